This design comes from an exercise in tuning for small area, a short achievable clock period and few clock cycles on the open sky130 flow, not from production work. RTL that was checked went through simulation tests only; none was proved equivalent to the original. Runs are listed by start time; runs that overlapped did not see each other's results, and the first one shown may already differ from the original design. Not every run is shown, and edits may drop behaviour that the tests do not exercise. For runs 2 to 7, 12, 24 to 28, 35 to 37, 46, 48, 49, 56 to 58, 61, 64 and 65, only the layout was checked, not whether the RTL still works. No activity file was given, so power comes from the tool's default toggle rates.

## design/flow/run.sh

```bash
#!/bin/bash
# synth_recipe.tcl (not shown) runs the flow's synth.tcl, then flattens the netlist and writes it again
# the make line also repeats each setting of config.mk as NAME=value (left out here)
make -C /OpenROAD-flow-scripts/flow DESIGN_CONFIG=/design/flow/config.mk WORK_HOME=/design/flow/orfs CLKGATE_MAP_FILE= SYNTH_SCRIPT=/design/flow/synth_recipe.tcl finish
```

## design/flow/config.mk

```make
export PLATFORM = sky130hd
export DESIGN_NAME = FAdd
export DESIGN_NICKNAME = FAdd
export VERILOG_FILES = /design/flow/design.v
export SDC_FILE = /design/flow/constraint.sdc
export NUM_CORES = 4
export LEC_CHECK = 0
export CAP_MARGIN = 20
export CORE_MARGIN = 2
export CORE_UTILIZATION = 40
export SLEW_MARGIN = 20
```

## design/flow/constraint.sdc

```tcl
create_clock -name core_clock -period 10.0 [get_ports {clk}]
set_input_delay 2.0000 -clock core_clock [delete_from_list [all_inputs] [get_ports {clk}]]
set_output_delay 2.0000 -clock core_clock [all_outputs]
set_load 0.01 [all_outputs]
```

## design/flow/design.v

```verilog
module FAdd(
    input rst,
    input clk,
    input  [31:0]               a,
    input  [31:0]               b,
    output reg [31:0]           c,
    output reg [2:0]           state
);
    parameter NAN = 32'b01111111100000000000000000000001;  
    parameter ZERO = 32'b0;  
    wire a_s = a[31];
    wire b_s = b[31];
    wire [7:0] a_e = a[30:23];
    wire [7:0] b_e = b[30:23];
    wire [22:0] a_m = a[22:0];
    wire [22:0] b_m = b[22:0];
    wire a_e_max = a_e == 8'b11111111;
    wire b_e_max = b_e == 8'b11111111;
    wire a_e_min = a_e == 8'b0;
    wire b_e_min = b_e == 8'b0;
    wire a_m_min = a_m == 23'b0;
    wire b_m_min = b_m == 23'b0;
    wire a_inf = a_e_max & a_m_min;
    wire b_inf = b_e_max & b_m_min;
    wire a_nan = a_e_max & ~a_m_min;
    wire b_nan = b_e_max & ~b_m_min;
    wire a_zero = a_e_min & a_m_min;
    wire b_zero = b_e_min & b_m_min;
    wire a_denorm = a_e_min & ~a_m_min;
    wire b_denorm = b_e_min & ~b_m_min;
    wire inverse = (a_s ^ b_s) & (a_e == b_e) & (a_m == b_m);
    wire special_case = a_nan | b_nan | a_inf | b_inf | a_zero | b_zero | inverse;
    wire [31:0] special_output = (a_nan | b_nan) ? NAN :
    a_inf ? ((b_inf & (a_s ^ b_s)) ? NAN : a) :
    b_inf ? b :
    a_zero ? ((b_zero & (a_s ^ b_s) ? ZERO : b)) :
    b_zero ? a :
    inverse ? ZERO : 32'hffffffff;
    reg a_sign;
    reg b_sign;
    reg [26:0] a_add;
    reg [26:0] b_add;
    reg [7:0] a_exp;
    reg [7:0] b_exp;
    parameter READ = 3'd0,
    ALIGN = 3'd1,
    ADD = 3'd2,
    NORM = 3'd3,
    DENORM = 3'd4,
    ROUND = 3'd5,
    PACK = 3'd6,
    OUTPUT = 3'd7;
    reg c_sign;
    reg[27:0] c_add;
    reg[7:0] c_exp;
always @(posedge clk) begin
if (!rst) begin
    state <= READ;
end
else begin
case (state)
READ: begin
    a_sign <= a_s;
    b_sign <= b_s;
    a_add <= {~a_denorm, a_m, 3'b0};
    b_add <= {~b_denorm, b_m, 3'b0};
    a_exp <= a_denorm ? 8'b1 : a_e;
    b_exp <= b_denorm ? 8'b1 : b_e;
    c <= special_output;
    state <= special_case ? OUTPUT : ALIGN;
end
ALIGN: begin
    if (a_exp > b_exp) begin
        b_exp <= b_exp + 1;
        b_add <= b_add >> 1;
        b_add[0] <= b_add[0] | b_add[1];  
    end else if (a_exp < b_exp) begin
        a_exp <= a_exp + 1;
        a_add <= a_add >> 1;
        a_add[0] <= a_add[0] | a_add[1];
    end else begin
        state <= ADD;
    end
end
ADD: begin
    c_exp <= a_exp;
    if (a_sign == b_sign) begin
        c_add <= a_add + b_add;
        c_sign <= a_sign;
    end else if (a_add > b_add) begin
        c_add <= a_add - b_add;
        c_sign <= a_sign;
    end else begin
        c_add <= b_add - a_add;
        c_sign <= b_sign;
    end
    state <= NORM;
end
NORM: begin
    if (c_add[27]) begin  
        c_exp <= c_exp + 1;
        c_add <= c_add >> 1;
        c_add[0] <= c_add[0] | c_add[1];
    end else if (~c_add[26] & c_exp != 8'b0) begin  
        c_exp <= c_exp - 1;
        c_add <= c_add << 1;
    end else begin
        state <= DENORM;
    end
end
DENORM: begin
    if (c_exp == 8'b0) begin  
        c_exp <= c_exp + 1;
        c_add <= c_add >> 1;
        c_add[0] <= c_add[0] | c_add[1];
    end
    state <= ROUND;
end
ROUND: begin
    if (c_add[2] & (c_add[1] | c_add[0] | c_add[3])) begin
        c_add <= c_add + 4'b1000;
    end
    state <= PACK;
end
PACK: begin
    c[31] <= c_sign;
    c[22:0] <= c_add[25:3];
    if (c_exp == 8'b11111111) begin  
        c[30:0] <= {8'b11111111, 23'b0};
    end else if (c_add[27]) begin  
        c[30:23] <= c_exp + 1;
    end else if (~c_add[26]) begin  
        c[30:23] <= c_exp - 1;
    end else begin
        c[30:23] <= c_exp;
    end
    state <= OUTPUT;
end
OUTPUT: begin
end
endcase
end
end
endmodule
```

==> flow_summary.ini, run 1 <==
[power]
power_frac_comb_pct = 46.5
p_switching_uw = 1297
swShare_pct = 44.34
power_frac_clock_pct = 22.3
powerDensity_mw_per_mm2 = 195.7
leakagePower_uw = 0.005778
internal_power_uw = 1627
vdd_ir_drop_max_mv = 0.1302
p_total_uw = 2924
power_frac_seq_pct = 31.1

[grt]
antenna_found_initial = 2
use_met1_pct = 39.28
grt_max_degree = 74
grt_pass1_wl_mm = 73.17
grt-ovfl-total = 0
first_global_vias = 11860
use_met2_pct = 45.25
grt_busiest_layer = met2
use_met3_pct = 3.912
grt.total_usage_pct = 28.78

[die]
ioPinCount = 101
die_w_microns = 184.5
core_area_sq_mm = 0.03229
die-area_sq_mm = 0.03405
die_y_microns = 184.5
rows = 66
start_util_pct = 40.38

[finish]
area_growth_pct = 14.58
final_area_sq_mm = 0.01494
layout.nets = 1747
layout-drive-gt1-share_pct = 5.016
instances_no_fill = 2038

[timing]
rsz0062_at_grt = false
final-setup-viol-count = 0
period_needed_ns = 5.267
tightest_slew_ns = 1.249
setup_tns_ns = 0
finalCritPeriodShare_pct = 52.67
clock.fmax_ghz = 0.1899
relSlewSlack_pct = 16.55
skew_ns = 0.01462
finalHoldViolations = 0
final_max_slew_viol_count = 0

[setup_path]
regToRegEndpoint = c_add[8]
cpMaxStageDelayCell = or3_2
critPathMaxStageDelay_ns = 0.82
r2r_slack_ns = 5.56
reg2reg_from = a_add[10]
start_kind = input pin
critPathRequiredTime_ns = 10.33
worstPathCellList = clkdlybuf4s50_1 > nor4_1 > nand4_1 > or3_2 > a221oi_2 > nor2_2 > o21ai_0 > a22o_1
endpoint_kind = register
path_max_fanout = 35
crit_end = c[5]
rr_worst_depth = 12
cp-startpoint = b[17]
worstSetupPathType = in2reg
arrival_ns = 5.60

[routing]
ant_nets = 0
first_pass_iters = 9
vias_per_cell = 6.200
vias = 12640
drc = 0
drt_wl_total_mm = 48.70
wl_per_cell_microns = 23.89
drtIter0Drc = 1532

[logic_synthesis]
yosysSeqAreaShare_pct = 32.94
syn_inst = 1542
syn_nets = 1707
syn_area_per_cell_sq_um = 8.455
synth_edf_count = 141
ys_ff_latch = 144
synth_cell_types = 80
synth_flop_cell = edfxtp_1
syn-cell-area_sq_mm = 0.01304
async_reset_ff_share_pct = 0
yosysWarnings = 1

[placement]
placed_cell_area_sq_mm = 0.01437
post-place-cells = 2004
portBuffers = 100
routabilityCongestion = 1.030
post-dp-hpwl_mm = 37.36

[status]
status = timing/DRC/antenna clean

[clocking]
cts_max_level = 4
cts_buffer_depth = 2
cts_resized = 0
holdBufCountCts = 0
cts_buffers = 17
cts_sinks = 144
path_clk_slew_ns = 0.08
cts_root_buffer = clkbuf_16
cts_setup_buffers = 0
cts_tree = done
clk_latency_ns = 0.47

[worst_hold_path]
min_path_type = reg2reg

[job]
maxCapViolCount = 0
==> synthesized netlist by cell type (5+ instances only) <==
cell type,number,area (sq um)
inv_1,97,364.1
a221o_1,7,70.07
and3_1,17,106.4
o31a_1,6,52.55
mux2i_1,18,180.2
a32oi_1,8,70.07
nand2b_1,14,87.58
o21a_1,9,67.56
edfxtp_1,141,4234
o221ai_1,8,70.07
clkbuf_1,75,281.5
o31ai_1,15,112.6
buf_2,6,30.03
nor3_1,37,185.2
ha_1,96,1201
nor2b_1,11,68.82
a22oi_1,6,45.04
a41oi_1,5,43.79
a211oi_1,7,52.55
nand2_1,170,638.1
nand4_1,22,137.6
xnor2_1,35,306.5
nand3_1,46,230.2
a21oi_1,92,460.4
xor2_1,57,499.2
or3_1,13,81.33
a222oi_1,19,190.2
a22o_1,29,254.0
o211ai_1,13,97.59
o21ai_0,131,655.6
o21bai_1,17,127.6
nor2_1,124,465.5
buf_4,5,37.54
a221oi_1,8,70.07
a31oi_1,13,81.33
a2111oi_0,6,52.55
a21o_1,26,195.2
o21ai_1,16,80.08
nor4_1,28,175.2
o311ai_0,5,43.79
and2_1,7,43.79
==> power groups by stage <==
stage / registers, uW / logic (uW) / clock network [uW]
finish: 910 / 1360 / 653
global route: 923 / 1490 / 682
CTS: 908 / 1340 / 664
detailed placement: 921 / 1330 / 0
global placement: 918 / 1330 / 0
floorplan: 877 / 971 / 0
==> metrics by stage <==
step,utilization (%),hold WS [ns],setup slack (ns)
after floorplan,-,0.5451,5.256
after global placement,44.47,0.5849,4.177
after detailed placement,44.49,0.5785,4.176
after CTS,46.23,0.5974,4.667
after global routing,46.26,0.6259,4.610
final,46.26,0.5965,4.733
==> sequential cells by signal (all words and copies together) (netlist names) <==
name and count:
c 32, c_add 28, a_add 27, b_add 27, a_exp 8, b_exp 8, c_exp 8, state 3
a_sign 1, b_sign 1, c_sign 1
==> area by class of cell <==
class | instances | area (sq um)
clock inverters | 15 | 137.6
flip-flops and latches | 144 | 4294
well taps | 442 | 553.0
fillers | 3138 | 17350
diodes | 1 | 2.502
multi-input cells | 1207 | 8056
repair buffers | 113 | 1096
inverters | 99 | 372.9
clock buffers | 17 | 425.4
==> metal layers <==
metal	wire length (microns)	vias to the layer above
met4	2130	0
met2	22010	591
met1	21230	6140
met3	3324	105
met5	0	-
li1	-	5800
==> how the worst min path moves through the flow <==
| stage | start | to | slack, ns | depth (start not counted) |
|---|---|---|---|---|
| finish | c_sign | c[31] | 0.60 | 2 |
| global placement | c_sign | c[31] | 0.58 | 2 |
| floorplan | c_sign | c[31] | 0.55 | 2 |
| detailed placement | c_sign | c[31] | 0.58 | 2 |
| global route | c_sign | c[31] | 0.63 | 2 |
| CTS | c_sign | c[31] | 0.60 | 2 |
==> cells by family after synthesis <==
logic type      count (synthesis)  share of synthesized area (%)
compound gates                481                          24.95
simple gates                  512                          18.43
buf+inv                       191                          6.017
fa+ha+maj                      99                          9.674
xor+xnor                       92                          6.180
mux                            23                          1.814
flops                         144                          32.94
==> critical path: cells and delay by family <==
kind | cells | cell delay [ns]
AND/OR/NAND/NOR | 4 | 1.93
AO/OA/AOI/OAI | 3 | 1.17
buffers and inverters | 1 | 0.48
==> layout by cell type, fill, tap and decap left out, drive strengths merged, types with 6 or more instances in the layout <==
cell type | Yosys | final
a31oi | 13 | 13
clkbuf | 75 | 18
nor2b | 11 | 11
a211oi | 7 | 7
o21a | 9 | 9
o211ai | 13 | 13
nor4 | 28 | 28
o31a | 6 | 6
and2 | 7 | 7
o21ai | 147 | 147
o21bai | 17 | 17
o31ai | 17 | 17
nand4 | 22 | 22
a222oi | 19 | 19
o221ai | 8 | 8
xnor2 | 35 | 35
a32oi | 8 | 8
and3 | 17 | 17
mux2i | 18 | 18
nand3 | 47 | 47
buf | 17 | 12
nand2b | 14 | 14
xor2 | 57 | 57
o311ai | 8 | 8
a22oi | 6 | 6
a21o | 26 | 26
nand2 | 170 | 170
ha | 96 | 96
a22o | 29 | 29
a221o | 7 | 7
clkdlybuf4s50 | 0 | 100
edfxtp | 141 | 141
a21oi | 92 | 92
inv | 98 | 111
a2111oi | 8 | 8
nor2 | 125 | 125
or3 | 13 | 13
a221oi | 9 | 9
nor3 | 38 | 38
Testbench counts, summed over its fixed seeds: cycles 116,666.
==> run 2, diff against run 1 <==
==> design/flow/design.v (replaced) <==
module FAdd(
    input rst,
    input clk,
    input  [31:0]               a,
    input  [31:0]               b,
    output reg [31:0]           c,
    output reg [2:0]            state
);
    wire a_s = a[31];
    wire b_s = b[31];
    wire [7:0] a_e = a[30:23];
    wire [7:0] b_e = b[30:23];
    wire a_h = |a_e;
    wire b_h = |b_e;
    wire a_max = &a_e;
    wire b_max = &b_e;
    wire a_mz = ~|a[22:0];
    wire b_mz = ~|b[22:0];
    wire a_inf = a_max & a_mz;
    wire b_inf = b_max & b_mz;
    wire any_nan = (a_max & ~a_mz) | (b_max & ~b_mz) | (a_inf & b_inf & (a_s ^ b_s));
    wire any_inf = a_inf | b_inf;
    wire swap = b[30:0] > a[30:0];
    wire [7:0] ea1 = {a_e[7:1], a_e[0] | ~a_h};    
    wire [7:0] eb1 = {b_e[7:1], b_e[0] | ~b_h};
    wire [7:0] dab = ea1 - eb1;
    wire [7:0] dba = eb1 - ea1;
    wire [7:0] d = swap ? dba : dab;
    wire [7:0] e_big = swap ? eb1 : ea1;
    wire s_big = swap ? b_s : a_s;
    wire [23:0] m_big = swap ? {b_h, b[22:0]} : {a_h, a[22:0]};
    wire [23:0] m_sml = swap ? {a_h, a[22:0]} : {b_h, b[22:0]};
    wire sub = a_s ^ b_s;
    wire big_shift = |d[7:5];
    wire [4:0] sh = d[4:0];
    wire [25:0] al = big_shift ? 26'd0 : ({m_sml, 2'b00} >> sh);
    wire [23:0] lost_mask = big_shift ? {24{1'b1}} : ~({24{1'b1}} << (sh > 5'd2 ? sh - 5'd2 : 5'd0));
    wire sticky = |(m_sml & lost_mask);
    wire [26:0] op_b = {m_big, 3'b000};
    wire [26:0] op_s = {al, sticky};
    wire [27:0] sum = sub ? {1'b0, op_b} - {1'b0, op_s} : {1'b0, op_b} + {1'b0, op_s};
    reg first_n;               
    reg [27:0] r_sum;
    reg [7:0]  r_e;
    reg        r_s;
    reg        r_sub;
    reg        r_nan;
    reg        r_inf;
    always @(posedge clk) begin
        first_n <= rst;
        if (!first_n) begin
            r_sum <= sum;
            r_e   <= e_big;
            r_s   <= s_big;
            r_sub <= sub;
            r_nan <= any_nan;
            r_inf <= any_inf;
        end
    end
    wire [7:0] em1 = r_e - 8'd1;
    reg [26:0] lim;
    integer i;
    always @* begin
        for (i = 0; i < 27; i = i + 1)
            lim[i] = (em1 == 26 - i);
    end
    wire [26:0] lz_in = r_sum[26:0] | lim;
    reg [4:0] lz;
    always @* begin
        lz = 5'd27;
        for (i = 0; i < 27; i = i + 1)
            if (lz_in[i]) lz = 26 - i;
    end
    wire [26:0] nl = r_sum[26:0] << lz;
    wire [7:0] el = r_e - {3'b0, lz};
    wire [26:0] nr = {r_sum[27:1], r_sum[0]} | 27'd0;
    wire [26:0] nrs = {r_sum[27:2], r_sum[1] | r_sum[0]};
    wire [26:0] n = r_sum[27] ? nrs : nl;
    wire [7:0] en = r_sum[27] ? r_e + 8'd1 : el;
    wire rnd = n[2] & (n[1] | n[0] | n[3]);
    wire [24:0] mr = {1'b0, n[26:3]} + {24'd0, rnd};
    wire [7:0] ef = mr[24] ? en + 8'd1 : (mr[23] ? en : 8'd0);
    wire ovf = (en == 8'hff) | (ef == 8'hff);
    wire zero = ~|r_sum;
    wire sgn = (zero & r_sub) ? 1'b0 : r_s;
    always @* begin
        state = {3{first_n}};
        if (r_nan)
            c = 32'h7f800001;
        else if (r_inf | ovf)
            c = {r_s, 8'hff, 23'd0};
        else
            c = {sgn, ef, mr[22:0]};
    end
endmodule
==> flow_summary.ini, run 2 <==
[die]
die-area_sq_mm = 0.03396
start_util_pct = 40.26
die_y_microns = 184.3
taps = 442
rows = 66
ioPinCount = 101
core_area_sq_mm = 0.03229
die_w_microns = 184.3

[logic_synthesis]
yosys-top-cells-count = 228 x nand2_1, 131 x nor2_1, 124 x a21oi_1
netlist_top_cells_area = ha_1 9.5%, edfxtp_1 9.2%, mux2i_1 7.7%
synth-xor-area-share_pct = 3.908
synth_flop_cell = edfxtp_1
syn_area_per_cell_sq_um = 7.038
yosysWarnings = 1
synth.largest_area_cell = ha_1
syn_nets = 2016
synth_most_common_cell = nand2_1
synth_cell_types = 105
yosysSeqAreaShare_pct = 9.394
synthAdderAreaFrac_pct = 10.14
synth_simple_gate_area_share_pct = 27.59
synth_edf_count = 40
synth_top_family_by_area = compound AO/OA/AOI/OAI gates
synth_top_area_share_pct = 9.528
ys_ff_latch = 41
syn_inst = 1847
synth_compound_area_share_pct = 31.45

[finish]
clkCellAreaFrac_pct = 1.100
non_clock_inverter_count = 125
largest-register = r_sum
sh_seq_area_pct = 8.261
clock_buffers = 6
reg_top3 = r_sum x28, r_e x8
largest_reg_flops = 28
layout-drive-gt1-share_pct = 8.800
ff_latch_area_sq_mm = 0.001221
nFlopsAndLatches = 41
layout_commonest_cell = nand2_1
multi_input_area_share_pct = 73.05
fin_util_pct = 45.78
buf_share_pct = 10.63
multi_input_comb_cells = 1564
multi_input_area_sq_mm = 0.01080
final_cell_mix = 228 x nand2_1, 131 x nor2_1, 124 x a21oi_1, 120 x inv_1, 105 x o21ai_0
n_antenna_cell = 0
area_growth_pct = 13.71

[setup_path]
path_delay_family = simple AND/OR/NAND/NOR gates
crit_buf_inv = 3
arrival_ns = 7.57
reg2reg_from = first_n
path_max_fanout = 21
critPathRequiredTime_ns = 8.00
cp-startpoint = r_e[5]
critPathMaxStageDelay_ns = 0.73
worstSetupPathType = reg2out
endpoint_kind = primary output

[clocking]
clk_latency_ns = 0.28
cts_buffers = 5
cts_tree = done
holdBufCountCts = 0
cts_buffer_depth = 2
path_clk_slew_ns = 0.06
cts_max_level = 2
cts_root_buffer = clkbuf_16

[timing]
finalCritPeriodShare_pct = 95.66
clock.fmax_ghz = 0.1045
whs_ns = 0.9276
rsz0062_at_grt = false
final-setup-viol-count = 0
fin_ws_ns = 0.4341
relSlewSlack_pct = 31.30
finalHoldViolations = 0
final_max_slew_viol_count = 0
skew_ns = 0.004336
tightest_slew_ns = 1.029
period_needed_ns = 9.566

[worst_hold_path]
min_path_type = reg2reg
holdCritStartpoint = first_n

[routing]
ant_nets = 0
wl_per_cell_microns = 23.00
vias = 14980
drc = 0
vias_per_cell = 6.370
first_pass_iters = 6

[grt]
grt_pass1_wl_mm = 83.41
use_met2_pct = 54.51
grt-ovfl-total = 0
grt.total_usage_pct = 31.49
use_met1_pct = 37.70
grt_max_degree = 89
antenna_found_initial = 0
first_global_vias = 14410

[placement]
place_ws_ns = 0.2642
post-dp-hpwl_mm = 43.48

[job]
maxCapViolCount = 0

[power]
p_switching_uw = 1336
powerDensity_mw_per_mm2 = 165.6
leakagePower_uw = 0.006229
internal_power_uw = 1112
vdd_ir_drop_max_mv = 0.07398
power_frac_seq_pct = 14.0

[status]
status = timing/DRC/antenna clean
[run 2: cell types whose count changed after synthesis, moves of 31 or more]
cell,previous run,this run
nand2_1,170,228
mux2i_1,18,100
a21oi_1,92,124
xor2_1,57,24
a211oi_1,7,38
edfxtp_1,141,40
[run 2: logic make-up after synthesis]
family,after synthesis
adder cells (fa/ha/maj),103
flip-flops,41
multiplexers,119
XOR/XNOR,58
AND/OR/NAND/NOR,699
AO/OA/AOI/OAI,584
buffers and inverters,243
[run 2: worst register-to-register path: stages, from the launching register on]
cell and delay (ns):
dfxtp_1 0.33, inv_1 0.06, buf_4 0.42
[run 2: what timing repair did]
action                     4_1_cts  5_1_grt
buffers inserted                 0        2
setup endpoints to repair        0        5
resized for setup                0        1
[run 2: per-layer routing]
metal	share of wire, %	wire, microns
met3	6.7	3613
met4	7.0	3777
met1	39	21320
met5	0	0
met2	47	25360
[run 2: worst paths after layout]
check | endpoint | slack [ns] | cells past startpoint
min reg2reg | r_nan | 0.93 | 2
min | r_nan | 0.93 | 2
max reg2reg | r_sum[9] | 8.79 | 2
max | c[16] | 0.43 | 20
[run 2: metrics by stage]
stage / instances / power (uW) / instance area, sq um
6_report: 2351 / 2448 / 14780
5_1_grt: 2351 / 2617 / 14780
4_1_cts: 2348 / 2401 / 14740
3_5_place_dp: 2340 / 2215 / 14580
3_3_place_gp: 2340 / 2220 / 14580
2_1_floorplan: 1847 / 1548 / 13000
[run 2: power groups by stage]
stage / clock network (uW) / logic (uW) / registers [uW]
6_report: 178 / 1930 / 343
3_3_place_gp: 0 / 1880 / 337
4_1_cts: 181 / 1890 / 334
3_5_place_dp: 0 / 1880 / 337
2_1_floorplan: 0 / 1290 / 261
5_1_grt: 190 / 2080 / 342
==> run 3, diff against run 2 <==
--- a/design/flow/config.mk
+++ b/design/flow/config.mk
@@ -5,7 +5,9 @@
 export SDC_FILE = /design/flow/constraint.sdc
 export NUM_CORES = 4
 export LEC_CHECK = 0
+export ABC_AREA = 1
 export CAP_MARGIN = 20
 export CORE_MARGIN = 2
-export CORE_UTILIZATION = 40
+export CORE_UTILIZATION = 65
+export PLACE_DENSITY = 0.75
 export SLEW_MARGIN = 20
==> flow_summary.ini, run 3 <==
[status]
status = timing/DRC/antenna clean

[logic_synthesis]
synth_top_family_by_area = simple AND/OR/NAND/NOR gates
synthAdderAreaFrac_pct = 11.47
syn_nets = 2185
synth_compound_area_share_pct = 18.65
synth-xor-area-share_pct = 4.265
synth_simple_gate_area_share_pct = 40.47
synth_edf_count = 40
synth_most_common_cell = nand2_1
synth_top_area_share_pct = 16.94
synth_cell_types = 65
yosysWarnings = 1
netlist_top_cells_area = nand2_1 17%, ha_1 11%, edfxtp_1 10%
synth_flop_cell = edfxtp_1
syn_area_per_cell_sq_um = 5.705
ys_ff_latch = 41
synth.largest_area_cell = nand2_1
syn_inst = 2016
yosysSeqAreaShare_pct = 10.62
yosys-top-cells-count = 519 x nand2_1, 303 x inv_1, 217 x nand3_1

[clocking]
cts_max_level = 2
cts_root_buffer = clkbuf_16
clk_latency_ns = 0.29
path_clk_slew_ns = 0.06
cts_setup_buffers = 0
cts_tree = done
cts_buffer_depth = 2
holdBufCountCts = 0
cts_buffers = 5

[grt]
grt_pass1_wl_mm = 62.43
antenna_found_initial = 2
first_global_vias = 12770
grt_max_degree = 59
use_met1_pct = 48.41
grt-ovfl-total = 0
use_met2_pct = 69.71
grt.total_usage_pct = 41.77

[setup_path]
path_max_fanout = 19
critPathMaxStageDelay_ns = 0.62
worstSetupPathType = in2reg
rr_worst_depth = 2
critPathRequiredTime_ns = 10.04
endpoint_kind = register
regToRegEndpoint = r_sum[10]
arrival_ns = 9.34
r2r_slack_ns = 8.81

[die]
ioPinCount = 101
die-area_sq_mm = 0.01877
start_util_pct = 66.49
die_y_microns = 137.0
core_area_sq_mm = 0.01730
die_w_microns = 137.0

[power]
powerDensity_mw_per_mm2 = 179.0
pg_comb_uw = 1790
power-top-group = combinational cells
powerSeq_uw = 292
p_switching_uw = 1258
p_clk_uw = 182
internal_power_uw = 1010
power_frac_seq_pct = 12.9
leakagePower_uw = 0.006339
vdd_ir_drop_max_mv = 0.1586

[timing]
relSlewSlack_pct = 32.18
skew_ns = 0.006239
period_needed_ns = 9.306
final-setup-viol-count = 0
final_max_slew_viol_count = 0
rsz0062_at_grt = false
finalCritPeriodShare_pct = 93.06
finalHoldViolations = 0
whs_ns = 0.9201
fin_ws_ns = 0.6945
clock.fmax_ghz = 0.1075
tightest_slew_ns = 1.016
setup_tns_ns = 0

[finish]
area_growth_pct = 10.18
layout-drive-gt1-share_pct = 5.217
n_antenna_cell = 0
largest_reg_flops = 28
fillerInstances = 1570
final_cell_mix = 518 x nand2_1, 303 x inv_1, 217 x nand3_1, 208 x o21ai_0, 148 x nor2_1
reg_top3 = r_sum x28, r_e x8
multi_input_area_sq_mm = 0.008676
layout_commonest_cell = nand2_1
largest-register = r_sum
final_area_sq_mm = 0.01267
ff_latch_area_sq_mm = 0.001221

[placement]
post-dp-hpwl_mm = 31.90
portBuffers = 100
place_ws_ns = 0.6073
placed_cell_area_sq_mm = 0.01250

[routing]
ant_nets = 0
first_pass_iters = 8
vias_per_cell = 6.105
drc = 0
wl_per_cell_microns = 17.03
vias = 14010

[job]
maxCapViolCount = 0

[worst_hold_path]
holdCritStartpoint = first_n
holdPathEnd = r_s
worstHoldPathCells = 2
min_path_type = reg2reg
-- run 3: cell types whose count changed after synthesis, sizes merged, moves of 24 or more --
cell    change
a211oi     -35
a21oi      -32
clkbuf     -26
inv       +185
mux2i      -94
nand2     +305
nand2b     -31
nand3     +166
nor2       +48
nor3       -60
o211ai     -25
o21ai     +110
xnor2      -24
-- run 3: final cells by class --
type	instances	area share (%)
multi-input combinational	1592	68.46
sequential	41	9.637
timing repair buffer	121	9.242
inverter	308	9.123
tap	225	2.222
clock buffer	5	0.9874
clock inverter	3	0.3258
-- run 3: worst max-delay path, delay by kind of cell --
family / cells / cell delay [ns]
fa+ha+maj: 2 / 0.57
buf+inv: 7 / 1.57
compound gates: 5 / 1.20
simple gates: 23 / 3.68
xor+xnor: 2 / 0.31
-- run 3: repair_timing --
item | CTS | global route
endpoints found under the setup margin | 0 | 1
gates resized for setup | 0 | 1
hold endpoints to repair | 0 | 0
-- run 3: how the worst max path moves through the flow --
stage / start / endpoint / slack (ns)
floorplan: a[24] / r_sum[26] / 1.90
global placement: a[24] / r_sum[24] / 0.72
detailed placement: a[24] / r_sum[26] / 0.61
CTS: a[24] / r_sum[26] / 0.89
global route: a[24] / r_sum[24] / 0.05
finish: a[24] / r_sum[24] / 0.69
-- run 3: layer usage --
metal / vias to the layer above / wire length, microns / part of all wire [%]
li1: 6784 / - / -
met1: 6149 / 14310 / 37
met2: 862 / 17830 / 46
met3: 212 / 3612 / 9.2
met4: 4 / 3324 / 8.5
met5: - / 20 / 0.051
-- run 3: stage by stage --
step                      instances  util, %  power [uW]
after floorplan                2016        -        1519
after global placement         2287    72.27        1994
after detailed placement       2287    72.27        2029
after CTS                      2295    73.24        2216
after global routing           2295    73.26        2477
final                          2295    73.26        2268
==> run 4, diff against run 3 <==
--- a/design/flow/config.mk
+++ b/design/flow/config.mk
@@ -8,6 +8,5 @@
 export ABC_AREA = 1
 export CAP_MARGIN = 20
 export CORE_MARGIN = 2
-export CORE_UTILIZATION = 65
-export PLACE_DENSITY = 0.75
+export CORE_UTILIZATION = 40
 export SLEW_MARGIN = 20
==> flow_summary.ini, run 4 <==
[logic_synthesis]
synth-xor-area-share_pct = 4.265
syn-cell-area_sq_mm = 0.01150
syn_inst = 2016
yosysSeqAreaShare_pct = 10.62
syn_nets = 2185
synth_edf_count = 40
synth_cell_types = 65
synth_simple_gate_area_share_pct = 40.47
synth_compound_area_share_pct = 18.65
muxShareOfSynthArea_pct = 0.5222
netlist_top_cells_area = nand2_1 17%, ha_1 11%, edfxtp_1 10%
synth_top_family_by_area = simple AND/OR/NAND/NOR gates
yosysWarnings = 1
syn_area_per_cell_sq_um = 5.705
synth.largest_area_cell = nand2_1
ys_ff_latch = 41
async_reset_ff_share_pct = 0
synthAdderAreaFrac_pct = 11.47
synth_top_area_share_pct = 16.94
yosys-top-cells-count = 519 x nand2_1, 303 x inv_1, 217 x nand3_1
synth_flop_cell = edfxtp_1
synth_most_common_cell = nand2_1

[finish]
layout_commonest_cell = nand2_1
largest_reg_flops = 28
reg_top3 = r_sum x28, r_e x8
largest-register = r_sum
ff_latch_area_sq_mm = 0.001221
n_antenna_cell = 0
area_growth_pct = 13.56
layout.nets = 2251
fillerInstances = 3099
layout-drive-gt1-share_pct = 5.905
multi_input_area_sq_mm = 0.008695
final_cell_mix = 518 x nand2_1, 303 x inv_1, 217 x nand3_1, 208 x o21ai_0, 148 x nor2_1

[setup_path]
critPathRequiredTime_ns = 10.05
cp-startpoint = a[24]
rr_worst_depth = 2
arrival_ns = 9.25
regToRegEndpoint = r_sum[16]
r2r_slack_ns = 8.81
path_max_fanout = 39
reg2reg_from = first_n
endpoint_kind = register
critPathMaxStageDelay_ns = 0.67
cpMaxStageDelayCell = clkdlybuf4s50_1
worstSetupPathType = in2reg
start_kind = input pin
crit_top_cell = nand2_1

[status]
status = timing/DRC/antenna clean

[routing]
first_pass_iters = 6
wl_per_cell_microns = 17.33
vias = 13600
met3_length_mm = 2.327
drc = 0
wl_met1_mm = 17.66
drt_wl_total_mm = 42.76
ant_nets = 0
highest_layer = met4
drtIter0Drc = 1239
vias_per_cell = 5.513
met2_length_mm = 20.23

[grt]
grt.total_usage_pct = 27.83
grt-ovfl-total = 0
first_global_vias = 12650
grt_pass1_wl_mm = 67.48
grt_max_degree = 42
antenna_found_initial = 0

[worst_hold_path]
holdPathEnd = r_s
min_path_type = reg2reg
worstHoldPathCells = 2
holdCritStartpoint = first_n

[die]
die_y_microns = 173.6
die_w_microns = 173.6
rows = 62
ioPinCount = 101
core_area_sq_mm = 0.02847
die-area_sq_mm = 0.03012
start_util_pct = 40.40

[timing]
skew_ns = 0.003856
final-setup-viol-count = 0
finalCritPeriodShare_pct = 92.03
clock.fmax_ghz = 0.1087
setup_tns_ns = 0
rsz0062_at_grt = false
final_max_slew_viol_count = 0
relSlewSlack_pct = 35.43
tightest_slew_ns = 0.9584
period_needed_ns = 9.203
finalHoldViolations = 0

[clocking]
cts_sinks = 41
cts_buffer_depth = 2
cts_max_level = 2
path_clk_slew_ns = 0.06
clk_latency_ns = 0.29
cts_root_buffer = clkbuf_16
cts_buffers = 5
cts_tree = done

[job]
maxCapViolCount = 0

[power]
leakagePower_uw = 0.006438
p_total_uw = 2339
powerDensity_mw_per_mm2 = 179.1
vdd_ir_drop_max_mv = 0.06813

[placement]
routabilityCongestion = 0.9752
post-dp-hpwl_mm = 35.64
portBuffers = 100
[run 4: cell counts after synthesis]
No cell type changed its count.
[run 4: how the worst max path moves through the flow]
stage	endpoint	slack [ns]	cells after the start
5_1_grt	r_sum[25]	0.02	46
4_1_cts	c[1]	0.69	54
3_3_place_gp	r_sum[26]	0.54	39
2_1_floorplan	r_sum[26]	1.90	40
6_report	r_sum[23]	0.80	45
3_5_place_dp	r_sum[25]	0.48	46
[run 4: where the power goes]
part	internal (uW)	total (uW)	switching (uW)
registers	238	295	57.4
logic	669	1830	1160
clock network	144	210	66.5
total	1050	2340	1290
[run 4: layout make-up]
class,instances,share of cell area (%)
tap,384,3.679
multi-input combinational,1592,66.57
clock inverter,3,0.5269
timing repair buffer,134,10.06
inverter,308,8.852
sequential,41,9.350
clock buffer,5,0.9580
[run 4: critical path: cells and delay by family]
kind	cells	cell delay, ns
fa+ha+maj	3	0.95
buf+inv	10	1.76
xor+xnor	1	0.23
simple gates	19	2.34
compound gates	12	1.95
[run 4: metrics by stage]
step	std cells	setup slack (ns)	instance area, sq um	hold slack, ns	utilization, %
2_1_floorplan	2016	1.899	11500	1.147	-
3_5_place_dp	2455	0.4843	12790	0.9378	44.93
4_1_cts	2463	0.6902	12990	0.9596	45.61
6_report	2467	0.7974	13060	0.9252	45.87
3_3_place_gp	2455	0.5432	12790	0.9015	44.93
5_1_grt	2467	0.01861	13060	1.020	45.87
[run 4: what timing repair did]
item / CTS / global route
hold buffers: 0 / 0
setup buffers: 0 / 3
gates resized for setup: 0 / 4
hold endpoints to repair: 0 / 0
setup endpoints to repair: 0 / 14
[run 4: metal layers]
metal  vias up  GRT usage (%)
met5         -              0
met4         0          15.15
met3       109          1.623
met2       536          48.43
met1      6143          34.44
li1       6812              -
==> run 5, diff against run 4 <==
==> design/flow/design.v (replaced) <==
module FAdd(
    input rst,
    input clk,
    input  [31:0]               a,
    input  [31:0]               b,
    output reg [31:0]           c,
    output reg [2:0]            state
);
    wire a_s = a[31];
    wire b_s = b[31];
    wire [7:0] a_e = a[30:23];
    wire [7:0] b_e = b[30:23];
    wire a_h = |a_e;
    wire b_h = |b_e;
    wire a_max = &a_e;
    wire b_max = &b_e;
    wire a_mz = ~|a[22:0];
    wire b_mz = ~|b[22:0];
    wire a_inf = a_max & a_mz;
    wire b_inf = b_max & b_mz;
    wire any_nan = (a_max & ~a_mz) | (b_max & ~b_mz) | (a_inf & b_inf & (a_s ^ b_s));
    wire any_inf = a_inf | b_inf;
    wire swap = b[30:0] > a[30:0];
    wire [7:0] ea1 = {a_e[7:1], a_e[0] | ~a_h};    
    wire [7:0] eb1 = {b_e[7:1], b_e[0] | ~b_h};
    wire [7:0] d = swap ? eb1 - ea1 : ea1 - eb1;
    wire [7:0] e_big = swap ? eb1 : ea1;
    wire s_big = swap ? b_s : a_s;
    wire [23:0] m_big = swap ? {b_h, b[22:0]} : {a_h, a[22:0]};
    wire [23:0] m_sml = swap ? {a_h, a[22:0]} : {b_h, b[22:0]};
    wire sub = a_s ^ b_s;
    wire big_shift = |d[7:5];
    wire [4:0] sh = d[4:0];
    wire [25:0] al = big_shift ? 26'd0 : ({m_sml, 2'b00} >> sh);
    wire [23:0] lost_mask = big_shift ? {24{1'b1}} : ~({24{1'b1}} << (sh > 5'd2 ? sh - 5'd2 : 5'd0));
    wire sticky = |(m_sml & lost_mask);
    wire [27:0] op_s = {1'b0, al, sticky};
    wire [27:0] sum = {1'b0, m_big, 3'b000} + (op_s ^ {28{sub}}) + {27'd0, sub};
    reg first_n;               
    reg [27:0] r_sum;
    reg [7:0]  r_e;
    reg        r_s;
    reg        r_sub;
    reg        r_nan;
    reg        r_inf;
    always @(posedge clk) begin
        first_n <= rst;
        if (!first_n) begin
            r_sum <= sum;
            r_e   <= e_big;
            r_s   <= s_big;
            r_sub <= sub;
            r_nan <= any_nan;
            r_inf <= any_inf;
        end
    end
    reg [27:0] lim;
    integer i;
    always @* begin
        for (i = 0; i < 28; i = i + 1)
            lim[i] = (r_e == 27 - i);
    end
    wire [27:0] lz_in = r_sum | lim;
    reg [4:0] lz;
    always @* begin
        lz = 5'd28;
        for (i = 0; i < 28; i = i + 1)
            if (lz_in[i]) lz = 27 - i;
    end
    wire zero = ~|lz_in;               
    wire [27:0] n = r_sum << lz;
    wire [7:0] ex = zero ? 8'd0 : r_e - {3'b0, lz} + {7'd0, n[27]};
    wire rnd = n[3] & (n[2] | n[1] | n[0] | n[4]);
    wire [30:0] pk = {ex, n[26:4]} + {30'd0, rnd};
    wire ovf = (r_e == 8'd254) & r_sum[27];
    wire sgn = (~|r_sum & r_sub) ? 1'b0 : r_s;
    always @* begin
        state = {3{first_n}};
        if (r_nan)
            c = 32'h7f800001;
        else if (r_inf | ovf)
            c = {r_s, 8'hff, 23'd0};
        else
            c = {sgn, pk};
    end
endmodule
==> flow_summary.ini, run 5 <==
[clocking]
holdBufCountCts = 0
cts_root_buffer = clkbuf_16
cts_sinks = 41
path_clk_slew_ns = 0.06
cts_tree = done
cts_buffers = 5
cts_max_level = 2
clk_latency_ns = 0.29
cts_buffer_depth = 2

[finish]
reg_top3 = r_sum x28, r_e x8
instances_no_fill = 2219
layout-drive-gt1-share_pct = 4.129
ff_latch_area_sq_mm = 0.001221
layout.nets = 2038
layout_commonest_cell = nand2_1
fillerInstances = 2766
area_growth_pct = 14.25
multi_input_area_sq_mm = 0.007881
n_antenna_cell = 0
largest_reg_flops = 28
final_cell_mix = 493 x nand2_1, 232 x inv_1, 206 x nand3_1, 173 x o21ai_0, 156 x nor2_1
fin_util_pct = 46.56
largest-register = r_sum

[grt]
grt-ovfl-total = 0
grt_pass1_wl_mm = 62.20
grt_max_degree = 71
antenna_found_initial = 0
first_global_vias = 11660
grt.total_usage_pct = 29.19

[logic_synthesis]
netlist_top_cells_area = nand2_1 18%, edfxtp_1 12%, nand3_1 10%
synth_edf_count = 40
yosysSeqAreaShare_pct = 11.87
syn_nets = 1976
syn_inst = 1826
syn_area_per_cell_sq_um = 5.636
yosys-top-cells-count = 493 x nand2_1, 232 x inv_1, 206 x nand3_1
ys_ff_latch = 41
yosysWarnings = 1
synth_cell_types = 62
synth_flop_cell = edfxtp_1
synth_most_common_cell = nand2_1
synth_top_area_share_pct = 17.98
synth.largest_area_cell = nand2_1
async_reset_ff_share_pct = 0
syn-cell-area_sq_mm = 0.01029

[timing]
finalHoldViolations = 0
skew_ns = 0.005429
final-setup-viol-count = 0
setup_tns_ns = 0
period_needed_ns = 9.108
rsz0062_at_grt = false
final_max_slew_viol_count = 0
finalCritPeriodShare_pct = 91.08
relSlewSlack_pct = 39.22
clock.fmax_ghz = 0.1098
tightest_slew_ns = 0.9022

[worst_hold_path]
min_path_type = reg2reg

[placement]
post-dp-hpwl_mm = 32.82
routabilityCongestion = 0.9731
portBuffers = 100
post-place-cells = 2211

[status]
status = timing/DRC/antenna clean

[die]
die_y_microns = 164.4
rows = 58
core_area_sq_mm = 0.02525
ioPinCount = 101
die_w_microns = 164.4
start_util_pct = 40.75
die-area_sq_mm = 0.02703

[setup_path]
cpMaxStageDelayCell = clkdlybuf4s50_1
critPathMaxStageDelay_ns = 0.57
worstSetupPathType = reg2out
arrival_ns = 7.11
crit_buf_inv = 8
endpoint_kind = primary output
crit_top_cell = nand2_1
start_kind = register
path_max_fanout = 30
path_delay_family = simple AND/OR/NAND/NOR gates
critPathRequiredTime_ns = 8.00

[power]
p_total_uw = 2433
powerDensity_mw_per_mm2 = 207.0
vdd_ir_drop_max_mv = 0.1128
leakagePower_uw = 0.005671

[routing]
vias_per_cell = 5.566
vias = 12350
first_pass_iters = 6
wl_per_cell_microns = 17.61
drc = 0
drtIter0Drc = 1259
ant_nets = 0
drt_wl_total_mm = 39.07

[job]
maxCapViolCount = 0
run 5: area by class of cell:
type	instances	share of cell area, %
multi-input cells	1479	67.03
clock inverters	3	0.5853
clock buffers	5	1.064
well taps	330	3.512
flip-flops and latches	41	10.39
inverters	244	7.822
repair buffers	117	9.599
run 5: final timing paths:
check        cells after the start  slack (ns)  startpoint         to
min                              2        0.93     first_n     r_e[7]
min reg2reg                      2        0.93     first_n     r_e[7]
max reg2reg                      2        8.78     first_n  r_sum[15]
max                             33        0.89      r_e[6]      c[29]
run 5: power by group:
part	leakage, uW	internal [uW]	switching [uW]
Combinational	0.00517	663	1240
Sequential	0.000407	255	60.2
Clock	0.0000944	144	69.1
Total	0.00567	1060	1370
run 5: repair_timing:
item                                   4_1_cts  5_1_grt
setup buffers                                0        0
setup endpoints to repair                    0        3
gates resized for setup                      0        2
endpoints found under the hold margin        0        0
run 5: per-layer routing:
layer	vias to the layer above	GRT usage, %	wire (microns)
met5	-	0	0
met4	0	10.59	1466
met1	5569	38.91	17610
met2	472	49.54	17960
li1	6231	-	-
met3	78	2.160	2036
run 5: cells by family after synthesis:
group,share of synthesized area (%)
xor+xnor,4.742
buf+inv,11.71
compound gates,19.34
simple gates,41.31
mux,0.5958
fa+ha+maj,10.43
flops,11.87
run 5: stage by stage:
step / instance area, sq um / worst slack (ns) / hold WS [ns]
2_1_floorplan: 10290 / 2.748 / 1.147
3_3_place_gp: 11550 / 0.9721 / 0.9493
3_5_place_dp: 11550 / 0.9763 / 0.9429
4_1_cts: 11750 / 0.6390 / 0.9637
5_1_grt: 11760 / 0.001394 / 1.017
6_report: 11760 / 0.8924 / 0.9340
==> run 6, diff against run 5 <==
--- a/design/flow/config.mk
+++ b/design/flow/config.mk
@@ -9,4 +9,5 @@
 export CAP_MARGIN = 20
 export CORE_MARGIN = 2
 export CORE_UTILIZATION = 40
+export SETUP_SLACK_MARGIN = 1.5
 export SLEW_MARGIN = 20
==> flow_summary.ini, run 6 <==
[status]
status = timing/DRC/antenna clean

[setup_path]
rr_worst_depth = 2
start_kind = register
critPathMaxStageDelay_ns = 0.52
path_max_fanout = 26
worstSetupPathType = reg2out
arrival_ns = 6.10
path_delay_family = simple AND/OR/NAND/NOR gates
endpoint_kind = primary output
cpMaxStageDelayCell = inv_1
crit_buf_inv = 9
cp_num_cells = 33
critPathRequiredTime_ns = 8.00
reg2reg_from = first_n
cp-startpoint = r_e[5]

[routing]
drc = 0
vias = 12680
vias_per_cell = 5.632
ant_nets = 0
drt_wl_total_mm = 39.88
first_pass_iters = 5
drtIter0Drc = 1375
wl_per_cell_microns = 17.71

[finish]
area_growth_pct = 19.96
reg_top3 = r_sum x28, r_e x8
n_antenna_cell = 0
final_cell_mix = 471 x nand2_1, 227 x inv_1, 193 x nand3_1, 165 x o21ai_0, 151 x nor2_1
largest-register = r_sum
final_area_sq_mm = 0.01235
instances_no_fill = 2252
layout_commonest_cell = nand2_1
layout-drive-gt1-share_pct = 8.897
layout.nets = 2071
largest_reg_flops = 28

[die]
die_w_microns = 164.4
start_util_pct = 40.75
die_y_microns = 164.4
core_area_sq_mm = 0.02525
die-area_sq_mm = 0.02703
ioPinCount = 101
rows = 58

[logic_synthesis]
synth_cell_types = 62
syn_area_per_cell_sq_um = 5.636
yosysWarnings = 1
synth_top_area_share_pct = 17.98
synth.largest_area_cell = nand2_1
synth_most_common_cell = nand2_1
synth_flop_cell = edfxtp_1
async_reset_ff_share_pct = 0
syn_nets = 1976
syn-cell-area_sq_mm = 0.01029
yosys-top-cells-count = 493 x nand2_1, 232 x inv_1, 206 x nand3_1
netlist_top_cells_area = nand2_1 18%, edfxtp_1 12%, nand3_1 10%
ys_ff_latch = 41
synth_edf_count = 40
syn_inst = 1826
yosysSeqAreaShare_pct = 11.87

[power]
powerDensity_mw_per_mm2 = 208.8
vdd_ir_drop_max_mv = 0.1123
leakagePower_uw = 0.005912

[clocking]
clk_latency_ns = 0.29
cts_buffers = 5
path_clk_slew_ns = 0.06
cts_resized = 14
cts_max_level = 2
cts_root_buffer = clkbuf_16
cts_sinks = 41
cts_setup_buffers = 1
cts_tree = done
holdBufCountCts = 0
cts_buffer_depth = 2

[placement]
post-place-cells = 2211
routabilityCongestion = 0.9731
placed_cell_area_sq_mm = 0.01155
portBuffers = 100
post-dp-hpwl_mm = 32.82

[timing]
final-setup-viol-count = 0
tightest_slew_ns = 0.7951
rsz0062_at_grt = true
finalCritPeriodShare_pct = 81.00
skew_ns = 0.004890
clock.fmax_ghz = 0.1235
relSlewSlack_pct = 46.94
period_needed_ns = 8.100
finalHoldViolations = 0
setup_tns_ns = 0
final_max_slew_viol_count = 0

[worst_hold_path]
worstHoldPathCells = 2
holdCritStartpoint = first_n
min_path_type = reg2reg

[grt]
grt_busiest_layer = met2
use_met3_pct = 1.783
grt_pass1_wl_mm = 62.72
grt.total_usage_pct = 29.38
use_met1_pct = 39.37
grt-ovfl-total = 0
use_met2_pct = 50.48
antenna_found_initial = 0
first_global_vias = 11730
grt_max_degree = 71

[job]
maxCapViolCount = 0
[run 6: logic make-up after synthesis]
family	Yosys count	share of synthesized area, %
AO/OA/AOI/OAI	359	19.34
buffers and inverters	306	11.71
XOR/XNOR	54	4.742
flip-flops	41	11.87
AND/OR/NAND/NOR	976	41.31
adder cells (fa/ha/maj)	84	10.43
multiplexers	6	0.5958
[run 6: cell type report]
cell class,count,area [sq um]
clock inverter,3,68.82
inverter,244,930.9
multi-input combinational,1484,8219
clock buffer,5,125.1
sequential,41,1221
fill,2732,12910
tap,330,412.9
timing repair buffer,145,1368
[run 6: per-stage QoR]
stage / util [%] / setup slack, ns / total power, uW / hold WS, ns
global placement: 45.75 / 0.9721 / 2198 / 0.9493
detailed placement: 45.75 / 0.9763 / 2183 / 0.9429
CTS: 46.83 / 1.528 / 2427 / 0.9637
floorplan: - / 2.748 / 1555 / 1.147
finish: 48.89 / 1.900 / 2578 / 0.9323
global route: 48.89 / 1.378 / 2813 / 1.017
[run 6: path summary, 6_finish.rpt]
path                                   to  slack [ns]
worst max register to register  r_sum[15]        8.78
worst min register to register     r_e[7]        0.93
worst max-delay path                c[29]        1.90
worst min-delay path               r_e[7]        0.93
[run 6: where the power goes]
part | switching [uW] | leakage, uW | total, uW | internal, uW
Clock | 69.4 | 0.0000944 | 213 | 144
Combinational | 1310 | 0.00541 | 2050 | 736
Sequential | 63.8 | 0.000407 | 319 | 256
[run 6: per-layer routing]
layer / wire length (microns) / vias up
met5: 0 / -
met4: 1413 / 0
met3: 2262 / 86
met2: 18540 / 541
met1: 17670 / 5741
li1: - / 6316
[run 6: tightest hold or removal path, cell delays in order, from the launching register on]
cell and delay (ns):
dfxtp_1 0.38, inv_1 0.06, buf_4 0.27
==> run 7, diff against run 6 <==
--- a/design/flow/config.mk
+++ b/design/flow/config.mk
@@ -9,5 +9,5 @@
 export CAP_MARGIN = 20
 export CORE_MARGIN = 2
 export CORE_UTILIZATION = 40
-export SETUP_SLACK_MARGIN = 1.5
+export SETUP_SLACK_MARGIN = 3
 export SLEW_MARGIN = 20
==> flow_summary.ini, run 7 <==
[status]
status = timing/DRC/antenna clean

[setup_path]
start_kind = register
reg2reg_from = first_n
cp-startpoint = r_e[7]
crit_end = c[30]
r2r_slack_ns = 8.78
path_max_fanout = 6
regToRegEndpoint = r_sum[16]
cp_num_cells = 62
path_delay_family = simple AND/OR/NAND/NOR gates
crit_top_cell = nand2_1
rr_worst_depth = 2
endpoint_kind = primary output
cpMaxStageDelayCell = edfxtp_1
worstSetupPathType = reg2out
critPathRequiredTime_ns = 8.00
critPathMaxStageDelay_ns = 0.43
crit_buf_inv = 7
arrival_ns = 6.09

[clocking]
path_clk_slew_ns = 0.06
cts_root_buffer = clkbuf_16
clk_latency_ns = 0.30
cts_buffers = 5
holdBufCountCts = 0
cts_sinks = 41
cts_max_level = 2
cts_setup_buffers = 129
cts_tree = done
cts_buffer_depth = 2
cts_resized = 446

[placement]
post-dp-hpwl_mm = 33.23
place_ws_ns = 1.202
post-place-cells = 2211
placed_cell_area_sq_mm = 0.01160
routabilityCongestion = 0.9523
portBuffers = 100

[die]
die-area_sq_mm = 0.02703
die_w_microns = 164.4
core_area_sq_mm = 0.02525
start_util_pct = 40.75
rows = 58
ioPinCount = 101
die_y_microns = 164.4

[logic_synthesis]
yosysSeqAreaShare_pct = 11.87
synth_most_common_cell = nand2_1
ys_ff_latch = 41
synth_flop_cell = edfxtp_1
syn_area_per_cell_sq_um = 5.636
yosysWarnings = 1
syn_nets = 1976
netlist_top_cells_area = nand2_1 18%, edfxtp_1 12%, nand3_1 10%
synth.largest_area_cell = nand2_1
synth_cell_types = 62
syn_inst = 1826
yosys-top-cells-count = 493 x nand2_1, 232 x inv_1, 206 x nand3_1
syn-cell-area_sq_mm = 0.01029
synth_edf_count = 40
synth_top_area_share_pct = 17.98
async_reset_ff_share_pct = 0

[finish]
layout_commonest_cell = nand2_1
final_cell_mix = 437 x nand2_1, 185 x inv_1, 164 x nand3_1, 163 x buf_4, 112 x nor2_1
reg_top3 = r_sum x28, r_e x8
largest-register = r_sum
ff_latch_area_sq_mm = 0.001221
n_antenna_cell = 0
layout-drive-gt1-share_pct = 31.81
final_area_sq_mm = 0.01532
fin_util_pct = 60.65
layout.nets = 2246
area_growth_pct = 48.84
fillerInstances = 2422
instances_no_fill = 2427
multi_input_area_sq_mm = 0.009806
largest_reg_flops = 28

[grt]
first_global_vias = 12780
grt.total_usage_pct = 32.79
grt_max_degree = 41
grt_pass1_wl_mm = 69.37
grt-ovfl-total = 0
antenna_found_initial = 1

[routing]
drtIter0Drc = 1302
first_pass_iters = 5
wl_per_cell_microns = 19.50
ant_nets = 0
drc = 0
drt_wl_total_mm = 47.32
vias = 14110
vias_per_cell = 5.813

[power]
powerDensity_mw_per_mm2 = 217.8
vdd_ir_drop_max_mv = 0.1235
p_total_uw = 3336
leakagePower_uw = 0.007279

[timing]
rsz0062_at_grt = true
fin_ws_ns = 1.906
relSlewSlack_pct = 39.55
final_max_slew_viol_count = 0
finalCritPeriodShare_pct = 80.94
final-setup-viol-count = 0
tightest_slew_ns = 0.8973
setup_tns_ns = 0
whs_ns = 0.9309
finalHoldViolations = 0
clock.fmax_ghz = 0.1235
skew_ns = 0.002787
period_needed_ns = 8.094

[worst_hold_path]
min_path_type = reg2reg

[job]
maxCapViolCount = 0
## run 7: kinds of logic after synthesis
family | synth area share (%)
AO/OA/AOI/OAI | 19.34
XOR/XNOR | 4.742
adder cells (fa/ha/maj) | 10.43
buffers and inverters | 11.71
flip-flops | 11.87
multiplexers | 0.5958
AND/OR/NAND/NOR | 41.31
## run 7: layer usage
| layer | wire length (microns) | share of wire (%) | track usage [%] | up-vias |
|---|---|---|---|---|
| met3 | 3246 | 6.9 | 2.737 | 192 |
| met2 | 21820 | 46 | 55.36 | 696 |
| met5 | 13 | 0.027 | 0 | - |
| met4 | 2647 | 5.6 | 13.91 | 2 |
| met1 | 19600 | 41 | 42.97 | 6530 |
| li1 | - | - | - | 6687 |
## run 7: layout make-up
| class | instances | area share, % |
|---|---|---|
| sequential | 41 | 7.973 |
| tap | 330 | 2.696 |
| timing repair buffer | 319 | 17.85 |
| inverter | 244 | 6.151 |
| timing repair inverter | 1 | 0.04901 |
| clock buffer | 5 | 0.8169 |
| multi-input combinational | 1484 | 64.02 |
| clock inverter | 3 | 0.4493 |
## run 7: report_power, final
group	internal [uW]	switching, uW	total (uW)
Clock	144	76.6	221
Sequential	256	68.9	324
Combinational	1110	1680	2790
Total	1510	1830	3340
## run 7: how the worst min path moves through the flow
stage          startpoint      to  slack (ns)  depth (start not counted)
3_3_place_gp      first_n  r_e[5]        0.92                          2
4_1_cts           first_n  r_e[5]        0.95                          2
2_1_floorplan     first_n  r_e[0]        1.15                          1
3_5_place_dp      first_n  r_e[5]        0.93                          2
5_1_grt           first_n  r_e[5]        1.01                          2
6_report          first_n  r_e[5]        0.93                          2
## run 7: worst reg2reg max path, delay by kind of cell, from the launching register on
kind	cells	cell delay [ns]
buf+inv	2	0.50
flops	1	0.33
==> run 8, diff against run 7 <==
--- a/design/flow/design.v
+++ b/design/flow/design.v
@@ -20,7 +20,8 @@
     wire b_inf = b_max & b_mz;
     wire any_nan = (a_max & ~a_mz) | (b_max & ~b_mz) | (a_inf & b_inf & (a_s ^ b_s));
     wire any_inf = a_inf | b_inf;
-    wire swap = b[30:0] > a[30:0];
+    wire swap;
+    fa_gt #(31) u_cmp(.a(b[30:0]), .b(a[30:0]), .gt(swap));
     wire [7:0] ea1 = {a_e[7:1], a_e[0] | ~a_h};    
     wire [7:0] eb1 = {b_e[7:1], b_e[0] | ~b_h};
     wire [7:0] d = swap ? eb1 - ea1 : ea1 - eb1;
@@ -35,7 +36,8 @@
     wire [23:0] lost_mask = big_shift ? {24{1'b1}} : ~({24{1'b1}} << (sh > 5'd2 ? sh - 5'd2 : 5'd0));
     wire sticky = |(m_sml & lost_mask);
     wire [27:0] op_s = {1'b0, al, sticky};
-    wire [27:0] sum = {1'b0, m_big, 3'b000} + (op_s ^ {28{sub}}) + {27'd0, sub};
+    wire [27:0] sum;
+    fa_add #(28) u_add(.x({1'b0, m_big, 3'b000}), .y(op_s ^ {28{sub}}), .ci(sub), .s(sum));
     reg first_n;               
     reg [27:0] r_sum;
     reg [7:0]  r_e;
@@ -71,7 +73,8 @@
     wire [27:0] n = r_sum << lz;
     wire [7:0] ex = zero ? 8'd0 : r_e - {3'b0, lz} + {7'd0, n[27]};
     wire rnd = n[3] & (n[2] | n[1] | n[0] | n[4]);
-    wire [30:0] pk = {ex, n[26:4]} + {30'd0, rnd};
+    wire [30:0] pk;
+    fa_inc #(31) u_inc(.x({ex, n[26:4]}), .ci(rnd), .s(pk));
     wire ovf = (r_e == 8'd254) & r_sum[27];
     wire sgn = (~|r_sum & r_sub) ? 1'b0 : r_s;
     always @* begin
@@ -84,3 +87,67 @@
             c = {sgn, pk};
     end
 endmodule
+module fa_add #(parameter N = 28) (
+    input  [N-1:0] x,
+    input  [N-1:0] y,
+    input          ci,
+    output [N-1:0] s
+);
+    localparam M = N + 1;
+    reg [M-1:0] g, p, gn, pn;
+    integer l, i;
+    always @* begin
+        g = {x & y, ci};
+        p = {x ^ y, 1'b0};
+        for (l = 1; l < M; l = l * 2) begin
+            gn = g; pn = p;
+            for (i = 0; i < M; i = i + 1)
+                if ((i / l) % 2 == 1) begin
+                    gn[i] = g[i] | (p[i] & g[(i/l)*l - 1]);
+                    pn[i] = p[i] & p[(i/l)*l - 1];
+                end
+            g = gn; p = pn;
+        end
+    end
+    assign s = x ^ y ^ g[M-2:0];
+endmodule
+module fa_inc #(parameter N = 31) (
+    input  [N-1:0] x,
+    input          ci,
+    output [N-1:0] s
+);
+    reg [N-1:0] p, pn;
+    integer l, i;
+    always @* begin
+        p = x;
+        for (l = 1; l < N; l = l * 2) begin
+            pn = p;
+            for (i = 0; i < N; i = i + 1)
+                if ((i / l) % 2 == 1) pn[i] = p[i] & p[(i/l)*l - 1];
+            p = pn;
+        end
+    end
+    assign s = x ^ ({p[N-2:0], 1'b1} & {N{ci}});
+endmodule
+module fa_gt #(parameter N = 31) (
+    input  [N-1:0] a,
+    input  [N-1:0] b,
+    output         gt
+);
+    reg [N-1:0] g, e, gn, en;
+    integer l, i;
+    always @* begin
+        g = a & ~b;
+        e = ~(a ^ b);
+        for (l = 1; l < N; l = l * 2) begin
+            gn = g; en = e;
+            for (i = 0; i < N; i = i + 1)
+                if ((i / l) % 2 == 1) begin
+                    gn[i] = g[i] | (e[i] & g[(i/l)*l - 1]);
+                    en[i] = e[i] & e[(i/l)*l - 1];
+                end
+            g = gn; e = en;
+        end
+    end
+    assign gt = g[N-1];
+endmodule
--- a/design/flow/config.mk
+++ b/design/flow/config.mk
@@ -9,5 +9,5 @@
 export CAP_MARGIN = 20
 export CORE_MARGIN = 2
 export CORE_UTILIZATION = 40
-export SETUP_SLACK_MARGIN = 3
+export SETUP_SLACK_MARGIN = 1.5
 export SLEW_MARGIN = 20
==> flow_summary.ini, run 8 <==
[die]
core_area_sq_mm = 0.02347
start_util_pct = 40.83
die-area_sq_mm = 0.02521
die_w_microns = 158.8
ioPinCount = 101
rows = 56
die_y_microns = 158.8

[placement]
portBuffers = 100
post-place-cells = 2030
routabilityCongestion = 0.9522
post-dp-hpwl_mm = 28.50
place_ws_ns = 1.026

[clocking]
holdBufCountCts = 0
cts_buffer_depth = 2
cts_buffers = 5
clk_latency_ns = 0.29
cts_tree = done
cts_root_buffer = clkbuf_16
path_clk_slew_ns = 0.07
cts_max_level = 2
cts_sinks = 41

[job]
maxCapViolCount = 0

[logic_synthesis]
yosys-top-cells-count = 472 x nand2_1, 207 x nand3_1, 192 x inv_1
syn_area_per_cell_sq_um = 5.774
synth_flop_cell = edfxtp_1
syn_inst = 1660
async_reset_ff_share_pct = 0
synth.largest_area_cell = nand2_1
syn-cell-area_sq_mm = 0.009584
yosysWarnings = 4
synth_top_area_share_pct = 18.49
synth_cell_types = 60
netlist_top_cells_area = nand2_1 18%, edfxtp_1 13%, nand3_1 11%
syn_nets = 1811
ys_ff_latch = 41
synth_edf_count = 40
yosysSeqAreaShare_pct = 12.74
synth_most_common_cell = nand2_1

[power]
power_frac_clock_pct = 8.2
p_clk_uw = 187
powerSeq_uw = 343
power-top-group = combinational cells
powerDensity_mw_per_mm2 = 197.0
power_frac_comb_pct = 76.8
pg_comb_uw = 1750
vdd_ir_drop_max_mv = 0.09885
leakagePower_uw = 0.005504
p_switching_uw = 1237
swShare_pct = 54.31
internal_power_uw = 1041
power_frac_seq_pct = 15.0

[setup_path]
cpMaxStageDelayCell = clkdlybuf4s50_1
endpoint_kind = register
worstSetupPathType = in2reg
critPathMaxStageDelay_ns = 0.50
critPathRequiredTime_ns = 10.04
r2r_slack_ns = 8.81
path_max_fanout = 19
start_kind = input pin
arrival_ns = 8.05
crit_top_cell = inv_1

[finish]
n_antenna_cell = 0
fin_util_pct = 49.26
largest_reg_flops = 28
instances_no_fill = 2076
reg_top3 = r_sum x28, r_e x8
layout-drive-gt1-share_pct = 9.789
largest-register = r_sum
layout_commonest_cell = nand2_1
layout.nets = 1907
final_cell_mix = 456 x nand2_1, 197 x nand3_1, 185 x inv_1, 146 x o21ai_0, 127 x nor2_1
area_growth_pct = 20.64

[grt]
grt.total_usage_pct = 27.03
first_global_vias = 10530
antenna_found_initial = 0
grt-ovfl-total = 0
grt_pass1_wl_mm = 55.49
grt_max_degree = 95

[routing]
vias_per_cell = 5.437
ant_nets = 0
drc = 0
first_pass_iters = 5
drt_wl_total_mm = 35.10
vias = 11290
wl_per_cell_microns = 16.91
drtIter0Drc = 947

[timing]
whs_ns = 0.9102
setup_tns_ns = 0
clock.fmax_ghz = 0.1248
finalHoldViolations = 0
final_max_slew_viol_count = 0
fin_ws_ns = 1.989
tightest_slew_ns = 1.071
period_needed_ns = 8.011
rsz0062_at_grt = false
skew_ns = 0.004489
finalCritPeriodShare_pct = 80.11
relSlewSlack_pct = 28.61
final-setup-viol-count = 0

[status]
status = timing/DRC/antenna clean

[worst_hold_path]
min_path_type = reg2reg
-- run 8: area by class of cell --
class / instances / area [sq um]
Tap cell: 319 / 399.1
Multi-Input combinational cell: 1353 / 7599
Fill cell: 2501 / 11910
Clock buffer: 5 / 125.1
Timing Repair Buffer: 149 / 1384
Clock inverter: 3 / 46.29
Inverter: 206 / 788.3
Sequential cell: 41 / 1221
-- run 8: through the flow --
stage	power (uW)	instance area, sq um
floorplan	1398	9584
global route	2492	11560
detailed placement	1937	10780
CTS	2162	11100
global placement	1939	10780
finish	2278	11560
-- run 8: routing by layer --
layer  vias up  part of all wire [%]  global-route usage (%)
li1       5728                     -                       -
met4         0                   3.5                   10.22
met3        50                   4.8                   1.176
met5         -                     0                       0
met1      5138                    43                   34.16
met2       371                    49                   48.55
-- run 8: repair_timing --
action | CTS | global route
cloned | 4 | 1
resized for setup | 13 | 82
setup buffers | 7 | 26
setup endpoints to repair | 7 | 26
pin swaps | 5 | 40
-- run 8: critical path, delay by kind of cell --
kind                     cells  cell delay [ns]
AO/OA/AOI/OAI               10             1.96
AND/OR/NAND/NOR             10             1.32
XOR/XNOR                     2             0.30
buffers and inverters        9             1.48
adder cells (fa/ha/maj)      3             0.99
-- run 8: worst paths after layout --
kind                 from         to  cells after the start
setup reg to reg  first_n   r_sum[9]                      2
hold reg to reg   first_n     r_e[7]                      2
setup / recovery    a[27]  r_sum[16]                     34
hold / removal    first_n     r_e[7]                      2
-- run 8: cell families after synthesis --
group           count (synthesis)  share of synthesized area (%)
compound gates                298                          17.58
xor+xnor                       50                          4.569
fa+ha+maj                      85                          11.57
buf+inv                       271                          11.59
flops                          41                          12.74
mux                             3                         0.3133
simple gates                  912                          41.63
Testbench counts for the RTL of run 8, summed over its fixed seeds: cycles 24,000.
==> run 9, diff against run 8 <==
==> design/flow/flow/run.sh (new file) <==
#!/bin/bash
# Standard layout, but with a faster cell for the port buffers that
# buffer_ports inserts (every input and output still gets its own buffer).
set -euo pipefail
export BUFFER_PORTS_ARGS="-buffer_cell sky130_fd_sc_hd__buf_2"
bash standard.sh > standard.log 2>&1
==> design/flow/standard.sh (new file) <==
#!/bin/bash
# synth_recipe.tcl (not shown) runs the flow's synth.tcl, then flattens the netlist and writes it again
# the make line also repeats each setting of config.mk as NAME=value (left out here)
make -C /OpenROAD-flow-scripts/flow DESIGN_CONFIG=/design/flow/config.mk WORK_HOME=/design/flow/orfs CLKGATE_MAP_FILE= SYNTH_SCRIPT=/design/flow/synth_recipe.tcl "${@:-finish}"
--- a/design/flow/config.mk
+++ b/design/flow/config.mk
@@ -9,5 +9,5 @@
 export CAP_MARGIN = 20
 export CORE_MARGIN = 2
 export CORE_UTILIZATION = 40
-export SETUP_SLACK_MARGIN = 1.5
+export SETUP_SLACK_MARGIN = 1.0
 export SLEW_MARGIN = 20
removed: design/flow/run.sh
==> flow_summary.ini, run 9 <==
[power]
vdd_ir_drop_max_mv = 0.08232
leakagePower_uw = 0.005276
powerDensity_mw_per_mm2 = 195.1
p_total_uw = 2055

[timing]
rsz0062_at_grt = false
setup_tns_ns = 0
clock.fmax_ghz = 0.1192
final_max_slew_viol_count = 0
whs_ns = 0.8963
finalCritPeriodShare_pct = 83.88
period_needed_ns = 8.388
finalHoldViolations = 0
skew_ns = 0.003101
tightest_slew_ns = 1.020
relSlewSlack_pct = 31.72
final-setup-viol-count = 0

[grt]
grt_busiest_layer = met2
antenna_found_initial = 0
use_met1_pct = 33.44
use_met2_pct = 44.60
first_global_vias = 10010
grt-ovfl-total = 0
grt_max_degree = 111
use_met3_pct = 1.045
grt.total_usage_pct = 25.36
grt_pass1_wl_mm = 52.31

[logic_synthesis]
syn_inst = 1660
synth_edf_count = 40
synth_top_family_by_area = simple AND/OR/NAND/NOR gates
synth_top_area_share_pct = 18.49
syn_nets = 1811
synth_simple_gate_area_share_pct = 41.63
ys_ff_latch = 41
synth_cell_types = 60
synth_most_common_cell = nand2_1
synth_flop_cell = edfxtp_1
synth-xor-area-share_pct = 4.569
async_reset_ff_share_pct = 0
netlist_top_cells_area = nand2_1 18%, edfxtp_1 13%, nand3_1 11%
syn-cell-area_sq_mm = 0.009584
yosys-top-cells-count = 472 x nand2_1, 207 x nand3_1, 192 x inv_1
yosysSeqAreaShare_pct = 12.74
synth.largest_area_cell = nand2_1
yosysWarnings = 4
synth_compound_area_share_pct = 17.58
muxShareOfSynthArea_pct = 0.3133
syn_area_per_cell_sq_um = 5.774
synthAdderAreaFrac_pct = 11.57

[setup_path]
arrival_ns = 8.42
path_max_fanout = 20
worstSetupPathType = in2reg
critPathRequiredTime_ns = 10.03
critPathMaxStageDelay_ns = 0.41
crit_top_cell = inv_1
start_kind = input pin
endpoint_kind = register
cpMaxStageDelayCell = o31ai_4
cp_num_cells = 36
path_delay_family = simple AND/OR/NAND/NOR gates
rr_worst_depth = 2
crit_buf_inv = 8

[finish]
largest-register = r_sum
fillerInstances = 2548
largest_reg_flops = 28
final_area_sq_mm = 0.01054
layout-drive-gt1-share_pct = 10.68
layout.nets = 1873
area_growth_pct = 9.922
layout_commonest_cell = nand2_1
instances_no_fill = 2042
ff_latch_area_sq_mm = 0.001221
multi_input_area_sq_mm = 0.007323
final_cell_mix = 471 x nand2_1, 206 x nand3_1, 192 x inv_1, 152 x o21ai_0, 134 x nor2_1
reg_top3 = r_sum x28, r_e x8
n_antenna_cell = 0

[die]
rows = 56
die_w_microns = 158.8
die_y_microns = 158.8
start_util_pct = 40.83
die-area_sq_mm = 0.02521
core_area_sq_mm = 0.02347
ioPinCount = 101

[job]
maxCapViolCount = 0

[routing]
vias = 10940
drtIter0Drc = 959
ant_nets = 0
wl_per_cell_microns = 16.12
first_pass_iters = 9
drt_wl_total_mm = 32.91
drc = 0
vias_per_cell = 5.356

[clocking]
cts_max_level = 2
cts_buffer_depth = 2
cts_tree = done
clk_latency_ns = 0.29
cts_buffers = 5
cts_sinks = 41
path_clk_slew_ns = 0.06
cts_root_buffer = clkbuf_16

[placement]
post-dp-hpwl_mm = 27.28
routabilityCongestion = 0.9415
post-place-cells = 2029
portBuffers = 100
placed_cell_area_sq_mm = 0.01027

[worst_hold_path]
min_path_type = reg2reg
worstHoldPathCells = 2

[status]
status = timing/DRC/antenna clean
==> run 9: cell counts after synthesis <==
Identical to the previous run, type by type.
==> run 9: cell type report <==
cell class                 instances  area share, %
clock inverter                     3         0.4394
inverter                         206          7.340
clock buffer                       5          1.188
timing repair buffer             119          6.140
sequential                        41          11.59
multi-input combinational       1349          69.51
tap                              319          3.789
==> run 9: per-layer routing <==
metal	share of wire, %	vias to the layer above
li1	-	5655
met1	45	4851
met2	47	382
met3	4.8	49
met4	3.1	0
met5	0	-
==> run 9: per-stage QoR <==
step	util [%]	worst slack [ns]
after floorplan	-	2.687
after global placement	43.77	0.9825
after detailed placement	43.77	1.050
after CTS	44.50	1.329
after global routing	44.88	1.021
final	44.88	1.612
==> run 9: path summary, 6_finish.rpt <==
kind                 from        end  slack [ns]
setup / recovery    a[19]  r_sum[16]        1.61
hold / removal    first_n     r_e[5]        0.90
setup reg to reg  first_n   r_sum[9]        8.83
hold reg to reg   first_n     r_e[5]        0.90
==> run 9: cell families (layout without fill, tap and decap cells) <==
kind of cell	after synthesis	after routing
muxes	3	3
and+or+nand+nor	912	913
adders and majority gates	85	85
DFF	41	41
buffers and inverters	271	333
AOI/OAI and AO/OA	298	298
xor gates and xnor gates	50	50
==> run 9: worst reg2reg max path, stage by stage (launching register included) <==
cell and delay [ns]:
dfxtp_1 0.33, inv_1 0.06, buf_4 0.40
==> run 9: report_power, final <==
group	total (uW)	internal, uW	switching [uW]
Sequential	332	255	76.8
Clock	187	118	68.4
Combinational	1540	512	1030
==> run 9: timing repair <==
action / 4_1_cts / 5_1_grt
hold buffers: 0 / 0
gates resized for setup: 0 / 9
buffers inserted: 0 / 4
endpoints found under the setup margin: 0 / 16
==> run 10, diff against run 9 <==
--- a/design/flow/config.mk
+++ b/design/flow/config.mk
@@ -9,5 +9,5 @@
 export CAP_MARGIN = 20
 export CORE_MARGIN = 2
 export CORE_UTILIZATION = 40
-export SETUP_SLACK_MARGIN = 1.0
+export SETUP_SLACK_MARGIN = 2.2
 export SLEW_MARGIN = 20
==> flow_summary.ini, run 10 <==
[status]
status = timing/DRC/antenna clean

[setup_path]
path_max_fanout = 8
critPathMaxStageDelay_ns = 0.40
rr_worst_depth = 2
reg2reg_from = first_n
start_kind = register
critPathRequiredTime_ns = 8.00
cpMaxStageDelayCell = edfxtp_1
crit_top_cell = nand2_1
path_delay_family = simple AND/OR/NAND/NOR gates
arrival_ns = 5.81
r2r_slack_ns = 8.82
worstSetupPathType = reg2out
regToRegEndpoint = r_sum[9]

[clocking]
cts_sinks = 41
cts_buffer_depth = 2
holdBufCountCts = 0
cts_buffers = 5
cts_max_level = 2
cts_root_buffer = clkbuf_16
cts_tree = done
clk_latency_ns = 0.29

[routing]
vias_per_cell = 5.396
vias = 11350
first_pass_iters = 8
drc = 0
highest_layer = met4
drtIter0Drc = 888
wl_per_cell_microns = 16.46
met2_length_mm = 16.34
met3_length_mm = 1.787

[finish]
final_cell_mix = 456 x nand2_1, 193 x nand3_1, 183 x inv_1, 147 x o21ai_0, 120 x nor2_1
largest_class = multi-input combinational cells
n_all_buffers = 174
buf_share_pct = 9.829
sh_seq_area_pct = 10.71
layout.nets = 1934
ff_latch_area_sq_mm = 0.001221
multi_input_comb_cells = 1354
largest_reg_flops = 28
multi_input_area_sq_mm = 0.007686
n_antenna_cell = 0
fin_util_pct = 48.59
largest-register = r_sum
area_growth_pct = 19.01
layout-drive-gt1-share_pct = 17.94
clkCellAreaFrac_pct = 1.503
non_clock_inverter_count = 207
multi_input_area_share_pct = 67.39

[grt]
antenna_found_initial = 0
grt_max_degree = 111
use_met2_pct = 45.16
first_global_vias = 10330
grt-ovfl-total = 0
use_met1_pct = 34.40
grt.total_usage_pct = 26.06

[worst_hold_path]
holdCritStartpoint = first_n
holdPathEnd = r_e[5]
worstHoldPathCells = 2
min_path_type = reg2reg

[power]
internal_power_uw = 993.1
powerDensity_mw_per_mm2 = 197.1
power_frac_seq_pct = 14.8
swShare_pct = 55.83
p_clk_uw = 186
power-top-group = combinational cells
power_frac_clock_pct = 8.3
powerSeq_uw = 333
leakagePower_uw = 0.005639
pg_comb_uw = 1730

[die]
ioPinCount = 101
die-area_sq_mm = 0.02521
start_util_pct = 40.83
die_w_microns = 158.8
die_y_microns = 158.8
rows = 56
taps = 319

[logic_synthesis]
yosys-top-cells-count = 472 x nand2_1, 207 x nand3_1, 192 x inv_1
synth_top_area_share_pct = 18.49
synth_cell_types = 60
syn-cell-area_sq_mm = 0.009584
yosysSeqAreaShare_pct = 12.74
ys_ff_latch = 41
synth_edf_count = 40
syn_nets = 1811
yosysWarnings = 4
syn_area_per_cell_sq_um = 5.774
syn_inst = 1660
synth_flop_cell = edfxtp_1

[timing]
clock.fmax_ghz = 0.1280
finalHoldViolations = 0
finalCritPeriodShare_pct = 78.11
whs_ns = 0.9068
final-setup-viol-count = 0
final_max_slew_viol_count = 0
tightest_slew_ns = 0.7052
relSlewSlack_pct = 52.49
period_needed_ns = 7.811
rsz0062_at_grt = true

[job]
maxCapViolCount = 0

[placement]
post-dp-hpwl_mm = 27.28
portBuffers = 100
[run 10: cell count changes in the layout (fill, tap and decap cells not counted), sizes merged]
cell,before,now
nand2,486,489
buf,119,174
nor2,147,149
clkinv,5,6
clkinvlp,1,4
inv,202,199
[run 10: how the worst max path moves through the flow]
stage               startpoint        end  slack, ns  depth (start not counted)
finish                  r_e[6]      c[30]       2.19                         60
floorplan                a[27]  r_sum[15]       2.69                         36
global route            r_e[6]      c[30]       1.52                         59
CTS                     r_e[7]      c[30]       2.20                         58
detailed placement       a[28]  r_sum[16]       1.05                         30
global placement         a[28]  r_sum[16]       0.98                         30
[run 10: metrics by stage]
stage | std cells | cell area, sq um | worst slack, ns | power, uW
5_1_grt | 2103 | 11410 | 1.520 | 2454
2_1_floorplan | 1660 | 9584 | 2.687 | 1398
6_report | 2103 | 11410 | 2.189 | 2248
3_5_place_dp | 2029 | 10270 | 1.050 | 1828
3_3_place_gp | 2029 | 10270 | 0.9825 | 1833
4_1_cts | 2069 | 10840 | 2.200 | 2106
[run 10: kinds of logic (layout without fill, tap and decap cells)]
| group | after synthesis | count (layout) | share of synthesized area, % |
|---|---|---|---|
| AND/OR/NAND/NOR | 912 | 918 | 41.63 |
| AO/OA/AOI/OAI | 298 | 298 | 17.58 |
| buffers and inverters | 271 | 389 | 11.59 |
| adder cells (fa/ha/maj) | 85 | 85 | 11.57 |
| XOR/XNOR | 50 | 50 | 4.569 |
| flip-flops | 41 | 41 | 12.74 |
| multiplexers | 3 | 3 | 0.3133 |
[run 10: what timing repair did]
item / 4_1_cts / 5_1_grt
buffers inserted: 26 / 31
setup endpoints to repair: 28 / 28
resized for setup: 38 / 78
cloned: 6 / 3
pin swaps: 20 / 41
==> run 11, diff against run 10 <==
--- a/design/flow/config.mk
+++ b/design/flow/config.mk
@@ -9,5 +9,5 @@
 export CAP_MARGIN = 20
 export CORE_MARGIN = 2
 export CORE_UTILIZATION = 40
-export SETUP_SLACK_MARGIN = 2.2
+export SETUP_SLACK_MARGIN = 1.5
 export SLEW_MARGIN = 20
==> flow_summary.ini, run 11 <==
[die]
die-area_sq_mm = 0.02521
die_y_microns = 158.8
rows = 56
ioPinCount = 101
die_w_microns = 158.8
start_util_pct = 40.83

[grt]
antenna_found_initial = 0
use_met1_pct = 33.47
first_global_vias = 10010
grt.total_usage_pct = 25.37
grt_max_degree = 111
grt-ovfl-total = 0
use_met2_pct = 44.60

[logic_synthesis]
synth_cell_types = 60
ys_ff_latch = 41
synth_top_area_share_pct = 18.49
synthAdderAreaFrac_pct = 11.57
syn_area_per_cell_sq_um = 5.774
yosys-top-cells-count = 472 x nand2_1, 207 x nand3_1, 192 x inv_1
synth_top_family_by_area = simple AND/OR/NAND/NOR gates
synth_compound_area_share_pct = 17.58
syn_nets = 1811
synth_edf_count = 40
synth-xor-area-share_pct = 4.569
muxShareOfSynthArea_pct = 0.3133
yosysSeqAreaShare_pct = 12.74
synth.largest_area_cell = nand2_1
syn-cell-area_sq_mm = 0.009584
synth_most_common_cell = nand2_1
syn_inst = 1660
synth_simple_gate_area_share_pct = 41.63
yosysWarnings = 4
synth_flop_cell = edfxtp_1

[setup_path]
critPathMaxStageDelay_ns = 0.41
crit_end = r_sum[16]
cpMaxStageDelayCell = o31ai_4
worstSetupPathType = in2reg
regToRegEndpoint = r_sum[9]
rr_worst_depth = 2
cp-startpoint = a[19]
start_kind = input pin
arrival_ns = 8.07
reg2reg_from = first_n
r2r_slack_ns = 8.82
critPathRequiredTime_ns = 10.04
crit_top_cell = inv_1
path_max_fanout = 21

[worst_hold_path]
holdPathEnd = r_e[5]
min_path_type = reg2reg
holdCritStartpoint = first_n
worstHoldPathCells = 2

[clocking]
path_clk_slew_ns = 0.06
cts_max_level = 2
cts_sinks = 41
holdBufCountCts = 0
cts_buffer_depth = 2
clk_latency_ns = 0.29
cts_tree = done
cts_buffers = 5
cts_root_buffer = clkbuf_16

[timing]
finalHoldViolations = 0
relSlewSlack_pct = 51.18
final-setup-viol-count = 0
finalCritPeriodShare_pct = 80.31
rsz0062_at_grt = true
final_max_slew_viol_count = 0
clock.fmax_ghz = 0.1245
fin_ws_ns = 1.969
period_needed_ns = 8.031
tightest_slew_ns = 0.7246
whs_ns = 0.8998

[finish]
largest_reg_flops = 28
area_growth_pct = 12.72
final_area_sq_mm = 0.01080
ff_latch_area_sq_mm = 0.001221
n_antenna_cell = 0
layout-drive-gt1-share_pct = 13.06
largest-register = r_sum
multi_input_area_sq_mm = 0.007476
final_cell_mix = 468 x nand2_1, 203 x nand3_1, 186 x inv_1, 152 x o21ai_0, 127 x nor2_1
reg_top3 = r_sum x28, r_e x8
layout.nets = 1888

[routing]
drtIter0Drc = 964
first_pass_iters = 5
vias = 11030
drc = 0
vias_per_cell = 5.361
ant_nets = 0
wl_per_cell_microns = 16.29

[power]
power_frac_comb_pct = 75.4
swShare_pct = 56.84
internal_power_uw = 909.7
leakagePower_uw = 0.005360
power_frac_seq_pct = 15.8
powerDensity_mw_per_mm2 = 195.1
power_frac_clock_pct = 8.9

[placement]
post-dp-hpwl_mm = 27.28
placed_cell_area_sq_mm = 0.01027
portBuffers = 100
place_ws_ns = 1.050

[job]
maxCapViolCount = 0

[status]
status = timing/DRC/antenna clean
run 11: final cells by class:
class	count	share of cell area [%]
Inverter	206	7.308
Clock buffer	5	1.158
Multi-Input combinational cell	1352	69.20
Sequential cell	41	11.30
Clock inverter	3	0.4285
Timing Repair inverter	1	0.04633
Timing Repair Buffer	130	6.857
Tap cell	319	3.695
run 11: through the flow:
| step | std cells | total power (uW) | utilization [%] |
|---|---|---|---|
| 2_1_floorplan | 1660 | 1398 | - |
| 3_3_place_gp | 2029 | 1833 | 43.77 |
| 3_5_place_dp | 2029 | 1828 | 43.77 |
| 4_1_cts | 2037 | 2023 | 44.59 |
| 5_1_grt | 2057 | 2315 | 46.02 |
| 6_report | 2057 | 2108 | 46.02 |
run 11: metal layers:
layer | vias up | wire length, microns
met4 | 0 | 1096
met5 | - | 0
met3 | 58 | 1497
met2 | 364 | 15780
li1 | 5688 | -
met1 | 4918 | 15130
run 11: power by group through the flow:
stage | logic [uW] | registers, uW | clock network (uW)
2_1_floorplan | 1110 | 288 | 0
3_3_place_gp | 1500 | 333 | 0
3_5_place_dp | 1500 | 332 | 0
4_1_cts | 1500 | 328 | 191
5_1_grt | 1790 | 332 | 197
6_report | 1590 | 332 | 187
run 11: timing repair:
item	CTS	global route
pin swaps	0	13
setup buffers	0	15
setup endpoints to repair	2	25
resized for setup	4	47
gates cloned	0	5
run 11: critical path, delay by kind of cell:
kind,cells,cell delay [ns]
buffers and inverters,7,0.96
adder cells (fa/ha/maj),3,0.87
AO/OA/AOI/OAI,10,2.20
XOR/XNOR,2,0.44
AND/OR/NAND/NOR,10,1.58
==> run 12, diff against run 11 <==
--- a/design/flow/design.v
+++ b/design/flow/design.v
@@ -20,16 +20,20 @@
     wire b_inf = b_max & b_mz;
     wire any_nan = (a_max & ~a_mz) | (b_max & ~b_mz) | (a_inf & b_inf & (a_s ^ b_s));
     wire any_inf = a_inf | b_inf;
-    wire swap;
-    fa_gt #(31) u_cmp(.a(b[30:0]), .b(a[30:0]), .gt(swap));
     wire [7:0] ea1 = {a_e[7:1], a_e[0] | ~a_h};    
     wire [7:0] eb1 = {b_e[7:1], b_e[0] | ~b_h};
-    wire [7:0] d = swap ? eb1 - ea1 : ea1 - eb1;
+    wire [8:0] dab = {1'b0, ea1} - {1'b0, eb1};
+    wire [7:0] dba = eb1 - ea1;
+    wire swap = dab[8];
+    wire [7:0] d = swap ? dba : dab[7:0];
     wire [7:0] e_big = swap ? eb1 : ea1;
     wire s_big = swap ? b_s : a_s;
     wire [23:0] m_big = swap ? {b_h, b[22:0]} : {a_h, a[22:0]};
     wire [23:0] m_sml = swap ? {a_h, a[22:0]} : {b_h, b[22:0]};
     wire sub = a_s ^ b_s;
+    wire b_gt;
+    fa_gt #(24) u_cmp(.a({b_h, b[22:0]}), .b({a_h, a[22:0]}), .gt(b_gt));
+    wire rev = sub & (ea1 == eb1) & b_gt;
     wire big_shift = |d[7:5];
     wire [4:0] sh = d[4:0];
     wire [25:0] al = big_shift ? 26'd0 : ({m_sml, 2'b00} >> sh);
@@ -37,7 +41,7 @@
     wire sticky = |(m_sml & lost_mask);
     wire [27:0] op_s = {1'b0, al, sticky};
     wire [27:0] sum;
-    fa_add #(28) u_add(.x({1'b0, m_big, 3'b000}), .y(op_s ^ {28{sub}}), .ci(sub), .s(sum));
+    fa_add #(28) u_add(.x({1'b0, m_big, 3'b000} ^ {28{rev}}), .y(op_s ^ {28{sub & ~rev}}), .ci(sub), .s(sum));
     reg first_n;               
     reg [27:0] r_sum;
     reg [7:0]  r_e;
@@ -50,7 +54,7 @@
         if (!first_n) begin
             r_sum <= sum;
             r_e   <= e_big;
-            r_s   <= s_big;
+            r_s   <= s_big ^ rev;
             r_sub <= sub;
             r_nan <= any_nan;
             r_inf <= any_inf;
==> flow_summary.ini, run 12 <==
[status]
status = timing/DRC/antenna clean

[setup_path]
endpoint_kind = register
crit_top_cell = nand2_1
start_kind = input pin
cp_num_cells = 29
worstSetupPathType = in2reg
rr_worst_depth = 2
path_max_fanout = 41
path_delay_family = simple AND/OR/NAND/NOR gates
crit_buf_inv = 5
cpMaxStageDelayCell = o21ai_0
arrival_ns = 8.06
critPathRequiredTime_ns = 10.04
critPathMaxStageDelay_ns = 0.62

[logic_synthesis]
synth_cell_types = 64
synth_top_area_share_pct = 19.16
syn_inst = 1737
synth_compound_area_share_pct = 16.65
synth.largest_area_cell = nand2_1
syn_nets = 1889
netlist_top_cells_area = nand2_1 19%, edfxtp_1 12%, ha_1 9.9%
synth_top_family_by_area = simple AND/OR/NAND/NOR gates
synth_edf_count = 40
synth_simple_gate_area_share_pct = 41.79
muxShareOfSynthArea_pct = 0.2004
synthAdderAreaFrac_pct = 11.29
syn-cell-area_sq_mm = 0.009992
synth_flop_cell = edfxtp_1
syn_area_per_cell_sq_um = 5.752
synth_most_common_cell = nand2_1
ys_ff_latch = 41
async_reset_ff_share_pct = 0
yosysSeqAreaShare_pct = 12.22
yosysWarnings = 4
yosys-top-cells-count = 510 x nand2_1, 201 x inv_1, 195 x nand3_1
synth-xor-area-share_pct = 6.286

[routing]
drt_wl_total_mm = 34.71
wl_per_cell_microns = 16.19
first_pass_iters = 6
highest_layer = met4
ant_nets = 0
vias = 11580
vias_per_cell = 5.399
drc = 0
met2_length_mm = 16.51
met3_length_mm = 1.687
wl_met1_mm = 14.45
drtIter0Drc = 832

[grt]
grt-ovfl-total = 0
use_met1_pct = 30.98
grt_max_degree = 82
antenna_found_initial = 0
grt_pass1_wl_mm = 53.52
grt_busiest_layer = met2
grt.total_usage_pct = 25.22
first_global_vias = 10320
use_met3_pct = 1.507
use_met2_pct = 44.37

[finish]
largest-register = r_sum
final_area_sq_mm = 0.01130
layout.nets = 1971
largest_reg_flops = 28
reg_top3 = r_sum x28, r_e x8
layout_commonest_cell = nand2_1
n_antenna_cell = 0
layout-drive-gt1-share_pct = 14.12
area_growth_pct = 13.06
final_cell_mix = 495 x nand2_1, 199 x inv_1, 187 x nand3_1, 147 x o21ai_0, 140 x nor2_1

[clocking]
cts_buffers = 5
cts_root_buffer = clkbuf_16
cts_tree = done
path_clk_slew_ns = 0.06
cts_sinks = 41
holdBufCountCts = 0
clk_latency_ns = 0.28
cts_resized = 3
cts_buffer_depth = 2
cts_max_level = 2
cts_setup_buffers = 0

[power]
vdd_ir_drop_max_mv = 0.08055
powerDensity_mw_per_mm2 = 188.3
leakagePower_uw = 0.005568

[timing]
setup_tns_ns = 0
skew_ns = 0.004451
rsz0062_at_grt = true
final_max_slew_viol_count = 0
tightest_slew_ns = 1.094
period_needed_ns = 8.027
relSlewSlack_pct = 27.09
finalCritPeriodShare_pct = 80.27
finalHoldViolations = 0
clock.fmax_ghz = 0.1246
final-setup-viol-count = 0

[placement]
portBuffers = 100
routabilityCongestion = 0.9939
placed_cell_area_sq_mm = 0.01072
post-dp-hpwl_mm = 28.13

[die]
rows = 57
die_w_microns = 162.1
core_area_sq_mm = 0.02439
ioPinCount = 101
die_y_microns = 162.1
die-area_sq_mm = 0.02626
start_util_pct = 40.97

[worst_hold_path]
worstHoldPathCells = 2
min_path_type = reg2reg

[job]
maxCapViolCount = 0
-- run 12: changes by cell type in the layout (fill, tap and decap cells not counted), sizes merged, moves of 5 or more --
cell / before / now
xor2: 46 / 55
buf: 130 / 139
nor3: 27 / 22
o2111ai: 6 / 1
nand2: 489 / 528
nand3: 212 / 202
nor2: 147 / 156
xnor2: 4 / 15
a21oi: 69 / 76
o221ai: 3 / 9
inv: 200 / 213
-- run 12: final timing paths --
path	end	slack [ns]	from
worst max-delay path	r_sum[16]	1.97	b[29]
worst min-delay path	r_e[6]	0.88	first_n
worst max register to register	r_sum[20]	8.83	first_n
worst min register to register	r_e[6]	0.88	first_n
-- run 12: report_power, final --
group	switching, uW	internal, uW
sequential	67.9	253
clock	63.3	117
combinational	1070	551
-- run 12: metrics by stage --
step / total power (uW) / hold WS (ns) / setup slack (ns) / std cells / utilization [%]
6_report: 2127 / 0.8834 / 1.973 / 2144 / 46.32
5_1_grt: 2333 / 0.9768 / 1.386 / 2144 / 46.32
4_1_cts: 2027 / 0.9040 / 1.522 / 2118 / 44.70
3_5_place_dp: 1834 / 0.8897 / 1.269 / 2110 / 43.94
3_3_place_gp: 1830 / 0.8814 / 1.416 / 2110 / 43.94
2_1_floorplan: 1410 / 1.147 / 2.548 / 1737 / -
-- run 12: layout make-up --
cell class / count / area, sq um
Sequential cell: 41 / 1221
Multi-Input combinational cell: 1411 / 7854
Timing Repair Buffer: 139 / 804.5
Timing Repair inverter: 1 / 5.005
Inverter: 220 / 840.8
Clock inverter: 3 / 41.29
Fill cell: 2665 / 13090
Clock buffer: 5 / 125.1
Tap cell: 324 / 405.4
-- run 12: worst reg2reg max path, cell delays in order (launching register included) --
cell and delay (ns):
dfxtp_1 0.32, inv_1 0.05, buf_4 0.40
==> run 13, diff against run 12 <==
--- a/design/flow/design.v
+++ b/design/flow/design.v
@@ -20,20 +20,16 @@
     wire b_inf = b_max & b_mz;
     wire any_nan = (a_max & ~a_mz) | (b_max & ~b_mz) | (a_inf & b_inf & (a_s ^ b_s));
     wire any_inf = a_inf | b_inf;
+    wire swap;
+    fa_gt #(31) u_cmp(.a(b[30:0]), .b(a[30:0]), .gt(swap));
     wire [7:0] ea1 = {a_e[7:1], a_e[0] | ~a_h};    
     wire [7:0] eb1 = {b_e[7:1], b_e[0] | ~b_h};
-    wire [8:0] dab = {1'b0, ea1} - {1'b0, eb1};
-    wire [7:0] dba = eb1 - ea1;
-    wire swap = dab[8];
-    wire [7:0] d = swap ? dba : dab[7:0];
+    wire [7:0] d = swap ? eb1 - ea1 : ea1 - eb1;
     wire [7:0] e_big = swap ? eb1 : ea1;
     wire s_big = swap ? b_s : a_s;
     wire [23:0] m_big = swap ? {b_h, b[22:0]} : {a_h, a[22:0]};
     wire [23:0] m_sml = swap ? {a_h, a[22:0]} : {b_h, b[22:0]};
     wire sub = a_s ^ b_s;
-    wire b_gt;
-    fa_gt #(24) u_cmp(.a({b_h, b[22:0]}), .b({a_h, a[22:0]}), .gt(b_gt));
-    wire rev = sub & (ea1 == eb1) & b_gt;
     wire big_shift = |d[7:5];
     wire [4:0] sh = d[4:0];
     wire [25:0] al = big_shift ? 26'd0 : ({m_sml, 2'b00} >> sh);
@@ -41,7 +37,7 @@
     wire sticky = |(m_sml & lost_mask);
     wire [27:0] op_s = {1'b0, al, sticky};
     wire [27:0] sum;
-    fa_add #(28) u_add(.x({1'b0, m_big, 3'b000} ^ {28{rev}}), .y(op_s ^ {28{sub & ~rev}}), .ci(sub), .s(sum));
+    fa_add #(28) u_add(.x({1'b0, m_big, 3'b000}), .y(op_s ^ {28{sub}}), .ci(sub), .s(sum));
     reg first_n;               
     reg [27:0] r_sum;
     reg [7:0]  r_e;
@@ -54,7 +50,7 @@
         if (!first_n) begin
             r_sum <= sum;
             r_e   <= e_big;
-            r_s   <= s_big ^ rev;
+            r_s   <= s_big;
             r_sub <= sub;
             r_nan <= any_nan;
             r_inf <= any_inf;
==> design/flow/flow/run.sh (replaced) <==
#!/bin/bash
# Layout flow: the standard flow (standard.sh) with two changes.
#  1. Synthesis is the standard synthesis script, except that ABC maps
#     the logic with flow/map.abc instead of ORFS's abc_area.script.  All
#     other synthesis steps, and so every register, are unchanged.
#  2. buffer_ports uses sky130_fd_sc_hd__buf_2 for the port buffers (every
#     input and output still gets its own buffer).
set -euo pipefail
W=$(pwd)
cat > "$W/my_synth.tcl" <<EOT
proc abc {args} {
  set i [lsearch -exact \$args -script]
  if {\$i >= 0} { lset args [expr {\$i+1}] $W/flow/map.abc }
  yosys abc {*}\$args
}
source $W/synth_recipe.tcl
EOT
sed "s#SYNTH_SCRIPT=[^ ]*#SYNTH_SCRIPT=$W/my_synth.tcl#" standard.sh > my_standard.sh
grep -q "SYNTH_SCRIPT=$W/my_synth.tcl" my_standard.sh
export BUFFER_PORTS_ARGS="-buffer_cell sky130_fd_sc_hd__buf_2"
bash my_standard.sh > standard.log 2>&1
==> design/flow/flow/map.abc (new file) <==
strash
dch
map -D 4000
topo
stime -c
buffer -c
upsize -c
dnsize -c
==> flow_summary.ini, run 13 <==
[routing]
ant_nets = 0
first_pass_iters = 6
vias_per_cell = 5.525
drtIter0Drc = 726
wl_per_cell_microns = 16.19
drc = 0
drt_wl_total_mm = 30.51
vias = 10410

[power]
p_clk_uw = 168
pg_comb_uw = 1490
power_frac_clock_pct = 8.6
powerSeq_uw = 300
power_frac_seq_pct = 15.4
leakagePower_uw = 0.004939
powerDensity_mw_per_mm2 = 184.0
vdd_ir_drop_max_mv = 0.07358
swShare_pct = 54.76
p_switching_uw = 1070
power_frac_comb_pct = 76.1
internal_power_uw = 883.7
p_total_uw = 1953
power-top-group = combinational cells

[logic_synthesis]
async_reset_ff_share_pct = 0
synth_edf_count = 40
synth_most_common_cell = nand2_1
syn_area_per_cell_sq_um = 6.021
syn-cell-area_sq_mm = 0.008965
yosysWarnings = 4
syn_inst = 1489
yosys-top-cells-count = 310 x nand2_1, 200 x inv_1, 187 x o21ai_0
synth_flop_cell = edfxtp_1
netlist_top_cells_area = edfxtp_1 13%, nand2_1 13%, ha_1 11%
yosysSeqAreaShare_pct = 13.62
synth_cell_types = 66
synth_top_area_share_pct = 13.40
synth.largest_area_cell = edfxtp_1
ys_ff_latch = 41
syn_nets = 1640

[worst_hold_path]
worstHoldPathCells = 2
min_path_type = reg2reg

[finish]
reg_top3 = r_sum x28, r_e x8
instances_no_fill = 1884
layout-drive-gt1-share_pct = 17.58
layout.nets = 1754
largest_reg_flops = 28
fin_util_pct = 48.50
area_growth_pct = 18.42
final_area_sq_mm = 0.01062
n_antenna_cell = 0
final_cell_mix = 307 x nand2_1, 196 x inv_1, 170 x o21ai_0, 148 x nor2_1, 100 x buf_2
largest-register = r_sum
layout_commonest_cell = nand2_1

[placement]
post-place-cells = 1825
post-dp-hpwl_mm = 24.94
placed_cell_area_sq_mm = 0.009641
routabilityCongestion = 1.005
place_ws_ns = 0.9806
portBuffers = 100

[grt]
first_global_vias = 9239
grt-ovfl-total = 0
antenna_found_initial = 0
grt_max_degree = 65
grt_pass1_wl_mm = 47.36
grt.total_usage_pct = 24.38

[clocking]
cts_root_buffer = clkbuf_16
path_clk_slew_ns = 0.07
cts_tree = done
cts_buffer_depth = 2
cts_sinks = 41
cts_buffers = 5
cts_max_level = 2
clk_latency_ns = 0.29

[die]
die_y_microns = 153.7
die_w_microns = 153.7
core_area_sq_mm = 0.02189
start_util_pct = 40.95
rows = 54
die-area_sq_mm = 0.02363
ioPinCount = 101

[timing]
fin_ws_ns = 1.543
tightest_slew_ns = 0.9156
whs_ns = 0.8918
clock.fmax_ghz = 0.1182
skew_ns = 0.005696
period_needed_ns = 8.457
setup_tns_ns = 0
finalCritPeriodShare_pct = 84.57
finalHoldViolations = 0
final_max_slew_viol_count = 0
relSlewSlack_pct = 38.55
rsz0062_at_grt = true
final-setup-viol-count = 0

[setup_path]
crit_top_cell = a21oi_1
critPathRequiredTime_ns = 8.00
cp_num_cells = 44
worstSetupPathType = reg2out
cpMaxStageDelayCell = edfxtp_1
critPathMaxStageDelay_ns = 0.51
endpoint_kind = primary output
path_delay_family = compound AO/OA/AOI/OAI gates
rr_worst_depth = 2
arrival_ns = 6.46
r2r_slack_ns = 8.82
start_kind = register
crit_buf_inv = 5
path_max_fanout = 8

[job]
maxCapViolCount = 0

[status]
status = timing/DRC/antenna clean
-- run 13: cell types whose count changed in the layout (fill, tap and decap cells not counted), moves of 9 or more --
cell,delta
nor3_1,+14
nand2_1,-188
nand3_2,-12
nand2_2,-20
o21ai_0,+23
o21ai_1,+41
nor2_4,+9
a21oi_1,+18
a31oi_1,+10
buf_4,+19
nand3_1,-162
-- run 13: final cells by class --
cell class	instances	area (sq um)
well taps	280	350.3
repair buffers	162	1015
clock buffers	5	125.1
flip-flops and latches	41	1221
clock inverters	3	28.78
fillers	2294	11270
inverters	217	827.0
multi-input cells	1176	7049
-- run 13: logic make-up (layout without fill, tap and decap cells) --
family	count (synthesis)	count (layout)	synth area share, %
simple gates	600	603	28.19
xor+xnor	58	58	5.834
compound gates	427	427	27.34
buf+inv	275	387	12.30
flops	41	41	13.62
fa+ha+maj	85	85	12.37
mux	3	3	0.3489
-- run 13: worst paths after layout --
| kind | to | from |
|---|---|---|
| worst max-delay path | c[30] | r_e[1] |
| worst min-delay path | r_e[5] | first_n |
| worst max register to register | r_sub | first_n |
| worst min register to register | r_e[5] | first_n |
-- run 13: what timing repair did --
item,4_1_cts,5_1_grt
setup buffers,10,37
endpoints found under the hold margin,0,0
gates cloned,2,2
hold buffers,0,0
resized for setup,24,89
pin swaps,13,41
setup endpoints to repair,19,43
-- run 13: per-layer routing --
metal | part of all wire [%] | global-route usage (%) | wire [microns] | vias up
li1 | - | - | - | 5254
met3 | 4.5 | 1.015 | 1371 | 66
met1 | 44 | 32.36 | 13450 | 4732
met4 | 3.2 | 8.475 | 975 | 0
met5 | 0 | 0 | 0 | -
met2 | 48 | 42.39 | 14710 | 357
Testbench counts for the RTL of run 13, summed over its fixed seeds: cycles 24,000.
==> run 14, diff against run 13 <==
--- a/design/flow/design.v
+++ b/design/flow/design.v
@@ -63,13 +63,9 @@
             lim[i] = (r_e == 27 - i);
     end
     wire [27:0] lz_in = r_sum | lim;
-    reg [4:0] lz;
-    always @* begin
-        lz = 5'd28;
-        for (i = 0; i < 28; i = i + 1)
-            if (lz_in[i]) lz = 27 - i;
-    end
-    wire zero = ~|lz_in;               
+    wire [4:0] lz;
+    wire zero;                         
+    fa_lzc u_lzc(.x({lz_in, 4'b0000}), .n(lz), .zero(zero));
     wire [27:0] n = r_sum << lz;
     wire [7:0] ex = zero ? 8'd0 : r_e - {3'b0, lz} + {7'd0, n[27]};
     wire rnd = n[3] & (n[2] | n[1] | n[0] | n[4]);
@@ -151,3 +147,34 @@
     end
     assign gt = g[N-1];
 endmodule
+module fa_lzc (
+    input  [31:0] x,
+    output [4:0]  n,
+    output        zero
+);
+    reg [15:0] z0;  reg [15:0] c0;       
+    reg [7:0]  z1;  reg [15:0] c1;       
+    reg [3:0]  z2;  reg [11:0] c2;       
+    reg [1:0]  z3;  reg [7:0]  c3;       
+    integer i;
+    always @* begin
+        for (i = 0; i < 16; i = i + 1) begin
+            z0[i] = ~x[2*i+1] & ~x[2*i];
+            c0[i] = ~x[2*i+1];
+        end
+        for (i = 0; i < 8; i = i + 1) begin
+            z1[i] = z0[2*i+1] & z0[2*i];
+            c1[2*i +: 2] = z0[2*i+1] ? {1'b1, c0[2*i]} : {1'b0, c0[2*i+1]};
+        end
+        for (i = 0; i < 4; i = i + 1) begin
+            z2[i] = z1[2*i+1] & z1[2*i];
+            c2[3*i +: 3] = z1[2*i+1] ? {1'b1, c1[2*(2*i) +: 2]} : {1'b0, c1[2*(2*i+1) +: 2]};
+        end
+        for (i = 0; i < 2; i = i + 1) begin
+            z3[i] = z2[2*i+1] & z2[2*i];
+            c3[4*i +: 4] = z2[2*i+1] ? {1'b1, c2[3*(2*i) +: 3]} : {1'b0, c2[3*(2*i+1) +: 3]};
+        end
+    end
+    assign n = z3[1] ? {1'b1, c3[3:0]} : {1'b0, c3[7:4]};
+    assign zero = z3[1] & z3[0];
+endmodule
==> design/flow/flow/run.sh (replaced) <==
#!/bin/bash
# Standard layout, but with a faster cell for the port buffers that
# buffer_ports inserts (every input and output still gets its own buffer).
set -euo pipefail
export BUFFER_PORTS_ARGS="-buffer_cell sky130_fd_sc_hd__buf_2"
bash standard.sh > standard.log 2>&1
removed: design/flow/flow/map.abc
==> flow_summary.ini, run 14 <==
[setup_path]
endpoint_kind = register
crit_end = r_sum[27]
cp-startpoint = a[27]
crit_buf_inv = 7
arrival_ns = 7.86
path_delay_family = simple AND/OR/NAND/NOR gates
regToRegEndpoint = r_sum[4]
rr_worst_depth = 2
path_max_fanout = 29
critPathRequiredTime_ns = 10.04
r2r_slack_ns = 8.83
cp_num_cells = 44
critPathMaxStageDelay_ns = 0.46
crit_top_cell = nand2_1

[die]
ioPinCount = 101
start_util_pct = 40.43
rows = 58
core_area_sq_mm = 0.02496
die_y_microns = 162.8
die_w_microns = 162.8

[timing]
finalCritPeriodShare_pct = 78.26
skew_ns = 0.003277
period_needed_ns = 7.826
final_max_slew_viol_count = 0
rsz0062_at_grt = false
relSlewSlack_pct = 33.49
fin_ws_ns = 2.174
whs_ns = 0.8962
tightest_slew_ns = 0.9900
clock.fmax_ghz = 0.1278
finalHoldViolations = 0
setup_tns_ns = 0

[power]
powerDensity_mw_per_mm2 = 177.1
swShare_pct = 56.41
power_frac_seq_pct = 14.9
vdd_ir_drop_max_mv = 0.07629
p_switching_uw = 1100
power_frac_comb_pct = 75.8
internal_power_uw = 850.4
p_clk_uw = 181
power_frac_clock_pct = 9.3
leakagePower_uw = 0.005643

[finish]
reg_top3 = r_sum x28, r_e x8
layout_commonest_cell = nand2_1
layout.nets = 1950
largest_reg_flops = 28
n_antenna_cell = 0
largest-register = r_sum
final_cell_mix = 464 x nand2_1, 299 x nand3_1, 192 x inv_1, 133 x nor2_1, 100 x buf_2
layout-drive-gt1-share_pct = 12.11
final_area_sq_mm = 0.01102

[logic_synthesis]
yosysSeqAreaShare_pct = 12.10
syn_inst = 1741
synth.largest_area_cell = nand2_1
syn-cell-area_sq_mm = 0.01009
synth_most_common_cell = nand2_1
async_reset_ff_share_pct = 0
synth_flop_cell = edfxtp_1
synth_edf_count = 40
yosys-top-cells-count = 465 x nand2_1, 299 x nand3_1, 193 x inv_1
yosysWarnings = 5
synth_cell_types = 61
ys_ff_latch = 41
synth_top_area_share_pct = 17.29
syn_nets = 1892
netlist_top_cells_area = nand2_1 17%, nand3_1 15%, edfxtp_1 12%
syn_area_per_cell_sq_um = 5.797

[clocking]
holdBufCountCts = 0
cts_buffer_depth = 2
clk_latency_ns = 0.28
cts_sinks = 41
path_clk_slew_ns = 0.06
cts_buffers = 5

[routing]
drtIter0Drc = 871
wl_met1_mm = 14.85
vias_per_cell = 5.456
met3_length_mm = 1.526
ant_nets = 0
wl_per_cell_microns = 16.34
vias = 11620
met2_length_mm = 16.95
first_pass_iters = 5
drt_wl_total_mm = 34.80
drc = 0
highest_layer = met4

[grt]
use_met3_pct = 1.324
antenna_found_initial = 0
use_met2_pct = 45.94
grt.total_usage_pct = 25.75
use_met1_pct = 32.20
grt_pass1_wl_mm = 54.88
first_global_vias = 10630
grt_max_degree = 59
grt_busiest_layer = met2

[job]
maxCapViolCount = 0

[worst_hold_path]
min_path_type = reg2reg

[status]
status = timing/DRC/antenna clean

[placement]
routabilityCongestion = 0.9612
place_ws_ns = 1.384
portBuffers = 100
post-dp-hpwl_mm = 28.81
placed_cell_area_sq_mm = 0.01071
-- run 14: cell count changes after synthesis, sizes merged, moves of 6 or more --
cell,delta
o221ai,-8
buf,+24
nor4,-7
nor2,-24
nor3,-13
clkbuf,-15
o21ai,-125
o22ai,-6
a21oi,-11
nand4,+13
a31oi,-9
nand2,+176
nand3,+278
-- run 14: worst min path at each step --
stage | slack [ns] | start | endpoint | cells past startpoint
after global placement | 0.89 | first_n | r_e[3] | 2
after floorplan | 1.15 | first_n | r_e[0] | 1
after detailed placement | 0.90 | first_n | r_s | 2
after global routing | 0.96 | first_n | r_e[4] | 2
final | 0.90 | first_n | r_e[4] | 2
after CTS | 0.92 | first_n | r_s | 2
-- run 14: area by class of cell --
class                   instances  area, sq um
inverters                     221        848.3
multi-input cells            1416         7756
flip-flops and latches         41         1221
well taps                     330        412.9
clock inverters                 3        41.29
repair buffers                114        613.1
fillers                      2795        13950
clock buffers                   5        125.1
-- run 14: cell families after synthesis --
kind of cell,after synthesis,synth area share [%]
AND/OR/NAND/NOR,1026,46.52
buffers and inverters,288,12.03
XOR/XNOR,50,4.339
flip-flops,41,12.10
AO/OA/AOI/OAI,251,14.03
adder cells (fa/ha/maj),85,10.98
-- run 14: timing repair --
action,4_1_cts,5_1_grt
buffers inserted,0,5
resized for setup,0,16
endpoints found under the setup margin,0,10
-- run 14: through the flow --
stage | power, uW | cells | utilization (%)
final | 1951 | 2130 | 44.14
after floorplan | 1365 | 1741 | -
after detailed placement | 1741 | 2113 | 42.89
after CTS | 1930 | 2121 | 43.55
after global placement | 1740 | 2113 | 42.89
after global routing | 2160 | 2130 | 44.14
-- run 14: worst reg2reg max path: stages (launching register included) --
cell     delay [ns]
dfxtp_1        0.32
inv_1          0.05
buf_4          0.41
Testbench counts for the RTL of run 14, summed over its fixed seeds: cycles 24,000.
==> run 15, diff against run 14 <==
--- a/design/flow/config.mk
+++ b/design/flow/config.mk
@@ -9,5 +9,5 @@
 export CAP_MARGIN = 20
 export CORE_MARGIN = 2
 export CORE_UTILIZATION = 40
-export SETUP_SLACK_MARGIN = 1.5
+export SETUP_SLACK_MARGIN = 2.5
 export SLEW_MARGIN = 20
==> flow_summary.ini, run 15 <==
[status]
status = timing/DRC/antenna clean

[finish]
layout.nets = 2044
instances_no_fill = 2224
n_antenna_cell = 0
area_growth_pct = 23.39
largest-register = r_sum
layout_commonest_cell = nand2_1
largest_reg_flops = 28
reg_top3 = r_sum x28, r_e x8
final_cell_mix = 435 x nand2_1, 287 x nand3_1, 183 x inv_1, 123 x nor2_1, 98 x buf_2
layout-drive-gt1-share_pct = 21.81

[clocking]
cts_buffers = 5
cts_buffer_depth = 2
cts_root_buffer = clkbuf_16
holdBufCountCts = 0
cts_sinks = 41
path_clk_slew_ns = 0.06
clk_latency_ns = 0.28
cts_max_level = 2
cts_tree = done

[die]
ioPinCount = 101
die_y_microns = 162.8
start_util_pct = 40.43
die-area_sq_mm = 0.02652
rows = 58
die_w_microns = 162.8
core_area_sq_mm = 0.02496

[setup_path]
start_kind = input pin
cpMaxStageDelayCell = ha_2
arrival_ns = 7.34
path_max_fanout = 26
rr_worst_depth = 2
critPathRequiredTime_ns = 10.04
worstSetupPathType = in2reg
critPathMaxStageDelay_ns = 0.33
crit_top_cell = nand2_1
endpoint_kind = register

[grt]
grt-ovfl-total = 0
grt_max_degree = 50
grt_pass1_wl_mm = 56.85
first_global_vias = 10930
grt.total_usage_pct = 26.82
antenna_found_initial = 0

[timing]
skew_ns = 0.003830
final-setup-viol-count = 0
relSlewSlack_pct = 26.02
tightest_slew_ns = 1.101
setup_tns_ns = 0
period_needed_ns = 7.295
clock.fmax_ghz = 0.1371
rsz0062_at_grt = true
whs_ns = 0.8996
finalHoldViolations = 0
finalCritPeriodShare_pct = 72.95
final_max_slew_viol_count = 0

[logic_synthesis]
yosysWarnings = 5
netlist_top_cells_area = nand2_1 17%, nand3_1 15%, edfxtp_1 12%
synthAdderAreaFrac_pct = 10.98
synth.largest_area_cell = nand2_1
syn-cell-area_sq_mm = 0.01009
syn_nets = 1892
synth_compound_area_share_pct = 14.03
async_reset_ff_share_pct = 0
yosys-top-cells-count = 465 x nand2_1, 299 x nand3_1, 193 x inv_1
ys_ff_latch = 41
synth_top_area_share_pct = 17.29
synth_flop_cell = edfxtp_1
synth_top_family_by_area = simple AND/OR/NAND/NOR gates
muxShareOfSynthArea_pct = 0
syn_area_per_cell_sq_um = 5.797
synth_simple_gate_area_share_pct = 46.52
yosysSeqAreaShare_pct = 12.10
synth_edf_count = 40
synth_cell_types = 61
synth_most_common_cell = nand2_1
synth-xor-area-share_pct = 4.339
syn_inst = 1741

[power]
pg_comb_uw = 1720
p_switching_uw = 1211
swShare_pct = 55.20
power_frac_comb_pct = 78.2
p_total_uw = 2194
power_frac_clock_pct = 8.3
power_frac_seq_pct = 13.4
power-top-group = combinational cells
vdd_ir_drop_max_mv = 0.07824
leakagePower_uw = 0.006213
powerSeq_uw = 294
internal_power_uw = 983.0
powerDensity_mw_per_mm2 = 176.2
p_clk_uw = 183

[routing]
vias_per_cell = 5.612
met3_length_mm = 2.270
met2_length_mm = 18.41
first_pass_iters = 6
drt_wl_total_mm = 38.15
highest_layer = met4
vias = 12480
drtIter0Drc = 1081
drc = 0
ant_nets = 0
wl_per_cell_microns = 17.16
wl_met1_mm = 15.19

[job]
maxCapViolCount = 0

[worst_hold_path]
min_path_type = reg2reg
worstHoldPathCells = 2

[placement]
post-dp-hpwl_mm = 28.81
post-place-cells = 2113
routabilityCongestion = 0.9612
portBuffers = 100
==> run 15: cell counts after synthesis <==
No cell type changed its count.
==> run 15: critical path, delay by kind of cell <==
kind	cells	cell delay, ns
AOI/OAI and AO/OA	8	1.33
and+or+nand+nor	20	1.95
adders and majority gates	2	0.52
xor gates and xnor gates	1	0.19
buffers and inverters	11	1.33
==> run 15: final timing paths <==
kind	startpoint	end	slack [ns]
worst min register to register	first_n	r_s	0.90
worst min-delay path	first_n	r_s	0.90
worst max register to register	first_n	r_sum[4]	8.82
worst max-delay path	a[29]	r_sum[27]	2.71
==> run 15: through the flow <==
stage | area (sq um) | setup slack [ns] | utilization, %
floorplan | 10090 | 2.633 | -
global placement | 10710 | 1.464 | 42.89
detailed placement | 10710 | 1.384 | 42.89
CTS | 11240 | 2.487 | 45.01
global route | 12450 | 2.285 | 49.88
finish | 12450 | 2.705 | 49.88
==> run 15: cell type report <==
| cell class | count | area, sq um |
|---|---|---|
| clock buffer | 5 | 125.1 |
| clock inverter | 3 | 41.29 |
| fill | 2648 | 12510 |
| inverter | 221 | 890.9 |
| multi-input combinational | 1425 | 8396 |
| sequential | 41 | 1221 |
| tap | 330 | 412.9 |
| timing repair buffer | 198 | 1358 |
| timing repair inverter | 1 | 8.758 |
==> run 15: per-layer routing <==
layer | track usage (%) | vias to the layer above
met5 | 0 | -
met4 | 12.83 | 0
met3 | 1.961 | 150
met2 | 47.86 | 582
met1 | 32.62 | 5618
li1 | - | 6131
==> run 15: timing repair <==
item                       CTS  global route
resized for setup           34           146
buffers inserted            17            70
pin swaps                   13            73
cloned                       9             7
setup endpoints to repair   29            26
==> run 16, diff against run 15 <==
--- a/design/flow/config.mk
+++ b/design/flow/config.mk
@@ -8,6 +8,7 @@
 export ABC_AREA = 1
 export CAP_MARGIN = 20
 export CORE_MARGIN = 2
-export CORE_UTILIZATION = 40
-export SETUP_SLACK_MARGIN = 2.5
+export CORE_UTILIZATION = 60
+export PLACE_DENSITY = 0.8
+export SETUP_SLACK_MARGIN = 1.5
 export SLEW_MARGIN = 20
==> flow_summary.ini, run 16 <==
[die]
rows = 47
ioPinCount = 101
die_y_microns = 133.7
core_area_sq_mm = 0.01652
die_w_microns = 133.7
die-area_sq_mm = 0.01787
start_util_pct = 61.07

[setup_path]
worstSetupPathType = reg2out
arrival_ns = 5.99
critPathMaxStageDelay_ns = 0.44
cpMaxStageDelayCell = fa_1
endpoint_kind = primary output
regToRegEndpoint = r_sum[2]
start_kind = register
path_max_fanout = 27
path_delay_family = simple AND/OR/NAND/NOR gates
reg2reg_from = first_n
rr_worst_depth = 2
crit_top_cell = inv_1
r2r_slack_ns = 8.81
crit_buf_inv = 11
critPathRequiredTime_ns = 8.00
cp-startpoint = r_e[6]

[grt]
grt-ovfl-total = 0
grt_max_degree = 58
use_met3_pct = 3.615
use_met2_pct = 59.94
use_met1_pct = 42.05
grt.total_usage_pct = 34.50
grt_busiest_layer = met2
antenna_found_initial = 0
first_global_vias = 10670
grt_pass1_wl_mm = 50.42

[finish]
final_cell_mix = 465 x nand2_1, 299 x nand3_1, 193 x inv_1, 133 x nor2_1, 100 x buf_2
final_area_sq_mm = 0.01084
n_antenna_cell = 0
multi_input_area_sq_mm = 0.007734
reg_top3 = r_sum x28, r_e x8
layout_commonest_cell = nand2_1
instances_no_fill = 2018
area_growth_pct = 7.426
ff_latch_area_sq_mm = 0.001221
layout-drive-gt1-share_pct = 11.96
largest-register = r_sum
layout.nets = 1948
fillerInstances = 1624
largest_reg_flops = 28

[clocking]
cts_root_buffer = clkbuf_16
cts_tree = done
cts_buffers = 5
cts_max_level = 2
cts_sinks = 41
clk_latency_ns = 0.29
cts_buffer_depth = 2
path_clk_slew_ns = 0.06

[timing]
clock.fmax_ghz = 0.1252
finalCritPeriodShare_pct = 79.88
relSlewSlack_pct = 37.29
rsz0062_at_grt = false
period_needed_ns = 7.988
finalHoldViolations = 0
skew_ns = 0.006563
fin_ws_ns = 2.012
final_max_slew_viol_count = 0
tightest_slew_ns = 0.9406
setup_tns_ns = 0
final-setup-viol-count = 0

[routing]
wl_met1_mm = 12.99
vias_per_cell = 5.944
drc = 0
ant_nets = 0
met2_length_mm = 14.96
met3_length_mm = 2.100
wl_per_cell_microns = 15.96
drtIter0Drc = 1007
first_pass_iters = 7
drt_wl_total_mm = 32.21
highest_layer = met4
vias = 12000

[logic_synthesis]
synth_edf_count = 40
synth_most_common_cell = nand2_1
synth_cell_types = 61
synth.largest_area_cell = nand2_1
yosys-top-cells-count = 465 x nand2_1, 299 x nand3_1, 193 x inv_1
netlist_top_cells_area = nand2_1 17%, nand3_1 15%, edfxtp_1 12%
synth_top_area_share_pct = 17.29
syn-cell-area_sq_mm = 0.01009
syn_inst = 1741
yosysWarnings = 5
async_reset_ff_share_pct = 0
synth_flop_cell = edfxtp_1
ys_ff_latch = 41
yosysSeqAreaShare_pct = 12.10
syn_nets = 1892
syn_area_per_cell_sq_um = 5.797

[power]
leakagePower_uw = 0.005624
vdd_ir_drop_max_mv = 0.1229
powerDensity_mw_per_mm2 = 180.4

[job]
maxCapViolCount = 0

[placement]
place_ws_ns = 1.507
placed_cell_area_sq_mm = 0.01055
portBuffers = 100
post-place-cells = 2001
routabilityCongestion = 1.039
post-dp-hpwl_mm = 26.09

[worst_hold_path]
holdPathEnd = r_e[4]
min_path_type = reg2reg
holdCritStartpoint = first_n
worstHoldPathCells = 2

[status]
status = timing/DRC/antenna clean
==> run 16: where the power goes <==
part | internal (uW) | switching [uW] | total, uW | leakage [uW]
Combinational | 482 | 1000 | 1480 | 0.00514
Sequential | 250 | 40.9 | 290 | 0.000406
Clock | 118 | 63.6 | 182 | 0.0000800
Total | 849 | 1110 | 1960 | 0.00562
==> run 16: layout make-up <==
| class | instances | share of cell area, % |
|---|---|---|
| clock buffers | 5 | 1.154 |
| clock inverters | 3 | 0.4270 |
| inverters | 221 | 7.802 |
| multi-input cells | 1416 | 71.33 |
| flip-flops and latches | 41 | 11.26 |
| well taps | 220 | 2.539 |
| repair buffers | 112 | 5.482 |
==> run 16: logic make-up after synthesis <==
kind of cell,synth area share [%]
buffers and inverters,12.03
adder cells (fa/ha/maj),10.98
XOR/XNOR,4.339
AND/OR/NAND/NOR,46.52
flip-flops,12.10
AO/OA/AOI/OAI,14.03
==> run 16: repair_timing <==
action | CTS | global route
setup buffers | 0 | 5
endpoints found under the setup margin | 0 | 8
hold buffers | 0 | 0
resized for setup | 0 | 10
==> run 16: tightest hold or removal path, delay by kind of cell (launching register included) <==
family                 cells  cell delay, ns
DFF                        1            0.36
buffers and inverters      2            0.32
==> run 16: worst max path at each step <==
stage	endpoint	slack [ns]	cells past startpoint
global placement	r_sum[27]	1.72	42
CTS	r_sum[27]	1.73	42
finish	c[29]	2.01	38
floorplan	r_sum[27]	2.63	47
detailed placement	r_sum[27]	1.51	42
global route	r_sum[27]	1.43	44
==> run 16: stage by stage <==
stage               utilization, %  power, uW  hold slack, ns
detailed placement           63.87       1722          0.9048
CTS                          64.91       1910          0.9251
global route                 65.61       2134          0.9585
floorplan                        -       1365           1.147
global placement             63.87       1708          0.8730
finish                       65.61       1956          0.9153
==> run 17, diff against run 16 <==
--- a/design/flow/config.mk
+++ b/design/flow/config.mk
@@ -8,7 +8,6 @@
 export ABC_AREA = 1
 export CAP_MARGIN = 20
 export CORE_MARGIN = 2
-export CORE_UTILIZATION = 60
-export PLACE_DENSITY = 0.8
-export SETUP_SLACK_MARGIN = 1.5
+export CORE_UTILIZATION = 40
+export SETUP_SLACK_MARGIN = 2.0
 export SLEW_MARGIN = 20
==> flow_summary.ini, run 17 <==
[die]
die_y_microns = 162.8
die-area_sq_mm = 0.02652
ioPinCount = 101
rows = 58
core_area_sq_mm = 0.02496
die_w_microns = 162.8
start_util_pct = 40.43

[routing]
highest_layer = met4
wl_per_cell_microns = 16.71
vias_per_cell = 5.543
met3_length_mm = 1.888
wl_met1_mm = 14.84
first_pass_iters = 6
ant_nets = 0
drc = 0
vias = 11980
drtIter0Drc = 995
drt_wl_total_mm = 36.13
met2_length_mm = 17.38

[setup_path]
regToRegEndpoint = r_sum[4]
rr_worst_depth = 2
r2r_slack_ns = 8.83
cpMaxStageDelayCell = a21oi_1
crit_buf_inv = 6
worstSetupPathType = in2reg
arrival_ns = 7.61
critPathRequiredTime_ns = 10.03
reg2reg_from = first_n
critPathMaxStageDelay_ns = 0.45
path_max_fanout = 20
crit_top_cell = nand2_1
start_kind = input pin
endpoint_kind = register
path_delay_family = simple AND/OR/NAND/NOR gates

[timing]
whs_ns = 0.8991
skew_ns = 0.003226
relSlewSlack_pct = 25.10
rsz0062_at_grt = true
fin_ws_ns = 2.419
tightest_slew_ns = 1.115
final-setup-viol-count = 0
final_max_slew_viol_count = 0
finalHoldViolations = 0
finalCritPeriodShare_pct = 75.81
setup_tns_ns = 0
clock.fmax_ghz = 0.1319
period_needed_ns = 7.581

[worst_hold_path]
holdPathEnd = r_e[4]
worstHoldPathCells = 2
holdCritStartpoint = first_n
min_path_type = reg2reg

[grt]
antenna_found_initial = 0
use_met3_pct = 1.426
grt_busiest_layer = met2
grt_max_degree = 59
use_met2_pct = 45.40
grt-ovfl-total = 0
grt_pass1_wl_mm = 54.98
grt.total_usage_pct = 25.79
first_global_vias = 10650
use_met1_pct = 32.17

[logic_synthesis]
synth.largest_area_cell = nand2_1
synth_most_common_cell = nand2_1
ys_ff_latch = 41
synth_top_area_share_pct = 17.29
yosys-top-cells-count = 465 x nand2_1, 299 x nand3_1, 193 x inv_1
syn_inst = 1741
yosysSeqAreaShare_pct = 12.10
yosysWarnings = 5
synth_cell_types = 61
synth_edf_count = 40
synth_flop_cell = edfxtp_1
syn_area_per_cell_sq_um = 5.797
syn-cell-area_sq_mm = 0.01009
async_reset_ff_share_pct = 0
netlist_top_cells_area = nand2_1 17%, nand3_1 15%, edfxtp_1 12%
syn_nets = 1892

[finish]
final_area_sq_mm = 0.01144
layout-drive-gt1-share_pct = 14.63
fin_util_pct = 45.82
largest_reg_flops = 28
layout_commonest_cell = nand2_1
reg_top3 = r_sum x28, r_e x8
largest-register = r_sum
layout.nets = 1982
n_antenna_cell = 0
area_growth_pct = 13.34
final_cell_mix = 463 x nand2_1, 298 x nand3_1, 192 x inv_1, 128 x nor2_1, 100 x buf_2
instances_no_fill = 2162

[clocking]
cts_buffer_depth = 2
cts_max_level = 2
cts_root_buffer = clkbuf_16
path_clk_slew_ns = 0.06
cts_buffers = 5
cts_sinks = 41
cts_tree = done
clk_latency_ns = 0.28

[power]
power_frac_clock_pct = 9.0
p_total_uw = 2019
leakagePower_uw = 0.005823
power_frac_comb_pct = 76.5
internal_power_uw = 884.6
p_switching_uw = 1134
powerDensity_mw_per_mm2 = 176.5
swShare_pct = 56.18
power_frac_seq_pct = 14.5
vdd_ir_drop_max_mv = 0.07952

[placement]
post-place-cells = 2113
routabilityCongestion = 0.9612
place_ws_ns = 1.384
placed_cell_area_sq_mm = 0.01071
post-dp-hpwl_mm = 28.81
portBuffers = 100

[status]
status = timing/DRC/antenna clean

[job]
maxCapViolCount = 0
[run 17: cell types whose count changed in the layout (fill, tap and decap cells not counted), sizes merged]
cell,previous run,this run
nor2,151,152
clkinvlp,1,2
nand2,488,492
buf,112,140
clkbuf,5,6
clkinv,5,4
[run 17: worst max-delay path by stage]
stage	slack, ns	start	depth (start not counted)	end
finish	2.42	a[26]	34	r_sum[16]
global route	1.91	a[26]	44	r_sum[27]
CTS	1.84	a[27]	43	r_sum[27]
detailed placement	1.38	a[27]	43	r_sum[27]
global placement	1.46	a[27]	43	r_sum[27]
floorplan	2.63	a[23]	47	r_sum[27]
[run 17: repair_timing]
item,4_1_cts,5_1_grt
cloned,0,10
endpoints found under the setup margin,10,27
buffers inserted,2,29
hold buffers,0,0
pin swaps,1,17
gates resized for setup,2,54
[run 17: cell families after synthesis]
family	after synthesis	share of synthesized area, %
xor gates and xnor gates	50	4.339
and+or+nand+nor	1026	46.52
adders and majority gates	85	10.98
AOI/OAI and AO/OA	251	14.03
DFF	41	12.10
buffers and inverters	288	12.03
[run 17: power groups by stage]
| stage | sequential [uW] | combinational [uW] | clock (uW) |
|---|---|---|---|
| after floorplan | 275 | 1090 | 0 |
| after global placement | 294 | 1450 | 0 |
| after detailed placement | 295 | 1450 | 0 |
| after CTS | 291 | 1450 | 186 |
| after global routing | 298 | 1740 | 193 |
| final | 293 | 1550 | 181 |
[run 17: final cells by class]
type | count | area, sq um
clock buffers | 5 | 125.1
well taps | 330 | 412.9
inverters | 221 | 865.8
clock inverters | 3 | 41.29
repair buffers | 141 | 863.3
fillers | 2760 | 13530
flip-flops and latches | 41 | 1221
multi-input cells | 1421 | 7909
==> run 18, diff against run 17 <==
==> design/flow/config.mk (replaced) <==
export PLATFORM = sky130hd
export DESIGN_NAME = FAdd
export DESIGN_NICKNAME = FAdd
export VERILOG_FILES = /design/flow/design.v
export SDC_FILE = /design/flow/constraint.sdc
export NUM_CORES = 4
export LEC_CHECK = 0
export ABC_AREA = 0
export CAP_MARGIN = 20
export CORE_MARGIN = 2
export CORE_UTILIZATION = 40
export SETUP_SLACK_MARGIN = 1.5
export SLEW_MARGIN = 20
==> flow_summary.ini, run 18 <==
[timing]
period_needed_ns = 8.256
setup_tns_ns = 0
rsz0062_at_grt = true
clock.fmax_ghz = 0.1211
finalCritPeriodShare_pct = 82.56
relSlewSlack_pct = 34.15
tightest_slew_ns = 0.9787
final-setup-viol-count = 0
finalHoldViolations = 0
skew_ns = 0.003299

[clocking]
cts_sinks = 41
cts_max_level = 2
cts_buffer_depth = 2
holdBufCountCts = 0
cts_buffers = 5
cts_tree = done
clk_latency_ns = 0.28
cts_root_buffer = clkbuf_16

[finish]
multi_input_comb_cells = 1284
fillerInstances = 2757
area_growth_pct = 13.79
n_all_buffers = 162
ff_latch_area_sq_mm = 0.001221
clock_buffers = 7
largest-register = r_sum
largest_reg_flops = 28
buf_share_pct = 7.964
layout-drive-gt1-share_pct = 17.55
n_antenna_cell = 0
final_cell_mix = 190 x nand2_1, 129 x nor2_1, 100 x buf_2, 96 x mux2i_1, 93 x a21oi_1
nFlopsAndLatches = 41
non_clock_inverter_count = 83
sh_seq_area_pct = 9.953
layout.nets = 1728
layout_commonest_cell = nand2_1
multi_input_area_share_pct = 74.38
multi_input_area_sq_mm = 0.009126
reg_top3 = r_sum x28, r_e x8
clkCellAreaFrac_pct = 1.407

[logic_synthesis]
yosysSeqAreaShare_pct = 11.33
async_reset_ff_share_pct = 0
synth_edf_count = 40
synth_compound_area_share_pct = 26.62
synth_top_area_share_pct = 11.14
yosys-top-cells-count = 192 x nand2_1, 132 x nor2_1, 101 x mux2i_1
syn_inst = 1501
synth_cell_types = 94
syn_area_per_cell_sq_um = 7.184
netlist_top_cells_area = edfxtp_1 11%, mux2i_1 9.4%, ha_1 9.2%
synth_top_family_by_area = compound AO/OA/AOI/OAI gates
synth-xor-area-share_pct = 6.301
synth_simple_gate_area_share_pct = 25.77
syn_nets = 1652
synth.largest_area_cell = edfxtp_1
syn-cell-area_sq_mm = 0.01078

[setup_path]
crit_top_cell = inv_1
r2r_slack_ns = 8.86
rr_worst_depth = 2
critPathMaxStageDelay_ns = 0.56
path_delay_family = simple AND/OR/NAND/NOR gates
path_max_fanout = 7
start_kind = input pin
reg2reg_from = first_n
endpoint_kind = register
arrival_ns = 8.30
cp-startpoint = a[24]
crit_end = r_sum[15]
cpMaxStageDelayCell = or4_1
crit_buf_inv = 5

[power]
p_switching_uw = 1203
pg_comb_uw = 1800
internal_power_uw = 1122
p_clk_uw = 184
power_frac_comb_pct = 77.4
swShare_pct = 51.75
leakagePower_uw = 0.005167
powerSeq_uw = 341
powerDensity_mw_per_mm2 = 189.5
p_total_uw = 2325
power_frac_clock_pct = 7.9

[die]
die_w_microns = 168.2
ioPinCount = 101
rows = 60
taps = 341
die-area_sq_mm = 0.02829
die_y_microns = 168.2

[worst_hold_path]
min_path_type = reg2reg

[routing]
drtIter0Drc = 1010
drt_wl_total_mm = 37.36
first_pass_iters = 6
wl_per_cell_microns = 19.47
ant_nets = 0
drc = 0
vias_per_cell = 6.121

[placement]
routabilityCongestion = 0.9417
portBuffers = 100
post-dp-hpwl_mm = 29.75

[grt]
grt_max_degree = 56
first_global_vias = 10770
grt-ovfl-total = 0
grt_pass1_wl_mm = 58.69

[status]
status = timing/DRC/antenna clean
-- run 18: what timing repair did --
item                                    4_1_cts  5_1_grt
pin swaps                                     2       11
setup buffers                                 4       34
resized for setup                            18       52
endpoints found under the setup margin       19       23
gates cloned                                  0        2
-- run 18: per-stage QoR --
step	instance area, sq um	worst slack (ns)	std cells	utilization (%)	hold slack (ns)
5_1_grt	12270	1.426	1919	45.91	0.9454
3_5_place_dp	11520	0.7735	1871	43.10	0.8894
6_report	12270	1.744	1919	45.91	0.8774
2_1_floorplan	10800	1.555	1501	-	1.147
4_1_cts	11790	1.378	1883	44.13	0.9045
3_3_place_gp	11520	0.8856	1871	43.10	0.8790
-- run 18: routing by layer --
| metal | share of wire (%) | wire length [microns] | vias to the layer above | GRT usage [%] |
|---|---|---|---|---|
| li1 | - | - | 5713 | - |
| met1 | 42 | 15810 | 5470 | 32.80 |
| met2 | 49 | 18150 | 486 | 45.49 |
| met3 | 5.5 | 2068 | 78 | 1.434 |
| met4 | 3.6 | 1332 | 0 | 9.445 |
| met5 | 0 | 0 | - | 0 |
-- run 18: worst min-delay path by stage --
| stage | from | endpoint | slack [ns] | cells after the start |
|---|---|---|---|---|
| finish | first_n | r_e[6] | 0.88 | 2 |
| global route | first_n | r_e[5] | 0.95 | 2 |
| CTS | first_n | r_e[6] | 0.90 | 2 |
| detailed placement | first_n | r_e[6] | 0.89 | 2 |
| global placement | first_n | r_e[6] | 0.88 | 2 |
| floorplan | first_n | r_e[0] | 1.15 | 1 |
-- run 18: worst reg2reg max path: stages (launching register included) --
cell and delay (ns):
dfxtp_1 0.32, inv_1 0.05, buf_4 0.39
==> run 19, diff against run 18 <==
==> design/flow/flow/run.sh (replaced) <==
#!/bin/bash
# Layout flow: the standard flow (standard.sh) with two changes.
#  1. Synthesis is the standard synthesis script, except that ABC maps
#     the logic with flow/map.abc instead of ORFS's abc_area.script.  All
#     other synthesis steps, and so every register, are unchanged.
#  2. buffer_ports uses sky130_fd_sc_hd__buf_2 for the port buffers (every
#     input and output still gets its own buffer).
set -euo pipefail
W=$(pwd)
cat > "$W/my_synth.tcl" <<EOT
proc abc {args} {
  set i [lsearch -exact \$args -script]
  if {\$i >= 0} { lset args [expr {\$i+1}] $W/flow/map.abc }
  yosys abc {*}\$args
}
source $W/synth_recipe.tcl
EOT
sed "s#SYNTH_SCRIPT=[^ ]*#SYNTH_SCRIPT=$W/my_synth.tcl#" standard.sh > my_standard.sh
grep -q "SYNTH_SCRIPT=$W/my_synth.tcl" my_standard.sh
export BUFFER_PORTS_ARGS="-buffer_cell sky130_fd_sc_hd__buf_2"
bash my_standard.sh > standard.log 2>&1
==> design/flow/flow/map.abc (new file) <==
strash
dch
amap
topo
stime -c
buffer -c
upsize -c
dnsize -c
--- a/design/flow/config.mk
+++ b/design/flow/config.mk
@@ -5,7 +5,7 @@
 export SDC_FILE = /design/flow/constraint.sdc
 export NUM_CORES = 4
 export LEC_CHECK = 0
-export ABC_AREA = 0
+export ABC_AREA = 1
 export CAP_MARGIN = 20
 export CORE_MARGIN = 2
 export CORE_UTILIZATION = 40
==> flow_summary.ini, run 19 <==
[status]
status = timing/DRC/antenna clean

[logic_synthesis]
synth_top_area_share_pct = 14.40
async_reset_ff_share_pct = 0
syn-cell-area_sq_mm = 0.008342
ys_ff_latch = 41
synth_flop_cell = edfxtp_1
syn_area_per_cell_sq_um = 6.711
yosys-top-cells-count = 242 x nor2_1, 127 x a21oi_1, 108 x inv_1
syn_inst = 1243
synth_edf_count = 40
syn_nets = 1394
yosysSeqAreaShare_pct = 14.64
yosysWarnings = 5
synth.largest_area_cell = edfxtp_1
synth_cell_types = 79
netlist_top_cells_area = edfxtp_1 14%, ha_1 12%, nor2_1 11%
synth_most_common_cell = nor2_1

[grt]
grt_max_degree = 64
grt.total_usage_pct = 24.79
grt_pass1_wl_mm = 44.33
antenna_found_initial = 0
grt-ovfl-total = 0
first_global_vias = 8567

[placement]
post-place-cells = 1576
post-dp-hpwl_mm = 22.81
portBuffers = 100
routabilityCongestion = 0.9539

[die]
ioPinCount = 101
rows = 52
die_y_microns = 148.4
start_util_pct = 40.96
die_w_microns = 148.4
die-area_sq_mm = 0.02203
core_area_sq_mm = 0.02036

[setup_path]
path_delay_family = compound AO/OA/AOI/OAI gates
r2r_slack_ns = 8.82
start_kind = input pin
cpMaxStageDelayCell = ha_1
critPathMaxStageDelay_ns = 0.38
path_max_fanout = 17
endpoint_kind = register
arrival_ns = 8.22
crit_top_cell = nor2_1
cp_num_cells = 46
reg2reg_from = first_n
crit_end = r_sum[27]
regToRegEndpoint = r_e[5]
worstSetupPathType = in2reg
critPathRequiredTime_ns = 10.00
rr_worst_depth = 2
crit_buf_inv = 10
cp-startpoint = a[1]

[clocking]
cts_tree = done
cts_max_level = 2
clk_latency_ns = 0.29
holdBufCountCts = 0
cts_root_buffer = clkbuf_16
path_clk_slew_ns = 0.06
cts_buffer_depth = 2
cts_buffers = 5
cts_sinks = 41

[power]
internal_power_uw = 863.0
p_total_uw = 1753
power-top-group = combinational cells
swShare_pct = 50.78
pg_comb_uw = 1310
p_switching_uw = 890.3
power_frac_clock_pct = 9.1
power_frac_comb_pct = 75.0
powerSeq_uw = 280
powerDensity_mw_per_mm2 = 173.2
p_clk_uw = 159
vdd_ir_drop_max_mv = 0.06985
power_frac_seq_pct = 16.0
leakagePower_uw = 0.004156

[timing]
finalCritPeriodShare_pct = 82.16
relSlewSlack_pct = 29.80
finalHoldViolations = 0
skew_ns = 0.004824
final_max_slew_viol_count = 0
period_needed_ns = 8.216
clock.fmax_ghz = 0.1217
rsz0062_at_grt = true
tightest_slew_ns = 1.045
setup_tns_ns = 0
final-setup-viol-count = 0

[routing]
first_pass_iters = 5
vias = 9668
drtIter0Drc = 803
wl_per_cell_microns = 17.71
vias_per_cell = 5.979
drc = 0
ant_nets = 0
drt_wl_total_mm = 28.63

[worst_hold_path]
worstHoldPathCells = 2
min_path_type = reg2reg
holdCritStartpoint = first_n
holdPathEnd = r_sum[12]

[finish]
n_antenna_cell = 0
layout-drive-gt1-share_pct = 22.35
layout.nets = 1497
final_cell_mix = 229 x nor2_1, 115 x a21oi_1, 102 x inv_1, 95 x buf_2, 78 x nand2_1
largest-register = r_sum
reg_top3 = r_sum x28, r_e x8
instances_no_fill = 1617
fin_util_pct = 49.71
fillerInstances = 2060
layout_commonest_cell = nor2_1
largest_reg_flops = 28
area_growth_pct = 21.34

[job]
maxCapViolCount = 0
## run 19: changes by cell type in the layout (fill, tap and decap cells not counted), moves of 18 or more
| cell | change |
|---|---|
| o21ai_0 | -35 |
| o211ai_1 | -18 |
| o22ai_1 | +55 |
| nor2_1 | +100 |
| mux2i_1 | -96 |
| o22a_1 | +61 |
| nand2_1 | -112 |
| inv_1 | +26 |
| xnor2_1 | -55 |
| nand3_1 | -21 |
| a21oi_1 | +22 |
## run 19: cell type report
cell class              instances  area, sq um  area share (%)
well taps                     270        337.8           3.337
clock inverters                 3        17.52          0.1731
flip-flops and latches         41         1221           12.06
clock buffers                   5        125.1           1.236
multi-input cells            1019         6855           67.73
repair inverters                1        5.005         0.04944
repair buffers                157         1075           10.62
inverters                     121        485.5           4.796
## run 19: routing by layer
layer / up-vias / global-route usage, % / wire length, microns
li1: 4836 / - / -
met2: 365 / 40.39 / 12840
met3: 41 / 2.669 / 1825
met1: 4426 / 35.94 / 13440
met5: - / 0 / 0
met4: 0 / 4.238 / 535
## run 19: per-stage QoR
stage	hold WS [ns]	setup slack, ns	instance area, sq um
floorplan	1.147	1.913	8342
global placement	0.8915	1.072	9116
detailed placement	0.9022	1.008	9116
CTS	0.9178	1.430	9286
global route	0.9668	1.207	10120
finish	0.8894	1.784	10120
## run 19: kinds of logic (layout without fill, tap and decap cells)
group           after synthesis  in the layout  share of synthesized area [%]
flops                        41             41                          14.64
xor+xnor                      1              1                         0.1050
simple gates                475            475                          26.47
fa+ha+maj                    85             85                          13.29
buf+inv                     183            287                          8.610
compound gates              458            458                          36.88
## run 19: repair_timing
action                                  CTS  global route
pin swaps                                 0            49
setup buffers                             0            30
endpoints found under the setup margin    5            29
gates cloned                              0             3
gates resized for setup                   6           130
==> run 20, diff against run 19 <==
--- a/design/flow/config.mk
+++ b/design/flow/config.mk
@@ -9,5 +9,5 @@
 export CAP_MARGIN = 20
 export CORE_MARGIN = 2
 export CORE_UTILIZATION = 40
-export SETUP_SLACK_MARGIN = 1.5
+export SETUP_SLACK_MARGIN = 0
 export SLEW_MARGIN = 20
==> flow_summary.ini, run 20 <==
[logic_synthesis]
syn-cell-area_sq_mm = 0.008342
synth_cell_types = 79
synth_flop_cell = edfxtp_1
async_reset_ff_share_pct = 0
synth_top_area_share_pct = 14.40
yosysWarnings = 5
syn_area_per_cell_sq_um = 6.711
yosys-top-cells-count = 242 x nor2_1, 127 x a21oi_1, 108 x inv_1
synth_most_common_cell = nor2_1
syn_inst = 1243
synth_edf_count = 40
ys_ff_latch = 41
yosysSeqAreaShare_pct = 14.64
syn_nets = 1394
netlist_top_cells_area = edfxtp_1 14%, ha_1 12%, nor2_1 11%
synth.largest_area_cell = edfxtp_1

[clocking]
cts_buffer_depth = 2
cts_buffers = 5
cts_tree = done
cts_max_level = 2
path_clk_slew_ns = 0.06
clk_latency_ns = 0.29
holdBufCountCts = 0
cts_sinks = 41
cts_resized = 0
cts_setup_buffers = 0
cts_root_buffer = clkbuf_16

[timing]
final-setup-viol-count = 0
finalCritPeriodShare_pct = 88.50
period_needed_ns = 8.850
relSlewSlack_pct = 45.78
clock.fmax_ghz = 0.1130
rsz0062_at_grt = false
final_max_slew_viol_count = 0
setup_tns_ns = 0
tightest_slew_ns = 0.8070
finalHoldViolations = 0
skew_ns = 0.004796

[finish]
largest_reg_flops = 28
fin_util_pct = 45.47
final_cell_mix = 242 x nor2_1, 127 x a21oi_1, 108 x inv_1, 100 x buf_2, 81 x o22ai_1
layout-drive-gt1-share_pct = 14.31
area_growth_pct = 10.99
largest-register = r_sum
reg_top3 = r_sum x28, r_e x8
final_area_sq_mm = 0.009259
fillerInstances = 2142
n_antenna_cell = 0
layout_commonest_cell = nor2_1
layout.nets = 1464

[setup_path]
arrival_ns = 6.85
crit_end = c[30]
start_kind = register
regToRegEndpoint = r_e[5]
worstSetupPathType = reg2out
cpMaxStageDelayCell = o21ai_2
cp-startpoint = r_e[6]
rr_worst_depth = 2
critPathRequiredTime_ns = 8.00
critPathMaxStageDelay_ns = 0.47
r2r_slack_ns = 8.83
endpoint_kind = primary output
reg2reg_from = first_n
path_max_fanout = 27

[routing]
vias = 9440
first_pass_iters = 5
drc = 0
ant_nets = 0
drtIter0Drc = 813
drt_wl_total_mm = 27.47
wl_per_cell_microns = 17.34
vias_per_cell = 5.960

[grt]
grt-ovfl-total = 0
antenna_found_initial = 0
grt_pass1_wl_mm = 44.28
grt.total_usage_pct = 24.76
grt_max_degree = 64
first_global_vias = 8560

[worst_hold_path]
worstHoldPathCells = 2
holdCritStartpoint = first_n
holdPathEnd = r_sum[12]
min_path_type = reg2reg

[status]
status = timing/DRC/antenna clean

[power]
vdd_ir_drop_max_mv = 0.06907
leakagePower_uw = 0.003858
powerDensity_mw_per_mm2 = 176.6
p_total_uw = 1635

[placement]
routabilityCongestion = 0.9539
portBuffers = 100
placed_cell_area_sq_mm = 0.009116
post-dp-hpwl_mm = 22.81

[die]
die_y_microns = 148.4
start_util_pct = 40.96
die_w_microns = 148.4
core_area_sq_mm = 0.02036
rows = 52
ioPinCount = 101
die-area_sq_mm = 0.02203

[job]
maxCapViolCount = 0
run 20: cell counts after synthesis:
No cell type changed its count.
run 20: report_power, final:
group / internal, uW / leakage [uW] / switching, uW
registers: 240 / 0.000405 / 38.8
logic: 464 / 0.00338 / 734
clock network: 91.5 / 0.0000696 / 66.8
total: 796 / 0.00386 / 839
run 20: cells by family (layout without fill, tap and decap cells):
logic type | Yosys count | in the layout | synth area share (%)
AO/OA/AOI/OAI | 458 | 458 | 36.88
XOR/XNOR | 1 | 1 | 0.1050
adder cells (fa/ha/maj) | 85 | 85 | 13.29
buffers and inverters | 183 | 254 | 8.610
flip-flops | 41 | 41 | 14.64
AND/OR/NAND/NOR | 475 | 475 | 26.47
run 20: layout make-up:
cell class,instances,area [sq um],share of cell area (%)
multi-input cells,1019,6415,69.28
clock buffers,5,125.1,1.351
well taps,270,337.8,3.649
flip-flops and latches,41,1221,13.19
inverters,121,454.2,4.905
clock inverters,3,17.52,0.1892
repair buffers,125,688.2,7.432
run 20: critical path: cells and delay by family, from the launching register on:
family,cells,cell delay (ns)
flip-flops,1,0.36
adder cells (fa/ha/maj),4,1.03
AND/OR/NAND/NOR,12,1.76
buffers and inverters,7,1.08
AO/OA/AOI/OAI,11,2.32
run 20: layer usage:
layer	global-route usage [%]	vias up	part of all wire [%]
met5	0	-	0
met4	4.238	0	1.6
met3	2.669	39	6.1
met2	40.37	351	44
met1	35.86	4278	48
li1	-	4772	-
run 20: per-stage QoR:
step | instances | hold WS, ns | worst slack (ns)
floorplan | 1243 | 1.147 | 1.913
global placement | 1576 | 0.8915 | 1.072
detailed placement | 1576 | 0.9022 | 1.008
CTS | 1584 | 0.9178 | 1.188
global route | 1584 | 0.9668 | 0.3298
finish | 1584 | 0.8886 | 1.150
==> run 21, diff against run 20 <==
--- a/design/flow/config.mk
+++ b/design/flow/config.mk
@@ -9,5 +9,5 @@
 export CAP_MARGIN = 20
 export CORE_MARGIN = 2
 export CORE_UTILIZATION = 40
-export SETUP_SLACK_MARGIN = 0
+export SETUP_SLACK_MARGIN = 0.5
 export SLEW_MARGIN = 20
==> flow_summary.ini, run 21 <==
[power]
pg_comb_uw = 1200
p_clk_uw = 158
vdd_ir_drop_max_mv = 0.07022
power_frac_clock_pct = 9.7
swShare_pct = 51.29
power-top-group = combinational cells
leakagePower_uw = 0.003860
internal_power_uw = 796.4
p_switching_uw = 838.5
power_frac_comb_pct = 73.3
power_frac_seq_pct = 17.0
powerSeq_uw = 278
powerDensity_mw_per_mm2 = 176.4

[timing]
clock.fmax_ghz = 0.1144
rsz0062_at_grt = true
final_max_slew_viol_count = 0
setup_tns_ns = 0
final-setup-viol-count = 0
skew_ns = 0.005198
finalHoldViolations = 0
tightest_slew_ns = 0.7919
relSlewSlack_pct = 46.80
period_needed_ns = 8.744
finalCritPeriodShare_pct = 87.44

[logic_synthesis]
synth_edf_count = 40
synth_compound_area_share_pct = 36.88
synth_top_family_by_area = compound AO/OA/AOI/OAI gates
yosysSeqAreaShare_pct = 14.64
syn_nets = 1394
ys_ff_latch = 41
synth_simple_gate_area_share_pct = 26.47
muxShareOfSynthArea_pct = 0
synth.largest_area_cell = edfxtp_1
synth_most_common_cell = nor2_1
synthAdderAreaFrac_pct = 13.29
yosysWarnings = 5
synth_cell_types = 79
synth-xor-area-share_pct = 0.1050
syn_inst = 1243
synth_top_area_share_pct = 14.40
yosys-top-cells-count = 242 x nor2_1, 127 x a21oi_1, 108 x inv_1
syn-cell-area_sq_mm = 0.008342
syn_area_per_cell_sq_um = 6.711
netlist_top_cells_area = edfxtp_1 14%, ha_1 12%, nor2_1 11%
synth_flop_cell = edfxtp_1
async_reset_ff_share_pct = 0

[setup_path]
endpoint_kind = primary output
cp-startpoint = r_e[1]
critPathMaxStageDelay_ns = 0.54
path_delay_family = compound AO/OA/AOI/OAI gates
crit_buf_inv = 4
reg2reg_from = first_n
critPathRequiredTime_ns = 8.00
cpMaxStageDelayCell = edfxtp_1
arrival_ns = 6.74
path_max_fanout = 27
start_kind = register
crit_top_cell = nor2_1
worstSetupPathType = reg2out
r2r_slack_ns = 8.83

[placement]
post-place-cells = 1576
portBuffers = 100
routabilityCongestion = 0.9539
post-dp-hpwl_mm = 22.81

[die]
die_y_microns = 148.4
start_util_pct = 40.96
core_area_sq_mm = 0.02036
ioPinCount = 101
rows = 52
die_w_microns = 148.4
die-area_sq_mm = 0.02203

[grt]
grt-ovfl-total = 0
first_global_vias = 8560
grt_max_degree = 64
grt_pass1_wl_mm = 44.28
grt.total_usage_pct = 24.76
antenna_found_initial = 0

[clocking]
cts_root_buffer = clkbuf_16
cts_tree = done
clk_latency_ns = 0.29
cts_buffers = 5
cts_sinks = 41
cts_max_level = 2
path_clk_slew_ns = 0.06
cts_buffer_depth = 2

[routing]
drtIter0Drc = 795
ant_nets = 0
first_pass_iters = 5
wl_per_cell_microns = 17.33
drc = 0
drt_wl_total_mm = 27.46
vias_per_cell = 5.940
vias = 9409

[finish]
largest-register = r_sum
layout.nets = 1464
largest_reg_flops = 28
n_antenna_cell = 0
reg_top3 = r_sum x28, r_e x8
instances_no_fill = 1584
fillerInstances = 2143
layout_commonest_cell = nor2_1
final_cell_mix = 242 x nor2_1, 127 x a21oi_1, 108 x inv_1, 100 x buf_2, 81 x o22ai_1
fin_util_pct = 45.52
layout-drive-gt1-share_pct = 14.31
area_growth_pct = 11.13

[worst_hold_path]
min_path_type = reg2reg
holdCritStartpoint = first_n

[job]
maxCapViolCount = 0

[status]
status = timing/DRC/antenna clean
run 21: metal layers:
layer / vias to the layer above / wire, microns / global-route usage [%]
li1: 4777 / - / -
met2: 314 / 12120 / 40.37
met4: 0 / 431 / 4.238
met5: - / 0 / 0
met3: 35 / 1545 / 2.669
met1: 4283 / 13360 / 35.86
run 21: repair_timing:
item | CTS | global route
endpoints found under the setup margin | 0 | 2
setup buffers | 0 | 0
resized for setup | 0 | 2
hold buffers | 0 | 0
run 21: through the flow:
stage | power [uW] | instance area, sq um | hold slack, ns | worst slack (ns)
2_1_floorplan | 1142 | 8342 | 1.147 | 1.913
3_3_place_gp | 1461 | 9116 | 0.8915 | 1.072
3_5_place_dp | 1459 | 9116 | 0.9022 | 1.008
4_1_cts | 1626 | 9259 | 0.9178 | 1.188
5_1_grt | 1793 | 9270 | 0.9668 | 0.4988
6_report | 1635 | 9270 | 0.8883 | 1.256
run 21: final cells by class:
cell class              instances  area, sq um  area share [%]
flip-flops and latches         41         1221           13.17
inverters                     121        454.2           4.899
clock inverters                 3        17.52          0.1890
repair buffers                125        691.9           7.464
multi-input cells            1019         6422           69.28
clock buffers                   5        125.1           1.350
well taps                     270        337.8           3.644
run 21: worst reg2reg max path: cells and delay by family, from the launching register on:
kind / cells / cell delay [ns]
buffers and inverters: 2 / 0.45
DFF: 1 / 0.32
run 21: final timing paths:
| kind | to | cells past startpoint |
|---|---|---|
| setup / recovery | c[30] | 29 |
| hold / removal | r_sum[12] | 2 |
| setup reg to reg | r_e[5] | 2 |
| hold reg to reg | r_sum[12] | 2 |
==> run 22, diff against run 21 <==
--- a/design/flow/flow/run.sh
+++ b/design/flow/flow/run.sh
@@ -17,5 +17,5 @@
 EOT
 sed "s#SYNTH_SCRIPT=[^ ]*#SYNTH_SCRIPT=$W/my_synth.tcl#" standard.sh > my_standard.sh
 grep -q "SYNTH_SCRIPT=$W/my_synth.tcl" my_standard.sh
-export BUFFER_PORTS_ARGS="-buffer_cell sky130_fd_sc_hd__buf_2"
+export BUFFER_PORTS_ARGS="-buffer_cell sky130_fd_sc_hd__buf_1"
 bash my_standard.sh > standard.log 2>&1
--- a/design/flow/config.mk
+++ b/design/flow/config.mk
@@ -9,5 +9,5 @@
 export CAP_MARGIN = 20
 export CORE_MARGIN = 2
 export CORE_UTILIZATION = 40
-export SETUP_SLACK_MARGIN = 0.5
+export SETUP_SLACK_MARGIN = 1.0
 export SLEW_MARGIN = 20
==> flow_summary.ini, run 22 <==
[status]
status = timing/DRC/antenna clean

[grt]
antenna_found_initial = 0
grt_max_degree = 43
grt-ovfl-total = 0
use_met1_pct = 34.22
use_met3_pct = 3.589
grt_pass1_wl_mm = 43.66
first_global_vias = 8464
grt_busiest_layer = met2
use_met2_pct = 38.82
grt.total_usage_pct = 24.37

[routing]
drtIter0Drc = 855
met3_length_mm = 1.903
vias = 9523
highest_layer = met4
met2_length_mm = 12.09
drt_wl_total_mm = 27.54
wl_met1_mm = 12.67
vias_per_cell = 6.001
ant_nets = 0
drc = 0
wl_per_cell_microns = 17.35
first_pass_iters = 6

[logic_synthesis]
synth_most_common_cell = nor2_1
synth_top_area_share_pct = 14.40
synth_flop_cell = edfxtp_1
syn-cell-area_sq_mm = 0.008342
synth.largest_area_cell = edfxtp_1
yosysWarnings = 5
async_reset_ff_share_pct = 0
syn_nets = 1394
yosysSeqAreaShare_pct = 14.64
netlist_top_cells_area = edfxtp_1 14%, ha_1 12%, nor2_1 11%
syn_inst = 1243
synth_edf_count = 40
ys_ff_latch = 41
synth_cell_types = 79
syn_area_per_cell_sq_um = 6.711
yosys-top-cells-count = 242 x nor2_1, 127 x a21oi_1, 108 x inv_1

[finish]
largest_reg_flops = 28
fillerInstances = 2162
layout-drive-gt1-share_pct = 8.732
final_area_sq_mm = 0.009371
instances_no_fill = 1587
reg_top3 = r_sum x28, r_e x8
multi_input_area_sq_mm = 0.006563
largest-register = r_sum
layout.nets = 1467
fin_util_pct = 46.02
ff_latch_area_sq_mm = 0.001221
final_cell_mix = 242 x nor2_1, 119 x a21oi_1, 107 x inv_1, 100 x buf_1, 79 x ha_1
layout_commonest_cell = nor2_1
n_antenna_cell = 0
area_growth_pct = 12.34

[timing]
final_max_slew_viol_count = 0
relSlewSlack_pct = 49.11
tightest_slew_ns = 0.7575
skew_ns = 0.007946
setup_tns_ns = 0
final-setup-viol-count = 0
rsz0062_at_grt = true
finalCritPeriodShare_pct = 85.31
finalHoldViolations = 0
clock.fmax_ghz = 0.1172
period_needed_ns = 8.531

[job]
maxCapViolCount = 0

[setup_path]
crit_buf_inv = 6
start_kind = register
endpoint_kind = primary output
path_delay_family = compound AO/OA/AOI/OAI gates
regToRegEndpoint = r_e[5]
path_max_fanout = 17
reg2reg_from = first_n
r2r_slack_ns = 8.81
rr_worst_depth = 2
arrival_ns = 6.53
cp-startpoint = r_e[6]
critPathRequiredTime_ns = 8.00
crit_end = c[30]
cpMaxStageDelayCell = fa_1
worstSetupPathType = reg2out
cp_num_cells = 32
critPathMaxStageDelay_ns = 0.43

[die]
die_w_microns = 148.4
die_y_microns = 148.4
ioPinCount = 101
rows = 52
die-area_sq_mm = 0.02203
core_area_sq_mm = 0.02036
start_util_pct = 40.96

[clocking]
path_clk_slew_ns = 0.06
cts_buffers = 5
cts_tree = done
holdBufCountCts = 0
cts_max_level = 2
clk_latency_ns = 0.28
cts_buffer_depth = 2
cts_root_buffer = clkbuf_16
cts_sinks = 41

[worst_hold_path]
min_path_type = reg2reg
holdCritStartpoint = first_n
holdPathEnd = r_sum[11]
worstHoldPathCells = 2

[placement]
portBuffers = 100
placed_cell_area_sq_mm = 0.008984
post-place-cells = 1575
routabilityCongestion = 0.9152
post-dp-hpwl_mm = 22.70

[power]
vdd_ir_drop_max_mv = 0.06842
powerDensity_mw_per_mm2 = 178.6
leakagePower_uw = 0.003661
p_total_uw = 1674
==> run 22: cell types whose count changed in the layout (fill, tap and decap cells not counted), sizes merged <==
cell | previous run | this run
buf | 125 | 128
bufinv | 0 | 1
clkbuf | 5 | 6
clkinv | 5 | 4
inv | 118 | 117
==> run 22: cell type report <==
| type | instances | share of cell area, % |
|---|---|---|
| Clock buffer | 6 | 1.375 |
| Clock inverter | 2 | 0.3738 |
| Inverter | 121 | 4.967 |
| Multi-Input combinational cell | 1019 | 70.03 |
| Sequential cell | 41 | 13.03 |
| Tap cell | 270 | 3.605 |
| Timing Repair Buffer | 128 | 6.622 |
==> run 22: timing repair <==
action / CTS / global route
gates cloned: 0 / 0
gates resized for setup: 0 / 45
pin swaps: 1 / 3
setup endpoints to repair: 2 / 19
buffers inserted: 1 / 3
==> run 22: power breakdown <==
| group | switching, uW | internal [uW] | total, uW |
|---|---|---|---|
| Clock | 63.5 | 117 | 181 |
| Combinational | 753 | 457 | 1210 |
| Sequential | 43.4 | 240 | 283 |
| Total | 860 | 814 | 1670 |
==> run 22: kinds of logic (layout without fill, tap and decap cells) <==
kind of cell / Yosys count / in the layout / synth area share [%]
AND/OR/NAND/NOR: 475 / 475 / 26.47
AO/OA/AOI/OAI: 458 / 458 / 36.88
buffers and inverters: 183 / 257 / 8.610
adder cells (fa/ha/maj): 85 / 85 / 13.29
flip-flops: 41 / 41 / 14.64
XOR/XNOR: 1 / 1 / 0.1050
==> run 22: metrics by stage <==
step	setup slack, ns	hold slack (ns)
after floorplan	1.913	1.147
after global placement	1.077	0.9107
after detailed placement	1.045	0.9170
after CTS	1.303	0.9315
after global routing	0.9284	0.9869
final	1.469	0.9226
==> run 23, diff against run 22 <==
--- a/design/flow/flow/run.sh
+++ b/design/flow/flow/run.sh
@@ -17,5 +17,5 @@
 EOT
 sed "s#SYNTH_SCRIPT=[^ ]*#SYNTH_SCRIPT=$W/my_synth.tcl#" standard.sh > my_standard.sh
 grep -q "SYNTH_SCRIPT=$W/my_synth.tcl" my_standard.sh
-export BUFFER_PORTS_ARGS="-buffer_cell sky130_fd_sc_hd__buf_1"
+export BUFFER_PORTS_ARGS="-buffer_cell sky130_fd_sc_hd__buf_2"
 bash my_standard.sh > standard.log 2>&1
==> flow_summary.ini, run 23 <==
[status]
status = timing/DRC/antenna clean

[grt]
antenna_found_initial = 0
use_met3_pct = 2.669
grt_max_degree = 64
grt_pass1_wl_mm = 44.28
grt.total_usage_pct = 24.76
use_met2_pct = 40.37
grt_busiest_layer = met2
first_global_vias = 8560
grt-ovfl-total = 0
use_met1_pct = 35.86

[finish]
largest-register = r_sum
instances_no_fill = 1588
area_growth_pct = 12.72
fin_util_pct = 46.17
final_area_sq_mm = 0.009403
largest_reg_flops = 28
n_antenna_cell = 0
layout.nets = 1468
layout-drive-gt1-share_pct = 15.48
final_cell_mix = 241 x nor2_1, 126 x a21oi_1, 108 x inv_1, 100 x buf_2, 80 x nand2_1
reg_top3 = r_sum x28, r_e x8
layout_commonest_cell = nor2_1

[setup_path]
regToRegEndpoint = r_e[5]
path_max_fanout = 27
rr_worst_depth = 2
cp-startpoint = r_e[1]
start_kind = register
critPathMaxStageDelay_ns = 0.56
worstSetupPathType = reg2out
reg2reg_from = first_n
critPathRequiredTime_ns = 8.00
cpMaxStageDelayCell = edfxtp_1
endpoint_kind = primary output
arrival_ns = 6.50
crit_top_cell = nor2_1
r2r_slack_ns = 8.82

[logic_synthesis]
synth_edf_count = 40
synth.largest_area_cell = edfxtp_1
synth_cell_types = 79
syn_area_per_cell_sq_um = 6.711
synth_top_area_share_pct = 14.40
yosys-top-cells-count = 242 x nor2_1, 127 x a21oi_1, 108 x inv_1
synth_most_common_cell = nor2_1
netlist_top_cells_area = edfxtp_1 14%, ha_1 12%, nor2_1 11%
synth_flop_cell = edfxtp_1
yosysWarnings = 5
syn_nets = 1394
ys_ff_latch = 41
yosysSeqAreaShare_pct = 14.64
syn-cell-area_sq_mm = 0.008342
async_reset_ff_share_pct = 0
syn_inst = 1243

[worst_hold_path]
holdPathEnd = r_sum[12]
worstHoldPathCells = 2
holdCritStartpoint = first_n
min_path_type = reg2reg

[clocking]
cts_buffer_depth = 2
path_clk_slew_ns = 0.06
clk_latency_ns = 0.29
cts_max_level = 2
cts_tree = done
cts_resized = 0
cts_sinks = 41
cts_buffers = 5
cts_root_buffer = clkbuf_16
cts_setup_buffers = 0
holdBufCountCts = 0

[routing]
met2_length_mm = 12.30
met3_length_mm = 1.778
drtIter0Drc = 852
vias = 9507
wl_per_cell_microns = 17.40
drc = 0
ant_nets = 0
drt_wl_total_mm = 27.63
vias_per_cell = 5.987
first_pass_iters = 5
highest_layer = met4
wl_met1_mm = 13.14

[job]
maxCapViolCount = 0

[placement]
portBuffers = 100
routabilityCongestion = 0.9539
placed_cell_area_sq_mm = 0.009116
post-place-cells = 1576
post-dp-hpwl_mm = 22.81
place_ws_ns = 1.008

[die]
rows = 52
die-area_sq_mm = 0.02203
start_util_pct = 40.96
die_w_microns = 148.4
ioPinCount = 101
die_y_microns = 148.4
core_area_sq_mm = 0.02036

[timing]
finalHoldViolations = 0
final-setup-viol-count = 0
period_needed_ns = 8.498
finalCritPeriodShare_pct = 84.98
skew_ns = 0.005220
clock.fmax_ghz = 0.1177
final_max_slew_viol_count = 0
setup_tns_ns = 0
rsz0062_at_grt = true
fin_ws_ns = 1.502
relSlewSlack_pct = 46.48
tightest_slew_ns = 0.7967

[power]
leakagePower_uw = 0.003904
vdd_ir_drop_max_mv = 0.07147
powerDensity_mw_per_mm2 = 176.4
## run 23: cell types whose count changed in the layout (fill, tap and decap cells not counted), sizes merged
cell / change
clkbuf: -1
bufinv: -1
buf: +1
inv: +1
clkinv: +1
## run 23: worst max-delay path: cells and delay by family, from the launching register on
family | cells | cell delay [ns]
AND/OR/NAND/NOR | 11 | 1.38
flip-flops | 1 | 0.56
AO/OA/AOI/OAI | 11 | 2.41
adder cells (fa/ha/maj) | 3 | 0.91
buffers and inverters | 5 | 0.93
## run 23: power breakdown
part,total (uW),switching (uW),internal (uW)
logic,1220,743,478
registers,279,39.0,240
clock network,158,66.9,91.5
total,1660,849,809
## run 23: kinds of logic (layout without fill, tap and decap cells)
group,Yosys count,in the layout,synth area share [%]
buf+inv,183,258,8.610
simple gates,475,475,26.47
xor+xnor,1,1,0.1050
flops,41,41,14.64
compound gates,458,458,36.88
fa+ha+maj,85,85,13.29
## run 23: final cells by class
class / instances / area, sq um
sequential: 41 / 1221
inverter: 121 / 456.7
clock buffer: 5 / 125.1
clock inverter: 3 / 17.52
fill: 2135 / 10960
tap: 270 / 337.8
timing repair buffer: 129 / 747.0
multi-input combinational: 1019 / 6497
## run 23: how the worst max path moves through the flow
stage,slack [ns],depth (start not counted),end
final,1.50,30,c[30]
after global routing,0.90,48,r_sum[27]
after CTS,1.19,34,c[30]
after detailed placement,1.01,44,r_sum[27]
after global placement,1.07,45,r_sum[27]
after floorplan,1.91,32,r_sum[15]
## run 23: stage by stage
stage / hold WS [ns] / total power (uW)
after detailed placement: 0.9022 / 1459
after global placement: 0.8915 / 1461
after floorplan: 1.147 / 1142
final: 0.8925 / 1658
after global routing: 0.9668 / 1814
after CTS: 0.9178 / 1626
==> run 24, diff against run 23 <==
--- a/design/flow/design.v
+++ b/design/flow/design.v
@@ -20,8 +20,8 @@
     wire b_inf = b_max & b_mz;
     wire any_nan = (a_max & ~a_mz) | (b_max & ~b_mz) | (a_inf & b_inf & (a_s ^ b_s));
     wire any_inf = a_inf | b_inf;
-    wire swap;
-    fa_gt #(31) u_cmp(.a(b[30:0]), .b(a[30:0]), .gt(swap));
+    wire swap, same;
+    fa_gt #(31) u_cmp(.a(b[30:0]), .b(a[30:0]), .gt(swap), .eq(same));
     wire [7:0] ea1 = {a_e[7:1], a_e[0] | ~a_h};    
     wire [7:0] eb1 = {b_e[7:1], b_e[0] | ~b_h};
     wire [7:0] d = swap ? eb1 - ea1 : ea1 - eb1;
@@ -42,7 +42,6 @@
     reg [27:0] r_sum;
     reg [7:0]  r_e;
     reg        r_s;
-    reg        r_sub;
     reg        r_nan;
     reg        r_inf;
     always @(posedge clk) begin
@@ -50,8 +49,7 @@
         if (!first_n) begin
             r_sum <= sum;
             r_e   <= e_big;
-            r_s   <= s_big;
-            r_sub <= sub;
+            r_s   <= s_big & ~(sub & same);    
             r_nan <= any_nan;
             r_inf <= any_inf;
         end
@@ -72,7 +70,6 @@
     wire [30:0] pk;
     fa_inc #(31) u_inc(.x({ex, n[26:4]}), .ci(rnd), .s(pk));
     wire ovf = (r_e == 8'd254) & r_sum[27];
-    wire sgn = (~|r_sum & r_sub) ? 1'b0 : r_s;
     always @* begin
         state = {3{first_n}};
         if (r_nan)
@@ -80,7 +77,7 @@
         else if (r_inf | ovf)
             c = {r_s, 8'hff, 23'd0};
         else
-            c = {sgn, pk};
+            c = {r_s, pk};
     end
 endmodule
 module fa_add #(parameter N = 28) (
@@ -128,7 +125,8 @@
 module fa_gt #(parameter N = 31) (
     input  [N-1:0] a,
     input  [N-1:0] b,
-    output         gt
+    output         gt,
+    output         eq
 );
     reg [N-1:0] g, e, gn, en;
     integer l, i;
@@ -146,6 +144,7 @@
         end
     end
     assign gt = g[N-1];
+    assign eq = e[N-1];
 endmodule
 module fa_lzc (
     input  [31:0] x,
==> flow_summary.ini, run 24 <==
[setup_path]
r2r_slack_ns = 8.83
crit_top_cell = or3_4
critPathRequiredTime_ns = 8.00
reg2reg_from = first_n
start_kind = register
cpMaxStageDelayCell = or3_4
cp-startpoint = r_e[6]
critPathMaxStageDelay_ns = 0.40
endpoint_kind = primary output
worstSetupPathType = reg2out
path_max_fanout = 8
arrival_ns = 6.78

[routing]
drt_wl_total_mm = 29.31
highest_layer = met4
met3_length_mm = 1.954
drtIter0Drc = 944
met2_length_mm = 13.25
drc = 0
wl_per_cell_microns = 17.78
first_pass_iters = 6
vias_per_cell = 5.941
vias = 9791
ant_nets = 0
wl_met1_mm = 13.25

[power]
leakagePower_uw = 0.004095
power-top-group = combinational cells
swShare_pct = 49.45
p_switching_uw = 891.1
powerDensity_mw_per_mm2 = 180.2
power_frac_clock_pct = 11.4
pg_comb_uw = 1320
powerSeq_uw = 271
power_frac_comb_pct = 73.5
p_total_uw = 1802
vdd_ir_drop_max_mv = 0.08127
p_clk_uw = 206
power_frac_seq_pct = 15.1
internal_power_uw = 910.8

[clocking]
path_clk_slew_ns = 0.06
clk_latency_ns = 0.28
cts_resized = 18
cts_max_level = 2
cts_tree = done
cts_setup_buffers = 13
holdBufCountCts = 0
cts_buffer_depth = 2
cts_sinks = 40
cts_root_buffer = clkbuf_16
cts_buffers = 5

[finish]
largest_reg_flops = 28
largest-register = r_sum
fin_util_pct = 48.01
area_growth_pct = 18.70
layout-drive-gt1-share_pct = 19.37
layout_commonest_cell = nor2_1
fillerInstances = 2152
n_antenna_cell = 0
reg_top3 = r_sum x28, r_e x8
final_cell_mix = 252 x nor2_1, 119 x a21oi_1, 105 x inv_1, 101 x buf_2, 82 x o22ai_1
layout.nets = 1524

[worst_hold_path]
min_path_type = reg2reg
holdCritStartpoint = first_n

[die]
start_util_pct = 40.45
die_w_microns = 149.1
die_y_microns = 149.1
rows = 53
die-area_sq_mm = 0.02223
core_area_sq_mm = 0.02082
ioPinCount = 101

[logic_synthesis]
yosysSeqAreaShare_pct = 14.14
synth_top_area_share_pct = 13.91
synth_cell_types = 75
async_reset_ff_share_pct = 0
synth.largest_area_cell = edfxtp_1
synth_most_common_cell = nor2_1
syn_inst = 1269
syn_nets = 1421
yosysWarnings = 5
syn_area_per_cell_sq_um = 6.637
ys_ff_latch = 40
synth_flop_cell = edfxtp_1
synth_edf_count = 39
yosys-top-cells-count = 255 x nor2_1, 123 x a21oi_1, 106 x inv_1
syn-cell-area_sq_mm = 0.008422
netlist_top_cells_area = edfxtp_1 14%, ha_1 12%, nor2_1 11%

[grt]
grt_pass1_wl_mm = 44.53
grt_max_degree = 68
first_global_vias = 8450
grt.total_usage_pct = 24.94
antenna_found_initial = 0
grt-ovfl-total = 0

[timing]
final_max_slew_viol_count = 0
clock.fmax_ghz = 0.1139
relSlewSlack_pct = 52.95
skew_ns = 0.006293
period_needed_ns = 8.779
finalHoldViolations = 0
finalCritPeriodShare_pct = 87.79
tightest_slew_ns = 0.7049
final-setup-viol-count = 0
setup_tns_ns = 0
rsz0062_at_grt = false

[placement]
post-dp-hpwl_mm = 23.12
portBuffers = 100
routabilityCongestion = 1.064

[job]
maxCapViolCount = 0

[status]
status = timing/DRC/antenna clean
run 24: worst max-delay path: cells and delay by family (launching register included):
kind | cells | cell delay [ns]
flip-flops | 1 | 0.37
AND/OR/NAND/NOR | 13 | 2.84
AO/OA/AOI/OAI | 9 | 1.69
buffers and inverters | 7 | 0.73
adder cells (fa/ha/maj) | 4 | 0.88
run 24: through the flow:
stage                     setup WS, ns  instances  hold WS (ns)  cell area (sq um)
after floorplan                  1.418       1269         1.134               8422
after global placement          0.4293       1597        0.9308               9138
after detailed placement        0.5228       1597        0.9277               9138
after CTS                        1.014       1618        0.9414               9522
after global routing            0.9077       1648        0.9779               9997
final                            1.222       1648        0.9043               9997
run 24: routing by layer:
metal,vias to the layer above,GRT usage (%)
met5,-,0
met4,0,7.000
met3,63,2.416
met2,406,40.32
met1,4413,35.38
li1,4909,-
run 24: worst paths after layout:
kind / to / depth (start not counted)
max: c[30] / 33
min: r_sum[4] / 2
max reg2reg: r_e[1] / 2
min reg2reg: r_sum[4] / 2
run 24: kinds of logic (layout without fill, tap and decap cells):
family	Yosys count	in the layout	share of synthesized area [%]
and+or+nand+nor	490	490	27.28
AOI/OAI and AO/OA	457	458	35.83
buffers and inverters	196	299	9.434
adders and majority gates	86	86	13.31
DFF	40	40	14.14
run 24: area by class of cell:
class / count / area, sq um / share of cell area (%)
Clock buffer: 6 / 128.9 / 1.289
Clock inverter: 2 / 60.06 / 0.6008
Inverter: 126 / 491.7 / 4.919
Multi-Input combinational cell: 1034 / 6699 / 67.01
Sequential cell: 40 / 1191 / 11.91
Tap cell: 275 / 344.1 / 3.442
Timing Repair Buffer: 164 / 1077 / 10.78
Timing Repair inverter: 1 / 5.005 / 0.05006
==> run 25, diff against run 24 <==
--- a/design/flow/design.v
+++ b/design/flow/design.v
@@ -20,8 +20,8 @@
     wire b_inf = b_max & b_mz;
     wire any_nan = (a_max & ~a_mz) | (b_max & ~b_mz) | (a_inf & b_inf & (a_s ^ b_s));
     wire any_inf = a_inf | b_inf;
-    wire swap, same;
-    fa_gt #(31) u_cmp(.a(b[30:0]), .b(a[30:0]), .gt(swap), .eq(same));
+    wire swap;
+    fa_gt #(31) u_cmp(.a(b[30:0]), .b(a[30:0]), .gt(swap));
     wire [7:0] ea1 = {a_e[7:1], a_e[0] | ~a_h};    
     wire [7:0] eb1 = {b_e[7:1], b_e[0] | ~b_h};
     wire [7:0] d = swap ? eb1 - ea1 : ea1 - eb1;
@@ -30,11 +30,19 @@
     wire [23:0] m_big = swap ? {b_h, b[22:0]} : {a_h, a[22:0]};
     wire [23:0] m_sml = swap ? {a_h, a[22:0]} : {b_h, b[22:0]};
     wire sub = a_s ^ b_s;
-    wire big_shift = |d[7:5];
-    wire [4:0] sh = d[4:0];
-    wire [25:0] al = big_shift ? 26'd0 : ({m_sml, 2'b00} >> sh);
-    wire [23:0] lost_mask = big_shift ? {24{1'b1}} : ~({24{1'b1}} << (sh > 5'd2 ? sh - 5'd2 : 5'd0));
-    wire sticky = |(m_sml & lost_mask);
+    wire [4:0] sh = d[4:0] | {5{|d[7:5]}};
+    reg [25:0] al;
+    reg        sticky;
+    integer k;
+    always @* begin
+        al = {m_sml, 2'b00};
+        sticky = 1'b0;
+        for (k = 4; k >= 0; k = k - 1)
+            if (sh[k]) begin
+                sticky = sticky | |(al & ((26'd1 << (1 << k)) - 1));
+                al = al >> (1 << k);
+            end
+    end
     wire [27:0] op_s = {1'b0, al, sticky};
     wire [27:0] sum;
     fa_add #(28) u_add(.x({1'b0, m_big, 3'b000}), .y(op_s ^ {28{sub}}), .ci(sub), .s(sum));
@@ -42,6 +50,7 @@
     reg [27:0] r_sum;
     reg [7:0]  r_e;
     reg        r_s;
+    reg        r_sub;
     reg        r_nan;
     reg        r_inf;
     always @(posedge clk) begin
@@ -49,7 +58,8 @@
         if (!first_n) begin
             r_sum <= sum;
             r_e   <= e_big;
-            r_s   <= s_big & ~(sub & same);    
+            r_s   <= s_big;
+            r_sub <= sub;
             r_nan <= any_nan;
             r_inf <= any_inf;
         end
@@ -70,6 +80,7 @@
     wire [30:0] pk;
     fa_inc #(31) u_inc(.x({ex, n[26:4]}), .ci(rnd), .s(pk));
     wire ovf = (r_e == 8'd254) & r_sum[27];
+    wire sgn = (~|r_sum & r_sub) ? 1'b0 : r_s;
     always @* begin
         state = {3{first_n}};
         if (r_nan)
@@ -77,7 +88,7 @@
         else if (r_inf | ovf)
             c = {r_s, 8'hff, 23'd0};
         else
-            c = {r_s, pk};
+            c = {sgn, pk};
     end
 endmodule
 module fa_add #(parameter N = 28) (
@@ -125,8 +136,7 @@
 module fa_gt #(parameter N = 31) (
     input  [N-1:0] a,
     input  [N-1:0] b,
-    output         gt,
-    output         eq
+    output         gt
 );
     reg [N-1:0] g, e, gn, en;
     integer l, i;
@@ -144,7 +154,6 @@
         end
     end
     assign gt = g[N-1];
-    assign eq = e[N-1];
 endmodule
 module fa_lzc (
     input  [31:0] x,
==> flow_summary.ini, run 25 <==
[routing]
ant_nets = 0
drt_wl_total_mm = 25.74
first_pass_iters = 5
drtIter0Drc = 963
wl_per_cell_microns = 16.56
vias_per_cell = 5.964
drc = 0
vias = 9268

[setup_path]
critPathRequiredTime_ns = 10.03
path_max_fanout = 12
r2r_slack_ns = 8.80
regToRegEndpoint = r_inf
critPathMaxStageDelay_ns = 0.43
endpoint_kind = register
arrival_ns = 8.73
rr_worst_depth = 2
reg2reg_from = first_n
cp-startpoint = b[23]
start_kind = input pin
worstSetupPathType = in2reg
cpMaxStageDelayCell = fa_1

[timing]
relSlewSlack_pct = 35.34
setup_tns_ns = 0
rsz0062_at_grt = true
finalHoldViolations = 0
final_max_slew_viol_count = 0
fin_ws_ns = 1.297
tightest_slew_ns = 0.9625
clock.fmax_ghz = 0.1149
finalCritPeriodShare_pct = 87.03
skew_ns = 0.004260
period_needed_ns = 8.703

[logic_synthesis]
ys_ff_latch = 41
syn_nets = 1344
syn_area_per_cell_sq_um = 6.843
netlist_top_cells_area = edfxtp_1 15%, ha_1 12%, o22a_1 8.7%
synth_edf_count = 40
synth_most_common_cell = nor2_1
syn-cell-area_sq_mm = 0.008170
async_reset_ff_share_pct = 0
synth_top_area_share_pct = 14.70
yosys-top-cells-count = 179 x nor2_1, 106 x inv_1, 105 x a21oi_1
syn_inst = 1194
yosysSeqAreaShare_pct = 14.95
synth.largest_area_cell = edfxtp_1
synth_cell_types = 83
synth_flop_cell = edfxtp_1

[power]
p_switching_uw = 973.2
power_frac_seq_pct = 16.7
internal_power_uw = 954.2
leakagePower_uw = 0.003945
vdd_ir_drop_max_mv = 0.09950
swShare_pct = 50.49
powerDensity_mw_per_mm2 = 203.4
power_frac_clock_pct = 9.5

[clocking]
clk_latency_ns = 0.28
cts_buffers = 5
cts_max_level = 2
path_clk_slew_ns = 0.06
holdBufCountCts = 0
cts_resized = 4
cts_root_buffer = clkbuf_16
cts_tree = done
cts_setup_buffers = 1

[die]
taps = 270
rows = 52
die-area_sq_mm = 0.02159
die_y_microns = 146.9
die_w_microns = 146.9
core_area_sq_mm = 0.02017
start_util_pct = 40.51
ioPinCount = 101

[finish]
clkCellAreaFrac_pct = 1.756
ff_latch_area_sq_mm = 0.001221
reg_top3 = r_sum x28, r_e x8
final_cell_mix = 174 x nor2_1, 104 x inv_1, 103 x nand2_1, 100 x buf_2, 95 x a21oi_1
layout.nets = 1433
multi_input_comb_cells = 977
instances_no_fill = 1554
nFlopsAndLatches = 41
clock_buffers = 5
fillerInstances = 2080
layout-drive-gt1-share_pct = 19.31
non_clock_inverter_count = 123
largest_reg_flops = 28
n_all_buffers = 135
largest-register = r_sum
sh_seq_area_pct = 12.88
multi_input_area_sq_mm = 0.006490

[grt]
first_global_vias = 8042
antenna_found_initial = 0
grt-ovfl-total = 0

[worst_hold_path]
min_path_type = reg2reg
worstHoldPathCells = 2
holdPathEnd = r_sum[8]

[placement]
portBuffers = 100
place_ws_ns = 0.4642
post-dp-hpwl_mm = 20.21
post-place-cells = 1517
routabilityCongestion = 0.9555

[job]
maxCapViolCount = 0

[status]
status = timing/DRC/antenna clean
run 25: metal layers:
layer	up-vias	track usage, %	share of wire [%]	wire length [microns]
li1	4656	-	-	-
met1	4205	32.52	46	11930
met2	365	35.82	44	11400
met3	42	2.671	7.3	1888
met4	0	4.760	2.0	520
met5	-	0	0	0
run 25: cell families after synthesis:
| group | after synthesis | synth area share [%] |
|---|---|---|
| compound gates | 462 | 38.19 |
| simple gates | 427 | 24.67 |
| buf+inv | 180 | 8.775 |
| fa+ha+maj | 84 | 13.42 |
| flops | 41 | 14.95 |
run 25: how the worst max path moves through the flow:
stage / end / slack [ns] / depth (start not counted)
global placement: r_sum[27] / 0.47 / 48
detailed placement: r_sum[27] / 0.46 / 48
floorplan: r_sum[27] / 1.32 / 50
finish: r_sum[27] / 1.30 / 50
CTS: r_sum[27] / 0.97 / 49
global route: r_sum[27] / 0.71 / 51
run 25: power by group through the flow:
stage / logic, uW / registers [uW] / clock network [uW]
floorplan: 1020 / 297 / 0
global placement: 1310 / 323 / 0
detailed placement: 1320 / 324 / 0
CTS: 1330 / 320 / 187
global route: 1590 / 328 / 192
finish: 1420 / 322 / 182
run 25: worst max-delay path, delay by kind of cell:
kind	cells	cell delay (ns)
and+or+nand+nor	21	2.34
adders and majority gates	3	1.01
buffers and inverters	9	0.78
AOI/OAI and AO/OA	17	2.56
run 25: through the flow:
step	utilization [%]	instance area [sq um]	power [uW]	hold slack (ns)
3_3_place_gp	43.90	8853	1636	0.9491
6_report	46.99	9478	1927	0.9336
4_1_cts	44.88	9052	1839	0.9756
3_5_place_dp	43.93	8861	1645	0.9613
2_1_floorplan	-	8170	1315	1.147
5_1_grt	46.99	9478	2107	1.024
==> run 26, diff against run 25 <==
==> design/flow/flow/map.abc (replaced) <==
&get -n
&st
&dch
&nf -R 1000
&put
topo
stime -c
buffer -c
upsize -c
dnsize -c
==> flow_summary.ini, run 26 <==
[status]
status = timing/DRC/antenna clean

[timing]
final-setup-viol-count = 0
clock.fmax_ghz = 0.1180
tightest_slew_ns = 0.8439
relSlewSlack_pct = 43.74
finalHoldViolations = 0
setup_tns_ns = 0
final_max_slew_viol_count = 0
whs_ns = 0.8787
skew_ns = 0.003762
finalCritPeriodShare_pct = 84.74
rsz0062_at_grt = true
period_needed_ns = 8.474
fin_ws_ns = 1.526

[logic_synthesis]
synth_flop_cell = edfxtp_1
synth_cell_types = 76
yosysSeqAreaShare_pct = 14.43
syn_area_per_cell_sq_um = 7.385
ys_ff_latch = 41
synth.largest_area_cell = edfxtp_1
synth_top_area_share_pct = 14.19
syn-cell-area_sq_mm = 0.008463
yosysWarnings = 5
async_reset_ff_share_pct = 0
netlist_top_cells_area = edfxtp_1 14%, mux2i_1 14%, ha_1 12%
syn_inst = 1146
syn_nets = 1296
yosys-top-cells-count = 155 x nor2_1, 124 x a21oi_1, 119 x mux2i_1
synth_edf_count = 40
synth_most_common_cell = nor2_1

[finish]
largest_reg_flops = 28
fillerInstances = 2175
clkCellAreaFrac_pct = 1.739
largest_class = multi-input combinational cells
layout_commonest_cell = nor2_1
largest-register = r_sum
n_all_buffers = 118
clock_buffers = 6
nFlopsAndLatches = 41
non_clock_inverter_count = 61
instances_no_fill = 1484
reg_top3 = r_sum x28, r_e x8
multi_input_comb_cells = 981
area_growth_pct = 10.54
layout.nets = 1358
multi_input_area_sq_mm = 0.006746
sh_seq_area_pct = 13.05
ff_latch_area_sq_mm = 0.001221
layout-drive-gt1-share_pct = 13.73
n_antenna_cell = 0
final_cell_mix = 154 x nor2_1, 123 x a21oi_1, 119 x mux2i_1, 100 x buf_2, 98 x nand2_1
multi_input_area_share_pct = 72.11
buf_share_pct = 6.968

[placement]
post-dp-hpwl_mm = 19.62
place_ws_ns = 1.071
post-place-cells = 1474
portBuffers = 100
routabilityCongestion = 0.9051

[routing]
first_pass_iters = 5
drt_wl_total_mm = 23.21
drc = 0
vias = 8149
ant_nets = 0
wl_per_cell_microns = 15.64
vias_per_cell = 5.491
drtIter0Drc = 498

[grt]
grt-ovfl-total = 0
grt_pass1_wl_mm = 37.29
grt.total_usage_pct = 20.55
antenna_found_initial = 0
grt_max_degree = 93
first_global_vias = 7462

[power]
powerDensity_mw_per_mm2 = 205.9
p_total_uw = 1926
vdd_ir_drop_max_mv = 0.07952
leakagePower_uw = 0.004203

[die]
die-area_sq_mm = 0.02234
core_area_sq_mm = 0.02089
start_util_pct = 40.52
die_y_microns = 149.5
ioPinCount = 101
die_w_microns = 149.5
taps = 275
rows = 53

[job]
maxCapViolCount = 0

[clocking]
clk_latency_ns = 0.28
cts_tree = done
cts_root_buffer = clkbuf_16
cts_buffer_depth = 2
path_clk_slew_ns = 0.06
cts_max_level = 2
cts_buffers = 5
cts_sinks = 41

[setup_path]
endpoint_kind = register
path_delay_family = compound AO/OA/AOI/OAI gates
start_kind = input pin
crit_buf_inv = 3
rr_worst_depth = 2
cpMaxStageDelayCell = a21oi_4
critPathMaxStageDelay_ns = 0.58
arrival_ns = 8.50
crit_top_cell = a21o_1
cp_num_cells = 32
critPathRequiredTime_ns = 10.02
path_max_fanout = 45
worstSetupPathType = in2reg

[worst_hold_path]
worstHoldPathCells = 2
min_path_type = reg2reg
==> run 26: cell count changes in the layout (fill, tap and decap cells not counted), sizes merged, moves of 27 or more <==
cell / delta
inv: -50
nor2: -27
mux2i: +119
xnor2: +50
o22a: -82
o22ai: -93
==> run 26: path summary, 6_finish.rpt <==
path	startpoint	to	slack [ns]
max	a[17]	r_sum[27]	1.53
max reg2reg	first_n	r_e[5]	8.86
min	first_n	r_sum[9]	0.88
min reg2reg	first_n	r_sum[9]	0.88
==> run 26: through the flow <==
step,instance area [sq um],utilization (%)
detailed placement,9143,43.77
global placement,9143,43.77
global route,9355,44.79
finish,9355,44.79
CTS,9305,44.55
floorplan,8463,-
==> run 26: logic make-up after synthesis <==
group,count (synthesis),share of synthesized area (%)
and+or+nand+nor,400,22.12
AOI/OAI and AO/OA,308,22.61
buffers and inverters,124,6.431
muxes,124,14.74
adders and majority gates,84,12.95
xor gates and xnor gates,65,6.727
DFF,41,14.43
==> run 26: what timing repair did <==
action | in CTS | in global routing
setup endpoints to repair | 0 | 7
hold endpoints to repair | 0 | 0
hold buffers | 0 | 0
setup buffers | 0 | 2
gates resized for setup | 0 | 7
==> run 26: where the power goes <==
| group | total (uW) | internal [uW] | switching [uW] |
|---|---|---|---|
| Combinational | 1420 | 585 | 833 |
| Sequential | 334 | 272 | 62.0 |
| Clock | 174 | 117 | 56.8 |
| Total | 1930 | 974 | 952 |
==> run 26: per-layer routing <==
metal / vias to the layer above / wire length [microns] / track usage, %
met5: - / 0 / 0
met2: 208 / 10830 / 35.73
li1: 4275 / - / -
met1: 3622 / 10920 / 27.25
met3: 44 / 766 / 0.7622
met4: 0 / 690 / 7.238
==> run 27, diff against run 26 <==
--- a/design/flow/config.mk
+++ b/design/flow/config.mk
@@ -9,5 +9,5 @@
 export CAP_MARGIN = 20
 export CORE_MARGIN = 2
 export CORE_UTILIZATION = 40
-export SETUP_SLACK_MARGIN = 1.0
+export SETUP_SLACK_MARGIN = 1.5
 export SLEW_MARGIN = 20
==> flow_summary.ini, run 27 <==
[status]
status = timing/DRC/antenna clean

[clocking]
clk_latency_ns = 0.28
path_clk_slew_ns = 0.06
cts_max_level = 2
cts_root_buffer = clkbuf_16
holdBufCountCts = 0
cts_buffers = 5
cts_sinks = 41
cts_buffer_depth = 2
cts_tree = done

[power]
leakagePower_uw = 0.004344
vdd_ir_drop_max_mv = 0.07915
p_total_uw = 1971
powerDensity_mw_per_mm2 = 204.1

[finish]
fillerInstances = 2148
largest-register = r_sum
instances_no_fill = 1501
layout-drive-gt1-share_pct = 16.07
largest_reg_flops = 28
multi_input_area_sq_mm = 0.006902
reg_top3 = r_sum x28, r_e x8
layout.nets = 1375
ff_latch_area_sq_mm = 0.001221
layout_commonest_cell = nor2_1
final_cell_mix = 152 x nor2_1, 120 x a21oi_1, 118 x mux2i_1, 100 x buf_2, 98 x nand2_1
fin_util_pct = 46.23
area_growth_pct = 14.10
final_area_sq_mm = 0.009657
n_antenna_cell = 0

[placement]
place_ws_ns = 1.071
placed_cell_area_sq_mm = 0.009143
routabilityCongestion = 0.9051
portBuffers = 100
post-place-cells = 1474
post-dp-hpwl_mm = 19.62

[logic_synthesis]
syn_area_per_cell_sq_um = 7.385
async_reset_ff_share_pct = 0
synth_cell_types = 76
yosysSeqAreaShare_pct = 14.43
synth_top_area_share_pct = 14.19
ys_ff_latch = 41
netlist_top_cells_area = edfxtp_1 14%, mux2i_1 14%, ha_1 12%
synth_edf_count = 40
synth.largest_area_cell = edfxtp_1
synth_most_common_cell = nor2_1
syn_nets = 1296
syn-cell-area_sq_mm = 0.008463
syn_inst = 1146
synth_flop_cell = edfxtp_1
yosys-top-cells-count = 155 x nor2_1, 124 x a21oi_1, 119 x mux2i_1
yosysWarnings = 5

[die]
rows = 53
start_util_pct = 40.52
die_y_microns = 149.5
core_area_sq_mm = 0.02089
die-area_sq_mm = 0.02234
die_w_microns = 149.5
ioPinCount = 101

[routing]
met2_length_mm = 11.37
wl_met1_mm = 11.09
ant_nets = 0
drc = 0
met3_length_microns = 925
drtIter0Drc = 542
highest_layer = met4
first_pass_iters = 6
vias = 8352
wl_per_cell_microns = 16.03
vias_per_cell = 5.564
drt_wl_total_mm = 24.07

[timing]
final-setup-viol-count = 0
skew_ns = 0.003784
whs_ns = 0.8770
rsz0062_at_grt = true
period_needed_ns = 8.155
tightest_slew_ns = 0.8444
final_max_slew_viol_count = 0
finalCritPeriodShare_pct = 81.55
finalHoldViolations = 0
clock.fmax_ghz = 0.1226
setup_tns_ns = 0
fin_ws_ns = 1.845
relSlewSlack_pct = 43.71

[grt]
grt_max_degree = 93
grt_pass1_wl_mm = 37.33
first_global_vias = 7459
grt-ovfl-total = 0
antenna_found_initial = 0
grt.total_usage_pct = 20.57

[setup_path]
cpMaxStageDelayCell = a2111oi_4
endpoint_kind = register
critPathRequiredTime_ns = 10.02
critPathMaxStageDelay_ns = 0.39
start_kind = input pin
crit_top_cell = a21o_1
crit_buf_inv = 3
arrival_ns = 8.18
path_max_fanout = 22
worstSetupPathType = in2reg
path_delay_family = compound AO/OA/AOI/OAI gates

[job]
maxCapViolCount = 0

[worst_hold_path]
min_path_type = reg2reg
-- run 27: cell counts after synthesis --
Identical to the previous run, type by type.
-- run 27: path summary, 6_finish.rpt --
| path | startpoint | to | slack, ns | cells past startpoint |
|---|---|---|---|---|
| worst max-delay path | a[28] | r_sum[27] | 1.84 | 37 |
| worst min-delay path | first_n | r_sum[9] | 0.88 | 2 |
| worst max register to register | first_n | r_e[5] | 8.86 | 2 |
| worst min register to register | first_n | r_sum[9] | 0.88 | 2 |
-- run 27: timing repair --
| item | 4_1_cts | 5_1_grt |
|---|---|---|
| setup endpoints to repair | 2 | 22 |
| cloned | 0 | 3 |
| resized for setup | 3 | 42 |
| pin swaps | 0 | 18 |
| setup buffers | 0 | 16 |
-- run 27: worst reg2reg max path, stage by stage, from the launching register on --
cell,delay (ns)
dfxtp_1,0.32
inv_1,0.05
buf_4,0.39
-- run 27: cell families (layout without fill, tap and decap cells) --
group           count (synthesis)  count (layout)  share of synthesized area [%]
buf+inv                       124             202                          6.431
xor+xnor                       65              65                          6.727
mux                           124             124                          14.74
flops                          41              41                          14.43
compound gates                308             310                          22.61
simple gates                  400             400                          22.12
fa+ha+maj                      84              84                          12.95
-- run 27: cell type report --
cell class / count / area share, %
clock buffer: 6 / 1.335
inverter: 61 / 2.371
sequential: 41 / 12.65
clock inverter: 2 / 0.3498
tap: 275 / 3.563
multi-input combinational: 983 / 71.47
timing repair buffer: 133 / 8.266
-- run 27: metal layers --
layer  track usage (%)  up-vias
met2             35.89      227
li1                  -     4309
met4             6.952        0
met5                 0        -
met1             27.31     3766
met3            0.7622       50
-- run 27: where the power goes --
part	switching, uW	internal, uW
clock network	56.5	117
logic	857	607
registers	61.8	272
==> run 28, diff against run 27 <==
--- a/design/flow/config.mk
+++ b/design/flow/config.mk
@@ -9,5 +9,5 @@
 export CAP_MARGIN = 20
 export CORE_MARGIN = 2
 export CORE_UTILIZATION = 40
-export SETUP_SLACK_MARGIN = 1.5
+export SETUP_SLACK_MARGIN = 0.5
 export SLEW_MARGIN = 20
==> flow_summary.ini, run 28 <==
[routing]
first_pass_iters = 5
drc = 0
wl_per_cell_microns = 15.68
ant_nets = 0
drt_wl_total_mm = 23.23
vias = 8166
drtIter0Drc = 490
vias_per_cell = 5.510

[clocking]
cts_root_buffer = clkbuf_16
cts_setup_buffers = 0
cts_max_level = 2
cts_tree = done
holdBufCountCts = 0
cts_resized = 0
path_clk_slew_ns = 0.06
cts_sinks = 41
cts_buffer_depth = 2
clk_latency_ns = 0.28
cts_buffers = 5

[die]
die_y_microns = 149.5
ioPinCount = 101
die-area_sq_mm = 0.02234
rows = 53
die_w_microns = 149.5
start_util_pct = 40.52
core_area_sq_mm = 0.02089

[finish]
layout.nets = 1356
reg_top3 = r_sum x28, r_e x8
final_area_sq_mm = 0.009305
largest-register = r_sum
n_antenna_cell = 0
final_cell_mix = 154 x nor2_1, 124 x a21oi_1, 119 x mux2i_1, 100 x buf_2, 98 x nand2_1
layout_commonest_cell = nor2_1
layout-drive-gt1-share_pct = 13.17
fillerInstances = 2181
area_growth_pct = 9.950
instances_no_fill = 1482
largest_reg_flops = 28

[logic_synthesis]
ys_ff_latch = 41
syn_nets = 1296
netlist_top_cells_area = edfxtp_1 14%, mux2i_1 14%, ha_1 12%
synth_flop_cell = edfxtp_1
syn_area_per_cell_sq_um = 7.385
synth_most_common_cell = nor2_1
synth.largest_area_cell = edfxtp_1
syn-cell-area_sq_mm = 0.008463
yosysWarnings = 5
syn_inst = 1146
async_reset_ff_share_pct = 0
synth_top_area_share_pct = 14.19
yosys-top-cells-count = 155 x nor2_1, 124 x a21oi_1, 119 x mux2i_1
yosysSeqAreaShare_pct = 14.43
synth_cell_types = 76
synth_edf_count = 40

[power]
swShare_pct = 49.46
power_frac_comb_pct = 73.6
powerDensity_mw_per_mm2 = 206.5
power_frac_clock_pct = 9.0
p_switching_uw = 950.5
power_frac_seq_pct = 17.4
p_total_uw = 1922
leakagePower_uw = 0.004185
vdd_ir_drop_max_mv = 0.07955
internal_power_uw = 971.3

[setup_path]
crit_top_cell = a21o_1
path_delay_family = compound AO/OA/AOI/OAI gates
r2r_slack_ns = 8.86
endpoint_kind = register
rr_worst_depth = 2
critPathMaxStageDelay_ns = 0.35
cp-startpoint = a[24]
crit_end = r_sum[27]
crit_buf_inv = 3
worstSetupPathType = in2reg
cpMaxStageDelayCell = or2_2
cp_num_cells = 37
arrival_ns = 8.70
reg2reg_from = first_n
regToRegEndpoint = r_e[5]
critPathRequiredTime_ns = 10.02
start_kind = input pin
path_max_fanout = 44

[timing]
finalCritPeriodShare_pct = 86.77
finalHoldViolations = 0
clock.fmax_ghz = 0.1153
relSlewSlack_pct = 43.53
setup_tns_ns = 0
skew_ns = 0.004204
final-setup-viol-count = 0
period_needed_ns = 8.677
final_max_slew_viol_count = 0
fin_ws_ns = 1.324
tightest_slew_ns = 0.8471
rsz0062_at_grt = false

[placement]
placed_cell_area_sq_mm = 0.009143
portBuffers = 100
post-place-cells = 1474
post-dp-hpwl_mm = 19.62
place_ws_ns = 1.071
routabilityCongestion = 0.9051

[worst_hold_path]
worstHoldPathCells = 2
holdCritStartpoint = first_n
holdPathEnd = r_sum[9]
min_path_type = reg2reg

[grt]
antenna_found_initial = 0
grt.total_usage_pct = 20.55
first_global_vias = 7462
grt_pass1_wl_mm = 37.29
grt_max_degree = 93
grt-ovfl-total = 0

[status]
status = timing/DRC/antenna clean

[job]
maxCapViolCount = 0
run 28: cell counts after synthesis:
Identical to the previous run, type by type.
run 28: per-stage QoR:
step                utilization [%]  hold slack (ns)
floorplan                         -            1.147
global placement              43.77           0.8766
detailed placement            43.77           0.8773
CTS                           44.55           0.8931
global route                  44.55           0.9382
finish                        44.55           0.8789
run 28: layout make-up:
cell class | instances | area, sq um | share of cell area (%)
clock inverter | 2 | 33.78 | 0.3630
inverter | 61 | 229.0 | 2.461
timing repair buffer | 116 | 633.1 | 6.804
sequential | 41 | 1221 | 13.12
clock buffer | 6 | 128.9 | 1.385
multi-input combinational | 981 | 6715 | 72.17
tap | 275 | 344.1 | 3.698
run 28: worst min-delay path: cells and delay by family (launching register included):
| kind | cells | cell delay, ns |
|---|---|---|
| buf+inv | 2 | 0.31 |
| flops | 1 | 0.34 |
run 28: power groups by stage:
stage          clock [uW]  sequential, uW  combinational (uW)
2_1_floorplan           0             311                1080
3_3_place_gp            0             335                1400
3_5_place_dp            0             336                1410
4_1_cts               178             332                1420
5_1_grt               185             342                1590
6_report              173             334                1410
run 28: logic make-up after synthesis:
| family | Yosys count | synth area share (%) |
|---|---|---|
| AND/OR/NAND/NOR | 400 | 22.12 |
| AO/OA/AOI/OAI | 308 | 22.61 |
| buffers and inverters | 124 | 6.431 |
| multiplexers | 124 | 14.74 |
| adder cells (fa/ha/maj) | 84 | 12.95 |
| XOR/XNOR | 65 | 6.727 |
| flip-flops | 41 | 14.43 |
run 28: metal layers:
layer	share of wire [%]	vias to the layer above	track usage (%)
li1	-	4272	-
met1	47	3639	27.25
met2	47	207	35.73
met3	3.0	48	0.7622
met4	3.0	0	7.238
met5	0	-	0
==> run 29, diff against run 28 <==
--- a/design/flow/design.v
+++ b/design/flow/design.v
@@ -20,8 +20,8 @@
     wire b_inf = b_max & b_mz;
     wire any_nan = (a_max & ~a_mz) | (b_max & ~b_mz) | (a_inf & b_inf & (a_s ^ b_s));
     wire any_inf = a_inf | b_inf;
-    wire swap;
-    fa_gt #(31) u_cmp(.a(b[30:0]), .b(a[30:0]), .gt(swap));
+    wire swap, same;
+    fa_gt #(31) u_cmp(.a(b[30:0]), .b(a[30:0]), .gt(swap), .eq(same));
     wire [7:0] ea1 = {a_e[7:1], a_e[0] | ~a_h};    
     wire [7:0] eb1 = {b_e[7:1], b_e[0] | ~b_h};
     wire [7:0] d = swap ? eb1 - ea1 : ea1 - eb1;
@@ -30,19 +30,21 @@
     wire [23:0] m_big = swap ? {b_h, b[22:0]} : {a_h, a[22:0]};
     wire [23:0] m_sml = swap ? {a_h, a[22:0]} : {b_h, b[22:0]};
     wire sub = a_s ^ b_s;
-    wire [4:0] sh = d[4:0] | {5{|d[7:5]}};
-    reg [25:0] al;
-    reg        sticky;
+    wire big = |d[7:5];
+    reg [25:0] t;
+    reg        st;
     integer k;
     always @* begin
-        al = {m_sml, 2'b00};
-        sticky = 1'b0;
-        for (k = 4; k >= 0; k = k - 1)
-            if (sh[k]) begin
-                sticky = sticky | |(al & ((26'd1 << (1 << k)) - 1));
-                al = al >> (1 << k);
+        t = {m_sml, 2'b00};
+        st = 1'b0;
+        for (k = 0; k < 5; k = k + 1)
+            if (d[k]) begin
+                st = st | |(t & ((26'd1 << (1 << k)) - 1));
+                t = t >> (1 << k);
             end
     end
+    wire [25:0] al = big ? 26'd0 : t;
+    wire sticky = big ? |m_sml : st;
     wire [27:0] op_s = {1'b0, al, sticky};
     wire [27:0] sum;
     fa_add #(28) u_add(.x({1'b0, m_big, 3'b000}), .y(op_s ^ {28{sub}}), .ci(sub), .s(sum));
@@ -50,7 +52,6 @@
     reg [27:0] r_sum;
     reg [7:0]  r_e;
     reg        r_s;
-    reg        r_sub;
     reg        r_nan;
     reg        r_inf;
     always @(posedge clk) begin
@@ -58,8 +59,7 @@
         if (!first_n) begin
             r_sum <= sum;
             r_e   <= e_big;
-            r_s   <= s_big;
-            r_sub <= sub;
+            r_s   <= s_big & ~(sub & same);    
             r_nan <= any_nan;
             r_inf <= any_inf;
         end
@@ -72,15 +72,13 @@
     end
     wire [27:0] lz_in = r_sum | lim;
     wire [4:0] lz;
-    wire zero;                         
-    fa_lzc u_lzc(.x({lz_in, 4'b0000}), .n(lz), .zero(zero));
+    fa_lzc u_lzc(.x({lz_in, 4'b0000}), .n(lz), .zero());
     wire [27:0] n = r_sum << lz;
-    wire [7:0] ex = zero ? 8'd0 : r_e - {3'b0, lz} + {7'd0, n[27]};
+    wire [7:0] ex = {8{n[27]}} & (r_e + 8'd1 - {3'b0, lz});
     wire rnd = n[3] & (n[2] | n[1] | n[0] | n[4]);
     wire [30:0] pk;
     fa_inc #(31) u_inc(.x({ex, n[26:4]}), .ci(rnd), .s(pk));
     wire ovf = (r_e == 8'd254) & r_sum[27];
-    wire sgn = (~|r_sum & r_sub) ? 1'b0 : r_s;
     always @* begin
         state = {3{first_n}};
         if (r_nan)
@@ -88,7 +86,7 @@
         else if (r_inf | ovf)
             c = {r_s, 8'hff, 23'd0};
         else
-            c = {sgn, pk};
+            c = {r_s, pk};
     end
 endmodule
 module fa_add #(parameter N = 28) (
@@ -136,7 +134,8 @@
 module fa_gt #(parameter N = 31) (
     input  [N-1:0] a,
     input  [N-1:0] b,
-    output         gt
+    output         gt,
+    output         eq
 );
     reg [N-1:0] g, e, gn, en;
     integer l, i;
@@ -154,6 +153,7 @@
         end
     end
     assign gt = g[N-1];
+    assign eq = e[N-1];
 endmodule
 module fa_lzc (
     input  [31:0] x,
--- a/design/flow/config.mk
+++ b/design/flow/config.mk
@@ -9,5 +9,5 @@
 export CAP_MARGIN = 20
 export CORE_MARGIN = 2
 export CORE_UTILIZATION = 40
-export SETUP_SLACK_MARGIN = 0.5
+export SETUP_SLACK_MARGIN = 1.0
 export SLEW_MARGIN = 20
==> flow_summary.ini, run 29 <==
[status]
status = timing/DRC/antenna clean

[finish]
n_antenna_cell = 0
reg_top3 = r_sum x28, r_e x8
final_area_sq_mm = 0.009295
layout-drive-gt1-share_pct = 13.37
largest-register = r_sum
final_cell_mix = 130 x nor2_1, 126 x mux2i_1, 125 x nand2_1, 111 x a21oi_1, 100 x buf_2
fillerInstances = 2208
layout.nets = 1368
fin_util_pct = 44.50
largest_reg_flops = 28
instances_no_fill = 1494
area_growth_pct = 10.06

[grt]
first_global_vias = 7649
use_met3_pct = 0.5810
grt.total_usage_pct = 21.44
grt-ovfl-total = 0
antenna_found_initial = 0
grt_pass1_wl_mm = 38.67
use_met1_pct = 27.67
grt_max_degree = 106

[power]
p_total_uw = 1841
power-top-group = combinational cells
powerDensity_mw_per_mm2 = 198.0
internal_power_uw = 892.3
p_clk_uw = 152
p_switching_uw = 948.4
leakagePower_uw = 0.004120
powerSeq_uw = 301
pg_comb_uw = 1390
swShare_pct = 51.52
vdd_ir_drop_max_mv = 0.06937
power_frac_clock_pct = 8.2

[routing]
first_pass_iters = 9
drtIter0Drc = 490
vias = 8334
drc = 0
vias_per_cell = 5.578
drt_wl_total_mm = 24.25
ant_nets = 0
wl_per_cell_microns = 16.23

[timing]
final-setup-viol-count = 0
skew_ns = 0.003109
tightest_slew_ns = 0.9047
final_max_slew_viol_count = 0
whs_ns = 0.8766
relSlewSlack_pct = 39.39
period_needed_ns = 8.364
fin_ws_ns = 1.636
finalCritPeriodShare_pct = 83.64
clock.fmax_ghz = 0.1196
setup_tns_ns = 0

[logic_synthesis]
syn-cell-area_sq_mm = 0.008446
yosysWarnings = 5
synth_cell_types = 74
synth-xor-area-share_pct = 6.622
synth_flop_cell = edfxtp_1
muxShareOfSynthArea_pct = 15.36
yosys-top-cells-count = 131 x nor2_1, 126 x mux2i_1, 125 x nand2_1
netlist_top_cells_area = mux2i_1 15%, edfxtp_1 14%, ha_1 12%
synth_compound_area_share_pct = 20.95
synth_top_area_share_pct = 14.93
synth_edf_count = 39
syn_area_per_cell_sq_um = 7.300
syn_nets = 1307
yosysSeqAreaShare_pct = 14.10
synth.largest_area_cell = mux2i_1
synth_top_family_by_area = simple AND/OR/NAND/NOR gates
async_reset_ff_share_pct = 0
synth_most_common_cell = nor2_1
synthAdderAreaFrac_pct = 12.98
ys_ff_latch = 40

[setup_path]
worstSetupPathType = reg2out
critPathMaxStageDelay_ns = 0.57
cpMaxStageDelayCell = a311oi_1
path_max_fanout = 19
crit_buf_inv = 7
critPathRequiredTime_ns = 8.00
start_kind = register
endpoint_kind = primary output
arrival_ns = 6.36

[clocking]
path_clk_slew_ns = 0.06
cts_max_level = 2
holdBufCountCts = 0
cts_buffer_depth = 2
cts_root_buffer = clkbuf_16
cts_buffers = 5
cts_sinks = 40
cts_tree = done

[placement]
post-place-cells = 1486
routabilityCongestion = 0.9472
post-dp-hpwl_mm = 20.48
place_ws_ns = 0.9672
placed_cell_area_sq_mm = 0.009133
portBuffers = 100

[die]
core_area_sq_mm = 0.02089
die_w_microns = 149.3
die-area_sq_mm = 0.02229
start_util_pct = 40.43
rows = 53

[worst_hold_path]
min_path_type = reg2reg

[job]
maxCapViolCount = 0
## run 29: changes by cell type after synthesis, moves of 11 or more
cell	change
nand2_1	+27
nor2_1	-24
nor3_1	-17
a311oi_1	+16
o21ai_0	-16
inv_1	+14
a21oi_1	-13
o21ai_1	+13
buf_2	-11
## run 29: cells by family after synthesis
group                      count (synthesis)
AOI/OAI and AO/OA                        296
xor gates and xnor gates                  63
adders and majority gates                 84
buffers and inverters                    143
DFF                                       40
muxes                                    129
and+or+nand+nor                          402
## run 29: what timing repair did
item / 4_1_cts / 5_1_grt
resized for setup: 0 / 4
setup endpoints to repair: 0 / 7
buffers inserted: 0 / 0
## run 29: final cells by class
cell class,instances,area [sq um],share of cell area [%]
multi-input combinational,974,6688,71.95
sequential,40,1191,12.81
timing repair buffer,113,610.6,6.569
tap,275,344.1,3.702
inverter,84,317.8,3.419
clock buffer,5,125.1,1.346
clock inverter,3,18.77,0.2019
## run 29: final timing paths
check / startpoint / to / slack (ns) / cells past startpoint
setup reg to reg: first_n / r_sum[25] / 8.86 / 2
hold / removal: first_n / r_sum[13] / 0.88 / 2
hold reg to reg: first_n / r_sum[13] / 0.88 / 2
setup / recovery: r_e[6] / c[29] / 1.64 / 27
## run 29: per-layer routing
| layer | part of all wire, % | routed length (microns) | vias to the layer above |
|---|---|---|---|
| li1 | - | - | 4296 |
| met1 | 45 | 10900 | 3776 |
| met2 | 49 | 11810 | 232 |
| met3 | 3.9 | 957 | 30 |
| met4 | 2.4 | 579 | 0 |
| met5 | 0 | 0 | - |
## run 29: worst register-to-register path, cell delays in order (launching register included)
cell	delay [ns]
dfxtp_1	0.32
inv_1	0.05
buf_4	0.39
Testbench counts for the RTL of run 29, summed over its fixed seeds: cycles 24,000.
==> run 30, diff against run 29 <==
--- a/design/flow/config.mk
+++ b/design/flow/config.mk
@@ -9,5 +9,5 @@
 export CAP_MARGIN = 20
 export CORE_MARGIN = 2
 export CORE_UTILIZATION = 40
-export SETUP_SLACK_MARGIN = 1.0
+export SETUP_SLACK_MARGIN = 2.5
 export SLEW_MARGIN = 20
==> flow_summary.ini, run 30 <==
[job]
maxCapViolCount = 0

[finish]
largest_reg_flops = 28
largest-register = r_sum
area_growth_pct = 31.59
instances_no_fill = 1582
layout_commonest_cell = nor2_1
layout.nets = 1456
final_area_sq_mm = 0.01111
n_antenna_cell = 0
final_cell_mix = 124 x nor2_1, 121 x nand2_1, 99 x buf_2, 97 x mux2i_1, 90 x a21oi_1
fin_util_pct = 53.20
fillerInstances = 1983
reg_top3 = r_sum x28, r_e x8
layout-drive-gt1-share_pct = 28.54

[timing]
setup_tns_ns = 0
whs_ns = 0.8769
final-setup-viol-count = 0
finalHoldViolations = 0
fin_ws_ns = 2.600
rsz0062_at_grt = true
skew_ns = 0.005082
final_max_slew_viol_count = 0
tightest_slew_ns = 0.6595
finalCritPeriodShare_pct = 74.00
period_needed_ns = 7.400
relSlewSlack_pct = 55.84
clock.fmax_ghz = 0.1351

[logic_synthesis]
synth_edf_count = 39
netlist_top_cells_area = mux2i_1 15%, edfxtp_1 14%, ha_1 12%
synth.largest_area_cell = mux2i_1
yosysSeqAreaShare_pct = 14.10
ys_ff_latch = 40
yosysWarnings = 5
synth_top_area_share_pct = 14.93
syn_area_per_cell_sq_um = 7.300
syn_inst = 1157
synth_flop_cell = edfxtp_1
syn_nets = 1307
syn-cell-area_sq_mm = 0.008446
synth_cell_types = 74
synth_most_common_cell = nor2_1
async_reset_ff_share_pct = 0
yosys-top-cells-count = 131 x nor2_1, 126 x mux2i_1, 125 x nand2_1

[clocking]
path_clk_slew_ns = 0.06
clk_latency_ns = 0.28
cts_buffer_depth = 2
cts_tree = done
cts_buffers = 5
cts_root_buffer = clkbuf_16
cts_max_level = 2
cts_sinks = 40
holdBufCountCts = 0

[routing]
met3_length_microns = 859
first_pass_iters = 6
wl_per_cell_microns = 17.00
drc = 0
vias = 8969
met2_length_mm = 13.52
highest_layer = met4
wl_met1_mm = 11.52
vias_per_cell = 5.669
drtIter0Drc = 532
drt_wl_total_mm = 26.90
ant_nets = 0

[power]
leakagePower_uw = 0.004722
vdd_ir_drop_max_mv = 0.07171
powerDensity_mw_per_mm2 = 198.1
p_total_uw = 2201

[setup_path]
path_delay_family = simple AND/OR/NAND/NOR gates
endpoint_kind = primary output
start_kind = register
crit_buf_inv = 8
critPathMaxStageDelay_ns = 0.41
worstSetupPathType = reg2out
critPathRequiredTime_ns = 8.00
arrival_ns = 5.40
path_max_fanout = 10
cpMaxStageDelayCell = or4_4

[placement]
place_ws_ns = 1.112
portBuffers = 100
post-dp-hpwl_mm = 20.22
post-place-cells = 1487
placed_cell_area_sq_mm = 0.009131
routabilityCongestion = 0.9614

[grt]
first_global_vias = 7912
antenna_found_initial = 0
grt_pass1_wl_mm = 39.21
grt_max_degree = 42
grt.total_usage_pct = 21.74
grt-ovfl-total = 0
use_met1_pct = 27.26
grt_busiest_layer = met2
use_met3_pct = 0.6422
use_met2_pct = 39.70

[die]
die_w_microns = 149.3
rows = 53
die-area_sq_mm = 0.02229
die_y_microns = 149.3
ioPinCount = 101
start_util_pct = 40.43
core_area_sq_mm = 0.02089

[status]
status = timing/DRC/antenna clean

[worst_hold_path]
min_path_type = reg2reg
-- run 30: cell counts after synthesis --
No cell type changed its count.
-- run 30: worst paths after layout --
check,startpoint,endpoint,slack [ns],depth (start not counted)
max,r_e[6],c[29],2.60,30
max reg2reg,first_n,r_nan,8.87,2
min,first_n,r_sum[12],0.88,2
min reg2reg,first_n,r_sum[12],0.88,2
-- run 30: what timing repair did --
| item | 4_1_cts | 5_1_grt |
|---|---|---|
| setup endpoints to repair | 53 | 38 |
| pin swaps | 13 | 49 |
| cloned | 2 | 7 |
| gates resized for setup | 63 | 150 |
| buffers inserted | 21 | 57 |
-- run 30: area by class of cell --
class                           count  area [sq um]  share of cell area (%)
Timing Repair Buffer              199          1575                   14.17
Clock inverter                      3         18.77                  0.1689
Clock buffer                        5         125.1                   1.126
Tap cell                          275         344.1                   3.096
Inverter                           84         344.1                   3.096
Sequential cell                    40          1191                   10.72
Timing Repair inverter              1         5.005                 0.04503
Multi-Input combinational cell    975          7510                   67.57
-- run 30: cells by family after synthesis --
logic type / share of synthesized area [%]
buffers and inverters: 7.511
adder cells (fa/ha/maj): 12.98
multiplexers: 15.36
AO/OA/AOI/OAI: 20.95
flip-flops: 14.10
AND/OR/NAND/NOR: 22.47
XOR/XNOR: 6.622
-- run 30: power by group --
| group | total [uW] | leakage (uW) | switching [uW] | internal, uW |
|---|---|---|---|---|
| clock | 153 | 0.0000736 | 61.1 | 91.7 |
| sequential | 307 | 0.000395 | 53.3 | 254 |
| combinational | 1740 | 0.00425 | 976 | 766 |
| total | 2200 | 0.00472 | 1090 | 1110 |
==> run 31, diff against run 30 <==
--- a/design/flow/config.mk
+++ b/design/flow/config.mk
@@ -9,5 +9,5 @@
 export CAP_MARGIN = 20
 export CORE_MARGIN = 2
 export CORE_UTILIZATION = 40
-export SETUP_SLACK_MARGIN = 2.5
+export SETUP_SLACK_MARGIN = 2.0
 export SLEW_MARGIN = 20
==> flow_summary.ini, run 31 <==
[status]
status = timing/DRC/antenna clean

[finish]
area_growth_pct = 16.55
layout.nets = 1393
multi_input_area_share_pct = 70.56
n_antenna_cell = 0
reg_top3 = r_sum x28, r_e x8
multi_input_area_sq_mm = 0.006945
clock_buffers = 5
n_all_buffers = 138
largest_reg_flops = 28
fin_util_pct = 47.12
layout-drive-gt1-share_pct = 18.01
nFlopsAndLatches = 40
ff_latch_area_sq_mm = 0.001191
sh_seq_area_pct = 12.10
largest_class = multi-input combinational cells
layout_commonest_cell = nor2_1
fillerInstances = 2151
multi_input_comb_cells = 974
final_cell_mix = 128 x nor2_1, 123 x nand2_1, 121 x mux2i_1, 106 x a21oi_1, 100 x buf_2
buf_share_pct = 9.076
clkCellAreaFrac_pct = 1.462
non_clock_inverter_count = 84
largest-register = r_sum

[placement]
routabilityCongestion = 0.9472
post-dp-hpwl_mm = 20.48
portBuffers = 100

[setup_path]
critPathRequiredTime_ns = 10.02
path_max_fanout = 26
crit_buf_inv = 5
arrival_ns = 7.77
worstSetupPathType = in2reg
path_delay_family = compound AO/OA/AOI/OAI gates
endpoint_kind = register
cpMaxStageDelayCell = a2111oi_1
critPathMaxStageDelay_ns = 0.35
start_kind = input pin

[timing]
period_needed_ns = 7.744
setup_tns_ns = 0
tightest_slew_ns = 0.8505
clock.fmax_ghz = 0.1291
whs_ns = 0.8794
skew_ns = 0.002908
relSlewSlack_pct = 43.05
final-setup-viol-count = 0
finalCritPeriodShare_pct = 77.44
finalHoldViolations = 0
rsz0062_at_grt = true
final_max_slew_viol_count = 0

[logic_synthesis]
netlist_top_cells_area = mux2i_1 15%, edfxtp_1 14%, ha_1 12%
synth_flop_cell = edfxtp_1
async_reset_ff_share_pct = 0
synth_top_area_share_pct = 14.93
ys_ff_latch = 40
yosys-top-cells-count = 131 x nor2_1, 126 x mux2i_1, 125 x nand2_1
syn_inst = 1157
syn_nets = 1307
synth_most_common_cell = nor2_1
syn-cell-area_sq_mm = 0.008446
yosysSeqAreaShare_pct = 14.10
syn_area_per_cell_sq_um = 7.300
synth_cell_types = 74
synth.largest_area_cell = mux2i_1
synth_edf_count = 39
yosysWarnings = 5

[power]
leakagePower_uw = 0.004320
powerDensity_mw_per_mm2 = 195.3
vdd_ir_drop_max_mv = 0.06978

[die]
taps = 275
start_util_pct = 40.43
rows = 53
ioPinCount = 101
core_area_sq_mm = 0.02089
die_w_microns = 149.3
die_y_microns = 149.3
die-area_sq_mm = 0.02229

[routing]
vias_per_cell = 5.604
drt_wl_total_mm = 25.33
wl_per_cell_microns = 16.68
highest_layer = met4
drc = 0
ant_nets = 0
first_pass_iters = 7
drtIter0Drc = 448
wl_met1_mm = 11.40
vias = 8513
met3_length_microns = 863
met2_length_mm = 12.48

[clocking]
cts_tree = done
cts_root_buffer = clkbuf_16
cts_buffers = 5
cts_sinks = 40
cts_buffer_depth = 2
path_clk_slew_ns = 0.06
cts_max_level = 2
clk_latency_ns = 0.28
holdBufCountCts = 0

[grt]
grt_pass1_wl_mm = 39.63
use_met3_pct = 0.5810
antenna_found_initial = 0
grt-ovfl-total = 0
grt_busiest_layer = met2
use_met2_pct = 40.12
first_global_vias = 7721
grt_max_degree = 53
grt.total_usage_pct = 21.97
use_met1_pct = 28.40

[job]
maxCapViolCount = 0

[worst_hold_path]
min_path_type = reg2reg
==> run 31: worst register-to-register path, cell delays in order (launching register included) <==
cell     delay (ns)
dfxtp_1        0.32
inv_1          0.05
buf_4          0.40
==> run 31: cells by family after synthesis <==
| family | count (synthesis) | synth area share (%) |
|---|---|---|
| simple gates | 402 | 22.47 |
| compound gates | 296 | 20.95 |
| buf+inv | 143 | 7.511 |
| mux | 129 | 15.36 |
| fa+ha+maj | 84 | 12.98 |
| xor+xnor | 63 | 6.622 |
| flops | 40 | 14.10 |
==> run 31: repair_timing <==
| action | 4_1_cts | 5_1_grt |
|---|---|---|
| pin swaps | 4 | 11 |
| setup endpoints to repair | 40 | 36 |
| resized for setup | 17 | 49 |
| gates cloned | 2 | 0 |
| setup buffers | 7 | 16 |
==> run 31: worst paths after layout <==
check | slack, ns | startpoint | cells after the start | to
setup / recovery | 2.26 | a[11] | 29 | r_sum[20]
hold / removal | 0.88 | first_n | 2 | r_sum[13]
setup reg to reg | 8.86 | first_n | 2 | r_sum[25]
hold reg to reg | 0.88 | first_n | 2 | r_sum[13]
==> run 31: per-stage QoR <==
| stage | cells | instance area [sq um] | setup WS (ns) | power (uW) |
|---|---|---|---|---|
| 6_report | 1519 | 9843 | 2.256 | 1923 |
| 3_3_place_gp | 1486 | 9133 | 1.062 | 1669 |
| 2_1_floorplan | 1157 | 8446 | 2.239 | 1323 |
| 5_1_grt | 1519 | 9843 | 1.906 | 2091 |
| 3_5_place_dp | 1486 | 9133 | 0.9672 | 1679 |
| 4_1_cts | 1503 | 9492 | 2.001 | 1868 |
==> run 31: power by group <==
part           total (uW)  switching, uW  internal [uW]
registers             306           52.0            254
clock network         152           60.5           91.3
logic                1470            872            593
total                1920            985            938
==> run 32, diff against run 31 <==
--- a/design/flow/config.mk
+++ b/design/flow/config.mk
@@ -9,5 +9,5 @@
 export CAP_MARGIN = 20
 export CORE_MARGIN = 2
 export CORE_UTILIZATION = 40
-export SETUP_SLACK_MARGIN = 2.0
+export SETUP_SLACK_MARGIN = 1.5
 export SLEW_MARGIN = 20
==> flow_summary.ini, run 32 <==
[finish]
largest_reg_flops = 28
largest-register = r_sum
layout.nets = 1375
layout_commonest_cell = nor2_1
reg_top3 = r_sum x28, r_e x8
fillerInstances = 2198
final_cell_mix = 130 x nor2_1, 125 x mux2i_1, 124 x nand2_1, 110 x a21oi_1, 100 x buf_2
area_growth_pct = 11.59
n_antenna_cell = 0
fin_util_pct = 45.12
instances_no_fill = 1501
ff_latch_area_sq_mm = 0.001191
layout-drive-gt1-share_pct = 14.44
multi_input_area_sq_mm = 0.006751

[logic_synthesis]
netlist_top_cells_area = mux2i_1 15%, edfxtp_1 14%, ha_1 12%
synth_flop_cell = edfxtp_1
synth_most_common_cell = nor2_1
synth_top_area_share_pct = 14.93
syn_nets = 1307
synth.largest_area_cell = mux2i_1
synth_cell_types = 74
yosysWarnings = 5
synth_edf_count = 39
syn-cell-area_sq_mm = 0.008446
syn_inst = 1157
yosys-top-cells-count = 131 x nor2_1, 126 x mux2i_1, 125 x nand2_1
async_reset_ff_share_pct = 0
ys_ff_latch = 40
yosysSeqAreaShare_pct = 14.10
syn_area_per_cell_sq_um = 7.300

[routing]
first_pass_iters = 5
ant_nets = 0
vias = 8443
drt_wl_total_mm = 24.68
vias_per_cell = 5.625
drc = 0
wl_per_cell_microns = 16.45
drtIter0Drc = 540

[setup_path]
critPathRequiredTime_ns = 8.00
worstSetupPathType = reg2out
arrival_ns = 6.11
start_kind = register
crit_top_cell = nand2_1
path_max_fanout = 29
endpoint_kind = primary output
critPathMaxStageDelay_ns = 0.48
cpMaxStageDelayCell = a311oi_1

[clocking]
cts_sinks = 40
holdBufCountCts = 0
cts_setup_buffers = 0
cts_buffer_depth = 2
cts_resized = 3
cts_buffers = 5
cts_root_buffer = clkbuf_16
cts_tree = done
clk_latency_ns = 0.28
cts_max_level = 2
path_clk_slew_ns = 0.06

[timing]
clock.fmax_ghz = 0.1232
skew_ns = 0.002954
setup_tns_ns = 0
final_max_slew_viol_count = 0
final-setup-viol-count = 0
tightest_slew_ns = 0.9181
finalHoldViolations = 0
rsz0062_at_grt = true
period_needed_ns = 8.114
fin_ws_ns = 1.886
finalCritPeriodShare_pct = 81.14
relSlewSlack_pct = 38.49
whs_ns = 0.8795

[placement]
post-place-cells = 1486
place_ws_ns = 0.9672
post-dp-hpwl_mm = 20.48
routabilityCongestion = 0.9472
portBuffers = 100

[power]
vdd_ir_drop_max_mv = 0.06926
powerDensity_mw_per_mm2 = 197.7
leakagePower_uw = 0.004181

[die]
die_y_microns = 149.3
die-area_sq_mm = 0.02229
die_w_microns = 149.3
core_area_sq_mm = 0.02089
rows = 53
start_util_pct = 40.43
ioPinCount = 101

[worst_hold_path]
min_path_type = reg2reg

[grt]
grt_pass1_wl_mm = 38.65
first_global_vias = 7647
grt.total_usage_pct = 21.43
grt_max_degree = 106
grt-ovfl-total = 0
antenna_found_initial = 0

[job]
maxCapViolCount = 0

[status]
status = timing/DRC/antenna clean
==> run 32: final timing paths <==
check	from	to	slack, ns	depth (start not counted)
max	r_e[6]	c[29]	1.89	28
min reg2reg	first_n	r_sum[13]	0.88	2
max reg2reg	first_n	r_sum[25]	8.86	2
min	first_n	r_sum[13]	0.88	2
==> run 32: kinds of logic after synthesis <==
family	count (synthesis)	synth area share, %
AND/OR/NAND/NOR	402	22.47
AO/OA/AOI/OAI	296	20.95
buffers and inverters	143	7.511
multiplexers	129	15.36
adder cells (fa/ha/maj)	84	12.98
XOR/XNOR	63	6.622
flip-flops	40	14.10
==> run 32: worst max-delay path: cells and delay by family, from the launching register on <==
kind / cells / cell delay (ns)
AOI/OAI and AO/OA: 3 / 0.89
adders and majority gates: 1 / 0.22
buffers and inverters: 7 / 1.02
DFF: 1 / 0.37
muxes: 1 / 0.22
and+or+nand+nor: 16 / 3.09
==> run 32: final cells by class <==
class                   instances  share of cell area, %
multi-input cells             974                  71.64
flip-flops and latches         40                  12.64
repair buffers                120                  7.130
well taps                     275                  3.651
inverters                      84                  3.412
clock buffers                   5                  1.328
clock inverters                 3                 0.1992
==> run 32: stage by stage <==
step / total power, uW / cell area, sq um
after global placement: 1669 / 9133
after CTS: 1841 / 9290
final: 1863 / 9424
after floorplan: 1323 / 8446
after detailed placement: 1679 / 9133
after global routing: 2037 / 9424
==> run 32: routing by layer <==
metal	up-vias	track usage, %	part of all wire (%)
li1	4318	-	-
met1	3853	27.65	45
met2	238	38.62	49
met3	34	0.5810	4.1
met4	0	7.095	2.5
met5	-	0	0
==> run 32: report_power, final <==
group / internal (uW) / switching, uW
Clock: 91.3 / 60.3
Sequential: 254 / 48.7
Combinational: 561 / 848
Total: 906 / 957
==> run 33, diff against run 32 <==
--- a/design/flow/config.mk
+++ b/design/flow/config.mk
@@ -9,5 +9,6 @@
 export CAP_MARGIN = 20
 export CORE_MARGIN = 2
 export CORE_UTILIZATION = 40
+export CTS_BUF_LIST = sky130_fd_sc_hd__clkbuf_8
 export SETUP_SLACK_MARGIN = 1.5
 export SLEW_MARGIN = 20
==> flow_summary.ini, run 33 <==
[status]
status = timing/DRC/antenna clean

[setup_path]
critPathMaxStageDelay_ns = 0.58
reg2reg_from = first_n
endpoint_kind = primary output
start_kind = register
crit_top_cell = nand2_1
path_max_fanout = 29
regToRegEndpoint = r_sum[25]
rr_worst_depth = 2
cpMaxStageDelayCell = nor3b_4

[logic_synthesis]
synth_top_area_share_pct = 14.93
synth_cell_types = 74
yosysSeqAreaShare_pct = 14.10
synth_compound_area_share_pct = 20.95
synth-xor-area-share_pct = 6.622
synth.largest_area_cell = mux2i_1
yosysWarnings = 5
syn_inst = 1157
synthAdderAreaFrac_pct = 12.98
syn_area_per_cell_sq_um = 7.300
synth_most_common_cell = nor2_1
synth_top_family_by_area = simple AND/OR/NAND/NOR gates
synth_simple_gate_area_share_pct = 22.47
ys_ff_latch = 40
async_reset_ff_share_pct = 0
yosys-top-cells-count = 131 x nor2_1, 126 x mux2i_1, 125 x nand2_1
syn_nets = 1307
synth_edf_count = 39
netlist_top_cells_area = mux2i_1 15%, edfxtp_1 14%, ha_1 12%
muxShareOfSynthArea_pct = 15.36

[worst_hold_path]
min_path_type = reg2reg
holdPathEnd = r_sum[13]
holdCritStartpoint = first_n
worstHoldPathCells = 2

[placement]
post-place-cells = 1486
portBuffers = 100
post-dp-hpwl_mm = 20.48
placed_cell_area_sq_mm = 0.009133
routabilityCongestion = 0.9472
place_ws_ns = 0.9672

[grt]
antenna_found_initial = 0
grt_pass1_wl_mm = 38.70
first_global_vias = 7633
grt.total_usage_pct = 21.44
grt-ovfl-total = 0
grt_max_degree = 106

[timing]
rsz0062_at_grt = true
fin_ws_ns = 1.876
finalCritPeriodShare_pct = 81.24
final-setup-viol-count = 0
relSlewSlack_pct = 38.43
setup_tns_ns = 0
final_max_slew_viol_count = 0
whs_ns = 0.8807
clock.fmax_ghz = 0.1231
tightest_slew_ns = 0.9190
finalHoldViolations = 0
skew_ns = 0.003214
period_needed_ns = 8.124

[die]
ioPinCount = 101
core_area_sq_mm = 0.02089
die-area_sq_mm = 0.02229
die_w_microns = 149.3
rows = 53
start_util_pct = 40.43

[power]
internal_power_uw = 863.3
powerDensity_mw_per_mm2 = 193.9
leakagePower_uw = 0.004157
p_switching_uw = 954.4
swShare_pct = 52.51
vdd_ir_drop_max_mv = 0.05310
p_total_uw = 1818
power_frac_clock_pct = 5.7
power_frac_comb_pct = 77.7
power_frac_seq_pct = 16.7

[routing]
ant_nets = 0
first_pass_iters = 5
met2_length_mm = 12.20
drt_wl_total_mm = 24.76
vias = 8426
wl_met1_mm = 11.09
vias_per_cell = 5.614
highest_layer = met4
drc = 0
drtIter0Drc = 574
met3_length_microns = 916

[finish]
instances_no_fill = 1501
largest-register = r_sum
final_area_sq_mm = 0.009374
layout-drive-gt1-share_pct = 14.52
final_cell_mix = 130 x nor2_1, 125 x mux2i_1, 124 x nand2_1, 110 x a21oi_1, 100 x buf_2
layout_commonest_cell = nor2_1
layout.nets = 1375
largest_reg_flops = 28
reg_top3 = r_sum x28, r_e x8
area_growth_pct = 10.99

[clocking]
clk_latency_ns = 0.29
cts_max_level = 2
cts_buffer_depth = 2
cts_sinks = 40
cts_root_buffer = clkbuf_8
cts_tree = done
[run 33: cell counts after synthesis]
Identical to the previous run, type by type.
[run 33: routing by layer]
metal / track usage, % / vias to the layer above
met5: 0 / -
met4: 6.857 / 0
met2: 38.71 / 223
met1: 27.69 / 3861
li1: - / 4310
met3: 0.5810 / 32
[run 33: worst max path at each step]
stage / from / to
3_5_place_dp: a[1] / r_sum[20]
6_report: r_e[6] / c[29]
5_1_grt: r_e[6] / c[30]
2_1_floorplan: a[11] / r_sum[20]
4_1_cts: a[1] / r_sum[20]
3_3_place_gp: a[1] / r_sum[20]
[run 33: area by class of cell]
| type | instances | area, sq um |
|---|---|---|
| timing repair buffer | 120 | 671.9 |
| tap | 275 | 344.1 |
| inverter | 84 | 321.6 |
| multi-input combinational | 974 | 6758 |
| clock buffer | 5 | 68.82 |
| sequential | 40 | 1191 |
| fill | 2202 | 11510 |
| clock inverter | 3 | 18.77 |
[run 33: what timing repair did]
action,4_1_cts,5_1_grt
cloned,0,1
resized for setup,2,17
pin swaps,0,2
buffers inserted,0,6
endpoints found under the setup margin,7,35
[run 33: worst max-delay path, delay by kind of cell, from the launching register on]
family,cells,cell delay (ns)
AND/OR/NAND/NOR,16,3.21
buffers and inverters,7,1.17
AO/OA/AOI/OAI,3,0.56
flip-flops,1,0.42
multiplexers,1,0.27
adder cells (fa/ha/maj),1,0.18
[run 33: cell families (layout without fill, tap and decap cells)]
family / Yosys count / count (layout)
xor+xnor: 63 / 63
buf+inv: 143 / 212
mux: 129 / 129
simple gates: 402 / 402
flops: 40 / 40
compound gates: 296 / 296
fa+ha+maj: 84 / 84
==> run 34, diff against run 33 <==
==> design/flow/flow/map.abc (replaced) <==
&get -n
&st
&dch
&nf -R 1000
&put
strash
dch
amap
topo
stime -c
buffer -c
upsize -c
dnsize -c
==> flow_summary.ini, run 34 <==
[status]
status = timing/DRC/antenna clean

[logic_synthesis]
syn_area_per_cell_sq_um = 6.689
async_reset_ff_share_pct = 0
netlist_top_cells_area = edfxtp_1 15%, o22ai_1 13%, ha_1 12%
yosysWarnings = 5
ys_ff_latch = 40
synth_most_common_cell = nor2_1
syn-cell-area_sq_mm = 0.008054
yosys-top-cells-count = 226 x nor2_1, 171 x o22ai_1, 116 x a21oi_1
syn_nets = 1354
synth.largest_area_cell = edfxtp_1
synth_flop_cell = edfxtp_1
yosysSeqAreaShare_pct = 14.79
synth_top_area_share_pct = 14.54
synth_cell_types = 82
synth_edf_count = 39
syn_inst = 1204

[finish]
layout_commonest_cell = nor2_1
fillerInstances = 2028
multi_input_area_sq_mm = 0.006256
ff_latch_area_sq_mm = 0.001191
largest-register = r_sum
final_cell_mix = 222 x nor2_1, 168 x o22ai_1, 114 x a21oi_1, 108 x inv_1, 101 x buf_2
area_growth_pct = 16.13
layout-drive-gt1-share_pct = 19.09
largest_reg_flops = 28
fin_util_pct = 47.74
layout.nets = 1443
reg_top3 = r_sum x28, r_e x8
final_area_sq_mm = 0.009353
n_antenna_cell = 0
instances_no_fill = 1559

[setup_path]
crit_top_cell = a21oi_1
endpoint_kind = register
crit_end = r_sum[27]
rr_worst_depth = 2
crit_buf_inv = 4
critPathRequiredTime_ns = 10.03
cpMaxStageDelayCell = nor4_4
path_max_fanout = 13
r2r_slack_ns = 8.84
reg2reg_from = first_n
arrival_ns = 8.11
regToRegEndpoint = r_e[6]
worstSetupPathType = in2reg
path_delay_family = compound AO/OA/AOI/OAI gates
cp_num_cells = 29
critPathMaxStageDelay_ns = 0.56
start_kind = input pin
cp-startpoint = a[15]

[routing]
drc = 0
ant_nets = 0
wl_per_cell_microns = 17.56
vias_per_cell = 6.015
drt_wl_total_mm = 27.38
drtIter0Drc = 981
vias = 9377
first_pass_iters = 8

[placement]
placed_cell_area_sq_mm = 0.008710
routabilityCongestion = 0.9643
portBuffers = 100
post-place-cells = 1516
post-dp-hpwl_mm = 21.36

[timing]
finalCritPeriodShare_pct = 80.85
clock.fmax_ghz = 0.1237
final-setup-viol-count = 0
period_needed_ns = 8.085
tightest_slew_ns = 0.8439
final_max_slew_viol_count = 0
skew_ns = 0.006213
setup_tns_ns = 0
relSlewSlack_pct = 43.15
rsz0062_at_grt = true
finalHoldViolations = 0

[worst_hold_path]
min_path_type = reg2reg
holdCritStartpoint = first_n
worstHoldPathCells = 2
holdPathEnd = r_sum[4]

[die]
core_area_sq_mm = 0.01959
die-area_sq_mm = 0.02129
start_util_pct = 41.11
die_y_microns = 145.9
die_w_microns = 145.9
rows = 51
ioPinCount = 101

[grt]
antenna_found_initial = 0
grt_pass1_wl_mm = 41.00
grt_max_degree = 77
grt.total_usage_pct = 23.13
grt-ovfl-total = 0
first_global_vias = 7970

[job]
maxCapViolCount = 0

[clocking]
cts_tree = done
cts_max_level = 2
cts_sinks = 40
path_clk_slew_ns = 0.08
cts_buffer_depth = 2
cts_buffers = 5
cts_root_buffer = clkbuf_8
clk_latency_ns = 0.30
holdBufCountCts = 0

[power]
powerDensity_mw_per_mm2 = 169.5
p_total_uw = 1585
leakagePower_uw = 0.003808
vdd_ir_drop_max_mv = 0.07864
run 34: cell types whose count changed in the layout (fill, tap and decap cells not counted), moves of 12 or more:
cell,before,now
a311oi_1,14,1
a31oi_1,18,3
and3_1,17,2
buf_4,18,33
inv_1,72,108
mux2i_1,125,0
nand2_1,124,62
nor2_1,130,222
nor3_1,15,44
o21ai_0,62,41
o21ai_1,24,12
o22ai_1,11,168
or3_1,2,14
xnor2_1,49,0
run 34: kinds of logic after synthesis:
family                   synth area share, %
AO/OA/AOI/OAI                          34.43
adder cells (fa/ha/maj)                13.61
buffers and inverters                  9.678
flip-flops                             14.79
AND/OR/NAND/NOR                        27.50
run 34: stage by stage:
step	worst slack, ns	hold slack (ns)
after floorplan	2.283	1.134
after global placement	1.319	0.8965
after detailed placement	1.262	0.9015
after CTS	1.576	0.9189
after global routing	1.423	0.9664
final	1.915	0.8920
run 34: timing repair:
| item | 4_1_cts | 5_1_grt |
|---|---|---|
| resized for setup | 0 | 56 |
| endpoints found under the setup margin | 7 | 28 |
| setup buffers | 2 | 25 |
| gates cloned | 0 | 8 |
| pin swaps | 2 | 13 |
run 34: layer usage:
layer,track usage (%),share of wire [%]
met2,37.22,44
met3,2.665,7.4
met5,0,0
met4,4.902,2.3
met1,33.29,46
run 34: area by class of cell:
class | instances | area share (%)
Clock inverter | 3 | 0.6823
Timing Repair inverter | 4 | 0.2408
Tap cell | 265 | 3.545
Timing Repair Buffer | 143 | 9.565
Clock buffer | 5 | 0.7358
Multi-Input combinational cell | 970 | 66.89
Inverter | 129 | 5.605
Sequential cell | 40 | 12.74
run 34: report_power, final:
group,switching [uW],internal (uW)
logic,724,440
registers,36.2,229
clock network,57.0,98.7
==> run 35, diff against run 34 <==
--- a/design/flow/design.v
+++ b/design/flow/design.v
@@ -24,7 +24,9 @@
     fa_gt #(31) u_cmp(.a(b[30:0]), .b(a[30:0]), .gt(swap), .eq(same));
     wire [7:0] ea1 = {a_e[7:1], a_e[0] | ~a_h};    
     wire [7:0] eb1 = {b_e[7:1], b_e[0] | ~b_h};
-    wire [7:0] d = swap ? eb1 - ea1 : ea1 - eb1;
+    wire eb_gt;
+    fa_gt #(8) u_ecmp(.a(b_e), .b(a_e), .gt(eb_gt), .eq());    
+    wire [7:0] d = eb_gt ? eb1 - ea1 : ea1 - eb1;
     wire [7:0] e_big = swap ? eb1 : ea1;
     wire s_big = swap ? b_s : a_s;
     wire [23:0] m_big = swap ? {b_h, b[22:0]} : {a_h, a[22:0]};
==> design/flow/flow/map.abc (replaced) <==
&get -n
&st
&dch
&nf -R 1000
&put
topo
stime -c
buffer -c
upsize -c
dnsize -c
==> flow_summary.ini, run 35 <==
[status]
status = timing/DRC/antenna clean

[timing]
fin_ws_ns = 1.914
whs_ns = 0.8828
setup_tns_ns = 0
finalHoldViolations = 0
finalCritPeriodShare_pct = 80.86
final-setup-viol-count = 0
clock.fmax_ghz = 0.1237
tightest_slew_ns = 1.067
rsz0062_at_grt = true
relSlewSlack_pct = 28.58
period_needed_ns = 8.086
final_max_slew_viol_count = 0
skew_ns = 0.006911

[die]
rows = 53
start_util_pct = 40.84
die_w_microns = 150.5
die-area_sq_mm = 0.02265
die_y_microns = 150.5

[logic_synthesis]
synth_most_common_cell = nor2_1
yosysWarnings = 6
synth.largest_area_cell = edfxtp_1
syn_area_per_cell_sq_um = 7.389
async_reset_ff_share_pct = 0
ys_ff_latch = 40
yosys-top-cells-count = 154 x nor2_1, 130 x a21oi_1, 115 x mux2i_1
synth_edf_count = 39
synth_flop_cell = edfxtp_1
synth_cell_types = 82
syn_nets = 1312
synth_top_area_share_pct = 13.64
syn_inst = 1162
syn-cell-area_sq_mm = 0.008586
yosysSeqAreaShare_pct = 13.87

[finish]
ff_latch_area_sq_mm = 0.001191
final_area_sq_mm = 0.009473
area_growth_pct = 10.33
largest_reg_flops = 28
layout_commonest_cell = nor2_1
layout-drive-gt1-share_pct = 15.72
n_antenna_cell = 0
multi_input_area_sq_mm = 0.006872
reg_top3 = r_sum x28, r_e x8
fillerInstances = 2158
instances_no_fill = 1509
layout.nets = 1383
fin_util_pct = 45.06
final_cell_mix = 154 x nor2_1, 129 x a21oi_1, 113 x mux2i_1, 100 x buf_2, 99 x nand2_1
largest-register = r_sum

[power]
power_frac_clock_pct = 5.3
vdd_ir_drop_max_mv = 0.06495
power_frac_comb_pct = 78.9
p_total_uw = 1930
internal_power_uw = 913.2
power_frac_seq_pct = 15.9
powerDensity_mw_per_mm2 = 203.7
leakagePower_uw = 0.004163
swShare_pct = 52.68

[routing]
first_pass_iters = 7
drtIter0Drc = 497
drc = 0
vias = 8473
vias_per_cell = 5.615
wl_per_cell_microns = 16.49
ant_nets = 0

[clocking]
path_clk_slew_ns = 0.08
holdBufCountCts = 0
cts_sinks = 40
cts_buffer_depth = 2
cts_buffers = 5
cts_setup_buffers = 0
cts_root_buffer = clkbuf_8
clk_latency_ns = 0.29
cts_resized = 4

[setup_path]
cp-startpoint = r_e[6]
arrival_ns = 6.09
reg2reg_from = first_n
path_max_fanout = 24
path_delay_family = simple AND/OR/NAND/NOR gates
endpoint_kind = primary output
critPathMaxStageDelay_ns = 0.49
rr_worst_depth = 2
cpMaxStageDelayCell = or3_1
crit_buf_inv = 4
critPathRequiredTime_ns = 8.00
cp_num_cells = 24
start_kind = register
worstPathCellList = inv_1 > ha_1 > nor3b_4 > buf_4 > a311oi_4 > nand2_2 > nor4_4 > and2_4 > inv_4 > a211oi_2 > nor2_4 > mux2i_1 > o21ai_0 > nor2_1 > and3_4 > and3_1 > nand4_4 > nor4_4 > nand3_2 > or3_1 > or3_1 > nand2_1 > o211ai_1 > buf_2

[grt]
grt_max_degree = 114
grt-ovfl-total = 0
grt_pass1_wl_mm = 39.86
first_global_vias = 7863
grt.total_usage_pct = 21.76

[placement]
routabilityCongestion = 0.9038
place_ws_ns = 1.449
placed_cell_area_sq_mm = 0.009246
post-place-cells = 1488
post-dp-hpwl_mm = 20.67
portBuffers = 100

[worst_hold_path]
holdCritStartpoint = first_n
min_path_type = reg2reg

[job]
maxCapViolCount = 0
## run 35: cell types whose count changed in the layout (fill, tap and decap cells not counted), sizes merged, moves of 12 or more
cell | before | now
a21oi | 117 | 132
a311oi | 1 | 15
buf | 142 | 126
inv | 122 | 65
mux2i | 0 | 115
nand2 | 66 | 104
nor2 | 234 | 160
nor3 | 46 | 21
o21ai | 58 | 79
o22ai | 173 | 15
o32ai | 13 | 1
xnor2 | 0 | 26
xor2 | 0 | 37
## run 35: final cells by class
cell class	count	share of cell area, %
Clock buffer	5	0.7265
Clock inverter	3	0.1981
Inverter	69	2.853
Multi-Input combinational cell	991	72.54
Sequential cell	40	12.57
Tap cell	275	3.632
Timing Repair Buffer	126	7.476
## run 35: power groups by stage
stage | combinational (uW) | clock (uW) | sequential [uW]
finish | 1520 | 102 | 306
floorplan | 1120 | 0 | 288
detailed placement | 1470 | 0 | 308
CTS | 1480 | 107 | 305
global route | 1680 | 112 | 312
global placement | 1470 | 0 | 307
## run 35: metal layers
metal	global-route usage, %	vias to the layer above	wire [microns]
met1	28.51	3841	11540
met3	1.152	42	742
met4	6.132	0	623
li1	-	4363	-
met2	38.70	227	11980
met5	0	-	0
## run 35: worst paths after layout
check / to / slack [ns]
setup / recovery: c[28] / 1.91
hold reg to reg: r_sum[9] / 0.88
setup reg to reg: r_sum[24] / 8.85
hold / removal: r_sum[9] / 0.88
## run 35: kinds of logic after synthesis
logic type,share of synthesized area (%)
adder cells (fa/ha/maj),12.77
buffers and inverters,7.462
flip-flops,13.87
AO/OA/AOI/OAI,22.11
multiplexers,14.33
AND/OR/NAND/NOR,23.04
XOR/XNOR,6.427
==> run 36, diff against run 35 <==
==> design/flow/flow/map.abc (replaced) <==
&get -n
&st
&dch
&nf -R 1000
&put
strash
dch
amap
topo
stime -c
buffer -c
upsize -c
dnsize -c
==> flow_summary.ini, run 36 <==
[placement]
portBuffers = 100
post-dp-hpwl_mm = 22.19
place_ws_ns = 0.9621
routabilityCongestion = 0.9580
placed_cell_area_sq_mm = 0.008656
post-place-cells = 1531

[finish]
layout_commonest_cell = nor2_1
layout.nets = 1476
area_growth_pct = 21.69
reg_top3 = r_sum x28, r_e x8
ff_latch_area_sq_mm = 0.001191
final_cell_mix = 224 x nor2_1, 158 x o22ai_1, 118 x a21oi_1, 100 x buf_2, 98 x inv_1
multi_input_area_sq_mm = 0.006414
layout-drive-gt1-share_pct = 22.16
largest-register = r_sum
n_antenna_cell = 0
fillerInstances = 1998
largest_reg_flops = 28
final_area_sq_mm = 0.009625
instances_no_fill = 1592
fin_util_pct = 49.46

[grt]
grt-ovfl-total = 0
first_global_vias = 8107
grt_max_degree = 48
grt_pass1_wl_mm = 42.50
antenna_found_initial = 0
grt.total_usage_pct = 25.35

[logic_synthesis]
yosysSeqAreaShare_pct = 15.06
syn_nets = 1359
netlist_top_cells_area = edfxtp_1 15%, o22ai_1 14%, ha_1 12%
ys_ff_latch = 40
yosys-top-cells-count = 228 x nor2_1, 177 x o22ai_1, 120 x a21oi_1
synth_edf_count = 39
synth_most_common_cell = nor2_1
synth_cell_types = 70
syn-cell-area_sq_mm = 0.007910
syn_inst = 1209
synth_flop_cell = edfxtp_1
yosysWarnings = 6
syn_area_per_cell_sq_um = 6.543
async_reset_ff_share_pct = 0
synth_top_area_share_pct = 14.81
synth.largest_area_cell = edfxtp_1

[timing]
fin_ws_ns = 1.676
finalCritPeriodShare_pct = 83.24
rsz0062_at_grt = true
tightest_slew_ns = 0.9360
relSlewSlack_pct = 37.47
whs_ns = 0.9016
final_max_slew_viol_count = 0
setup_tns_ns = 0
finalHoldViolations = 0
clock.fmax_ghz = 0.1201
final-setup-viol-count = 0
skew_ns = 0.01035
period_needed_ns = 8.324

[power]
p_total_uw = 1634
swShare_pct = 51.56
power_frac_clock_pct = 9.5
internal_power_uw = 791.5
power_frac_comb_pct = 74.1
leakagePower_uw = 0.003934
power_frac_seq_pct = 16.4
p_switching_uw = 842.5
vdd_ir_drop_max_mv = 0.08085
pg_comb_uw = 1210
powerDensity_mw_per_mm2 = 169.8
p_clk_uw = 156
powerSeq_uw = 268
power-top-group = combinational cells

[setup_path]
cp-startpoint = r_e[1]
endpoint_kind = primary output
critPathMaxStageDelay_ns = 0.43
crit_buf_inv = 10
reg2reg_from = first_n
cpMaxStageDelayCell = or3_4
start_kind = register
arrival_ns = 6.32
rr_worst_depth = 2
path_max_fanout = 28
path_delay_family = simple AND/OR/NAND/NOR gates
critPathRequiredTime_ns = 8.00
regToRegEndpoint = r_sum[18]
r2r_slack_ns = 8.83
worstSetupPathType = reg2out
crit_top_cell = nor2_4

[die]
rows = 51
die_w_microns = 144.6
die-area_sq_mm = 0.02092
ioPinCount = 101
start_util_pct = 40.64
core_area_sq_mm = 0.01946
die_y_microns = 144.6

[routing]
drt_wl_total_mm = 28.23
first_pass_iters = 8
wl_per_cell_microns = 17.73
vias_per_cell = 5.945
drc = 0
vias = 9465
drtIter0Drc = 838
ant_nets = 0

[clocking]
cts_max_level = 2
holdBufCountCts = 0
cts_buffer_depth = 2
cts_buffers = 5
cts_sinks = 40
clk_latency_ns = 0.30
path_clk_slew_ns = 0.08
cts_root_buffer = clkbuf_8
cts_tree = done

[status]
status = timing/DRC/antenna clean

[worst_hold_path]
holdCritStartpoint = first_n
worstHoldPathCells = 2
min_path_type = reg2reg
holdPathEnd = r_sum[7]

[job]
maxCapViolCount = 0
[run 36: cell count changes after synthesis, moves of 11 or more]
cell,delta
nand2_1,-28
o21ai_0,-25
mux2i_1,-115
a311oi_1,-12
nor2_1,+74
inv_2,+16
or3_1,+12
xor2_1,-37
o22a_1,+11
o22ai_1,+162
inv_1,+39
clkbuf_1,+17
xnor2_1,-26
nor3_1,+25
[run 36: worst max path at each step]
stage | end | depth (start not counted)
after detailed placement | r_sum[27] | 35
after floorplan | r_sum[27] | 33
final | c[30] | 36
after global routing | c[30] | 34
after CTS | r_sum[27] | 34
after global placement | r_sum[27] | 35
[run 36: kinds of logic after synthesis]
logic type                 count (synthesis)  synth area share [%]
and+or+nand+nor                          467                 28.12
AOI/OAI and AO/OA                        433                 33.93
buffers and inverters                    185                 9.032
adders and majority gates                 84                 13.86
DFF                                       40                 15.06
[run 36: layout make-up]
type | count | area share, %
Tap cell | 265 | 3.445
Clock buffer | 5 | 0.7149
Inverter | 125 | 5.161
Multi-Input combinational cell | 985 | 66.63
Sequential cell | 40 | 12.37
Timing Repair Buffer | 165 | 10.78
Timing Repair inverter | 4 | 0.2340
Clock inverter | 3 | 0.6629
[run 36: layer usage]
metal	part of all wire [%]	up-vias	global-route usage [%]
met5	0	-	0
met2	46	371	41.76
met4	2.1	0	5.519
met3	5.6	32	1.556
li1	-	4744	-
met1	47	4318	36.51
[run 36: timing repair]
item / in CTS / in global routing
pin swaps: 4 / 25
gates resized for setup: 14 / 80
setup endpoints to repair: 21 / 31
cloned: 2 / 4
setup buffers: 4 / 43
==> run 37, diff against run 36 <==
--- a/design/flow/design.v
+++ b/design/flow/design.v
@@ -24,29 +24,25 @@
     fa_gt #(31) u_cmp(.a(b[30:0]), .b(a[30:0]), .gt(swap), .eq(same));
     wire [7:0] ea1 = {a_e[7:1], a_e[0] | ~a_h};    
     wire [7:0] eb1 = {b_e[7:1], b_e[0] | ~b_h};
-    wire eb_gt;
-    fa_gt #(8) u_ecmp(.a(b_e), .b(a_e), .gt(eb_gt), .eq());    
-    wire [7:0] d = eb_gt ? eb1 - ea1 : ea1 - eb1;
+    wire [7:0] d = swap ? eb1 - ea1 : ea1 - eb1;
     wire [7:0] e_big = swap ? eb1 : ea1;
     wire s_big = swap ? b_s : a_s;
     wire [23:0] m_big = swap ? {b_h, b[22:0]} : {a_h, a[22:0]};
     wire [23:0] m_sml = swap ? {a_h, a[22:0]} : {b_h, b[22:0]};
     wire sub = a_s ^ b_s;
-    wire big = |d[7:5];
-    reg [25:0] t;
-    reg        st;
+    wire [4:0] sh = d[4:0] | {5{|d[7:5]}};
+    reg [25:0] al;
+    reg        sticky;
     integer k;
     always @* begin
-        t = {m_sml, 2'b00};
-        st = 1'b0;
-        for (k = 0; k < 5; k = k + 1)
-            if (d[k]) begin
-                st = st | |(t & ((26'd1 << (1 << k)) - 1));
-                t = t >> (1 << k);
+        al = {m_sml, 2'b00};
+        sticky = 1'b0;
+        for (k = 4; k >= 0; k = k - 1)
+            if (sh[k]) begin
+                sticky = sticky | |(al & ((26'd1 << (1 << k)) - 1));
+                al = al >> (1 << k);
             end
     end
-    wire [25:0] al = big ? 26'd0 : t;
-    wire sticky = big ? |m_sml : st;
     wire [27:0] op_s = {1'b0, al, sticky};
     wire [27:0] sum;
     fa_add #(28) u_add(.x({1'b0, m_big, 3'b000}), .y(op_s ^ {28{sub}}), .ci(sub), .s(sum));
==> design/flow/flow/map.abc (replaced) <==
&get -n
&st
&dch
&nf -R 1000
&put
topo
stime -c
buffer -c
upsize -c
dnsize -c
==> flow_summary.ini, run 37 <==
[setup_path]
rr_worst_depth = 2
r2r_slack_ns = 8.86
critPathMaxStageDelay_ns = 0.56
start_kind = input pin
endpoint_kind = register
worstSetupPathType = in2reg
crit_top_cell = buf_4
arrival_ns = 8.15
crit_buf_inv = 5
cp-startpoint = a[17]
reg2reg_from = first_n
regToRegEndpoint = r_e[1]
critPathRequiredTime_ns = 10.04
path_delay_family = compound AO/OA/AOI/OAI gates
path_max_fanout = 16
cpMaxStageDelayCell = o31ai_1

[worst_hold_path]
holdPathEnd = r_sum[5]
holdCritStartpoint = first_n
min_path_type = reg2reg
worstHoldPathCells = 2

[logic_synthesis]
syn_inst = 1112
synth_top_area_share_pct = 16.07
synth.largest_area_cell = mux2i_1
synth_flop_cell = edfxtp_1
netlist_top_cells_area = mux2i_1 16%, edfxtp_1 14%, ha_1 12%
yosys-top-cells-count = 134 x mux2i_1, 124 x nor2_1, 103 x a21oi_1
yosysWarnings = 5
syn_nets = 1262
synth_edf_count = 39
yosysSeqAreaShare_pct = 14.28
async_reset_ff_share_pct = 0
syn-cell-area_sq_mm = 0.008344
ys_ff_latch = 40
synth_cell_types = 78
syn_area_per_cell_sq_um = 7.504
synth_most_common_cell = mux2i_1

[placement]
portBuffers = 100
post-dp-hpwl_mm = 18.79
post-place-cells = 1432
place_ws_ns = 1.083
placed_cell_area_sq_mm = 0.009031
routabilityCongestion = 0.9158

[grt]
grt-ovfl-total = 0
first_global_vias = 7211
grt_pass1_wl_mm = 35.32
antenna_found_initial = 0
grt.total_usage_pct = 19.53
grt_max_degree = 76

[routing]
vias = 8207
first_pass_iters = 6
ant_nets = 0
drtIter0Drc = 463
drc = 0
vias_per_cell = 5.617
wl_per_cell_microns = 15.51
drt_wl_total_mm = 22.66

[clocking]
cts_root_buffer = clkbuf_8
cts_buffer_depth = 2
clk_latency_ns = 0.29
cts_sinks = 40
cts_tree = done
cts_buffers = 5
path_clk_slew_ns = 0.07
cts_max_level = 2

[die]
ioPinCount = 101
start_util_pct = 40.97
core_area_sq_mm = 0.02036
die_y_microns = 148.4
rows = 52
die_w_microns = 148.4
die-area_sq_mm = 0.02203

[finish]
instances_no_fill = 1461
layout.nets = 1340
n_antenna_cell = 0
final_cell_mix = 132 x mux2i_1, 119 x nor2_1, 101 x a21oi_1, 100 x buf_2, 98 x nand2_1
final_area_sq_mm = 0.009575
reg_top3 = r_sum x28, r_e x8
area_growth_pct = 14.75
layout-drive-gt1-share_pct = 17.72
largest_reg_flops = 28
layout_commonest_cell = mux2i_1
fin_util_pct = 47.02
largest-register = r_sum

[timing]
period_needed_ns = 8.115
clock.fmax_ghz = 0.1232
skew_ns = 0.002523
setup_tns_ns = 0
rsz0062_at_grt = true
whs_ns = 0.8820
relSlewSlack_pct = 47.49
tightest_slew_ns = 0.7867
finalHoldViolations = 0
fin_ws_ns = 1.885
finalCritPeriodShare_pct = 81.15
final_max_slew_viol_count = 0
final-setup-viol-count = 0

[power]
leakagePower_uw = 0.004242
swShare_pct = 49.93
p_switching_uw = 893.3
power_frac_comb_pct = 75.3
p_total_uw = 1789
power_frac_seq_pct = 17.5
vdd_ir_drop_max_mv = 0.06392
powerDensity_mw_per_mm2 = 186.9
power_frac_clock_pct = 7.3
internal_power_uw = 895.9

[status]
status = timing/DRC/antenna clean

[job]
maxCapViolCount = 0
[run 37: worst max path at each step]
stage	endpoint	slack, ns	depth (start not counted)
detailed placement	r_sum[27]	1.08	31
CTS	r_sum[27]	1.55	31
global route	r_sum[27]	1.40	34
floorplan	r_sum[27]	1.76	35
finish	r_sum[15]	1.88	26
global placement	r_sum[15]	1.16	23
[run 37: power by group through the flow]
stage | combinational [uW] | sequential [uW] | clock (uW)
CTS | 1290 | 309 | 134
finish | 1350 | 313 | 130
floorplan | 978 | 293 | 0
global route | 1500 | 321 | 141
detailed placement | 1280 | 312 | 0
global placement | 1280 | 311 | 0
[run 37: layout make-up]
cell class	count	area [sq um]
inverters	61	231.5
clock buffers	5	68.82
clock inverters	3	46.29
well taps	270	337.8
fillers	2023	10790
multi-input cells	949	6889
flip-flops and latches	40	1191
repair buffers	133	810.8
[run 37: kinds of logic (layout without fill, tap and decap cells)]
kind of cell | count (synthesis) | in the layout | share of synthesized area (%)
DFF | 40 | 40 | 14.27
AOI/OAI and AO/OA | 295 | 295 | 21.49
and+or+nand+nor | 365 | 366 | 21.19
muxes | 140 | 140 | 16.88
adders and majority gates | 84 | 84 | 13.14
buffers and inverters | 124 | 202 | 6.313
xor gates and xnor gates | 64 | 64 | 6.718
[run 37: timing repair]
item,in CTS,in global routing
buffers inserted,1,17
gates resized for setup,4,51
hold buffers,0,0
cloned,0,3
setup endpoints to repair,18,36
pin swaps,1,9
[run 37: per-layer routing]
layer	up-vias	part of all wire, %	GRT usage [%]
met5	-	0	0
met4	0	3.5	8.190
met3	49	3.3	0.5828
met2	240	46	32.94
met1	3701	47	26.39
li1	4217	-	-
==> run 38, diff against run 37 <==
--- a/design/flow/design.v
+++ b/design/flow/design.v
@@ -30,19 +30,21 @@
     wire [23:0] m_big = swap ? {b_h, b[22:0]} : {a_h, a[22:0]};
     wire [23:0] m_sml = swap ? {a_h, a[22:0]} : {b_h, b[22:0]};
     wire sub = a_s ^ b_s;
-    wire [4:0] sh = d[4:0] | {5{|d[7:5]}};
-    reg [25:0] al;
-    reg        sticky;
+    wire big = |d[7:5];
+    reg [25:0] t;
+    reg        st;
     integer k;
     always @* begin
-        al = {m_sml, 2'b00};
-        sticky = 1'b0;
-        for (k = 4; k >= 0; k = k - 1)
-            if (sh[k]) begin
-                sticky = sticky | |(al & ((26'd1 << (1 << k)) - 1));
-                al = al >> (1 << k);
+        t = {m_sml, 2'b00};
+        st = 1'b0;
+        for (k = 0; k < 5; k = k + 1)
+            if (d[k]) begin
+                st = st | |(t & ((26'd1 << (1 << k)) - 1));
+                t = t >> (1 << k);
             end
     end
+    wire [25:0] al = big ? 26'd0 : t;
+    wire sticky = big ? |m_sml : st;
     wire [27:0] op_s = {1'b0, al, sticky};
     wire [27:0] sum;
     fa_add #(28) u_add(.x({1'b0, m_big, 3'b000}), .y(op_s ^ {28{sub}}), .ci(sub), .s(sum));
--- a/design/flow/config.mk
+++ b/design/flow/config.mk
@@ -8,7 +8,7 @@
 export ABC_AREA = 1
 export CAP_MARGIN = 20
 export CORE_MARGIN = 2
-export CORE_UTILIZATION = 40
+export CORE_UTILIZATION = 55
 export CTS_BUF_LIST = sky130_fd_sc_hd__clkbuf_8
 export SETUP_SLACK_MARGIN = 1.5
 export SLEW_MARGIN = 20
==> flow_summary.ini, run 38 <==
[clocking]
cts_sinks = 40
cts_buffers = 5
cts_max_level = 2
cts_tree = done
path_clk_slew_ns = 0.08
cts_buffer_depth = 2
clk_latency_ns = 0.29
holdBufCountCts = 0
cts_root_buffer = clkbuf_8

[power]
leakagePower_uw = 0.004144
powerDensity_mw_per_mm2 = 201.9
p_total_uw = 1864
vdd_ir_drop_max_mv = 0.1115

[worst_hold_path]
holdPathEnd = r_sum[4]
worstHoldPathCells = 2
holdCritStartpoint = first_n

[logic_synthesis]
syn-cell-area_sq_mm = 0.008446
muxShareOfSynthArea_pct = 15.36
synth_most_common_cell = nor2_1
synth_compound_area_share_pct = 20.95
yosysWarnings = 5
synth_cell_types = 74
netlist_top_cells_area = mux2i_1 15%, edfxtp_1 14%, ha_1 12%
yosysSeqAreaShare_pct = 14.10
synth_top_area_share_pct = 14.93
yosys-top-cells-count = 131 x nor2_1, 126 x mux2i_1, 125 x nand2_1
synth_edf_count = 39
synthAdderAreaFrac_pct = 12.98
synth_simple_gate_area_share_pct = 22.47
synth_top_family_by_area = simple AND/OR/NAND/NOR gates
syn_area_per_cell_sq_um = 7.300
ys_ff_latch = 40
synth_flop_cell = edfxtp_1
syn_inst = 1157
synth.largest_area_cell = mux2i_1

[finish]
n_antenna_cell = 0
reg_top3 = r_sum x28, r_e x8
instances_no_fill = 1410
area_growth_pct = 9.333
layout-drive-gt1-share_pct = 14.08
layout_commonest_cell = nor2_1
final_cell_mix = 130 x nor2_1, 125 x mux2i_1, 124 x nand2_1, 111 x a21oi_1, 100 x buf_2
fillerInstances = 1455
final_area_sq_mm = 0.009234
largest-register = r_sum
layout.nets = 1371

[job]
maxCapViolCount = 0

[placement]
placed_cell_area_sq_mm = 0.009004
place_ws_ns = 1.349
post-dp-hpwl_mm = 20.22
portBuffers = 100

[setup_path]
critPathRequiredTime_ns = 8.00
reg2reg_from = first_n
crit_end = c[29]
crit_buf_inv = 6
worstSetupPathType = reg2out
cpMaxStageDelayCell = edfxtp_1
cp-startpoint = r_e[1]
rr_worst_depth = 2
r2r_slack_ns = 8.84
regToRegEndpoint = r_sum[26]
path_max_fanout = 23
arrival_ns = 6.07
cp_num_cells = 22
critPathMaxStageDelay_ns = 0.66
path_delay_family = simple AND/OR/NAND/NOR gates
start_kind = register
endpoint_kind = primary output

[grt]
grt-ovfl-total = 0
antenna_found_initial = 0
use_met3_pct = 2.003
grt_pass1_wl_mm = 37.63
use_met2_pct = 50.46
use_met1_pct = 38.58
grt_max_degree = 65
grt.total_usage_pct = 28.73

[timing]
final_max_slew_viol_count = 0
final-setup-viol-count = 0
fin_ws_ns = 1.934
rsz0062_at_grt = false
clock.fmax_ghz = 0.1240
skew_ns = 0.01117
finalCritPeriodShare_pct = 80.66
finalHoldViolations = 0
tightest_slew_ns = 0.7976
period_needed_ns = 8.066
relSlewSlack_pct = 46.59

[die]
core_area_sq_mm = 0.01509
start_util_pct = 55.97
ioPinCount = 101
die_y_microns = 127.9
die_w_microns = 127.9
rows = 45

[routing]
drt_wl_total_mm = 23.93
drc = 0
ant_nets = 0
first_pass_iters = 6
vias_per_cell = 5.965
drtIter0Drc = 578
vias = 8410
wl_per_cell_microns = 16.97

[status]
status = timing/DRC/antenna clean
[run 38: cell type report]
cell class / instances / area, sq um / area share (%)
Inverter: 84 / 321.6 / 3.482
Clock inverter: 3 / 63.81 / 0.6911
Timing Repair Buffer: 116 / 644.4 / 6.978
Multi-Input combinational cell: 974 / 6709 / 72.66
Clock buffer: 5 / 68.82 / 0.7453
Sequential cell: 40 / 1191 / 12.90
Tap cell: 188 / 235.2 / 2.547
[run 38: metal layers]
layer	wire, microns	up-vias	part of all wire [%]
met4	499	0	2.1
li1	-	4307	-
met3	1307	38	5.5
met2	11420	300	48
met1	10700	3765	45
met5	0	-	0
[run 38: kinds of logic (layout without fill, tap and decap cells)]
group | after synthesis | in the layout
AO/OA/AOI/OAI | 296 | 296
XOR/XNOR | 63 | 63
multiplexers | 129 | 129
buffers and inverters | 143 | 208
flip-flops | 40 | 40
adder cells (fa/ha/maj) | 84 | 84
AND/OR/NAND/NOR | 402 | 402
[run 38: timing repair]
action                     CTS  global route
setup endpoints to repair   14            24
pin swaps                    1             1
setup buffers                1             3
resized for setup            1            16
[run 38: where the power goes]
part	switching, uW	internal [uW]	total [uW]
sequential	51.2	253	304
combinational	854	554	1410
clock	52.8	98.7	151
total	958	906	1860
[run 38: stage by stage]
stage	utilization, %	hold WS (ns)
after floorplan	-	1.134
after global placement	59.67	0.8699
after detailed placement	59.67	0.8832
after CTS	60.65	0.9025
after global routing	61.19	0.9490
final	61.19	0.8843
[run 38: worst min-delay path, cell delays in order (launching register included)]
cell and delay, ns:
dfxtp_1 0.35, inv_1 0.05, buf_4 0.26
Testbench counts for the RTL of run 38, summed over its fixed seeds: cycles 24,000.
==> run 39, diff against run 38 <==
--- a/design/flow/config.mk
+++ b/design/flow/config.mk
@@ -6,9 +6,9 @@
 export NUM_CORES = 4
 export LEC_CHECK = 0
 export ABC_AREA = 1
-export CAP_MARGIN = 20
+export CAP_MARGIN = 0
 export CORE_MARGIN = 2
-export CORE_UTILIZATION = 55
+export CORE_UTILIZATION = 40
 export CTS_BUF_LIST = sky130_fd_sc_hd__clkbuf_8
 export SETUP_SLACK_MARGIN = 1.5
-export SLEW_MARGIN = 20
+export SLEW_MARGIN = 0
==> flow_summary.ini, run 39 <==
[finish]
largest_reg_flops = 28
largest-register = r_sum
reg_top3 = r_sum x28, r_e x8
final_cell_mix = 130 x nor2_1, 125 x mux2i_1, 124 x nand2_1, 110 x a21oi_1, 100 x buf_2
layout-drive-gt1-share_pct = 14.51
layout_commonest_cell = nor2_1
area_growth_pct = 11.17
layout.nets = 1376
final_area_sq_mm = 0.009389
n_antenna_cell = 0

[routing]
met3_length_microns = 893
ant_nets = 0
met2_length_mm = 12.20
drtIter0Drc = 579
drt_wl_total_mm = 24.87
drc = 0
wl_per_cell_microns = 16.56
vias = 8443
highest_layer = met4
wl_met1_mm = 11.17
first_pass_iters = 6
vias_per_cell = 5.621

[die]
die_w_microns = 149.3
die_y_microns = 149.3
start_util_pct = 40.43
rows = 53
core_area_sq_mm = 0.02089
ioPinCount = 101
die-area_sq_mm = 0.02229

[worst_hold_path]
holdCritStartpoint = first_n
min_path_type = reg2reg
holdPathEnd = r_sum[13]
worstHoldPathCells = 2

[clocking]
cts_max_level = 2
cts_sinks = 40
path_clk_slew_ns = 0.08
cts_buffers = 5
clk_latency_ns = 0.29
holdBufCountCts = 0
cts_tree = done
cts_buffer_depth = 2
cts_root_buffer = clkbuf_8

[logic_synthesis]
syn-cell-area_sq_mm = 0.008446
synth_edf_count = 39
synth_cell_types = 74
async_reset_ff_share_pct = 0
syn_inst = 1157
synth_flop_cell = edfxtp_1
syn_nets = 1307
yosysSeqAreaShare_pct = 14.10
synth_most_common_cell = nor2_1
netlist_top_cells_area = mux2i_1 15%, edfxtp_1 14%, ha_1 12%
syn_area_per_cell_sq_um = 7.300
yosys-top-cells-count = 131 x nor2_1, 126 x mux2i_1, 125 x nand2_1
yosysWarnings = 5
synth.largest_area_cell = mux2i_1
ys_ff_latch = 40
synth_top_area_share_pct = 14.93

[placement]
routabilityCongestion = 0.9472
place_ws_ns = 0.9672
post-dp-hpwl_mm = 20.48
placed_cell_area_sq_mm = 0.009133
portBuffers = 100

[status]
status = timing/DRC/antenna clean

[grt]
use_met1_pct = 27.69
grt-ovfl-total = 0
use_met3_pct = 0.5810
grt_max_degree = 106
use_met2_pct = 38.71
first_global_vias = 7633
grt.total_usage_pct = 21.44
grt_busiest_layer = met2
antenna_found_initial = 0
grt_pass1_wl_mm = 38.70

[power]
powerDensity_mw_per_mm2 = 193.9
vdd_ir_drop_max_mv = 0.05316
leakagePower_uw = 0.004167

[setup_path]
start_kind = input pin
r2r_slack_ns = 8.86
arrival_ns = 8.13
rr_worst_depth = 2
cpMaxStageDelayCell = a2111oi_0
crit_top_cell = a21oi_1
reg2reg_from = first_n
cp-startpoint = a[11]
path_max_fanout = 53
regToRegEndpoint = r_sum[25]
endpoint_kind = register
critPathRequiredTime_ns = 10.03
critPathMaxStageDelay_ns = 0.37
worstSetupPathType = in2reg
crit_end = r_sum[27]

[job]
maxCapViolCount = 0

[timing]
finalCritPeriodShare_pct = 80.95
finalHoldViolations = 0
relSlewSlack_pct = 24.37
clock.fmax_ghz = 0.1235
fin_ws_ns = 1.905
period_needed_ns = 8.095
final_max_slew_viol_count = 0
rsz0062_at_grt = true
setup_tns_ns = 0
tightest_slew_ns = 1.132
final-setup-viol-count = 0
skew_ns = 0.003159
[run 39: cell counts after synthesis]
Identical to the previous run, type by type.
[run 39: repair_timing]
action / 4_1_cts / 5_1_grt
gates resized for setup: 2 / 18
buffers inserted: 0 / 6
gates cloned: 0 / 2
pin swaps: 0 / 2
setup endpoints to repair: 7 / 35
[run 39: final cells by class]
cell class,instances,area [sq um]
Multi-Input combinational cell,975,6773
Inverter,84,321.6
Fill cell,2201,11500
Clock buffer,5,68.82
Clock inverter,3,18.77
Tap cell,275,344.1
Timing Repair Buffer,120,671.9
Sequential cell,40,1191
[run 39: report_power, final]
group	switching, uW	internal, uW	total (uW)
clock network	54.9	48.1	103
registers	50.2	253	303
logic	851	562	1410
[run 39: worst max-delay path: cells and delay by family]
kind / cells / cell delay [ns]
and+or+nand+nor: 4 / 0.84
xor gates and xnor gates: 3 / 0.43
adders and majority gates: 2 / 0.63
buffers and inverters: 5 / 0.77
AOI/OAI and AO/OA: 18 / 3.44
[run 39: cell families after synthesis]
family	synth area share, %
AOI/OAI and AO/OA	20.95
xor gates and xnor gates	6.622
adders and majority gates	12.98
buffers and inverters	7.511
DFF	14.10
muxes	15.36
and+or+nand+nor	22.47
[run 39: per-stage QoR]
step | power [uW] | hold WS, ns | cells | utilization [%]
after detailed placement | 1679 | 0.8886 | 1486 | 43.72
after CTS | 1792 | 0.9062 | 1494 | 44.18
after global routing | 1991 | 0.9665 | 1502 | 44.95
after floorplan | 1323 | 1.134 | 1157 | -
final | 1820 | 0.8803 | 1502 | 44.95
after global placement | 1669 | 0.8805 | 1486 | 43.72
==> run 40, diff against run 39 <==
--- a/design/flow/config.mk
+++ b/design/flow/config.mk
@@ -6,9 +6,9 @@
 export NUM_CORES = 4
 export LEC_CHECK = 0
 export ABC_AREA = 1
-export CAP_MARGIN = 0
+export CAP_MARGIN = 20
 export CORE_MARGIN = 2
-export CORE_UTILIZATION = 40
+export CORE_UTILIZATION = 30
 export CTS_BUF_LIST = sky130_fd_sc_hd__clkbuf_8
 export SETUP_SLACK_MARGIN = 1.5
-export SLEW_MARGIN = 0
+export SLEW_MARGIN = 20
==> flow_summary.ini, run 40 <==
[timing]
finalHoldViolations = 0
finalCritPeriodShare_pct = 80.13
setup_tns_ns = 0
clock.fmax_ghz = 0.1248
period_needed_ns = 8.013
fin_ws_ns = 1.987
skew_ns = 0.007152
tightest_slew_ns = 0.7673
final-setup-viol-count = 0
final_max_slew_viol_count = 0
rsz0062_at_grt = false

[die]
die_y_microns = 171.8
rows = 61
start_util_pct = 30.40
ioPinCount = 101
die-area_sq_mm = 0.02951
core_area_sq_mm = 0.02778

[finish]
n_antenna_cell = 0
multi_input_area_sq_mm = 0.006708
area_growth_pct = 12.16
final_area_sq_mm = 0.009473
final_cell_mix = 130 x nor2_1, 125 x mux2i_1, 124 x nand2_1, 111 x a21oi_1, 100 x buf_2
ff_latch_area_sq_mm = 0.001191
layout-drive-gt1-share_pct = 14.15
fin_util_pct = 34.10
fillerInstances = 3068
instances_no_fill = 1601
largest-register = r_sum
largest_reg_flops = 28
layout.nets = 1372

[power]
leakagePower_uw = 0.004142
pg_comb_uw = 1410
p_total_uw = 1838
p_clk_uw = 131
vdd_ir_drop_max_mv = 0.06507
internal_power_uw = 884.1
power_frac_comb_pct = 76.5
powerSeq_uw = 301
swShare_pct = 51.89
power-top-group = combinational cells
p_switching_uw = 953.6

[placement]
place_ws_ns = 0.9671
placed_cell_area_sq_mm = 0.009249
post-dp-hpwl_mm = 20.69
post-place-cells = 1589
routabilityCongestion = 0.9455

[routing]
first_pass_iters = 5
drtIter0Drc = 458
drc = 0
vias = 8321
vias_per_cell = 5.197
ant_nets = 0
wl_per_cell_microns = 15.15

[logic_synthesis]
synth_top_area_share_pct = 14.93
syn_nets = 1307
yosysWarnings = 5
async_reset_ff_share_pct = 0
syn-cell-area_sq_mm = 0.008446
syn_inst = 1157
ys_ff_latch = 40
synth.largest_area_cell = mux2i_1
syn_area_per_cell_sq_um = 7.300
synth_cell_types = 74
yosys-top-cells-count = 131 x nor2_1, 126 x mux2i_1, 125 x nand2_1
synth_flop_cell = edfxtp_1
yosysSeqAreaShare_pct = 14.10
netlist_top_cells_area = mux2i_1 15%, edfxtp_1 14%, ha_1 12%
synth_most_common_cell = nor2_1

[job]
maxCapViolCount = 0

[worst_hold_path]
holdCritStartpoint = first_n
worstHoldPathCells = 2
holdPathEnd = r_sum[14]

[setup_path]
path_max_fanout = 29
cp-startpoint = r_e[6]
critPathMaxStageDelay_ns = 0.52
arrival_ns = 6.01
start_kind = register
path_delay_family = simple AND/OR/NAND/NOR gates
endpoint_kind = primary output
cp_num_cells = 27
regToRegEndpoint = r_sum[23]
critPathRequiredTime_ns = 8.00
rr_worst_depth = 2
crit_buf_inv = 6
worstSetupPathType = reg2out
r2r_slack_ns = 8.84
reg2reg_from = first_n

[clocking]
holdBufCountCts = 0
path_clk_slew_ns = 0.08
cts_tree = done
cts_sinks = 40
clk_latency_ns = 0.29
cts_buffer_depth = 2
cts_buffers = 5
cts_root_buffer = clkbuf_8
cts_max_level = 2

[grt]
grt-ovfl-total = 0
grt_max_degree = 45
grt.total_usage_pct = 16.26
grt_pass1_wl_mm = 38.94
antenna_found_initial = 0

[status]
status = timing/DRC/antenna clean
-- run 40: cell counts after synthesis --
Identical to the previous run, type by type.
-- run 40: what timing repair did --
item / in CTS / in global routing
setup endpoints to repair: 28 / 38
setup buffers: 1 / 2
resized for setup: 2 / 13
pin swaps: 1 / 1
hold endpoints to repair: 0 / 0
-- run 40: final cells by class --
type / count / share of cell area (%)
Timing Repair Buffer: 117 / 7.014
Multi-Input combinational cell: 974 / 70.81
Inverter: 84 / 3.395
Clock inverter: 3 / 0.4887
Clock buffer: 5 / 0.7265
Tap cell: 378 / 4.993
Sequential cell: 40 / 12.57
-- run 40: cell families (layout without fill, tap and decap cells) --
| logic type | count (synthesis) | in the layout | share of synthesized area [%] |
|---|---|---|---|
| buffers and inverters | 143 | 209 | 7.511 |
| multiplexers | 129 | 129 | 15.36 |
| AND/OR/NAND/NOR | 402 | 402 | 22.47 |
| flip-flops | 40 | 40 | 14.10 |
| adder cells (fa/ha/maj) | 84 | 84 | 12.98 |
| XOR/XNOR | 63 | 63 | 6.622 |
| AO/OA/AOI/OAI | 296 | 296 | 20.95 |
-- run 40: layer usage --
layer | up-vias | track usage (%) | share of wire, % | routed length, microns
li1 | 4299 | - | - | -
met1 | 3774 | 22.64 | 49 | 11920
met2 | 203 | 27.13 | 45 | 10930
met3 | 45 | 0.3912 | 3.0 | 734
met4 | 0 | 5.517 | 2.8 | 671
met5 | - | 0 | 0 | 0
-- run 40: worst max path at each step --
stage                           end  slack [ns]
after global placement    r_sum[20]        1.07
after CTS                 r_sum[20]        1.52
after detailed placement  r_sum[20]        0.97
final                         c[29]        1.99
after global routing          c[30]        1.51
after floorplan           r_sum[20]        2.24
==> run 41, diff against run 40 <==
--- a/design/flow/config.mk
+++ b/design/flow/config.mk
@@ -8,7 +8,8 @@
 export ABC_AREA = 1
 export CAP_MARGIN = 20
 export CORE_MARGIN = 2
-export CORE_UTILIZATION = 30
+export CORE_UTILIZATION = 40
 export CTS_BUF_LIST = sky130_fd_sc_hd__clkbuf_8
+export PLACE_DENSITY = 0.7
 export SETUP_SLACK_MARGIN = 1.5
 export SLEW_MARGIN = 20
==> flow_summary.ini, run 41 <==
[power]
powerSeq_uw = 301
vdd_ir_drop_max_mv = 0.06403
p_total_uw = 1847
internal_power_uw = 884.1
power-top-group = combinational cells
p_switching_uw = 962.7
pg_comb_uw = 1410
leakagePower_uw = 0.004143
power_frac_comb_pct = 76.4
swShare_pct = 52.13
p_clk_uw = 134
power_frac_clock_pct = 7.3

[routing]
vias_per_cell = 5.725
drtIter0Drc = 622
wl_per_cell_microns = 16.18
vias = 8587
ant_nets = 0
drc = 0
first_pass_iters = 6

[clocking]
path_clk_slew_ns = 0.08
cts_tree = done
clk_latency_ns = 0.30
cts_root_buffer = clkbuf_8
holdBufCountCts = 0
cts_sinks = 40
cts_buffers = 5
cts_buffer_depth = 2
cts_max_level = 2

[logic_synthesis]
muxShareOfSynthArea_pct = 15.36
syn_nets = 1307
synthAdderAreaFrac_pct = 12.98
syn-cell-area_sq_mm = 0.008446
syn_area_per_cell_sq_um = 7.300
synth-xor-area-share_pct = 6.622
synth_edf_count = 39
synth_most_common_cell = nor2_1
netlist_top_cells_area = mux2i_1 15%, edfxtp_1 14%, ha_1 12%
yosysWarnings = 5
async_reset_ff_share_pct = 0
yosys-top-cells-count = 131 x nor2_1, 126 x mux2i_1, 125 x nand2_1
syn_inst = 1157
synth_top_family_by_area = simple AND/OR/NAND/NOR gates
synth_cell_types = 74
synth_simple_gate_area_share_pct = 22.47
synth_compound_area_share_pct = 20.95
ys_ff_latch = 40
yosysSeqAreaShare_pct = 14.10
synth.largest_area_cell = mux2i_1
synth_flop_cell = edfxtp_1

[timing]
finalHoldViolations = 0
clock.fmax_ghz = 0.1224
setup_tns_ns = 0
period_needed_ns = 8.168
skew_ns = 0.003267
final_max_slew_viol_count = 0
final-setup-viol-count = 0
fin_ws_ns = 1.832
tightest_slew_ns = 1.048
finalCritPeriodShare_pct = 81.68

[placement]
post-place-cells = 1483
post-dp-hpwl_mm = 19.75
place_ws_ns = 0.8898
placed_cell_area_sq_mm = 0.009110
routabilityCongestion = 0.9633

[die]
core_area_sq_mm = 0.02089
die-area_sq_mm = 0.02229
rows = 53
die_y_microns = 149.3
start_util_pct = 40.43

[finish]
final_area_sq_mm = 0.009373
layout.nets = 1374
layout-drive-gt1-share_pct = 14.37
largest_reg_flops = 28
final_cell_mix = 130 x nor2_1, 125 x mux2i_1, 124 x nand2_1, 111 x a21oi_1, 100 x buf_2
n_antenna_cell = 0
fin_util_pct = 44.87
instances_no_fill = 1500
area_growth_pct = 10.98

[setup_path]
critPathMaxStageDelay_ns = 0.48
start_kind = register
reg2reg_from = first_n
regToRegEndpoint = r_sum[24]
rr_worst_depth = 2
r2r_slack_ns = 8.86
worstSetupPathType = reg2out
crit_end = c[29]
critPathRequiredTime_ns = 8.00
path_max_fanout = 29
arrival_ns = 6.17
cp-startpoint = r_e[6]
endpoint_kind = primary output

[job]
maxCapViolCount = 0

[status]
status = timing/DRC/antenna clean

[grt]
use_met2_pct = 37.37
grt_max_degree = 89
grt_pass1_wl_mm = 38.25
use_met3_pct = 0.6728
grt-ovfl-total = 0
grt.total_usage_pct = 21.07
antenna_found_initial = 0
use_met1_pct = 27.66
grt_busiest_layer = met2
-- run 41: cell counts after synthesis --
No cell type changed its count.
-- run 41: metal layers --
layer / vias to the layer above / wire length, microns
met3: 48 / 1094
li1: 4313 / -
met5: - / 0
met1: 3932 / 10900
met2: 294 / 11580
met4: 0 / 695
-- run 41: layout make-up --
cell class                 instances  area, sq um
inverter                          84        321.6
multi-input combinational        977         6759
fill                            2161        11520
timing repair buffer             116        641.9
tap                              275        344.1
clock buffer                       5        68.82
clock inverter                     3        46.29
sequential                        40         1191
-- run 41: worst max-delay path, delay by kind of cell, from the launching register on --
| kind | cells | cell delay (ns) |
|---|---|---|
| and+or+nand+nor | 16 | 3.20 |
| AOI/OAI and AO/OA | 3 | 0.93 |
| buffers and inverters | 6 | 0.82 |
| DFF | 1 | 0.37 |
| muxes | 1 | 0.31 |
| adders and majority gates | 1 | 0.20 |
-- run 41: cell families after synthesis --
family | after synthesis
multiplexers | 129
flip-flops | 40
AO/OA/AOI/OAI | 296
adder cells (fa/ha/maj) | 84
AND/OR/NAND/NOR | 402
buffers and inverters | 143
XOR/XNOR | 63
-- run 41: worst min-delay path by stage --
stage / startpoint / slack, ns / depth (start not counted) / endpoint
after floorplan: first_n / 1.13 / 1 / r_e[0]
after global placement: first_n / 0.87 / 2 / r_sum[12]
after detailed placement: first_n / 0.88 / 2 / r_sum[8]
after CTS: first_n / 0.90 / 2 / r_sum[8]
after global routing: first_n / 0.95 / 2 / r_sum[10]
final: first_n / 0.88 / 2 / r_sum[8]
-- run 41: what timing repair did --
action,CTS,global route
gates resized for setup,2,12
gates cloned,2,2
setup endpoints to repair,14,29
pin swaps,2,2
endpoints found under the hold margin,0,0
buffers inserted,3,2
==> run 42, diff against run 41 <==
--- a/design/flow/config.mk
+++ b/design/flow/config.mk
@@ -8,8 +8,7 @@
 export ABC_AREA = 1
 export CAP_MARGIN = 20
 export CORE_MARGIN = 2
-export CORE_UTILIZATION = 40
+export CORE_UTILIZATION = 55
 export CTS_BUF_LIST = sky130_fd_sc_hd__clkbuf_8
-export PLACE_DENSITY = 0.7
-export SETUP_SLACK_MARGIN = 1.5
+export SETUP_SLACK_MARGIN = 2.0
 export SLEW_MARGIN = 20
==> flow_summary.ini, run 42 <==
[setup_path]
critPathMaxStageDelay_ns = 0.41
path_max_fanout = 29
worstSetupPathType = reg2out
reg2reg_from = first_n
regToRegEndpoint = r_sum[26]
crit_end = c[29]
critPathRequiredTime_ns = 8.00
r2r_slack_ns = 8.84
start_kind = register
endpoint_kind = primary output
cp-startpoint = r_e[6]
arrival_ns = 5.71
rr_worst_depth = 2

[timing]
final-setup-viol-count = 0
tightest_slew_ns = 0.8086
period_needed_ns = 7.709
skew_ns = 0.01252
fin_ws_ns = 2.291
rsz0062_at_grt = true
finalCritPeriodShare_pct = 77.09
finalHoldViolations = 0
final_max_slew_viol_count = 0
clock.fmax_ghz = 0.1297
setup_tns_ns = 0

[clocking]
cts_tree = done
cts_root_buffer = clkbuf_8
cts_buffers = 5
cts_sinks = 40
clk_latency_ns = 0.29
cts_buffer_depth = 2
path_clk_slew_ns = 0.08
cts_max_level = 2

[grt]
grt.total_usage_pct = 28.82
grt-ovfl-total = 0
grt_pass1_wl_mm = 37.74
antenna_found_initial = 0
grt_max_degree = 65

[finish]
fillerInstances = 1399
final_area_sq_mm = 0.009794
largest_reg_flops = 28
final_cell_mix = 128 x nor2_1, 122 x nand2_1, 115 x mux2i_1, 107 x a21oi_1, 100 x buf_2
layout.nets = 1394
ff_latch_area_sq_mm = 0.001191
multi_input_area_sq_mm = 0.006964
n_antenna_cell = 0
area_growth_pct = 15.97
fin_util_pct = 64.91
layout-drive-gt1-share_pct = 18.15
instances_no_fill = 1433
reg_top3 = r_sum x28, r_e x8

[logic_synthesis]
synth_top_family_by_area = simple AND/OR/NAND/NOR gates
synth_cell_types = 74
yosysSeqAreaShare_pct = 14.10
synth.largest_area_cell = mux2i_1
ys_ff_latch = 40
syn_inst = 1157
syn_nets = 1307
synth-xor-area-share_pct = 6.622
synthAdderAreaFrac_pct = 12.98
synth_most_common_cell = nor2_1
syn-cell-area_sq_mm = 0.008446
syn_area_per_cell_sq_um = 7.300
synth_flop_cell = edfxtp_1
yosysWarnings = 5
synth_simple_gate_area_share_pct = 22.47
yosys-top-cells-count = 131 x nor2_1, 126 x mux2i_1, 125 x nand2_1
synth_edf_count = 39
netlist_top_cells_area = mux2i_1 15%, edfxtp_1 14%, ha_1 12%
muxShareOfSynthArea_pct = 15.36
synth_compound_area_share_pct = 20.95
async_reset_ff_share_pct = 0

[power]
p_total_uw = 1964
leakagePower_uw = 0.004339
power_frac_clock_pct = 7.7
power-top-group = combinational cells
powerSeq_uw = 311
vdd_ir_drop_max_mv = 0.1115
p_switching_uw = 1001
p_clk_uw = 151
power_frac_comb_pct = 76.4
pg_comb_uw = 1500
swShare_pct = 50.98
internal_power_uw = 962.7

[routing]
vias_per_cell = 5.985
drtIter0Drc = 670
first_pass_iters = 6
vias = 8576
wl_per_cell_microns = 17.39
ant_nets = 0
drc = 0

[die]
die-area_sq_mm = 0.01636
die_y_microns = 127.9
core_area_sq_mm = 0.01509
rows = 45

[worst_hold_path]
min_path_type = reg2reg

[placement]
post-dp-hpwl_mm = 20.22
routabilityCongestion = 0.9475
post-place-cells = 1398
place_ws_ns = 1.349
placed_cell_area_sq_mm = 0.009004

[status]
status = timing/DRC/antenna clean

[job]
maxCapViolCount = 0
-- run 42: repair_timing --
| item | CTS | global route |
|---|---|---|
| gates resized for setup | 11 | 63 |
| gates cloned | 0 | 4 |
| setup buffers | 2 | 21 |
| endpoints found under the setup margin | 34 | 41 |
| pin swaps | 2 | 8 |
| hold buffers | 0 | 0 |
-- run 42: per-layer routing --
layer  vias up  wire (microns)  track usage [%]
li1       4359               -                -
met1      3863           10870            38.81
met2       316           12110            50.49
met3        38            1415            1.836
met4         0             517            7.175
met5         -               0                0
-- run 42: layout make-up --
cell class	count	area share [%]
clock inverter	3	0.6515
clock buffer	5	0.7026
inverter	84	3.283
tap	188	2.402
sequential	40	12.16
multi-input combinational	974	71.10
timing repair buffer	139	9.696
-- run 42: cells by family (layout without fill, tap and decap cells) --
group,count (synthesis),after routing
compound gates,296,296
flops,40,40
simple gates,402,402
buf+inv,143,231
mux,129,129
fa+ha+maj,84,84
xor+xnor,63,63
-- run 42: how the worst min path moves through the flow --
stage / from / endpoint / slack, ns / depth (start not counted)
after floorplan: first_n / r_e[0] / 1.13 / 1
after global placement: first_n / r_sum[4] / 0.87 / 2
after detailed placement: first_n / r_sum[4] / 0.88 / 2
after CTS: first_n / r_sum[4] / 0.90 / 2
after global routing: first_n / r_sum[8] / 0.95 / 2
final: first_n / r_sum[4] / 0.89 / 2
-- run 42: critical path, delay by kind of cell (launching register included) --
| family | cells | cell delay (ns) |
|---|---|---|
| AOI/OAI and AO/OA | 3 | 0.72 |
| adders and majority gates | 1 | 0.22 |
| buffers and inverters | 8 | 0.97 |
| DFF | 1 | 0.35 |
| muxes | 1 | 0.22 |
| and+or+nand+nor | 16 | 2.92 |
==> run 43, diff against run 42 <==
==> design/flow/flow/map.abc (replaced) <==
&get -n
&st
&dch
&nf -R 1000
&put
topo
dnsize -c
--- a/design/flow/config.mk
+++ b/design/flow/config.mk
@@ -8,7 +8,7 @@
 export ABC_AREA = 1
 export CAP_MARGIN = 20
 export CORE_MARGIN = 2
-export CORE_UTILIZATION = 55
+export CORE_UTILIZATION = 40
 export CTS_BUF_LIST = sky130_fd_sc_hd__clkbuf_8
-export SETUP_SLACK_MARGIN = 2.0
+export SETUP_SLACK_MARGIN = 1.5
 export SLEW_MARGIN = 20
==> flow_summary.ini, run 43 <==
[setup_path]
rr_worst_depth = 2
path_delay_family = simple AND/OR/NAND/NOR gates
worstSetupPathType = reg2out
cp_num_cells = 22
arrival_ns = 6.09
critPathMaxStageDelay_ns = 0.73
endpoint_kind = primary output
r2r_slack_ns = 8.87
worstPathCellList = clkinv_1 > ha_1 > and3_2 > a311o_1 > nand2b_1 > nor2_2 > a31oi_2 > o21ai_2 > mux2i_1 > mux2i_1 > mux2i_1 > a21oi_1 > o21ai_0 > nand2b_1 > nor4_1 > nand2_1 > or2_1 > clkinv_1 > nand2_2 > or4_1 > nand3_1 > buf_2
crit_buf_inv = 3
regToRegEndpoint = r_sum[9]
critPathRequiredTime_ns = 8.00
start_kind = register
path_max_fanout = 14
reg2reg_from = first_n

[job]
maxCapViolCount = 0

[grt]
antenna_found_initial = 0
use_met1_pct = 27.40
grt.total_usage_pct = 21.87
grt-ovfl-total = 0
use_met3_pct = 0.6270
grt_pass1_wl_mm = 38.62
grt_max_degree = 106
use_met2_pct = 40.14
grt_busiest_layer = met2

[logic_synthesis]
synth_simple_gate_area_share_pct = 22.72
ys_ff_latch = 40
netlist_top_cells_area = mux2i_1 16%, edfxtp_1 15%, ha_1 12%
synth.largest_area_cell = mux2i_1
syn-cell-area_sq_mm = 0.008024
yosys-top-cells-count = 135 x nor2_1, 128 x nand2_1, 127 x mux2i_1
syn_nets = 1251
synth-xor-area-share_pct = 6.877
synth_edf_count = 39
synth_most_common_cell = nor2_1
synthAdderAreaFrac_pct = 13.66
synth_compound_area_share_pct = 21.57
yosysWarnings = 5
synth_cell_types = 47
synth_flop_cell = edfxtp_1
async_reset_ff_share_pct = 0
syn_area_per_cell_sq_um = 7.288
syn_inst = 1101
synth_top_family_by_area = simple AND/OR/NAND/NOR gates
yosysSeqAreaShare_pct = 14.84
muxShareOfSynthArea_pct = 16.12

[placement]
place_ws_ns = 1.039
routabilityCongestion = 0.9272
post-dp-hpwl_mm = 20.33

[routing]
met2_length_mm = 11.87
wl_met1_mm = 10.72
vias = 8351
ant_nets = 0
vias_per_cell = 5.556
highest_layer = met4
drc = 0
first_pass_iters = 6
wl_per_cell_microns = 15.99
met3_length_microns = 586
drtIter0Drc = 418

[timing]
final-setup-viol-count = 0
relSlewSlack_pct = 44.60
clock.fmax_ghz = 0.1236
tightest_slew_ns = 0.8310
finalHoldViolations = 0
finalCritPeriodShare_pct = 80.93
setup_tns_ns = 0
skew_ns = 0.003846
fin_ws_ns = 1.907
rsz0062_at_grt = true
final_max_slew_viol_count = 0
period_needed_ns = 8.093

[finish]
fillerInstances = 2039
layout-drive-gt1-share_pct = 16.80
layout.nets = 1387
multi_input_area_sq_mm = 0.006997
largest-register = r_sum
area_growth_pct = 21.07
n_antenna_cell = 0
final_cell_mix = 132 x nor2_1, 126 x mux2i_1, 123 x nand2_1, 107 x a21oi_1, 100 x buf_2
reg_top3 = r_sum x28, r_e x8
ff_latch_area_sq_mm = 0.001191
largest_reg_flops = 28

[status]
status = timing/DRC/antenna clean

[clocking]
cts_max_level = 2
cts_root_buffer = clkbuf_8
cts_tree = done
cts_buffer_depth = 2
path_clk_slew_ns = 0.07
cts_sinks = 40
cts_buffers = 5
clk_latency_ns = 0.29

[die]
die_y_microns = 145.6
die-area_sq_mm = 0.02121
core_area_sq_mm = 0.01959
rows = 51

[worst_hold_path]
worstHoldPathCells = 2
holdPathEnd = r_e[4]
holdCritStartpoint = first_n
min_path_type = reg2reg

[power]
leakagePower_uw = 0.003941
vdd_ir_drop_max_mv = 0.05769
-- run 43: changes by cell type in the layout (fill, tap and decap cells not counted), sizes merged --
cell,change
o21ai,+2
clkbuf,-4
bufinv,-2
buf,-5
inv,-81
clkinv,+83
-- run 43: area by class of cell --
class | instances | share of cell area (%)
multi-input combinational | 976 | 72.02
sequential | 40 | 12.26
timing repair buffer | 130 | 7.638
inverter | 84 | 3.825
tap | 265 | 3.413
clock buffer | 5 | 0.7084
clock inverter | 3 | 0.1288
-- run 43: timing repair --
item	in CTS	in global routing
setup buffers	4	6
pin swaps	3	3
endpoints found under the setup margin	19	20
gates resized for setup	13	23
cloned	1	1
hold buffers	0	0
-- run 43: worst max-delay path by stage --
stage,start,end
6_report,r_e[6],c[29]
5_1_grt,r_e[6],c[29]
4_1_cts,r_e[6],c[29]
3_5_place_dp,r_e[6],c[30]
3_3_place_gp,r_e[6],c[30]
2_1_floorplan,a[15],r_sum[15]
-- run 43: stage by stage --
stage	cell area, sq um	utilization (%)	std cells	total power (uW)	hold WS, ns
2_1_floorplan	8371	-	1101	1303	1.125
3_3_place_gp	9370	47.83	1483	1680	0.8990
3_5_place_dp	9370	47.83	1483	1684	0.9140
4_1_cts	9555	48.78	1496	1812	0.9337
5_1_grt	9714	49.59	1503	2013	0.9851
6_report	9714	49.59	1503	1843	0.9124
-- run 43: report_power, final --
part	switching, uW	internal, uW	total, uW
Sequential	50.7	253	304
Combinational	866	574	1440
Clock	52.2	46.9	99.1
Total	969	874	1840
-- run 43: worst min-delay path: cells and delay by family, from the launching register on --
family / cells / cell delay, ns
buffers and inverters: 2 / 0.34
DFF: 1 / 0.36
==> run 44, diff against run 43 <==
==> design/flow/flow/map.abc (replaced) <==
&get -n
&st
&dch
&nf -R 1000
&put
topo
stime -c
buffer -c
upsize -c
dnsize -c
--- a/design/flow/config.mk
+++ b/design/flow/config.mk
@@ -8,7 +8,7 @@
 export ABC_AREA = 1
 export CAP_MARGIN = 20
 export CORE_MARGIN = 2
-export CORE_UTILIZATION = 40
+export CORE_UTILIZATION = 70
 export CTS_BUF_LIST = sky130_fd_sc_hd__clkbuf_8
 export SETUP_SLACK_MARGIN = 1.5
 export SLEW_MARGIN = 20
==> flow_summary.ini, run 44 <==
[status]
status = timing/DRC/antenna clean

[routing]
first_pass_iters = 5
drtIter0Drc = 962
drc = 0
ant_nets = 0
vias = 8975
vias_per_cell = 6.546
wl_per_cell_microns = 17.98

[finish]
multi_input_area_sq_mm = 0.006723
fin_util_pct = 77.41
layout.nets = 1373
nFlopsAndLatches = 40
layout-drive-gt1-share_pct = 14.38
multi_input_comb_cells = 974
n_antenna_cell = 0
largest-register = r_sum
n_all_buffers = 118
non_clock_inverter_count = 84
reg_top3 = r_sum x28, r_e x8
clock_buffers = 5
area_growth_pct = 9.170
instances_no_fill = 1371
clkCellAreaFrac_pct = 1.208
largest_reg_flops = 28
ff_latch_area_sq_mm = 0.001191
buf_share_pct = 7.477
final_cell_mix = 130 x nor2_1, 124 x nand2_1, 124 x mux2i_1, 111 x a21oi_1, 100 x buf_2
final_area_sq_mm = 0.009220
fillerInstances = 944

[setup_path]
worstSetupPathType = reg2out
crit_buf_inv = 4
arrival_ns = 6.19
critPathMaxStageDelay_ns = 0.79
reg2reg_from = first_n
path_delay_family = simple AND/OR/NAND/NOR gates
start_kind = register
r2r_slack_ns = 8.83
worstPathCellList = inv_1 > ha_1 > nor3b_4 > buf_12 > a311oi_2 > nand2_2 > nor2_2 > o21a_1 > clkinvlp_4 > ha_1 > ha_1 > a21oi_1 > nand2_1 > a21o_1 > a21oi_1 > xnor2_1 > and2_1 > or4_1 > nand3_1 > buf_2
rr_worst_depth = 2
regToRegEndpoint = r_e[1]
endpoint_kind = primary output
critPathRequiredTime_ns = 8.00

[timing]
skew_ns = 0.009760
final_max_slew_viol_count = 0
final-setup-viol-count = 0
clock.fmax_ghz = 0.1221
whs_ns = 0.8901
relSlewSlack_pct = 40.78
rsz0062_at_grt = true
finalCritPeriodShare_pct = 81.88
setup_tns_ns = 0
tightest_slew_ns = 0.8882
period_needed_ns = 8.188
fin_ws_ns = 1.812

[job]
maxCapViolCount = 0

[placement]
portBuffers = 100
post-place-cells = 1354
place_ws_ns = 1.276
post-dp-hpwl_mm = 19.71
routabilityCongestion = 1.077
placed_cell_area_sq_mm = 0.008942

[clocking]
cts_max_level = 2
holdBufCountCts = 0
cts_buffers = 5
clk_latency_ns = 0.30
path_clk_slew_ns = 0.08
cts_tree = done
cts_root_buffer = clkbuf_8
cts_sinks = 40
cts_buffer_depth = 2

[logic_synthesis]
syn-cell-area_sq_mm = 0.008446
synth_cell_types = 74
yosys-top-cells-count = 131 x nor2_1, 126 x mux2i_1, 125 x nand2_1
syn_inst = 1157
syn_area_per_cell_sq_um = 7.300
synth.largest_area_cell = mux2i_1
synth_edf_count = 39
async_reset_ff_share_pct = 0
synth_most_common_cell = nor2_1
syn_nets = 1307
yosysSeqAreaShare_pct = 14.10
netlist_top_cells_area = mux2i_1 15%, edfxtp_1 14%, ha_1 12%
ys_ff_latch = 40
synth_flop_cell = edfxtp_1
yosysWarnings = 5

[die]
ioPinCount = 101
rows = 40
die-area_sq_mm = 0.01296
taps = 147
die_y_microns = 113.8

[power]
leakagePower_uw = 0.004155
vdd_ir_drop_max_mv = 0.1052
p_total_uw = 1873

[grt]
grt-ovfl-total = 0
grt_pass1_wl_mm = 37.96
antenna_found_initial = 0
grt_max_degree = 95
grt.total_usage_pct = 36.30

[worst_hold_path]
worstHoldPathCells = 2
holdCritStartpoint = first_n
min_path_type = reg2reg
holdPathEnd = r_sum[6]
==> run 44: cell count changes in the layout (fill, tap and decap cells not counted), sizes merged <==
| cell | before | now |
|---|---|---|
| clkbuf | 5 | 6 |
| clkinvlp | 1 | 2 |
| clkinv | 84 | 2 |
| inv | 2 | 82 |
| bufinv | 0 | 1 |
| buf | 130 | 117 |
| o21ai | 90 | 88 |
==> run 44: logic make-up after synthesis <==
kind of cell / Yosys count / share of synthesized area (%)
AOI/OAI and AO/OA: 296 / 20.95
xor gates and xnor gates: 63 / 6.622
adders and majority gates: 84 / 12.98
buffers and inverters: 143 / 7.511
DFF: 40 / 14.10
muxes: 129 / 15.36
and+or+nand+nor: 402 / 22.47
==> run 44: worst max path at each step <==
| stage | startpoint | to | slack, ns | cells past startpoint |
|---|---|---|---|---|
| after floorplan | a[11] | r_sum[20] | 2.24 | 27 |
| after global placement | a[11] | r_sum[20] | 1.32 | 27 |
| after detailed placement | a[11] | r_sum[27] | 1.28 | 31 |
| after CTS | r_e[6] | c[29] | 1.53 | 27 |
| after global routing | r_e[6] | c[30] | 1.44 | 25 |
| final | r_e[6] | c[29] | 1.81 | 20 |
==> run 44: timing repair <==
| item | in CTS | in global routing |
|---|---|---|
| setup endpoints to repair | 15 | 34 |
| gates resized for setup | 0 | 12 |
| buffers inserted | 1 | 6 |
| cloned | 0 | 1 |
| pin swaps | 1 | 2 |
==> run 44: power breakdown <==
group | internal [uW] | switching (uW)
combinational | 561 | 877
sequential | 253 | 50.4
clock | 73.8 | 57.5
total | 888 | 985
==> run 44: routing by layer <==
metal,share of wire [%],track usage [%],up-vias
li1,-,-,4301
met1,40,45.98,4098
met2,48,63.11,488
met3,7.2,3.082,88
met4,4.5,16.34,0
met5,0,0,-
==> run 45, diff against run 44 <==
--- a/design/flow/config.mk
+++ b/design/flow/config.mk
@@ -8,7 +8,9 @@
 export ABC_AREA = 1
 export CAP_MARGIN = 20
 export CORE_MARGIN = 2
-export CORE_UTILIZATION = 70
+export CORE_UTILIZATION = 55
 export CTS_BUF_LIST = sky130_fd_sc_hd__clkbuf_8
+export CTS_CLUSTER_DIAMETER = 300
+export CTS_CLUSTER_SIZE = 40
 export SETUP_SLACK_MARGIN = 1.5
 export SLEW_MARGIN = 20
==> flow_summary.ini, run 45 <==
[status]
status = timing/DRC/antenna clean

[routing]
vias_per_cell = 5.965
vias = 8410
wl_per_cell_microns = 16.97
first_pass_iters = 6

[finish]
clkCellAreaFrac_pct = 1.436
layout.nets = 1371
final_area_sq_mm = 0.009234
area_growth_pct = 9.333
ff_latch_area_sq_mm = 0.001191
reg_top3 = r_sum x28, r_e x8
largest-register = r_sum
buf_share_pct = 6.978
n_antenna_cell = 0
nFlopsAndLatches = 40
final_cell_mix = 130 x nor2_1, 125 x mux2i_1, 124 x nand2_1, 111 x a21oi_1, 100 x buf_2
n_all_buffers = 116
largest_reg_flops = 28
non_clock_inverter_count = 84

[die]
rows = 45
die-area_sq_mm = 0.01636
taps = 188
die_y_microns = 127.9

[clocking]
cts_buffers = 5
cts_sinks = 40
path_clk_slew_ns = 0.08
cts_max_level = 2
cts_root_buffer = clkbuf_8
cts_buffer_depth = 2
clk_latency_ns = 0.29
cts_tree = done

[worst_hold_path]
min_path_type = reg2reg

[placement]
portBuffers = 100

[logic_synthesis]
syn-cell-area_sq_mm = 0.008446
synthAdderAreaFrac_pct = 12.98
synth_simple_gate_area_share_pct = 22.47
yosysSeqAreaShare_pct = 14.10
ys_ff_latch = 40
synth_top_family_by_area = simple AND/OR/NAND/NOR gates
syn_nets = 1307
synth_most_common_cell = nor2_1
synth_flop_cell = edfxtp_1
synth-xor-area-share_pct = 6.622
syn_inst = 1157
synth.largest_area_cell = mux2i_1
yosys-top-cells-count = 131 x nor2_1, 126 x mux2i_1, 125 x nand2_1
synth_cell_types = 74
yosysWarnings = 5
async_reset_ff_share_pct = 0
netlist_top_cells_area = mux2i_1 15%, edfxtp_1 14%, ha_1 12%

[timing]
relSlewSlack_pct = 46.59
finalCritPeriodShare_pct = 80.66
final-setup-viol-count = 0
skew_ns = 0.01117
clock.fmax_ghz = 0.1240
period_needed_ns = 8.066
tightest_slew_ns = 0.7976
setup_tns_ns = 0
final_max_slew_viol_count = 0

[setup_path]
path_delay_family = simple AND/OR/NAND/NOR gates
worstPathCellList = inv_2 > a311oi_1 > nand2_1 > nor4_4 > inv_4 > o21a_1 > inv_1 > nand2_1 > nor2_2 > and3_1 > and2_2 > inv_2 > nor3_4 > and3_1 > and2_2 > nand2_1 > or2_4 > inv_2 > nand2_4 > or4_1 > nand3_1 > buf_2
worstSetupPathType = reg2out
crit_buf_inv = 6
start_kind = register
endpoint_kind = primary output
critPathRequiredTime_ns = 8.00

[power]
leakagePower_uw = 0.004144
vdd_ir_drop_max_mv = 0.1115

[grt]
grt_pass1_wl_mm = 37.63
grt_max_degree = 65
grt.total_usage_pct = 28.73
## run 45: cell counts after synthesis
Identical to the previous run, type by type.
## run 45: path summary, 6_finish.rpt
path            from        end  slack (ns)  depth (start not counted)
max           r_e[1]      c[29]        1.93                         22
min          first_n   r_sum[4]        0.88                          2
max reg2reg  first_n  r_sum[26]        8.84                          2
min reg2reg  first_n   r_sum[4]        0.88                          2
## run 45: metrics by stage
stage          hold WS [ns]  utilization, %  std cells  setup WS, ns  power [uW]
4_1_cts              0.9025           60.65       1407         1.641        1843
3_5_place_dp         0.8832           59.67       1398         1.349        1683
3_3_place_gp         0.8699           59.67       1398         1.385        1682
6_report             0.8843           61.19       1410         1.934        1864
2_1_floorplan         1.134               -       1157         2.239        1323
5_1_grt              0.9490           61.19       1410         1.506        2027
## run 45: what timing repair did
action,4_1_cts,5_1_grt
setup endpoints to repair,14,24
setup buffers,1,3
resized for setup,1,16
pin swaps,1,1
## run 45: cells by family after synthesis
| kind of cell | Yosys count |
|---|---|
| AOI/OAI and AO/OA | 296 |
| xor gates and xnor gates | 63 |
| adders and majority gates | 84 |
| buffers and inverters | 143 |
| DFF | 40 |
| muxes | 129 |
| and+or+nand+nor | 402 |
## run 45: power by group
part	switching [uW]	leakage, uW	internal [uW]	total (uW)
Sequential	51.2	0.000395	253	304
Clock	52.8	0.0000695	98.7	151
Combinational	854	0.00368	554	1410
Total	958	0.00414	906	1860
## run 45: layer usage
metal / up-vias / global-route usage, % / part of all wire [%]
li1: 4307 / - / -
met1: 3765 / 38.58 / 45
met2: 300 / 50.46 / 48
met3: 38 / 2.003 / 5.5
met4: 0 / 6.917 / 2.1
met5: - / 0 / 0
==> run 46, diff against run 45 <==
--- a/design/flow/design.v
+++ b/design/flow/design.v
@@ -73,7 +73,13 @@
     wire [27:0] lz_in = r_sum | lim;
     wire [4:0] lz;
     fa_lzc u_lzc(.x({lz_in, 4'b0000}), .n(lz), .zero());
-    wire [27:0] n = r_sum << lz;
+    reg [27:0] n;
+    integer j;
+    always @* begin
+        n = r_sum;
+        for (j = 4; j >= 0; j = j - 1)
+            if (lz[j]) n = n << (1 << j);
+    end
     wire [7:0] ex = {8{n[27]}} & (r_e + 8'd1 - {3'b0, lz});
     wire rnd = n[3] & (n[2] | n[1] | n[0] | n[4]);
     wire [30:0] pk;
--- a/design/flow/config.mk
+++ b/design/flow/config.mk
@@ -8,9 +8,7 @@
 export ABC_AREA = 1
 export CAP_MARGIN = 20
 export CORE_MARGIN = 2
-export CORE_UTILIZATION = 55
+export CORE_UTILIZATION = 40
 export CTS_BUF_LIST = sky130_fd_sc_hd__clkbuf_8
-export CTS_CLUSTER_DIAMETER = 300
-export CTS_CLUSTER_SIZE = 40
 export SETUP_SLACK_MARGIN = 1.5
 export SLEW_MARGIN = 20
==> flow_summary.ini, run 46 <==
[timing]
final_max_slew_viol_count = 0
whs_ns = 0.8782
tightest_slew_ns = 0.7816
period_needed_ns = 8.094
finalCritPeriodShare_pct = 80.94
rsz0062_at_grt = true
clock.fmax_ghz = 0.1235
fin_ws_ns = 1.906
setup_tns_ns = 0
relSlewSlack_pct = 47.70
final-setup-viol-count = 0
skew_ns = 0.008763
finalHoldViolations = 0

[logic_synthesis]
synth.largest_area_cell = edfxtp_1
netlist_top_cells_area = edfxtp_1 14%, ha_1 12%, mux2i_1 8.6%
yosys-top-cells-count = 157 x nor2_1, 135 x a21oi_1, 119 x nand2_1
synth_edf_count = 39
async_reset_ff_share_pct = 0
yosysWarnings = 5
syn-cell-area_sq_mm = 0.008346
synth_most_common_cell = nor2_1
synth_flop_cell = edfxtp_1
synth_top_area_share_pct = 14.03
yosysSeqAreaShare_pct = 14.27
syn_nets = 1326
ys_ff_latch = 40
synth_cell_types = 76
syn_inst = 1176
syn_area_per_cell_sq_um = 7.097

[placement]
portBuffers = 100
place_ws_ns = 1.059
post-place-cells = 1497
post-dp-hpwl_mm = 20.54
placed_cell_area_sq_mm = 0.008999
routabilityCongestion = 0.9594

[routing]
met2_length_mm = 12.16
highest_layer = met4
wl_met1_mm = 11.02
vias = 8366
first_pass_iters = 5
drc = 0
vias_per_cell = 5.522
ant_nets = 0
drtIter0Drc = 371
wl_per_cell_microns = 16.10
met3_length_microns = 813
drt_wl_total_mm = 24.40

[setup_path]
regToRegEndpoint = r_e[1]
critPathRequiredTime_ns = 10.02
path_delay_family = compound AO/OA/AOI/OAI gates
path_max_fanout = 15
rr_worst_depth = 2
crit_top_cell = a21oi_1
start_kind = input pin
arrival_ns = 8.12
crit_buf_inv = 3
critPathMaxStageDelay_ns = 0.46
endpoint_kind = register
worstSetupPathType = in2reg
cpMaxStageDelayCell = xor2_1
reg2reg_from = first_n
r2r_slack_ns = 8.86

[worst_hold_path]
worstHoldPathCells = 2
min_path_type = reg2reg
holdPathEnd = r_sum[6]
holdCritStartpoint = first_n

[grt]
grt_busiest_layer = met2
antenna_found_initial = 0
grt_max_degree = 96
grt-ovfl-total = 0
grt.total_usage_pct = 21.84
use_met1_pct = 27.64
first_global_vias = 7689
grt_pass1_wl_mm = 39.14
use_met2_pct = 40.81
use_met3_pct = 0.8282

[finish]
final_cell_mix = 157 x nor2_1, 134 x a21oi_1, 118 x nand2_1, 100 x buf_2, 80 x inv_1
fin_util_pct = 45.17
instances_no_fill = 1515
largest_reg_flops = 28
largest-register = r_sum
layout.nets = 1395
layout_commonest_cell = nor2_1
reg_top3 = r_sum x28, r_e x8
area_growth_pct = 10.22
layout-drive-gt1-share_pct = 15.02
final_area_sq_mm = 0.009199
n_antenna_cell = 0

[clocking]
cts_buffers = 5
cts_root_buffer = clkbuf_8
path_clk_slew_ns = 0.07
cts_max_level = 2
cts_sinks = 40
holdBufCountCts = 0
cts_tree = done
cts_buffer_depth = 2
clk_latency_ns = 0.29

[die]
die_w_microns = 148.4
die_y_microns = 148.4
ioPinCount = 101
core_area_sq_mm = 0.02036
start_util_pct = 40.98
die-area_sq_mm = 0.02203
rows = 52

[job]
maxCapViolCount = 0

[power]
leakagePower_uw = 0.004094
vdd_ir_drop_max_mv = 0.04809
p_total_uw = 1626
powerDensity_mw_per_mm2 = 176.8

[status]
status = timing/DRC/antenna clean
[run 46: what timing repair did]
item                                    in CTS  in global routing
pin swaps                                    0                  2
endpoints found under the setup margin       5                 27
gates cloned                                 1                  0
resized for setup                            2                  4
buffers inserted                             0                 10
[run 46: worst max-delay path by stage]
stage / from / endpoint / slack (ns) / cells past startpoint
2_1_floorplan: a[17] / r_sum[20] / 2.19 / 28
3_3_place_gp: a[25] / r_sum[20] / 1.17 / 29
3_5_place_dp: a[25] / r_sum[20] / 1.06 / 29
4_1_cts: r_e[6] / c[30] / 1.51 / 26
5_1_grt: r_e[6] / c[30] / 1.48 / 26
6_report: a[25] / r_sum[27] / 1.91 / 30
[run 46: cell type report]
type / instances / area (sq um)
flip-flops and latches: 40 / 1191
inverters: 82 / 312.8
repair buffers: 122 / 678.2
multi-input cells: 994 / 6601
clock buffers: 5 / 68.82
clock inverters: 2 / 8.758
well taps: 270 / 337.8
fillers: 2188 / 11170
[run 46: cell families (layout without fill, tap and decap cells)]
kind of cell	Yosys count	in the layout	share of synthesized area (%)
DFF	40	40	14.27
xor gates and xnor gates	65	65	6.822
and+or+nand+nor	423	423	23.75
muxes	78	78	9.535
buffers and inverters	143	211	7.466
AOI/OAI and AO/OA	343	344	25.02
adders and majority gates	84	84	13.13
[run 46: worst reg2reg max path, stage by stage, from the launching register on]
cell     delay [ns]
dfxtp_1        0.32
inv_1          0.05
buf_4          0.39
[run 46: report_power, final]
group	internal (uW)	switching [uW]	leakage, uW
registers	254	60.7	0.000395
logic	484	732	0.00365
clock network	46.3	48.6	0.0000452
==> run 47, diff against run 46 <==
--- a/design/flow/design.v
+++ b/design/flow/design.v
@@ -19,7 +19,6 @@
     wire a_inf = a_max & a_mz;
     wire b_inf = b_max & b_mz;
     wire any_nan = (a_max & ~a_mz) | (b_max & ~b_mz) | (a_inf & b_inf & (a_s ^ b_s));
-    wire any_inf = a_inf | b_inf;
     wire swap, same;
     fa_gt #(31) u_cmp(.a(b[30:0]), .b(a[30:0]), .gt(swap), .eq(same));
     wire [7:0] ea1 = {a_e[7:1], a_e[0] | ~a_h};    
@@ -53,7 +52,6 @@
     reg [7:0]  r_e;
     reg        r_s;
     reg        r_nan;
-    reg        r_inf;
     always @(posedge clk) begin
         first_n <= rst;
         if (!first_n) begin
@@ -61,7 +59,6 @@
             r_e   <= e_big;
             r_s   <= s_big & ~(sub & same);    
             r_nan <= any_nan;
-            r_inf <= any_inf;
         end
     end
     reg [27:0] lim;
@@ -89,7 +86,7 @@
         state = {3{first_n}};
         if (r_nan)
             c = 32'h7f800001;
-        else if (r_inf | ovf)
+        else if (&r_e | ovf)         
             c = {r_s, 8'hff, 23'd0};
         else
             c = {r_s, pk};
==> design/flow/flow/map.abc (replaced) <==
&get -n
&st
&dch
&nf -R 1000
&put
strash
dch
amap
topo
stime -c
buffer -c
upsize -c
dnsize -c
==> flow_summary.ini, run 47 <==
[finish]
final_cell_mix = 199 x nor2_1, 151 x o22ai_1, 113 x a21oi_1, 112 x inv_1, 100 x buf_2
n_antenna_cell = 0
final_area_sq_mm = 0.009708
layout.nets = 1456
area_growth_pct = 22.69
layout_commonest_cell = nor2_1
largest_reg_flops = 28
reg_top3 = r_sum x28, r_e x8
largest-register = r_sum
layout-drive-gt1-share_pct = 23.03

[setup_path]
arrival_ns = 6.23
path_delay_family = simple AND/OR/NAND/NOR gates
crit_top_cell = inv_2
worstSetupPathType = reg2out
crit_buf_inv = 11
cpMaxStageDelayCell = or3_4
path_max_fanout = 7
critPathRequiredTime_ns = 8.00
endpoint_kind = primary output
critPathMaxStageDelay_ns = 0.43
start_kind = register

[die]
die_y_microns = 144.6
core_area_sq_mm = 0.01946
ioPinCount = 101
die-area_sq_mm = 0.02092
rows = 51
start_util_pct = 40.66
die_w_microns = 144.6

[timing]
final_max_slew_viol_count = 0
whs_ns = 0.9039
finalCritPeriodShare_pct = 82.31
clock.fmax_ghz = 0.1215
relSlewSlack_pct = 55.55
skew_ns = 0.01240
final-setup-viol-count = 0
finalHoldViolations = 0
rsz0062_at_grt = true
period_needed_ns = 8.231
tightest_slew_ns = 0.6659
setup_tns_ns = 0

[routing]
drt_wl_total_mm = 27.24
vias = 9378
vias_per_cell = 5.966
wl_per_cell_microns = 17.33
drc = 0
first_pass_iters = 6
ant_nets = 0
drtIter0Drc = 963

[logic_synthesis]
synthAdderAreaFrac_pct = 13.85
yosysSeqAreaShare_pct = 14.67
synth-xor-area-share_pct = 0
synth_cell_types = 79
synth_compound_area_share_pct = 36.35
synth_most_common_cell = nor2_1
syn_area_per_cell_sq_um = 6.717
netlist_top_cells_area = edfxtp_1 14%, o22ai_1 13%, ha_1 12%
yosys-top-cells-count = 202 x nor2_1, 161 x o22ai_1, 121 x a21oi_1
syn_nets = 1328
synth_top_family_by_area = compound AO/OA/AOI/OAI gates
async_reset_ff_share_pct = 0
muxShareOfSynthArea_pct = 0
synth.largest_area_cell = edfxtp_1
syn_inst = 1178
yosysWarnings = 5
synth_edf_count = 38
syn-cell-area_sq_mm = 0.007913
synth_simple_gate_area_share_pct = 25.44
synth_flop_cell = edfxtp_1
ys_ff_latch = 39
synth_top_area_share_pct = 14.42

[clocking]
cts_buffers = 5
holdBufCountCts = 0
cts_max_level = 2
path_clk_slew_ns = 0.09
cts_sinks = 39
cts_tree = done
clk_latency_ns = 0.30
cts_root_buffer = clkbuf_8
cts_buffer_depth = 2

[power]
powerDensity_mw_per_mm2 = 152.8
vdd_ir_drop_max_mv = 0.07805
leakagePower_uw = 0.004057

[status]
status = timing/DRC/antenna clean

[grt]
antenna_found_initial = 0
grt-ovfl-total = 0
grt_max_degree = 59
grt.total_usage_pct = 24.64
first_global_vias = 7965
grt_pass1_wl_mm = 40.98

[worst_hold_path]
min_path_type = reg2reg

[placement]
portBuffers = 100
placed_cell_area_sq_mm = 0.008633
post-dp-hpwl_mm = 21.22
routabilityCongestion = 1.012

[job]
maxCapViolCount = 0
-- run 47: worst paths after layout --
kind / cells after the start / endpoint / start / slack, ns
worst max-delay path: 40 / c[30] / r_e[6] / 1.77
worst min-delay path: 2 / r_sum[8] / first_n / 0.90
worst max register to register: 2 / r_sum[27] / first_n / 8.81
worst min register to register: 2 / r_sum[8] / first_n / 0.90
-- run 47: kinds of logic after synthesis --
group,count (synthesis)
buf+inv,195
fa+ha+maj,84
flops,39
compound gates,450
simple gates,410
-- run 47: what timing repair did --
| item | CTS | global route |
|---|---|---|
| cloned | 2 | 4 |
| buffers inserted | 1 | 57 |
| pin swaps | 1 | 41 |
| resized for setup | 5 | 84 |
| endpoints found under the setup margin | 7 | 25 |
-- run 47: routing by layer --
metal | up-vias | share of wire [%] | track usage [%]
met4 | 0 | 2.3 | 5.979
met1 | 4271 | 46 | 34.54
met2 | 405 | 46 | 40.88
met3 | 44 | 6.2 | 2.252
li1 | 4658 | - | -
met5 | - | 0 | 0
-- run 47: final cells by class --
type | count | area [sq um]
clock buffer | 6 | 82.58
clock inverter | 2 | 35.03
fill | 1994 | 9754
inverter | 134 | 548.0
multi-input combinational | 946 | 6355
sequential | 39 | 1161
tap | 265 | 331.6
timing repair buffer | 178 | 1182
timing repair inverter | 2 | 12.51
-- run 47: stage by stage --
stage               util [%]  power (uW)  worst slack, ns  cells
finish                 49.88        1483            1.769   1572
global route           49.88        1618            1.338   1572
CTS                    45.24        1378            1.508   1511
detailed placement     44.36        1225            1.094   1500
global placement       44.36        1225            1.115   1500
floorplan                  -       962.5            2.235   1178
-- run 47: where the power goes --
group	total, uW	internal, uW	switching [uW]
combinational	1090	421	669
clock	140	80.8	59.5
sequential	253	224	28.1
Testbench counts for the RTL of run 47, summed over its fixed seeds: cycles 24,000.
==> run 48, diff against run 47 <==
--- a/design/flow/design.v
+++ b/design/flow/design.v
@@ -19,6 +19,7 @@
     wire a_inf = a_max & a_mz;
     wire b_inf = b_max & b_mz;
     wire any_nan = (a_max & ~a_mz) | (b_max & ~b_mz) | (a_inf & b_inf & (a_s ^ b_s));
+    wire any_inf = a_inf | b_inf;
     wire swap, same;
     fa_gt #(31) u_cmp(.a(b[30:0]), .b(a[30:0]), .gt(swap), .eq(same));
     wire [7:0] ea1 = {a_e[7:1], a_e[0] | ~a_h};    
@@ -52,6 +53,7 @@
     reg [7:0]  r_e;
     reg        r_s;
     reg        r_nan;
+    reg        r_inf;
     always @(posedge clk) begin
         first_n <= rst;
         if (!first_n) begin
@@ -59,6 +61,7 @@
             r_e   <= e_big;
             r_s   <= s_big & ~(sub & same);    
             r_nan <= any_nan;
+            r_inf <= any_inf;
         end
     end
     reg [27:0] lim;
@@ -86,7 +89,7 @@
         state = {3{first_n}};
         if (r_nan)
             c = 32'h7f800001;
-        else if (&r_e | ovf)         
+        else if (r_inf | ovf)
             c = {r_s, 8'hff, 23'd0};
         else
             c = {r_s, pk};
==> flow_summary.ini, run 48 <==
[grt]
use_met3_pct = 1.954
grt-ovfl-total = 0
grt_max_degree = 69
grt_busiest_layer = met2
use_met1_pct = 34.57
antenna_found_initial = 1
use_met2_pct = 38.04

[setup_path]
path_delay_family = simple AND/OR/NAND/NOR gates
r2r_slack_ns = 8.82
critPathRequiredTime_ns = 8.00
cp-startpoint = r_e[6]
arrival_ns = 6.18
path_max_fanout = 12
reg2reg_from = first_n
crit_buf_inv = 8
cpMaxStageDelayCell = nor3_1
start_kind = register
rr_worst_depth = 2
worstSetupPathType = reg2out
crit_top_cell = nor2_4

[finish]
non_clock_inverter_count = 134
ff_latch_area_sq_mm = 0.001191
multi_input_comb_cells = 952
sh_seq_area_pct = 13.01
largest-register = r_sum
n_all_buffers = 142
n_antenna_cell = 0
multi_input_area_share_pct = 66.52
largest_reg_flops = 28
layout.nets = 1425
final_cell_mix = 194 x nor2_1, 154 x o22ai_1, 125 x a21oi_1, 115 x inv_1, 102 x buf_2
nFlopsAndLatches = 40
clkCellAreaFrac_pct = 1.449
layout-drive-gt1-share_pct = 18.18
multi_input_area_sq_mm = 0.006090
reg_top3 = r_sum x28, r_e x8
clock_buffers = 5
instances_no_fill = 1541
buf_share_pct = 9.457
largest_class = multi-input combinational cells

[logic_synthesis]
yosysWarnings = 5
syn_nets = 1333
synth_cell_types = 83
yosysSeqAreaShare_pct = 15.09
yosys-top-cells-count = 195 x nor2_1, 157 x o22ai_1, 127 x a21oi_1
synth.largest_area_cell = edfxtp_1
netlist_top_cells_area = edfxtp_1 15%, o22ai_1 12%, ha_1 12%
synth_edf_count = 39
synth_most_common_cell = nor2_1
synth_flop_cell = edfxtp_1
syn_area_per_cell_sq_um = 6.674
syn_inst = 1183
ys_ff_latch = 40

[clocking]
cts_max_level = 2
cts_sinks = 40
cts_buffers = 5
holdBufCountCts = 0
path_clk_slew_ns = 0.10
cts_tree = done
clk_latency_ns = 0.32

[timing]
final_max_slew_viol_count = 0
finalHoldViolations = 0
rsz0062_at_grt = true
skew_ns = 0.01838
relSlewSlack_pct = 35.81
final-setup-viol-count = 0
tightest_slew_ns = 0.9609
setup_tns_ns = 0

[die]
die_y_microns = 144.5
taps = 265
die-area_sq_mm = 0.02088
core_area_sq_mm = 0.01940
die_w_microns = 144.5
ioPinCount = 101

[placement]
post-place-cells = 1498
post-dp-hpwl_mm = 20.99
portBuffers = 100

[power]
powerDensity_mw_per_mm2 = 157.7
power_frac_comb_pct = 70.8
power_frac_seq_pct = 18.1
p_clk_uw = 160
vdd_ir_drop_max_mv = 0.05749
swShare_pct = 50.26
powerSeq_uw = 261
p_total_uw = 1444
p_switching_uw = 725.6

[routing]
met2_length_mm = 11.72
drc = 0
first_pass_iters = 5
vias_per_cell = 5.836
vias = 8994
drtIter0Drc = 876
ant_nets = 0
met3_length_mm = 1.395
wl_per_cell_microns = 16.98
drt_wl_total_mm = 26.17

[worst_hold_path]
holdPathEnd = r_sum[19]
worstHoldPathCells = 2
holdCritStartpoint = first_n
min_path_type = reg2reg

[status]
status = timing/DRC/antenna clean

[job]
maxCapViolCount = 0
## run 48: cell types whose count changed in the layout (fill, tap and decap cells not counted), sizes merged, moves of 7 or more
cell   previous run  this run
nor4             20         8
nor3             34        42
nor2            208       201
buf             176       140
o21ai            59        75
nand4            19        26
## run 48: how the worst max path moves through the flow
stage | cells after the start | end | slack (ns)
2_1_floorplan | 39 | r_sum[27] | 2.15
3_3_place_gp | 38 | r_sum[27] | 0.94
3_5_place_dp | 37 | r_sum[27] | 0.93
4_1_cts | 34 | c[30] | 1.54
5_1_grt | 35 | c[30] | 1.45
6_report | 35 | c[30] | 1.82
## run 48: stage by stage
stage | worst slack, ns | util (%) | hold WS (ns) | area [sq um]
4_1_cts | 1.541 | 44.97 | 0.9192 | 8723
6_report | 1.821 | 47.19 | 0.8903 | 9155
3_3_place_gp | 0.9447 | 44.12 | 0.9042 | 8558
3_5_place_dp | 0.9269 | 44.12 | 0.9064 | 8558
5_1_grt | 1.446 | 47.19 | 1.011 | 9155
2_1_floorplan | 2.149 | - | 1.134 | 7895
## run 48: cell families (layout without fill, tap and decap cells)
family,count (synthesis),count (layout),share of synthesized area [%]
fa+ha+maj,84,84,13.88
compound gates,452,452,36.12
simple gates,414,415,25.10
flops,40,40,15.09
xor+xnor,1,1,0.1110
buf+inv,192,284,9.699
## run 48: timing repair
item | 4_1_cts | 5_1_grt
endpoints found under the setup margin | 6 | 28
pin swaps | 1 | 8
gates resized for setup | 2 | 50
cloned | 0 | 5
buffers inserted | 3 | 27
hold endpoints to repair | 0 | 0
==> run 49, diff against run 48 <==
--- a/design/flow/design.v
+++ b/design/flow/design.v
@@ -19,7 +19,6 @@
     wire a_inf = a_max & a_mz;
     wire b_inf = b_max & b_mz;
     wire any_nan = (a_max & ~a_mz) | (b_max & ~b_mz) | (a_inf & b_inf & (a_s ^ b_s));
-    wire any_inf = a_inf | b_inf;
     wire swap, same;
     fa_gt #(31) u_cmp(.a(b[30:0]), .b(a[30:0]), .gt(swap), .eq(same));
     wire [7:0] ea1 = {a_e[7:1], a_e[0] | ~a_h};    
@@ -45,15 +44,15 @@
     end
     wire [25:0] al = big ? 26'd0 : t;
     wire sticky = big ? |m_sml : st;
-    wire [27:0] op_s = {1'b0, al, sticky};
+    wire [2:0] lo = {al[1:0], sticky};
     wire [27:0] sum;
-    fa_add #(28) u_add(.x({1'b0, m_big, 3'b000}), .y(op_s ^ {28{sub}}), .ci(sub), .s(sum));
+    assign sum[2:0] = sub ? {lo[2] ^ (lo[1] | lo[0]), lo[1] ^ lo[0], lo[0]} : lo;
+    fa_add_lc #(25) u_add(.x({1'b0, m_big}), .y({1'b0, al[25:2]} ^ {25{sub}}), .ci(sub & ~|lo), .s(sum[27:3]));
     reg first_n;               
     reg [27:0] r_sum;
     reg [7:0]  r_e;
     reg        r_s;
     reg        r_nan;
-    reg        r_inf;
     always @(posedge clk) begin
         first_n <= rst;
         if (!first_n) begin
@@ -61,7 +60,6 @@
             r_e   <= e_big;
             r_s   <= s_big & ~(sub & same);    
             r_nan <= any_nan;
-            r_inf <= any_inf;
         end
     end
     reg [27:0] lim;
@@ -89,7 +87,7 @@
         state = {3{first_n}};
         if (r_nan)
             c = 32'h7f800001;
-        else if (r_inf | ovf)
+        else if (&r_e | ovf)         
             c = {r_s, 8'hff, 23'd0};
         else
             c = {r_s, pk};
@@ -119,6 +117,30 @@
     end
     assign s = x ^ y ^ g[M-2:0];
 endmodule
+module fa_add_lc #(parameter N = 25) (
+    input  [N-1:0] x,
+    input  [N-1:0] y,
+    input          ci,
+    output [N-1:0] s
+);
+    reg [N-1:0] g, p, gn, pn;
+    integer l, i;
+    always @* begin
+        g = x & y;
+        p = x ^ y;
+        for (l = 1; l < N; l = l * 2) begin
+            gn = g; pn = p;
+            for (i = 0; i < N; i = i + 1)
+                if ((i / l) % 2 == 1) begin
+                    gn[i] = g[i] | (p[i] & g[(i/l)*l - 1]);
+                    pn[i] = p[i] & p[(i/l)*l - 1];
+                end
+            g = gn; p = pn;
+        end
+    end
+    wire [N-1:0] c = {g[N-2:0] | (p[N-2:0] & {(N-1){ci}}), ci};
+    assign s = x ^ y ^ c;
+endmodule
 module fa_inc #(parameter N = 31) (
     input  [N-1:0] x,
     input          ci,
==> design/flow/flow/map.abc (replaced) <==
&get -n
&st
&dch
&nf -R 1000
&put
topo
stime -c
buffer -c
upsize -c
dnsize -c
==> flow_summary.ini, run 49 <==
[logic_synthesis]
syn_area_per_cell_sq_um = 7.024
synth_compound_area_share_pct = 25.76
synth_top_family_by_area = compound AO/OA/AOI/OAI gates
synth.largest_area_cell = edfxtp_1
netlist_top_cells_area = edfxtp_1 14%, ha_1 12%, a21oi_1 9.3%
synth-xor-area-share_pct = 6.643
synth_simple_gate_area_share_pct = 24.32
synth_cell_types = 78
muxShareOfSynthArea_pct = 9.620
syn_nets = 1308
yosysSeqAreaShare_pct = 14.24
syn_inst = 1161
yosysWarnings = 5
ys_ff_latch = 39
synth_flop_cell = edfxtp_1
synth_most_common_cell = a21oi_1
yosys-top-cells-count = 152 x a21oi_1, 149 x nor2_1, 119 x nand2_1
synthAdderAreaFrac_pct = 12.80
synth_edf_count = 38

[clocking]
cts_tree = done
clk_latency_ns = 0.29
holdBufCountCts = 0
cts_buffers = 5
cts_sinks = 39
cts_max_level = 2
path_clk_slew_ns = 0.08

[finish]
layout-drive-gt1-share_pct = 15.90
largest_reg_flops = 28
instances_no_fill = 1515
largest-register = r_sum
fin_util_pct = 46.28
multi_input_area_sq_mm = 0.006624
layout.nets = 1391
ff_latch_area_sq_mm = 0.001161
n_antenna_cell = 0
reg_top3 = r_sum x28, r_e x8
final_cell_mix = 150 x a21oi_1, 149 x nor2_1, 118 x nand2_1, 100 x buf_2, 94 x o21ai_0

[setup_path]
reg2reg_from = first_n
cpMaxStageDelayCell = a2111oi_2
worstSetupPathType = in2reg
path_delay_family = compound AO/OA/AOI/OAI gates
path_max_fanout = 34
rr_worst_depth = 2
arrival_ns = 8.19
crit_top_cell = a21o_1
start_kind = input pin
crit_buf_inv = 5
critPathRequiredTime_ns = 10.03
r2r_slack_ns = 8.85
critPathMaxStageDelay_ns = 0.39

[power]
powerSeq_uw = 320
internal_power_uw = 830.3
power_frac_seq_pct = 18.5
swShare_pct = 52.05
pg_comb_uw = 1310
p_switching_uw = 901.3
p_clk_uw = 101
power_frac_comb_pct = 75.6
p_total_uw = 1732
powerDensity_mw_per_mm2 = 186.1
vdd_ir_drop_max_mv = 0.05713

[placement]
post-dp-hpwl_mm = 20.31
post-place-cells = 1482
portBuffers = 100

[die]
die_y_microns = 146.8
rows = 52
die_w_microns = 146.8
ioPinCount = 101
die-area_sq_mm = 0.02155
core_area_sq_mm = 0.02010

[routing]
vias_per_cell = 5.704
vias = 8642
wl_per_cell_microns = 16.59
drc = 0
met3_length_mm = 1.016
met2_length_mm = 12.21
drt_wl_total_mm = 25.13
first_pass_iters = 8
drtIter0Drc = 464
ant_nets = 0

[grt]
use_met2_pct = 39.48
grt_pass1_wl_mm = 38.98
grt-ovfl-total = 0
grt_busiest_layer = met2
use_met1_pct = 27.35
grt_max_degree = 90
antenna_found_initial = 0
use_met3_pct = 1.491

[worst_hold_path]
worstHoldPathCells = 2
min_path_type = reg2reg
holdCritStartpoint = first_n
holdPathEnd = r_sum[8]

[timing]
rsz0062_at_grt = false
setup_tns_ns = 0
tightest_slew_ns = 0.8335
finalHoldViolations = 0
final_max_slew_viol_count = 0
final-setup-viol-count = 0
relSlewSlack_pct = 44.23
skew_ns = 0.005024

[job]
maxCapViolCount = 0

[status]
status = timing/DRC/antenna clean
run 49: changes by cell type after synthesis, moves of 42 or more:
| cell | previous run | this run |
|---|---|---|
| nand2_1 | 73 | 119 |
| xnor2_1 | 1 | 43 |
| nor2_1 | 195 | 149 |
| mux2i_1 | 0 | 75 |
| o22ai_1 | 157 | 7 |
| inv_1 | 117 | 58 |
run 49: worst max path at each step:
stage                       from         to  slack [ns]  cells after the start
after detailed placement   a[15]  r_sum[26]        1.08                     29
after floorplan            a[17]  r_sum[26]        2.43                     33
final                       a[1]  r_sum[26]        1.85                     31
after global routing       a[26]  r_sum[26]        1.38                     35
after CTS                 r_e[6]      c[30]        1.49                     28
after global placement     a[15]  r_sum[26]        1.18                     29
run 49: stage by stage:
stage	worst slack, ns	hold slack (ns)	cell area, sq um
2_1_floorplan	2.428	1.121	8155
6_report	1.847	0.8882	9305
4_1_cts	1.493	0.9087	8941
3_5_place_dp	1.078	0.8870	8827
5_1_grt	1.375	0.9524	9305
3_3_place_gp	1.180	0.8750	8820
run 49: final cells by class:
cell class                      count  area share (%)
Clock inverter                      3          0.1614
Multi-Input combinational cell    998           71.18
Inverter                           65           2.662
Timing Repair Buffer              135           9.143
Tap cell                          270           3.630
Sequential cell                    39           12.48
Clock buffer                        5          0.7395
run 49: worst min-delay path: stages (launching register included):
cell	delay [ns]
dfxtp_1	0.35
inv_1	0.05
buf_4	0.27
run 49: logic make-up after synthesis:
group,Yosys count
AOI/OAI and AO/OA,357
DFF,39
xor gates and xnor gates,61
buffers and inverters,125
and+or+nand+nor,420
adders and majority gates,81
muxes,78
run 49: timing repair:
item                       4_1_cts  5_1_grt
pin swaps                        0        4
setup buffers                    0       21
gates cloned                     0        3
resized for setup                4       23
setup endpoints to repair        8       20
==> run 50, diff against run 49 <==
--- a/design/flow/design.v
+++ b/design/flow/design.v
@@ -44,10 +44,9 @@
     end
     wire [25:0] al = big ? 26'd0 : t;
     wire sticky = big ? |m_sml : st;
-    wire [2:0] lo = {al[1:0], sticky};
+    wire [27:0] op_s = {1'b0, al, sticky};
     wire [27:0] sum;
-    assign sum[2:0] = sub ? {lo[2] ^ (lo[1] | lo[0]), lo[1] ^ lo[0], lo[0]} : lo;
-    fa_add_lc #(25) u_add(.x({1'b0, m_big}), .y({1'b0, al[25:2]} ^ {25{sub}}), .ci(sub & ~|lo), .s(sum[27:3]));
+    fa_add #(28) u_add(.x({1'b0, m_big, 3'b000}), .y(op_s ^ {28{sub}}), .ci(sub), .s(sum));
     reg first_n;               
     reg [27:0] r_sum;
     reg [7:0]  r_e;
@@ -116,30 +115,6 @@
         end
     end
     assign s = x ^ y ^ g[M-2:0];
-endmodule
-module fa_add_lc #(parameter N = 25) (
-    input  [N-1:0] x,
-    input  [N-1:0] y,
-    input          ci,
-    output [N-1:0] s
-);
-    reg [N-1:0] g, p, gn, pn;
-    integer l, i;
-    always @* begin
-        g = x & y;
-        p = x ^ y;
-        for (l = 1; l < N; l = l * 2) begin
-            gn = g; pn = p;
-            for (i = 0; i < N; i = i + 1)
-                if ((i / l) % 2 == 1) begin
-                    gn[i] = g[i] | (p[i] & g[(i/l)*l - 1]);
-                    pn[i] = p[i] & p[(i/l)*l - 1];
-                end
-            g = gn; p = pn;
-        end
-    end
-    wire [N-1:0] c = {g[N-2:0] | (p[N-2:0] & {(N-1){ci}}), ci};
-    assign s = x ^ y ^ c;
 endmodule
 module fa_inc #(parameter N = 31) (
     input  [N-1:0] x,
==> flow_summary.ini, run 50 <==
[status]
status = timing/DRC/antenna clean

[finish]
final_cell_mix = 168 x nor2_1, 159 x a21oi_1, 100 x buf_2, 97 x nand2_1, 79 x o21ai_0
layout-drive-gt1-share_pct = 14.54
largest-register = r_sum
largest_reg_flops = 28
n_antenna_cell = 0
ff_latch_area_sq_mm = 0.001161
area_growth_pct = 13.18
multi_input_area_sq_mm = 0.006515
layout.nets = 1387
fillerInstances = 2094
layout_commonest_cell = nor2_1
reg_top3 = r_sum x28, r_e x8

[logic_synthesis]
synth_flop_cell = edfxtp_1
synth_top_area_share_pct = 14.06
ys_ff_latch = 39
netlist_top_cells_area = edfxtp_1 14%, ha_1 12%, a21oi_1 9.9%
yosysSeqAreaShare_pct = 14.31
syn_inst = 1162
synth.largest_area_cell = edfxtp_1
synth_cell_types = 64
synth_edf_count = 38
syn-cell-area_sq_mm = 0.008117
syn_area_per_cell_sq_um = 6.985
synth_most_common_cell = nor2_1
syn_nets = 1312
async_reset_ff_share_pct = 0
yosys-top-cells-count = 172 x nor2_1, 161 x a21oi_1, 98 x nand2_1
yosysWarnings = 5

[placement]
place_ws_ns = 1.178
post-dp-hpwl_mm = 19.81
routabilityCongestion = 0.9297
portBuffers = 100

[clocking]
cts_max_level = 2
cts_root_buffer = clkbuf_8
cts_sinks = 39
clk_latency_ns = 0.29
cts_tree = done
holdBufCountCts = 0
cts_buffers = 5
path_clk_slew_ns = 0.08
cts_buffer_depth = 2

[power]
p_clk_uw = 131
pg_comb_uw = 1230
powerDensity_mw_per_mm2 = 181.9
power_frac_seq_pct = 18.8
swShare_pct = 51.00
p_switching_uw = 852.1
vdd_ir_drop_max_mv = 0.06520
power_frac_comb_pct = 73.4
power-top-group = combinational cells
powerSeq_uw = 314
internal_power_uw = 818.6
leakagePower_uw = 0.004182
power_frac_clock_pct = 7.8

[die]
die_w_microns = 146.4
rows = 52
start_util_pct = 40.37
die-area_sq_mm = 0.02145
ioPinCount = 101
die_y_microns = 146.4
core_area_sq_mm = 0.02010

[worst_hold_path]
min_path_type = reg2reg
holdCritStartpoint = first_n

[routing]
drtIter0Drc = 558
drt_wl_total_mm = 24.11
wl_per_cell_microns = 15.99
met3_length_mm = 1.013
met2_length_mm = 11.32
highest_layer = met4
drc = 0
first_pass_iters = 5
wl_met1_mm = 10.87
ant_nets = 0
vias_per_cell = 5.584
vias = 8420

[setup_path]
arrival_ns = 8.06
cpMaxStageDelayCell = a2111oi_0
path_max_fanout = 25
start_kind = input pin
crit_top_cell = a21o_1
critPathRequiredTime_ns = 10.02
crit_buf_inv = 4
endpoint_kind = register
r2r_slack_ns = 8.85
cp-startpoint = a[17]
rr_worst_depth = 2
regToRegEndpoint = r_sum[9]
crit_end = r_sum[27]
worstSetupPathType = in2reg
path_delay_family = compound AO/OA/AOI/OAI gates
critPathMaxStageDelay_ns = 0.39
cp_num_cells = 31
reg2reg_from = first_n

[grt]
antenna_found_initial = 0
first_global_vias = 7732
grt-ovfl-total = 0
grt.total_usage_pct = 21.78
use_met1_pct = 27.93
grt_pass1_wl_mm = 38.54
use_met3_pct = 1.969
grt_busiest_layer = met2
use_met2_pct = 37.55
grt_max_degree = 116

[timing]
skew_ns = 0.009193
period_needed_ns = 8.037
finalCritPeriodShare_pct = 80.37
setup_tns_ns = 0
rsz0062_at_grt = true
finalHoldViolations = 0
clock.fmax_ghz = 0.1244
fin_ws_ns = 1.963
tightest_slew_ns = 0.6996
relSlewSlack_pct = 53.14
final_max_slew_viol_count = 0
final-setup-viol-count = 0

[job]
maxCapViolCount = 0
==> run 50: worst min-delay path by stage <==
stage | end | slack [ns] | cells after the start
after global routing | r_s | 0.97 | 2
after detailed placement | r_s | 0.89 | 2
after floorplan | r_e[0] | 1.12 | 1
after CTS | r_sum[23] | 0.91 | 2
final | r_e[7] | 0.89 | 2
after global placement | r_s | 0.88 | 2
==> run 50: repair_timing <==
item	4_1_cts	5_1_grt
gates resized for setup	2	16
pin swaps	0	3
setup buffers	0	18
gates cloned	0	2
setup endpoints to repair	3	29
==> run 50: through the flow <==
| step | hold WS, ns | power [uW] | cell area, sq um | instances | utilization, % |
|---|---|---|---|---|---|
| after CTS | 0.9111 | 1638 | 8949 | 1488 | 44.51 |
| after global placement | 0.8777 | 1495 | 8827 | 1480 | 43.91 |
| after floorplan | 1.121 | 1170 | 8117 | 1162 | - |
| after global routing | 0.9712 | 1837 | 9186 | 1508 | 45.69 |
| final | 0.8921 | 1671 | 9186 | 1508 | 45.69 |
| after detailed placement | 0.8880 | 1498 | 8827 | 1480 | 43.91 |
==> run 50: final cells by class <==
class | count | share of cell area, %
clock buffer | 5 | 0.7491
clock inverter | 3 | 0.4767
inverter | 79 | 3.228
multi-input combinational | 982 | 70.92
sequential | 39 | 12.64
tap | 270 | 3.677
timing repair buffer | 130 | 8.308
==> run 50: cell families after synthesis <==
family / count (synthesis) / synth area share [%]
xor+xnor: 62 / 6.690
buf+inv: 142 / 7.230
flops: 39 / 14.31
mux: 84 / 10.47
compound gates: 343 / 24.80
simple gates: 408 / 23.00
fa+ha+maj: 84 / 13.50
Testbench counts for the RTL of run 50, summed over its fixed seeds: cycles 24,000.
==> run 51, diff against run 50 <==
==> design/flow/flow/map.abc (replaced) <==
&get -n
&st
&dch
&nf -R 10
&put
topo
stime -c
buffer -c
upsize -c
dnsize -c
==> flow_summary.ini, run 51 <==
[status]
status = timing/DRC/antenna clean

[finish]
largest_reg_flops = 28
largest-register = r_sum
n_antenna_cell = 0
layout.nets = 1317
multi_input_area_sq_mm = 0.006955
area_growth_pct = 10.39
layout_commonest_cell = mux2i_1
instances_no_fill = 1443
ff_latch_area_sq_mm = 0.001161
layout-drive-gt1-share_pct = 16.01
reg_top3 = r_sum x28, r_e x8
fillerInstances = 2157

[setup_path]
rr_worst_depth = 2
worstSetupPathType = in2reg
critPathMaxStageDelay_ns = 0.60
r2r_slack_ns = 8.84
start_kind = input pin
endpoint_kind = register
critPathRequiredTime_ns = 10.02
cp-startpoint = a[3]
cpMaxStageDelayCell = o31ai_2
path_max_fanout = 30
arrival_ns = 8.08
crit_buf_inv = 4
crit_top_cell = a21o_1
reg2reg_from = first_n

[worst_hold_path]
worstHoldPathCells = 2
holdPathEnd = r_sum[2]
min_path_type = reg2reg
holdCritStartpoint = first_n

[logic_synthesis]
synth_top_family_by_area = compound AO/OA/AOI/OAI gates
yosysSeqAreaShare_pct = 13.50
syn_nets = 1252
synth_simple_gate_area_share_pct = 20.25
synth_most_common_cell = mux2i_1
synth_edf_count = 38
yosys-top-cells-count = 132 x mux2i_1, 104 x nor2_1, 103 x a21oi_1
yosysWarnings = 5
synthAdderAreaFrac_pct = 12.75
synth-xor-area-share_pct = 6.489
syn-cell-area_sq_mm = 0.008599
synth_top_area_share_pct = 15.36
syn_inst = 1102
syn_area_per_cell_sq_um = 7.804
synth_flop_cell = edfxtp_1
ys_ff_latch = 39
muxShareOfSynthArea_pct = 17.36
synth.largest_area_cell = mux2i_1
synth_compound_area_share_pct = 22.39
netlist_top_cells_area = mux2i_1 15%, edfxtp_1 13%, ha_1 11%

[placement]
place_ws_ns = 1.156
post-place-cells = 1428
portBuffers = 100
post-dp-hpwl_mm = 20.40
routabilityCongestion = 0.9077

[power]
internal_power_uw = 838.7
power_frac_clock_pct = 5.8
power_frac_seq_pct = 18.6
powerDensity_mw_per_mm2 = 183.0
power_frac_comb_pct = 75.6
leakagePower_uw = 0.004276
vdd_ir_drop_max_mv = 0.07168
swShare_pct = 51.72
p_switching_uw = 898.6

[routing]
vias = 8319
drc = 0
ant_nets = 0
drt_wl_total_mm = 24.85
vias_per_cell = 5.765
drtIter0Drc = 686

[grt]
grt.total_usage_pct = 21.19
grt_max_degree = 61
antenna_found_initial = 0
first_global_vias = 7661
grt-ovfl-total = 0
grt_pass1_wl_mm = 38.94

[timing]
rsz0062_at_grt = false
final-setup-viol-count = 0
final_max_slew_viol_count = 0
tightest_slew_ns = 0.8412
finalHoldViolations = 0
relSlewSlack_pct = 43.92
clock.fmax_ghz = 0.1241
fin_ws_ns = 1.942

[die]
die_y_microns = 150.6
ioPinCount = 101
die_w_microns = 150.6
die-area_sq_mm = 0.02269
core_area_sq_mm = 0.02109
rows = 53
start_util_pct = 40.78

[clocking]
cts_buffers = 5
cts_tree = done
cts_sinks = 39
cts_buffer_depth = 2
path_clk_slew_ns = 0.08
holdBufCountCts = 0
cts_max_level = 2
clk_latency_ns = 0.29
cts_root_buffer = clkbuf_8

[job]
maxCapViolCount = 0
==> run 51: routing by layer <==
metal,track usage (%),up-vias,part of all wire [%]
met1,27.85,3844,46
met4,6.449,0,2.5
met3,2.030,31,4.3
li1,-,4217,-
met5,0,-,0
met2,36.70,227,47
==> run 51: layout make-up <==
class	count	area share (%)
Multi-Input combinational cell	931	73.27
Sequential cell	39	12.23
Timing Repair Buffer	116	7.065
Tap cell	275	3.625
Inverter	74	2.926
Clock buffer	5	0.7249
Clock inverter	3	0.1582
==> run 51: worst max-delay path by stage <==
stage	depth (start not counted)	slack, ns	endpoint
finish	31	1.94	r_sum[27]
detailed placement	27	1.16	r_sum[16]
CTS	28	1.58	r_sum[27]
global placement	25	1.18	r_sum[16]
floorplan	31	1.84	r_sum[27]
global route	31	1.55	r_sum[27]
==> run 51: power groups by stage <==
stage	Clock [uW]	Sequential, uW	Combinational, uW
floorplan	0	287	980
global placement	0	321	1270
detailed placement	0	323	1280
CTS	105	319	1290
global route	110	327	1460
finish	101	322	1310
==> run 51: through the flow <==
step	util [%]	cell area [sq um]	hold WS (ns)	power, uW
3_3_place_gp	43.80	9236	0.8814	1593
4_1_cts	44.21	9324	0.9203	1712
6_report	45.02	9493	0.8960	1737
3_5_place_dp	43.80	9236	0.9034	1604
5_1_grt	45.02	9493	0.9831	1901
2_1_floorplan	-	8600	1.121	1267
==> run 51: worst reg2reg max path, cell delays in order (launching register included) <==
cell and delay (ns):
dfxtp_1 0.33, inv_1 0.05, buf_4 0.40
==> run 51: timing repair <==
action,in CTS,in global routing
hold endpoints to repair,0,0
endpoints found under the setup margin,3,13
gates cloned,0,4
gates resized for setup,2,18
pin swaps,0,2
buffers inserted,0,3
==> run 52, diff against run 51 <==
==> design/flow/flow/map.abc (replaced) <==
&get -n
&st
&dch
&nf -R 30
&put
topo
stime -c
buffer -c
upsize -c
dnsize -c
==> flow_summary.ini, run 52 <==
[status]
status = timing/DRC/antenna clean

[setup_path]
cpMaxStageDelayCell = ha_1
critPathMaxStageDelay_ns = 0.38
endpoint_kind = register
start_kind = input pin
worstSetupPathType = in2reg
reg2reg_from = first_n
arrival_ns = 8.17
critPathRequiredTime_ns = 10.03
rr_worst_depth = 2
crit_buf_inv = 4
path_max_fanout = 25
cp-startpoint = a[25]
r2r_slack_ns = 8.87
crit_top_cell = a21o_1

[grt]
grt_max_degree = 97
grt_pass1_wl_mm = 38.38
grt_busiest_layer = met2
antenna_found_initial = 0
use_met1_pct = 28.44
grt.total_usage_pct = 21.31
use_met2_pct = 37.71
use_met3_pct = 0.6748
grt-ovfl-total = 0

[timing]
fin_ws_ns = 1.857
final_max_slew_viol_count = 0
finalHoldViolations = 0
relSlewSlack_pct = 46.25
clock.fmax_ghz = 0.1228
tightest_slew_ns = 0.8046
rsz0062_at_grt = true
final-setup-viol-count = 0
whs_ns = 0.8768

[routing]
ant_nets = 0
drc = 0
drtIter0Drc = 522
drt_wl_total_mm = 24.38
vias = 8313

[power]
swShare_pct = 50.89
internal_power_uw = 834.5
vdd_ir_drop_max_mv = 0.05665
power_frac_seq_pct = 18.4
leakagePower_uw = 0.004151
p_switching_uw = 864.7
power_frac_clock_pct = 7.2
power_frac_comb_pct = 74.3

[finish]
layout_commonest_cell = nor2_1
fin_util_pct = 45.38
multi_input_area_sq_mm = 0.006724
largest-register = r_sum
layout-drive-gt1-share_pct = 15.09
reg_top3 = r_sum x28, r_e x8
n_antenna_cell = 0
layout.nets = 1336
largest_reg_flops = 28
fillerInstances = 2128
area_growth_pct = 10.39
final_cell_mix = 138 x nor2_1, 131 x a21oi_1, 100 x buf_2, 88 x mux2i_1, 82 x nand2_1
final_area_sq_mm = 0.009241

[clocking]
cts_sinks = 39
holdBufCountCts = 0
cts_resized = 0
clk_latency_ns = 0.29
cts_max_level = 2
cts_buffers = 5
cts_root_buffer = clkbuf_8
cts_setup_buffers = 0
cts_buffer_depth = 2

[die]
ioPinCount = 101
die_w_microns = 148.7
core_area_sq_mm = 0.02036
die-area_sq_mm = 0.02210
rows = 52
die_y_microns = 148.7
start_util_pct = 41.11

[logic_synthesis]
muxShareOfSynthArea_pct = 12.69
synthAdderAreaFrac_pct = 13.09
syn_inst = 1121
netlist_top_cells_area = edfxtp_1 14%, ha_1 12%, mux2i_1 11%
synth_compound_area_share_pct = 24.91
synth_flop_cell = edfxtp_1
synth_top_area_share_pct = 13.63
syn-cell-area_sq_mm = 0.008372
synth_top_family_by_area = compound AO/OA/AOI/OAI gates
syn_nets = 1271
synth_edf_count = 38
yosys-top-cells-count = 139 x nor2_1, 133 x a21oi_1, 90 x mux2i_1
ys_ff_latch = 39
yosysSeqAreaShare_pct = 13.87
synth-xor-area-share_pct = 6.486
synth_most_common_cell = nor2_1
syn_area_per_cell_sq_um = 7.468

[job]
maxCapViolCount = 0

[placement]
place_ws_ns = 1.300
placed_cell_area_sq_mm = 0.009035
post-dp-hpwl_mm = 20.01
portBuffers = 100
routabilityCongestion = 0.9568

[worst_hold_path]
worstHoldPathCells = 2
holdPathEnd = r_sum[9]
min_path_type = reg2reg
holdCritStartpoint = first_n
-- run 52: logic make-up (layout without fill, tap and decap cells) --
kind of cell,after synthesis,in the layout
multiplexers,104,104
adder cells (fa/ha/maj),84,84
buffers and inverters,129,193
AND/OR/NAND/NOR,370,370
AO/OA/AOI/OAI,333,334
XOR/XNOR,62,62
flip-flops,39,39
-- run 52: final cells by class --
type | instances | share of cell area [%]
Timing Repair Buffer | 116 | 7.067
Tap cell | 270 | 3.656
Clock inverter | 2 | 0.3656
Inverter | 70 | 2.843
Multi-Input combinational cell | 954 | 72.76
Clock buffer | 5 | 0.7447
Sequential cell | 39 | 12.56
-- run 52: tightest hold or removal path, cell delays in order (launching register included) --
cell,delay (ns)
dfxtp_1,0.35
inv_1,0.05
buf_4,0.26
-- run 52: metrics by stage --
stage	std cells	power (uW)
2_1_floorplan	1121	1233
3_3_place_gp	1443	1543
3_5_place_dp	1443	1549
4_1_cts	1450	1682
5_1_grt	1456	1861
6_report	1456	1699
-- run 52: metal layers --
metal  vias up  routed length [microns]
met1      3777                    11050
met3        41                     1007
met2       256                    11810
met4         0                      510
li1       4239                        -
met5         -                        0
-- run 52: worst max path at each step --
stage                      endpoint  slack [ns]  cells after the start
final                     r_sum[27]        1.86                     34
after global routing      r_sum[27]        1.37                     34
after CTS                 r_sum[27]        1.58                     34
after detailed placement  r_sum[27]        1.30                     34
after global placement    r_sum[27]        1.45                     34
after floorplan           r_sum[27]        1.75                     31
-- run 52: power by group through the flow --
stage	registers (uW)	logic [uW]	clock network, uW
2_1_floorplan	282	951	0
3_3_place_gp	314	1230	0
3_5_place_dp	313	1240	0
4_1_cts	310	1240	129
5_1_grt	316	1410	132
6_report	313	1260	123
==> run 53, diff against run 52 <==
==> design/flow/flow/map.abc (replaced) <==
&get -n
&st
&dch
&nf -R 1000
&put
topo
stime -c
buffer -c
upsize -c
dnsize -c
--- a/design/flow/config.mk
+++ b/design/flow/config.mk
@@ -10,5 +10,5 @@
 export CORE_MARGIN = 2
 export CORE_UTILIZATION = 40
 export CTS_BUF_LIST = sky130_fd_sc_hd__clkbuf_8
-export SETUP_SLACK_MARGIN = 1.5
+export SETUP_SLACK_MARGIN = 2.0
 export SLEW_MARGIN = 20
==> flow_summary.ini, run 53 <==
[routing]
drt_wl_total_mm = 25.61
wl_per_cell_microns = 16.80
vias = 8681
drtIter0Drc = 655
drc = 0
ant_nets = 0
vias_per_cell = 5.696
first_pass_iters = 8

[grt]
antenna_found_initial = 0
grt_max_degree = 59
first_global_vias = 7814
grt-ovfl-total = 0
grt.total_usage_pct = 22.07
grt_pass1_wl_mm = 39.08

[logic_synthesis]
muxShareOfSynthArea_pct = 10.47
syn_area_per_cell_sq_um = 6.985
synth.largest_area_cell = edfxtp_1
yosysWarnings = 5
synth_compound_area_share_pct = 24.80
synth-xor-area-share_pct = 6.690
synth_top_area_share_pct = 14.06
synth_simple_gate_area_share_pct = 23.00
synth_edf_count = 38
async_reset_ff_share_pct = 0
syn_inst = 1162
synth_most_common_cell = nor2_1
ys_ff_latch = 39
synthAdderAreaFrac_pct = 13.50
synth_cell_types = 64
netlist_top_cells_area = edfxtp_1 14%, ha_1 12%, a21oi_1 9.9%
synth_flop_cell = edfxtp_1
syn-cell-area_sq_mm = 0.008117
syn_nets = 1312
yosysSeqAreaShare_pct = 14.31
yosys-top-cells-count = 172 x nor2_1, 161 x a21oi_1, 98 x nand2_1
synth_top_family_by_area = compound AO/OA/AOI/OAI gates

[die]
rows = 52
die-area_sq_mm = 0.02145
die_y_microns = 146.4
core_area_sq_mm = 0.02010
die_w_microns = 146.4
start_util_pct = 40.37
ioPinCount = 101

[setup_path]
endpoint_kind = register
path_delay_family = compound AO/OA/AOI/OAI gates
critPathMaxStageDelay_ns = 0.47
worstSetupPathType = in2reg
start_kind = input pin
critPathRequiredTime_ns = 10.04
path_max_fanout = 7
crit_buf_inv = 4
arrival_ns = 7.82
cpMaxStageDelayCell = or4_1

[timing]
final-setup-viol-count = 0
finalHoldViolations = 0
tightest_slew_ns = 0.7315
whs_ns = 0.8917
relSlewSlack_pct = 51.07
clock.fmax_ghz = 0.1286
final_max_slew_viol_count = 0
fin_ws_ns = 2.226
rsz0062_at_grt = false
setup_tns_ns = 0
finalCritPeriodShare_pct = 77.74
period_needed_ns = 7.774
skew_ns = 0.009775

[finish]
largest-register = r_sum
final_cell_mix = 162 x nor2_1, 135 x a21oi_1, 100 x buf_2, 97 x nand2_1, 75 x ha_1
largest_reg_flops = 28
reg_top3 = r_sum x28, r_e x8
layout_commonest_cell = nor2_1
n_antenna_cell = 0
layout.nets = 1403
fillerInstances = 2040
layout-drive-gt1-share_pct = 19.30
fin_util_pct = 47.95
final_area_sq_mm = 0.009641
instances_no_fill = 1524
area_growth_pct = 18.78
ff_latch_area_sq_mm = 0.001161
multi_input_area_sq_mm = 0.006765

[status]
status = timing/DRC/antenna clean

[power]
powerDensity_mw_per_mm2 = 181.7
leakagePower_uw = 0.004317
p_total_uw = 1752
vdd_ir_drop_max_mv = 0.06443

[placement]
place_ws_ns = 1.178
portBuffers = 100
post-dp-hpwl_mm = 19.81
placed_cell_area_sq_mm = 0.008827
post-place-cells = 1480
routabilityCongestion = 0.9297

[clocking]
cts_max_level = 2
cts_root_buffer = clkbuf_8
cts_buffers = 5
cts_sinks = 39
cts_tree = done
path_clk_slew_ns = 0.08
cts_buffer_depth = 2
clk_latency_ns = 0.30

[worst_hold_path]
min_path_type = reg2reg

[job]
maxCapViolCount = 0
run 53: worst reg2reg max path, delay by kind of cell (launching register included):
family,cells,cell delay [ns]
DFF,1,0.33
buffers and inverters,2,0.44
run 53: timing repair:
| item | CTS | global route |
|---|---|---|
| pin swaps | 3 | 19 |
| hold buffers | 0 | 0 |
| endpoints found under the setup margin | 26 | 29 |
| cloned | 1 | 5 |
| gates resized for setup | 12 | 78 |
| setup buffers | 7 | 23 |
run 53: cell families (layout without fill, tap and decap cells):
| kind of cell | after synthesis | count (layout) |
|---|---|---|
| AND/OR/NAND/NOR | 408 | 408 |
| AO/OA/AOI/OAI | 343 | 344 |
| XOR/XNOR | 62 | 62 |
| flip-flops | 39 | 39 |
| multiplexers | 84 | 85 |
| buffers and inverters | 142 | 232 |
| adder cells (fa/ha/maj) | 84 | 84 |
run 53: power breakdown:
group	internal [uW]	switching, uW
Combinational	536	770
Sequential	249	65.5
Clock	74.3	57.0
run 53: final timing paths:
path           start        end  slack, ns  cells past startpoint
max reg2reg  first_n  r_sum[21]       8.85                      2
min          first_n     r_e[7]       0.89                      2
min reg2reg  first_n     r_e[7]       0.89                      2
max            a[17]  r_sum[20]       2.23                     31
run 53: final cells by class:
cell class | count | share of cell area, %
clock inverter | 3 | 0.4543
sequential | 39 | 12.04
inverter | 79 | 3.115
multi-input combinational | 983 | 70.18
tap | 270 | 3.504
clock buffer | 5 | 0.7138
timing repair buffer | 145 | 9.994
run 53: metal layers:
metal	track usage, %	share of wire (%)	routed length [microns]
met5	0	0	0
met4	8.689	3.7	953
met3	1.938	4.6	1187
met2	38.16	47	12150
met1	28.51	44	11320
==> run 54, diff against run 53 <==
--- a/design/flow/config.mk
+++ b/design/flow/config.mk
@@ -8,7 +8,7 @@
 export ABC_AREA = 1
 export CAP_MARGIN = 20
 export CORE_MARGIN = 2
-export CORE_UTILIZATION = 40
+export CORE_UTILIZATION = 30
 export CTS_BUF_LIST = sky130_fd_sc_hd__clkbuf_8
-export SETUP_SLACK_MARGIN = 2.0
+export SETUP_SLACK_MARGIN = 1.5
 export SLEW_MARGIN = 20
==> flow_summary.ini, run 54 <==
[routing]
met3_length_mm = 1.070
vias_per_cell = 5.271
wl_met1_mm = 11.76
drc = 0
first_pass_iters = 5
met2_length_mm = 10.82
drt_wl_total_mm = 24.23
wl_per_cell_microns = 15.42
vias = 8281

[clocking]
cts_tree = done
path_clk_slew_ns = 0.07
cts_buffers = 5
holdBufCountCts = 0
clk_latency_ns = 0.29
cts_sinks = 39

[timing]
rsz0062_at_grt = false
skew_ns = 0.007765
finalCritPeriodShare_pct = 79.99
finalHoldViolations = 0
clock.fmax_ghz = 0.1250
whs_ns = 0.8858
final-setup-viol-count = 0
period_needed_ns = 7.999
relSlewSlack_pct = 51.33
setup_tns_ns = 0

[die]
core_area_sq_mm = 0.02673
taps = 341
ioPinCount = 101
die_y_microns = 168.5
die-area_sq_mm = 0.02839
die_w_microns = 168.5
rows = 60

[placement]
portBuffers = 100
routabilityCongestion = 0.9337
post-place-cells = 1553
placed_cell_area_sq_mm = 0.008920
post-dp-hpwl_mm = 20.11

[logic_synthesis]
synth_cell_types = 64
synth_flop_cell = edfxtp_1
syn-cell-area_sq_mm = 0.008117
yosys-top-cells-count = 172 x nor2_1, 161 x a21oi_1, 98 x nand2_1
yosysSeqAreaShare_pct = 14.31
syn_inst = 1162
netlist_top_cells_area = edfxtp_1 14%, ha_1 12%, a21oi_1 9.9%
yosysWarnings = 5
syn_nets = 1312
ys_ff_latch = 39
synth_edf_count = 38
synth_top_area_share_pct = 14.06
syn_area_per_cell_sq_um = 6.985
synth.largest_area_cell = edfxtp_1
async_reset_ff_share_pct = 0

[power]
leakagePower_uw = 0.004160
powerDensity_mw_per_mm2 = 181.7
vdd_ir_drop_max_mv = 0.06944

[finish]
instances_no_fill = 1571
largest-register = r_sum
largest_class = multi-input combinational cells
nFlopsAndLatches = 39
final_area_sq_mm = 0.009203
multi_input_area_share_pct = 70.58
n_all_buffers = 122
area_growth_pct = 13.38
largest_reg_flops = 28
layout_commonest_cell = nor2_1
fillerInstances = 2921
final_cell_mix = 171 x nor2_1, 159 x a21oi_1, 100 x buf_2, 97 x nand2_1
non_clock_inverter_count = 79
n_antenna_cell = 0
layout-drive-gt1-share_pct = 13.50
sh_seq_area_pct = 12.62
ff_latch_area_sq_mm = 0.001161
buf_share_pct = 7.505
clock_buffers = 5
clkCellAreaFrac_pct = 1.441
reg_top3 = r_sum x28, r_e x8
multi_input_area_sq_mm = 0.006495
layout.nets = 1379

[setup_path]
rr_worst_depth = 2
cpMaxStageDelayCell = nor3_1
r2r_slack_ns = 8.86
endpoint_kind = register
path_delay_family = compound AO/OA/AOI/OAI gates
worstSetupPathType = in2reg
start_kind = input pin
critPathRequiredTime_ns = 10.02
regToRegEndpoint = r_sum[19]

[worst_hold_path]
holdCritStartpoint = first_n
holdPathEnd = r_e[4]
worstHoldPathCells = 2

[grt]
use_met3_pct = 0.7014
grt_busiest_layer = met2
grt.total_usage_pct = 16.30
use_met1_pct = 22.84
grt_pass1_wl_mm = 38.14
grt_max_degree = 124
antenna_found_initial = 0
grt-ovfl-total = 0
first_global_vias = 7423
use_met2_pct = 27.16

[status]
status = timing/DRC/antenna clean

[job]
maxCapViolCount = 0
==> run 54: changes by cell type in the layout (fill, tap and decap cells not counted), moves of 8 or more <==
cell     before  now
a21oi_1     135  159
a21oi_2      25    1
buf_4        35   19
nor2_1      162  171
nor2_2       10    2
o21ai_0      69   78
o21ai_1      11    3
==> run 54: report_power, final <==
part | internal (uW) | leakage [uW] | switching, uW | total (uW)
clock | 98.6 | 0.0000695 | 52.2 | 151
combinational | 488 | 0.00371 | 721 | 1210
sequential | 249 | 0.000383 | 62.3 | 312
==> run 54: worst max-delay path by stage <==
stage | start | end | slack [ns] | cells past startpoint
floorplan | a[17] | r_sum[20] | 2.11 | 29
detailed placement | a[9] | r_sum[20] | 1.43 | 27
finish | a[15] | r_sum[27] | 2.00 | 31
global placement | a[15] | r_sum[27] | 1.61 | 31
CTS | r_e[6] | c[30] | 1.54 | 27
global route | a[26] | r_sum[27] | 1.52 | 31
==> run 54: metrics by stage <==
stage               total power (uW)  utilization [%]  setup slack, ns
floorplan                       1170                -            2.111
global placement                1486            33.38            1.615
detailed placement              1494            33.38            1.426
CTS                             1651            33.89            1.545
global route                    1832            34.43            1.520
finish                          1672            34.43            2.001
==> run 54: logic make-up (layout without fill, tap and decap cells) <==
family | Yosys count | after routing | synth area share, %
and+or+nand+nor | 408 | 409 | 23.00
AOI/OAI and AO/OA | 343 | 343 | 24.80
buffers and inverters | 142 | 209 | 7.230
adders and majority gates | 84 | 84 | 13.50
muxes | 84 | 84 | 10.47
xor gates and xnor gates | 62 | 62 | 6.690
DFF | 39 | 39 | 14.31
==> run 54: repair_timing <==
item	in CTS	in global routing
endpoints found under the setup margin	1	28
gates resized for setup	1	15
pin swaps	0	1
cloned	0	2
buffers inserted	0	8
==> run 55, diff against run 54 <==
--- a/design/flow/flow/run.sh
+++ b/design/flow/flow/run.sh
@@ -5,6 +5,8 @@
 #     other synthesis steps, and so every register, are unchanged.
 #  2. buffer_ports uses sky130_fd_sc_hd__buf_2 for the port buffers (every
 #     input and output still gets its own buffer).
+#  3. ORFS's power recovery (RECOVER_POWER) runs after global routing: it
+#     downsizes gates on paths that have slack to spare.
 set -euo pipefail
 W=$(pwd)
 cat > "$W/my_synth.tcl" <<EOT
@@ -18,4 +20,5 @@
 sed "s#SYNTH_SCRIPT=[^ ]*#SYNTH_SCRIPT=$W/my_synth.tcl#" standard.sh > my_standard.sh
 grep -q "SYNTH_SCRIPT=$W/my_synth.tcl" my_standard.sh
 export BUFFER_PORTS_ARGS="-buffer_cell sky130_fd_sc_hd__buf_2"
+export RECOVER_POWER=100
 bash my_standard.sh > standard.log 2>&1
==> flow_summary.ini, run 55 <==
[power]
power_frac_clock_pct = 9.1
pg_comb_uw = 1190
p_switching_uw = 832.5
leakagePower_uw = 0.004052
vdd_ir_drop_max_mv = 0.06921
internal_power_uw = 821.0
powerDensity_mw_per_mm2 = 181.9
swShare_pct = 50.35
powerSeq_uw = 311
power_frac_seq_pct = 18.8
power-top-group = combinational cells
power_frac_comb_pct = 72.0
p_clk_uw = 151

[clocking]
cts_buffers = 5
cts_resized = 1
cts_root_buffer = clkbuf_8
cts_sinks = 39
cts_setup_buffers = 0
holdBufCountCts = 0
cts_tree = done
path_clk_slew_ns = 0.07
cts_buffer_depth = 2
cts_max_level = 2
clk_latency_ns = 0.29

[grt]
antenna_found_initial = 0
grt.total_usage_pct = 16.30
grt_max_degree = 124
first_global_vias = 7423
grt-ovfl-total = 0
grt_pass1_wl_mm = 38.14

[timing]
tightest_slew_ns = 2.469
finalCritPeriodShare_pct = 86.54
relSlewSlack_pct = -64.59
fin_ws_ns = 1.346
clock.fmax_ghz = 0.1155
period_needed_ns = 8.654
final_max_slew_viol_count = 116
setup_tns_ns = 0
rsz0062_at_grt = false
skew_ns = 0.007974
final-setup-viol-count = 0
finalHoldViolations = 0

[logic_synthesis]
synth_flop_cell = edfxtp_1
muxShareOfSynthArea_pct = 10.47
synth_edf_count = 38
synth.largest_area_cell = edfxtp_1
netlist_top_cells_area = edfxtp_1 14%, ha_1 12%, a21oi_1 9.9%
yosysSeqAreaShare_pct = 14.31
synth_top_family_by_area = compound AO/OA/AOI/OAI gates
yosysWarnings = 5
syn_inst = 1162
synthAdderAreaFrac_pct = 13.50
synth_top_area_share_pct = 14.06
async_reset_ff_share_pct = 0
syn_nets = 1312
syn_area_per_cell_sq_um = 6.985
ys_ff_latch = 39
synth-xor-area-share_pct = 6.690
synth_cell_types = 64
synth_most_common_cell = nor2_1
synth_simple_gate_area_share_pct = 23.00
syn-cell-area_sq_mm = 0.008117
yosys-top-cells-count = 172 x nor2_1, 161 x a21oi_1, 98 x nand2_1
synth_compound_area_share_pct = 24.80

[setup_path]
critPathMaxStageDelay_ns = 0.80
start_kind = register
arrival_ns = 6.65
worstSetupPathType = reg2out
critPathRequiredTime_ns = 8.00
cpMaxStageDelayCell = nor3b_1
path_max_fanout = 29
crit_top_cell = nor2_1
endpoint_kind = primary output
r2r_slack_ns = 7.78

[status]
so.violations = max-capacitance violations, max-slew violations
status = failed layout checks

[die]
ioPinCount = 101
die-area_sq_mm = 0.02839
die_y_microns = 168.5
die_w_microns = 168.5
core_area_sq_mm = 0.02673
start_util_pct = 30.37
rows = 60

[finish]
largest_reg_flops = 28
area_growth_pct = 11.98
final_cell_mix = 171 x nor2_1, 160 x a21oi_1, 97 x nand2_1
largest-register = r_sum
layout.nets = 1379
layout_commonest_cell = nor2_1
reg_top3 = r_sum x28, r_e x8
n_antenna_cell = 0
layout-drive-gt1-share_pct = 10.89

[worst_hold_path]
min_path_type = reg2reg

[routing]
vias_per_cell = 5.276
wl_per_cell_microns = 15.48
drt_wl_total_mm = 24.31
ant_nets = 0
drtIter0Drc = 409
first_pass_iters = 5
drc = 0
vias = 8289

[placement]
post-dp-hpwl_mm = 20.11
portBuffers = 100
place_ws_ns = 1.426
routabilityCongestion = 0.9337

[job]
maxCapViolCount = 3
## run 55: worst max-delay path, delay by kind of cell (launching register included)
family | cells | cell delay, ns
buf+inv | 5 | 0.85
simple gates | 18 | 3.88
mux | 2 | 0.35
compound gates | 4 | 0.70
flops | 1 | 0.40
fa+ha+maj | 1 | 0.17
## run 55: cells by family (layout without fill, tap and decap cells)
group	after synthesis	count (layout)
xor gates and xnor gates	62	62
AOI/OAI and AO/OA	343	343
DFF	39	39
adders and majority gates	84	84
and+or+nand+nor	408	409
buffers and inverters	142	209
muxes	84	84
## run 55: final cells by class
cell class                      instances  area, sq um
Fill cell                            2949        17640
Multi-Input combinational cell        982         6420
Sequential cell                        39         1161
Timing Repair Buffer                  122        651.9
Tap cell                              341        426.7
Inverter                               79        296.5
Clock buffer                            5        68.82
Clock inverter                          3        63.81
## run 55: metal layers
layer	global-route usage [%]	share of wire (%)
met4	5.022	2.2
met1	22.84	49
met3	0.7014	4.3
met2	27.16	45
met5	0	0
## run 55: through the flow
step           power, uW  std cells  utilization [%]  cell area, sq um  hold slack (ns)
4_1_cts             1651       1561            33.89              9057           0.9078
3_5_place_dp        1494       1553            33.38              8920           0.8879
3_3_place_gp        1486       1553            33.38              8920           0.8744
5_1_grt             1813       1571            34.01              9089            1.706
6_report            1654       1571            34.01              9089            1.554
2_1_floorplan       1170       1162                -              8117            1.121
## run 55: worst paths after layout
| check | endpoint | cells past startpoint | startpoint |
|---|---|---|---|
| setup / recovery | c[29] | 30 | r_e[6] |
| hold / removal | r_e[4] | 2 | first_n |
| setup reg to reg | r_sum[19] | 2 | first_n |
| hold reg to reg | r_e[4] | 2 | first_n |
==> run 56, diff against run 55 <==
--- a/design/flow/design.v
+++ b/design/flow/design.v
@@ -44,9 +44,10 @@
     end
     wire [25:0] al = big ? 26'd0 : t;
     wire sticky = big ? |m_sml : st;
-    wire [27:0] op_s = {1'b0, al, sticky};
+    wire [2:0] lo = {al[1:0], sticky};
     wire [27:0] sum;
-    fa_add #(28) u_add(.x({1'b0, m_big, 3'b000}), .y(op_s ^ {28{sub}}), .ci(sub), .s(sum));
+    assign sum[2:0] = sub ? {lo[2] ^ (lo[1] | lo[0]), lo[1] ^ lo[0], lo[0]} : lo;
+    fa_add_lc #(25) u_add(.x({1'b0, m_big}), .y({1'b0, al[25:2]} ^ {25{sub}}), .ci(sub & ~|lo), .s(sum[27:3]));
     reg first_n;               
     reg [27:0] r_sum;
     reg [7:0]  r_e;
@@ -116,6 +117,30 @@
     end
     assign s = x ^ y ^ g[M-2:0];
 endmodule
+module fa_add_lc #(parameter N = 25) (
+    input  [N-1:0] x,
+    input  [N-1:0] y,
+    input          ci,
+    output [N-1:0] s
+);
+    reg [N-1:0] g, p, gn, pn;
+    integer l, i;
+    always @* begin
+        g = x & y;
+        p = x ^ y;
+        for (l = 1; l < N; l = l * 2) begin
+            gn = g; pn = p;
+            for (i = 0; i < N; i = i + 1)
+                if ((i / l) % 2 == 1) begin
+                    gn[i] = g[i] | (p[i] & g[(i/l)*l - 1]);
+                    pn[i] = p[i] & p[(i/l)*l - 1];
+                end
+            g = gn; p = pn;
+        end
+    end
+    wire [N-1:0] c = {g[N-2:0] | (p[N-2:0] & {(N-1){ci}}), ci};
+    assign s = x ^ y ^ c;
+endmodule
 module fa_inc #(parameter N = 31) (
     input  [N-1:0] x,
     input          ci,
--- a/design/flow/flow/run.sh
+++ b/design/flow/flow/run.sh
@@ -5,8 +5,6 @@
 #     other synthesis steps, and so every register, are unchanged.
 #  2. buffer_ports uses sky130_fd_sc_hd__buf_2 for the port buffers (every
 #     input and output still gets its own buffer).
-#  3. ORFS's power recovery (RECOVER_POWER) runs after global routing: it
-#     downsizes gates on paths that have slack to spare.
 set -euo pipefail
 W=$(pwd)
 cat > "$W/my_synth.tcl" <<EOT
@@ -20,5 +18,4 @@
 sed "s#SYNTH_SCRIPT=[^ ]*#SYNTH_SCRIPT=$W/my_synth.tcl#" standard.sh > my_standard.sh
 grep -q "SYNTH_SCRIPT=$W/my_synth.tcl" my_standard.sh
 export BUFFER_PORTS_ARGS="-buffer_cell sky130_fd_sc_hd__buf_2"
-export RECOVER_POWER=100
 bash my_standard.sh > standard.log 2>&1
==> flow_summary.ini, run 56 <==
[status]
status = timing/DRC/antenna clean

[routing]
ant_nets = 0
wl_met1_mm = 11.99
met3_length_mm = 1.144
highest_layer = met4
vias_per_cell = 5.489
first_pass_iters = 5
drt_wl_total_mm = 26.13
met2_length_mm = 11.94
drc = 0
wl_per_cell_microns = 16.45
vias = 8716
drtIter0Drc = 566

[placement]
placed_cell_area_sq_mm = 0.008909
routabilityCongestion = 0.9498
post-place-cells = 1552
post-dp-hpwl_mm = 20.81
portBuffers = 100
place_ws_ns = 0.9033

[grt]
use_met1_pct = 23.28
grt_max_degree = 52
use_met3_pct = 0.6547
grt-ovfl-total = 0
use_met2_pct = 30.15
first_global_vias = 7950
antenna_found_initial = 0
grt_pass1_wl_mm = 40.81
grt_busiest_layer = met2
grt.total_usage_pct = 17.52

[logic_synthesis]
syn-cell-area_sq_mm = 0.008155
syn_nets = 1308
synth.largest_area_cell = edfxtp_1
synth_flop_cell = edfxtp_1
yosysWarnings = 5
syn_inst = 1161
async_reset_ff_share_pct = 0
ys_ff_latch = 39
syn_area_per_cell_sq_um = 7.024
synth_top_area_share_pct = 13.99
netlist_top_cells_area = edfxtp_1 14%, ha_1 12%, a21oi_1 9.3%
synth_cell_types = 78
yosysSeqAreaShare_pct = 14.24
yosys-top-cells-count = 152 x a21oi_1, 149 x nor2_1, 119 x nand2_1
synth_most_common_cell = a21oi_1
synth_edf_count = 38

[setup_path]
arrival_ns = 8.26
cpMaxStageDelayCell = a2111oi_1
worstSetupPathType = in2reg
path_delay_family = compound AO/OA/AOI/OAI gates
crit_buf_inv = 4
start_kind = input pin
critPathRequiredTime_ns = 10.03
critPathMaxStageDelay_ns = 0.62
endpoint_kind = register
path_max_fanout = 13

[timing]
finalHoldViolations = 0
whs_ns = 0.8764
final_max_slew_viol_count = 0
relSlewSlack_pct = 47.22
finalCritPeriodShare_pct = 82.32
final-setup-viol-count = 0
skew_ns = 0.01189
rsz0062_at_grt = true
clock.fmax_ghz = 0.1215
tightest_slew_ns = 0.7900
period_needed_ns = 8.232
setup_tns_ns = 0
fin_ws_ns = 1.768

[finish]
n_antenna_cell = 0
largest-register = r_sum
final_cell_mix = 150 x a21oi_1, 147 x nor2_1, 117 x nand2_1, 100 x buf_2, 90 x o21ai_0
area_growth_pct = 16.43
layout.nets = 1393
final_area_sq_mm = 0.009495
reg_top3 = r_sum x28, r_e x8
fin_util_pct = 35.43
instances_no_fill = 1588
largest_reg_flops = 28
layout-drive-gt1-share_pct = 16.28
layout_commonest_cell = a21oi_1

[die]
ioPinCount = 101
core_area_sq_mm = 0.02680
die_y_microns = 168.9
die_w_microns = 168.9
rows = 60
start_util_pct = 30.43
die-area_sq_mm = 0.02852

[clocking]
cts_tree = done
cts_buffers = 5
cts_buffer_depth = 2
path_clk_slew_ns = 0.08
holdBufCountCts = 0
cts_sinks = 39
clk_latency_ns = 0.29
cts_root_buffer = clkbuf_8
cts_max_level = 2

[power]
powerDensity_mw_per_mm2 = 187.0
p_total_uw = 1775
leakagePower_uw = 0.004075
vdd_ir_drop_max_mv = 0.05878

[worst_hold_path]
min_path_type = reg2reg

[job]
maxCapViolCount = 0
## run 56: cell count changes after synthesis, moves of 5 or more
cell / delta
nor2_1: -23
buf_6: +5
nand4b_1: -5
and3_1: -8
xnor2_1: +19
nand2_1: +21
a21oi_1: -9
xor2_1: -21
a211oi_1: -8
nor3_1: +9
o21ai_0: +16
o31ai_1: +5
inv_1: -17
## run 56: repair_timing
item / CTS / global route
gates cloned: 3 / 4
gates resized for setup: 4 / 33
setup buffers: 1 / 20
pin swaps: 1 / 5
endpoints found under the setup margin: 10 / 22
## run 56: worst paths after layout
kind              slack (ns)         to  cells after the start     from
hold reg to reg         0.88     r_e[3]                      2  first_n
hold / removal          0.88     r_e[3]                      2  first_n
setup reg to reg        8.87   r_sum[9]                      2  first_n
setup / recovery        1.77  r_sum[26]                     30    a[23]
## run 56: kinds of logic (layout without fill, tap and decap cells)
family,after synthesis,after routing,share of synthesized area [%]
and+or+nand+nor,420,422,24.32
buffers and inverters,125,206,6.628
adders and majority gates,81,81,12.80
xor gates and xnor gates,61,61,6.643
muxes,78,80,9.619
AOI/OAI and AO/OA,357,358,25.76
DFF,39,39,14.24
## run 56: power by group
group	switching [uW]	internal [uW]
logic	800	529
registers	70.0	251
clock network	51.6	74.2
total	921	854
## run 56: worst reg2reg max path: stages (launching register included)
cell and delay, ns:
dfxtp_1 0.33, inv_1 0.05, buf_4 0.38
## run 56: layout make-up
type                       instances  area, sq um
tap                              341        426.7
clock buffer                       5        68.82
fill                            2868        17310
multi-input combinational       1002         6728
sequential                        39         1161
clock inverter                     3        43.79
timing repair buffer             133        823.3
inverter                          65        244.0
==> run 57, diff against run 56 <==
--- a/design/flow/design.v
+++ b/design/flow/design.v
@@ -44,10 +44,9 @@
     end
     wire [25:0] al = big ? 26'd0 : t;
     wire sticky = big ? |m_sml : st;
-    wire [2:0] lo = {al[1:0], sticky};
+    wire [27:0] op_s = {1'b0, al, sticky};
     wire [27:0] sum;
-    assign sum[2:0] = sub ? {lo[2] ^ (lo[1] | lo[0]), lo[1] ^ lo[0], lo[0]} : lo;
-    fa_add_lc #(25) u_add(.x({1'b0, m_big}), .y({1'b0, al[25:2]} ^ {25{sub}}), .ci(sub & ~|lo), .s(sum[27:3]));
+    fa_add #(28) u_add(.x({1'b0, m_big, 3'b000}), .y(op_s ^ {28{sub}}), .ci(sub), .s(sum));
     reg first_n;               
     reg [27:0] r_sum;
     reg [7:0]  r_e;
@@ -79,7 +78,8 @@
             if (lz[j]) n = n << (1 << j);
     end
     wire [7:0] ex = {8{n[27]}} & (r_e + 8'd1 - {3'b0, lz});
-    wire rnd = n[3] & (n[2] | n[1] | n[0] | n[4]);
+    wire below = r_sum[27] ? |r_sum[2:0] : r_sum[26] ? |r_sum[1:0] : r_sum[25] & r_sum[0];
+    wire rnd = n[3] & (below | n[4]);
     wire [30:0] pk;
     fa_inc #(31) u_inc(.x({ex, n[26:4]}), .ci(rnd), .s(pk));
     wire ovf = (r_e == 8'd254) & r_sum[27];
@@ -116,30 +116,6 @@
         end
     end
     assign s = x ^ y ^ g[M-2:0];
-endmodule
-module fa_add_lc #(parameter N = 25) (
-    input  [N-1:0] x,
-    input  [N-1:0] y,
-    input          ci,
-    output [N-1:0] s
-);
-    reg [N-1:0] g, p, gn, pn;
-    integer l, i;
-    always @* begin
-        g = x & y;
-        p = x ^ y;
-        for (l = 1; l < N; l = l * 2) begin
-            gn = g; pn = p;
-            for (i = 0; i < N; i = i + 1)
-                if ((i / l) % 2 == 1) begin
-                    gn[i] = g[i] | (p[i] & g[(i/l)*l - 1]);
-                    pn[i] = p[i] & p[(i/l)*l - 1];
-                end
-            g = gn; p = pn;
-        end
-    end
-    wire [N-1:0] c = {g[N-2:0] | (p[N-2:0] & {(N-1){ci}}), ci};
-    assign s = x ^ y ^ c;
 endmodule
 module fa_inc #(parameter N = 31) (
     input  [N-1:0] x,
==> flow_summary.ini, run 57 <==
[timing]
fin_ws_ns = 2.024
finalCritPeriodShare_pct = 79.76
relSlewSlack_pct = 40.09
skew_ns = 0.002655
finalHoldViolations = 0
rsz0062_at_grt = false
final-setup-viol-count = 0
tightest_slew_ns = 0.8953
whs_ns = 0.9060
period_needed_ns = 7.976
setup_tns_ns = 0
final_max_slew_viol_count = 0
clock.fmax_ghz = 0.1254

[finish]
fillerInstances = 3034
reg_top3 = r_sum x28, r_e x8
layout-drive-gt1-share_pct = 16.64
final_area_sq_mm = 0.009527
largest_reg_flops = 28
fin_util_pct = 34.29
n_antenna_cell = 0
layout_commonest_cell = nor2_1
largest-register = r_sum
area_growth_pct = 12.33
final_cell_mix = 136 x nor2_1, 124 x a21oi_1, 103 x nand2_1, 100 x buf_2, 98 x mux2i_1
instances_no_fill = 1592
layout.nets = 1364

[power]
swShare_pct = 51.15
leakagePower_uw = 0.004166
p_switching_uw = 874.2
power_frac_seq_pct = 18.4
power_frac_comb_pct = 74.3
internal_power_uw = 834.9
powerDensity_mw_per_mm2 = 179.4
vdd_ir_drop_max_mv = 0.05847
power_frac_clock_pct = 7.4
p_total_uw = 1709

[setup_path]
r2r_slack_ns = 8.85
crit_top_cell = nand3_1
endpoint_kind = primary output
reg2reg_from = first_n
cpMaxStageDelayCell = edfxtp_1
rr_worst_depth = 2
worstSetupPathType = reg2out
crit_end = c[24]
start_kind = register
regToRegEndpoint = r_e[1]
critPathRequiredTime_ns = 8.00
cp-startpoint = r_e[6]
arrival_ns = 5.98
path_max_fanout = 13
critPathMaxStageDelay_ns = 0.36

[logic_synthesis]
syn_inst = 1129
synth_top_area_share_pct = 13.46
synth_edf_count = 38
synth_flop_cell = edfxtp_1
synth_cell_types = 86
syn_area_per_cell_sq_um = 7.512
async_reset_ff_share_pct = 0
synth.largest_area_cell = edfxtp_1
ys_ff_latch = 39
netlist_top_cells_area = edfxtp_1 13%, ha_1 12%, mux2i_1 12%
synth_most_common_cell = nor2_1
yosysSeqAreaShare_pct = 13.69
syn-cell-area_sq_mm = 0.008481
yosys-top-cells-count = 136 x nor2_1, 126 x a21oi_1, 103 x nand2_1
syn_nets = 1280
yosysWarnings = 5

[clocking]
cts_sinks = 39
clk_latency_ns = 0.29
holdBufCountCts = 0
cts_resized = 0
path_clk_slew_ns = 0.07
cts_tree = done
cts_max_level = 2
cts_buffers = 5
cts_root_buffer = clkbuf_8
cts_setup_buffers = 0
cts_buffer_depth = 2

[routing]
first_pass_iters = 5
highest_layer = met4
met3_length_microns = 935
drc = 0
wl_per_cell_microns = 15.59
ant_nets = 0
vias = 8266
vias_per_cell = 5.192
wl_met1_mm = 12.21
drt_wl_total_mm = 24.82
met2_length_mm = 11.20
drtIter0Drc = 511

[placement]
post-place-cells = 1561
post-dp-hpwl_mm = 20.33
routabilityCongestion = 0.9397
place_ws_ns = 1.163
portBuffers = 100
placed_cell_area_sq_mm = 0.009161

[die]
die_w_microns = 172.1
rows = 61
die_y_microns = 172.1
start_util_pct = 30.53
core_area_sq_mm = 0.02778
ioPinCount = 101
die-area_sq_mm = 0.02963

[grt]
first_global_vias = 7326
grt.total_usage_pct = 16.44
grt_pass1_wl_mm = 39.06
antenna_found_initial = 0
grt-ovfl-total = 0
grt_max_degree = 119

[worst_hold_path]
min_path_type = reg2reg
holdCritStartpoint = first_n
holdPathEnd = r_sum[6]
worstHoldPathCells = 2

[status]
status = timing/DRC/antenna clean

[job]
maxCapViolCount = 0
run 57: cell count changes after synthesis, moves of 11 or more:
cell / delta
xor2_1: +23
inv_1: +16
o21ai_0: -31
mux2i_1: +23
nor2_1: -13
clkbuf_8: +12
xnor2_1: -17
clkbuf_1: -11
a21oi_1: -26
nand2_1: -16
run 57: critical path, delay by kind of cell, from the launching register on:
family                     cells  cell delay [ns]
AOI/OAI and AO/OA              5             1.05
buffers and inverters          7             0.83
and+or+nand+nor               15             2.72
DFF                            1             0.36
adders and majority gates      1             0.21
muxes                          2             0.50
run 57: per-layer routing:
metal	GRT usage [%]	vias to the layer above
met5	0	-
met4	4.129	0
met3	0.7095	27
met2	26.93	229
met1	23.69	3745
li1	-	4265
run 57: cells by family after synthesis:
family                     count (synthesis)  share of synthesized area [%]
xor gates and xnor gates                  67                          7.008
adders and majority gates                 85                          13.07
DFF                                       39                          13.69
muxes                                    107                          12.97
AOI/OAI and AO/OA                        315                          23.40
and+or+nand+nor                          382                          21.27
buffers and inverters                    134                          8.587
run 57: final cells by class:
class / instances / area (sq um) / share of cell area, %
Timing Repair Buffer: 133 / 794.5 / 8.340
Tap cell: 378 / 473.0 / 4.965
Clock inverter: 3 / 38.79 / 0.4071
Inverter: 77 / 297.8 / 3.126
Sequential cell: 39 / 1161 / 12.19
Multi-Input combinational cell: 957 / 6693 / 70.25
Clock buffer: 5 / 68.82 / 0.7224
run 57: power by group through the flow:
stage / logic [uW] / clock network (uW) / registers, uW
floorplan: 954 / 0 / 281
global placement: 1220 / 0 / 316
detailed placement: 1230 / 0 / 315
CTS: 1240 / 131 / 312
global route: 1430 / 136 / 318
finish: 1270 / 126 / 314
==> run 58, diff against run 57 <==
--- a/design/flow/design.v
+++ b/design/flow/design.v
@@ -19,6 +19,7 @@
     wire a_inf = a_max & a_mz;
     wire b_inf = b_max & b_mz;
     wire any_nan = (a_max & ~a_mz) | (b_max & ~b_mz) | (a_inf & b_inf & (a_s ^ b_s));
+    wire any_inf = a_inf | b_inf;
     wire swap, same;
     fa_gt #(31) u_cmp(.a(b[30:0]), .b(a[30:0]), .gt(swap), .eq(same));
     wire [7:0] ea1 = {a_e[7:1], a_e[0] | ~a_h};    
@@ -52,6 +53,7 @@
     reg [7:0]  r_e;
     reg        r_s;
     reg        r_nan;
+    reg        r_inf;
     always @(posedge clk) begin
         first_n <= rst;
         if (!first_n) begin
@@ -59,6 +61,7 @@
             r_e   <= e_big;
             r_s   <= s_big & ~(sub & same);    
             r_nan <= any_nan;
+            r_inf <= any_inf;
         end
     end
     reg [27:0] lim;
@@ -78,8 +81,7 @@
             if (lz[j]) n = n << (1 << j);
     end
     wire [7:0] ex = {8{n[27]}} & (r_e + 8'd1 - {3'b0, lz});
-    wire below = r_sum[27] ? |r_sum[2:0] : r_sum[26] ? |r_sum[1:0] : r_sum[25] & r_sum[0];
-    wire rnd = n[3] & (below | n[4]);
+    wire rnd = n[3] & (n[2] | n[1] | n[0] | n[4]);
     wire [30:0] pk;
     fa_inc #(31) u_inc(.x({ex, n[26:4]}), .ci(rnd), .s(pk));
     wire ovf = (r_e == 8'd254) & r_sum[27];
@@ -87,7 +89,7 @@
         state = {3{first_n}};
         if (r_nan)
             c = 32'h7f800001;
-        else if (&r_e | ovf)         
+        else if (r_inf | ovf)
             c = {r_s, 8'hff, 23'd0};
         else
             c = {r_s, pk};
==> flow_summary.ini, run 58 <==
[status]
status = timing/DRC/antenna clean

[setup_path]
start_kind = input pin
critPathRequiredTime_ns = 10.05
worstSetupPathType = in2reg
critPathMaxStageDelay_ns = 0.52
arrival_ns = 7.99
cpMaxStageDelayCell = o41ai_4
path_max_fanout = 64
endpoint_kind = register
crit_top_cell = mux2i_1
rr_worst_depth = 2

[placement]
post-place-cells = 1605
placed_cell_area_sq_mm = 0.009136
place_ws_ns = 1.187
portBuffers = 100
post-dp-hpwl_mm = 20.57
routabilityCongestion = 0.9281

[timing]
fin_ws_ns = 2.060
final-setup-viol-count = 0
relSlewSlack_pct = 47.19
tightest_slew_ns = 0.7892
period_needed_ns = 7.940
rsz0062_at_grt = true
skew_ns = 0.001954
setup_tns_ns = 0
finalCritPeriodShare_pct = 79.40
finalHoldViolations = 0
final_max_slew_viol_count = 0
clock.fmax_ghz = 0.1259
whs_ns = 0.9166

[finish]
final_area_sq_mm = 0.009355
instances_no_fill = 1622
reg_top3 = r_sum x28, r_e x8
final_cell_mix = 157 x nor2_1, 134 x a21oi_1, 119 x nand2_1, 100 x buf_2
largest-register = r_sum
largest_reg_flops = 28
layout.nets = 1393
layout-drive-gt1-share_pct = 15.03
n_antenna_cell = 0
fin_util_pct = 33.95
layout_commonest_cell = nor2_1
area_growth_pct = 12.10

[clocking]
cts_buffers = 5
cts_resized = 2
cts_max_level = 2
clk_latency_ns = 0.29
cts_buffer_depth = 2
cts_setup_buffers = 0
cts_root_buffer = clkbuf_8
holdBufCountCts = 0
cts_tree = done
path_clk_slew_ns = 0.08
cts_sinks = 40

[die]
die-area_sq_mm = 0.02917
start_util_pct = 30.29
ioPinCount = 101
rows = 61
die_y_microns = 170.8
die_w_microns = 170.8
core_area_sq_mm = 0.02755

[grt]
grt.total_usage_pct = 16.58
antenna_found_initial = 0
grt-ovfl-total = 0
first_global_vias = 7517
grt_max_degree = 65
grt_pass1_wl_mm = 39.15

[logic_synthesis]
synth_simple_gate_area_share_pct = 23.75
syn_inst = 1176
muxShareOfSynthArea_pct = 9.535
ys_ff_latch = 40
synthAdderAreaFrac_pct = 13.13
synth_edf_count = 39
yosysSeqAreaShare_pct = 14.27
synth_most_common_cell = nor2_1
synth.largest_area_cell = edfxtp_1
async_reset_ff_share_pct = 0
syn_area_per_cell_sq_um = 7.097
synth_top_area_share_pct = 14.03
synth_compound_area_share_pct = 25.02
synth_flop_cell = edfxtp_1
netlist_top_cells_area = edfxtp_1 14%, ha_1 12%, mux2i_1 8.6%
yosysWarnings = 5
syn_nets = 1326
yosys-top-cells-count = 157 x nor2_1, 135 x a21oi_1, 119 x nand2_1
syn-cell-area_sq_mm = 0.008346
synth_top_family_by_area = compound AO/OA/AOI/OAI gates
synth-xor-area-share_pct = 6.822
synth_cell_types = 76

[routing]
first_pass_iters = 5
vias_per_cell = 5.117
ant_nets = 0
drc = 0
drt_wl_total_mm = 24.18
vias = 8299
drtIter0Drc = 394
wl_per_cell_microns = 14.91

[worst_hold_path]
min_path_type = reg2reg
worstHoldPathCells = 2

[job]
maxCapViolCount = 0

[power]
vdd_ir_drop_max_mv = 0.07192
leakagePower_uw = 0.004093
powerDensity_mw_per_mm2 = 177.2
p_total_uw = 1658
==> run 58: cell count changes in the layout (fill, tap and decap cells not counted), sizes merged, moves of 9 or more <==
cell and change:
and3 +9, buf -12, a21oi +21, xnor2 +25, xor2 -27, o21ai +19, nor2 +24, mux2i -29
nand2 +14
==> run 58: layer usage <==
layer | wire length [microns] | vias up | part of all wire (%) | GRT usage [%]
met1 | 11970 | 3713 | 50 | 23.43
met4 | 440 | 0 | 1.8 | 4.459
met5 | 0 | - | 0 | 0
met2 | 10870 | 207 | 45 | 27.53
li1 | - | 4354 | - | -
met3 | 898 | 25 | 3.7 | 0.7634
==> run 58: worst max-delay path, delay by kind of cell <==
family | cells | cell delay, ns
AOI/OAI and AO/OA | 10 | 1.99
and+or+nand+nor | 11 | 1.86
muxes | 4 | 0.89
buffers and inverters | 4 | 0.57
adders and majority gates | 2 | 0.56
xor gates and xnor gates | 1 | 0.08
==> run 58: area by class of cell <==
cell class / count / area [sq um]
Sequential cell: 40 / 1191
Multi-Input combinational cell: 994 / 6604
Timing Repair Buffer: 120 / 663.1
Clock inverter: 3 / 42.54
Tap cell: 378 / 473.0
Fill cell: 3006 / 18200
Inverter: 82 / 312.8
Clock buffer: 5 / 68.82
==> run 58: worst paths after layout <==
| check | start | endpoint | slack [ns] |
|---|---|---|---|
| setup / recovery | a[25] | r_sum[20] | 2.06 |
| hold reg to reg | first_n | r_sum[7] | 0.92 |
| hold / removal | first_n | r_sum[7] | 0.92 |
| setup reg to reg | first_n | r_nan | 8.83 |
==> run 58: where the power goes <==
group | switching [uW] | internal [uW]
Clock | 57.5 | 73.8
Combinational | 728 | 481
Sequential | 63.3 | 254
==> run 59, diff against run 58 <==
--- a/design/flow/design.v
+++ b/design/flow/design.v
@@ -19,7 +19,6 @@
     wire a_inf = a_max & a_mz;
     wire b_inf = b_max & b_mz;
     wire any_nan = (a_max & ~a_mz) | (b_max & ~b_mz) | (a_inf & b_inf & (a_s ^ b_s));
-    wire any_inf = a_inf | b_inf;
     wire swap, same;
     fa_gt #(31) u_cmp(.a(b[30:0]), .b(a[30:0]), .gt(swap), .eq(same));
     wire [7:0] ea1 = {a_e[7:1], a_e[0] | ~a_h};    
@@ -53,7 +52,6 @@
     reg [7:0]  r_e;
     reg        r_s;
     reg        r_nan;
-    reg        r_inf;
     always @(posedge clk) begin
         first_n <= rst;
         if (!first_n) begin
@@ -61,7 +59,6 @@
             r_e   <= e_big;
             r_s   <= s_big & ~(sub & same);    
             r_nan <= any_nan;
-            r_inf <= any_inf;
         end
     end
     reg [27:0] lim;
@@ -89,7 +86,7 @@
         state = {3{first_n}};
         if (r_nan)
             c = 32'h7f800001;
-        else if (r_inf | ovf)
+        else if (&r_e | ovf)         
             c = {r_s, 8'hff, 23'd0};
         else
             c = {r_s, pk};
--- a/design/flow/config.mk
+++ b/design/flow/config.mk
@@ -10,5 +10,5 @@
 export CORE_MARGIN = 2
 export CORE_UTILIZATION = 30
 export CTS_BUF_LIST = sky130_fd_sc_hd__clkbuf_8
-export SETUP_SLACK_MARGIN = 1.5
+export SETUP_SLACK_MARGIN = 2.5
 export SLEW_MARGIN = 20
==> flow_summary.ini, run 59 <==
[routing]
drc = 0
first_pass_iters = 5
drtIter0Drc = 481
highest_layer = met4
vias = 8867
drt_wl_total_mm = 26.66
ant_nets = 0
wl_per_cell_microns = 16.22

[finish]
n_all_buffers = 189
largest_class = multi-input combinational cells
multi_input_area_sq_mm = 0.007269
clock_buffers = 6
clkCellAreaFrac_pct = 0.8631
multi_input_area_share_pct = 68.69
largest_reg_flops = 28
largest-register = r_sum
multi_input_comb_cells = 987
nFlopsAndLatches = 39
layout-drive-gt1-share_pct = 28.49
area_growth_pct = 30.38
final_area_sq_mm = 0.01058
final_cell_mix = 156 x nor2_1, 115 x a21oi_1, 98 x buf_2, 90 x nand2_1, 73 x buf_4
fillerInstances = 2777
non_clock_inverter_count = 79
layout.nets = 1451

[worst_hold_path]
worstHoldPathCells = 2
min_path_type = reg2reg
holdCritStartpoint = first_n

[power]
p_switching_uw = 942.0
power_frac_seq_pct = 16.9
vdd_ir_drop_max_mv = 0.08077
powerDensity_mw_per_mm2 = 176.6
leakagePower_uw = 0.004580
power_frac_comb_pct = 77.5
power_frac_clock_pct = 5.6
swShare_pct = 50.41

[clocking]
cts_buffers = 5
cts_sinks = 39
cts_max_level = 2
path_clk_slew_ns = 0.07
clk_latency_ns = 0.29
cts_tree = done
cts_root_buffer = clkbuf_8
holdBufCountCts = 0
cts_buffer_depth = 2

[timing]
final-setup-viol-count = 0
whs_ns = 0.8785
clock.fmax_ghz = 0.1355
period_needed_ns = 7.379
final_max_slew_viol_count = 0
tightest_slew_ns = 0.7449
finalCritPeriodShare_pct = 73.79
relSlewSlack_pct = 50.17
finalHoldViolations = 0

[placement]
placed_cell_area_sq_mm = 0.008922
portBuffers = 100
place_ws_ns = 1.073
post-dp-hpwl_mm = 19.96

[grt]
grt_busiest_layer = met2
antenna_found_initial = 0
use_met3_pct = 0.6313
grt_pass1_wl_mm = 39.85
first_global_vias = 7869
use_met2_pct = 28.82
use_met1_pct = 23.32
grt.total_usage_pct = 17.07
grt_max_degree = 40
grt-ovfl-total = 0

[die]
start_util_pct = 30.37
rows = 60
die-area_sq_mm = 0.02839
ioPinCount = 101
die_y_microns = 168.5
core_area_sq_mm = 0.02673

[status]
status = timing/DRC/antenna clean

[logic_synthesis]
yosysWarnings = 5
synth_top_area_share_pct = 14.06
ys_ff_latch = 39
synth.largest_area_cell = edfxtp_1
syn-cell-area_sq_mm = 0.008117
syn_area_per_cell_sq_um = 6.985
async_reset_ff_share_pct = 0
yosysSeqAreaShare_pct = 14.31
synth_cell_types = 64
syn_nets = 1312
yosys-top-cells-count = 172 x nor2_1, 161 x a21oi_1, 98 x nand2_1
netlist_top_cells_area = edfxtp_1 14%, ha_1 12%, a21oi_1 9.9%
synth_most_common_cell = nor2_1
synth_flop_cell = edfxtp_1

[setup_path]
path_delay_family = compound AO/OA/AOI/OAI gates
start_kind = input pin
endpoint_kind = register
cp-startpoint = a[17]
cp_num_cells = 29
crit_buf_inv = 7
rr_worst_depth = 2
reg2reg_from = first_n
cpMaxStageDelayCell = fa_2
worstSetupPathType = in2reg
arrival_ns = 7.43
path_max_fanout = 24

[job]
maxCapViolCount = 0
## run 59: cell types whose count changed after synthesis, sizes merged, moves of 4 or more
cell    previous run  this run
o21ai             92        81
inv               82        78
nand3             19        24
mux2i             72        77
xnor2             51        24
nand4b             1         6
xor2              14        38
nor3              22        15
nand4             24        19
nor2             163       173
a21oi            153       162
nand2            119        98
## run 59: cell families (layout without fill, tap and decap cells)
family	count (synthesis)	in the layout	share of synthesized area, %
buffers and inverters	142	276	7.230
adders and majority gates	84	84	13.50
and+or+nand+nor	408	409	23.00
DFF	39	39	14.31
xor gates and xnor gates	62	62	6.690
AOI/OAI and AO/OA	343	346	24.80
muxes	84	86	10.47
## run 59: repair_timing
action	4_1_cts	5_1_grt
pin swaps	15	56
gates resized for setup	58	170
cloned	6	4
setup buffers	17	53
setup endpoints to repair	47	38
## run 59: final timing paths
path	to	slack [ns]
hold reg to reg	r_e[4]	0.88
setup / recovery	r_sum[15]	2.62
setup reg to reg	r_sum[7]	8.86
hold / removal	r_e[4]	0.88
## run 59: power by group through the flow
| stage | registers (uW) | logic (uW) | clock network [uW] |
|---|---|---|---|
| floorplan | 280 | 891 | 0 |
| global placement | 312 | 1170 | 0 |
| detailed placement | 311 | 1180 | 0 |
| CTS | 309 | 1250 | 107 |
| global route | 319 | 1600 | 114 |
| finish | 316 | 1450 | 104 |
## run 59: per-stage QoR
| stage | total power, uW | std cells | util [%] |
|---|---|---|---|
| after floorplan | 1171 | 1162 | - |
| after global placement | 1479 | 1555 | 33.38 |
| after detailed placement | 1488 | 1555 | 33.38 |
| after CTS | 1667 | 1586 | 35.54 |
| after global routing | 2030 | 1643 | 39.60 |
| final | 1869 | 1643 | 39.60 |
Testbench counts for the RTL of run 59, summed over its fixed seeds: cycles 24,000.
==> run 60, diff against run 59 <==
--- a/design/flow/config.mk
+++ b/design/flow/config.mk
@@ -8,7 +8,7 @@
 export ABC_AREA = 1
 export CAP_MARGIN = 20
 export CORE_MARGIN = 2
-export CORE_UTILIZATION = 30
+export CORE_UTILIZATION = 25
 export CTS_BUF_LIST = sky130_fd_sc_hd__clkbuf_8
-export SETUP_SLACK_MARGIN = 2.5
+export SETUP_SLACK_MARGIN = 2.0
 export SLEW_MARGIN = 20
==> flow_summary.ini, run 60 <==
[status]
status = timing/DRC/antenna clean

[setup_path]
crit_buf_inv = 5
worstSetupPathType = in2reg
start_kind = input pin
path_max_fanout = 7
critPathRequiredTime_ns = 10.04
endpoint_kind = register
cpMaxStageDelayCell = or4_1
critPathMaxStageDelay_ns = 0.48
arrival_ns = 7.73
path_delay_family = simple AND/OR/NAND/NOR gates

[logic_synthesis]
synth.largest_area_cell = edfxtp_1
yosysWarnings = 5
yosysSeqAreaShare_pct = 14.31
muxShareOfSynthArea_pct = 10.47
synthAdderAreaFrac_pct = 13.50
synth_most_common_cell = nor2_1
syn_nets = 1312
ys_ff_latch = 39
syn_area_per_cell_sq_um = 6.985
synth_edf_count = 38
synth_flop_cell = edfxtp_1
syn_inst = 1162
netlist_top_cells_area = edfxtp_1 14%, ha_1 12%, a21oi_1 9.9%
async_reset_ff_share_pct = 0
synth_top_area_share_pct = 14.06
syn-cell-area_sq_mm = 0.008117
synth_top_family_by_area = compound AO/OA/AOI/OAI gates
synth_compound_area_share_pct = 24.80
yosys-top-cells-count = 172 x nor2_1, 161 x a21oi_1, 98 x nand2_1
synth-xor-area-share_pct = 6.690
synth_simple_gate_area_share_pct = 23.00
synth_cell_types = 64

[die]
core_area_sq_mm = 0.03180
ioPinCount = 101
die-area_sq_mm = 0.03392
die_w_microns = 184.2
start_util_pct = 25.52
die_y_microns = 184.2
rows = 65

[grt]
grt_busiest_layer = met2
grt_pass1_wl_mm = 39.08
grt-ovfl-total = 0
grt_max_degree = 93
first_global_vias = 7529
antenna_found_initial = 0
use_met3_pct = 0.5335
grt.total_usage_pct = 14.07
use_met2_pct = 22.58
use_met1_pct = 20.77

[placement]
portBuffers = 100
routabilityCongestion = 0.9325
post-dp-hpwl_mm = 20.02

[clocking]
cts_sinks = 39
cts_buffer_depth = 2
path_clk_slew_ns = 0.07
cts_max_level = 2
clk_latency_ns = 0.29
holdBufCountCts = 0
cts_tree = done
cts_buffers = 5
cts_root_buffer = clkbuf_8

[power]
vdd_ir_drop_max_mv = 0.07268
power_frac_seq_pct = 18.6
internal_power_uw = 815.6
powerDensity_mw_per_mm2 = 173.6
leakagePower_uw = 0.004253
p_switching_uw = 863.8
pg_comb_uw = 1270
swShare_pct = 51.43
power_frac_comb_pct = 75.4
power-top-group = combinational cells
p_total_uw = 1679
p_clk_uw = 99.6
powerSeq_uw = 313
power_frac_clock_pct = 5.9

[finish]
layout_commonest_cell = nor2_1
final_cell_mix = 163 x nor2_1, 146 x a21oi_1, 101 x buf_2, 97 x nand2_1, 77 x o21ai_0
largest-register = r_sum
fillerInstances = 3478
largest_reg_flops = 28
reg_top3 = r_sum x28, r_e x8
layout-drive-gt1-share_pct = 17.91
layout.nets = 1400
n_antenna_cell = 0
area_growth_pct = 19.21

[timing]
finalCritPeriodShare_pct = 76.94
relSlewSlack_pct = 52.88
clock.fmax_ghz = 0.1300
skew_ns = 0.007760
rsz0062_at_grt = true
final-setup-viol-count = 0
final_max_slew_viol_count = 0
setup_tns_ns = 0
finalHoldViolations = 0
period_needed_ns = 7.694
tightest_slew_ns = 0.7041

[routing]
vias = 8440
wl_per_cell_microns = 14.67
met3_length_mm = 1.197
highest_layer = met4
drt_wl_total_mm = 24.73
drc = 0
vias_per_cell = 5.006
ant_nets = 0
drtIter0Drc = 554
wl_met1_mm = 12.39
met2_length_mm = 10.74
first_pass_iters = 5

[worst_hold_path]
min_path_type = reg2reg

[job]
maxCapViolCount = 0
==> run 60: layout make-up <==
| class | instances | area, sq um | area share, % |
|---|---|---|---|
| clock buffer | 5 | 68.82 | 0.7112 |
| clock inverter | 3 | 12.51 | 0.1293 |
| inverter | 79 | 300.3 | 3.104 |
| multi-input combinational | 985 | 6715 | 69.40 |
| sequential | 39 | 1161 | 12.00 |
| tap | 435 | 544.3 | 5.625 |
| timing repair buffer | 140 | 873.3 | 9.026 |
==> run 60: path summary, 6_finish.rpt <==
check              endpoint  slack [ns]  cells past startpoint  startpoint
setup / recovery  r_sum[20]        2.31                     28       a[29]
hold / removal       r_e[4]        0.88                      2     first_n
setup reg to reg   r_sum[8]        8.86                      2     first_n
hold reg to reg      r_e[4]        0.88                      2     first_n
==> run 60: logic make-up after synthesis <==
| group | count (synthesis) |
|---|---|
| flops | 39 |
| compound gates | 343 |
| mux | 84 |
| fa+ha+maj | 84 |
| buf+inv | 142 |
| simple gates | 408 |
| xor+xnor | 62 |
==> run 60: what timing repair did <==
| item | in CTS | in global routing |
|---|---|---|
| cloned | 2 | 5 |
| endpoints found under the setup margin | 33 | 27 |
| resized for setup | 11 | 54 |
| pin swaps | 3 | 10 |
| buffers inserted | 5 | 20 |
==> run 60: through the flow <==
step	hold WS, ns	util [%]	area [sq um]	setup WS, ns	cells
floorplan	1.121	-	8117	2.111	1162
global placement	0.8774	28.40	9030	1.070	1646
detailed placement	0.8853	28.40	9030	0.9299	1646
CTS	0.9033	28.99	9218	1.954	1661
global route	0.9778	30.43	9676	1.964	1686
finish	0.8843	30.43	9676	2.306	1686
==> run 61, diff against run 60 <==
--- a/design/flow/design.v
+++ b/design/flow/design.v
@@ -19,6 +19,7 @@
     wire a_inf = a_max & a_mz;
     wire b_inf = b_max & b_mz;
     wire any_nan = (a_max & ~a_mz) | (b_max & ~b_mz) | (a_inf & b_inf & (a_s ^ b_s));
+    wire any_inf = a_inf | b_inf;
     wire swap, same;
     fa_gt #(31) u_cmp(.a(b[30:0]), .b(a[30:0]), .gt(swap), .eq(same));
     wire [7:0] ea1 = {a_e[7:1], a_e[0] | ~a_h};    
@@ -52,6 +53,7 @@
     reg [7:0]  r_e;
     reg        r_s;
     reg        r_nan;
+    reg        r_inf;
     always @(posedge clk) begin
         first_n <= rst;
         if (!first_n) begin
@@ -59,6 +61,7 @@
             r_e   <= e_big;
             r_s   <= s_big & ~(sub & same);    
             r_nan <= any_nan;
+            r_inf <= any_inf;
         end
     end
     reg [27:0] lim;
@@ -86,7 +89,7 @@
         state = {3{first_n}};
         if (r_nan)
             c = 32'h7f800001;
-        else if (&r_e | ovf)         
+        else if (r_inf | ovf)
             c = {r_s, 8'hff, 23'd0};
         else
             c = {r_s, pk};
--- a/design/flow/config.mk
+++ b/design/flow/config.mk
@@ -8,7 +8,7 @@
 export ABC_AREA = 1
 export CAP_MARGIN = 20
 export CORE_MARGIN = 2
-export CORE_UTILIZATION = 25
+export CORE_UTILIZATION = 30
 export CTS_BUF_LIST = sky130_fd_sc_hd__clkbuf_8
 export SETUP_SLACK_MARGIN = 2.0
 export SLEW_MARGIN = 20
==> flow_summary.ini, run 61 <==
[status]
status = timing/DRC/antenna clean

[logic_synthesis]
syn_nets = 1326
synth_top_family_by_area = compound AO/OA/AOI/OAI gates
synth_edf_count = 39
synth_top_area_share_pct = 14.03
synth_simple_gate_area_share_pct = 23.75
yosysSeqAreaShare_pct = 14.27
yosysWarnings = 5
async_reset_ff_share_pct = 0
synthAdderAreaFrac_pct = 13.13
netlist_top_cells_area = edfxtp_1 14%, ha_1 12%, mux2i_1 8.6%
syn-cell-area_sq_mm = 0.008346
synth-xor-area-share_pct = 6.822
synth_cell_types = 76
synth.largest_area_cell = edfxtp_1
ys_ff_latch = 40
yosys-top-cells-count = 157 x nor2_1, 135 x a21oi_1, 119 x nand2_1
muxShareOfSynthArea_pct = 9.535
syn_inst = 1176
synth_compound_area_share_pct = 25.02
synth_flop_cell = edfxtp_1
synth_most_common_cell = nor2_1
syn_area_per_cell_sq_um = 7.097

[routing]
ant_nets = 0
drtIter0Drc = 429
drt_wl_total_mm = 25.18
vias_per_cell = 5.168
first_pass_iters = 5
vias = 8480
drc = 0
wl_per_cell_microns = 15.34

[finish]
largest-register = r_sum
n_antenna_cell = 0
layout-drive-gt1-share_pct = 17.74
instances_no_fill = 1641
final_cell_mix = 155 x nor2_1, 130 x a21oi_1, 118 x nand2_1, 101 x buf_2, 79 x inv_1
largest_reg_flops = 28
layout_commonest_cell = nor2_1
final_area_sq_mm = 0.009678
fin_util_pct = 35.13
reg_top3 = r_sum x28, r_e x8
area_growth_pct = 15.97
layout.nets = 1412

[worst_hold_path]
holdCritStartpoint = first_n
holdPathEnd = r_sum[5]
worstHoldPathCells = 2
min_path_type = reg2reg

[power]
powerDensity_mw_per_mm2 = 177.6
p_total_uw = 1719
leakagePower_uw = 0.004223
vdd_ir_drop_max_mv = 0.07203

[timing]
setup_tns_ns = 0
whs_ns = 0.9189
finalCritPeriodShare_pct = 75.82
final_max_slew_viol_count = 0
fin_ws_ns = 2.418
relSlewSlack_pct = 46.44
skew_ns = 0.001886
finalHoldViolations = 0
rsz0062_at_grt = true
period_needed_ns = 7.582
final-setup-viol-count = 0
tightest_slew_ns = 0.8018
clock.fmax_ghz = 0.1319

[setup_path]
start_kind = register
path_max_fanout = 21
critPathRequiredTime_ns = 8.00
crit_end = c[30]
rr_worst_depth = 2
reg2reg_from = first_n
r2r_slack_ns = 8.83
cp-startpoint = r_e[6]
arrival_ns = 5.58
regToRegEndpoint = r_nan
worstSetupPathType = reg2out
endpoint_kind = primary output

[placement]
post-dp-hpwl_mm = 20.57
placed_cell_area_sq_mm = 0.009136
place_ws_ns = 1.187
post-place-cells = 1605
portBuffers = 100
routabilityCongestion = 0.9281

[grt]
grt_max_degree = 65
grt.total_usage_pct = 16.63
grt-ovfl-total = 0
grt_pass1_wl_mm = 39.25
first_global_vias = 7549
antenna_found_initial = 0

[die]
die-area_sq_mm = 0.02917
start_util_pct = 30.29
die_y_microns = 170.8
die_w_microns = 170.8
ioPinCount = 101
core_area_sq_mm = 0.02755
rows = 61

[clocking]
cts_max_level = 2
holdBufCountCts = 0
path_clk_slew_ns = 0.08
cts_buffer_depth = 2
clk_latency_ns = 0.29
cts_sinks = 40
cts_tree = done
cts_buffers = 5
cts_root_buffer = clkbuf_8

[job]
maxCapViolCount = 0
-- run 61: cell count changes after synthesis, moves of 6 or more --
cell,change
nand3_1,-7
o21ai_1,+10
buf_6,+6
xnor2_1,+27
nand2_1,+21
a21oi_2,+16
a21oi_1,-26
nor2_1,-15
xor2_1,-24
-- run 61: area by class of cell --
| cell class | count | area (sq um) |
|---|---|---|
| multi-input combinational | 996 | 6751 |
| inverter | 82 | 312.8 |
| sequential | 40 | 1191 |
| tap | 378 | 473.0 |
| timing repair buffer | 137 | 838.3 |
| clock buffer | 5 | 68.82 |
| fill | 2994 | 17870 |
| clock inverter | 3 | 42.54 |
-- run 61: repair_timing --
item                       4_1_cts  5_1_grt
cloned                           1        4
buffers inserted                 4       19
pin swaps                        2        6
setup endpoints to repair       29       29
resized for setup                3       32
-- run 61: critical path, cell delays in order (launching register included) --
cell and delay, ns:
edfxtp_1 0.40, inv_1 0.09, ha_1 0.17, nor3b_4 0.41, buf_4 0.19, a311oi_1 0.08
nand2_1 0.27, o21ai_0 0.13, a21oi_1 0.33, o21a_4 0.39, mux2_4 0.35, nor2_2 0.07
a21oi_1 0.06, nor2_2 0.14, and3_2 0.22, and2_4 0.15, nand4_1 0.11, nor3_2 0.20
nand3_2 0.14, nor2_4 0.16, and4_1 0.24, and2b_1 0.18, nand3_2 0.11, nor2_4 0.13
nand2_1 0.09, o31a_1 0.24, o21ai_0 0.06, buf_2 0.15
-- run 61: per-layer routing --
metal	routed length, microns	track usage, %	up-vias
li1	-	-	4395
met1	12270	23.43	3800
met2	11330	27.62	246
met3	934	0.7634	39
met4	646	4.608	0
met5	0	0	-
-- run 61: where the power goes --
part	switching [uW]	internal [uW]
registers	67.3	254
clock network	57.6	73.8
logic	754	513
total	879	841
==> run 62, diff against run 61 <==
--- a/design/flow/design.v
+++ b/design/flow/design.v
@@ -19,7 +19,6 @@
     wire a_inf = a_max & a_mz;
     wire b_inf = b_max & b_mz;
     wire any_nan = (a_max & ~a_mz) | (b_max & ~b_mz) | (a_inf & b_inf & (a_s ^ b_s));
-    wire any_inf = a_inf | b_inf;
     wire swap, same;
     fa_gt #(31) u_cmp(.a(b[30:0]), .b(a[30:0]), .gt(swap), .eq(same));
     wire [7:0] ea1 = {a_e[7:1], a_e[0] | ~a_h};    
@@ -53,7 +52,6 @@
     reg [7:0]  r_e;
     reg        r_s;
     reg        r_nan;
-    reg        r_inf;
     always @(posedge clk) begin
         first_n <= rst;
         if (!first_n) begin
@@ -61,7 +59,6 @@
             r_e   <= e_big;
             r_s   <= s_big & ~(sub & same);    
             r_nan <= any_nan;
-            r_inf <= any_inf;
         end
     end
     reg [27:0] lim;
@@ -89,7 +86,7 @@
         state = {3{first_n}};
         if (r_nan)
             c = 32'h7f800001;
-        else if (r_inf | ovf)
+        else if (&r_e | ovf)         
             c = {r_s, 8'hff, 23'd0};
         else
             c = {r_s, pk};
--- a/design/flow/config.mk
+++ b/design/flow/config.mk
@@ -8,7 +8,7 @@
 export ABC_AREA = 1
 export CAP_MARGIN = 20
 export CORE_MARGIN = 2
-export CORE_UTILIZATION = 30
+export CORE_UTILIZATION = 35
 export CTS_BUF_LIST = sky130_fd_sc_hd__clkbuf_8
 export SETUP_SLACK_MARGIN = 2.0
 export SLEW_MARGIN = 20
==> flow_summary.ini, run 62 <==
[routing]
ant_nets = 0
drtIter0Drc = 665
first_pass_iters = 5
vias = 8853
vias_per_cell = 5.704
drt_wl_total_mm = 27.20
drc = 0
wl_per_cell_microns = 17.53

[setup_path]
reg2reg_from = first_n
cp-startpoint = a[25]
endpoint_kind = register
path_delay_family = compound AO/OA/AOI/OAI gates
cp_num_cells = 29
cpMaxStageDelayCell = or4_4
rr_worst_depth = 2
r2r_slack_ns = 8.84
critPathRequiredTime_ns = 10.04
arrival_ns = 7.85
worstSetupPathType = in2reg
crit_buf_inv = 4
crit_end = r_sum[16]
critPathMaxStageDelay_ns = 0.50
path_max_fanout = 7
regToRegEndpoint = r_sum[25]
start_kind = input pin

[die]
ioPinCount = 101
die-area_sq_mm = 0.02442
die_y_microns = 156.3
rows = 55
start_util_pct = 35.74
core_area_sq_mm = 0.02271
die_w_microns = 156.3

[logic_synthesis]
syn_area_per_cell_sq_um = 6.985
synth_flop_cell = edfxtp_1
syn-cell-area_sq_mm = 0.008117
synth_top_area_share_pct = 14.06
synth_edf_count = 38
netlist_top_cells_area = edfxtp_1 14%, ha_1 12%, a21oi_1 9.9%
ys_ff_latch = 39
yosysWarnings = 5
synth.largest_area_cell = edfxtp_1
yosysSeqAreaShare_pct = 14.31
yosys-top-cells-count = 172 x nor2_1, 161 x a21oi_1, 98 x nand2_1
async_reset_ff_share_pct = 0
synth_most_common_cell = nor2_1
synth_cell_types = 64
syn_inst = 1162
syn_nets = 1312

[power]
vdd_ir_drop_max_mv = 0.08325
internal_power_uw = 884.2
swShare_pct = 51.27
leakagePower_uw = 0.004354
power_frac_seq_pct = 17.4
power_frac_clock_pct = 7.1
p_switching_uw = 930.5
power_frac_comb_pct = 75.6
p_total_uw = 1815
powerDensity_mw_per_mm2 = 183.1

[clocking]
cts_max_level = 2
cts_sinks = 39
cts_root_buffer = clkbuf_8
cts_buffers = 5
cts_buffer_depth = 2
cts_setup_buffers = 8
cts_resized = 19
clk_latency_ns = 0.29
cts_tree = done
path_clk_slew_ns = 0.08
holdBufCountCts = 0

[job]
maxCapViolCount = 0

[timing]
final-setup-viol-count = 0
finalHoldViolations = 0
relSlewSlack_pct = 52.78
finalCritPeriodShare_pct = 78.07
skew_ns = 0.01067
rsz0062_at_grt = true
tightest_slew_ns = 0.7059
setup_tns_ns = 0
final_max_slew_viol_count = 0
period_needed_ns = 7.807
fin_ws_ns = 2.193
whs_ns = 0.8899
clock.fmax_ghz = 0.1281

[placement]
place_ws_ns = 1.168
post-dp-hpwl_mm = 20.58
portBuffers = 100
placed_cell_area_sq_mm = 0.008880
post-place-cells = 1498
routabilityCongestion = 0.9303

[finish]
area_growth_pct = 22.14
fin_util_pct = 43.65
n_antenna_cell = 0
largest_reg_flops = 28
final_cell_mix = 160 x nor2_1, 130 x a21oi_1, 99 x buf_2, 97 x nand2_1
fillerInstances = 2332
layout-drive-gt1-share_pct = 22.34
largest-register = r_sum
instances_no_fill = 1552
reg_top3 = r_sum x28, r_e x8
layout.nets = 1416
final_area_sq_mm = 0.009913
layout_commonest_cell = nor2_1

[worst_hold_path]
min_path_type = reg2reg

[status]
status = timing/DRC/antenna clean

[grt]
grt.total_usage_pct = 20.26
antenna_found_initial = 0
first_global_vias = 7794
grt_pass1_wl_mm = 40.20
grt-ovfl-total = 0
grt_max_degree = 124
[run 62: cell families (layout without fill, tap and decap cells)]
| group | Yosys count | count (layout) | share of synthesized area, % |
|---|---|---|---|
| adder cells (fa/ha/maj) | 84 | 84 | 13.50 |
| XOR/XNOR | 62 | 63 | 6.690 |
| multiplexers | 84 | 87 | 10.47 |
| AND/OR/NAND/NOR | 408 | 408 | 23.00 |
| flip-flops | 39 | 39 | 14.31 |
| buffers and inverters | 142 | 242 | 7.230 |
| AO/OA/AOI/OAI | 343 | 344 | 24.80 |
[run 62: power groups by stage]
stage	logic (uW)	clock network, uW	registers (uW)
6_report	1370	128	315
5_1_grt	1520	139	317
4_1_cts	1240	133	310
3_5_place_dp	1210	0	312
3_3_place_gp	1200	0	312
2_1_floorplan	890	0	280
[run 62: layout make-up]
cell class / instances / area, sq um / area share [%]
multi-input combinational: 986 / 6987 / 70.48
sequential: 39 / 1161 / 11.71
timing repair buffer: 155 / 997.2 / 10.06
tap: 285 / 356.6 / 3.597
inverter: 79 / 299.0 / 3.017
clock buffer: 5 / 68.82 / 0.6942
clock inverter: 3 / 43.79 / 0.4418
[run 62: how the worst min path moves through the flow]
stage	slack, ns	cells past startpoint	start	endpoint
2_1_floorplan	1.12	1	first_n	r_e[0]
3_3_place_gp	0.88	2	first_n	r_sum[5]
3_5_place_dp	0.89	2	first_n	r_sum[4]
4_1_cts	0.91	2	first_n	r_sum[0]
5_1_grt	0.96	2	first_n	r_sum[9]
6_report	0.89	2	first_n	r_sum[7]
[run 62: routing by layer]
metal	track usage [%]	part of all wire [%]
met1	26.77	45
met4	5.767	3.0
met2	35.91	48
met5	0	0
met3	0.8585	3.9
Testbench counts for the RTL of run 62, summed over its fixed seeds: cycles 24,000.
==> run 63, diff against run 62 <==
--- a/design/flow/config.mk
+++ b/design/flow/config.mk
@@ -8,7 +8,7 @@
 export ABC_AREA = 1
 export CAP_MARGIN = 20
 export CORE_MARGIN = 2
-export CORE_UTILIZATION = 35
+export CORE_UTILIZATION = 30
 export CTS_BUF_LIST = sky130_fd_sc_hd__clkbuf_8
 export SETUP_SLACK_MARGIN = 2.0
 export SLEW_MARGIN = 20
==> flow_summary.ini, run 63 <==
[timing]
fin_ws_ns = 2.372
period_needed_ns = 7.628
relSlewSlack_pct = 58.66
clock.fmax_ghz = 0.1311
final_max_slew_viol_count = 0
finalCritPeriodShare_pct = 76.28
finalHoldViolations = 0
setup_tns_ns = 0
tightest_slew_ns = 0.6192
skew_ns = 0.007791
rsz0062_at_grt = false
final-setup-viol-count = 0
whs_ns = 0.8886

[routing]
drc = 0
met2_length_mm = 11.13
first_pass_iters = 5
drtIter0Drc = 413
wl_met1_mm = 11.72
wl_per_cell_microns = 15.58
drt_wl_total_mm = 24.49
highest_layer = met4
vias_per_cell = 5.301
ant_nets = 0
vias = 8333
met3_length_mm = 1.126

[grt]
first_global_vias = 7446
grt-ovfl-total = 0
use_met3_pct = 0.6780
grt_max_degree = 124
use_met2_pct = 27.25
grt.total_usage_pct = 16.33
grt_busiest_layer = met2
use_met1_pct = 22.87
grt_pass1_wl_mm = 38.21
antenna_found_initial = 0

[logic_synthesis]
yosysSeqAreaShare_pct = 14.31
async_reset_ff_share_pct = 0
syn-cell-area_sq_mm = 0.008117
synth_most_common_cell = nor2_1
synth_flop_cell = edfxtp_1
synth.largest_area_cell = edfxtp_1
yosysWarnings = 5
synth_cell_types = 64
synth_top_area_share_pct = 14.06
synth_edf_count = 38
syn_inst = 1162
yosys-top-cells-count = 172 x nor2_1, 161 x a21oi_1, 98 x nand2_1
syn_nets = 1312
syn_area_per_cell_sq_um = 6.985
netlist_top_cells_area = edfxtp_1 14%, ha_1 12%, a21oi_1 9.9%
ys_ff_latch = 39

[finish]
instances_no_fill = 1572
n_antenna_cell = 0
multi_input_area_sq_mm = 0.006616
area_growth_pct = 15.12
layout-drive-gt1-share_pct = 15.52
fin_util_pct = 34.96
layout_commonest_cell = nor2_1
fillerInstances = 2900
reg_top3 = r_sum x28, r_e x8
largest-register = r_sum
final_cell_mix = 164 x nor2_1, 157 x a21oi_1, 100 x buf_2, 97 x nand2_1, 78 x o21ai_0
layout.nets = 1380
ff_latch_area_sq_mm = 0.001161
largest_reg_flops = 28
final_area_sq_mm = 0.009344

[clocking]
cts_sinks = 39
cts_max_level = 2
cts_root_buffer = clkbuf_8
clk_latency_ns = 0.29
cts_buffer_depth = 2
holdBufCountCts = 0
cts_buffers = 5
cts_tree = done
path_clk_slew_ns = 0.07

[setup_path]
cpMaxStageDelayCell = or4_1
reg2reg_from = first_n
rr_worst_depth = 2
path_max_fanout = 31
r2r_slack_ns = 8.85
start_kind = input pin
worstSetupPathType = in2reg
endpoint_kind = register
critPathMaxStageDelay_ns = 0.48
regToRegEndpoint = r_sum[19]
critPathRequiredTime_ns = 10.03
arrival_ns = 7.66

[die]
die_y_microns = 168.5
start_util_pct = 30.37
rows = 60
ioPinCount = 101
die-area_sq_mm = 0.02839
core_area_sq_mm = 0.02673
die_w_microns = 168.5

[placement]
routabilityCongestion = 0.9337
portBuffers = 100
post-place-cells = 1553
placed_cell_area_sq_mm = 0.008920
post-dp-hpwl_mm = 20.11
place_ws_ns = 1.426

[status]
status = timing/DRC/antenna clean

[power]
leakagePower_uw = 0.004172
powerDensity_mw_per_mm2 = 181.0
p_total_uw = 1692
vdd_ir_drop_max_mv = 0.06949

[worst_hold_path]
min_path_type = reg2reg
worstHoldPathCells = 2
holdPathEnd = r_e[4]
holdCritStartpoint = first_n

[job]
maxCapViolCount = 0
-- run 63: cell counts after synthesis --
No cell type changed its count.
-- run 63: logic make-up after synthesis --
kind of cell	count (synthesis)	share of synthesized area [%]
simple gates	408	23.00
buf+inv	142	7.230
compound gates	343	24.80
xor+xnor	62	6.690
flops	39	14.31
mux	84	10.47
fa+ha+maj	84	13.50
-- run 63: final cells by class --
type | count | share of cell area [%]
Multi-Input combinational cell | 982 | 70.81
Inverter | 79 | 3.174
Clock inverter | 3 | 0.6829
Timing Repair Buffer | 123 | 7.606
Tap cell | 341 | 4.566
Clock buffer | 5 | 0.7365
Sequential cell | 39 | 12.43
-- run 63: how the worst max path moves through the flow --
| stage | from | to | slack (ns) | cells past startpoint |
|---|---|---|---|---|
| after floorplan | a[17] | r_sum[20] | 2.11 | 29 |
| after global placement | a[15] | r_sum[27] | 1.61 | 31 |
| after detailed placement | a[9] | r_sum[20] | 1.43 | 27 |
| after CTS | a[26] | r_sum[27] | 2.02 | 31 |
| after global routing | a[15] | r_sum[27] | 1.93 | 31 |
| final | a[15] | r_sum[20] | 2.37 | 32 |
-- run 63: timing repair --
item                                    CTS  global route
endpoints found under the setup margin   16            32
gates resized for setup                  10            38
setup buffers                             3             5
cloned                                    0             3
pin swaps                                 2             4
-- run 63: power breakdown --
part           total (uW)  internal [uW]  switching [uW]
Sequential            312            249            62.9
Clock                 151           98.6            52.1
Combinational        1230            496             733
Total                1690            844             848
-- run 63: critical path, delay by kind of cell --
kind	cells	cell delay [ns]
buffers and inverters	5	0.60
xor gates and xnor gates	1	0.09
AOI/OAI and AO/OA	9	1.58
muxes	3	0.63
adders and majority gates	2	0.50
and+or+nand+nor	12	2.26
==> run 64, diff against run 63 <==
--- a/design/flow/design.v
+++ b/design/flow/design.v
@@ -78,7 +78,8 @@
             if (lz[j]) n = n << (1 << j);
     end
     wire [7:0] ex = {8{n[27]}} & (r_e + 8'd1 - {3'b0, lz});
-    wire rnd = n[3] & (n[2] | n[1] | n[0] | n[4]);
+    wire below = r_sum[27] ? |r_sum[2:0] : r_sum[26] ? |r_sum[1:0] : r_sum[25] & r_sum[0];
+    wire rnd = n[3] & (below | n[4]);
     wire [30:0] pk;
     fa_inc #(31) u_inc(.x({ex, n[26:4]}), .ci(rnd), .s(pk));
     wire ovf = (r_e == 8'd254) & r_sum[27];
==> flow_summary.ini, run 64 <==
[power]
internal_power_uw = 873.9
swShare_pct = 50.93
powerDensity_mw_per_mm2 = 180.8
vdd_ir_drop_max_mv = 0.05902
leakagePower_uw = 0.004277
power_frac_clock_pct = 7.1
p_switching_uw = 907.1
p_clk_uw = 126
power-top-group = combinational cells
power_frac_comb_pct = 75.1
pg_comb_uw = 1340
powerSeq_uw = 317

[logic_synthesis]
synth_compound_area_share_pct = 23.40
synth_cell_types = 86
synth.largest_area_cell = edfxtp_1
syn-cell-area_sq_mm = 0.008481
synth_simple_gate_area_share_pct = 21.27
netlist_top_cells_area = edfxtp_1 13%, ha_1 12%, mux2i_1 12%
muxShareOfSynthArea_pct = 12.97
synth_top_family_by_area = compound AO/OA/AOI/OAI gates
syn_nets = 1280
synth-xor-area-share_pct = 7.008
synthAdderAreaFrac_pct = 13.07
async_reset_ff_share_pct = 0
ys_ff_latch = 39
syn_area_per_cell_sq_um = 7.512
yosysSeqAreaShare_pct = 13.69
yosys-top-cells-count = 136 x nor2_1, 126 x a21oi_1, 103 x nand2_1
synth_most_common_cell = nor2_1
syn_inst = 1129
synth_top_area_share_pct = 13.46
synth_flop_cell = edfxtp_1

[placement]
placed_cell_area_sq_mm = 0.009161
routabilityCongestion = 0.9397
post-place-cells = 1561
place_ws_ns = 1.163
portBuffers = 100

[timing]
fin_ws_ns = 2.326
finalHoldViolations = 0
tightest_slew_ns = 0.8983
relSlewSlack_pct = 39.89
period_needed_ns = 7.674
whs_ns = 0.9049
setup_tns_ns = 0
finalCritPeriodShare_pct = 76.74
final-setup-viol-count = 0
rsz0062_at_grt = false
clock.fmax_ghz = 0.1303

[finish]
reg_top3 = r_sum x28, r_e x8
layout-drive-gt1-share_pct = 19.72
layout.nets = 1377
instances_no_fill = 1605
layout_commonest_cell = nor2_1
area_growth_pct = 16.14
final_cell_mix = 136 x nor2_1, 116 x a21oi_1, 102 x nand2_1, 100 x buf_2, 94 x mux2i_1
final_area_sq_mm = 0.009849
largest_reg_flops = 28

[die]
rows = 61
core_area_sq_mm = 0.02778
die_w_microns = 172.1
ioPinCount = 101
die_y_microns = 172.1

[setup_path]
endpoint_kind = register
cp-startpoint = a[17]
start_kind = input pin
arrival_ns = 7.72
path_max_fanout = 7
crit_end = r_sum[20]
cpMaxStageDelayCell = or4_1
rr_worst_depth = 2
worstSetupPathType = in2reg
r2r_slack_ns = 8.85
critPathRequiredTime_ns = 10.04
regToRegEndpoint = r_e[1]
critPathMaxStageDelay_ns = 0.49
reg2reg_from = first_n

[clocking]
cts_root_buffer = clkbuf_8
cts_max_level = 2
holdBufCountCts = 0
cts_sinks = 39
path_clk_slew_ns = 0.07
cts_buffer_depth = 2
cts_buffers = 5
clk_latency_ns = 0.29

[grt]
grt_pass1_wl_mm = 39.74
grt_max_degree = 60
use_met2_pct = 27.59
use_met3_pct = 0.7553
use_met1_pct = 23.79
first_global_vias = 7490
grt.total_usage_pct = 16.72
antenna_found_initial = 0
grt_busiest_layer = met2
grt-ovfl-total = 0

[routing]
highest_layer = met4
drc = 0
first_pass_iters = 5
drtIter0Drc = 405
wl_met1_mm = 12.40

[worst_hold_path]
min_path_type = reg2reg

[job]
maxCapViolCount = 0

[status]
status = timing/DRC/antenna clean
## run 64: cell types whose count changed after synthesis, sizes merged, moves of 4 or more
cell	before	now
nor2	173	139
nand2	98	105
nand4b	6	0
mux2i	77	100
nor3	15	19
a21oi	162	133
and3	19	13
o21ai	81	73
and2	13	8
buf	30	24
nand4	19	30
## run 64: cell type report
cell class,instances,area [sq um]
sequential,39,1161
clock buffer,5,68.82
tap,378,473.0
fill,3000,17930
clock inverter,3,38.79
inverter,77,297.8
multi-input combinational,958,6854
timing repair buffer,145,955.9
## run 64: critical path, delay by kind of cell
kind	cells	cell delay [ns]
compound gates	10	1.81
simple gates	8	1.73
mux	4	0.91
buf+inv	6	0.71
fa+ha+maj	2	0.49
xor+xnor	1	0.08
## run 64: repair_timing
item	4_1_cts	5_1_grt
pin swaps	3	7
setup buffers	12	19
endpoints found under the setup margin	27	37
cloned	2	3
hold endpoints to repair	0	0
resized for setup	6	45
## run 64: per-stage QoR
stage          power, uW  utilization, %
6_report            1781           35.45
5_1_grt             1953           35.45
4_1_cts             1705           34.04
3_5_place_dp        1549           32.98
3_3_place_gp        1539           32.98
2_1_floorplan       1235               -
## run 64: worst min path at each step
| stage | from | end | slack, ns | cells after the start |
|---|---|---|---|---|
| after CTS | first_n | r_sum[5] | 0.94 | 2 |
| after global routing | first_n | r_sum[5] | 1.01 | 2 |
| final | first_n | r_sum[6] | 0.90 | 2 |
| after global placement | first_n | r_sum[6] | 0.91 | 2 |
| after floorplan | first_n | r_e[0] | 1.12 | 1 |
| after detailed placement | first_n | r_sum[5] | 0.92 | 2 |
==> run 65, diff against run 64 <==
--- a/design/flow/design.v
+++ b/design/flow/design.v
@@ -44,9 +44,10 @@
     end
     wire [25:0] al = big ? 26'd0 : t;
     wire sticky = big ? |m_sml : st;
-    wire [27:0] op_s = {1'b0, al, sticky};
+    wire [2:0] lo = {al[1:0], sticky};
     wire [27:0] sum;
-    fa_add #(28) u_add(.x({1'b0, m_big, 3'b000}), .y(op_s ^ {28{sub}}), .ci(sub), .s(sum));
+    assign sum[2:0] = sub ? {lo[2] ^ (lo[1] | lo[0]), lo[1] ^ lo[0], lo[0]} : lo;
+    fa_add_lc #(25) u_add(.x({1'b0, m_big}), .y({1'b0, al[25:2]} ^ {25{sub}}), .ci(sub & ~|lo), .s(sum[27:3]));
     reg first_n;               
     reg [27:0] r_sum;
     reg [7:0]  r_e;
@@ -78,8 +79,7 @@
             if (lz[j]) n = n << (1 << j);
     end
     wire [7:0] ex = {8{n[27]}} & (r_e + 8'd1 - {3'b0, lz});
-    wire below = r_sum[27] ? |r_sum[2:0] : r_sum[26] ? |r_sum[1:0] : r_sum[25] & r_sum[0];
-    wire rnd = n[3] & (below | n[4]);
+    wire rnd = n[3] & (n[2] | n[1] | n[0] | n[4]);
     wire [30:0] pk;
     fa_inc #(31) u_inc(.x({ex, n[26:4]}), .ci(rnd), .s(pk));
     wire ovf = (r_e == 8'd254) & r_sum[27];
@@ -117,6 +117,30 @@
     end
     assign s = x ^ y ^ g[M-2:0];
 endmodule
+module fa_add_lc #(parameter N = 25) (
+    input  [N-1:0] x,
+    input  [N-1:0] y,
+    input          ci,
+    output [N-1:0] s
+);
+    reg [N-1:0] g, p, gn, pn;
+    integer l, i;
+    always @* begin
+        g = x & y;
+        p = x ^ y;
+        for (l = 1; l < N; l = l * 2) begin
+            gn = g; pn = p;
+            for (i = 0; i < N; i = i + 1)
+                if ((i / l) % 2 == 1) begin
+                    gn[i] = g[i] | (p[i] & g[(i/l)*l - 1]);
+                    pn[i] = p[i] & p[(i/l)*l - 1];
+                end
+            g = gn; p = pn;
+        end
+    end
+    wire [N-1:0] c = {g[N-2:0] | (p[N-2:0] & {(N-1){ci}}), ci};
+    assign s = x ^ y ^ c;
+endmodule
 module fa_inc #(parameter N = 31) (
     input  [N-1:0] x,
     input          ci,
==> flow_summary.ini, run 65 <==
[status]
status = timing/DRC/antenna clean

[power]
power_frac_clock_pct = 6.8
power-top-group = combinational cells
vdd_ir_drop_max_mv = 0.05895
p_switching_uw = 961.9
powerSeq_uw = 321
powerDensity_mw_per_mm2 = 186.5
internal_power_uw = 905.8
pg_comb_uw = 1420
swShare_pct = 51.50
leakagePower_uw = 0.004222
p_clk_uw = 126
power_frac_comb_pct = 76.0
power_frac_seq_pct = 17.2

[die]
rows = 60
die-area_sq_mm = 0.02852
start_util_pct = 30.43
die_y_microns = 168.9
core_area_sq_mm = 0.02680
die_w_microns = 168.9
ioPinCount = 101

[logic_synthesis]
syn_nets = 1308
syn-cell-area_sq_mm = 0.008155
netlist_top_cells_area = edfxtp_1 14%, ha_1 12%, a21oi_1 9.3%
synth.largest_area_cell = edfxtp_1
synth_most_common_cell = a21oi_1
async_reset_ff_share_pct = 0
ys_ff_latch = 39
yosys-top-cells-count = 152 x a21oi_1, 149 x nor2_1, 119 x nand2_1
yosysWarnings = 5
synth_cell_types = 78
syn_inst = 1161
synth_top_area_share_pct = 13.99
yosysSeqAreaShare_pct = 14.24
syn_area_per_cell_sq_um = 7.024
synth_flop_cell = edfxtp_1
synth_edf_count = 38

[clocking]
cts_root_buffer = clkbuf_8
cts_resized = 27
cts_sinks = 39
cts_setup_buffers = 5
clk_latency_ns = 0.29
path_clk_slew_ns = 0.08
cts_buffers = 5
cts_max_level = 2
cts_tree = done
holdBufCountCts = 0
cts_buffer_depth = 2

[setup_path]
critPathMaxStageDelay_ns = 0.42
cp-startpoint = a[17]
cpMaxStageDelayCell = a2111oi_4
r2r_slack_ns = 8.87
critPathRequiredTime_ns = 10.02
worstSetupPathType = in2reg
path_max_fanout = 13
start_kind = input pin
reg2reg_from = first_n
endpoint_kind = register
crit_top_cell = a21o_1
arrival_ns = 7.80

[timing]
rsz0062_at_grt = false
fin_ws_ns = 2.226
finalCritPeriodShare_pct = 77.74
final-setup-viol-count = 0
setup_tns_ns = 0
clock.fmax_ghz = 0.1286
period_needed_ns = 7.774
relSlewSlack_pct = 46.69
final_max_slew_viol_count = 0
tightest_slew_ns = 0.7981
finalHoldViolations = 0
skew_ns = 0.01277

[grt]
grt_pass1_wl_mm = 41.93
grt-ovfl-total = 0
grt.total_usage_pct = 18.00
grt_max_degree = 52
antenna_found_initial = 0
first_global_vias = 8160

[routing]
vias = 8891
first_pass_iters = 6
ant_nets = 0
drt_wl_total_mm = 27.25
drc = 0
wl_per_cell_microns = 16.97
vias_per_cell = 5.536
drtIter0Drc = 688

[finish]
n_antenna_cell = 0
final_cell_mix = 144 x nor2_1, 128 x a21oi_1, 116 x nand2_1, 100 x buf_2, 83 x o21ai_0
multi_input_area_sq_mm = 0.007053
largest_reg_flops = 28
fillerInstances = 2821
ff_latch_area_sq_mm = 0.001161
layout-drive-gt1-share_pct = 21.34
largest-register = r_sum
reg_top3 = r_sum x28, r_e x8
area_growth_pct = 22.80
layout_commonest_cell = nor2_1
instances_no_fill = 1606
layout.nets = 1411

[job]
maxCapViolCount = 0

[placement]
post-place-cells = 1552
routabilityCongestion = 0.9498
portBuffers = 100
place_ws_ns = 0.9033
post-dp-hpwl_mm = 20.81

[worst_hold_path]
min_path_type = reg2reg
holdCritStartpoint = first_n
==> run 65: per-layer routing <==
layer  vias up  global-route usage, %  share of wire [%]
li1       4440                      -                  -
met1      4027                  23.60                 45
met2       355                  31.27                 47
met3        69                 0.7248                4.6
met4         0                  7.121                3.8
met5         -                      0                  0
==> run 65: worst paths after layout <==
kind / end / cells after the start
min reg2reg: r_e[4] / 2
max reg2reg: r_sum[9] / 2
max: r_sum[26] / 33
min: r_e[4] / 2
==> run 65: final cells by class <==
class,count,share of cell area (%)
Multi-Input combinational cell,1004,70.43
Sequential cell,39,11.59
Timing Repair Buffer,149,10.08
Tap cell,341,4.260
Inverter,65,2.511
Clock buffer,5,0.6872
Clock inverter,3,0.4373
==> run 65: through the flow <==
step | hold WS, ns | utilization [%] | total power [uW] | instance area, sq um
floorplan | 1.121 | - | 1229 | 8155
global placement | 0.8695 | 33.24 | 1560 | 8909
detailed placement | 0.8764 | 33.24 | 1571 | 8909
CTS | 0.8980 | 34.82 | 1750 | 9333
global route | 0.9747 | 37.37 | 2032 | 10010
finish | 0.8780 | 37.37 | 1868 | 10010
==> run 65: logic make-up after synthesis <==
group	share of synthesized area (%)
mux	9.619
flops	14.24
compound gates	25.76
simple gates	24.32
xor+xnor	6.643
fa+ha+maj	12.80
buf+inv	6.628
==> run 65: worst max-delay path, delay by kind of cell <==
kind	cells	cell delay, ns
buf+inv	4	0.47
xor+xnor	1	0.16
compound gates	19	3.48
simple gates	5	0.55
fa+ha+maj	2	0.52
mux	2	0.58
==> run 66, diff against run 65 <==
==> design/flow/design.v: back to that of run 29 <==
==> flow_summary.ini, run 66 <==
[finish]
largest_reg_flops = 28
layout_commonest_cell = nor2_1
largest-register = r_sum
layout.nets = 1399
instances_no_fill = 1628
fin_util_pct = 36.13
final_area_sq_mm = 0.01004
layout-drive-gt1-share_pct = 18.16
final_cell_mix = 129 x nor2_1, 123 x nand2_1, 118 x mux2i_1, 109 x a21oi_1, 100 x buf_2
area_growth_pct = 18.86
reg_top3 = r_sum x28, r_e x8
n_antenna_cell = 0

[placement]
post-place-cells = 1589
placed_cell_area_sq_mm = 0.009249
post-dp-hpwl_mm = 20.69
routabilityCongestion = 0.9455
portBuffers = 100
place_ws_ns = 0.9671

[power]
p_total_uw = 1933
vdd_ir_drop_max_mv = 0.06669
powerDensity_mw_per_mm2 = 192.5
leakagePower_uw = 0.004330

[timing]
finalCritPeriodShare_pct = 77.21
whs_ns = 0.8979
period_needed_ns = 7.721
clock.fmax_ghz = 0.1295
final-setup-viol-count = 0
setup_tns_ns = 0
rsz0062_at_grt = false
relSlewSlack_pct = 49.13
tightest_slew_ns = 0.7597
skew_ns = 0.007258
fin_ws_ns = 2.279
final_max_slew_viol_count = 0
finalHoldViolations = 0

[job]
maxCapViolCount = 0

[die]
die-area_sq_mm = 0.02951
die_w_microns = 171.8
core_area_sq_mm = 0.02778
rows = 61
start_util_pct = 30.40
die_y_microns = 171.8
ioPinCount = 101

[clocking]
cts_root_buffer = clkbuf_8
cts_sinks = 40
cts_max_level = 2
cts_buffers = 5
cts_buffer_depth = 2
cts_tree = done
path_clk_slew_ns = 0.08
clk_latency_ns = 0.29

[logic_synthesis]
yosysWarnings = 5
synth_most_common_cell = nor2_1
synth_cell_types = 74
synth_flop_cell = edfxtp_1
synth_top_area_share_pct = 14.93
syn_inst = 1157
syn_nets = 1307
yosys-top-cells-count = 131 x nor2_1, 126 x mux2i_1, 125 x nand2_1
ys_ff_latch = 40
synth_edf_count = 39
synth.largest_area_cell = mux2i_1
syn_area_per_cell_sq_um = 7.300
async_reset_ff_share_pct = 0
yosysSeqAreaShare_pct = 14.10
netlist_top_cells_area = mux2i_1 15%, edfxtp_1 14%, ha_1 12%
syn-cell-area_sq_mm = 0.008446

[grt]
grt-ovfl-total = 0
grt_max_degree = 45
antenna_found_initial = 0
grt.total_usage_pct = 16.47
grt_pass1_wl_mm = 39.40
first_global_vias = 7756

[routing]
first_pass_iters = 5
drc = 0
vias_per_cell = 5.259
vias = 8562
wl_per_cell_microns = 15.69
ant_nets = 0
drtIter0Drc = 523
drt_wl_total_mm = 25.54

[worst_hold_path]
worstHoldPathCells = 2
min_path_type = reg2reg

[setup_path]
arrival_ns = 5.72
crit_buf_inv = 7
path_max_fanout = 15
cp_num_cells = 28
rr_worst_depth = 2
start_kind = register
critPathMaxStageDelay_ns = 0.41
worstSetupPathType = reg2out
endpoint_kind = primary output
cpMaxStageDelayCell = or4_1
path_delay_family = simple AND/OR/NAND/NOR gates
critPathRequiredTime_ns = 8.00

[status]
status = timing/DRC/antenna clean
## run 66: changes by cell type after synthesis, moves of 6 or more
cell,delta
nand3_1,-6
xnor2_1,+7
a31oi_1,+6
and3_1,+6
o21ai_1,+18
buf_1,-6
a21oi_1,-41
nor2_1,-18
o21ai_0,-32
nand2_1,+6
inv_1,+15
nor3_1,-7
buf_4,+6
mux2i_1,+51
## run 66: kinds of logic after synthesis
| group | synth area share [%] |
|---|---|
| buf+inv | 7.511 |
| flops | 14.10 |
| mux | 15.36 |
| fa+ha+maj | 12.98 |
| xor+xnor | 6.622 |
| simple gates | 22.47 |
| compound gates | 20.95 |
## run 66: final cells by class
| cell class | instances | area, sq um |
|---|---|---|
| multi-input combinational | 977 | 6984 |
| clock buffer | 5 | 68.82 |
| fill | 3000 | 17740 |
| clock inverter | 3 | 46.29 |
| tap | 378 | 473.0 |
| timing repair buffer | 140 | 933.4 |
| inverter | 84 | 336.6 |
| sequential | 40 | 1191 |
| timing repair inverter | 1 | 5.005 |
## run 66: timing repair
item	CTS	global route
pin swaps	2	11
buffers inserted	3	21
hold buffers	0	0
resized for setup	13	59
cloned	1	6
setup endpoints to repair	42	39
## run 66: final timing paths
kind,from,end,slack [ns]
max,r_e[6],c[29],2.28
min,first_n,r_sum[14],0.90
max reg2reg,first_n,r_sum[23],8.84
min reg2reg,first_n,r_sum[14],0.90
## run 66: power breakdown
group | switching (uW) | internal (uW)
clock | 56.1 | 75.1
sequential | 55.0 | 253
combinational | 886 | 607
total | 997 | 936
## run 66: per-layer routing
layer  GRT usage, %  up-vias  share of wire [%]
met1          22.76     3896                 48
li1               -     4357                  -
met3         0.3912       52                3.3
met4          5.882        0                3.3
met2          27.57      257                 46
met5              0        -                  0
Testbench counts for the RTL of run 66, summed over its fixed seeds: cycles 24,000.
==> run 67, diff against run 66 <==
--- a/design/flow/design.v
+++ b/design/flow/design.v
@@ -19,7 +19,6 @@
     wire a_inf = a_max & a_mz;
     wire b_inf = b_max & b_mz;
     wire any_nan = (a_max & ~a_mz) | (b_max & ~b_mz) | (a_inf & b_inf & (a_s ^ b_s));
-    wire any_inf = a_inf | b_inf;
     wire swap, same;
     fa_gt #(31) u_cmp(.a(b[30:0]), .b(a[30:0]), .gt(swap), .eq(same));
     wire [7:0] ea1 = {a_e[7:1], a_e[0] | ~a_h};    
@@ -53,7 +52,6 @@
     reg [7:0]  r_e;
     reg        r_s;
     reg        r_nan;
-    reg        r_inf;
     always @(posedge clk) begin
         first_n <= rst;
         if (!first_n) begin
@@ -61,7 +59,6 @@
             r_e   <= e_big;
             r_s   <= s_big & ~(sub & same);    
             r_nan <= any_nan;
-            r_inf <= any_inf;
         end
     end
     reg [27:0] lim;
@@ -73,7 +70,13 @@
     wire [27:0] lz_in = r_sum | lim;
     wire [4:0] lz;
     fa_lzc u_lzc(.x({lz_in, 4'b0000}), .n(lz), .zero());
-    wire [27:0] n = r_sum << lz;
+    reg [27:0] n;
+    integer j;
+    always @* begin
+        n = r_sum;
+        for (j = 4; j >= 0; j = j - 1)
+            if (lz[j]) n = n << (1 << j);
+    end
     wire [7:0] ex = {8{n[27]}} & (r_e + 8'd1 - {3'b0, lz});
     wire rnd = n[3] & (n[2] | n[1] | n[0] | n[4]);
     wire [30:0] pk;
@@ -83,7 +86,7 @@
         state = {3{first_n}};
         if (r_nan)
             c = 32'h7f800001;
-        else if (r_inf | ovf)
+        else if (&r_e | ovf)         
             c = {r_s, 8'hff, 23'd0};
         else
             c = {r_s, pk};
--- a/design/flow/config.mk
+++ b/design/flow/config.mk
@@ -10,5 +10,5 @@
 export CORE_MARGIN = 2
 export CORE_UTILIZATION = 30
 export CTS_BUF_LIST = sky130_fd_sc_hd__clkbuf_8
-export SETUP_SLACK_MARGIN = 2.0
+export SETUP_SLACK_MARGIN = 1.75
 export SLEW_MARGIN = 20
==> flow_summary.ini, run 67 <==
[setup_path]
r2r_slack_ns = 8.85
endpoint_kind = register
cp-startpoint = a[9]
critPathRequiredTime_ns = 10.02
worstSetupPathType = in2reg
crit_buf_inv = 4
start_kind = input pin
crit_top_cell = a21o_1
arrival_ns = 7.88
path_max_fanout = 12
critPathMaxStageDelay_ns = 0.45
cpMaxStageDelayCell = a211oi_1
path_delay_family = compound AO/OA/AOI/OAI gates
reg2reg_from = first_n

[logic_synthesis]
syn_nets = 1312
yosys-top-cells-count = 172 x nor2_1, 161 x a21oi_1, 98 x nand2_1
synth_cell_types = 64
synth_most_common_cell = nor2_1
yosysWarnings = 5
ys_ff_latch = 39
netlist_top_cells_area = edfxtp_1 14%, ha_1 12%, a21oi_1 9.9%
synth_top_area_share_pct = 14.06
async_reset_ff_share_pct = 0
yosysSeqAreaShare_pct = 14.31
syn_area_per_cell_sq_um = 6.985
syn-cell-area_sq_mm = 0.008117
synth.largest_area_cell = edfxtp_1
synth_flop_cell = edfxtp_1
syn_inst = 1162
synth_edf_count = 38

[worst_hold_path]
holdCritStartpoint = first_n
min_path_type = reg2reg

[power]
vdd_ir_drop_max_mv = 0.06948
leakagePower_uw = 0.004171
p_total_uw = 1686
powerDensity_mw_per_mm2 = 181.7

[timing]
setup_tns_ns = 0
clock.fmax_ghz = 0.1272
final_max_slew_viol_count = 0
whs_ns = 0.8886
relSlewSlack_pct = 57.72
skew_ns = 0.007756
fin_ws_ns = 2.141
final-setup-viol-count = 0
rsz0062_at_grt = false
finalHoldViolations = 0
period_needed_ns = 7.859
tightest_slew_ns = 0.6328
finalCritPeriodShare_pct = 78.59

[finish]
fillerInstances = 2912
largest-register = r_sum
layout.nets = 1380
final_cell_mix = 167 x nor2_1, 158 x a21oi_1, 100 x buf_2, 97 x nand2_1, 78 x o21ai_0
layout_commonest_cell = nor2_1
area_growth_pct = 14.32
largest_reg_flops = 28
reg_top3 = r_sum x28, r_e x8
n_antenna_cell = 0
final_area_sq_mm = 0.009279
layout-drive-gt1-share_pct = 14.54

[routing]
vias = 8304
drt_wl_total_mm = 24.45
drtIter0Drc = 456
ant_nets = 0
wl_per_cell_microns = 15.55
first_pass_iters = 5
vias_per_cell = 5.282
drc = 0

[clocking]
cts_root_buffer = clkbuf_8
holdBufCountCts = 0
cts_buffer_depth = 2
cts_tree = done
cts_sinks = 39
path_clk_slew_ns = 0.07
cts_max_level = 2
clk_latency_ns = 0.29
cts_buffers = 5

[die]
die-area_sq_mm = 0.02839
core_area_sq_mm = 0.02673
start_util_pct = 30.37
die_y_microns = 168.5
die_w_microns = 168.5
ioPinCount = 101
rows = 60

[grt]
grt.total_usage_pct = 16.30
first_global_vias = 7419
grt_pass1_wl_mm = 38.14
antenna_found_initial = 0
grt_max_degree = 124
grt-ovfl-total = 0

[status]
status = timing/DRC/antenna clean

[placement]
routabilityCongestion = 0.9337
place_ws_ns = 1.426
placed_cell_area_sq_mm = 0.008920
post-dp-hpwl_mm = 20.11
portBuffers = 100

[job]
maxCapViolCount = 0
[run 67: timing repair]
action / in CTS / in global routing
resized for setup: 5 / 27
cloned: 0 / 3
pin swaps: 0 / 3
buffers inserted: 0 / 8
endpoints found under the setup margin: 4 / 30
[run 67: worst paths after layout]
kind / to / depth (start not counted)
min: r_e[4] / 2
max: r_sum[27] / 30
max reg2reg: r_sum[19] / 2
min reg2reg: r_e[4] / 2
[run 67: kinds of logic (layout without fill, tap and decap cells)]
logic type               after synthesis  in the layout  share of synthesized area [%]
XOR/XNOR                              62             62                          6.690
AND/OR/NAND/NOR                      408            409                          23.00
flip-flops                            39             39                          14.31
buffers and inverters                142            210                          7.230
multiplexers                          84             84                          10.47
adder cells (fa/ha/maj)               84             84                          13.50
AO/OA/AOI/OAI                        343            343                          24.80
[run 67: where the power goes]
part           total [uW]  switching [uW]  leakage (uW)  internal [uW]
clock network         151            52.3     0.0000695           98.6
registers             313            64.0      0.000383            249
logic                1220             728       0.00372            494
total                1690             844       0.00417            842
[run 67: layout make-up]
class	count	area [sq um]	area share [%]
inverters	79	296.5	3.196
clock inverters	3	63.81	0.6877
well taps	341	426.7	4.598
clock buffers	5	68.82	0.7416
multi-input cells	982	6553	70.62
repair buffers	123	709.4	7.646
flip-flops and latches	39	1161	12.51
[run 67: stage by stage]
stage          util [%]  instances
3_3_place_gp      33.38       1553
5_1_grt           34.72       1572
3_5_place_dp      33.38       1553
6_report          34.72       1572
4_1_cts           33.97       1561
2_1_floorplan         -       1162
[run 67: per-layer routing]
metal,GRT usage (%),vias up,part of all wire [%]
met5,0,-,0
met3,0.7014,29,4.7
met1,22.86,3706,48
met4,5.022,0,2.2
li1,-,4318,-
met2,27.14,251,45
Testbench counts for the RTL of run 67, summed over its fixed seeds: cycles 24,000.
==> run 68, diff against run 67 <==
--- a/design/flow/config.mk
+++ b/design/flow/config.mk
@@ -9,6 +9,6 @@
 export CAP_MARGIN = 20
 export CORE_MARGIN = 2
 export CORE_UTILIZATION = 30
-export CTS_BUF_LIST = sky130_fd_sc_hd__clkbuf_8
-export SETUP_SLACK_MARGIN = 1.75
+export CTS_BUF_LIST = sky130_fd_sc_hd__clkbuf_4 sky130_fd_sc_hd__clkbuf_8
+export SETUP_SLACK_MARGIN = 2.0
 export SLEW_MARGIN = 20
==> flow_summary.ini, run 68 <==
[status]
status = timing/DRC/antenna clean

[power]
vdd_ir_drop_max_mv = 0.06954
pg_comb_uw = 1230
powerSeq_uw = 312
swShare_pct = 50.02
power_frac_seq_pct = 18.4
leakagePower_uw = 0.004172
p_clk_uw = 154
p_switching_uw = 848.3
powerDensity_mw_per_mm2 = 181.4
power_frac_comb_pct = 72.5
power_frac_clock_pct = 9.1
power-top-group = combinational cells
internal_power_uw = 847.7

[finish]
layout_commonest_cell = nor2_1
multi_input_area_sq_mm = 0.006616
layout-drive-gt1-share_pct = 15.60
non_clock_inverter_count = 79
area_growth_pct = 15.17
multi_input_comb_cells = 982
ff_latch_area_sq_mm = 0.001161
sh_seq_area_pct = 12.42
nFlopsAndLatches = 39
final_cell_mix = 164 x nor2_1, 157 x a21oi_1, 100 x buf_2, 97 x nand2_1, 78 x o21ai_0
clock_buffers = 6
reg_top3 = r_sum x28, r_e x8
fillerInstances = 2901
layout.nets = 1380
n_all_buffers = 123
buf_share_pct = 7.603
largest_class = multi-input combinational cells
clkCellAreaFrac_pct = 1.459
largest_reg_flops = 28
multi_input_area_share_pct = 70.78
largest-register = r_sum
n_antenna_cell = 0

[routing]
ant_nets = 0
drtIter0Drc = 413
first_pass_iters = 5
vias = 8335
vias_per_cell = 5.302
drc = 0
wl_per_cell_microns = 15.59
drt_wl_total_mm = 24.50

[clocking]
path_clk_slew_ns = 0.07
cts_buffers = 5
cts_tree = done
clk_latency_ns = 0.29
cts_sinks = 39
cts_max_level = 2
cts_buffer_depth = 2
holdBufCountCts = 0
cts_root_buffer = clkbuf_8

[timing]
period_needed_ns = 7.612
relSlewSlack_pct = 58.69
final-setup-viol-count = 0
setup_tns_ns = 0
finalCritPeriodShare_pct = 76.12
rsz0062_at_grt = false
clock.fmax_ghz = 0.1314
tightest_slew_ns = 0.6187
fin_ws_ns = 2.388
skew_ns = 0.007791
finalHoldViolations = 0
final_max_slew_viol_count = 0

[die]
ioPinCount = 101
taps = 341
rows = 60
die_y_microns = 168.5
die_w_microns = 168.5
core_area_sq_mm = 0.02673
die-area_sq_mm = 0.02839
start_util_pct = 30.37

[grt]
grt-ovfl-total = 0
antenna_found_initial = 0
grt_max_degree = 124
grt_pass1_wl_mm = 38.21
grt.total_usage_pct = 16.33
first_global_vias = 7446

[logic_synthesis]
synth_flop_cell = edfxtp_1
syn_inst = 1162
yosysWarnings = 5
ys_ff_latch = 39
yosys-top-cells-count = 172 x nor2_1, 161 x a21oi_1, 98 x nand2_1
syn-cell-area_sq_mm = 0.008117
synth_top_area_share_pct = 14.06
synth_cell_types = 64
async_reset_ff_share_pct = 0
syn_nets = 1312
synth_edf_count = 38
yosysSeqAreaShare_pct = 14.31
syn_area_per_cell_sq_um = 6.985
netlist_top_cells_area = edfxtp_1 14%, ha_1 12%, a21oi_1 9.9%
synth_most_common_cell = nor2_1
synth.largest_area_cell = edfxtp_1

[setup_path]
arrival_ns = 7.63
rr_worst_depth = 2
critPathMaxStageDelay_ns = 0.31
start_kind = input pin
worstSetupPathType = in2reg
path_max_fanout = 31
endpoint_kind = register
cpMaxStageDelayCell = ha_1
critPathRequiredTime_ns = 10.02

[worst_hold_path]
min_path_type = reg2reg
worstHoldPathCells = 2

[placement]
routabilityCongestion = 0.9337
portBuffers = 100
post-dp-hpwl_mm = 20.11
place_ws_ns = 1.426

[job]
maxCapViolCount = 0
==> run 68: cell counts after synthesis <==
No cell type changed its count.
==> run 68: metrics by stage <==
step | hold slack (ns) | area, sq um | util [%] | power (uW) | cells
after global routing | 0.9549 | 9348 | 34.98 | 1856 | 1572
after CTS | 0.9075 | 9123 | 34.13 | 1663 | 1564
final | 0.8890 | 9348 | 34.98 | 1696 | 1572
after detailed placement | 0.8879 | 8920 | 33.38 | 1494 | 1553
after global placement | 0.8744 | 8920 | 33.38 | 1486 | 1553
after floorplan | 1.121 | 8117 | - | 1170 | 1162
==> run 68: path summary, 6_finish.rpt <==
check	from	end	slack (ns)
max	a[15]	r_sum[27]	2.39
min reg2reg	first_n	r_e[4]	0.89
max reg2reg	first_n	r_sum[19]	8.85
min	first_n	r_e[4]	0.89
==> run 68: routing by layer <==
layer	track usage, %	wire length (microns)	vias to the layer above	share of wire [%]
met5	0	0	-	0
met4	5.060	510	0	2.1
met3	0.6780	1111	31	4.5
met1	22.87	11760	3733	48
met2	27.25	11130	252	45
li1	-	-	4319	-
==> run 68: cell families after synthesis <==
logic type	Yosys count	synth area share, %
and+or+nand+nor	408	23.00
DFF	39	14.31
AOI/OAI and AO/OA	343	24.80
xor gates and xnor gates	62	6.690
muxes	84	10.47
buffers and inverters	142	7.230
adders and majority gates	84	13.50
==> run 68: what timing repair did <==
action                     in CTS  in global routing
buffers inserted                3                  5
cloned                          0                  3
setup endpoints to repair      16                 32
pin swaps                       2                  4
resized for setup              10                 38
==> run 68: critical path, delay by kind of cell <==
family	cells	cell delay [ns]
compound gates	14	2.60
simple gates	6	1.06
buf+inv	6	0.86
fa+ha+maj	2	0.61
xor+xnor	3	0.50
==> run 69, diff against run 68 <==
--- a/design/flow/flow/run.sh
+++ b/design/flow/flow/run.sh
@@ -3,7 +3,7 @@
 #  1. Synthesis is the standard synthesis script, except that ABC maps
 #     the logic with flow/map.abc instead of ORFS's abc_area.script.  All
 #     other synthesis steps, and so every register, are unchanged.
-#  2. buffer_ports uses sky130_fd_sc_hd__buf_2 for the port buffers (every
+#  2. buffer_ports uses sky130_fd_sc_hd__buf_1 for the port buffers (every
 #     input and output still gets its own buffer).
 set -euo pipefail
 W=$(pwd)
@@ -17,5 +17,5 @@
 EOT
 sed "s#SYNTH_SCRIPT=[^ ]*#SYNTH_SCRIPT=$W/my_synth.tcl#" standard.sh > my_standard.sh
 grep -q "SYNTH_SCRIPT=$W/my_synth.tcl" my_standard.sh
-export BUFFER_PORTS_ARGS="-buffer_cell sky130_fd_sc_hd__buf_2"
+export BUFFER_PORTS_ARGS="-buffer_cell sky130_fd_sc_hd__buf_1"
 bash my_standard.sh > standard.log 2>&1
--- a/design/flow/config.mk
+++ b/design/flow/config.mk
@@ -9,6 +9,6 @@
 export CAP_MARGIN = 20
 export CORE_MARGIN = 2
 export CORE_UTILIZATION = 30
-export CTS_BUF_LIST = sky130_fd_sc_hd__clkbuf_4 sky130_fd_sc_hd__clkbuf_8
+export CTS_BUF_LIST = sky130_fd_sc_hd__clkbuf_8
 export SETUP_SLACK_MARGIN = 2.0
 export SLEW_MARGIN = 20
==> flow_summary.ini, run 69 <==
[status]
status = timing/DRC/antenna clean

[setup_path]
cp-startpoint = a[23]
crit_buf_inv = 5
worstSetupPathType = in2reg
path_delay_family = compound AO/OA/AOI/OAI gates
regToRegEndpoint = r_sum[2]
cpMaxStageDelayCell = a2111oi_2
path_max_fanout = 14
cp_num_cells = 31
critPathRequiredTime_ns = 10.02
endpoint_kind = register
start_kind = input pin
arrival_ns = 7.76
critPathMaxStageDelay_ns = 0.40
r2r_slack_ns = 8.86
crit_end = r_sum[27]

[timing]
clock.fmax_ghz = 0.1291
final-setup-viol-count = 0
skew_ns = 0.006273
rsz0062_at_grt = true
finalHoldViolations = 0
setup_tns_ns = 0
relSlewSlack_pct = 34.78
finalCritPeriodShare_pct = 77.48
final_max_slew_viol_count = 0
period_needed_ns = 7.748
tightest_slew_ns = 0.9748

[finish]
layout.nets = 1403
layout-drive-gt1-share_pct = 11.72
area_growth_pct = 18.67
layout_commonest_cell = nor2_1
fin_util_pct = 36.04
reg_top3 = r_sum x28, r_e x8
n_antenna_cell = 0
largest-register = r_sum

[routing]
vias_per_cell = 5.429
drc = 0
highest_layer = met4
wl_per_cell_microns = 16.34
drtIter0Drc = 479
first_pass_iters = 5
vias = 8660
wl_met1_mm = 12.12
met2_length_mm = 12.18
met3_length_mm = 1.146
drt_wl_total_mm = 26.07

[clocking]
cts_root_buffer = clkbuf_8
path_clk_slew_ns = 0.07
cts_max_level = 2
holdBufCountCts = 0
cts_sinks = 39
clk_latency_ns = 0.29
cts_tree = done
cts_buffer_depth = 2
cts_setup_buffers = 8
cts_resized = 16

[logic_synthesis]
synth_edf_count = 38
syn-cell-area_sq_mm = 0.008117
synth_top_family_by_area = compound AO/OA/AOI/OAI gates
ys_ff_latch = 39
yosys-top-cells-count = 172 x nor2_1, 161 x a21oi_1, 98 x nand2_1
async_reset_ff_share_pct = 0
synth_flop_cell = edfxtp_1
netlist_top_cells_area = edfxtp_1 14%, ha_1 12%, a21oi_1 9.9%
yosysWarnings = 5
synth_cell_types = 64
synthAdderAreaFrac_pct = 13.50
syn_nets = 1312
synth-xor-area-share_pct = 6.690
synth_simple_gate_area_share_pct = 23.00
synth_top_area_share_pct = 14.06
muxShareOfSynthArea_pct = 10.47
synth_compound_area_share_pct = 24.80
syn_inst = 1162
yosysSeqAreaShare_pct = 14.31
syn_area_per_cell_sq_um = 6.985
synth.largest_area_cell = edfxtp_1
synth_most_common_cell = nor2_1

[power]
p_total_uw = 1715
powerDensity_mw_per_mm2 = 178.1
leakagePower_uw = 0.004067

[grt]
grt-ovfl-total = 0
use_met1_pct = 23.48
grt.total_usage_pct = 16.91
grt_max_degree = 63
first_global_vias = 7528
use_met2_pct = 28.99
grt_pass1_wl_mm = 39.23
grt_busiest_layer = met2
use_met3_pct = 0.4442

[worst_hold_path]
min_path_type = reg2reg
worstHoldPathCells = 2

[placement]
routabilityCongestion = 0.9460
portBuffers = 100
post-dp-hpwl_mm = 20.35
place_ws_ns = 1.341

[die]
ioPinCount = 101
core_area_sq_mm = 0.02673
rows = 60
die_w_microns = 168.5
die-area_sq_mm = 0.02839

[job]
maxCapViolCount = 0
[run 69: cell count changes in the layout (fill, tap and decap cells not counted), sizes merged]
cell | before | now
a21oi | 162 | 163
bufbuf | 0 | 1
o221ai | 3 | 4
nor3b | 2 | 1
inv | 79 | 80
buf | 122 | 134
mux2 | 7 | 8
clkbuf | 7 | 14
clkinvlp | 0 | 1
bufinv | 2 | 1
[run 69: where the power goes]
part	total (uW)	leakage, uW	internal, uW	switching (uW)
registers	315	0.000383	250	65.6
logic	1280	0.00363	509	767
clock network	125	0.0000556	73.3	51.5
[run 69: layout make-up]
type                            count  area [sq um]
Sequential cell                    39          1161
Inverter                           79         296.5
Fill cell                        2898         17090
Clock inverter                      3         41.29
Timing Repair Buffer              144         864.6
Tap cell                          341         426.7
Clock buffer                        5         68.82
Multi-Input combinational cell    984          6773
[run 69: kinds of logic (layout without fill, tap and decap cells)]
group | count (synthesis) | in the layout
compound gates | 343 | 345
xor+xnor | 62 | 62
fa+ha+maj | 84 | 84
flops | 39 | 39
buf+inv | 142 | 231
mux | 84 | 85
simple gates | 408 | 408
[run 69: how the worst min path moves through the flow]
stage / start / endpoint / slack (ns)
3_5_place_dp: first_n / r_e[4] / 0.89
6_report: first_n / r_e[3] / 0.89
3_3_place_gp: first_n / r_e[3] / 0.88
5_1_grt: first_n / r_e[0] / 0.97
4_1_cts: first_n / r_e[3] / 0.91
2_1_floorplan: first_n / r_e[0] / 1.12
[run 69: metrics by stage]
step / std cells / hold slack, ns / cell area [sq um]
finish: 1595 / 0.8938 / 9632
global route: 1595 / 0.9734 / 9632
CTS: 1571 / 0.9087 / 9112
detailed placement: 1552 / 0.8909 / 8798
global placement: 1552 / 0.8812 / 8798
floorplan: 1162 / 1.121 / 8117

[separate check: timing with driven ports]
The results above use ideal ports. As a check the final layouts listed here were re-extracted and re-timed, cells and wires unchanged.
Step 1 sets driving cells, clkbuf_16 on the clock port and buf_2 on the other inputs (assumed; they add their load-dependent delay and slew).
Step 2, shift: input delay + t, output delay - t, t = (earliest + latest rising clock arrival at the registers) / 2. This alone moves slack from input paths to output paths.
Slacks: ideal / step 1 / step 2; pairs: ideal / step 1.
| run | t, ns | slack for setup (ns) | worst setup path at the end | slew at the worst register clock pin (ns) |
|---|---|---|---|---|
| run 1 | 0.510 | 4.733 / 4.751 / 4.241 | input to register | 0.08 / 0.08 |
| run 2 | 0.327 | 0.434 / 0.390 / 0.179 | input to register | 0.06 / 0.06 |
| run 3 | 0.323 | 0.694 / 0.708 / 0.386 | input to register | 0.06 / 0.06 |
| run 4 | 0.328 | 0.797 / 0.809 / 0.483 | input to register | 0.06 / 0.06 |
| run 5 | 0.337 | 0.892 / 0.846 / 1.068 | input to register | 0.06 / 0.06 |
| run 6 | 0.335 | 1.900 / 1.854 / 1.648 | input to register | 0.06 / 0.06 |
| run 7 | 0.341 | 1.906 / 1.860 / 2.201 | register to output | 0.07 / 0.07 |
| run 8 | 0.325 | 1.989 / 1.973 / 1.680 | input to register | 0.07 / 0.07 |
| run 9 | 0.326 | 1.612 / 1.629 / 1.304 | input to register | 0.06 / 0.06 |
| run 10 | 0.326 | 2.189 / 2.149 / 2.232 | input to register | 0.06 / 0.06 |
| run 11 | 0.328 | 1.969 / 1.988 / 1.660 | input to register | 0.06 / 0.06 |
| run 12 | 0.318 | 1.973 / 1.958 / 1.674 | input to register | 0.06 / 0.06 |
| run 13 | 0.323 | 1.543 / 1.506 / 1.567 | input to register | 0.07 / 0.07 |
| run 14 | 0.322 | 2.174 / 2.171 / 1.874 | input to register | 0.06 / 0.06 |
| run 15 | 0.320 | 2.705 / 2.722 / 2.403 | input to register | 0.06 / 0.06 |
| run 16 | 0.319 | 2.012 / 1.976 / 1.720 | input to register | 0.06 / 0.06 |
| run 17 | 0.321 | 2.419 / 2.423 / 2.114 | input to register | 0.06 / 0.06 |
| run 18 | 0.320 | 1.744 / 1.725 / 1.446 | input to register | 0.06 / 0.06 |
| run 19 | 0.326 | 1.784 / 1.777 / 1.452 | input to register | 0.06 / 0.06 |
| run 20 | 0.325 | 1.150 / 1.111 / 0.911 | input to register | 0.06 / 0.06 |
| run 21 | 0.325 | 1.256 / 1.215 / 1.063 | input to register | 0.06 / 0.06 |
| run 22 | 0.320 | 1.469 / 1.430 / 1.217 | input to register | 0.06 / 0.06 |
| run 23 | 0.326 | 1.502 / 1.461 / 1.246 | input to register | 0.06 / 0.06 |
| run 24 | 0.321 | 1.222 / 1.180 / 1.290 | input to register | 0.06 / 0.06 |
| run 25 | 0.323 | 1.297 / 1.318 / 0.995 | input to register | 0.06 / 0.06 |
| run 26 | 0.310 | 1.526 / 1.539 / 1.229 | input to register | 0.06 / 0.06 |
| run 27 | 0.309 | 1.845 / 1.857 / 1.548 | input to register | 0.06 / 0.06 |
| run 28 | 0.310 | 1.324 / 1.336 / 1.026 | input to register | 0.06 / 0.06 |
| run 29 | 0.313 | 1.636 / 1.600 / 1.331 | input to register | 0.06 / 0.06 |
| run 30 | 0.320 | 2.600 / 2.560 / 2.342 | input to register | 0.06 / 0.06 |
| run 31 | 0.316 | 2.256 / 2.273 / 1.957 | input to register | 0.06 / 0.06 |
| run 32 | 0.313 | 1.886 / 1.850 / 1.601 | input to register | 0.06 / 0.06 |
| run 33 | 0.317 | 1.876 / 1.845 / 1.596 | input to register | 0.08 / 0.08 |
| run 34 | 0.332 | 1.915 / 1.904 / 1.597 | input to register | 0.08 / 0.08 |
| run 35 | 0.320 | 1.914 / 1.881 / 1.878 | input to register | 0.08 / 0.08 |
| run 36 | 0.324 | 1.676 / 1.644 / 1.590 | input to register | 0.09 / 0.09 |
| run 37 | 0.321 | 1.885 / 1.885 / 1.574 | input to register | 0.08 / 0.08 |
| run 38 | 0.321 | 1.934 / 1.902 / 1.776 | input to register | 0.08 / 0.08 |
| run 39 | 0.317 | 1.905 / 1.880 / 1.598 | input to register | 0.08 / 0.08 |
| run 40 | 0.321 | 1.987 / 1.955 / 1.737 | input to register | 0.08 / 0.08 |
| run 41 | 0.330 | 1.832 / 1.802 / 1.591 | input to register | 0.08 / 0.08 |
| run 42 | 0.320 | 2.291 / 2.259 / 2.025 | input to register | 0.08 / 0.08 |
| run 43 | 0.322 | 1.907 / 1.873 / 1.737 | input to register | 0.07 / 0.07 |
| run 44 | 0.329 | 1.812 / 1.777 / 1.602 | input to register | 0.08 / 0.08 |
| run 45 | 0.321 | 1.934 / 1.902 / 1.776 | input to register | 0.08 / 0.08 |
| run 46 | 0.310 | 1.906 / 1.907 / 1.597 | input to register | 0.07 / 0.07 |
| run 47 | 0.329 | 1.769 / 1.736 / 1.499 | input to register | 0.09 / 0.09 |
| run 48 | 0.346 | 1.821 / 1.788 / 1.704 | input to register | 0.10 / 0.10 |
| run 49 | 0.318 | 1.847 / 1.855 / 1.537 | input to register | 0.08 / 0.08 |
| run 50 | 0.325 | 1.963 / 1.981 / 1.656 | input to register | 0.09 / 0.09 |
| run 51 | 0.319 | 1.942 / 1.949 / 1.631 | input to register | 0.08 / 0.08 |
| run 52 | 0.312 | 1.857 / 1.863 / 1.551 | input to register | 0.07 / 0.07 |
| run 53 | 0.326 | 2.226 / 2.244 / 1.918 | input to register | 0.09 / 0.09 |
| run 54 | 0.318 | 2.001 / 2.011 / 1.693 | input to register | 0.07 / 0.07 |
| run 55 | 0.320 | 1.346 / 1.314 / 1.188 | input to register | 0.07 / 0.07 |
| run 56 | 0.320 | 1.768 / 1.780 / 1.460 | input to register | 0.08 / 0.08 |
| run 57 | 0.323 | 2.024 / 1.991 / 1.714 | input to register | 0.07 / 0.07 |
| run 58 | 0.325 | 2.060 / 2.072 / 1.748 | input to register | 0.08 / 0.08 |
| run 59 | 0.317 | 2.621 / 2.630 / 2.314 | input to register | 0.08 / 0.08 |
| run 60 | 0.319 | 2.306 / 2.317 / 1.998 | input to register | 0.07 / 0.07 |
| run 61 | 0.325 | 2.418 / 2.385 / 2.109 | input to register | 0.08 / 0.08 |
| run 62 | 0.316 | 2.193 / 2.199 / 1.884 | input to register | 0.08 / 0.08 |
| run 63 | 0.318 | 2.372 / 2.381 / 2.063 | input to register | 0.07 / 0.07 |
| run 64 | 0.323 | 2.326 / 2.336 / 2.013 | input to register | 0.07 / 0.07 |
| run 65 | 0.321 | 2.226 / 2.238 / 1.917 | input to register | 0.08 / 0.08 |
| run 66 | 0.322 | 2.279 / 2.246 / 1.973 | input to register | 0.08 / 0.08 |
| run 67 | 0.318 | 2.141 / 2.148 / 1.830 | input to register | 0.07 / 0.07 |
| run 68 | 0.318 | 2.388 / 2.397 / 2.080 | input to register | 0.07 / 0.07 |
| run 69 | 0.318 | 2.252 / 2.255 / 1.938 | input to register | 0.08 / 0.08 |
The setup slack of run 1, which loses most, moves by +0.018 ns with the drivers and by -0.492 ns with both steps.
